This design comes from an exercise in tuning for small area, a short achievable clock period and few clock cycles per item on the open sky130 flow, not from production work. In this exercise RTL edits were held to simulation tests only and were not proved equivalent to the original. The runs stand in the order in which they began. Some may have run side by side, so a run need not build on the results above it, and the first need not be the original design. Some runs may be left out. An edit can pass the tests and still lose a function that they never use. Power figures rest on the tool's default switching activity, not on a simulated workload.

==> flow/design.v <==
module mnist_classifier (
    input wire clk,
    input wire rst_n,
    input wire start,              
    output reg [9:0] ram_addr,     
    input wire       ram_data,     
    output reg [3:0] prediction,   
    output reg       done          
);
    localparam IDLE = 0, WAIT_RAM = 1, CALC = 2, RESULT = 3;
    reg [1:0] state;
    reg signed [15:0] score [0:9];
    reg [9:0] total_ink;
    reg [9:0] rom_data;         
    reg [9:0] rom_data_left;    
    reg [9:0] rom_data_right;   
    function [9:0] get_rom_data;
        input [9:0] addr;
        begin
        case (addr)
            10'd0   : get_rom_data = 10'b0000000000;
            10'd1   : get_rom_data = 10'b0000000000;
            10'd2   : get_rom_data = 10'b0000000000;
            10'd3   : get_rom_data = 10'b0000000000;
            10'd4   : get_rom_data = 10'b0000000000;
            10'd5   : get_rom_data = 10'b0000000000;
            10'd6   : get_rom_data = 10'b0000000000;
            10'd7   : get_rom_data = 10'b0000000000;
            10'd8   : get_rom_data = 10'b0000000000;
            10'd9   : get_rom_data = 10'b0000000000;
            10'd10  : get_rom_data = 10'b0000000000;
            10'd11  : get_rom_data = 10'b0000000000;
            10'd12  : get_rom_data = 10'b0000000000;
            10'd13  : get_rom_data = 10'b0000000000;
            10'd14  : get_rom_data = 10'b0000000000;
            10'd15  : get_rom_data = 10'b0000000000;
            10'd16  : get_rom_data = 10'b0000000000;
            10'd17  : get_rom_data = 10'b0000000000;
            10'd18  : get_rom_data = 10'b0000000000;
            10'd19  : get_rom_data = 10'b0000000000;
            10'd20  : get_rom_data = 10'b0000000000;
            10'd21  : get_rom_data = 10'b0000000000;
            10'd22  : get_rom_data = 10'b0000000000;
            10'd23  : get_rom_data = 10'b0000000000;
            10'd24  : get_rom_data = 10'b0000000000;
            10'd25  : get_rom_data = 10'b0000000000;
            10'd26  : get_rom_data = 10'b0000000000;
            10'd27  : get_rom_data = 10'b0000000000;
            10'd28  : get_rom_data = 10'b0000000000;
            10'd29  : get_rom_data = 10'b0000000000;
            10'd30  : get_rom_data = 10'b0000000000;
            10'd31  : get_rom_data = 10'b0000000000;
            10'd32  : get_rom_data = 10'b0000000000;
            10'd33  : get_rom_data = 10'b0000000000;
            10'd34  : get_rom_data = 10'b0000000000;
            10'd35  : get_rom_data = 10'b0000000000;
            10'd36  : get_rom_data = 10'b0000000000;
            10'd37  : get_rom_data = 10'b0000000000;
            10'd38  : get_rom_data = 10'b0000000000;
            10'd39  : get_rom_data = 10'b0000000000;
            10'd40  : get_rom_data = 10'b0000000000;
            10'd41  : get_rom_data = 10'b0000000000;
            10'd42  : get_rom_data = 10'b0000000000;
            10'd43  : get_rom_data = 10'b0000000000;
            10'd44  : get_rom_data = 10'b0000000000;
            10'd45  : get_rom_data = 10'b0000000000;
            10'd46  : get_rom_data = 10'b0000000000;
            10'd47  : get_rom_data = 10'b0000000000;
            10'd48  : get_rom_data = 10'b0000000000;
            10'd49  : get_rom_data = 10'b0000000000;
            10'd50  : get_rom_data = 10'b0000000000;
            10'd51  : get_rom_data = 10'b0000000000;
            10'd52  : get_rom_data = 10'b0000000000;
            10'd53  : get_rom_data = 10'b0000000000;
            10'd54  : get_rom_data = 10'b0000000000;
            10'd55  : get_rom_data = 10'b0000000000;
            10'd56  : get_rom_data = 10'b0000000000;
            10'd57  : get_rom_data = 10'b0000000000;
            10'd58  : get_rom_data = 10'b0000000000;
            10'd59  : get_rom_data = 10'b0000000000;
            10'd60  : get_rom_data = 10'b0000000000;
            10'd61  : get_rom_data = 10'b0000000000;
            10'd62  : get_rom_data = 10'b0000000000;
            10'd63  : get_rom_data = 10'b0000000000;
            10'd64  : get_rom_data = 10'b0000000000;
            10'd65  : get_rom_data = 10'b0000000000;
            10'd66  : get_rom_data = 10'b0000000000;
            10'd67  : get_rom_data = 10'b0000000000;
            10'd68  : get_rom_data = 10'b0000000000;
            10'd69  : get_rom_data = 10'b0000000000;
            10'd70  : get_rom_data = 10'b0000000000;
            10'd71  : get_rom_data = 10'b0000000000;
            10'd72  : get_rom_data = 10'b0000000000;
            10'd73  : get_rom_data = 10'b0000000000;
            10'd74  : get_rom_data = 10'b0000000000;
            10'd75  : get_rom_data = 10'b0000000000;
            10'd76  : get_rom_data = 10'b0000000000;
            10'd77  : get_rom_data = 10'b0000000000;
            10'd78  : get_rom_data = 10'b0000000000;
            10'd79  : get_rom_data = 10'b0000000000;
            10'd80  : get_rom_data = 10'b0000000000;
            10'd81  : get_rom_data = 10'b0000000000;
            10'd82  : get_rom_data = 10'b0000000000;
            10'd83  : get_rom_data = 10'b0000000000;
            10'd84  : get_rom_data = 10'b0000000000;
            10'd85  : get_rom_data = 10'b0000000000;
            10'd86  : get_rom_data = 10'b0000000000;
            10'd87  : get_rom_data = 10'b0000000000;
            10'd88  : get_rom_data = 10'b0000000000;
            10'd89  : get_rom_data = 10'b0000000000;
            10'd90  : get_rom_data = 10'b0000000000;
            10'd91  : get_rom_data = 10'b0000000000;
            10'd92  : get_rom_data = 10'b0000000000;
            10'd93  : get_rom_data = 10'b0000000000;
            10'd94  : get_rom_data = 10'b0000000000;
            10'd95  : get_rom_data = 10'b0000000000;
            10'd96  : get_rom_data = 10'b0000000000;
            10'd97  : get_rom_data = 10'b0000000000;
            10'd98  : get_rom_data = 10'b0000000000;
            10'd99  : get_rom_data = 10'b0000000000;
            10'd100 : get_rom_data = 10'b0000000000;
            10'd101 : get_rom_data = 10'b0000000000;
            10'd102 : get_rom_data = 10'b0000000000;
            10'd103 : get_rom_data = 10'b0000000000;
            10'd104 : get_rom_data = 10'b0000000000;
            10'd105 : get_rom_data = 10'b0000000000;
            10'd106 : get_rom_data = 10'b0000000000;
            10'd107 : get_rom_data = 10'b0000000000;
            10'd108 : get_rom_data = 10'b0000000000;
            10'd109 : get_rom_data = 10'b0000000000;
            10'd110 : get_rom_data = 10'b0000000000;
            10'd111 : get_rom_data = 10'b0000000000;
            10'd112 : get_rom_data = 10'b0000000000;
            10'd113 : get_rom_data = 10'b0000000000;
            10'd114 : get_rom_data = 10'b0000000000;
            10'd115 : get_rom_data = 10'b0000000000;
            10'd116 : get_rom_data = 10'b0000000000;
            10'd117 : get_rom_data = 10'b0000000000;
            10'd118 : get_rom_data = 10'b0000000000;
            10'd119 : get_rom_data = 10'b0000000000;
            10'd120 : get_rom_data = 10'b0000000000;
            10'd121 : get_rom_data = 10'b0000000000;
            10'd122 : get_rom_data = 10'b0000000000;
            10'd123 : get_rom_data = 10'b0000000000;
            10'd124 : get_rom_data = 10'b0000000100;
            10'd125 : get_rom_data = 10'b0000000100;
            10'd126 : get_rom_data = 10'b0001000100;
            10'd127 : get_rom_data = 10'b0001000100;
            10'd128 : get_rom_data = 10'b0001000100;
            10'd129 : get_rom_data = 10'b0001000100;
            10'd130 : get_rom_data = 10'b0000000000;
            10'd131 : get_rom_data = 10'b0000000000;
            10'd132 : get_rom_data = 10'b0000000000;
            10'd133 : get_rom_data = 10'b0000000000;
            10'd134 : get_rom_data = 10'b0000000000;
            10'd135 : get_rom_data = 10'b0000000000;
            10'd136 : get_rom_data = 10'b0000000000;
            10'd137 : get_rom_data = 10'b0000000000;
            10'd138 : get_rom_data = 10'b0000000000;
            10'd139 : get_rom_data = 10'b0000000000;
            10'd140 : get_rom_data = 10'b0000000000;
            10'd141 : get_rom_data = 10'b0000000000;
            10'd142 : get_rom_data = 10'b0000000000;
            10'd143 : get_rom_data = 10'b0000000000;
            10'd144 : get_rom_data = 10'b0000000000;
            10'd145 : get_rom_data = 10'b0000000000;
            10'd146 : get_rom_data = 10'b0000000000;
            10'd147 : get_rom_data = 10'b0000000000;
            10'd148 : get_rom_data = 10'b0000000000;
            10'd149 : get_rom_data = 10'b0000000000;
            10'd150 : get_rom_data = 10'b0000001100;
            10'd151 : get_rom_data = 10'b0000001100;
            10'd152 : get_rom_data = 10'b0000001100;
            10'd153 : get_rom_data = 10'b0101001101;
            10'd154 : get_rom_data = 10'b0101001101;
            10'd155 : get_rom_data = 10'b0101001111;
            10'd156 : get_rom_data = 10'b0101001111;
            10'd157 : get_rom_data = 10'b0101001101;
            10'd158 : get_rom_data = 10'b0100000101;
            10'd159 : get_rom_data = 10'b0000000001;
            10'd160 : get_rom_data = 10'b0000000000;
            10'd161 : get_rom_data = 10'b0000000000;
            10'd162 : get_rom_data = 10'b0000000000;
            10'd163 : get_rom_data = 10'b0000000000;
            10'd164 : get_rom_data = 10'b0000000000;
            10'd165 : get_rom_data = 10'b0000000000;
            10'd166 : get_rom_data = 10'b0000000000;
            10'd167 : get_rom_data = 10'b0000000000;
            10'd168 : get_rom_data = 10'b0000000000;
            10'd169 : get_rom_data = 10'b0000000000;
            10'd170 : get_rom_data = 10'b0000000000;
            10'd171 : get_rom_data = 10'b0000000000;
            10'd172 : get_rom_data = 10'b0000000000;
            10'd173 : get_rom_data = 10'b0000000000;
            10'd174 : get_rom_data = 10'b0000000000;
            10'd175 : get_rom_data = 10'b0000000000;
            10'd176 : get_rom_data = 10'b0000000000;
            10'd177 : get_rom_data = 10'b0000001100;
            10'd178 : get_rom_data = 10'b0000001100;
            10'd179 : get_rom_data = 10'b0100001100;
            10'd180 : get_rom_data = 10'b0101101101;
            10'd181 : get_rom_data = 10'b0101101101;
            10'd182 : get_rom_data = 10'b1101101111;
            10'd183 : get_rom_data = 10'b1101101111;
            10'd184 : get_rom_data = 10'b1101101111;
            10'd185 : get_rom_data = 10'b1100101111;
            10'd186 : get_rom_data = 10'b0100101101;
            10'd187 : get_rom_data = 10'b0100101101;
            10'd188 : get_rom_data = 10'b0100100001;
            10'd189 : get_rom_data = 10'b0000100000;
            10'd190 : get_rom_data = 10'b0000000000;
            10'd191 : get_rom_data = 10'b0000000000;
            10'd192 : get_rom_data = 10'b0000000000;
            10'd193 : get_rom_data = 10'b0000000000;
            10'd194 : get_rom_data = 10'b0000000000;
            10'd195 : get_rom_data = 10'b0000000000;
            10'd196 : get_rom_data = 10'b0000000000;
            10'd197 : get_rom_data = 10'b0000000000;
            10'd198 : get_rom_data = 10'b0000000000;
            10'd199 : get_rom_data = 10'b0000000000;
            10'd200 : get_rom_data = 10'b0000000000;
            10'd201 : get_rom_data = 10'b0000000000;
            10'd202 : get_rom_data = 10'b0000000000;
            10'd203 : get_rom_data = 10'b0000000000;
            10'd204 : get_rom_data = 10'b0000001000;
            10'd205 : get_rom_data = 10'b0000001100;
            10'd206 : get_rom_data = 10'b0100001101;
            10'd207 : get_rom_data = 10'b1110101101;
            10'd208 : get_rom_data = 10'b1111101101;
            10'd209 : get_rom_data = 10'b1111101101;
            10'd210 : get_rom_data = 10'b1111101111;
            10'd211 : get_rom_data = 10'b1111101111;
            10'd212 : get_rom_data = 10'b1110101111;
            10'd213 : get_rom_data = 10'b1110101111;
            10'd214 : get_rom_data = 10'b1110111101;
            10'd215 : get_rom_data = 10'b0100111101;
            10'd216 : get_rom_data = 10'b0100100001;
            10'd217 : get_rom_data = 10'b0000100001;
            10'd218 : get_rom_data = 10'b0000000000;
            10'd219 : get_rom_data = 10'b0000000000;
            10'd220 : get_rom_data = 10'b0000000000;
            10'd221 : get_rom_data = 10'b0000000000;
            10'd222 : get_rom_data = 10'b0000000000;
            10'd223 : get_rom_data = 10'b0000000000;
            10'd224 : get_rom_data = 10'b0000000000;
            10'd225 : get_rom_data = 10'b0000000000;
            10'd226 : get_rom_data = 10'b0000000000;
            10'd227 : get_rom_data = 10'b0000000000;
            10'd228 : get_rom_data = 10'b0000000000;
            10'd229 : get_rom_data = 10'b0000000000;
            10'd230 : get_rom_data = 10'b0000000000;
            10'd231 : get_rom_data = 10'b0000000000;
            10'd232 : get_rom_data = 10'b0010000000;
            10'd233 : get_rom_data = 10'b0010000000;
            10'd234 : get_rom_data = 10'b1110110001;
            10'd235 : get_rom_data = 10'b1111110101;
            10'd236 : get_rom_data = 10'b1111100001;
            10'd237 : get_rom_data = 10'b1111100001;
            10'd238 : get_rom_data = 10'b1111101011;
            10'd239 : get_rom_data = 10'b1110101111;
            10'd240 : get_rom_data = 10'b1110101111;
            10'd241 : get_rom_data = 10'b1110111111;
            10'd242 : get_rom_data = 10'b1110111101;
            10'd243 : get_rom_data = 10'b1110111101;
            10'd244 : get_rom_data = 10'b0110110001;
            10'd245 : get_rom_data = 10'b0100000001;
            10'd246 : get_rom_data = 10'b0000000000;
            10'd247 : get_rom_data = 10'b0000000000;
            10'd248 : get_rom_data = 10'b0000000000;
            10'd249 : get_rom_data = 10'b0000000000;
            10'd250 : get_rom_data = 10'b0000000000;
            10'd251 : get_rom_data = 10'b0000000000;
            10'd252 : get_rom_data = 10'b0000000000;
            10'd253 : get_rom_data = 10'b0000000000;
            10'd254 : get_rom_data = 10'b0000000000;
            10'd255 : get_rom_data = 10'b0000000000;
            10'd256 : get_rom_data = 10'b0000000000;
            10'd257 : get_rom_data = 10'b0000000000;
            10'd258 : get_rom_data = 10'b0000000000;
            10'd259 : get_rom_data = 10'b0010000000;
            10'd260 : get_rom_data = 10'b0010000000;
            10'd261 : get_rom_data = 10'b1110010001;
            10'd262 : get_rom_data = 10'b1111110001;
            10'd263 : get_rom_data = 10'b1111110001;
            10'd264 : get_rom_data = 10'b1111110001;
            10'd265 : get_rom_data = 10'b1111100001;
            10'd266 : get_rom_data = 10'b1011100011;
            10'd267 : get_rom_data = 10'b1010101011;
            10'd268 : get_rom_data = 10'b1010001111;
            10'd269 : get_rom_data = 10'b1110011111;
            10'd270 : get_rom_data = 10'b1110011101;
            10'd271 : get_rom_data = 10'b1110011101;
            10'd272 : get_rom_data = 10'b0110010001;
            10'd273 : get_rom_data = 10'b0100000001;
            10'd274 : get_rom_data = 10'b0000000001;
            10'd275 : get_rom_data = 10'b0000000000;
            10'd276 : get_rom_data = 10'b0000000000;
            10'd277 : get_rom_data = 10'b0000000000;
            10'd278 : get_rom_data = 10'b0000000000;
            10'd279 : get_rom_data = 10'b0000000000;
            10'd280 : get_rom_data = 10'b0000000000;
            10'd281 : get_rom_data = 10'b0000000000;
            10'd282 : get_rom_data = 10'b0000000000;
            10'd283 : get_rom_data = 10'b0000000000;
            10'd284 : get_rom_data = 10'b0000000000;
            10'd285 : get_rom_data = 10'b0000000000;
            10'd286 : get_rom_data = 10'b0000000000;
            10'd287 : get_rom_data = 10'b0010000000;
            10'd288 : get_rom_data = 10'b1010000001;
            10'd289 : get_rom_data = 10'b1110110001;
            10'd290 : get_rom_data = 10'b1111110001;
            10'd291 : get_rom_data = 10'b1111110001;
            10'd292 : get_rom_data = 10'b1111110001;
            10'd293 : get_rom_data = 10'b0011100011;
            10'd294 : get_rom_data = 10'b0010101011;
            10'd295 : get_rom_data = 10'b0010001010;
            10'd296 : get_rom_data = 10'b1010001110;
            10'd297 : get_rom_data = 10'b1110011110;
            10'd298 : get_rom_data = 10'b1110011101;
            10'd299 : get_rom_data = 10'b1110010101;
            10'd300 : get_rom_data = 10'b0110010001;
            10'd301 : get_rom_data = 10'b0000000001;
            10'd302 : get_rom_data = 10'b0000000001;
            10'd303 : get_rom_data = 10'b0000000000;
            10'd304 : get_rom_data = 10'b0000000000;
            10'd305 : get_rom_data = 10'b0000000000;
            10'd306 : get_rom_data = 10'b0000000000;
            10'd307 : get_rom_data = 10'b0000000000;
            10'd308 : get_rom_data = 10'b0000000000;
            10'd309 : get_rom_data = 10'b0000000000;
            10'd310 : get_rom_data = 10'b0000000000;
            10'd311 : get_rom_data = 10'b0000000000;
            10'd312 : get_rom_data = 10'b0000000000;
            10'd313 : get_rom_data = 10'b0000000000;
            10'd314 : get_rom_data = 10'b0000000000;
            10'd315 : get_rom_data = 10'b0000000000;
            10'd316 : get_rom_data = 10'b1010010001;
            10'd317 : get_rom_data = 10'b1111110001;
            10'd318 : get_rom_data = 10'b1111110001;
            10'd319 : get_rom_data = 10'b1101110001;
            10'd320 : get_rom_data = 10'b0101101001;
            10'd321 : get_rom_data = 10'b0101101010;
            10'd322 : get_rom_data = 10'b0000101010;
            10'd323 : get_rom_data = 10'b0000001010;
            10'd324 : get_rom_data = 10'b1110011110;
            10'd325 : get_rom_data = 10'b1110011100;
            10'd326 : get_rom_data = 10'b1110011100;
            10'd327 : get_rom_data = 10'b1110010101;
            10'd328 : get_rom_data = 10'b0110000001;
            10'd329 : get_rom_data = 10'b0000000001;
            10'd330 : get_rom_data = 10'b0000000001;
            10'd331 : get_rom_data = 10'b0000000000;
            10'd332 : get_rom_data = 10'b0000000000;
            10'd333 : get_rom_data = 10'b0000000000;
            10'd334 : get_rom_data = 10'b0000000000;
            10'd335 : get_rom_data = 10'b0000000000;
            10'd336 : get_rom_data = 10'b0000000000;
            10'd337 : get_rom_data = 10'b0000000000;
            10'd338 : get_rom_data = 10'b0000000000;
            10'd339 : get_rom_data = 10'b0000000000;
            10'd340 : get_rom_data = 10'b0000000000;
            10'd341 : get_rom_data = 10'b0000000000;
            10'd342 : get_rom_data = 10'b0000000000;
            10'd343 : get_rom_data = 10'b0000000001;
            10'd344 : get_rom_data = 10'b1000010001;
            10'd345 : get_rom_data = 10'b1001110001;
            10'd346 : get_rom_data = 10'b1101110001;
            10'd347 : get_rom_data = 10'b0101111001;
            10'd348 : get_rom_data = 10'b0101101000;
            10'd349 : get_rom_data = 10'b0100101010;
            10'd350 : get_rom_data = 10'b0100101010;
            10'd351 : get_rom_data = 10'b1100101010;
            10'd352 : get_rom_data = 10'b1110011110;
            10'd353 : get_rom_data = 10'b1111011100;
            10'd354 : get_rom_data = 10'b1111011100;
            10'd355 : get_rom_data = 10'b1111010101;
            10'd356 : get_rom_data = 10'b0000000001;
            10'd357 : get_rom_data = 10'b0000000001;
            10'd358 : get_rom_data = 10'b0000000001;
            10'd359 : get_rom_data = 10'b0000000001;
            10'd360 : get_rom_data = 10'b0000000000;
            10'd361 : get_rom_data = 10'b0000000000;
            10'd362 : get_rom_data = 10'b0000000000;
            10'd363 : get_rom_data = 10'b0000000000;
            10'd364 : get_rom_data = 10'b0000000000;
            10'd365 : get_rom_data = 10'b0000000000;
            10'd366 : get_rom_data = 10'b0000000000;
            10'd367 : get_rom_data = 10'b0000000000;
            10'd368 : get_rom_data = 10'b0000000000;
            10'd369 : get_rom_data = 10'b0000000000;
            10'd370 : get_rom_data = 10'b0000000000;
            10'd371 : get_rom_data = 10'b0000010001;
            10'd372 : get_rom_data = 10'b1001110001;
            10'd373 : get_rom_data = 10'b1001110001;
            10'd374 : get_rom_data = 10'b1101111001;
            10'd375 : get_rom_data = 10'b0101111001;
            10'd376 : get_rom_data = 10'b0101101000;
            10'd377 : get_rom_data = 10'b0100101010;
            10'd378 : get_rom_data = 10'b1100101010;
            10'd379 : get_rom_data = 10'b1101111110;
            10'd380 : get_rom_data = 10'b1111111110;
            10'd381 : get_rom_data = 10'b1111011100;
            10'd382 : get_rom_data = 10'b1111011100;
            10'd383 : get_rom_data = 10'b1011010101;
            10'd384 : get_rom_data = 10'b0001000001;
            10'd385 : get_rom_data = 10'b0000000001;
            10'd386 : get_rom_data = 10'b0000000001;
            10'd387 : get_rom_data = 10'b0000000001;
            10'd388 : get_rom_data = 10'b0000000000;
            10'd389 : get_rom_data = 10'b0000000000;
            10'd390 : get_rom_data = 10'b0000000000;
            10'd391 : get_rom_data = 10'b0000000000;
            10'd392 : get_rom_data = 10'b0000000000;
            10'd393 : get_rom_data = 10'b0000000000;
            10'd394 : get_rom_data = 10'b0000000000;
            10'd395 : get_rom_data = 10'b0000000000;
            10'd396 : get_rom_data = 10'b0000000000;
            10'd397 : get_rom_data = 10'b0000000000;
            10'd398 : get_rom_data = 10'b0000000001;
            10'd399 : get_rom_data = 10'b0000010001;
            10'd400 : get_rom_data = 10'b1001010001;
            10'd401 : get_rom_data = 10'b1001110001;
            10'd402 : get_rom_data = 10'b1101111001;
            10'd403 : get_rom_data = 10'b1101111000;
            10'd404 : get_rom_data = 10'b1101111000;
            10'd405 : get_rom_data = 10'b1101111110;
            10'd406 : get_rom_data = 10'b1101111110;
            10'd407 : get_rom_data = 10'b1111111110;
            10'd408 : get_rom_data = 10'b1111111100;
            10'd409 : get_rom_data = 10'b1111111100;
            10'd410 : get_rom_data = 10'b1011011100;
            10'd411 : get_rom_data = 10'b0011011001;
            10'd412 : get_rom_data = 10'b0001000001;
            10'd413 : get_rom_data = 10'b0001000001;
            10'd414 : get_rom_data = 10'b0000000001;
            10'd415 : get_rom_data = 10'b0000000000;
            10'd416 : get_rom_data = 10'b0000000000;
            10'd417 : get_rom_data = 10'b0000000000;
            10'd418 : get_rom_data = 10'b0000000000;
            10'd419 : get_rom_data = 10'b0000000000;
            10'd420 : get_rom_data = 10'b0000000000;
            10'd421 : get_rom_data = 10'b0000000000;
            10'd422 : get_rom_data = 10'b0000000000;
            10'd423 : get_rom_data = 10'b0000000000;
            10'd424 : get_rom_data = 10'b0000000000;
            10'd425 : get_rom_data = 10'b0000000000;
            10'd426 : get_rom_data = 10'b0000000001;
            10'd427 : get_rom_data = 10'b0000010001;
            10'd428 : get_rom_data = 10'b1001010001;
            10'd429 : get_rom_data = 10'b1001010001;
            10'd430 : get_rom_data = 10'b1001110100;
            10'd431 : get_rom_data = 10'b1101111100;
            10'd432 : get_rom_data = 10'b1101111110;
            10'd433 : get_rom_data = 10'b1101111110;
            10'd434 : get_rom_data = 10'b1101111110;
            10'd435 : get_rom_data = 10'b1111111110;
            10'd436 : get_rom_data = 10'b1111111100;
            10'd437 : get_rom_data = 10'b1111111100;
            10'd438 : get_rom_data = 10'b1011111100;
            10'd439 : get_rom_data = 10'b0001011001;
            10'd440 : get_rom_data = 10'b0001000001;
            10'd441 : get_rom_data = 10'b0001000001;
            10'd442 : get_rom_data = 10'b0000000001;
            10'd443 : get_rom_data = 10'b0000000000;
            10'd444 : get_rom_data = 10'b0000000000;
            10'd445 : get_rom_data = 10'b0000000000;
            10'd446 : get_rom_data = 10'b0000000000;
            10'd447 : get_rom_data = 10'b0000000000;
            10'd448 : get_rom_data = 10'b0000000000;
            10'd449 : get_rom_data = 10'b0000000000;
            10'd450 : get_rom_data = 10'b0000000000;
            10'd451 : get_rom_data = 10'b0000000000;
            10'd452 : get_rom_data = 10'b0000000000;
            10'd453 : get_rom_data = 10'b0000000000;
            10'd454 : get_rom_data = 10'b0000000001;
            10'd455 : get_rom_data = 10'b0000010001;
            10'd456 : get_rom_data = 10'b0001010101;
            10'd457 : get_rom_data = 10'b1001010101;
            10'd458 : get_rom_data = 10'b1101010100;
            10'd459 : get_rom_data = 10'b1101010100;
            10'd460 : get_rom_data = 10'b1101010110;
            10'd461 : get_rom_data = 10'b1101010110;
            10'd462 : get_rom_data = 10'b1111010110;
            10'd463 : get_rom_data = 10'b1111010110;
            10'd464 : get_rom_data = 10'b1111111100;
            10'd465 : get_rom_data = 10'b1111111100;
            10'd466 : get_rom_data = 10'b1011111101;
            10'd467 : get_rom_data = 10'b0001011001;
            10'd468 : get_rom_data = 10'b0001001001;
            10'd469 : get_rom_data = 10'b0001000001;
            10'd470 : get_rom_data = 10'b0000000001;
            10'd471 : get_rom_data = 10'b0000000000;
            10'd472 : get_rom_data = 10'b0000000000;
            10'd473 : get_rom_data = 10'b0000000000;
            10'd474 : get_rom_data = 10'b0000000000;
            10'd475 : get_rom_data = 10'b0000000000;
            10'd476 : get_rom_data = 10'b0000000000;
            10'd477 : get_rom_data = 10'b0000000000;
            10'd478 : get_rom_data = 10'b0000000000;
            10'd479 : get_rom_data = 10'b0000000000;
            10'd480 : get_rom_data = 10'b0000000000;
            10'd481 : get_rom_data = 10'b0000000001;
            10'd482 : get_rom_data = 10'b0000000001;
            10'd483 : get_rom_data = 10'b0000000101;
            10'd484 : get_rom_data = 10'b0001000101;
            10'd485 : get_rom_data = 10'b0001010101;
            10'd486 : get_rom_data = 10'b0101010100;
            10'd487 : get_rom_data = 10'b0101010100;
            10'd488 : get_rom_data = 10'b0101010110;
            10'd489 : get_rom_data = 10'b0101010110;
            10'd490 : get_rom_data = 10'b1111010110;
            10'd491 : get_rom_data = 10'b1111010110;
            10'd492 : get_rom_data = 10'b1111110100;
            10'd493 : get_rom_data = 10'b1111111101;
            10'd494 : get_rom_data = 10'b0001111101;
            10'd495 : get_rom_data = 10'b0001101101;
            10'd496 : get_rom_data = 10'b0001001001;
            10'd497 : get_rom_data = 10'b0001000001;
            10'd498 : get_rom_data = 10'b0000000000;
            10'd499 : get_rom_data = 10'b0000000000;
            10'd500 : get_rom_data = 10'b0000000000;
            10'd501 : get_rom_data = 10'b0000000000;
            10'd502 : get_rom_data = 10'b0000000000;
            10'd503 : get_rom_data = 10'b0000000000;
            10'd504 : get_rom_data = 10'b0000000000;
            10'd505 : get_rom_data = 10'b0000000000;
            10'd506 : get_rom_data = 10'b0000000000;
            10'd507 : get_rom_data = 10'b0000000000;
            10'd508 : get_rom_data = 10'b0000000000;
            10'd509 : get_rom_data = 10'b0000000001;
            10'd510 : get_rom_data = 10'b0000000101;
            10'd511 : get_rom_data = 10'b0000000101;
            10'd512 : get_rom_data = 10'b0001000101;
            10'd513 : get_rom_data = 10'b0101000101;
            10'd514 : get_rom_data = 10'b0101000100;
            10'd515 : get_rom_data = 10'b0101000110;
            10'd516 : get_rom_data = 10'b0101000110;
            10'd517 : get_rom_data = 10'b0111010110;
            10'd518 : get_rom_data = 10'b1111010110;
            10'd519 : get_rom_data = 10'b1111010110;
            10'd520 : get_rom_data = 10'b1111110101;
            10'd521 : get_rom_data = 10'b1111111101;
            10'd522 : get_rom_data = 10'b0001101101;
            10'd523 : get_rom_data = 10'b0001101101;
            10'd524 : get_rom_data = 10'b0001001101;
            10'd525 : get_rom_data = 10'b0000000001;
            10'd526 : get_rom_data = 10'b0000000000;
            10'd527 : get_rom_data = 10'b0000000000;
            10'd528 : get_rom_data = 10'b0000000000;
            10'd529 : get_rom_data = 10'b0000000000;
            10'd530 : get_rom_data = 10'b0000000000;
            10'd531 : get_rom_data = 10'b0000000000;
            10'd532 : get_rom_data = 10'b0000000000;
            10'd533 : get_rom_data = 10'b0000000000;
            10'd534 : get_rom_data = 10'b0000000000;
            10'd535 : get_rom_data = 10'b0000000000;
            10'd536 : get_rom_data = 10'b0000000000;
            10'd537 : get_rom_data = 10'b0000000000;
            10'd538 : get_rom_data = 10'b0000000101;
            10'd539 : get_rom_data = 10'b0000000101;
            10'd540 : get_rom_data = 10'b0101000101;
            10'd541 : get_rom_data = 10'b0101000101;
            10'd542 : get_rom_data = 10'b0101000101;
            10'd543 : get_rom_data = 10'b0101000110;
            10'd544 : get_rom_data = 10'b0101000110;
            10'd545 : get_rom_data = 10'b0011000110;
            10'd546 : get_rom_data = 10'b1011010110;
            10'd547 : get_rom_data = 10'b1111110101;
            10'd548 : get_rom_data = 10'b1111111101;
            10'd549 : get_rom_data = 10'b1101111101;
            10'd550 : get_rom_data = 10'b0001101101;
            10'd551 : get_rom_data = 10'b0001001101;
            10'd552 : get_rom_data = 10'b0001001101;
            10'd553 : get_rom_data = 10'b0000000100;
            10'd554 : get_rom_data = 10'b0000000000;
            10'd555 : get_rom_data = 10'b0000000000;
            10'd556 : get_rom_data = 10'b0000000000;
            10'd557 : get_rom_data = 10'b0000000000;
            10'd558 : get_rom_data = 10'b0000000000;
            10'd559 : get_rom_data = 10'b0000000000;
            10'd560 : get_rom_data = 10'b0000000000;
            10'd561 : get_rom_data = 10'b0000000000;
            10'd562 : get_rom_data = 10'b0000000000;
            10'd563 : get_rom_data = 10'b0000000000;
            10'd564 : get_rom_data = 10'b0000000000;
            10'd565 : get_rom_data = 10'b0000000000;
            10'd566 : get_rom_data = 10'b0000000101;
            10'd567 : get_rom_data = 10'b0000100101;
            10'd568 : get_rom_data = 10'b0100100101;
            10'd569 : get_rom_data = 10'b0101100101;
            10'd570 : get_rom_data = 10'b0101100101;
            10'd571 : get_rom_data = 10'b0101000111;
            10'd572 : get_rom_data = 10'b0111000111;
            10'd573 : get_rom_data = 10'b0011100111;
            10'd574 : get_rom_data = 10'b1111111111;
            10'd575 : get_rom_data = 10'b1111111101;
            10'd576 : get_rom_data = 10'b1111111101;
            10'd577 : get_rom_data = 10'b0101101101;
            10'd578 : get_rom_data = 10'b0001101101;
            10'd579 : get_rom_data = 10'b0000001101;
            10'd580 : get_rom_data = 10'b0000000100;
            10'd581 : get_rom_data = 10'b0000000000;
            10'd582 : get_rom_data = 10'b0000000000;
            10'd583 : get_rom_data = 10'b0000000000;
            10'd584 : get_rom_data = 10'b0000000000;
            10'd585 : get_rom_data = 10'b0000000000;
            10'd586 : get_rom_data = 10'b0000000000;
            10'd587 : get_rom_data = 10'b0000000000;
            10'd588 : get_rom_data = 10'b0000000000;
            10'd589 : get_rom_data = 10'b0000000000;
            10'd590 : get_rom_data = 10'b0000000000;
            10'd591 : get_rom_data = 10'b0000000000;
            10'd592 : get_rom_data = 10'b0000000000;
            10'd593 : get_rom_data = 10'b0000000000;
            10'd594 : get_rom_data = 10'b0000000001;
            10'd595 : get_rom_data = 10'b0000101101;
            10'd596 : get_rom_data = 10'b0100101101;
            10'd597 : get_rom_data = 10'b0100101101;
            10'd598 : get_rom_data = 10'b0101101111;
            10'd599 : get_rom_data = 10'b0101101111;
            10'd600 : get_rom_data = 10'b0111101111;
            10'd601 : get_rom_data = 10'b1111101111;
            10'd602 : get_rom_data = 10'b1111111111;
            10'd603 : get_rom_data = 10'b1111111101;
            10'd604 : get_rom_data = 10'b1101111101;
            10'd605 : get_rom_data = 10'b0101101101;
            10'd606 : get_rom_data = 10'b0000101101;
            10'd607 : get_rom_data = 10'b0000000100;
            10'd608 : get_rom_data = 10'b0000000000;
            10'd609 : get_rom_data = 10'b0000000000;
            10'd610 : get_rom_data = 10'b0000000000;
            10'd611 : get_rom_data = 10'b0000000000;
            10'd612 : get_rom_data = 10'b0000000000;
            10'd613 : get_rom_data = 10'b0000000000;
            10'd614 : get_rom_data = 10'b0000000000;
            10'd615 : get_rom_data = 10'b0000000000;
            10'd616 : get_rom_data = 10'b0000000000;
            10'd617 : get_rom_data = 10'b0000000000;
            10'd618 : get_rom_data = 10'b0000000000;
            10'd619 : get_rom_data = 10'b0000000000;
            10'd620 : get_rom_data = 10'b0000000000;
            10'd621 : get_rom_data = 10'b0000000000;
            10'd622 : get_rom_data = 10'b0000000000;
            10'd623 : get_rom_data = 10'b0000001001;
            10'd624 : get_rom_data = 10'b0100101101;
            10'd625 : get_rom_data = 10'b0100101101;
            10'd626 : get_rom_data = 10'b0100101111;
            10'd627 : get_rom_data = 10'b0110101111;
            10'd628 : get_rom_data = 10'b0110101111;
            10'd629 : get_rom_data = 10'b1110101011;
            10'd630 : get_rom_data = 10'b1110101011;
            10'd631 : get_rom_data = 10'b1110101001;
            10'd632 : get_rom_data = 10'b0100101001;
            10'd633 : get_rom_data = 10'b0100101001;
            10'd634 : get_rom_data = 10'b0000000000;
            10'd635 : get_rom_data = 10'b0000000000;
            10'd636 : get_rom_data = 10'b0000000000;
            10'd637 : get_rom_data = 10'b0000000000;
            10'd638 : get_rom_data = 10'b0000000000;
            10'd639 : get_rom_data = 10'b0000000000;
            10'd640 : get_rom_data = 10'b0000000000;
            10'd641 : get_rom_data = 10'b0000000000;
            10'd642 : get_rom_data = 10'b0000000000;
            10'd643 : get_rom_data = 10'b0000000000;
            10'd644 : get_rom_data = 10'b0000000000;
            10'd645 : get_rom_data = 10'b0000000000;
            10'd646 : get_rom_data = 10'b0000000000;
            10'd647 : get_rom_data = 10'b0000000000;
            10'd648 : get_rom_data = 10'b0000000000;
            10'd649 : get_rom_data = 10'b0000000000;
            10'd650 : get_rom_data = 10'b0000000000;
            10'd651 : get_rom_data = 10'b0000000000;
            10'd652 : get_rom_data = 10'b0000001000;
            10'd653 : get_rom_data = 10'b0100101001;
            10'd654 : get_rom_data = 10'b0100101001;
            10'd655 : get_rom_data = 10'b0110101001;
            10'd656 : get_rom_data = 10'b0110101001;
            10'd657 : get_rom_data = 10'b1110101001;
            10'd658 : get_rom_data = 10'b1110101001;
            10'd659 : get_rom_data = 10'b0100101001;
            10'd660 : get_rom_data = 10'b0100001000;
            10'd661 : get_rom_data = 10'b0000000000;
            10'd662 : get_rom_data = 10'b0000000000;
            10'd663 : get_rom_data = 10'b0000000000;
            10'd664 : get_rom_data = 10'b0000000000;
            10'd665 : get_rom_data = 10'b0000000000;
            10'd666 : get_rom_data = 10'b0000000000;
            10'd667 : get_rom_data = 10'b0000000000;
            10'd668 : get_rom_data = 10'b0000000000;
            10'd669 : get_rom_data = 10'b0000000000;
            10'd670 : get_rom_data = 10'b0000000000;
            10'd671 : get_rom_data = 10'b0000000000;
            10'd672 : get_rom_data = 10'b0000000000;
            10'd673 : get_rom_data = 10'b0000000000;
            10'd674 : get_rom_data = 10'b0000000000;
            10'd675 : get_rom_data = 10'b0000000000;
            10'd676 : get_rom_data = 10'b0000000000;
            10'd677 : get_rom_data = 10'b0000000000;
            10'd678 : get_rom_data = 10'b0000000000;
            10'd679 : get_rom_data = 10'b0000000000;
            10'd680 : get_rom_data = 10'b0000000000;
            10'd681 : get_rom_data = 10'b0000000000;
            10'd682 : get_rom_data = 10'b0000000000;
            10'd683 : get_rom_data = 10'b0110000000;
            10'd684 : get_rom_data = 10'b0110000000;
            10'd685 : get_rom_data = 10'b0110000000;
            10'd686 : get_rom_data = 10'b0100000000;
            10'd687 : get_rom_data = 10'b0000000000;
            10'd688 : get_rom_data = 10'b0000000000;
            10'd689 : get_rom_data = 10'b0000000000;
            10'd690 : get_rom_data = 10'b0000000000;
            10'd691 : get_rom_data = 10'b0000000000;
            10'd692 : get_rom_data = 10'b0000000000;
            10'd693 : get_rom_data = 10'b0000000000;
            10'd694 : get_rom_data = 10'b0000000000;
            10'd695 : get_rom_data = 10'b0000000000;
            10'd696 : get_rom_data = 10'b0000000000;
            10'd697 : get_rom_data = 10'b0000000000;
            10'd698 : get_rom_data = 10'b0000000000;
            10'd699 : get_rom_data = 10'b0000000000;
            10'd700 : get_rom_data = 10'b0000000000;
            10'd701 : get_rom_data = 10'b0000000000;
            10'd702 : get_rom_data = 10'b0000000000;
            10'd703 : get_rom_data = 10'b0000000000;
            10'd704 : get_rom_data = 10'b0000000000;
            10'd705 : get_rom_data = 10'b0000000000;
            10'd706 : get_rom_data = 10'b0000000000;
            10'd707 : get_rom_data = 10'b0000000000;
            10'd708 : get_rom_data = 10'b0000000000;
            10'd709 : get_rom_data = 10'b0000000000;
            10'd710 : get_rom_data = 10'b0000000000;
            10'd711 : get_rom_data = 10'b0000000000;
            10'd712 : get_rom_data = 10'b0000000000;
            10'd713 : get_rom_data = 10'b0000000000;
            10'd714 : get_rom_data = 10'b0000000000;
            10'd715 : get_rom_data = 10'b0000000000;
            10'd716 : get_rom_data = 10'b0000000000;
            10'd717 : get_rom_data = 10'b0000000000;
            10'd718 : get_rom_data = 10'b0000000000;
            10'd719 : get_rom_data = 10'b0000000000;
            10'd720 : get_rom_data = 10'b0000000000;
            10'd721 : get_rom_data = 10'b0000000000;
            10'd722 : get_rom_data = 10'b0000000000;
            10'd723 : get_rom_data = 10'b0000000000;
            10'd724 : get_rom_data = 10'b0000000000;
            10'd725 : get_rom_data = 10'b0000000000;
            10'd726 : get_rom_data = 10'b0000000000;
            10'd727 : get_rom_data = 10'b0000000000;
            10'd728 : get_rom_data = 10'b0000000000;
            10'd729 : get_rom_data = 10'b0000000000;
            10'd730 : get_rom_data = 10'b0000000000;
            10'd731 : get_rom_data = 10'b0000000000;
            10'd732 : get_rom_data = 10'b0000000000;
            10'd733 : get_rom_data = 10'b0000000000;
            10'd734 : get_rom_data = 10'b0000000000;
            10'd735 : get_rom_data = 10'b0000000000;
            10'd736 : get_rom_data = 10'b0000000000;
            10'd737 : get_rom_data = 10'b0000000000;
            10'd738 : get_rom_data = 10'b0000000000;
            10'd739 : get_rom_data = 10'b0000000000;
            10'd740 : get_rom_data = 10'b0000000000;
            10'd741 : get_rom_data = 10'b0000000000;
            10'd742 : get_rom_data = 10'b0000000000;
            10'd743 : get_rom_data = 10'b0000000000;
            10'd744 : get_rom_data = 10'b0000000000;
            10'd745 : get_rom_data = 10'b0000000000;
            10'd746 : get_rom_data = 10'b0000000000;
            10'd747 : get_rom_data = 10'b0000000000;
            10'd748 : get_rom_data = 10'b0000000000;
            10'd749 : get_rom_data = 10'b0000000000;
            10'd750 : get_rom_data = 10'b0000000000;
            10'd751 : get_rom_data = 10'b0000000000;
            10'd752 : get_rom_data = 10'b0000000000;
            10'd753 : get_rom_data = 10'b0000000000;
            10'd754 : get_rom_data = 10'b0000000000;
            10'd755 : get_rom_data = 10'b0000000000;
            10'd756 : get_rom_data = 10'b0000000000;
            10'd757 : get_rom_data = 10'b0000000000;
            10'd758 : get_rom_data = 10'b0000000000;
            10'd759 : get_rom_data = 10'b0000000000;
            10'd760 : get_rom_data = 10'b0000000000;
            10'd761 : get_rom_data = 10'b0000000000;
            10'd762 : get_rom_data = 10'b0000000000;
            10'd763 : get_rom_data = 10'b0000000000;
            10'd764 : get_rom_data = 10'b0000000000;
            10'd765 : get_rom_data = 10'b0000000000;
            10'd766 : get_rom_data = 10'b0000000000;
            10'd767 : get_rom_data = 10'b0000000000;
            10'd768 : get_rom_data = 10'b0000000000;
            10'd769 : get_rom_data = 10'b0000000000;
            10'd770 : get_rom_data = 10'b0000000000;
            10'd771 : get_rom_data = 10'b0000000000;
            10'd772 : get_rom_data = 10'b0000000000;
            10'd773 : get_rom_data = 10'b0000000000;
            10'd774 : get_rom_data = 10'b0000000000;
            10'd775 : get_rom_data = 10'b0000000000;
            10'd776 : get_rom_data = 10'b0000000000;
            10'd777 : get_rom_data = 10'b0000000000;
            10'd778 : get_rom_data = 10'b0000000000;
            10'd779 : get_rom_data = 10'b0000000000;
            10'd780 : get_rom_data = 10'b0000000000;
            10'd781 : get_rom_data = 10'b0000000000;
            10'd782 : get_rom_data = 10'b0000000000;
            10'd783 : get_rom_data = 10'b0000000000;
            default:  get_rom_data = 10'b0000000000;
        endcase
        end
    endfunction
    always @(*) begin
        rom_data = get_rom_data(ram_addr);
        if (ram_addr > 0) 
            rom_data_left = get_rom_data(ram_addr - 10'd1);
        else 
            rom_data_left = 10'b0;
        if (ram_addr < 783) 
            rom_data_right = get_rom_data(ram_addr + 10'd1);
        else 
            rom_data_right = 10'b0;
    end
    integer i;
    always @(posedge clk) begin
        if (!rst_n) begin
            state <= IDLE; ram_addr <= 0; prediction <= 0; done <= 0;
            total_ink <= 0;
            for (i=0; i<10; i=i+1) score[i] <= 0;
        end else begin
            case (state)
                IDLE: begin
                    done <= 0; ram_addr <= 0;
                    if (start) begin 
                        for (i=0; i<10; i=i+1) score[i] <= 0;
                        total_ink <= 0;
                        state <= WAIT_RAM;
                    end
                end
                WAIT_RAM: state <= CALC; 
                CALC: begin
                    if (ram_data == 1) begin
                        total_ink <= total_ink + 1;
                        for (i=0; i<10; i=i+1) begin
                            if (rom_data[i] || rom_data_left[i] || rom_data_right[i]) begin
                                score[i] <= score[i] + 10;  
                            end else begin
                                score[i] <= score[i] - 20;  
                            end
                        end
                    end 
                    if (ram_addr == 783) state <= RESULT;
                    else begin 
                        ram_addr <= ram_addr + 1;
                        state <= WAIT_RAM;
                    end
                end
                RESULT: begin
                    if (total_ink < 5 || total_ink > 700) begin
                        prediction <= 15;
                    end else begin
                        prediction <= 0; 
                        if (score[1] >= score[0] && score[1] >= score[2] && score[1] >= score[3] && score[1] >= score[4] && score[1] >= score[5] && score[1] >= score[6] && score[1] >= score[7] && score[1] >= score[8] && score[1] >= score[9]) prediction <= 1;
                        else if (score[2] >= score[0] && score[2] >= score[3] && score[2] >= score[4] && score[2] >= score[5] && score[2] >= score[6] && score[2] >= score[7] && score[2] >= score[8] && score[2] >= score[9]) prediction <= 2;
                        else if (score[3] >= score[0] && score[3] >= score[4] && score[3] >= score[5] && score[3] >= score[6] && score[3] >= score[7] && score[3] >= score[8] && score[3] >= score[9]) prediction <= 3;
                        else if (score[4] >= score[0] && score[4] >= score[5] && score[4] >= score[6] && score[4] >= score[7] && score[4] >= score[8] && score[4] >= score[9]) prediction <= 4;
                        else if (score[5] >= score[0] && score[5] >= score[6] && score[5] >= score[7] && score[5] >= score[8] && score[5] >= score[9]) prediction <= 5;
                        else if (score[6] >= score[0] && score[6] >= score[7] && score[6] >= score[8] && score[6] >= score[9]) prediction <= 6;
                        else if (score[7] >= score[0] && score[7] >= score[8] && score[7] >= score[9]) prediction <= 7;
                        else if (score[8] >= score[0] && score[8] >= score[9]) prediction <= 8;
                        else if (score[9] >= score[0]) prediction <= 9;
                        else prediction <= 0;
                    end
                    done <= 1; state <= IDLE;
                end
            endcase
        end
    end
endmodule
==> flow/run.sh <==
#!/bin/bash
# synth_recipe.tcl (not shown) runs the flow's synth.tcl, then flattens the netlist and writes it again
# the make line also repeats each setting of config.mk as NAME=value (left out here)
make -C /OpenROAD-flow-scripts/flow DESIGN_CONFIG=/design/flow/config.mk WORK_HOME=/design/flow/orfs CLKGATE_MAP_FILE= SYNTH_SCRIPT=/design/flow/synth_recipe.tcl finish
==> flow/config.mk <==
export PLATFORM = sky130hd
export DESIGN_NAME = mnist_classifier
export DESIGN_NICKNAME = mnist_classifier
export VERILOG_FILES = /design/flow/design.v
export SDC_FILE = /design/flow/constraint.sdc
export NUM_CORES = 4
export LEC_CHECK = 0
export CAP_MARGIN = 20
export CORE_MARGIN = 2
export CORE_UTILIZATION = 40
export SLEW_MARGIN = 20
export SYNTH_MEMORY_MAX_BITS = 32768
==> flow/constraint.sdc <==
create_clock -name core_clock -period 8.0 [get_ports {clk}]
set_input_delay 1.6000 -clock core_clock [delete_from_list [all_inputs] [get_ports {clk}]]
set_output_delay 1.6000 -clock core_clock [all_outputs]
set_load 0.01 [all_outputs]
==> results of run 1 <==
-- cell usage after synthesis, drive strengths merged, types with 39 or more instances --
cell    instances  area share, %
mux2i         101            2.8
nand4         153            2.6
or3            69            1.2
ha            750             26
o21a           73            1.5
nand2         324            3.4
a211oi         77            1.6
a21oi         405            5.6
o211ai         69            1.4
and3           40           0.69
nand3         177            2.5
a31oi          69            1.2
nor2b          87            1.5
dfxtp         187             10
nand2b         58            1.0
nor4           62            1.1
or4            50            1.1
a21o          133            2.7
buf            92            1.2
xnor2          39           0.98
nor2          402            4.2
o22ai          50           0.86
clkbuf        189            2.0
nor3          185            2.6
o21ai         370            5.1
inv           219            2.3
-- cell type report --
type	count	area (um^2)	share of cell area (%)
flip-flops and latches	187	3745	9.655
clock buffers	20	456.7	1.177
well taps	1176	1471	3.794
multi-input cells	4287	30780	79.37
diodes	2	5.005	0.01290
inverters	222	833.3	2.148
repair buffers	173	1354	3.490
clock inverters	12	136.4	0.3516
-- state kept, by name, summed over array words and instances, names as in the netlist --
| name | flops |
|---|---|
| done | 1 |
| prediction | 4 |
| ram_addr | 10 |
| state | 2 |
| total_ink | 10 |
| score | 150 |
| rom_data | 10 |
-- cell families after synthesis --
logic type / count (synthesis) / share of synthesized area (%)
AOI/OAI and AO/OA: 1647 / 29.73
xor gates and xnor gates: 59 / 1.462
adders and majority gates: 752 / 25.85
buffers and inverters: 503 / 5.459
DFF: 187 / 10.29
muxes: 125 / 3.522
and+or+nand+nor: 1704 / 23.68
-- worst min-delay path, delay by kind of cell (launching register included) --
family	cells	cell delay, ns
and+or+nand+nor	1	0.06
DFF	1	0.33
AOI/OAI and AO/OA	1	0.05
-- layer usage --
metal | global-route usage [%] | part of all wire [%] | vias to the layer above
met4 | 19.41 | 6.4 | 4
met2 | 53.95 | 41 | 3032
li1 | - | - | 18930
met1 | 47.76 | 40 | 20070
met5 | 0 | 0.015 | -
met3 | 9.609 | 13 | 747
-- final timing paths --
| kind | startpoint | end | slack [ns] |
|---|---|---|---|
| setup / recovery | ram_addr[0]$_SDFFE_PN0N_ | score[3][5]$_SDFFE_PN0P_ | 1.83 |
| hold / removal | total_ink[1]$_SDFFE_PN0P_ | total_ink[1]$_SDFFE_PN0P_ | 0.48 |
| setup reg to reg | ram_addr[0]$_SDFFE_PN0N_ | score[3][5]$_SDFFE_PN0P_ | 1.83 |
| hold reg to reg | total_ink[1]$_SDFFE_PN0P_ | total_ink[1]$_SDFFE_PN0P_ | 0.48 |
-- power groups by stage --
stage	combinational (mW)	sequential, mW	clock [mW]
floorplan	4.91	1.27	0
CTS	6.94	1.43	0.976
global placement	6.85	1.45	0
finish	7.18	1.45	0.970
detailed placement	6.91	1.45	0
global route	7.82	1.45	1.00
==> qor.csv, run 1 <==
stage,metric,value,unit
run_status,status,timing/DRC/antenna clean,
clock_network,number of hold buffers added after cts,0,
global_route,total global routing track utilization,36.32,%
timing,post-route fraction of the period consumed by the critical path,77.07,%
placement,Buffers on Ports,18,
cells_and_area,number of fill cells in the layout,9429,
timing,clock period minus worst slack,6.166,ns
placement,placed cells,6045,
power_and_ir_drop,power per unit of standard cell area,247.4,nW/um^2
timing,final worst clock skew,0.01940,ns
power_and_ir_drop,peak ir drop on the vdd network,0.0002062,V
die,die footprint,93360,um^2
power_and_ir_drop,static leakage power,16.39,nW
setup_path,"logic depth of the worst path, buffers included",15,
setup_path,"Worst Path Class, Setup",reg -> reg,
die,Core Box Area,90010,um^2
timing,Worst-Margin Slew,1.168,ns
die,floorplan die height,305.6,um
routing,drt first pass iters,11,
die,initial core utilization,40.41,%
routing,total via count in the routed design,42790,
logic_synthesis,Synth async-reset ratio,0,%
cells_and_area,Non-Filler Instances,6079,
power_and_ir_drop,P_int,4.373,mW
routing,vias per inst,7.039,
power_and_ir_drop,part of the total power dissipated in the clock network,10.1,%
clock_network,clk root buf,clkbuf_16,
min_path,Hold Path Stages,2,
setup_path,category of the worst setup path capture point,flip-flop,
timing,number of setup violations in the final report,0,
clock_network,number of H-tree levels,4,
clock_network,number of buffers inserted to repair setup after CTS,0,
setup_path,largest fanout on the critical path,30,
setup_path,cell breakdown of the critical path,buf_4 > ha_1 > buf_4 > ha_1 > clkinv_1 > buf_4 > ha_1 > o21ai_0 > o21ai_0 > nor2_1 > o311ai_0 > a21o_1 > mux2_2 > or4_1 > o311ai_0,
power_and_ir_drop,total power of the final layout,9.597,mW
cells_and_area,core utilization of the finished layout,43.09,%
logic_synthesis,number of synthesized flops with an enable pin,0,
clock_network,Resize count post-CTS,0,
clock_network,CTS clock-pin slew for the worst setup and hold paths,0.08,ns
cells_and_area,final cell area excluding filler cells,38790,um^2
logic_synthesis,Mapped Cells,4977,
placement,post-detailed-placement half-perimeter wirelength,123.0,mm
global_route,total overflow reported by the global router,0,
power_and_ir_drop,power spent charging and discharging nets,5.224,mW
setup_path,arrival time of data at the critical path endpoint,6.57,ns
placement,placed cell area,38190,um^2
global_route,wire length of the first global-routing pass,258.3,mm
die,Top-Level Pins,19,
clock_network,worst-skew pair later-pin latency,0.53,ns
timing,Final Hold Fails,0,
clock_network,CTS buffer count,17,
routing,wire length per cell,28.97,um
power_and_ir_drop,Seq pwr share,15.1,%
min_path,min-delay worst type,reg -> reg,
routing,"antenna viol nets, final",0,
logic_synthesis,commonest register cell after synthesis,dfxtp_1,
timing,"crit path setup slack, layout",1.834,ns
cells_and_area,most frequent cells in the layout,"ha_1 (749), a21oi_1 (404), nor2_1 (397), o21ai_0 (367), nand2_1 (320)",
timing,setup repair after global routing missed its margin,false,
power_and_ir_drop,net switching share of the total power,54.44,%
timing,Achievable Freq,0.1622,GHz
timing,hold_ws,0.4782,ns
setup_path,Required @ worst endpoint,8.41,ns
global_route,number of antenna violations at the first check in global routing,2,
die,Row Count,110,
logic_synthesis,Cell variety after synth,92,
routing,number of violations reported at the end of detailed-routing iteration 0,6169,
setup_path,Worst Setup Start Kind,flip-flop,
power_and_ir_drop,power share of the combinational group,74.8,%
logic_synthesis,count of warnings emitted by yosys,2,
logic_synthesis,cell area after synthesis,36370,um^2
setup_path,largest incremental delay on the critical path,0.98,ns
logic_synthesis,Post-Syn Area per Cell,7.309,um^2
timing,normalized max-slew margin,21.12,%
timing,Pins Over Slew Limit,0,
setup_path,number of cells traversed by the worst register-to-register path,15,
cells_and_area,nets,5642,
setup_path,slowest cell on the critical path,o311ai_0,
timing,Setup Total Neg Slack,0,ns
setup_path,worst path bufs/invs,4,
cells_and_area,"most common cell after layout, fill and taps aside",ha_1,
die,Die X-Extent,305.6,um
placement,setup slack at placement,2.294,ns
global_route,via count of the first global-routing pass,39780,
clock_network,TritonCTS clock tree,built,
routing,number of DRC violations after detailed routing,0,
logic_synthesis,post-synthesis sequential area ratio,10.29,%
routing,post-detailed-routing wire length,176.1,mm
cells_and_area,growth of design area from synthesis to finish,6.628,%
logic_synthesis,total of flip-flops plus latches after synthesis,187,
cells_and_area,layout cells sized above 1,5.999,%
clock_network,TritonCTS Sinks,187,
global_route,largest net degree at the start of global routing,68,
setup_path,kind of cell adding the most delay to the critical path,compound AO/OA/AOI/OAI gates,
clock_network,clk buf depth,2,
logic_synthesis,nets in the synthesized netlist,5731,
placement,GP Congestion,1.048,
job,number of max-cap violations,0,
Testbench counts, summed over its fixed seeds: cycles 301,448, items 192.
==> run 2, diff against run 1 <==
==> flow/design.v (replaced) <==
module mnist_classifier (
    input wire clk,
    input wire rst_n,
    input wire start,
    output reg [9:0] ram_addr,
    input wire       ram_data,
    output reg [3:0] prediction,
    output reg       done
);
    localparam IDLE = 2'd0, SCAN = 2'd1, FULL = 2'd2, FIN = 2'd3;
    localparam [9:0] FIRST = 10'd123, LAST = 10'd687;
    reg [1:0] state;
    reg       v;         
    reg       lastv;     
    reg [9:0] w;         
    reg [9:0] ink;
    reg [7:0] h0;
    reg [6:0] h1;
    reg [7:0] h2;
    reg [7:0] h3;
    reg [7:0] h4;
    reg [7:0] h5;
    reg [7:0] h6;
    reg [7:0] h7;
    reg [7:0] h8;
    reg [7:0] h9;
    reg [9:0] wn;
    always @(*) begin
        case (ram_addr)
            10'd123: wn = 10'b0000000100;
            10'd124: wn = 10'b0000000100;
            10'd125: wn = 10'b0001000100;
            10'd126: wn = 10'b0001000100;
            10'd127: wn = 10'b0001000100;
            10'd128: wn = 10'b0001000100;
            10'd129: wn = 10'b0001000100;
            10'd130: wn = 10'b0001000100;
            10'd149: wn = 10'b0000001100;
            10'd150: wn = 10'b0000001100;
            10'd151: wn = 10'b0000001100;
            10'd152: wn = 10'b0101001101;
            10'd153: wn = 10'b0101001101;
            10'd154: wn = 10'b0101001111;
            10'd155: wn = 10'b0101001111;
            10'd156: wn = 10'b0101001111;
            10'd157: wn = 10'b0101001111;
            10'd158: wn = 10'b0101001101;
            10'd159: wn = 10'b0100000101;
            10'd160: wn = 10'b0000000001;
            10'd176: wn = 10'b0000001100;
            10'd177: wn = 10'b0000001100;
            10'd178: wn = 10'b0100001100;
            10'd179: wn = 10'b0101101101;
            10'd180: wn = 10'b0101101101;
            10'd181: wn = 10'b1101101111;
            10'd182: wn = 10'b1101101111;
            10'd183: wn = 10'b1101101111;
            10'd184: wn = 10'b1101101111;
            10'd185: wn = 10'b1101101111;
            10'd186: wn = 10'b1100101111;
            10'd187: wn = 10'b0100101101;
            10'd188: wn = 10'b0100101101;
            10'd189: wn = 10'b0100100001;
            10'd190: wn = 10'b0000100000;
            10'd203: wn = 10'b0000001000;
            10'd204: wn = 10'b0000001100;
            10'd205: wn = 10'b0100001101;
            10'd206: wn = 10'b1110101101;
            10'd207: wn = 10'b1111101101;
            10'd208: wn = 10'b1111101101;
            10'd209: wn = 10'b1111101111;
            10'd210: wn = 10'b1111101111;
            10'd211: wn = 10'b1111101111;
            10'd212: wn = 10'b1111101111;
            10'd213: wn = 10'b1110111111;
            10'd214: wn = 10'b1110111111;
            10'd215: wn = 10'b1110111101;
            10'd216: wn = 10'b0100111101;
            10'd217: wn = 10'b0100100001;
            10'd218: wn = 10'b0000100001;
            10'd231: wn = 10'b0010000000;
            10'd232: wn = 10'b0010000000;
            10'd233: wn = 10'b1110110001;
            10'd234: wn = 10'b1111110101;
            10'd235: wn = 10'b1111110101;
            10'd236: wn = 10'b1111110101;
            10'd237: wn = 10'b1111101011;
            10'd238: wn = 10'b1111101111;
            10'd239: wn = 10'b1111101111;
            10'd240: wn = 10'b1110111111;
            10'd241: wn = 10'b1110111111;
            10'd242: wn = 10'b1110111111;
            10'd243: wn = 10'b1110111101;
            10'd244: wn = 10'b1110111101;
            10'd245: wn = 10'b0110110001;
            10'd246: wn = 10'b0100000001;
            10'd258: wn = 10'b0010000000;
            10'd259: wn = 10'b0010000000;
            10'd260: wn = 10'b1110010001;
            10'd261: wn = 10'b1111110001;
            10'd262: wn = 10'b1111110001;
            10'd263: wn = 10'b1111110001;
            10'd264: wn = 10'b1111110001;
            10'd265: wn = 10'b1111110011;
            10'd266: wn = 10'b1111101011;
            10'd267: wn = 10'b1011101111;
            10'd268: wn = 10'b1110111111;
            10'd269: wn = 10'b1110011111;
            10'd270: wn = 10'b1110011111;
            10'd271: wn = 10'b1110011101;
            10'd272: wn = 10'b1110011101;
            10'd273: wn = 10'b0110010001;
            10'd274: wn = 10'b0100000001;
            10'd275: wn = 10'b0000000001;
            10'd286: wn = 10'b0010000000;
            10'd287: wn = 10'b1010000001;
            10'd288: wn = 10'b1110110001;
            10'd289: wn = 10'b1111110001;
            10'd290: wn = 10'b1111110001;
            10'd291: wn = 10'b1111110001;
            10'd292: wn = 10'b1111110011;
            10'd293: wn = 10'b1111111011;
            10'd294: wn = 10'b0011101011;
            10'd295: wn = 10'b1010101111;
            10'd296: wn = 10'b1110011110;
            10'd297: wn = 10'b1110011111;
            10'd298: wn = 10'b1110011111;
            10'd299: wn = 10'b1110011101;
            10'd300: wn = 10'b1110010101;
            10'd301: wn = 10'b0110010001;
            10'd302: wn = 10'b0000000001;
            10'd303: wn = 10'b0000000001;
            10'd315: wn = 10'b1010010001;
            10'd316: wn = 10'b1111110001;
            10'd317: wn = 10'b1111110001;
            10'd318: wn = 10'b1111110001;
            10'd319: wn = 10'b1111111001;
            10'd320: wn = 10'b1101111011;
            10'd321: wn = 10'b0101101011;
            10'd322: wn = 10'b0101101010;
            10'd323: wn = 10'b1110111110;
            10'd324: wn = 10'b1110011110;
            10'd325: wn = 10'b1110011110;
            10'd326: wn = 10'b1110011101;
            10'd327: wn = 10'b1110011101;
            10'd328: wn = 10'b1110010101;
            10'd329: wn = 10'b0110000001;
            10'd330: wn = 10'b0000000001;
            10'd331: wn = 10'b0000000001;
            10'd342: wn = 10'b0000000001;
            10'd343: wn = 10'b1000010001;
            10'd344: wn = 10'b1001110001;
            10'd345: wn = 10'b1101110001;
            10'd346: wn = 10'b1101111001;
            10'd347: wn = 10'b1101111001;
            10'd348: wn = 10'b0101111011;
            10'd349: wn = 10'b0101101010;
            10'd350: wn = 10'b1100101010;
            10'd351: wn = 10'b1110111110;
            10'd352: wn = 10'b1111111110;
            10'd353: wn = 10'b1111011110;
            10'd354: wn = 10'b1111011101;
            10'd355: wn = 10'b1111011101;
            10'd356: wn = 10'b1111010101;
            10'd357: wn = 10'b0000000001;
            10'd358: wn = 10'b0000000001;
            10'd359: wn = 10'b0000000001;
            10'd360: wn = 10'b0000000001;
            10'd370: wn = 10'b0000010001;
            10'd371: wn = 10'b1001110001;
            10'd372: wn = 10'b1001110001;
            10'd373: wn = 10'b1101111001;
            10'd374: wn = 10'b1101111001;
            10'd375: wn = 10'b1101111001;
            10'd376: wn = 10'b0101111011;
            10'd377: wn = 10'b1101101010;
            10'd378: wn = 10'b1101111110;
            10'd379: wn = 10'b1111111110;
            10'd380: wn = 10'b1111111110;
            10'd381: wn = 10'b1111111110;
            10'd382: wn = 10'b1111011101;
            10'd383: wn = 10'b1111011101;
            10'd384: wn = 10'b1011010101;
            10'd385: wn = 10'b0001000001;
            10'd386: wn = 10'b0000000001;
            10'd387: wn = 10'b0000000001;
            10'd388: wn = 10'b0000000001;
            10'd397: wn = 10'b0000000001;
            10'd398: wn = 10'b0000010001;
            10'd399: wn = 10'b1001010001;
            10'd400: wn = 10'b1001110001;
            10'd401: wn = 10'b1101111001;
            10'd402: wn = 10'b1101111001;
            10'd403: wn = 10'b1101111001;
            10'd404: wn = 10'b1101111110;
            10'd405: wn = 10'b1101111110;
            10'd406: wn = 10'b1111111110;
            10'd407: wn = 10'b1111111110;
            10'd408: wn = 10'b1111111110;
            10'd409: wn = 10'b1111111100;
            10'd410: wn = 10'b1111111101;
            10'd411: wn = 10'b1011011101;
            10'd412: wn = 10'b0011011001;
            10'd413: wn = 10'b0001000001;
            10'd414: wn = 10'b0001000001;
            10'd415: wn = 10'b0000000001;
            10'd425: wn = 10'b0000000001;
            10'd426: wn = 10'b0000010001;
            10'd427: wn = 10'b1001010001;
            10'd428: wn = 10'b1001010001;
            10'd429: wn = 10'b1001110101;
            10'd430: wn = 10'b1101111101;
            10'd431: wn = 10'b1101111110;
            10'd432: wn = 10'b1101111110;
            10'd433: wn = 10'b1101111110;
            10'd434: wn = 10'b1111111110;
            10'd435: wn = 10'b1111111110;
            10'd436: wn = 10'b1111111110;
            10'd437: wn = 10'b1111111100;
            10'd438: wn = 10'b1111111101;
            10'd439: wn = 10'b1011111101;
            10'd440: wn = 10'b0001011001;
            10'd441: wn = 10'b0001000001;
            10'd442: wn = 10'b0001000001;
            10'd443: wn = 10'b0000000001;
            10'd453: wn = 10'b0000000001;
            10'd454: wn = 10'b0000010001;
            10'd455: wn = 10'b0001010101;
            10'd456: wn = 10'b1001010101;
            10'd457: wn = 10'b1101010101;
            10'd458: wn = 10'b1101010101;
            10'd459: wn = 10'b1101010110;
            10'd460: wn = 10'b1101010110;
            10'd461: wn = 10'b1111010110;
            10'd462: wn = 10'b1111010110;
            10'd463: wn = 10'b1111111110;
            10'd464: wn = 10'b1111111110;
            10'd465: wn = 10'b1111111101;
            10'd466: wn = 10'b1111111101;
            10'd467: wn = 10'b1011111101;
            10'd468: wn = 10'b0001011001;
            10'd469: wn = 10'b0001001001;
            10'd470: wn = 10'b0001000001;
            10'd471: wn = 10'b0000000001;
            10'd480: wn = 10'b0000000001;
            10'd481: wn = 10'b0000000001;
            10'd482: wn = 10'b0000000101;
            10'd483: wn = 10'b0001000101;
            10'd484: wn = 10'b0001010101;
            10'd485: wn = 10'b0101010101;
            10'd486: wn = 10'b0101010101;
            10'd487: wn = 10'b0101010110;
            10'd488: wn = 10'b0101010110;
            10'd489: wn = 10'b1111010110;
            10'd490: wn = 10'b1111010110;
            10'd491: wn = 10'b1111110110;
            10'd493: wn = 10'b1111111101;
            10'd494: wn = 10'b1111111101;
            10'd495: wn = 10'b0001111101;
            10'd496: wn = 10'b0001101101;
            10'd497: wn = 10'b0001001001;
            10'd498: wn = 10'b0001000001;
            10'd508: wn = 10'b0000000001;
            10'd509: wn = 10'b0000000101;
            10'd510: wn = 10'b0000000101;
            10'd511: wn = 10'b0001000101;
            10'd512: wn = 10'b0101000101;
            10'd513: wn = 10'b0101000101;
            10'd514: wn = 10'b0101000111;
            10'd515: wn = 10'b0101000110;
            10'd516: wn = 10'b0111010110;
            10'd517: wn = 10'b1111010110;
            10'd518: wn = 10'b1111010110;
            10'd519: wn = 10'b1111110111;
            10'd521: wn = 10'b1111111101;
            10'd522: wn = 10'b1111111101;
            10'd523: wn = 10'b0001101101;
            10'd524: wn = 10'b0001101101;
            10'd525: wn = 10'b0001001101;
            10'd526: wn = 10'b0000000001;
            10'd537: wn = 10'b0000000101;
            10'd538: wn = 10'b0000000101;
            10'd539: wn = 10'b0101000101;
            10'd540: wn = 10'b0101000101;
            10'd541: wn = 10'b0101000101;
            10'd542: wn = 10'b0101000111;
            10'd543: wn = 10'b0101000111;
            10'd544: wn = 10'b0111000110;
            10'd545: wn = 10'b1111010110;
            10'd546: wn = 10'b1111110111;
            10'd548: wn = 10'b1111111101;
            10'd549: wn = 10'b1111111101;
            10'd550: wn = 10'b1101111101;
            10'd551: wn = 10'b0001101101;
            10'd552: wn = 10'b0001001101;
            10'd553: wn = 10'b0001001101;
            10'd554: wn = 10'b0000000100;
            10'd565: wn = 10'b0000000101;
            10'd566: wn = 10'b0000100101;
            10'd567: wn = 10'b0100100101;
            10'd568: wn = 10'b0101100101;
            10'd569: wn = 10'b0101100101;
            10'd570: wn = 10'b0101100111;
            10'd571: wn = 10'b0111100111;
            10'd572: wn = 10'b0111100111;
            10'd576: wn = 10'b1111111101;
            10'd577: wn = 10'b1111111101;
            10'd578: wn = 10'b0101101101;
            10'd579: wn = 10'b0001101101;
            10'd580: wn = 10'b0000001101;
            10'd581: wn = 10'b0000000100;
            10'd593: wn = 10'b0000000001;
            10'd594: wn = 10'b0000101101;
            10'd595: wn = 10'b0100101101;
            10'd596: wn = 10'b0100101101;
            10'd597: wn = 10'b0101101111;
            10'd598: wn = 10'b0101101111;
            10'd599: wn = 10'b0111101111;
            10'd600: wn = 10'b1111101111;
            10'd604: wn = 10'b1111111101;
            10'd605: wn = 10'b1101111101;
            10'd606: wn = 10'b0101101101;
            10'd607: wn = 10'b0000101101;
            10'd608: wn = 10'b0000000100;
            10'd622: wn = 10'b0000001001;
            10'd623: wn = 10'b0100101101;
            10'd624: wn = 10'b0100101101;
            10'd625: wn = 10'b0100101111;
            10'd626: wn = 10'b0110101111;
            10'd627: wn = 10'b0110101111;
            10'd628: wn = 10'b1110101111;
            10'd629: wn = 10'b1110101111;
            10'd630: wn = 10'b1110101011;
            10'd631: wn = 10'b1110101011;
            10'd632: wn = 10'b1110101001;
            10'd633: wn = 10'b0100101001;
            10'd634: wn = 10'b0100101001;
            10'd651: wn = 10'b0000001000;
            10'd652: wn = 10'b0100101001;
            10'd653: wn = 10'b0100101001;
            10'd654: wn = 10'b0110101001;
            10'd655: wn = 10'b0110101001;
            10'd656: wn = 10'b1110101001;
            10'd657: wn = 10'b1110101001;
            10'd658: wn = 10'b1110101001;
            10'd659: wn = 10'b1110101001;
            10'd660: wn = 10'b0100101001;
            10'd661: wn = 10'b0100001000;
            10'd682: wn = 10'b0110000000;
            10'd683: wn = 10'b0110000000;
            10'd684: wn = 10'b0110000000;
            10'd685: wn = 10'b0110000000;
            10'd686: wn = 10'b0110000000;
            10'd687: wn = 10'b0100000000;
            default: wn = 10'b0;
        endcase
    end
    reg [9:0] nxt;
    reg       seg_end;
    always @(*) begin
        seg_end = 1'b1;
        case (ram_addr)
            10'd130: nxt = 10'd149;
            10'd160: nxt = 10'd176;
            10'd190: nxt = 10'd203;
            10'd218: nxt = 10'd231;
            10'd246: nxt = 10'd258;
            10'd275: nxt = 10'd286;
            10'd303: nxt = 10'd315;
            10'd331: nxt = 10'd342;
            10'd360: nxt = 10'd370;
            10'd388: nxt = 10'd397;
            10'd415: nxt = 10'd425;
            10'd443: nxt = 10'd453;
            10'd471: nxt = 10'd480;
            10'd498: nxt = 10'd508;
            10'd526: nxt = 10'd537;
            10'd554: nxt = 10'd565;
            10'd581: nxt = 10'd593;
            10'd608: nxt = 10'd622;
            10'd634: nxt = 10'd651;
            10'd661: nxt = 10'd682;
            default: begin nxt = ram_addr + 10'd1; seg_end = 1'b0; end
        endcase
    end
    wire pix = v & ram_data;
    wire [7:0] m12 = (h1 >= h2) ? h1 : h2;  wire [3:0] i12 = (h1 >= h2) ? 4'd1 : 4'd2;
    wire [7:0] m34 = (h3 >= h4) ? h3 : h4;  wire [3:0] i34 = (h3 >= h4) ? 4'd3 : 4'd4;
    wire [7:0] m56 = (h5 >= h6) ? h5 : h6;  wire [3:0] i56 = (h5 >= h6) ? 4'd5 : 4'd6;
    wire [7:0] m78 = (h7 >= h8) ? h7 : h8;  wire [3:0] i78 = (h7 >= h8) ? 4'd7 : 4'd8;
    wire [7:0] mA = (m12 >= m34) ? m12 : m34; wire [3:0] iA = (m12 >= m34) ? i12 : i34;
    wire [7:0] mB = (m56 >= m78) ? m56 : m78; wire [3:0] iB = (m56 >= m78) ? i56 : i78;
    wire [7:0] mC = (mA >= mB) ? mA : mB;     wire [3:0] iC = (mA >= mB) ? iA : iB;
    wire [7:0] mD = (mC >= h9) ? mC : h9;     wire [3:0] iD = (mC >= h9) ? iC : 4'd9;
    wire [3:0] best = (mD >= h0) ? iD : 4'd0;
    wire pass = ink >= 10'd5 && ink <= (ram_addr == 10'd784 ? 10'd700 : 10'd250);
    always @(posedge clk) begin
        if (!rst_n) begin
            state <= IDLE; done <= 1'b0; v <= 1'b0; lastv <= 1'b0; ram_addr <= FIRST;
        end else begin
            done <= 1'b0;
            case (state)
                IDLE: if (start) begin
                    state <= SCAN; v <= 1'b1; ram_addr <= nxt;
                end
                SCAN: begin
                    ram_addr <= nxt;
                    if (ram_addr == LAST) begin lastv <= 1'b1; state <= FIN; end
                end
                FULL: begin
                    v <= 1'b1;
                    ram_addr <= ram_addr + 10'd1;
                    if (ram_addr == 10'd783) begin lastv <= 1'b1; state <= FIN; end
                end
                FIN: begin
                    v <= 1'b0; lastv <= 1'b0;
                    if (!lastv) begin
                        if (pass || ram_addr == 10'd784) begin
                            prediction <= pass ? best : 4'd15;
                            done <= 1'b1; state <= IDLE; ram_addr <= FIRST;
                        end else begin
                            state <= FULL; ram_addr <= 10'd0;
                        end
                    end
                end
            endcase
        end
    end
    always @(posedge clk) begin
        if (state == IDLE || (state == FIN && !lastv)) ink <= 10'd0;
        else if (pix) ink <= ink + 10'd1;
        if (state == IDLE) begin
            h0 <= 8'd0;
            h1 <= 7'd0;
            h2 <= 8'd0;
            h3 <= 8'd0;
            h4 <= 8'd0;
            h5 <= 8'd0;
            h6 <= 8'd0;
            h7 <= 8'd0;
            h8 <= 8'd0;
            h9 <= 8'd0;
        end else begin
            if (pix & w[0]) h0 <= h0 + 8'd1;
            if (pix & w[1]) h1 <= h1 + 7'd1;
            if (pix & w[2]) h2 <= h2 + 8'd1;
            if (pix & w[3]) h3 <= h3 + 8'd1;
            if (pix & w[4]) h4 <= h4 + 8'd1;
            if (pix & w[5]) h5 <= h5 + 8'd1;
            if (pix & w[6]) h6 <= h6 + 8'd1;
            if (pix & w[7]) h7 <= h7 + 8'd1;
            if (pix & w[8]) h8 <= h8 + 8'd1;
            if (pix & w[9]) h9 <= h9 + 8'd1;
        end
        w <= (state == FULL) ? 10'd0 : wn;
    end
endmodule
==> run 2 against run 1 <==
  * Setup slack worse by 1.6 ns
  * Count of clock-buffer cells in the layout is 2 higher
  * Register-to-register slack worse by 1.6 ns
  * First-iteration DRC count is 77% lower
  * Global-route usage is 8.6 points lower
  * Critical endpoint is now prediction[3]$_SDFFCE_PN1P_
==> qor.csv, run 2 <==
stage,metric,value,unit,change
run_status,status,timing/DRC/antenna clean,,
logic_synthesis,cell types occupying the most area after synthesis,"dfxtp_1 (19%), ha_1 (13%), nor2_1 (6.3%)",,
logic_synthesis,ranking of synthesized cells by instance count,"nor2_1 (198), a21oi_1 (124), ha_1 (123)",,
setup_path,"Worst Path Class, Setup",reg -> reg,,
die,Core Box Area,28780,um^2,-68%
logic_synthesis,top-count cell post-synth,nor2_1,,
clock_network,worst-skew pair later-pin latency,0.43,ns,-0.10 ns
cells_and_area,number of fill cells in the layout,2863,,-70%
routing,vias per inst,6.282,,-11%
timing,clock period minus worst slack,7.801,ns,+1.636 ns
cells_and_area,area occupied by registers,2424,um^2,-35%
min_path,min-delay worst type,reg -> reg,,
global_route,total overflow reported by the global router,0,,unchanged
logic_synthesis,Cell variety after synth,82,,-11%
clock_network,clk root buf,clkbuf_16,,
logic_synthesis,Mapped Cells,1594,,-68%
logic_synthesis,count of warnings emitted by yosys,1,,-1
timing,hold_ws,0.5040,ns,+0.02577 ns
global_route,via count of the first global-routing pass,11770,,-70%
placement,Buffers on Ports,18,,unchanged
clock_network,number of H-tree levels,4,,unchanged
placement,placed cells,1938,,-68%
cells_and_area,nets,1724,,-69%
die,Die X-Extent,175.2,um,-43%
cells_and_area,Non-Filler Instances,1994,,-67%
logic_synthesis,Post-Syn Area per Cell,7.356,um^2,+0.66%
cells_and_area,Top Registers,"ink (10), ram_addr (10), w (10)",,
die,die footprint,30700,um^2,-67%
job,number of max-cap violations,0,,unchanged
timing,Pins Over Slew Limit,0,,unchanged
timing,post-route fraction of the period consumed by the critical path,97.52,%,+20 points
routing,post-detailed-routing wire length,43.16,mm,-75%
routing,number of DRC violations after detailed routing,0,,unchanged
global_route,largest net degree at the start of global routing,82,,+21%
power_and_ir_drop,static leakage power,5.115,nW,-69%
logic_synthesis,number of synthesized flops with an enable pin,4,,+4
routing,number of violations reported at the end of detailed-routing iteration 0,1391,,-77%
cells_and_area,area occupied by multi-input gates,8713,um^2,-72%
routing,drt first pass iters,6,,-5
logic_synthesis,total of flip-flops plus latches after synthesis,118,,-37%
timing,normalized max-slew margin,29.16,%,+8.0 points
cells_and_area,growth of design area from synthesis to finish,14.15,%,
cells_and_area,most frequent cells in the layout,"nor2_1 (196), ha_1 (121), nand2_1 (120), a21oi_1 (116), dfxtp_1 (101)",,
logic_synthesis,commonest register cell after synthesis,dfxtp_1,,
logic_synthesis,nets in the synthesized netlist,1721,,-70%
global_route,wire length of the first global-routing pass,67.03,mm,-74%
placement,post-detailed-placement half-perimeter wirelength,30.07,mm,-76%
setup_path,category of the worst setup path capture point,flip-flop,,
setup_path,Critical Path Most Common Cell,ha_1,,
routing,wire length per cell,21.64,um,-25%
logic_synthesis,cell area after synthesis,11730,um^2,-68%
logic_synthesis,Synth async-reset ratio,0,%,unchanged
power_and_ir_drop,power per unit of standard cell area,264.2,nW/um^2,+6.8%
global_route,number of antenna violations at the first check in global routing,0,,-2
clock_network,TritonCTS clock tree,built,,
power_and_ir_drop,peak ir drop on the vdd network,0.0002159,V,+4.7%
timing,Achievable Freq,0.1282,GHz,-21%
die,Row Count,62,,-44%
routing,"antenna viol nets, final",0,,unchanged
cells_and_area,"most common cell after layout, fill and taps aside",nor2_1,,
clock_network,TritonCTS Sinks,118,,-37%
die,floorplan die height,175.2,um,-43%
setup_path,largest incremental delay on the critical path,0.39,ns,-0.59 ns
setup_path,Worst Setup Start Kind,flip-flop,,
setup_path,Required @ worst endpoint,8.13,ns,-0.28 ns
setup_path,arrival time of data at the critical path endpoint,7.93,ns,+1.36 ns
placement,GP Congestion,1.052,,+0.40%
clock_network,CTS clock-pin slew for the worst setup and hold paths,0.05,ns,-0.03 ns
global_route,total global routing track utilization,27.68,%,-8.6 points
cells_and_area,layout cells sized above 1,12.05,%,+6.1 points
routing,total via count in the routed design,12530,,-71%
setup_path,slowest cell on the critical path,dfxtp_1,,
clock_network,clk buf depth,2,,unchanged
die,Top-Level Pins,19,,unchanged
clock_network,CTS buffer count,17,,unchanged
timing,Final Hold Fails,0,,unchanged
setup_path,largest fanout on the critical path,5,,-83%
die,initial core utilization,40.74,%,+0.33 points
timing,number of setup violations in the final report,0,,unchanged
timing,final worst clock skew,0.01071,ns,-0.008696 ns
logic_synthesis,top-area cell type share of the netlist area,19.46,%,-6.3 points
logic_synthesis,post-synthesis sequential area ratio,20.49,%,+10 points
timing,Worst-Margin Slew,1.059,ns,-0.1091 ns
logic_synthesis,dominant cell type by area after synthesis,dfxtp_1,,
cells_and_area,Antenna Cells,0,,-2
==> run 2: cell count changes after synthesis, sizes merged, moves of 66 or more <==
cell | previous run | this run
ha | 750 | 123
a21oi | 405 | 124
o21ai | 370 | 89
nor2 | 402 | 198
nand2 | 324 | 121
nor3 | 185 | 31
inv | 219 | 81
clkbuf | 189 | 57
nand4 | 153 | 35
nand3 | 177 | 62
a21o | 133 | 22
dfxtp | 187 | 114
nor2b | 87 | 16
mux2i | 101 | 35
==> run 2: repair_timing <==
| action | in CTS | in global routing |
|---|---|---|
| resized for setup | 5 | 61 |
| hold buffers | 0 | 0 |
| pin swaps | 2 | 27 |
| gates cloned | 0 | 1 |
| setup buffers | 2 | 21 |
| endpoints found under the setup margin | 4 | 4 |
| endpoints found under the hold margin | 0 | 0 |
==> run 2: worst paths after layout <==
path | startpoint | slack [ns] | to | cells past startpoint
worst max register to register | h1[0]$_SDFFE_PP0P_ | 0.20 | prediction[3]$_SDFFCE_PN1P_ | 37
worst max-delay path | h1[0]$_SDFFE_PP0P_ | 0.20 | prediction[3]$_SDFFCE_PN1P_ | 37
worst min register to register | w[1]$_SDFF_PP0_ | 0.50 | h1[1]$_SDFFE_PP0P_ | 2
worst min-delay path | w[1]$_SDFF_PP0_ | 0.50 | h1[1]$_SDFFE_PP0P_ | 2
==> run 2: metrics by stage <==
step                setup TNS, ns  instance area (um^2)  utilization, %  worst slack, ns  power, mW
finish                          0                 13390           46.51           0.1986      3.537
global route              -0.5023                 13390           46.51          -0.1311      3.683
global placement          -0.1890                 12330           42.84         -0.05806      2.672
detailed placement        -0.5965                 12330           42.84          -0.1644      2.646
CTS                             0                 12960           45.02          0.04590      3.436
floorplan                       0                 11730               -          0.06306      2.018
==> run 2: cells by family after synthesis <==
family / share of synthesized area [%]
and+or+nand+nor: 23.14
AOI/OAI and AO/OA: 25.96
buffers and inverters: 7.053
adders and majority gates: 13.12
DFF: 20.49
xor gates and xnor gates: 5.901
muxes: 4.332
==> run 2: cell type report <==
| cell class | instances | area share (%) |
|---|---|---|
| clock inverters | 10 | 0.9628 |
| multi-input cells | 1276 | 65.10 |
| inverters | 82 | 2.300 |
| repair buffers | 102 | 6.478 |
| flip-flops and latches | 118 | 18.11 |
| well taps | 384 | 3.589 |
| clock buffers | 22 | 3.468 |
==> run 2: per-layer routing <==
metal,share of wire (%),vias to the layer above,wire length [um],track usage [%]
li1,-,5806,-,-
met1,42,5850,17930,36.66
met2,44,702,18850,42.01
met3,9.5,169,4117,6.158
met4,5.2,0,2262,14.31
met5,0,-,0,0
==> run 2: worst max-delay path, delay by kind of cell (launching register included) <==
family                   cells  cell delay (ns)
AO/OA/AOI/OAI               18             3.56
adder cells (fa/ha/maj)      5             1.46
AND/OR/NAND/NOR              8             0.82
multiplexers                 2             0.71
buffers and inverters        4             0.57
flip-flops                   1             0.39
==> run 2: power breakdown <==
part | switching, mW | total, mW | internal [mW]
clock | 0.275 | 0.777 | 0.503
sequential | 0.0788 | 0.704 | 0.626
combinational | 1.45 | 2.06 | 0.601
total | 1.81 | 3.54 | 1.73
Testbench counts for the RTL of run 2, summed over its fixed seeds: cycles 64,520, items 192.
==> run 3, diff against run 2 <==
==> flow/design.v (replaced) <==
module mnist_classifier (
    input wire clk,
    input wire rst_n,
    input wire start,
    output reg [9:0] ram_addr,
    input wire       ram_data,
    output reg [3:0] prediction,
    output reg       done
);
    localparam IDLE = 2'd0, SCAN = 2'd1, FULL = 2'd2, CMP = 2'd3;
    localparam HW = 8;
    reg [1:0] state;
    reg       full;      
    reg       v;         
    reg [4:0] row, col;  
    reg [9:0] w;         
    reg [9:0] ink;
    reg [7:0] h0;
    reg [6:0] h1;
    reg [7:0] h2;
    reg [7:0] h3;
    reg [7:0] h4;
    reg [7:0] h5;
    reg [7:0] h6;
    reg [7:0] h7;
    reg [7:0] h8;
    reg [7:0] h9;
    reg [2:0] bitk;
    reg [9:1] cand;
    reg       zgt, zlt;
    integer i;
    wire [9:0] wn;
    wire [9:0] ridx = {row, col};
  wire rn21, rn22, rn23, rn24, rn25, rn26, rn27,
      rn28, rn29, rn30, rn31, rn32, rn33, rn34, rn35,
      rn36, rn37, rn38, rn39, rn40, rn41, rn42, rn43,
      rn44, rn45, rn46, rn47, rn48, rn49, rn50, rn51,
      rn52, rn53, rn54, rn55, rn56, rn57, rn58, rn59,
      rn60, rn61, rn62, rn63, rn64, rn65, rn66, rn67,
      rn68, rn69, rn70, rn71, rn72, rn73, rn74, rn75,
      rn76, rn77, rn78, rn79, rn80, rn81, rn82, rn83,
      rn84, rn85, rn86, rn87, rn88, rn89, rn90, rn91,
      rn92, rn93, rn94, rn95, rn96, rn97, rn98, rn99,
      rn100, rn101, rn102, rn103, rn104, rn105, rn106,
      rn107, rn108, rn109, rn110, rn111, rn112, rn113,
      rn114, rn115, rn117, rn118, rn119, rn120, rn121,
      rn122, rn123, rn124, rn125, rn126, rn127, rn128,
      rn129, rn130, rn131, rn132, rn133, rn134, rn135,
      rn136, rn137, rn138, rn139, rn140, rn141, rn142,
      rn143, rn144, rn145, rn146, rn147, rn148, rn149,
      rn150, rn151, rn152, rn153, rn154, rn155, rn156,
      rn157, rn158, rn159, rn160, rn161, rn162, rn163,
      rn164, rn165, rn166, rn167, rn168, rn169, rn170,
      rn171, rn172, rn173, rn174, rn175, rn176, rn177,
      rn178, rn179, rn180, rn181, rn182, rn183, rn184,
      rn185, rn186, rn187, rn188, rn189, rn190, rn191,
      rn192, rn193, rn194, rn195, rn196, rn197, rn198,
      rn199, rn200, rn201, rn202, rn203, rn204, rn205,
      rn206, rn207, rn208, rn209, rn210, rn211, rn213,
      rn214, rn215, rn216, rn217, rn218, rn219, rn220,
      rn221, rn222, rn223, rn224, rn225, rn226, rn227,
      rn228, rn229, rn230, rn231, rn232, rn233, rn234,
      rn235, rn236, rn237, rn238, rn240, rn241, rn242,
      rn243, rn244, rn245, rn246, rn247, rn248, rn249,
      rn250, rn251, rn252, rn253, rn254, rn255, rn256,
      rn257, rn258, rn259, rn260, rn261, rn262, rn263,
      rn264, rn265, rn266, rn267, rn268, rn269, rn270,
      rn271, rn272, rn273, rn274, rn275, rn276, rn277,
      rn278, rn280, rn281, rn282, rn283, rn284, rn285,
      rn286, rn287, rn288, rn289, rn290, rn291, rn292,
      rn293, rn294, rn295, rn296, rn297, rn298, rn299,
      rn300, rn301, rn302, rn303, rn304, rn305, rn306,
      rn307, rn308, rn309, rn310, rn311, rn312, rn314,
      rn315, rn316, rn317, rn318, rn319, rn320, rn321,
      rn322, rn323, rn324, rn325, rn326, rn327, rn328,
      rn329, rn330, rn331, rn332, rn333, rn334, rn335,
      rn336, rn337, rn338, rn339, rn340, rn341, rn342,
      rn343, rn344, rn345, rn346, rn347, rn348, rn349,
      rn350, rn351, rn352, rn353, rn354, rn355, rn357,
      rn358, rn359, rn360, rn361, rn362, rn363, rn364,
      rn365, rn366, rn367, rn368, rn369, rn370, rn371,
      rn372, rn373, rn374, rn375, rn376, rn377, rn378,
      rn379, rn380, rn381, rn382, rn383, rn384, rn385,
      rn386, rn387, rn389, rn390, rn391, rn392, rn393,
      rn394, rn395, rn396, rn397, rn398, rn399, rn400,
      rn401, rn402, rn403, rn404, rn405, rn406, rn407,
      rn408, rn409, rn410, rn411, rn412, rn413, rn414,
      rn415, rn416, rn417, rn418, rn419, rn420, rn421,
      rn422, rn423, rn424, rn426, rn427, rn428, rn429,
      rn430, rn431, rn432, rn433, rn434, rn435, rn436,
      rn437, rn438, rn439, rn440, rn441, rn442, rn443,
      rn444, rn445, rn446, rn448, rn449, rn450, rn451,
      rn452, rn453, rn454, rn455, rn456, rn457, rn458,
      rn459, rn460, rn461, rn462, rn463, rn464, rn465,
      rn466, rn467, rn468, rn469, rn470, rn471, rn472;
    assign rn21 = ~ridx[9] & ridx[7];
    assign rn22 = ridx[5] & rn21;
    assign rn23 = ridx[2] & rn22;
    assign rn24 = ~ridx[1] & ~ridx[0];
    assign rn25 = ~ridx[2] & rn24;
    assign rn26 = ridx[7] & ridx[6];
    assign rn27 = ridx[5] & rn26;
    assign rn28 = ridx[1] & ridx[0];
    assign rn29 = ~ridx[2] & ~rn28;
    assign rn30 = rn26 & ~rn29;
    assign rn31 = ~rn27 & ~rn30;
    assign rn32 = ~rn25 & ~rn31;
    assign rn33 = ridx[2] & ridx[1];
    assign rn34 = ridx[6] & ridx[5];
    assign rn35 = rn33 & ~rn34;
    assign rn36 = ridx[2] & ridx[0];
    assign rn37 = ridx[9] & ~rn36;
    assign rn38 = ~rn35 & rn37;
    assign rn39 = ~rn32 & ~rn38;
    assign rn40 = ~ridx[7] & ~rn34;
    assign rn41 = rn28 & rn40;
    assign rn42 = ridx[4] & ~rn40;
    assign rn43 = ~rn41 & ~rn42;
    assign rn44 = ~rn39 & rn43;
    assign rn45 = ~rn23 & ~rn44;
    assign rn46 = ~ridx[7] & ridx[2];
    assign rn47 = ~ridx[1] & rn46;
    assign rn48 = ~ridx[8] & ~rn47;
    assign rn49 = ~rn45 & rn48;
    assign rn50 = ridx[2] & ~rn24;
    assign rn51 = ridx[7] & rn50;
    assign rn52 = ~ridx[7] & ~ridx[6];
    assign rn53 = ~ridx[0] & rn52;
    assign rn54 = ridx[2] & ~rn53;
    assign rn55 = rn27 & rn28;
    assign rn56 = ~rn54 & ~rn55;
    assign rn57 = ridx[1] & ~rn40;
    assign rn58 = ~rn26 & ~rn57;
    assign rn59 = ~rn56 & ~rn58;
    assign rn60 = ~ridx[9] & ridx[8];
    assign rn61 = ~ridx[6] & ~ridx[5];
    assign rn62 = ~ridx[7] & rn61;
    assign rn63 = ~ridx[4] & rn25;
    assign rn64 = rn62 & rn63;
    assign rn65 = rn60 & ~rn64;
    assign rn66 = ~rn59 & rn65;
    assign rn67 = ~rn51 & rn66;
    assign rn68 = ridx[4] & rn22;
    assign rn69 = ridx[3] & ~rn68;
    assign rn70 = ~rn67 & rn69;
    assign rn71 = ~rn49 & rn70;
    assign rn72 = ~ridx[6] & ~ridx[1];
    assign rn73 = ~ridx[5] & ~ridx[0];
    assign rn74 = rn72 & rn73;
    assign rn75 = rn54 & ~rn74;
    assign rn76 = ~ridx[7] & ~ridx[0];
    assign rn77 = ~rn75 & ~rn76;
    assign rn78 = ridx[4] & ~ridx[3];
    assign rn79 = ~rn77 & rn78;
    assign rn80 = ~ridx[4] & rn60;
    assign rn81 = ~rn40 & rn80;
    assign rn82 = ridx[9] & ~ridx[8];
    assign rn83 = ~rn26 & rn82;
    assign rn84 = ~ridx[3] & ~rn83;
    assign rn85 = ~rn81 & rn84;
    assign rn86 = ~rn79 & ~rn85;
    assign rn87 = ~rn71 & rn86;
    assign rn88 = ~ridx[7] & rn60;
    assign rn89 = ~rn82 & ~rn88;
    assign rn90 = ridx[0] & rn33;
    assign rn91 = ~ridx[7] & ~rn90;
    assign rn92 = ridx[6] & ~ridx[5];
    assign rn93 = ~rn91 & rn92;
    assign rn94 = ~rn89 & rn93;
    assign rn95 = ~ridx[2] & ~ridx[1];
    assign rn96 = rn40 & rn82;
    assign rn97 = ~rn60 & ~rn96;
    assign rn98 = ~rn95 & ~rn97;
    assign rn99 = ~rn22 & ~rn60;
    assign rn100 = ridx[9] & ridx[5];
    assign rn101 = ~ridx[7] & ~rn100;
    assign rn102 = ridx[6] & ~rn33;
    assign rn103 = ~rn101 & rn102;
    assign rn104 = rn99 & ~rn103;
    assign rn105 = ridx[6] & ~ridx[0];
    assign rn106 = rn40 & ~rn105;
    assign rn107 = ~ridx[8] & ~ridx[3];
    assign rn108 = ~rn106 & ~rn107;
    assign rn109 = ridx[9] & ridx[7];
    assign rn110 = ~rn25 & rn109;
    assign rn111 = ~rn108 & ~rn110;
    assign rn112 = ~rn104 & rn111;
    assign rn113 = ~rn98 & ~rn112;
    assign rn114 = ridx[4] & ~rn113;
    assign rn115 = ~rn94 & ~rn114;
    assign wn[0] = rn87 | ~rn115;
    assign rn117 = ~ridx[2] & rn78;
    assign rn118 = rn82 & rn117;
    assign rn119 = ~rn36 & rn61;
    assign rn120 = rn36 & rn72;
    assign rn121 = ~rn119 & ~rn120;
    assign rn122 = rn50 & rn121;
    assign rn123 = ~ridx[3] & ~rn122;
    assign rn124 = ~ridx[4] & ~rn123;
    assign rn125 = ~rn34 & rn124;
    assign rn126 = ~ridx[4] & ridx[3];
    assign rn127 = rn34 & ~rn126;
    assign rn128 = ~rn33 & rn78;
    assign rn129 = ~rn25 & rn128;
    assign rn130 = rn121 & rn129;
    assign rn131 = ~rn127 & ~rn130;
    assign rn132 = ~rn125 & rn131;
    assign rn133 = rn78 & rn105;
    assign rn134 = ~ridx[1] & rn133;
    assign rn135 = ridx[6] & ~ridx[3];
    assign rn136 = ~ridx[4] & ~rn135;
    assign rn137 = ~rn117 & ~rn136;
    assign rn138 = ~rn134 & rn137;
    assign rn139 = ~ridx[5] & ~rn90;
    assign rn140 = ~rn91 & ~rn139;
    assign rn141 = ~rn138 & rn140;
    assign rn142 = rn132 & rn141;
    assign rn143 = ~ridx[4] & rn142;
    assign rn144 = ~rn25 & rn126;
    assign rn145 = ~rn102 & rn144;
    assign rn146 = ~ridx[3] & ~rn90;
    assign rn147 = ridx[6] & rn146;
    assign rn148 = ridx[7] & ~rn34;
    assign rn149 = ~rn147 & rn148;
    assign rn150 = ~rn145 & rn149;
    assign rn151 = ~rn143 & rn150;
    assign rn152 = ~rn40 & rn90;
    assign rn153 = ~rn51 & ~rn152;
    assign rn154 = rn126 & rn153;
    assign rn155 = rn53 & rn95;
    assign rn156 = rn154 & ~rn155;
    assign rn157 = rn132 & ~rn156;
    assign rn158 = ~ridx[7] & ~rn157;
    assign rn159 = ~ridx[6] & ridx[5];
    assign rn160 = ~ridx[6] & ~rn28;
    assign rn161 = ridx[4] & ~rn160;
    assign rn162 = ridx[2] & rn126;
    assign rn163 = ~rn24 & ~rn28;
    assign rn164 = ridx[5] & ~rn163;
    assign rn165 = rn162 & ~rn164;
    assign rn166 = ridx[3] & ~rn102;
    assign rn167 = ~rn165 & rn166;
    assign rn168 = ~rn161 & ~rn167;
    assign rn169 = ~rn159 & ~rn168;
    assign rn170 = ~rn50 & rn78;
    assign rn171 = ~rn50 & rn144;
    assign rn172 = ~rn170 & ~rn171;
    assign rn173 = ~rn169 & rn172;
    assign rn174 = ~ridx[6] & rn126;
    assign rn175 = ~rn173 & rn174;
    assign rn176 = rn61 & rn117;
    assign rn177 = ridx[9] & ~rn176;
    assign rn178 = ~rn175 & rn177;
    assign rn179 = ~rn158 & rn178;
    assign rn180 = ~rn151 & rn179;
    assign rn181 = rn118 & ~rn180;
    assign rn182 = ~ridx[1] & rn181;
    assign rn183 = ~rn26 & rn99;
    assign rn184 = ~rn182 & rn183;
    assign rn185 = ~ridx[8] & rn26;
    assign rn186 = ~rn24 & ~rn185;
    assign rn187 = ~rn58 & rn186;
    assign rn188 = ~ridx[9] & ridx[4];
    assign rn189 = ~ridx[3] & rn188;
    assign rn190 = rn29 & rn189;
    assign rn191 = ~rn187 & rn190;
    assign rn192 = ~rn184 & rn191;
    assign rn193 = ~wn[0] & rn181;
    assign rn194 = rn33 & ~rn99;
    assign rn195 = ~rn56 & rn60;
    assign rn196 = ~rn194 & ~rn195;
    assign rn197 = rn126 & ~rn196;
    assign rn198 = rn82 & rn154;
    assign rn199 = ridx[7] & ~rn61;
    assign rn200 = ridx[0] & rn199;
    assign rn201 = rn95 & ~rn200;
    assign rn202 = ~ridx[2] & rn53;
    assign rn203 = ~rn27 & ~rn202;
    assign rn204 = ~rn201 & rn203;
    assign rn205 = rn198 & rn204;
    assign rn206 = ~rn24 & rn162;
    assign rn207 = ~rn100 & rn185;
    assign rn208 = rn206 & rn207;
    assign rn209 = ~rn205 & ~rn208;
    assign rn210 = ~rn197 & rn209;
    assign rn211 = ~rn193 & rn210;
    assign wn[1] = rn192 | ~rn211;
    assign rn213 = ridx[4] & rn26;
    assign rn214 = ~rn22 & ~rn213;
    assign rn215 = rn138 & ~rn214;
    assign rn216 = ~ridx[8] & ~rn215;
    assign rn217 = ~rn180 & rn216;
    assign rn218 = ~ridx[9] & rn26;
    assign rn219 = ~ridx[1] & rn199;
    assign rn220 = ridx[0] & ~rn27;
    assign rn221 = ~rn219 & rn220;
    assign rn222 = rn117 & ~rn221;
    assign rn223 = rn218 & rn222;
    assign rn224 = rn66 & rn170;
    assign rn225 = ~rn223 & ~rn224;
    assign rn226 = ridx[7] & ~ridx[6];
    assign rn227 = rn73 & rn226;
    assign rn228 = rn144 & ~rn227;
    assign rn229 = ~ridx[1] & ridx[0];
    assign rn230 = rn62 & ~rn229;
    assign rn231 = rn33 & ~rn76;
    assign rn232 = ~ridx[5] & ~ridx[2];
    assign rn233 = rn26 & ~rn232;
    assign rn234 = ~rn231 & ~rn233;
    assign rn235 = ~rn230 & rn234;
    assign rn236 = rn228 & ~rn235;
    assign rn237 = rn225 & ~rn236;
    assign rn238 = ~ridx[9] & ~rn237;
    assign wn[2] = rn217 | rn238;
    assign rn240 = ridx[4] & ~rn222;
    assign rn241 = ridx[5] & ~rn240;
    assign rn242 = wn[2] & rn241;
    assign rn243 = rn226 & rn242;
    assign rn244 = rn56 & rn128;
    assign rn245 = ~rn36 & ~rn200;
    assign rn246 = ~ridx[5] & ~rn245;
    assign rn247 = ~rn29 & rn34;
    assign rn248 = ridx[7] & ~rn95;
    assign rn249 = ~rn33 & ~rn248;
    assign rn250 = ridx[5] & ridx[0];
    assign rn251 = rn226 & rn250;
    assign rn252 = rn249 & ~rn251;
    assign rn253 = ~rn247 & rn252;
    assign rn254 = ~rn246 & rn253;
    assign rn255 = rn126 & ~rn254;
    assign rn256 = ~rn244 & ~rn255;
    assign rn257 = rn60 & ~rn256;
    assign rn258 = ridx[7] & rn82;
    assign rn259 = ~ridx[7] & ~ridx[1];
    assign rn260 = ridx[6] & ridx[1];
    assign rn261 = ~ridx[8] & ~rn260;
    assign rn262 = ridx[6] & rn261;
    assign rn263 = ~rn259 & ~rn262;
    assign rn264 = rn75 & rn263;
    assign rn265 = rn78 & ~rn264;
    assign rn266 = rn258 & rn265;
    assign rn267 = rn28 & rn126;
    assign rn268 = rn61 & rn267;
    assign rn269 = ~rn128 & ~rn268;
    assign rn270 = rn46 & rn82;
    assign rn271 = ~rn269 & rn270;
    assign rn272 = rn170 & rn218;
    assign rn273 = rn185 & ~rn188;
    assign rn274 = ~rn272 & ~rn273;
    assign rn275 = ~rn271 & rn274;
    assign rn276 = ~rn266 & rn275;
    assign rn277 = ~rn257 & rn276;
    assign rn278 = ~rn181 & rn277;
    assign wn[3] = rn243 | ~rn278;
    assign rn280 = rn32 & rn68;
    assign rn281 = ~rn60 & ~rn280;
    assign rn282 = ~ridx[4] & ~ridx[3];
    assign rn283 = ~rn27 & rn282;
    assign rn284 = rn34 & rn283;
    assign rn285 = rn172 & ~rn284;
    assign rn286 = ~rn61 & rn126;
    assign rn287 = ~rn78 & ~rn286;
    assign rn288 = ~ridx[1] & ~rn34;
    assign rn289 = ridx[2] & ~rn288;
    assign rn290 = ~ridx[7] & ~rn289;
    assign rn291 = ~rn287 & rn290;
    assign rn292 = ~rn24 & ~rn121;
    assign rn293 = rn33 & rn282;
    assign rn294 = ~rn126 & ~rn293;
    assign rn295 = ridx[7] & ~rn294;
    assign rn296 = ~rn292 & rn295;
    assign rn297 = ~rn291 & ~rn296;
    assign rn298 = rn285 & rn297;
    assign rn299 = ~rn142 & rn298;
    assign rn300 = ~rn281 & ~rn299;
    assign rn301 = ridx[1] & rn117;
    assign rn302 = ~rn126 & ~rn301;
    assign rn303 = ~ridx[0] & rn301;
    assign rn304 = ridx[6] & ~rn303;
    assign rn305 = ~rn302 & ~rn304;
    assign rn306 = ~rn170 & ~rn293;
    assign rn307 = rn61 & ~rn306;
    assign rn308 = ~rn165 & ~rn307;
    assign rn309 = ~rn305 & rn308;
    assign rn310 = ~ridx[7] & rn82;
    assign rn311 = ~rn309 & rn310;
    assign rn312 = ~rn300 & ~rn311;
    assign wn[4] = rn182 | ~rn312;
    assign rn314 = ridx[3] & rn148;
    assign rn315 = ~rn251 & ~rn314;
    assign rn316 = rn124 & ~rn315;
    assign rn317 = ~rn26 & ~rn72;
    assign rn318 = rn222 & ~rn317;
    assign rn319 = ~rn135 & ~rn159;
    assign rn320 = rn291 & rn319;
    assign rn321 = ~rn228 & ~rn320;
    assign rn322 = ~rn318 & rn321;
    assign rn323 = ~rn316 & rn322;
    assign rn324 = rn60 & ~rn323;
    assign rn325 = ~ridx[0] & ~rn34;
    assign rn326 = ~rn95 & rn218;
    assign rn327 = rn33 & rn82;
    assign rn328 = rn153 & rn327;
    assign rn329 = ~rn326 & ~rn328;
    assign rn330 = ~rn325 & ~rn329;
    assign rn331 = ~ridx[2] & rn258;
    assign rn332 = ~rn330 & ~rn331;
    assign rn333 = rn126 & ~rn332;
    assign rn334 = rn40 & ~rn163;
    assign rn335 = ~rn57 & ~rn334;
    assign rn336 = ~rn61 & ~rn335;
    assign rn337 = rn271 & rn336;
    assign rn338 = ridx[9] & rn90;
    assign rn339 = ~ridx[4] & ~rn338;
    assign rn340 = ~rn100 & ~rn339;
    assign rn341 = ~ridx[1] & ~rn250;
    assign rn342 = ~rn160 & ~rn341;
    assign rn343 = rn117 & ~rn342;
    assign rn344 = rn33 & ~rn185;
    assign rn345 = ~rn162 & ~rn344;
    assign rn346 = ~rn343 & rn345;
    assign rn347 = ~rn340 & rn346;
    assign rn348 = ridx[3] & ~rn24;
    assign rn349 = ~ridx[4] & rn258;
    assign rn350 = ~rn348 & rn349;
    assign rn351 = ~rn185 & ~rn350;
    assign rn352 = ~rn347 & ~rn351;
    assign rn353 = ~rn337 & ~rn352;
    assign rn354 = ~rn333 & rn353;
    assign rn355 = ~rn324 & rn354;
    assign wn[5] = rn181 | ~rn355;
    assign rn357 = ~ridx[4] & rn90;
    assign rn358 = ~rn128 & ~rn133;
    assign rn359 = ~rn357 & rn358;
    assign rn360 = rn36 & rn61;
    assign rn361 = ridx[7] & ~rn360;
    assign rn362 = ~rn359 & rn361;
    assign rn363 = ~rn62 & ~rn334;
    assign rn364 = rn95 & ~rn363;
    assign rn365 = ~rn52 & rn231;
    assign rn366 = rn126 & ~rn365;
    assign rn367 = ~rn364 & rn366;
    assign rn368 = ~rn362 & ~rn367;
    assign rn369 = rn60 & ~rn368;
    assign rn370 = ridx[4] & ~rn199;
    assign rn371 = ~rn206 & ~rn370;
    assign rn372 = ~rn343 & rn371;
    assign rn373 = ~ridx[8] & ~rn372;
    assign rn374 = ~rn23 & ~rn30;
    assign rn375 = rn126 & ~rn374;
    assign rn376 = ~rn82 & ~rn375;
    assign rn377 = ~rn373 & rn376;
    assign rn378 = ~rn369 & rn377;
    assign rn379 = rn151 & rn222;
    assign rn380 = ridx[4] & ridx[2];
    assign rn381 = rn146 & ~rn380;
    assign rn382 = ~rn169 & ~rn381;
    assign rn383 = rn128 & ~rn132;
    assign rn384 = ~rn382 & ~rn383;
    assign rn385 = ~ridx[7] & ~rn384;
    assign rn386 = rn178 & ~rn385;
    assign rn387 = ~rn379 & rn386;
    assign wn[6] = ~rn378 & ~rn387;
    assign rn389 = ridx[7] & ~rn132;
    assign rn390 = rn118 & rn249;
    assign rn391 = ~rn336 & rn390;
    assign rn392 = ~rn389 & rn391;
    assign rn393 = rn267 & rn331;
    assign rn394 = ~rn27 & rn60;
    assign rn395 = ridx[6] & ~ridx[2];
    assign rn396 = rn22 & rn395;
    assign rn397 = ~rn394 & ~rn396;
    assign rn398 = rn128 & ~rn397;
    assign rn399 = rn82 & rn162;
    assign rn400 = ~ridx[1] & rn76;
    assign rn401 = rn399 & ~rn400;
    assign rn402 = ~rn398 & ~rn401;
    assign rn403 = rn153 & ~rn402;
    assign rn404 = ~rn393 & ~rn403;
    assign rn405 = ~rn34 & rn339;
    assign rn406 = ~rn282 & ~rn405;
    assign rn407 = ridx[3] & rn90;
    assign rn408 = rn21 & ~rn407;
    assign rn409 = ridx[8] & ~rn408;
    assign rn410 = ~rn406 & rn409;
    assign rn411 = ridx[8] & ridx[7];
    assign rn412 = ~rn46 & ~rn411;
    assign rn413 = ~rn231 & ~rn412;
    assign rn414 = ~ridx[8] & ~ridx[5];
    assign rn415 = ~rn413 & ~rn414;
    assign rn416 = ~ridx[9] & ~rn415;
    assign rn417 = ridx[8] & rn338;
    assign rn418 = rn48 & ~rn248;
    assign rn419 = ridx[6] & rn126;
    assign rn420 = ~rn418 & rn419;
    assign rn421 = ~rn417 & rn420;
    assign rn422 = ~rn416 & rn421;
    assign rn423 = ~rn410 & ~rn422;
    assign rn424 = rn404 & rn423;
    assign wn[7] = rn392 | ~rn424;
    assign rn426 = ridx[5] & ~wn[3];
    assign rn427 = ~rn87 & rn261;
    assign rn428 = ~ridx[6] & ~rn250;
    assign rn429 = rn40 & ~rn428;
    assign rn430 = rn144 & ~rn429;
    assign rn431 = ~rn427 & rn430;
    assign rn432 = ~rn426 & rn431;
    assign rn433 = ridx[4] & rn62;
    assign rn434 = ~rn291 & ~rn433;
    assign rn435 = ~rn216 & ~rn434;
    assign rn436 = ~ridx[9] & ~rn435;
    assign rn437 = rn152 & rn283;
    assign rn438 = ~rn303 & ~rn437;
    assign rn439 = ~rn156 & rn438;
    assign rn440 = rn216 & rn439;
    assign rn441 = ~rn436 & ~rn440;
    assign rn442 = ridx[8] & ridx[6];
    assign rn443 = rn28 & rn442;
    assign rn444 = rn265 & ~rn443;
    assign rn445 = ~rn184 & rn444;
    assign rn446 = ~rn441 & ~rn445;
    assign wn[8] = rn432 | ~rn446;
    assign rn448 = rn242 & rn390;
    assign rn449 = rn52 & ~rn87;
    assign rn450 = rn226 & rn341;
    assign rn451 = ridx[6] & ridx[3];
    assign rn452 = ~rn341 & rn451;
    assign rn453 = ~rn450 & ~rn452;
    assign rn454 = ridx[2] & ~rn28;
    assign rn455 = ~rn453 & rn454;
    assign rn456 = ~ridx[7] & ridx[5];
    assign rn457 = rn146 & ~rn456;
    assign rn458 = rn80 & ~rn457;
    assign rn459 = ~rn455 & rn458;
    assign rn460 = ~rn449 & rn459;
    assign rn461 = rn121 & rn399;
    assign rn462 = rn352 & rn461;
    assign rn463 = ~rn50 & ~rn62;
    assign rn464 = rn198 & ~rn463;
    assign rn465 = ~ridx[5] & ~rn50;
    assign rn466 = rn126 & ~rn465;
    assign rn467 = ~rn329 & rn466;
    assign rn468 = ~rn464 & ~rn467;
    assign rn469 = rn225 & rn468;
    assign rn470 = ~rn462 & rn469;
    assign rn471 = ~rn392 & rn470;
    assign rn472 = ~rn460 & rn471;
    assign wn[9] = rn448 | ~rn472;
    reg [4:0] cend, nstart;
    reg [9:0] naddr;
    always @(*) begin
        cend = 5'd0; nstart = 5'd0; naddr = 10'd0;
        if (row == 5'd4) begin cend = 5'd18; nstart = 5'd9; naddr = 10'd149; end
        if (row == 5'd5) begin cend = 5'd20; nstart = 5'd8; naddr = 10'd176; end
        if (row == 5'd6) begin cend = 5'd22; nstart = 5'd7; naddr = 10'd203; end
        if (row == 5'd7) begin cend = 5'd22; nstart = 5'd7; naddr = 10'd231; end
        if (row == 5'd8) begin cend = 5'd22; nstart = 5'd6; naddr = 10'd258; end
        if (row == 5'd9) begin cend = 5'd23; nstart = 5'd6; naddr = 10'd286; end
        if (row == 5'd10) begin cend = 5'd23; nstart = 5'd7; naddr = 10'd315; end
        if (row == 5'd11) begin cend = 5'd23; nstart = 5'd6; naddr = 10'd342; end
        if (row == 5'd12) begin cend = 5'd24; nstart = 5'd6; naddr = 10'd370; end
        if (row == 5'd13) begin cend = 5'd24; nstart = 5'd5; naddr = 10'd397; end
        if (row == 5'd14) begin cend = 5'd23; nstart = 5'd5; naddr = 10'd425; end
        if (row == 5'd15) begin cend = 5'd23; nstart = 5'd5; naddr = 10'd453; end
        if (row == 5'd16) begin cend = 5'd23; nstart = 5'd4; naddr = 10'd480; end
        if (row == 5'd17) begin cend = 5'd22; nstart = 5'd4; naddr = 10'd508; end
        if (row == 5'd18) begin cend = 5'd22; nstart = 5'd5; naddr = 10'd537; end
        if (row == 5'd19) begin cend = 5'd22; nstart = 5'd5; naddr = 10'd565; end
        if (row == 5'd20) begin cend = 5'd21; nstart = 5'd5; naddr = 10'd593; end
        if (row == 5'd21) begin cend = 5'd20; nstart = 5'd6; naddr = 10'd622; end
        if (row == 5'd22) begin cend = 5'd18; nstart = 5'd7; naddr = 10'd651; end
        if (row == 5'd23) begin cend = 5'd17; nstart = 5'd10; naddr = 10'd682; end
        if (row == 5'd24) begin cend = 5'd15; nstart = 5'd11; naddr = 10'd123; end
    end
    wire seg_end = (col == cend);
    wire last = seg_end && (row == 5'd24);
    wire pix = v & ram_data;
    reg [9:0] hb;
    always @(*) begin
        hb[0] = h0[bitk];
        hb[1] = (bitk < 3'd7) & h1[bitk[2:0]];
        hb[2] = h2[bitk];
        hb[3] = h3[bitk];
        hb[4] = h4[bitk];
        hb[5] = h5[bitk];
        hb[6] = h6[bitk];
        hb[7] = h7[bitk];
        hb[8] = h8[bitk];
        hb[9] = h9[bitk];
    end
    wire any = |(cand & hb[9:1]);
    wire [9:1] cand_n = any ? (cand & hb[9:1]) : cand;
    wire zgt_n = zgt | (!zlt & hb[0] & !any);
    wire zlt_n = zlt | (!zgt & !hb[0] & any);
    reg [3:0] best;
    always @(*) begin
        best = 4'd0;
        for (i = 9; i >= 1; i = i - 1) if (cand_n[i]) best = i;
        if (zgt_n) best = 4'd0;
    end
    wire pass = ink >= 10'd5 && ink <= (full ? 10'd700 : 10'd250);
    always @(posedge clk) begin
        if (!rst_n) begin
            state <= IDLE; done <= 1'b0; v <= 1'b0; full <= 1'b0;
            row <= 5'd4; col <= 5'd11; ram_addr <= 10'd123;
        end else begin
            done <= 1'b0;
            case (state)
                IDLE: if (start) begin
                    state <= SCAN; v <= 1'b1; full <= 1'b0;
                end
                SCAN: if (last) state <= CMP;
                FULL: begin
                    v <= 1'b1;
                    ram_addr <= ram_addr + 10'd1;
                    if (ram_addr == 10'd783) state <= CMP;
                end
                CMP: begin
                    v <= 1'b0;
                    if (!v && bitk == 3'd0) begin
                        if (pass || full) begin
                            prediction <= pass ? best : 4'd15;
                            done <= 1'b1; state <= IDLE;
                        end else begin
                            state <= FULL; full <= 1'b1; ram_addr <= 10'd0;
                        end
                    end
                end
            endcase
            if ((state == IDLE && start) || state == SCAN) begin
                if (seg_end) begin
                    row <= (row == 5'd24) ? 5'd4 : row + 5'd1;
                    col <= nstart; ram_addr <= naddr;
                end else begin
                    col <= col + 5'd1; ram_addr <= ram_addr + 10'd1;
                end
            end
            if (state == CMP && !v && bitk == 3'd0 && (pass || full)) ram_addr <= 10'd123;
        end
    end
    always @(posedge clk) begin
        w <= (state == FULL) ? 10'd0 : wn;
        if (state == IDLE || (state == CMP && !v && bitk == 3'd0)) ink <= 10'd0;
        else if (pix) ink <= ink + 10'd1;
        if (state == IDLE) h0 <= 8'd0;
        else if (pix & w[0]) h0 <= h0 + 8'd1;
        if (state == IDLE) h1 <= 7'd0;
        else if (pix & w[1]) h1 <= h1 + 7'd1;
        if (state == IDLE) h2 <= 8'd0;
        else if (pix & w[2]) h2 <= h2 + 8'd1;
        if (state == IDLE) h3 <= 8'd0;
        else if (pix & w[3]) h3 <= h3 + 8'd1;
        if (state == IDLE) h4 <= 8'd0;
        else if (pix & w[4]) h4 <= h4 + 8'd1;
        if (state == IDLE) h5 <= 8'd0;
        else if (pix & w[5]) h5 <= h5 + 8'd1;
        if (state == IDLE) h6 <= 8'd0;
        else if (pix & w[6]) h6 <= h6 + 8'd1;
        if (state == IDLE) h7 <= 8'd0;
        else if (pix & w[7]) h7 <= h7 + 8'd1;
        if (state == IDLE) h8 <= 8'd0;
        else if (pix & w[8]) h8 <= h8 + 8'd1;
        if (state == IDLE) h9 <= 8'd0;
        else if (pix & w[9]) h9 <= h9 + 8'd1;
        if (state != CMP || v) begin
            bitk <= HW - 1; cand <= {9{1'b1}}; zgt <= 1'b0; zlt <= 1'b0;
        end else begin
            bitk <= bitk - 3'd1; cand <= cand_n; zgt <= zgt_n; zlt <= zlt_n;
        end
    end
endmodule
--- a/flow/config.mk
+++ b/flow/config.mk
@@ -6,7 +6,9 @@
 export NUM_CORES = 4
 export LEC_CHECK = 0
+export ABC_CLOCK_PERIOD_IN_PS = 2500
 export CAP_MARGIN = 20
 export CORE_MARGIN = 2
 export CORE_UTILIZATION = 40
+export SETUP_SLACK_MARGIN = 5
 export SLEW_MARGIN = 20
 export SYNTH_MEMORY_MAX_BITS = 32768
==> run 3 against run 2 <==
  * Core utilization is 4.7 points higher
  * Synthesized cell count is 21% lower
  * Routed wire length is 24% lower
==> qor.csv, run 3 <==
stage,metric,value,unit,change
logic_synthesis,nets in the synthesized netlist,1296,,-25%
placement,setup slack at placement,3.368,ns,+3.533 ns
global_route,via count of the first global-routing pass,9327,,-21%
die,Row Count,57,,-8.1%
routing,vias per inst,6.260,,-0.35%
cells_and_area,core utilization of the finished layout,51.24,%,+4.7 points
clock_network,clk root buf,clkbuf_16,,
logic_synthesis,top-area cell type share of the netlist area,27.83,%,+8.4 points
cells_and_area,Top Registers,"ink (10), ram_addr (10), w (10)",,
timing,Final Hold Fails,0,,unchanged
timing,clock period minus worst slack,3.226,ns,-4.575 ns
setup_path,Worst Setup Start Kind,flip-flop,,
routing,number of violations reported at the end of detailed-routing iteration 0,1274,,-8.4%
timing,Worst-Margin Slew,0.8869,ns,-0.1723 ns
global_route,total overflow reported by the global router,0,,unchanged
timing,post-route fraction of the period consumed by the critical path,40.33,%,-57 points
die,Top-Level Pins,19,,unchanged
logic_synthesis,commonest register cell after synthesis,dfxtp_1,,
logic_synthesis,Mapped Cells,1252,,-21%
placement,placed cells,1521,,-22%
setup_path,Required @ worst endpoint,8.30,ns,+0.17 ns
setup_path,"Worst Path Class, Setup",reg -> reg,,
die,initial core utilization,40.82,%,+0.075 points
routing,drt first pass iters,6,,unchanged
timing,number of setup violations in the final report,0,,unchanged
timing,setup repair after global routing missed its margin,true,,
logic_synthesis,ranking of synthesized cells by instance count,"nor2_1 (169), dfxtp_1 (138), nand2_1 (99)",,
clock_network,TritonCTS clock tree,built,,
cells_and_area,"most common cell after layout, fill and taps aside",nor2_1,,
cells_and_area,layout cells sized above 1,21.81,%,+9.8 points
logic_synthesis,cell area after synthesis,9927,um^2,-15%
timing,"crit path setup slack, layout",4.774,ns,+4.575 ns
logic_synthesis,count of warnings emitted by yosys,1,,unchanged
power_and_ir_drop,static leakage power,4.583,nW,-10%
logic_synthesis,total of flip-flops plus latches after synthesis,142,,+20%
cells_and_area,Antenna Cells,0,,unchanged
cells_and_area,Non-Filler Instances,1617,,-19%
logic_synthesis,Post-Syn Area per Cell,7.929,um^2,+7.8%
logic_synthesis,Synth async-reset ratio,0,%,unchanged
logic_synthesis,dominant cell type by area after synthesis,dfxtp_1,,
routing,number of DRC violations after detailed routing,0,,unchanged
die,Core Box Area,24320,um^2,-15%
clock_network,CTS clock-pin slew for the worst setup and hold paths,0.06,ns,about the same
setup_path,arrival time of data at the critical path endpoint,3.52,ns,-4.41 ns
logic_synthesis,top-count cell post-synth,nor2_1,,
timing,final worst clock skew,0.01430,ns,+0.003591 ns
setup_path,category of the worst setup path capture point,flip-flop,,
clock_network,worst-skew pair later-pin latency,0.42,ns,about the same
logic_synthesis,cell types occupying the most area after synthesis,"dfxtp_1 (28%), nor2_1 (6.4%), ha_1 (5.0%)",,
placement,Buffers on Ports,18,,unchanged
clock_network,number of H-tree levels,4,,unchanged
clock_network,CTS buffer count,17,,unchanged
die,die footprint,26090,um^2,-15%
placement,post-detailed-placement half-perimeter wirelength,20.52,mm,-32%
cells_and_area,final cell area excluding filler cells,12460,um^2,-6.9%
timing,normalized max-slew margin,40.87,%,+12 points
job,number of max-cap violations,0,,unchanged
clock_network,clk buf depth,2,,unchanged
cells_and_area,growth of design area from synthesis to finish,25.52,%,
global_route,largest net degree at the start of global routing,86,,+4.9%
timing,Pins Over Slew Limit,0,,unchanged
clock_network,TritonCTS Sinks,142,,+20%
min_path,min-delay worst type,reg -> reg,,
logic_synthesis,number of synthesized flops with an enable pin,4,,unchanged
timing,hold_ws,0.5078,ns,+0.003855 ns
global_route,wire length of the first global-routing pass,51.47,mm,-23%
timing,Achievable Freq,0.3100,GHz,+140%
routing,post-detailed-routing wire length,32.93,mm,-24%
timing,Setup Total Neg Slack,0,ns,unchanged
power_and_ir_drop,total power of the final layout,3.033,mW,-14%
logic_synthesis,post-synthesis sequential area ratio,29.04,%,+8.6 points
power_and_ir_drop,peak ir drop on the vdd network,0.0002093,V,-3.1%
power_and_ir_drop,power per unit of standard cell area,243.4,nW/um^2,-7.9%
routing,"antenna viol nets, final",0,,unchanged
setup_path,largest fanout on the critical path,6,,+1
die,Die X-Extent,161.5,um,-7.8%
cells_and_area,nets,1324,,-23%
die,floorplan die height,161.5,um,-7.8%
global_route,number of antenna violations at the first check in global routing,0,,unchanged
global_route,total global routing track utilization,24.38,%,-3.3 points
cells_and_area,most frequent cells in the layout,"nor2_1 (157), dfxtp_1 (119), nand2_1 (97), a21oi_1 (64), o21ai_0 (57)",,
run_status,status,timing/DRC/antenna clean,,
logic_synthesis,Cell variety after synth,89,,+8.5%
placement,GP Congestion,1.025,,-2.6%
routing,wire length per cell,20.36,um,-5.9%
placement,placed cell area,10340,um^2,-16%
routing,total via count in the routed design,10120,,-19%
run 3: cell count changes after synthesis, moves of 20 or more:
cell,change
a21o_1,-20
a21oi_1,-50
buf_2,-30
dfxtp_1,+24
ha_1,-83
inv_1,-50
nand2_1,-22
nor2_1,-29
xor2_1,+30
run 3: kinds of logic (layout without fill, tap and decap cells):
family	Yosys count	count (layout)	share of synthesized area [%]
mux	45	45	7.033
compound gates	306	306	20.92
flops	142	142	29.04
buf+inv	123	164	4.928
xor+xnor	90	90	7.940
fa+ha+maj	40	40	5.042
simple gates	506	506	25.09
run 3: area by class of cell:
class	count	area (um^2)
Clock buffer	20	457.9
Clock inverter	12	181.4
Fill cell	2231	11860
Inverter	33	148.9
Multi-Input combinational cell	987	7271
Sequential cell	142	2924
Tap cell	324	405.4
Timing Repair Buffer	99	1072
run 3: path summary, 6_finish.rpt:
| kind | startpoint | end | slack (ns) | depth (start not counted) |
|---|---|---|---|---|
| setup / recovery | row[0]$_SDFFE_PN0P_ | ram_addr[2]$_SDFFE_PP0P_ | 4.77 | 13 |
| hold / removal | zlt$_SDFF_PP0_ | zlt$_SDFF_PP0_ | 0.51 | 2 |
| setup reg to reg | row[0]$_SDFFE_PN0P_ | ram_addr[2]$_SDFFE_PP0P_ | 4.77 | 13 |
| hold reg to reg | zlt$_SDFF_PP0_ | zlt$_SDFF_PP0_ | 0.51 | 2 |
run 3: power breakdown:
group,internal (mW),switching [mW],total [mW]
sequential,0.769,0.109,0.878
combinational,0.483,0.815,1.30
clock,0.544,0.313,0.857
total,1.80,1.24,3.03
run 3: what timing repair did:
| item | in CTS | in global routing |
|---|---|---|
| cloned | 3 | 2 |
| pin swaps | 35 | 32 |
| resized for setup | 130 | 76 |
| endpoints found under the setup margin | 81 | 41 |
| hold buffers | 0 | 0 |
| setup buffers | 39 | 20 |
run 3: worst max-delay path, cell delays in order (launching register included):
cell	delay, ns
dfxtp_4	0.40
clkinvlp_4	0.12
ha_4	0.18
buf_12	0.13
and2_4	0.15
a221o_2	0.40
buf_4	0.18
a221oi_4	0.29
o2bb2ai_4	0.21
xnor2_2	0.19
nor3_4	0.28
buf_12	0.16
nor3_1	0.04
o41a_1	0.36
run 3: layer usage:
layer	GRT usage (%)	part of all wire, %	up-vias
li1	-	-	4635
met2	37.28	44	576
met4	10.27	5.2	0
met5	0	0	-
met3	5.316	9.1	168
met1	33.18	42	4744
Testbench counts for the RTL of run 3, summed over its fixed seeds: cycles 65,864, items 192.
==> run 4, diff against run 3 <==
--- a/flow/config.mk
+++ b/flow/config.mk
@@ -6,5 +6,4 @@
 export NUM_CORES = 4
 export LEC_CHECK = 0
-export ABC_CLOCK_PERIOD_IN_PS = 2500
 export CAP_MARGIN = 20
 export CORE_MARGIN = 2
==> run 4 against run 3 <==
  * Still clean on timing, DRC and antenna
  * Register-to-register slack about the same
  * Hold slack unchanged
  * Power unchanged
  * Cell area unchanged
  * Clock skew unchanged
  * Maximum frequency unchanged
  * Final cell count unchanged
  * Die area unchanged
  * Core utilization unchanged
  * Clock power about the same
  * Largest cell class unchanged
  * Highest routed layer unchanged
==> qor.csv, run 4 <==
stage,metric,value,unit,change
global_route,largest net degree at the start of global routing,86,,unchanged
job,number of max-cap violations,0,,unchanged
routing,"antenna viol nets, final",0,,unchanged
die,Top-Level Pins,19,,unchanged
logic_synthesis,top-area cell type share of the netlist area,27.83,%,unchanged
die,initial core utilization,40.82,%,unchanged
clock_network,TritonCTS Sinks,142,,unchanged
routing,drt first pass iters,6,,unchanged
setup_path,Required @ worst endpoint,8.30,ns,about the same
die,floorplan die height,161.5,um,unchanged
cells_and_area,Antenna Cells,0,,unchanged
timing,post-route fraction of the period consumed by the critical path,40.33,%,unchanged
logic_synthesis,nets in the synthesized netlist,1296,,unchanged
routing,total via count in the routed design,10120,,unchanged
die,Die X-Extent,161.5,um,unchanged
placement,Buffers on Ports,18,,unchanged
setup_path,category of the worst setup path capture point,flip-flop,,
timing,Achievable Freq,0.3100,GHz,unchanged
global_route,total overflow reported by the global router,0,,unchanged
timing,Pins Over Slew Limit,0,,unchanged
cells_and_area,Top Registers,"ink (10), ram_addr (10), w (10)",,
die,Core Box Area,24320,um^2,unchanged
setup_path,largest fanout on the critical path,6,,unchanged
setup_path,Worst Setup Start Kind,flip-flop,,
placement,setup slack at placement,3.368,ns,unchanged
cells_and_area,number of fill cells in the layout,2231,,unchanged
clock_network,TritonCTS clock tree,built,,
timing,Worst-Margin Slew,0.8869,ns,unchanged
logic_synthesis,Cell variety after synth,89,,unchanged
timing,Final Hold Fails,0,,unchanged
clock_network,CTS clock-pin slew for the worst setup and hold paths,0.06,ns,about the same
logic_synthesis,count of warnings emitted by yosys,1,,unchanged
die,Row Count,57,,unchanged
timing,setup repair after global routing missed its margin,true,,
cells_and_area,most frequent cells in the layout,"nor2_1 (157), dfxtp_1 (119), nand2_1 (97), a21oi_1 (64), o21ai_0 (57)",,
timing,final worst clock skew,0.01430,ns,unchanged
routing,vias per inst,6.260,,unchanged
routing,wire length per cell,20.36,um,unchanged
logic_synthesis,number of synthesized flops with an enable pin,4,,unchanged
logic_synthesis,cell types occupying the most area after synthesis,"dfxtp_1 (28%), nor2_1 (6.4%), ha_1 (5.0%)",,
clock_network,clk buf depth,2,,unchanged
clock_network,worst-skew pair later-pin latency,0.42,ns,about the same
cells_and_area,nets,1324,,unchanged
global_route,via count of the first global-routing pass,9327,,unchanged
timing,number of setup violations in the final report,0,,unchanged
clock_network,number of H-tree levels,4,,unchanged
run_status,status,timing/DRC/antenna clean,,
logic_synthesis,dominant cell type by area after synthesis,dfxtp_1,,
clock_network,CTS buffer count,17,,unchanged
timing,clock period minus worst slack,3.226,ns,unchanged
setup_path,arrival time of data at the critical path endpoint,3.52,ns,about the same
routing,post-detailed-routing wire length,32.93,mm,unchanged
logic_synthesis,Synth async-reset ratio,0,%,unchanged
logic_synthesis,Mapped Cells,1252,,unchanged
logic_synthesis,post-synthesis sequential area ratio,29.04,%,unchanged
logic_synthesis,commonest register cell after synthesis,dfxtp_1,,
timing,Setup Total Neg Slack,0,ns,unchanged
routing,number of DRC violations after detailed routing,0,,unchanged
setup_path,"Worst Path Class, Setup",reg -> reg,,
clock_network,clk root buf,clkbuf_16,,
logic_synthesis,total of flip-flops plus latches after synthesis,142,,unchanged
global_route,total global routing track utilization,24.38,%,unchanged
power_and_ir_drop,peak ir drop on the vdd network,0.0002093,V,unchanged
routing,number of violations reported at the end of detailed-routing iteration 0,1274,,unchanged
power_and_ir_drop,static leakage power,4.583,nW,unchanged
logic_synthesis,top-count cell post-synth,nor2_1,,
timing,normalized max-slew margin,40.87,%,unchanged
logic_synthesis,Post-Syn Area per Cell,7.929,um^2,unchanged
cells_and_area,"most common cell after layout, fill and taps aside",nor2_1,,
global_route,wire length of the first global-routing pass,51.47,mm,unchanged
logic_synthesis,ranking of synthesized cells by instance count,"nor2_1 (169), dfxtp_1 (138), nand2_1 (99)",,
placement,post-detailed-placement half-perimeter wirelength,20.52,mm,unchanged
placement,GP Congestion,1.025,,unchanged
min_path,min-delay worst type,reg -> reg,,
cells_and_area,growth of design area from synthesis to finish,25.52,%,unchanged
timing,"crit path setup slack, layout",4.774,ns,unchanged
power_and_ir_drop,power per unit of standard cell area,243.4,nW/um^2,unchanged
die,die footprint,26090,um^2,unchanged
global_route,number of antenna violations at the first check in global routing,0,,unchanged
logic_synthesis,cell area after synthesis,9927,um^2,unchanged
cells_and_area,layout cells sized above 1,21.81,%,unchanged
-- run 4: cell counts after synthesis --
No cell type changed its count.
-- run 4: worst max-delay path: stages, from the launching register on --
cell	delay, ns
dfxtp_4	0.40
clkinvlp_4	0.12
ha_4	0.18
buf_12	0.13
and2_4	0.15
a221o_2	0.40
buf_4	0.18
a221oi_4	0.29
o2bb2ai_4	0.21
xnor2_2	0.19
nor3_4	0.28
buf_12	0.16
nor3_1	0.04
o41a_1	0.36
-- run 4: final cells by class --
| cell class | instances | area [um^2] | area share, % |
|---|---|---|---|
| inverter | 33 | 148.9 | 1.195 |
| clock inverter | 12 | 181.4 | 1.456 |
| multi-input combinational | 987 | 7271 | 58.35 |
| tap | 324 | 405.4 | 3.253 |
| timing repair buffer | 99 | 1072 | 8.605 |
| sequential | 142 | 2924 | 23.47 |
| clock buffer | 20 | 457.9 | 3.675 |
-- run 4: what timing repair did --
action | 4_1_cts | 5_1_grt
pin swaps | 35 | 32
resized for setup | 130 | 76
cloned | 3 | 2
setup endpoints to repair | 81 | 41
buffers inserted | 39 | 20
hold buffers | 0 | 0
-- run 4: power by group --
group | switching [mW] | leakage, nW | internal, mW
sequential | 0.109 | 1.15 | 0.769
clock | 0.313 | 0.307 | 0.544
combinational | 0.815 | 3.12 | 0.483
total | 1.24 | 4.58 | 1.80
-- run 4: cell families after synthesis --
group,count (synthesis),synth area share (%)
adders and majority gates,40,5.042
xor gates and xnor gates,90,7.940
muxes,45,7.033
buffers and inverters,123,4.928
AOI/OAI and AO/OA,306,20.92
and+or+nand+nor,506,25.09
DFF,142,29.04
-- run 4: final timing paths --
kind                  startpoint                  endpoint  slack (ns)  depth (start not counted)
min reg2reg       zlt$_SDFF_PP0_            zlt$_SDFF_PP0_        0.51                          2
min               zlt$_SDFF_PP0_            zlt$_SDFF_PP0_        0.51                          2
max reg2reg  row[0]$_SDFFE_PN0P_  ram_addr[2]$_SDFFE_PP0P_        4.77                         13
max          row[0]$_SDFFE_PN0P_  ram_addr[2]$_SDFFE_PP0P_        4.77                         13
-- run 4: through the flow --
step / std cells / total power, mW / instance area [um^2] / utilization [%] / hold WS [ns]
after floorplan: 1252 / 1.582 / 10050 / - / 0.4688
after global placement: 1521 / 1.923 / 10340 / 42.52 / 0.4803
after detailed placement: 1521 / 1.907 / 10340 / 42.52 / 0.4903
after CTS: 1595 / 2.857 / 11890 / 48.90 / 0.5017
after global routing: 1617 / 3.150 / 12460 / 51.24 / 0.5324
final: 1617 / 3.033 / 12460 / 51.24 / 0.5078
-- run 4: per-layer routing --
layer	up-vias	wire length, um	track usage (%)
met3	168	3002	5.316
met1	4744	13840	33.18
met4	0	1702	10.27
li1	4635	-	-
met2	576	14380	37.28
met5	-	0	0
==> run 5, diff against run 4 <==
--- a/flow/design.v
+++ b/flow/design.v
@@ -547,31 +547,31 @@
     assign rn472 = ~rn460 & rn471;
     assign wn[9] = rn448 | ~rn472;
-    reg [4:0] cend, nstart;
+    reg [4:0] cpre, nstart;
     reg [9:0] naddr;
     always @(*) begin
-        cend = 5'd0; nstart = 5'd0; naddr = 10'd0;
-        if (row == 5'd4) begin cend = 5'd18; nstart = 5'd9; naddr = 10'd149; end
-        if (row == 5'd5) begin cend = 5'd20; nstart = 5'd8; naddr = 10'd176; end
-        if (row == 5'd6) begin cend = 5'd22; nstart = 5'd7; naddr = 10'd203; end
-        if (row == 5'd7) begin cend = 5'd22; nstart = 5'd7; naddr = 10'd231; end
-        if (row == 5'd8) begin cend = 5'd22; nstart = 5'd6; naddr = 10'd258; end
-        if (row == 5'd9) begin cend = 5'd23; nstart = 5'd6; naddr = 10'd286; end
-        if (row == 5'd10) begin cend = 5'd23; nstart = 5'd7; naddr = 10'd315; end
-        if (row == 5'd11) begin cend = 5'd23; nstart = 5'd6; naddr = 10'd342; end
-        if (row == 5'd12) begin cend = 5'd24; nstart = 5'd6; naddr = 10'd370; end
-        if (row == 5'd13) begin cend = 5'd24; nstart = 5'd5; naddr = 10'd397; end
-        if (row == 5'd14) begin cend = 5'd23; nstart = 5'd5; naddr = 10'd425; end
-        if (row == 5'd15) begin cend = 5'd23; nstart = 5'd5; naddr = 10'd453; end
-        if (row == 5'd16) begin cend = 5'd23; nstart = 5'd4; naddr = 10'd480; end
-        if (row == 5'd17) begin cend = 5'd22; nstart = 5'd4; naddr = 10'd508; end
-        if (row == 5'd18) begin cend = 5'd22; nstart = 5'd5; naddr = 10'd537; end
-        if (row == 5'd19) begin cend = 5'd22; nstart = 5'd5; naddr = 10'd565; end
-        if (row == 5'd20) begin cend = 5'd21; nstart = 5'd5; naddr = 10'd593; end
-        if (row == 5'd21) begin cend = 5'd20; nstart = 5'd6; naddr = 10'd622; end
-        if (row == 5'd22) begin cend = 5'd18; nstart = 5'd7; naddr = 10'd651; end
-        if (row == 5'd23) begin cend = 5'd17; nstart = 5'd10; naddr = 10'd682; end
-        if (row == 5'd24) begin cend = 5'd15; nstart = 5'd11; naddr = 10'd123; end
+        cpre = 5'd0; nstart = 5'd0; naddr = 10'd0;
+        if (row == 5'd4) begin cpre = 5'd17; nstart = 5'd9; naddr = 10'd149; end
+        if (row == 5'd5) begin cpre = 5'd19; nstart = 5'd8; naddr = 10'd176; end
+        if (row == 5'd6) begin cpre = 5'd21; nstart = 5'd7; naddr = 10'd203; end
+        if (row == 5'd7) begin cpre = 5'd21; nstart = 5'd7; naddr = 10'd231; end
+        if (row == 5'd8) begin cpre = 5'd21; nstart = 5'd6; naddr = 10'd258; end
+        if (row == 5'd9) begin cpre = 5'd22; nstart = 5'd6; naddr = 10'd286; end
+        if (row == 5'd10) begin cpre = 5'd22; nstart = 5'd7; naddr = 10'd315; end
+        if (row == 5'd11) begin cpre = 5'd22; nstart = 5'd6; naddr = 10'd342; end
+        if (row == 5'd12) begin cpre = 5'd23; nstart = 5'd6; naddr = 10'd370; end
+        if (row == 5'd13) begin cpre = 5'd23; nstart = 5'd5; naddr = 10'd397; end
+        if (row == 5'd14) begin cpre = 5'd22; nstart = 5'd5; naddr = 10'd425; end
+        if (row == 5'd15) begin cpre = 5'd22; nstart = 5'd5; naddr = 10'd453; end
+        if (row == 5'd16) begin cpre = 5'd22; nstart = 5'd4; naddr = 10'd480; end
+        if (row == 5'd17) begin cpre = 5'd21; nstart = 5'd4; naddr = 10'd508; end
+        if (row == 5'd18) begin cpre = 5'd21; nstart = 5'd5; naddr = 10'd537; end
+        if (row == 5'd19) begin cpre = 5'd21; nstart = 5'd5; naddr = 10'd565; end
+        if (row == 5'd20) begin cpre = 5'd20; nstart = 5'd5; naddr = 10'd593; end
+        if (row == 5'd21) begin cpre = 5'd19; nstart = 5'd6; naddr = 10'd622; end
+        if (row == 5'd22) begin cpre = 5'd17; nstart = 5'd7; naddr = 10'd651; end
+        if (row == 5'd23) begin cpre = 5'd16; nstart = 5'd10; naddr = 10'd682; end
+        if (row == 5'd24) begin cpre = 5'd14; nstart = 5'd11; naddr = 10'd123; end
     end
-    wire seg_end = (col == cend);
+    reg seg_end;     
     wire last = seg_end && (row == 5'd24);
     wire pix = v & ram_data;
@@ -603,5 +603,5 @@
         if (!rst_n) begin
             state <= IDLE; done <= 1'b0; v <= 1'b0; full <= 1'b0;
-            row <= 5'd4; col <= 5'd11; ram_addr <= 10'd123;
+            row <= 5'd4; col <= 5'd11; ram_addr <= 10'd123; seg_end <= 1'b0;
         end else begin
             done <= 1'b0;
@@ -629,4 +629,5 @@
             endcase
             if ((state == IDLE && start) || state == SCAN) begin
+                seg_end <= !seg_end && (col == cpre);
                 if (seg_end) begin
                     row <= (row == 5'd24) ? 5'd4 : row + 5'd1;
==> run 5 against run 4 <==
  * Largest power group unchanged
  * Count of clock-buffer cells in the layout is the same
  * Still clean on timing, DRC and antenna
  * Clock skew is 0.0026 ns lower
  * Combinational power decreased by 27%
  * Register-to-register slack gained 0.19 ns
  * Maximum frequency grew 6.3%
  * Critical endpoint is now w[8]$_SDFF_PP0_
  * Largest cell class unchanged
==> qor.csv, run 5 <==
stage,metric,value,unit,change
power_and_ir_drop,P_int,1.523,mW,-15%
cells_and_area,final cell area excluding filler cells,11520,um^2,-7.6%
logic_synthesis,Post-Syn Area per Cell,7.962,um^2,+0.42%
clock_network,CTS buffer count,17,,unchanged
clock_network,clk root buf,clkbuf_16,,
timing,final worst clock skew,0.01167,ns,-0.002626 ns
timing,"crit path setup slack, layout",4.964,ns,+0.1902 ns
setup_path,Worst Setup Start Kind,flip-flop,,
run_status,status,timing/DRC/antenna clean,,
global_route,total overflow reported by the global router,0,,unchanged
routing,post-detailed-routing wire length,30.01,mm,-8.9%
logic_synthesis,top-area cell type share of the netlist area,28.48,%,+0.65 points
logic_synthesis,post-synthesis sequential area ratio,29.71,%,+0.67 points
setup_path,Required @ worst endpoint,8.31,ns,about the same
power_and_ir_drop,power share of the combinational group,37.7,%,-5.1 points
clock_network,number of hold buffers added after cts,0,,unchanged
die,Top-Level Pins,19,,unchanged
global_route,total global routing track utilization,22.76,%,-1.6 points
placement,placed cells,1495,,-1.7%
global_route,largest net degree at the start of global routing,84,,-2.3%
routing,total via count in the routed design,9683,,-4.3%
logic_synthesis,top-count cell post-synth,nor2_1,,
clock_network,clk buf depth,2,,unchanged
cells_and_area,growth of design area from synthesis to finish,17.89,%,
timing,normalized max-slew margin,40.67,%,-0.20 points
power_and_ir_drop,part of the total power dissipated in the clock network,29.0,%,+0.8 points
logic_synthesis,count of warnings emitted by yosys,1,,unchanged
timing,post-route fraction of the period consumed by the critical path,37.95,%,-2.4 points
clock_network,CTS clock-pin slew for the worst setup and hold paths,0.07,ns,about the same
power_and_ir_drop,static leakage power,4.356,nW,-4.9%
timing,setup repair after global routing missed its margin,true,,
cells_and_area,Non-Filler Instances,1574,,-2.7%
logic_synthesis,ranking of synthesized cells by instance count,"nor2_1 (160), dfxtp_1 (139), nand2_1 (97)",,
global_route,number of antenna violations at the first check in global routing,0,,unchanged
die,Row Count,57,,unchanged
timing,Final Hold Fails,0,,unchanged
logic_synthesis,Synth async-reset ratio,0,%,unchanged
setup_path,largest fanout on the critical path,11,,+5
logic_synthesis,number of synthesized flops with an enable pin,4,,unchanged
timing,Achievable Freq,0.3294,GHz,+6.3%
routing,drt first pass iters,7,,+1
cells_and_area,"most common cell after layout, fill and taps aside",nor2_1,,
logic_synthesis,Mapped Cells,1227,,-2.0%
logic_synthesis,nets in the synthesized netlist,1272,,-1.9%
cells_and_area,most frequent cells in the layout,"nor2_1 (158), dfxtp_1 (124), nand2_1 (95), a21oi_1 (75), o21ai_0 (67)",,
die,initial core utilization,40.41,%,-0.41 points
die,Core Box Area,24180,um^2,-0.59%
cells_and_area,Top Registers,"ink (10), ram_addr (10), w (10)",,
placement,setup slack at placement,3.479,ns,+0.1109 ns
timing,Pins Over Slew Limit,0,,unchanged
power_and_ir_drop,Seq pwr share,33.3,%,+4.3 points
timing,clock period minus worst slack,3.036,ns,-0.1902 ns
clock_network,number of H-tree levels,4,,unchanged
logic_synthesis,cell types occupying the most area after synthesis,"dfxtp_1 (28%), nor2_1 (6.1%), ha_1 (5.3%)",,
logic_synthesis,commonest register cell after synthesis,dfxtp_1,,
clock_network,TritonCTS Sinks,143,,+0.70%
timing,Worst-Margin Slew,0.8899,ns,+0.003017 ns
power_and_ir_drop,total power of the final layout,2.507,mW,-17%
logic_synthesis,dominant cell type by area after synthesis,dfxtp_1,,
global_route,via count of the first global-routing pass,8847,,-5.1%
global_route,wire length of the first global-routing pass,47.47,mm,-7.8%
cells_and_area,nets,1282,,-3.2%
cells_and_area,Antenna Cells,0,,unchanged
routing,"antenna viol nets, final",0,,unchanged
power_and_ir_drop,power spent charging and discharging nets,984.3,uW,-20%
logic_synthesis,Cell variety after synth,77,,-13%
setup_path,arrival time of data at the critical path endpoint,3.34,ns,-0.18 ns
routing,number of violations reported at the end of detailed-routing iteration 0,999,,-22%
timing,number of setup violations in the final report,0,,unchanged
cells_and_area,layout cells sized above 1,15.12,%,-6.7 points
placement,Buffers on Ports,18,,unchanged
placement,placed cell area,10100,um^2,-2.3%
placement,post-detailed-placement half-perimeter wirelength,19.15,mm,-6.7%
logic_synthesis,cell area after synthesis,9769,um^2,-1.6%
clock_network,TritonCTS clock tree,built,,
logic_synthesis,total of flip-flops plus latches after synthesis,143,,+0.70%
clock_network,worst-skew pair later-pin latency,0.42,ns,about the same
timing,Setup Total Neg Slack,0,ns,unchanged
setup_path,"Worst Path Class, Setup",reg -> reg,,
job,number of max-cap violations,0,,unchanged
routing,vias per inst,6.152,,-1.7%
die,Die X-Extent,160.3,um,-0.78%
routing,number of DRC violations after detailed routing,0,,unchanged
routing,wire length per cell,19.07,um,-6.4%
power_and_ir_drop,power per unit of standard cell area,217.7,nW/um^2,-11%
setup_path,category of the worst setup path capture point,flip-flop,,
die,die footprint,25690,um^2,-1.5%
power_and_ir_drop,peak ir drop on the vdd network,0.0001379,V,-34%
placement,GP Congestion,1.017,,-0.80%
power_and_ir_drop,net switching share of the total power,39.26,%,-1.5 points
die,floorplan die height,160.3,um,-0.78%
min_path,min-delay worst type,reg -> reg,,
[run 5: worst paths after layout]
path / start / endpoint / slack [ns] / cells after the start
min: h1[1]$_SDFFE_PP0P_ / h1[1]$_SDFFE_PP0P_ / 0.50 / 2
min reg2reg: h1[1]$_SDFFE_PP0P_ / h1[1]$_SDFFE_PP0P_ / 0.50 / 2
max: row[0]$_SDFFE_PN0P_ / w[8]$_SDFF_PP0_ / 4.96 / 11
max reg2reg: row[0]$_SDFFE_PN0P_ / w[8]$_SDFF_PP0_ / 4.96 / 11
[run 5: cells by family after synthesis]
group,share of synthesized area [%]
flip-flops,29.71
AND/OR/NAND/NOR,24.12
XOR/XNOR,7.710
multiplexers,7.223
adder cells (fa/ha/maj),5.251
buffers and inverters,5.033
AO/OA/AOI/OAI,20.95
[run 5: metal layers]
metal	vias up	share of wire (%)	track usage [%]
li1	4495	-	-
met1	4462	43	31.07
met2	579	43	34.61
met3	147	9.5	5.481
met4	0	4.7	9.091
met5	-	0	0
[run 5: per-stage QoR]
stage / hold WS, ns / utilization, %
2_1_floorplan: 0.4636 / -
3_3_place_gp: 0.4805 / 41.78
3_5_place_dp: 0.4886 / 41.78
4_1_cts: 0.4997 / 46.17
5_1_grt: 0.5276 / 47.64
6_report: 0.5044 / 47.64
[run 5: cell type report]
| class | count | area, um^2 |
|---|---|---|
| multi-input combinational | 963 | 6674 |
| timing repair buffer | 80 | 808.3 |
| inverter | 32 | 155.1 |
| clock buffer | 20 | 457.9 |
| tap | 324 | 405.4 |
| fill | 2283 | 12660 |
| sequential | 143 | 2929 |
| clock inverter | 12 | 87.58 |
[run 5: power by group through the flow]
stage / sequential (mW) / combinational [mW] / clock, mW
finish: 0.835 / 0.944 / 0.727
global route: 0.843 / 0.997 / 0.784
CTS: 0.829 / 0.863 / 0.747
detailed placement: 0.838 / 0.799 / 0
global placement: 0.839 / 0.811 / 0
floorplan: 0.819 / 0.574 / 0
[run 5: repair_timing]
item / 4_1_cts / 5_1_grt
cloned: 1 / 2
endpoints found under the setup margin: 82 / 24
buffers inserted: 23 / 21
endpoints found under the hold margin: 0 / 0
resized for setup: 85 / 43
pin swaps: 7 / 10
[run 5: critical path, stage by stage, from the launching register on]
cell and delay (ns):
dfxtp_2 0.34, buf_12 0.15, clkinvlp_4 0.12, ha_4 0.24, a21boi_4 0.24, nor2_1 0.12
a221oi_2 0.44, a31oi_1 0.20, or4b_4 0.60, nand2_1 0.15, nand4_1 0.11, a21o_1 0.19
Testbench counts for the RTL of run 5, summed over its fixed seeds: cycles 65,864, items 192.
==> run 6, diff against run 5 <==
--- a/flow/config.mk
+++ b/flow/config.mk
@@ -8,5 +8,5 @@
 export CAP_MARGIN = 20
 export CORE_MARGIN = 2
-export CORE_UTILIZATION = 40
+export CORE_UTILIZATION = 55
 export SETUP_SLACK_MARGIN = 5
 export SLEW_MARGIN = 20
==> run 6 against run 5 <==
  * Die area decreased by 27%
  * Synthesized cell count unchanged
  * Routed wire length increased by 0.34%
  * Non-clock buffer count increased by 24
==> qor.csv, run 6 <==
stage,metric,value,unit,change
logic_synthesis,area share of xor/xnor cells in the synthesized design,7.710,%,unchanged
clock_network,clk root buf,clkbuf_16,,
die,Core Box Area,17360,um^2,-28%
cells_and_area,layout cells sized above 1,18.21,%,+3.1 points
routing,drt first pass iters,6,,-1
logic_synthesis,Synth async-reset ratio,0,%,unchanged
cells_and_area,nets,1306,,+1.9%
timing,Pins Over Slew Limit,0,,unchanged
cells_and_area,final cell area excluding filler cells,11760,um^2,+2.1%
placement,placed cell area,9985,um^2,-1.2%
logic_synthesis,Post-Syn Area per Cell,7.962,um^2,unchanged
global_route,total global routing track utilization,31.73,%,+9.0 points
clock_network,clk buf depth,2,,unchanged
routing,wire length per cell,20.09,um,+5.4%
global_route,via count of the first global-routing pass,8994,,+1.7%
placement,Buffers on Ports,18,,unchanged
timing,Final Hold Fails,0,,unchanged
power_and_ir_drop,peak ir drop on the vdd network,0.0001694,V,+23%
setup_path,arrival time of data at the critical path endpoint,3.31,ns,-0.03 ns
cells_and_area,Antenna Cells,0,,unchanged
setup_path,largest fanout on the critical path,8,,-3
cells_and_area,"most common cell after layout, fill and taps aside",nor2_1,,
cells_and_area,most frequent cells in the layout,"nor2_1 (154), dfxtp_1 (122), nand2_1 (94), a21oi_1 (72), buf_4 (72)",,
cells_and_area,core utilization of the finished layout,67.73,%,+20 points
power_and_ir_drop,total power of the final layout,2.647,mW,+5.6%
timing,hold_ws,0.4909,ns,-0.01357 ns
timing,Worst-Margin Slew,0.8757,ns,-0.01424 ns
power_and_ir_drop,power per unit of standard cell area,225.2,nW/um^2,+3.5%
clock_network,TritonCTS clock tree,built,,
power_and_ir_drop,static leakage power,4.538,nW,+4.2%
logic_synthesis,ranking of synthesized cells by instance count,"nor2_1 (160), dfxtp_1 (139), nand2_1 (97)",,
run_status,status,timing/DRC/antenna clean,,
die,initial core utilization,56.29,%,+16 points
logic_synthesis,simple-gate portion of the synthesized area,24.12,%,unchanged
logic_synthesis,cell area after synthesis,9769,um^2,unchanged
clock_network,number of hold buffers added after cts,0,,unchanged
min_path,min-delay worst type,reg -> reg,,
logic_synthesis,nets in the synthesized netlist,1272,,unchanged
clock_network,CTS buffer count,17,,unchanged
setup_path,Worst Setup Start Kind,flip-flop,,
die,Die X-Extent,137.3,um,-14%
logic_synthesis,total of flip-flops plus latches after synthesis,143,,unchanged
logic_synthesis,multiplexer fraction of the synthesized cell area,7.223,%,unchanged
routing,number of violations reported at the end of detailed-routing iteration 0,1025,,+2.6%
timing,setup repair after global routing missed its margin,true,,
job,number of max-cap violations,0,,unchanged
timing,final worst clock skew,0.01096,ns,-0.0007092 ns
clock_network,worst-skew pair later-pin latency,0.43,ns,about the same
logic_synthesis,commonest register cell after synthesis,dfxtp_1,,
logic_synthesis,dominant combinational cell family by area after synthesis,simple AND/OR/NAND/NOR gates,,
routing,vias per inst,6.496,,+5.6%
logic_synthesis,fraction of the mapped netlist area in compound gates,20.95,%,unchanged
global_route,total overflow reported by the global router,0,,unchanged
setup_path,"Worst Path Class, Setup",reg -> reg,,
logic_synthesis,count of warnings emitted by yosys,1,,unchanged
logic_synthesis,adder-cell share of the synthesized area,5.251,%,unchanged
timing,clock period minus worst slack,2.996,ns,-0.03990 ns
cells_and_area,Top Registers,"ink (10), ram_addr (10), w (10)",,
setup_path,category of the worst setup path capture point,flip-flop,,
clock_network,number of H-tree levels,4,,unchanged
logic_synthesis,Cell variety after synth,77,,unchanged
logic_synthesis,post-synthesis sequential area ratio,29.71,%,unchanged
die,Row Count,48,,-16%
global_route,largest net degree at the start of global routing,84,,unchanged
logic_synthesis,cell types occupying the most area after synthesis,"dfxtp_1 (28%), nor2_1 (6.1%), ha_1 (5.3%)",,
routing,post-detailed-routing wire length,30.11,mm,+0.34%
cells_and_area,growth of design area from synthesis to finish,20.33,%,
timing,Setup Total Neg Slack,0,ns,unchanged
routing,number of DRC violations after detailed routing,0,,unchanged
logic_synthesis,top-area cell type share of the netlist area,28.48,%,unchanged
global_route,wire length of the first global-routing pass,47.19,mm,-0.60%
logic_synthesis,top-count cell post-synth,nor2_1,,
die,floorplan die height,137.3,um,-14%
clock_network,CTS clock-pin slew for the worst setup and hold paths,0.06,ns,about the same
timing,post-route fraction of the period consumed by the critical path,37.45,%,-0.50 points
logic_synthesis,number of synthesized flops with an enable pin,4,,unchanged
placement,post-detailed-placement half-perimeter wirelength,18.99,mm,-0.83%
timing,number of setup violations in the final report,0,,unchanged
setup_path,Required @ worst endpoint,8.32,ns,about the same
timing,Achievable Freq,0.3338,GHz,+1.3%
global_route,number of antenna violations at the first check in global routing,0,,unchanged
placement,GP Congestion,0.9895,,-2.7%
clock_network,TritonCTS Sinks,143,,unchanged
die,die footprint,18840,um^2,-27%
routing,total via count in the routed design,9737,,+0.56%
logic_synthesis,Mapped Cells,1227,,unchanged
logic_synthesis,dominant cell type by area after synthesis,dfxtp_1,,
routing,"antenna viol nets, final",0,,unchanged
timing,normalized max-slew margin,41.62,%,+0.95 points
die,Top-Level Pins,19,,unchanged
run 6: cell counts after synthesis:
Identical to the previous run, type by type.
run 6: critical path, stage by stage, from the launching register on:
cell and delay [ns]:
dfxtp_4 0.35, buf_12 0.13, clkinvlp_4 0.12, ha_4 0.16, buf_6 0.14, a21boi_4 0.27, o41ai_4 0.09, a221oi_2 0.36
buf_4 0.21, a21oi_2 0.05, or4b_4 0.61, nand3_1 0.13, a31oi_1 0.09, a21o_1 0.19
run 6: final cells by class:
class	count	area, um^2
clock buffer	18	439.2
clock inverter	14	178.9
fill	1441	5602
inverter	32	148.9
multi-input combinational	963	6783
sequential	143	2929
tap	225	281.5
timing repair buffer	104	994.7
run 6: metrics by stage:
step / setup slack (ns) / cells
after global routing: 4.933 / 1499
after CTS: 4.837 / 1473
after global placement: 3.566 / 1397
after detailed placement: 3.494 / 1397
final: 5.004 / 1499
after floorplan: 4.979 / 1227
run 6: cell families after synthesis:
family,Yosys count
DFF,143
xor gates and xnor gates,86
muxes,43
AOI/OAI and AO/OA,311
and+or+nand+nor,482
buffers and inverters,121
adders and majority gates,41
run 6: what timing repair did:
item / in CTS / in global routing
gates resized for setup: 91 / 57
endpoints found under the hold margin: 0 / 0
setup endpoints to repair: 59 / 29
pin swaps: 13 / 17
setup buffers: 43 / 24
cloned: 1 / 2
run 6: path summary, 6_finish.rpt:
path	cells past startpoint	slack (ns)	to	startpoint
worst min-delay path	2	0.49	h1[1]$_SDFFE_PP0P_	h1[1]$_SDFFE_PP0P_
worst max register to register	13	5.00	w[8]$_SDFF_PP0_	row[0]$_SDFFE_PN0P_
worst max-delay path	13	5.00	w[8]$_SDFF_PP0_	row[0]$_SDFFE_PN0P_
worst min register to register	2	0.49	h1[1]$_SDFFE_PP0P_	h1[1]$_SDFFE_PP0P_
run 6: routing by layer:
| layer | GRT usage, % | vias to the layer above | routed length (um) |
|---|---|---|---|
| met4 | 16.32 | 0 | 1398 |
| met1 | 40.84 | 4495 | 12430 |
| met2 | 49.61 | 562 | 13600 |
| met3 | 7.358 | 125 | 2686 |
| li1 | - | 4555 | - |
| met5 | 0 | - | 0 |
run 6: power by group:
| group | internal [mW] | leakage (nW) | switching (mW) | total [mW] |
|---|---|---|---|---|
| clock | 0.505 | 0.303 | 0.326 | 0.830 |
| combinational | 0.380 | 3.08 | 0.614 | 0.994 |
| sequential | 0.761 | 1.16 | 0.0623 | 0.823 |
==> run 7, diff against run 6 <==
==> flow/flow/run.sh (new file) <==
#!/bin/bash
# Standard layout, with the setup repair aiming at 5.5 ns of slack instead of 5.
bash standard.sh SETUP_SLACK_MARGIN=5.5 finish > standard_flow.log 2>&1
==> flow/standard.sh (new file) <==
#!/bin/bash
# synth_recipe.tcl (not shown) runs the flow's synth.tcl, then flattens the netlist and writes it again
# the make line also repeats each setting of config.mk as NAME=value (left out here)
make -C /OpenROAD-flow-scripts/flow DESIGN_CONFIG=/design/flow/config.mk WORK_HOME=/design/flow/orfs CLKGATE_MAP_FILE= SYNTH_SCRIPT=/design/flow/synth_recipe.tcl "${@:-finish}"
removed: flow/run.sh
==> run 7 against run 6 <==
  * Routed wire length up 4.4%
  * Count of clock-buffer cells in the layout up 2
  * Cell area up 2.4%
  * Setup slack better by 0.20 ns
  * Still clean
  * Clock skew down 0.00094 ns
  * Clock power down 7.5%
  * Critical path type unchanged
  * Hold slack about the same
  * Final cell count up 0.60%
  * Sequential power up 2%
==> qor.csv, run 7 <==
stage,metric,value,unit,change
min_path,Hold Path Origin,h1[1]$_SDFFE_PP0P_,,
global_route,largest net degree at the start of global routing,84,,unchanged
global_route,via count of the first global-routing pass,8982,,-0.13%
logic_synthesis,commonest register cell after synthesis,dfxtp_1,,
timing,setup repair after global routing missed its margin,true,,
logic_synthesis,area share of xor/xnor cells in the synthesized design,7.710,%,unchanged
clock_network,CTS clock-pin slew for the worst setup and hold paths,0.06,ns,about the same
power_and_ir_drop,total power of the final layout,2.682,mW,+1.3%
clock_network,CTS buffer count,17,,unchanged
timing,number of setup violations in the final report,0,,unchanged
logic_synthesis,Post-Syn Area per Cell,7.962,um^2,unchanged
global_route,wire length of the first global-routing pass,47.98,mm,+1.7%
placement,post-detailed-placement half-perimeter wirelength,19.22,mm,+1.2%
timing,Setup Total Neg Slack,0,ns,unchanged
logic_synthesis,total of flip-flops plus latches after synthesis,143,,unchanged
timing,"crit path setup slack, layout",5.206,ns,+0.2023 ns
placement,placed cells,1393,,-0.29%
die,Die X-Extent,137.3,um,unchanged
die,initial core utilization,56.29,%,unchanged
setup_path,largest fanout on the critical path,7,,-1
cells_and_area,Top Registers,"ink (10), ram_addr (10), w (10)",,
setup_path,"Worst Path Class, Setup",reg -> reg,,
routing,vias per inst,6.607,,+1.7%
cells_and_area,Antenna Cells,0,,unchanged
logic_synthesis,count of warnings emitted by yosys,1,,unchanged
logic_synthesis,cell area after synthesis,9769,um^2,unchanged
power_and_ir_drop,static leakage power,4.537,nW,about the same
die,Top-Level Pins,19,,unchanged
routing,number of violations reported at the end of detailed-routing iteration 0,1341,,+31%
logic_synthesis,Cell variety after synth,77,,unchanged
power_and_ir_drop,power per unit of standard cell area,222.7,nW/um^2,-1.1%
timing,Worst-Margin Slew,0.8062,ns,-0.06947 ns
logic_synthesis,multiplexer fraction of the synthesized cell area,7.223,%,unchanged
setup_path,Worst Setup Start Kind,flip-flop,,
clock_network,worst-skew pair later-pin latency,0.42,ns,about the same
setup_path,arrival time of data at the critical path endpoint,3.16,ns,-0.15 ns
die,die footprint,18840,um^2,unchanged
routing,drt first pass iters,7,,+1
power_and_ir_drop,peak ir drop on the vdd network,0.0001923,V,+14%
routing,total via count in the routed design,9963,,+2.3%
logic_synthesis,Mapped Cells,1227,,unchanged
timing,post-route fraction of the period consumed by the critical path,34.92,%,-2.5 points
clock_network,clk buf depth,2,,unchanged
logic_synthesis,post-synthesis sequential area ratio,29.71,%,unchanged
clock_network,TritonCTS Sinks,143,,unchanged
cells_and_area,most frequent cells in the layout,"nor2_1 (152), dfxtp_1 (118), nand2_1 (91), buf_4 (75), a21oi_1 (68)",,
logic_synthesis,dominant combinational cell family by area after synthesis,simple AND/OR/NAND/NOR gates,,
timing,final worst clock skew,0.01002,ns,-0.0009423 ns
cells_and_area,final cell area excluding filler cells,12040,um^2,+2.4%
min_path,min-delay worst type,reg -> reg,,
logic_synthesis,number of synthesized flops with an enable pin,4,,unchanged
logic_synthesis,dominant cell type by area after synthesis,dfxtp_1,,
cells_and_area,growth of design area from synthesis to finish,23.27,%,
timing,Pins Over Slew Limit,0,,unchanged
global_route,total overflow reported by the global router,0,,unchanged
timing,Final Hold Fails,0,,unchanged
setup_path,Required @ worst endpoint,8.37,ns,+0.05 ns
timing,normalized max-slew margin,45.84,%,+4.2 points
logic_synthesis,cell types occupying the most area after synthesis,"dfxtp_1 (28%), nor2_1 (6.1%), ha_1 (5.3%)",,
clock_network,clk root buf,clkbuf_16,,
routing,number of DRC violations after detailed routing,0,,unchanged
routing,"antenna viol nets, final",0,,unchanged
setup_path,startpoint of the worst register-to-register path,row[1]$_SDFFE_PN0P_,,
global_route,total global routing track utilization,32.54,%,+0.81 points
logic_synthesis,top-count cell post-synth,nor2_1,,
setup_path,category of the worst setup path capture point,flip-flop,,
timing,hold_ws,0.4908,ns,-0.0001150 ns
global_route,number of antenna violations at the first check in global routing,1,,+1
cells_and_area,core utilization of the finished layout,69.38,%,+1.7 points
die,floorplan die height,137.3,um,unchanged
timing,Achievable Freq,0.3580,GHz,+7.2%
logic_synthesis,nets in the synthesized netlist,1272,,unchanged
job,number of max-cap violations,0,,unchanged
cells_and_area,layout cells sized above 1,24.24,%,+6.0 points
clock_network,number of hold buffers added after cts,0,,unchanged
cells_and_area,nets,1315,,+0.69%
routing,post-detailed-routing wire length,31.45,mm,+4.4%
setup_path,timing startpoint of the critical path,row[1]$_SDFFE_PN0P_,,
placement,placed cell area,10190,um^2,+2.1%
logic_synthesis,Synth async-reset ratio,0,%,unchanged
logic_synthesis,top-area cell type share of the netlist area,28.48,%,unchanged
placement,Buffers on Ports,18,,unchanged
die,Core Box Area,17360,um^2,unchanged
timing,clock period minus worst slack,2.794,ns,-0.2023 ns
cells_and_area,"most common cell after layout, fill and taps aside",nor2_1,,
run_status,status,timing/DRC/antenna clean,,
clock_network,TritonCTS clock tree,built,,
logic_synthesis,fraction of the mapped netlist area in compound gates,20.95,%,unchanged
logic_synthesis,ranking of synthesized cells by instance count,"nor2_1 (160), dfxtp_1 (139), nand2_1 (97)",,
placement,setup slack at placement,4.205,ns,+0.7107 ns
cells_and_area,Non-Filler Instances,1508,,+0.60%
clock_network,number of H-tree levels,4,,unchanged
routing,wire length per cell,20.85,um,+3.8%
logic_synthesis,adder-cell share of the synthesized area,5.251,%,unchanged
die,Row Count,48,,unchanged
placement,GP Congestion,1.006,,+1.7%
logic_synthesis,simple-gate portion of the synthesized area,24.12,%,unchanged
[run 7: changes by cell type in the layout (fill, tap and decap cells not counted), moves of 6 or more]
cell,delta
mux4_2,+8
dfxtp_4,+9
mux4_1,-8
clkdlybuf4s50_1,-9
and4_4,+9
o21ai_0,-11
and4_1,-9
o21ai_1,+7
buf_2,+6
buf_6,+8
[run 7: logic make-up after synthesis]
kind of cell	after synthesis
muxes	43
DFF	143
adders and majority gates	41
xor gates and xnor gates	86
and+or+nand+nor	482
AOI/OAI and AO/OA	311
buffers and inverters	121
[run 7: repair_timing]
item                       in CTS  in global routing
hold endpoints to repair        0                  0
gates cloned                    2                  1
setup endpoints to repair     158                 66
pin swaps                      33                 39
resized for setup             201                 46
buffers inserted               61                 19
[run 7: worst max-delay path, cell delays in order (launching register included)]
cell	delay, ns
dfxtp_4	0.42
buf_12	0.12
ha_4	0.18
clkinvlp_4	0.18
nor2_4	0.15
ha_4	0.20
inv_1	0.07
o221ai_1	0.11
o311ai_2	0.15
a22o_1	0.20
and3_1	0.18
or4_1	0.48
nor4_2	0.17
o21a_1	0.14
[run 7: path summary, 6_finish.rpt]
| kind | end | slack [ns] | cells after the start |
|---|---|---|---|
| max | seg_end$_SDFFE_PN0N_ | 5.21 | 13 |
| min reg2reg | h1[1]$_SDFFE_PP0P_ | 0.49 | 2 |
| max reg2reg | seg_end$_SDFFE_PN0N_ | 5.21 | 13 |
| min | h1[1]$_SDFFE_PP0P_ | 0.49 | 2 |
[run 7: layout make-up]
class | count | area, um^2
Fill cell | 1371 | 5314
Tap cell | 225 | 281.5
Timing Repair Buffer | 112 | 1047
Clock buffer | 20 | 446.7
Sequential cell | 143 | 2957
Multi-Input combinational cell | 964 | 7013
Clock inverter | 12 | 121.4
Inverter | 32 | 176.4
[run 7: power breakdown]
group | internal, mW | switching (mW) | total [mW]
Clock | 0.444 | 0.324 | 0.768
Combinational | 0.423 | 0.653 | 1.08
Sequential | 0.764 | 0.0740 | 0.838
[run 7: layer usage]
layer / GRT usage, % / wire (um)
met5: 0 / 0
met1: 43.70 / 12950
met3: 8.021 / 3219
met4: 14.03 / 1578
met2: 49.61 / 13700
==> run 8, diff against run 7 <==
==> flow/run.sh (new file) <==
#!/bin/bash
# synth_recipe.tcl (not shown) runs the flow's synth.tcl, then flattens the netlist and writes it again
# the make line also repeats each setting of config.mk as NAME=value (left out here)
make -C /OpenROAD-flow-scripts/flow DESIGN_CONFIG=/design/flow/config.mk WORK_HOME=/design/flow/orfs CLKGATE_MAP_FILE= SYNTH_SCRIPT=/design/flow/synth_recipe.tcl finish
--- a/flow/config.mk
+++ b/flow/config.mk
@@ -9,4 +9,6 @@
 export CORE_MARGIN = 2
 export CORE_UTILIZATION = 55
+export CTS_BUF_LIST = sky130_fd_sc_hd__clkbuf_4 sky130_fd_sc_hd__clkbuf_8
+export CTS_CLUSTER_SIZE = 30
 export SETUP_SLACK_MARGIN = 5
 export SLEW_MARGIN = 20
removed: flow/flow/run.sh
removed: flow/standard.sh
==> run 8 against run 7 <==
  * Still clean on timing, DRC and antenna
  * Via count is 3.5% lower
  * Hold slack better by 0.0026 ns
  * Setup slack worse by 0.29 ns
  * Flip-flop and latch count stayed put
  * Die area stayed put
  * Final cell count is 1.6% lower
  * Core utilization is 4.2 points lower
==> qor.csv, run 8 <==
stage,metric,value,unit,change
run_status,status,timing/DRC/antenna clean,,
power_and_ir_drop,total power of the final layout,2.388,mW,-11%
setup_path,Critical Path Most Common Cell,nor2_1,,
setup_path,arrival time of data at the critical path endpoint,3.45,ns,+0.29 ns
global_route,largest net degree at the start of global routing,84,,unchanged
timing,Pins Over Slew Limit,0,,unchanged
placement,post-detailed-placement half-perimeter wirelength,18.99,mm,-1.2%
power_and_ir_drop,static leakage power,4.337,nW,-4.4%
routing,drt first pass iters,6,,-1
logic_synthesis,Post-Syn Area per Cell,7.962,um^2,unchanged
placement,Buffers on Ports,18,,unchanged
setup_path,cell breakdown of the critical path,buf_6 > clkinvlp_4 > nor2_1 > nand3_1 > nor4_1 > nor2_1 > o2111a_1 > o22ai_1,,
power_and_ir_drop,part of the total power dissipated in the clock network,25.9,%,-2.7 points
job,number of max-cap violations,0,,unchanged
logic_synthesis,ranking of synthesized cells by instance count,"nor2_1 (160), dfxtp_1 (139), nand2_1 (97)",,
setup_path,category of the worst setup path capture point,flip-flop,,
logic_synthesis,count of warnings emitted by yosys,1,,unchanged
logic_synthesis,Synth async-reset ratio,0,%,unchanged
timing,final worst clock skew,0.01578,ns,+0.005757 ns
cells_and_area,Antenna Cells,0,,unchanged
logic_synthesis,nets in the synthesized netlist,1272,,unchanged
die,Top-Level Pins,19,,unchanged
power_and_ir_drop,net switching share of the total power,39.82,%,+0.61 points
logic_synthesis,dominant cell type by area after synthesis,dfxtp_1,,
logic_synthesis,number of synthesized flops with an enable pin,4,,unchanged
setup_path,largest fanout on the critical path,37,,+30
logic_synthesis,total of flip-flops plus latches after synthesis,143,,unchanged
setup_path,slowest cell on the critical path,nor2_1,,
timing,Worst-Margin Slew,0.9915,ns,+0.1852 ns
die,Row Count,48,,unchanged
timing,hold_ws,0.4934,ns,+0.002600 ns
cells_and_area,nets,1291,,-1.8%
routing,vias per inst,6.478,,-2.0%
logic_synthesis,post-synthesis sequential area ratio,29.71,%,unchanged
logic_synthesis,fraction of the mapped netlist area in compound gates,20.95,%,unchanged
timing,Final Hold Fails,0,,unchanged
clock_network,TritonCTS Sinks,143,,unchanged
clock_network,CTS clock-pin slew for the worst setup and hold paths,0.08,ns,+0.02 ns
cells_and_area,final cell area excluding filler cells,11320,um^2,-6.0%
min_path,min-delay worst type,reg -> reg,,
timing,clock period minus worst slack,3.080,ns,+0.2865 ns
global_route,number of antenna violations at the first check in global routing,0,,-1
logic_synthesis,commonest register cell after synthesis,dfxtp_1,,
logic_synthesis,multiplexer fraction of the synthesized cell area,7.223,%,unchanged
placement,placed cell area,9985,um^2,-2.0%
timing,post-route fraction of the period consumed by the critical path,38.50,%,+3.6 points
die,Core Box Area,17360,um^2,unchanged
placement,GP Congestion,0.9895,,-1.6%
routing,post-detailed-routing wire length,29.30,mm,-6.8%
clock_network,clk buf depth,2,,unchanged
routing,wire length per cell,19.75,um,-5.3%
global_route,total global routing track utilization,31.35,%,-1.2 points
setup_path,Required @ worst endpoint,8.37,ns,about the same
clock_network,TritonCTS clock tree,built,,
logic_synthesis,top-count cell post-synth,nor2_1,,
setup_path,largest incremental delay on the critical path,0.79,ns,+0.31 ns
cells_and_area,most frequent cells in the layout,"nor2_1 (156), dfxtp_1 (123), nand2_1 (95), a21oi_1 (73), o21ai_0 (68)",,
power_and_ir_drop,power per unit of standard cell area,211.0,nW/um^2,-5.3%
clock_network,clk root buf,clkbuf_8,,
die,initial core utilization,56.29,%,unchanged
logic_synthesis,Cell variety after synth,77,,unchanged
setup_path,Worst Setup Start Kind,flip-flop,,
power_and_ir_drop,Seq pwr share,34.5,%,+3.3 points
logic_synthesis,cell types occupying the most area after synthesis,"dfxtp_1 (28%), nor2_1 (6.1%), ha_1 (5.3%)",,
routing,"antenna viol nets, final",0,,unchanged
die,die footprint,18840,um^2,unchanged
timing,Achievable Freq,0.3247,GHz,-9.3%
cells_and_area,Top Registers,"ink (10), ram_addr (10), w (10)",,
clock_network,number of hold buffers added after cts,0,,unchanged
power_and_ir_drop,power share of the combinational group,39.6,%,-0.5 points
power_and_ir_drop,peak ir drop on the vdd network,0.0001658,V,-14%
global_route,via count of the first global-routing pass,9067,,+0.95%
placement,placed cells,1397,,+0.29%
timing,number of setup violations in the final report,0,,unchanged
timing,normalized max-slew margin,33.66,%,-12 points
logic_synthesis,area share of xor/xnor cells in the synthesized design,7.710,%,unchanged
logic_synthesis,adder-cell share of the synthesized area,5.251,%,unchanged
timing,Setup Total Neg Slack,0,ns,unchanged
timing,setup repair after global routing missed its margin,true,,
logic_synthesis,cell area after synthesis,9769,um^2,unchanged
clock_network,CTS buffer count,17,,unchanged
setup_path,"Worst Path Class, Setup",reg -> reg,,
clock_network,worst-skew pair later-pin latency,0.45,ns,+0.03 ns
logic_synthesis,top-area cell type share of the netlist area,28.48,%,unchanged
routing,total via count in the routed design,9613,,-3.5%
routing,number of violations reported at the end of detailed-routing iteration 0,1137,,-15%
cells_and_area,"most common cell after layout, fill and taps aside",nor2_1,,
global_route,total overflow reported by the global router,0,,unchanged
cells_and_area,layout cells sized above 1,16.44,%,-7.8 points
cells_and_area,growth of design area from synthesis to finish,15.88,%,
routing,number of DRC violations after detailed routing,0,,unchanged
power_and_ir_drop,power spent charging and discharging nets,951.1,uW,-9.5%
power_and_ir_drop,P_int,1.437,mW,-12%
logic_synthesis,simple-gate portion of the synthesized area,24.12,%,unchanged
logic_synthesis,dominant combinational cell family by area after synthesis,simple AND/OR/NAND/NOR gates,,
die,floorplan die height,137.3,um,unchanged
die,Die X-Extent,137.3,um,unchanged
global_route,wire length of the first global-routing pass,46.69,mm,-2.7%
logic_synthesis,Mapped Cells,1227,,unchanged
cells_and_area,Non-Filler Instances,1484,,-1.6%
clock_network,number of H-tree levels,4,,unchanged
[run 8: critical path: cells and delay by family, from the launching register on]
kind	cells	cell delay, ns
AND/OR/NAND/NOR	4	1.82
flip-flops	1	0.33
AO/OA/AOI/OAI	2	0.32
buffers and inverters	2	0.53
[run 8: area by class of cell]
class                           count  area, um^2
Multi-Input combinational cell    963        6708
Fill cell                        1511        6036
Sequential cell                   143        2935
Timing Repair Buffer               89       820.8
Tap cell                          225       281.5
Clock buffer                       18       247.7
Clock inverter                     14       178.9
Inverter                           32       148.9
[run 8: cell families after synthesis]
| group | after synthesis |
|---|---|
| flip-flops | 143 |
| XOR/XNOR | 86 |
| adder cells (fa/ha/maj) | 41 |
| AO/OA/AOI/OAI | 311 |
| multiplexers | 43 |
| AND/OR/NAND/NOR | 482 |
| buffers and inverters | 121 |
[run 8: per-layer routing]
layer | global-route usage (%) | routed length [um]
met1 | 39.95 | 12010
met2 | 48.65 | 13200
met3 | 7.285 | 2592
met4 | 17.87 | 1503
met5 | 0 | 0
[run 8: what timing repair did]
action | CTS | global route
setup buffers | 43 | 10
endpoints found under the setup margin | 57 | 26
pin swaps | 15 | 6
endpoints found under the hold margin | 0 | 0
gates resized for setup | 92 | 42
gates cloned | 1 | 1
[run 8: path summary, 6_finish.rpt]
kind | start | end | slack [ns] | cells past startpoint
worst min register to register | h1[1]$_SDFFE_PP0P_ | h1[1]$_SDFFE_PP0P_ | 0.49 | 2
worst max-delay path | row[4]$_SDFFE_PN0P_ | w[9]$_SDFF_PP0_ | 4.92 | 8
worst max register to register | row[4]$_SDFFE_PN0P_ | w[9]$_SDFF_PP0_ | 4.92 | 8
worst min-delay path | h1[1]$_SDFFE_PP0P_ | h1[1]$_SDFFE_PP0P_ | 0.49 | 2
[run 8: stage by stage]
stage	setup WS (ns)	util, %
2_1_floorplan	4.979	-
3_3_place_gp	3.566	57.53
3_5_place_dp	3.494	57.53
4_1_cts	4.855	63.66
5_1_grt	4.887	65.22
6_report	4.920	65.22
[run 8: power groups by stage]
stage	clock network (mW)	logic (mW)	registers (mW)
detailed placement	0	0.807	0.830
finish	0.617	0.947	0.824
global placement	0	0.816	0.830
floorplan	0	0.574	0.819
CTS	0.632	0.862	0.822
global route	0.663	1.02	0.831
==> run 9, diff against run 8 <==
==> flow/design.v (replaced) <==
module mnist_classifier (
    input wire clk,
    input wire rst_n,
    input wire start,
    output reg [9:0] ram_addr,
    input wire       ram_data,
    output reg [3:0] prediction,
    output reg       done
);
    localparam IDLE = 2'd0, SCAN = 2'd1, FULL = 2'd2, CMP = 2'd3;
    localparam HW = 8;
    reg [1:0] state;
    reg       full;      
    reg       v;         
    reg [4:0] seg, col;  
    reg [9:0] w;         
    reg [9:0] ink;
    reg [7:0] h0;
    reg [6:0] h1;
    reg [7:0] h2;
    reg [7:0] h3;
    reg [7:0] h4;
    reg [7:0] h5;
    reg [7:0] h6;
    reg [7:0] h7;
    reg [7:0] h8;
    reg [7:0] h9;
    reg [2:0] bitk;
    reg [9:1] cand;
    reg       zgt, zlt;
    integer i;
    wire [10:0] wn;      
    wire [9:0] ridx = {seg, col};
  wire rn22, rn23, rn24, rn25, rn26, rn27, rn28,
      rn29, rn30, rn31, rn32, rn33, rn34, rn35, rn36,
      rn37, rn38, rn39, rn40, rn41, rn42, rn43, rn44,
      rn45, rn46, rn47, rn48, rn49, rn50, rn51, rn52,
      rn53, rn54, rn55, rn56, rn57, rn58, rn59, rn60,
      rn61, rn62, rn63, rn64, rn65, rn66, rn67, rn68,
      rn69, rn70, rn71, rn72, rn73, rn74, rn75, rn76,
      rn77, rn78, rn79, rn80, rn81, rn82, rn83, rn84,
      rn85, rn86, rn87, rn88, rn89, rn90, rn91, rn92,
      rn93, rn94, rn95, rn96, rn97, rn98, rn99,
      rn100, rn101, rn102, rn103, rn104, rn105, rn106,
      rn107, rn108, rn109, rn110, rn111, rn112, rn113,
      rn114, rn115, rn116, rn117, rn118, rn119, rn120,
      rn121, rn122, rn123, rn124, rn125, rn126, rn127,
      rn128, rn129, rn130, rn131, rn132, rn133, rn134,
      rn135, rn136, rn137, rn138, rn139, rn140, rn141,
      rn142, rn143, rn144, rn145, rn146, rn147, rn148,
      rn149, rn150, rn151, rn152, rn153, rn154, rn155,
      rn156, rn157, rn158, rn159, rn160, rn161, rn162,
      rn163, rn164, rn165, rn166, rn167, rn168, rn169,
      rn170, rn171, rn172, rn173, rn174, rn175, rn176,
      rn177, rn178, rn179, rn180, rn181, rn182, rn183,
      rn184, rn185, rn186, rn187, rn188, rn189, rn190,
      rn191, rn192, rn194, rn195, rn196, rn197, rn198,
      rn199, rn200, rn201, rn202, rn203, rn204, rn205,
      rn206, rn207, rn208, rn209, rn210, rn211, rn212,
      rn213, rn214, rn215, rn216, rn217, rn218, rn219,
      rn220, rn221, rn223, rn224, rn225, rn226, rn227,
      rn228, rn229, rn230, rn231, rn232, rn233, rn234,
      rn235, rn236, rn237, rn238, rn239, rn240, rn241,
      rn242, rn243, rn244, rn245, rn246, rn247, rn248,
      rn249, rn250, rn251, rn252, rn253, rn254, rn255,
      rn256, rn257, rn258, rn259, rn260, rn261, rn262,
      rn264, rn265, rn266, rn267, rn268, rn269, rn270,
      rn271, rn272, rn273, rn274, rn275, rn276, rn277,
      rn278, rn279, rn280, rn281, rn282, rn283, rn284,
      rn285, rn286, rn287, rn288, rn289, rn290, rn291,
      rn292, rn293, rn294, rn295, rn296, rn297, rn298,
      rn299, rn300, rn301, rn302, rn303, rn305, rn306,
      rn307, rn308, rn309, rn310, rn311, rn312, rn313,
      rn314, rn315, rn316, rn317, rn318, rn319, rn320,
      rn321, rn322, rn323, rn324, rn325, rn326, rn327,
      rn328, rn329, rn330, rn331, rn332, rn333, rn334,
      rn335, rn336, rn337, rn338, rn339, rn340, rn341,
      rn342, rn343, rn344, rn345, rn346, rn347, rn348,
      rn349, rn350, rn351, rn352, rn353, rn354, rn355,
      rn356, rn357, rn358, rn359, rn360, rn361, rn362,
      rn363, rn365, rn366, rn367, rn368, rn369, rn370,
      rn371, rn372, rn373, rn374, rn375, rn376, rn377,
      rn378, rn379, rn380, rn382, rn383, rn384, rn385,
      rn386, rn387, rn388, rn389, rn390, rn391, rn392,
      rn393, rn394, rn395, rn396, rn397, rn398, rn399,
      rn400, rn401, rn402, rn403, rn404, rn405, rn406,
      rn407, rn408, rn409, rn410, rn411, rn412, rn413,
      rn414, rn415, rn416, rn417, rn418, rn419, rn420,
      rn422, rn423, rn424, rn425, rn426, rn427, rn428,
      rn429, rn430, rn431, rn432, rn433, rn435, rn436,
      rn437, rn438, rn439, rn440, rn441, rn442, rn443,
      rn444, rn445, rn446, rn447, rn448, rn449, rn450,
      rn451, rn452, rn453, rn454, rn455, rn456, rn457,
      rn458, rn459, rn460, rn461, rn462, rn463, rn464,
      rn466, rn467, rn468, rn469, rn470, rn471, rn472,
      rn473, rn474, rn475, rn476, rn477, rn478, rn479,
      rn480, rn481, rn482, rn483, rn484, rn485, rn486,
      rn487, rn488, rn489, rn490, rn491, rn492, rn493,
      rn494, rn495, rn497, rn498, rn499, rn500, rn501,
      rn502, rn503, rn504, rn505, rn506, rn507, rn508,
      rn509, rn510, rn511, rn512, rn513, rn514, rn515,
      rn516, rn517, rn518, rn519, rn520, rn521, rn522,
      rn523, rn524, rn525, rn526, rn527, rn528;
    assign rn22 = ~ridx[6] & ~ridx[5];
    assign rn23 = ridx[7] & ~rn22;
    assign rn24 = ridx[1] & ridx[0];
    assign rn25 = ~ridx[3] & ~rn24;
    assign rn26 = ~rn23 & ~rn25;
    assign rn27 = ~ridx[7] & ~ridx[6];
    assign rn28 = ~ridx[5] & ridx[0];
    assign rn29 = ~ridx[1] & ~rn28;
    assign rn30 = rn27 & ~rn29;
    assign rn31 = ~rn26 & ~rn30;
    assign rn32 = ridx[8] & rn31;
    assign rn33 = ~ridx[8] & ~ridx[5];
    assign rn34 = rn27 & rn33;
    assign rn35 = ~rn32 & ~rn34;
    assign rn36 = ridx[4] & ~rn35;
    assign rn37 = ~ridx[8] & ~ridx[7];
    assign rn38 = ridx[8] & ridx[7];
    assign rn39 = ridx[6] & rn38;
    assign rn40 = ~ridx[1] & ~rn39;
    assign rn41 = ridx[8] & ridx[0];
    assign rn42 = rn40 & ~rn41;
    assign rn43 = ridx[2] & ~rn42;
    assign rn44 = ~rn37 & ~rn43;
    assign rn45 = ~ridx[8] & ridx[2];
    assign rn46 = ridx[5] & rn45;
    assign rn47 = rn27 & ~rn46;
    assign rn48 = ~rn44 & rn47;
    assign rn49 = ~ridx[1] & ~ridx[0];
    assign rn50 = ridx[5] & ~rn49;
    assign rn51 = ~ridx[2] & ~rn50;
    assign rn52 = ~ridx[8] & ridx[7];
    assign rn53 = ~ridx[6] & rn52;
    assign rn54 = ~rn24 & rn53;
    assign rn55 = ridx[2] & ~rn54;
    assign rn56 = ridx[8] & ~rn27;
    assign rn57 = rn24 & rn56;
    assign rn58 = ~rn55 & ~rn57;
    assign rn59 = ~rn51 & rn58;
    assign rn60 = ridx[8] & rn51;
    assign rn61 = ~ridx[8] & ~ridx[4];
    assign rn62 = rn24 & rn61;
    assign rn63 = ~ridx[7] & ridx[6];
    assign rn64 = ~rn62 & rn63;
    assign rn65 = ~rn60 & rn64;
    assign rn66 = ~rn59 & rn65;
    assign rn67 = ~rn48 & ~rn66;
    assign rn68 = ridx[4] & ~ridx[3];
    assign rn69 = ~ridx[2] & rn68;
    assign rn70 = ~ridx[6] & ~ridx[0];
    assign rn71 = ridx[1] & ~rn70;
    assign rn72 = rn69 & ~rn71;
    assign rn73 = ridx[2] & ridx[0];
    assign rn74 = ridx[1] & rn73;
    assign rn75 = ~ridx[4] & rn74;
    assign rn76 = ~rn22 & rn75;
    assign rn77 = ~rn72 & ~rn76;
    assign rn78 = ~rn67 & ~rn77;
    assign rn79 = ~rn36 & ~rn78;
    assign rn80 = ridx[2] & ~ridx[1];
    assign rn81 = ridx[8] & rn27;
    assign rn82 = ~rn80 & rn81;
    assign rn83 = ~rn79 & rn82;
    assign rn84 = rn49 & rn68;
    assign rn85 = ridx[7] & ridx[6];
    assign rn86 = ~rn52 & ~rn85;
    assign rn87 = ~rn81 & rn86;
    assign rn88 = rn84 & ~rn87;
    assign rn89 = ~ridx[5] & ~ridx[4];
    assign rn90 = rn39 & rn89;
    assign rn91 = ridx[5] & ridx[4];
    assign rn92 = rn38 & rn91;
    assign rn93 = ~rn69 & ~rn92;
    assign rn94 = ~rn90 & rn93;
    assign rn95 = ~rn88 & rn94;
    assign rn96 = rn38 & ~rn95;
    assign rn97 = ridx[4] & rn63;
    assign rn98 = ridx[1] & rn28;
    assign rn99 = rn69 & ~rn98;
    assign rn100 = ridx[8] & ~rn99;
    assign rn101 = rn97 & ~rn100;
    assign rn102 = ridx[9] & ~ridx[8];
    assign rn103 = ~rn101 & ~rn102;
    assign rn104 = ~rn96 & rn103;
    assign rn105 = ridx[6] & ridx[5];
    assign rn106 = rn49 & rn105;
    assign rn107 = ~ridx[8] & ~ridx[1];
    assign rn108 = ~ridx[8] & ~ridx[0];
    assign rn109 = ~rn105 & rn108;
    assign rn110 = ~rn107 & ~rn109;
    assign rn111 = ~rn106 & rn110;
    assign rn112 = rn49 & ~rn85;
    assign rn113 = ridx[7] & ~rn112;
    assign rn114 = ~ridx[2] & ~rn113;
    assign rn115 = ~rn111 & rn114;
    assign rn116 = ~ridx[4] & ridx[3];
    assign rn117 = ~ridx[8] & rn27;
    assign rn118 = rn116 & ~rn117;
    assign rn119 = rn38 & ~rn74;
    assign rn120 = rn118 & ~rn119;
    assign rn121 = ~rn115 & rn120;
    assign rn122 = ridx[7] & ~ridx[6];
    assign rn123 = ~ridx[1] & rn33;
    assign rn124 = ~rn51 & ~rn123;
    assign rn125 = rn68 & ~rn124;
    assign rn126 = rn122 & rn125;
    assign rn127 = ~rn121 & ~rn126;
    assign rn128 = rn104 & rn127;
    assign rn129 = ~rn83 & rn128;
    assign rn130 = rn84 & ~rn85;
    assign rn131 = ~rn69 & ~rn130;
    assign rn132 = ridx[7] & ~ridx[5];
    assign rn133 = ridx[4] & rn132;
    assign rn134 = rn131 & rn133;
    assign rn135 = ridx[2] & rn116;
    assign rn136 = ~ridx[6] & ridx[5];
    assign rn137 = ~ridx[1] & rn136;
    assign rn138 = rn135 & rn137;
    assign rn139 = ridx[9] & ~rn138;
    assign rn140 = ~ridx[3] & ~ridx[1];
    assign rn141 = rn97 & ~rn140;
    assign rn142 = ~ridx[7] & rn22;
    assign rn143 = ridx[8] & ~rn142;
    assign rn144 = ~rn141 & ~rn143;
    assign rn145 = rn139 & rn144;
    assign rn146 = ~rn134 & rn145;
    assign rn147 = ~rn129 & rn146;
    assign rn148 = ~rn67 & ~rn91;
    assign rn149 = ~ridx[2] & ~rn24;
    assign rn150 = ~ridx[4] & rn149;
    assign rn151 = ridx[7] & ~rn150;
    assign rn152 = ridx[5] & ridx[1];
    assign rn153 = ridx[2] & rn152;
    assign rn154 = ridx[6] & ~ridx[5];
    assign rn155 = ridx[8] & ~rn154;
    assign rn156 = ~rn153 & ~rn155;
    assign rn157 = rn151 & ~rn156;
    assign rn158 = ~ridx[6] & rn33;
    assign rn159 = rn49 & rn158;
    assign rn160 = ~rn151 & rn159;
    assign rn161 = ~rn157 & ~rn160;
    assign rn162 = ~rn148 & rn161;
    assign rn163 = ridx[3] & rn162;
    assign rn164 = ridx[6] & rn74;
    assign rn165 = ~rn68 & ~rn164;
    assign rn166 = ridx[6] & rn80;
    assign rn167 = ~rn49 & rn132;
    assign rn168 = ~rn166 & ~rn167;
    assign rn169 = ~ridx[8] & rn136;
    assign rn170 = ~rn39 & ~rn53;
    assign rn171 = ~rn169 & rn170;
    assign rn172 = rn168 & rn171;
    assign rn173 = ~rn165 & ~rn172;
    assign rn174 = rn91 & rn122;
    assign rn175 = ~ridx[8] & ~rn85;
    assign rn176 = ~rn33 & ~rn175;
    assign rn177 = ~rn174 & rn176;
    assign rn178 = ~rn118 & rn177;
    assign rn179 = ridx[6] & rn132;
    assign rn180 = ~ridx[2] & ~ridx[1];
    assign rn181 = rn68 & rn180;
    assign rn182 = ~rn179 & rn181;
    assign rn183 = rn178 & ~rn182;
    assign rn184 = ~rn173 & ~rn183;
    assign rn185 = ~rn163 & rn184;
    assign rn186 = ~ridx[9] & ~rn185;
    assign rn187 = ~rn85 & rn91;
    assign rn188 = ~rn135 & ~rn187;
    assign rn189 = ~rn69 & rn188;
    assign rn190 = ~rn27 & rn175;
    assign rn191 = ~rn189 & rn190;
    assign rn192 = ~rn186 & ~rn191;
    assign wn[0] = rn147 | ~rn192;
    assign rn194 = ~rn51 & rn116;
    assign rn195 = ridx[3] & ~rn180;
    assign rn196 = ~ridx[7] & ~rn195;
    assign rn197 = ridx[5] & ~rn196;
    assign rn198 = rn194 & rn197;
    assign rn199 = ~rn187 & ~rn198;
    assign rn200 = rn102 & ~rn199;
    assign rn201 = ridx[0] & ~rn107;
    assign rn202 = ~rn27 & ~rn201;
    assign rn203 = ~ridx[1] & rn27;
    assign rn204 = ~rn33 & rn203;
    assign rn205 = ~rn202 & ~rn204;
    assign rn206 = rn69 & ~rn205;
    assign rn207 = ridx[8] & ~ridx[4];
    assign rn208 = ~ridx[7] & ridx[2];
    assign rn209 = rn85 & rn152;
    assign rn210 = ~rn208 & ~rn209;
    assign rn211 = rn162 & rn210;
    assign rn212 = rn207 & ~rn211;
    assign rn213 = ~rn206 & ~rn212;
    assign rn214 = ~rn183 & ~rn213;
    assign rn215 = rn27 & ~rn152;
    assign rn216 = ~rn112 & rn135;
    assign rn217 = ~rn215 & rn216;
    assign rn218 = ~ridx[8] & rn217;
    assign rn219 = ~rn92 & ~rn218;
    assign rn220 = ~rn214 & rn219;
    assign rn221 = ~ridx[9] & ~rn220;
    assign wn[1] = rn200 | rn221;
    assign rn223 = ridx[2] & ridx[1];
    assign rn224 = ~ridx[3] & ~rn223;
    assign rn225 = rn142 & ~rn224;
    assign rn226 = rn102 & ~rn225;
    assign rn227 = ~ridx[3] & rn105;
    assign rn228 = rn61 & ~rn227;
    assign rn229 = ~rn226 & ~rn228;
    assign rn230 = ~ridx[3] & ridx[0];
    assign rn231 = rn153 & ~rn230;
    assign rn232 = ~rn91 & ~rn231;
    assign rn233 = ridx[6] & ~rn232;
    assign rn234 = ridx[5] & ~ridx[4];
    assign rn235 = rn224 & rn234;
    assign rn236 = ridx[9] & ~rn235;
    assign rn237 = ~rn233 & rn236;
    assign rn238 = ridx[7] & ~rn237;
    assign rn239 = ~rn229 & ~rn238;
    assign rn240 = ridx[6] & rn107;
    assign rn241 = rn84 & rn240;
    assign rn242 = ~rn51 & rn63;
    assign rn243 = ridx[7] & ridx[1];
    assign rn244 = rn22 & rn243;
    assign rn245 = ~rn38 & ~rn244;
    assign rn246 = ~rn242 & rn245;
    assign rn247 = rn116 & ~rn246;
    assign rn248 = ~rn73 & ~rn153;
    assign rn249 = ~rn85 & ~rn243;
    assign rn250 = rn207 & ~rn249;
    assign rn251 = ~rn248 & rn250;
    assign rn252 = ridx[1] & rn135;
    assign rn253 = rn143 & rn252;
    assign rn254 = ~rn34 & ~rn253;
    assign rn255 = ~rn251 & rn254;
    assign rn256 = ~rn24 & ~rn159;
    assign rn257 = rn135 & ~rn256;
    assign rn258 = rn95 & ~rn257;
    assign rn259 = rn255 & rn258;
    assign rn260 = ~rn247 & rn259;
    assign rn261 = ~rn241 & rn260;
    assign rn262 = ~ridx[9] & ~rn261;
    assign wn[2] = rn239 | rn262;
    assign rn264 = ridx[8] & rn142;
    assign rn265 = ridx[9] & ~rn264;
    assign rn266 = ~ridx[7] & rn224;
    assign rn267 = ~ridx[5] & ridx[4];
    assign rn268 = ~rn266 & rn267;
    assign rn269 = ~ridx[6] & rn235;
    assign rn270 = ~ridx[7] & ridx[5];
    assign rn271 = ~rn269 & ~rn270;
    assign rn272 = ~rn268 & rn271;
    assign rn273 = ~ridx[8] & rn272;
    assign rn274 = rn265 & ~rn273;
    assign rn275 = ~rn208 & rn224;
    assign rn276 = ridx[4] & ~rn275;
    assign rn277 = ridx[5] & rn38;
    assign rn278 = ridx[8] & ~rn277;
    assign rn279 = ~rn122 & ~rn196;
    assign rn280 = ~rn22 & ~rn105;
    assign rn281 = ridx[3] & ridx[0];
    assign rn282 = rn280 & rn281;
    assign rn283 = ~ridx[4] & ~rn282;
    assign rn284 = ~rn279 & rn283;
    assign rn285 = ~rn257 & rn284;
    assign rn286 = rn278 & ~rn285;
    assign rn287 = ~rn276 & rn286;
    assign rn288 = rn68 & rn149;
    assign rn289 = ridx[4] & ~rn288;
    assign rn290 = ~rn22 & rn37;
    assign rn291 = ~rn289 & rn290;
    assign rn292 = ~rn69 & ~rn84;
    assign rn293 = rn63 & ~rn292;
    assign rn294 = ~ridx[9] & ~rn293;
    assign rn295 = ~rn291 & rn294;
    assign rn296 = ~rn287 & rn295;
    assign rn297 = ~rn274 & ~rn296;
    assign rn298 = rn105 & ~rn149;
    assign rn299 = ridx[2] & ~rn29;
    assign rn300 = ~rn298 & ~rn299;
    assign rn301 = rn116 & ~rn300;
    assign rn302 = rn131 & ~rn301;
    assign rn303 = rn52 & ~rn302;
    assign wn[3] = rn297 | rn303;
    assign rn305 = ~ridx[7] & ~rn49;
    assign rn306 = rn234 & ~rn305;
    assign rn307 = ridx[5] & ~rn27;
    assign rn308 = ridx[6] & ridx[2];
    assign rn309 = ~rn243 & ~rn308;
    assign rn310 = ~rn73 & ~rn309;
    assign rn311 = ridx[0] & rn85;
    assign rn312 = ~ridx[1] & rn311;
    assign rn313 = ~rn310 & ~rn312;
    assign rn314 = rn72 & rn313;
    assign rn315 = rn24 & ~rn27;
    assign rn316 = ridx[6] & rn243;
    assign rn317 = ~ridx[2] & ~rn316;
    assign rn318 = ~rn315 & rn317;
    assign rn319 = rn116 & ~rn318;
    assign rn320 = ~rn314 & ~rn319;
    assign rn321 = ~rn89 & ~rn187;
    assign rn322 = rn320 & rn321;
    assign rn323 = rn102 & ~rn322;
    assign rn324 = ~rn307 & rn323;
    assign rn325 = ~ridx[9] & rn277;
    assign rn326 = ~rn324 & ~rn325;
    assign rn327 = ~rn306 & ~rn326;
    assign rn328 = ~rn27 & rn223;
    assign rn329 = ~rn74 & ~rn328;
    assign rn330 = rn278 & ~rn329;
    assign rn331 = ridx[5] & ~rn56;
    assign rn332 = rn178 & rn331;
    assign rn333 = ~ridx[5] & rn39;
    assign rn334 = ~rn332 & ~rn333;
    assign rn335 = ~rn330 & rn334;
    assign rn336 = ~ridx[4] & ~rn335;
    assign rn337 = ~ridx[2] & rn116;
    assign rn338 = ~rn159 & rn337;
    assign rn339 = ~rn39 & rn338;
    assign rn340 = rn107 & rn280;
    assign rn341 = ~rn108 & rn152;
    assign rn342 = ~rn169 & rn341;
    assign rn343 = ~rn49 & ~rn56;
    assign rn344 = ~rn342 & rn343;
    assign rn345 = ~rn340 & rn344;
    assign rn346 = rn135 & ~rn345;
    assign rn347 = ~rn339 & ~rn346;
    assign rn348 = ~rn37 & ~rn347;
    assign rn349 = ~rn51 & rn105;
    assign rn350 = ~rn44 & ~rn349;
    assign rn351 = rn105 & ~rn248;
    assign rn352 = rn68 & ~rn351;
    assign rn353 = ~rn350 & rn352;
    assign rn354 = ~rn348 & ~rn353;
    assign rn355 = ~rn336 & rn354;
    assign rn356 = ~ridx[9] & ~rn355;
    assign rn357 = ~ridx[5] & rn102;
    assign rn358 = ~rn56 & ~rn188;
    assign rn359 = ~ridx[8] & ~rn243;
    assign rn360 = rn288 & rn359;
    assign rn361 = ~rn358 & ~rn360;
    assign rn362 = rn357 & ~rn361;
    assign rn363 = ~rn356 & ~rn362;
    assign wn[4] = rn327 | ~rn363;
    assign rn365 = rn31 & rn142;
    assign rn366 = ~ridx[7] & rn223;
    assign rn367 = ~ridx[6] & ~ridx[3];
    assign rn368 = rn366 & ~rn367;
    assign rn369 = rn234 & ~rn368;
    assign rn370 = ~rn69 & rn267;
    assign rn371 = ~rn143 & ~rn370;
    assign rn372 = ~rn369 & rn371;
    assign rn373 = ridx[6] & ~ridx[0];
    assign rn374 = rn223 & ~rn373;
    assign rn375 = ~ridx[3] & ~rn374;
    assign rn376 = ~rn27 & rn61;
    assign rn377 = ~rn375 & rn376;
    assign rn378 = ridx[9] & ~rn377;
    assign rn379 = ~rn372 & rn378;
    assign rn380 = ~rn365 & rn379;
    assign wn[5] = ~rn129 & ~rn380;
    assign rn382 = rn176 & ~rn223;
    assign rn383 = rn313 & ~rn382;
    assign rn384 = ~rn250 & rn383;
    assign rn385 = ~rn116 & ~rn383;
    assign rn386 = ~rn287 & rn385;
    assign rn387 = ~rn384 & ~rn386;
    assign rn388 = rn37 & ~rn49;
    assign rn389 = ~rn270 & ~rn388;
    assign rn390 = rn319 & ~rn389;
    assign rn391 = rn79 & ~rn390;
    assign rn392 = ~rn387 & rn391;
    assign rn393 = ~ridx[9] & ~rn392;
    assign rn394 = ridx[6] & ~rn195;
    assign rn395 = rn61 & ~rn394;
    assign rn396 = ~rn69 & ~rn395;
    assign rn397 = ~ridx[7] & ~rn105;
    assign rn398 = ~rn85 & ~rn397;
    assign rn399 = ~rn396 & rn398;
    assign rn400 = ~rn135 & rn155;
    assign rn401 = ~ridx[8] & ridx[5];
    assign rn402 = rn135 & rn401;
    assign rn403 = rn113 & ~rn402;
    assign rn404 = ~rn400 & rn403;
    assign rn405 = ~rn289 & rn404;
    assign rn406 = ~rn292 & rn397;
    assign rn407 = ~rn257 & ~rn406;
    assign rn408 = ~rn405 & rn407;
    assign rn409 = ~rn37 & ~rn408;
    assign rn410 = ~rn399 & ~rn409;
    assign rn411 = ~rn272 & rn410;
    assign rn412 = rn357 & ~rn411;
    assign rn413 = rn53 & rn194;
    assign rn414 = rn27 & rn75;
    assign rn415 = ridx[3] & rn270;
    assign rn416 = ~rn187 & ~rn415;
    assign rn417 = ~rn414 & rn416;
    assign rn418 = rn102 & ~rn417;
    assign rn419 = ~rn413 & ~rn418;
    assign rn420 = ~rn412 & rn419;
    assign wn[6] = rn393 | ~rn420;
    assign rn422 = ridx[3] & rn328;
    assign rn423 = ~ridx[9] & ~rn422;
    assign rn424 = ~rn142 & rn257;
    assign rn425 = rn142 & ~rn195;
    assign rn426 = rn207 & ~rn425;
    assign rn427 = ~rn424 & rn426;
    assign rn428 = ~rn323 & ~rn427;
    assign rn429 = ~rn423 & ~rn428;
    assign rn430 = rn52 & rn224;
    assign rn431 = ~rn92 & ~rn430;
    assign rn432 = rn410 & rn431;
    assign rn433 = ~ridx[9] & ~rn432;
    assign wn[7] = rn429 | rn433;
    assign rn435 = ~rn74 & rn401;
    assign rn436 = rn265 & ~rn435;
    assign rn437 = ~ridx[7] & ~ridx[0];
    assign rn438 = rn401 & ~rn437;
    assign rn439 = ~rn63 & ~rn70;
    assign rn440 = rn180 & ~rn439;
    assign rn441 = ~rn438 & rn440;
    assign rn442 = ridx[3] & ~rn441;
    assign rn443 = ~rn48 & rn442;
    assign rn444 = ~rn286 & ~rn443;
    assign rn445 = ~rn58 & ~rn240;
    assign rn446 = rn52 & rn280;
    assign rn447 = rn445 & rn446;
    assign rn448 = ~rn444 & ~rn447;
    assign rn449 = ~rn436 & ~rn448;
    assign rn450 = ~ridx[4] & ~rn449;
    assign rn451 = ~ridx[9] & ~rn117;
    assign rn452 = rn33 & ~rn451;
    assign rn453 = ridx[4] & ~rn452;
    assign rn454 = rn288 & rn357;
    assign rn455 = ~rn453 & ~rn454;
    assign rn456 = ~ridx[3] & ~rn445;
    assign rn457 = ~ridx[9] & ~rn277;
    assign rn458 = ~rn158 & rn457;
    assign rn459 = ~rn456 & rn458;
    assign rn460 = ~rn455 & ~rn459;
    assign rn461 = ridx[9] & rn116;
    assign rn462 = rn84 & rn264;
    assign rn463 = ~rn461 & ~rn462;
    assign rn464 = ~rn460 & rn463;
    assign wn[8] = rn450 | ~rn464;
    assign rn466 = rn49 & rn85;
    assign rn467 = ~ridx[9] & ~rn466;
    assign rn468 = rn69 & rn311;
    assign rn469 = rn345 & rn468;
    assign rn470 = ~rn270 & ~rn361;
    assign rn471 = ~rn469 & rn470;
    assign rn472 = ~rn327 & ~rn471;
    assign rn473 = ~rn467 & ~rn472;
    assign rn474 = rn75 & ~rn122;
    assign rn475 = ~rn338 & ~rn474;
    assign rn476 = rn260 & rn475;
    assign rn477 = ~rn37 & ~rn38;
    assign rn478 = ~rn288 & ~rn477;
    assign rn479 = ~rn399 & rn478;
    assign rn480 = ~rn476 & ~rn479;
    assign rn481 = ridx[6] & ~ridx[4];
    assign rn482 = ~rn334 & rn481;
    assign rn483 = ridx[5] & rn73;
    assign rn484 = ~rn45 & ~rn132;
    assign rn485 = ~rn223 & rn484;
    assign rn486 = ~rn483 & rn485;
    assign rn487 = ~ridx[8] & ~rn136;
    assign rn488 = ~rn28 & rn487;
    assign rn489 = ~rn486 & ~rn488;
    assign rn490 = ~rn366 & ~rn489;
    assign rn491 = rn116 & ~rn490;
    assign rn492 = ~rn92 & ~rn491;
    assign rn493 = ~rn482 & rn492;
    assign rn494 = ~rn480 & rn493;
    assign rn495 = rn451 & ~rn494;
    assign wn[9] = rn473 | rn495;
    assign rn497 = rn175 & rn234;
    assign rn498 = ~rn217 & rn497;
    assign rn499 = ~rn320 & rn498;
    assign rn500 = rn125 & rn208;
    assign rn501 = ridx[0] & ~rn500;
    assign rn502 = ~rn499 & rn501;
    assign rn503 = ridx[2] & rn126;
    assign rn504 = ~ridx[0] & ~rn253;
    assign rn505 = ~rn503 & rn504;
    assign rn506 = ~rn502 & ~rn505;
    assign rn507 = ~ridx[2] & rn462;
    assign rn508 = ~rn469 & ~rn507;
    assign rn509 = ~rn506 & rn508;
    assign rn510 = ~rn457 & ~rn509;
    assign rn511 = ~ridx[2] & ~rn203;
    assign rn512 = rn33 & ~rn511;
    assign rn513 = ridx[2] & ~rn40;
    assign rn514 = ~rn152 & ~rn308;
    assign rn515 = rn37 & ~rn514;
    assign rn516 = ~rn513 & ~rn515;
    assign rn517 = ~rn512 & rn516;
    assign rn518 = ridx[2] & rn27;
    assign rn519 = ~rn39 & ~rn518;
    assign rn520 = ~rn41 & ~rn519;
    assign rn521 = rn68 & ~rn315;
    assign rn522 = rn457 & rn521;
    assign rn523 = ridx[7] & rn240;
    assign rn524 = ~rn23 & rn108;
    assign rn525 = ~rn523 & ~rn524;
    assign rn526 = rn522 & rn525;
    assign rn527 = ~rn520 & rn526;
    assign rn528 = ~rn517 & rn527;
    assign wn[10] = rn510 | rn528;
    reg [4:0] nstart;
    reg [9:0] naddr;
    always @(*) begin
        nstart = 5'd0; naddr = 10'd0;
        if (seg == 5'd0) begin nstart = 5'd9; naddr = 10'd149; end
        if (seg == 5'd1) begin nstart = 5'd8; naddr = 10'd176; end
        if (seg == 5'd2) begin nstart = 5'd7; naddr = 10'd203; end
        if (seg == 5'd3) begin nstart = 5'd7; naddr = 10'd231; end
        if (seg == 5'd4) begin nstart = 5'd6; naddr = 10'd258; end
        if (seg == 5'd5) begin nstart = 5'd6; naddr = 10'd286; end
        if (seg == 5'd6) begin nstart = 5'd7; naddr = 10'd315; end
        if (seg == 5'd7) begin nstart = 5'd6; naddr = 10'd342; end
        if (seg == 5'd8) begin nstart = 5'd6; naddr = 10'd370; end
        if (seg == 5'd9) begin nstart = 5'd5; naddr = 10'd397; end
        if (seg == 5'd10) begin nstart = 5'd5; naddr = 10'd425; end
        if (seg == 5'd11) begin nstart = 5'd5; naddr = 10'd453; end
        if (seg == 5'd12) begin nstart = 5'd4; naddr = 10'd480; end
        if (seg == 5'd13) begin nstart = 5'd17; naddr = 10'd493; end
        if (seg == 5'd14) begin nstart = 5'd4; naddr = 10'd508; end
        if (seg == 5'd15) begin nstart = 5'd17; naddr = 10'd521; end
        if (seg == 5'd16) begin nstart = 5'd5; naddr = 10'd537; end
        if (seg == 5'd17) begin nstart = 5'd16; naddr = 10'd548; end
        if (seg == 5'd18) begin nstart = 5'd5; naddr = 10'd565; end
        if (seg == 5'd19) begin nstart = 5'd16; naddr = 10'd576; end
        if (seg == 5'd20) begin nstart = 5'd5; naddr = 10'd593; end
        if (seg == 5'd21) begin nstart = 5'd16; naddr = 10'd604; end
        if (seg == 5'd22) begin nstart = 5'd6; naddr = 10'd622; end
        if (seg == 5'd23) begin nstart = 5'd7; naddr = 10'd651; end
        if (seg == 5'd24) begin nstart = 5'd10; naddr = 10'd682; end
        if (seg == 5'd25) begin nstart = 5'd11; naddr = 10'd123; end
    end
    reg seg_end;     
    wire last = seg_end && (seg == 5'd25);
    wire pix = v & ram_data;
    reg [9:0] hb;
    always @(*) begin
        hb[0] = h0[bitk];
        hb[1] = (bitk < 3'd7) & h1[bitk[2:0]];
        hb[2] = h2[bitk];
        hb[3] = h3[bitk];
        hb[4] = h4[bitk];
        hb[5] = h5[bitk];
        hb[6] = h6[bitk];
        hb[7] = h7[bitk];
        hb[8] = h8[bitk];
        hb[9] = h9[bitk];
    end
    wire any = |(cand & hb[9:1]);
    wire [9:1] cand_n = any ? (cand & hb[9:1]) : cand;
    wire zgt_n = zgt | (!zlt & hb[0] & !any);
    wire zlt_n = zlt | (!zgt & !hb[0] & any);
    reg       fin;       
    reg [3:0] best;
    always @(*) begin
        best = 4'd0;
        for (i = 9; i >= 1; i = i - 1) if (cand[i]) best = i;
        if (zgt) best = 4'd0;
    end
    wire pass = ink >= 10'd5 && ink <= (full ? 10'd700 : 10'd241);
    always @(posedge clk) begin
        if (!rst_n) begin
            state <= IDLE; done <= 1'b0; v <= 1'b0; full <= 1'b0;
            seg <= 5'd0; col <= 5'd11; ram_addr <= 10'd123; seg_end <= 1'b0;
        end else begin
            done <= 1'b0;
            case (state)
                IDLE: if (start) begin
                    state <= SCAN; v <= 1'b1; full <= 1'b0;
                end
                SCAN: if (last) state <= CMP;
                FULL: begin
                    v <= 1'b1;
                    ram_addr <= ram_addr + 10'd1;
                    if (ram_addr == 10'd783) state <= CMP;
                end
                CMP: begin
                    v <= 1'b0;
                    if (fin) begin
                        if (pass || full) begin
                            prediction <= pass ? best : 4'd15;
                            done <= 1'b1; state <= IDLE;
                        end else begin
                            state <= FULL; full <= 1'b1; ram_addr <= 10'd0;
                        end
                    end
                end
            endcase
            if ((state == IDLE && start) || state == SCAN) begin
                seg_end <= wn[10];
                if (seg_end) begin
                    seg <= (seg == 5'd25) ? 5'd0 : seg + 5'd1;
                    col <= nstart; ram_addr <= naddr;
                end else begin
                    col <= col + 5'd1; ram_addr <= ram_addr + 10'd1;
                end
            end
            if (state == CMP && fin && (pass || full)) ram_addr <= 10'd123;
        end
    end
    always @(posedge clk) begin
        w <= (state == FULL) ? 10'd0 : wn;
        if (state == IDLE || (state == CMP && fin)) ink <= 10'd0;
        else if (pix) ink <= ink + 10'd1;
        if (state == IDLE) h0 <= 8'd0;
        else if (pix & w[0]) h0 <= h0 + 8'd1;
        if (state == IDLE) h1 <= 7'd0;
        else if (pix & w[1]) h1 <= h1 + 7'd1;
        if (state == IDLE) h2 <= 8'd0;
        else if (pix & w[2]) h2 <= h2 + 8'd1;
        if (state == IDLE) h3 <= 8'd0;
        else if (pix & w[3]) h3 <= h3 + 8'd1;
        if (state == IDLE) h4 <= 8'd0;
        else if (pix & w[4]) h4 <= h4 + 8'd1;
        if (state == IDLE) h5 <= 8'd0;
        else if (pix & w[5]) h5 <= h5 + 8'd1;
        if (state == IDLE) h6 <= 8'd0;
        else if (pix & w[6]) h6 <= h6 + 8'd1;
        if (state == IDLE) h7 <= 8'd0;
        else if (pix & w[7]) h7 <= h7 + 8'd1;
        if (state == IDLE) h8 <= 8'd0;
        else if (pix & w[8]) h8 <= h8 + 8'd1;
        if (state == IDLE) h9 <= 8'd0;
        else if (pix & w[9]) h9 <= h9 + 8'd1;
        if (state != CMP || v) begin
            bitk <= HW - 1; cand <= {9{1'b1}}; zgt <= 1'b0; zlt <= 1'b0; fin <= 1'b0;
        end else if (!fin) begin
            bitk <= bitk - 3'd1; cand <= cand_n; zgt <= zgt_n; zlt <= zlt_n; fin <= (bitk == 3'd0);
        end
    end
endmodule
--- a/flow/config.mk
+++ b/flow/config.mk
@@ -8,7 +8,5 @@
 export CAP_MARGIN = 20
 export CORE_MARGIN = 2
-export CORE_UTILIZATION = 55
-export CTS_BUF_LIST = sky130_fd_sc_hd__clkbuf_4 sky130_fd_sc_hd__clkbuf_8
-export CTS_CLUSTER_SIZE = 30
+export CORE_UTILIZATION = 50
 export SETUP_SLACK_MARGIN = 5
 export SLEW_MARGIN = 20
==> run 9 against run 8 <==
  * Routed wire length is 8.7% higher
  * Sequential share of layout area is 0.096 points higher
  * Count of clock-buffer cells in the layout is 1 higher
  * Synthesized area is 3.8% higher
  * First-iteration DRC count is 16% higher
  * Cell area is 0.45% lower
  * Critical path depth is 1 higher
  * Die area is 14% higher
  * Clock power is 35% higher
  * Critical path type unchanged
  * Critical endpoint is now w[0]$_SDFF_PP0_
  * Largest cell class unchanged
==> qor.csv, run 9 <==
stage,metric,value,unit,change
min_path,min-delay worst type,reg -> reg,,
die,floorplan die height,146.4,um,+6.7%
timing,number of setup violations in the final report,0,,unchanged
routing,post-detailed-routing wire length,31.86,mm,+8.7%
clock_network,CTS buffer count,17,,unchanged
timing,Achievable Freq,0.3280,GHz,+1.0%
clock_network,TritonCTS clock tree,built,,
setup_path,largest fanout on the critical path,29,,-22%
cells_and_area,nets,1331,,+3.1%
setup_path,worst path bufs/invs,2,,unchanged
setup_path,timing startpoint of the critical path,col[1]$_SDFFE_PN1N_,,
setup_path,startpoint of the worst register-to-register path,col[1]$_SDFFE_PN1N_,,
logic_synthesis,dominant cell type by area after synthesis,dfxtp_1,,
cells_and_area,growth of design area from synthesis to finish,11.12,%,
logic_synthesis,Post-Syn Area per Cell,7.689,um^2,-3.4%
logic_synthesis,count of warnings emitted by yosys,1,,unchanged
routing,number of DRC violations after detailed routing,0,,unchanged
placement,setup slack at placement,4.328,ns,+0.8339 ns
global_route,peak-usage layer in the global routing report,met2,,
setup_path,category of the worst setup path capture point,flip-flop,,
global_route,via count of the first global-routing pass,9406,,+3.7%
clock_network,number of hold buffers added after cts,0,,unchanged
timing,"crit path setup slack, layout",4.951,ns,+0.03088 ns
cells_and_area,most frequent cells in the layout,"nor2_1 (174), dfxtp_1 (132), nand2_1 (123), o21ai_0 (91), a21oi_1 (88)",,
cells_and_area,"most common cell after layout, fill and taps aside",nor2_1,,
min_path,Hold Path Origin,h3[7]$_SDFFE_PP0P_,,
setup_path,Required @ worst endpoint,8.30,ns,-0.07 ns
logic_synthesis,Synth async-reset ratio,0,%,unchanged
run_status,status,timing/DRC/antenna clean,,
logic_synthesis,commonest register cell after synthesis,dfxtp_1,,
global_route,global-route met1 utilization,39.00,%,-0.95 points
timing,Pins Over Slew Limit,0,,unchanged
logic_synthesis,Cell variety after synth,81,,+5.2%
logic_synthesis,top-count cell post-synth,nor2_1,,
timing,normalized max-slew margin,47.04,%,+13 points
clock_network,clk buf depth,2,,unchanged
routing,number of violations reported at the end of detailed-routing iteration 0,1317,,+16%
cells_and_area,Antenna Cells,0,,unchanged
timing,Final Hold Fails,0,,unchanged
job,number of max-cap violations,0,,unchanged
routing,vias per inst,6.474,,about the same
global_route,met3 Use GR,6.469,%,-0.82 points
clock_network,number of H-tree levels,4,,unchanged
global_route,total overflow reported by the global router,0,,unchanged
routing,"antenna viol nets, final",0,,unchanged
global_route,GR Util met2,46.16,%,-2.5 points
setup_path,Worst Setup Start Kind,flip-flop,,
global_route,total global routing track utilization,29.38,%,-2.0 points
power_and_ir_drop,power per unit of standard cell area,203.3,nW/um^2,-3.7%
setup_path,slowest cell on the critical path,ha_1,,
placement,GP Congestion,0.9817,,-0.79%
clock_network,CTS clock-pin slew for the worst setup and hold paths,0.07,ns,about the same
setup_path,cell breakdown of the critical path,buf_4 > ha_1 > inv_1 > ha_1 > a21oi_1 > mux2i_1 > a311o_1 > a21oi_1 > o21ai_0,,
global_route,wire length of the first global-routing pass,50.99,mm,+9.2%
die,Top-Level Pins,19,,unchanged
die,Die X-Extent,146.4,um,+6.7%
setup_path,arrival time of data at the critical path endpoint,3.35,ns,-0.10 ns
setup_path,"Worst Path Class, Setup",reg -> reg,,
timing,final worst clock skew,0.01441,ns,-0.001373 ns
die,die footprint,21440,um^2,+14%
logic_synthesis,cell area after synthesis,10140,um^2,+3.8%
logic_synthesis,top-area cell type share of the netlist area,27.63,%,-0.85 points
routing,drt first pass iters,8,,+2
setup_path,largest incremental delay on the critical path,0.59,ns,-0.20 ns
clock_network,worst-skew pair later-pin latency,0.42,ns,-0.03 ns
timing,setup repair after global routing missed its margin,true,,
routing,wire length per cell,20.31,um,+2.8%
clock_network,TritonCTS Sinks,144,,+0.70%
timing,Worst-Margin Slew,0.7927,ns,-0.1987 ns
cells_and_area,area occupied by registers,2933,um^2,about the same
logic_synthesis,nets in the synthesized netlist,1363,,+7.2%
timing,Setup Total Neg Slack,0,ns,unchanged
cells_and_area,Top Registers,"ink (10), ram_addr (10), w (10)",,
setup_path,kind of cell adding the most delay to the critical path,adder cells,,
placement,post-detailed-placement half-perimeter wirelength,21.48,mm,+13%
logic_synthesis,cell types occupying the most area after synthesis,"dfxtp_1 (28%), nor2_1 (6.4%), ha_1 (4.9%)",,
die,initial core utilization,50.61,%,-5.7 points
logic_synthesis,post-synthesis sequential area ratio,28.82,%,-0.89 points
clock_network,clk root buf,clkbuf_16,,
global_route,largest net degree at the start of global routing,82,,-2.4%
logic_synthesis,total of flip-flops plus latches after synthesis,144,,+0.70%
cells_and_area,area occupied by multi-input gates,6758,um^2,+0.75%
die,Core Box Area,20040,um^2,+15%
cells_and_area,layout cells sized above 1,10.16,%,-6.3 points
power_and_ir_drop,peak ir drop on the vdd network,0.0001339,V,-19%
logic_synthesis,number of synthesized flops with an enable pin,4,,unchanged
placement,Buffers on Ports,18,,unchanged
logic_synthesis,Mapped Cells,1319,,+7.5%
power_and_ir_drop,static leakage power,4.142,nW,-4.5%
cells_and_area,number of fill cells in the layout,1971,,+30%
timing,post-route fraction of the period consumed by the critical path,38.11,%,-0.39 points
logic_synthesis,ranking of synthesized cells by instance count,"nor2_1 (174), dfxtp_1 (140), nand2_1 (127)",,
routing,total via count in the routed design,10160,,+5.7%
global_route,number of antenna violations at the first check in global routing,0,,unchanged
die,Row Count,52,,+8.3%
timing,clock period minus worst slack,3.049,ns,-0.03088 ns
==> run 9: path summary, 6_finish.rpt <==
check / to / slack (ns) / depth (start not counted)
worst max register to register: w[0]$_SDFF_PP0_ / 4.95 / 9
worst min register to register: h3[7]$_SDFFE_PP0P_ / 0.51 / 2
worst min-delay path: h3[7]$_SDFFE_PP0P_ / 0.51 / 2
worst max-delay path: w[0]$_SDFF_PP0_ / 4.95 / 9
==> run 9: final cells by class <==
type / instances / area share [%]
sequential: 144 / 26.02
tap: 270 / 2.998
clock inverter: 12 / 1.377
clock buffer: 19 / 4.119
timing repair buffer: 53 / 4.319
multi-input combinational: 1040 / 59.96
inverter: 31 / 1.199
==> run 9: kinds of logic (layout without fill, tap and decap cells) <==
kind of cell | count (synthesis) | count (layout) | share of synthesized area [%]
AO/OA/AOI/OAI | 347 | 347 | 22.09
XOR/XNOR | 82 | 82 | 7.081
adder cells (fa/ha/maj) | 40 | 40 | 4.935
buffers and inverters | 135 | 115 | 5.329
flip-flops | 144 | 144 | 28.82
multiplexers | 34 | 34 | 5.983
AND/OR/NAND/NOR | 537 | 537 | 25.76
==> run 9: timing repair <==
| item | CTS | global route |
|---|---|---|
| gates cloned | 0 | 0 |
| pin swaps | 0 | 0 |
| gates resized for setup | 30 | 26 |
| setup buffers | 8 | 7 |
| setup endpoints to repair | 46 | 25 |
==> run 9: report_power, final <==
part | total (mW) | internal, mW | switching [mW] | leakage, nW
Combinational | 0.653 | 0.217 | 0.436 | 2.68
Sequential | 0.803 | 0.755 | 0.0480 | 1.17
Clock | 0.834 | 0.517 | 0.318 | 0.301
==> run 9: per-layer routing <==
metal,vias to the layer above,wire length [um]
met5,-,0
met4,0,1528
met3,158,2765
met2,565,14160
met1,4703,13410
li1,4731,-
==> run 9: through the flow <==
stage,cell area (um^2),util (%),cells,hold WS [ns],total power [mW]
2_1_floorplan,10140,-,1319,0.4713,1.229
3_3_place_gp,10390,51.84,1523,0.4871,1.438
3_5_place_dp,10390,51.84,1523,0.4969,1.421
4_1_cts,11130,55.52,1562,0.5094,2.278
5_1_grt,11270,56.24,1569,0.5426,2.385
6_report,11270,56.24,1569,0.5103,2.291
==> run 9: worst reg2reg max path: stages, from the launching register on <==
cell and delay (ns):
dfxtp_1 0.31, buf_4 0.30, ha_1 0.60, inv_1 0.23, ha_1 0.41, a21oi_1 0.24, mux2i_1 0.13, a311o_1 0.44
a21oi_1 0.16, o21ai_0 0.11
Testbench counts for the RTL of run 9, summed over its fixed seeds: cycles 64,328, items 192.
==> run 10, diff against run 9 <==
==> flow/flow/run.sh (new file) <==
#!/bin/bash
# The standard layout, with the setup repair aiming at 5.5 ns of slack instead of 5.
bash standard.sh SETUP_SLACK_MARGIN=5.5 finish > standard_flow.log 2>&1
==> flow/standard.sh (new file) <==
#!/bin/bash
# synth_recipe.tcl (not shown) runs the flow's synth.tcl, then flattens the netlist and writes it again
# the make line also repeats each setting of config.mk as NAME=value (left out here)
make -C /OpenROAD-flow-scripts/flow DESIGN_CONFIG=/design/flow/config.mk WORK_HOME=/design/flow/orfs CLKGATE_MAP_FILE= SYNTH_SCRIPT=/design/flow/synth_recipe.tcl "${@:-finish}"
--- a/flow/config.mk
+++ b/flow/config.mk
@@ -8,5 +8,5 @@
 export CAP_MARGIN = 20
 export CORE_MARGIN = 2
-export CORE_UTILIZATION = 50
+export CORE_UTILIZATION = 55
 export SETUP_SLACK_MARGIN = 5
 export SLEW_MARGIN = 20
removed: flow/run.sh
==> run 10 against run 9 <==
  * Still clean on timing, DRC and antenna
  * Clock skew decreased by 0.0013 ns
  * Combinational power increased by 28%
  * Synthesized area unchanged
  * Cell area increased by 8.9%
  * Critical path depth increased by 1
  * Hold slack improved by 0.0027 ns
  * Critical path type unchanged
==> qor.csv, run 10 <==
stage,metric,value,unit,change
cells_and_area,nets,1388,,+4.3%
clock_network,CTS buffer count,17,,unchanged
timing,Achievable Freq,0.3872,GHz,+18%
setup_path,largest fanout on the critical path,16,,-45%
timing,hold_ws,0.5131,ns,+0.002738 ns
routing,post-detailed-routing wire length,33.80,mm,+6.1%
clock_network,TritonCTS Sinks,144,,unchanged
timing,setup repair after global routing missed its margin,true,,
logic_synthesis,number of synthesized flops with an enable pin,4,,unchanged
die,Row Count,49,,-5.8%
placement,GP Congestion,1.031,,+5.0%
logic_synthesis,top-count cell post-synth,nor2_1,,
routing,vias per inst,6.752,,+4.3%
cells_and_area,Top Registers,"ink (10), ram_addr (10), w (10)",,
timing,normalized max-slew margin,48.21,%,+1.2 points
logic_synthesis,commonest register cell after synthesis,dfxtp_1,,
timing,Setup Total Neg Slack,0,ns,unchanged
logic_synthesis,ranking of synthesized cells by instance count,"nor2_1 (174), dfxtp_1 (140), nand2_1 (127)",,
placement,post-detailed-placement half-perimeter wirelength,20.79,mm,-3.2%
routing,number of violations reported at the end of detailed-routing iteration 0,1558,,+18%
logic_synthesis,Cell variety after synth,81,,unchanged
timing,Pins Over Slew Limit,0,,unchanged
die,floorplan die height,139.8,um,-4.5%
routing,wire length per cell,21.31,um,+5.0%
placement,placed cell area,10420,um^2,+0.25%
cells_and_area,layout cells sized above 1,20.78,%,+11 points
logic_synthesis,cell area after synthesis,10140,um^2,unchanged
power_and_ir_drop,Seq pwr share,33.2,%,-1.9 points
logic_synthesis,simple-gate portion of the synthesized area,25.76,%,unchanged
die,Top-Level Pins,19,,unchanged
clock_network,number of hold buffers added after cts,0,,unchanged
power_and_ir_drop,part of the total power dissipated in the clock network,32.1,%,-4.3 points
logic_synthesis,Post-Syn Area per Cell,7.689,um^2,unchanged
setup_path,Required @ worst endpoint,8.35,ns,+0.05 ns
power_and_ir_drop,P_int,1.499,mW,+0.63%
logic_synthesis,post-synthesis sequential area ratio,28.82,%,unchanged
logic_synthesis,adder-cell share of the synthesized area,4.935,%,unchanged
clock_network,worst-skew pair later-pin latency,0.42,ns,about the same
global_route,largest net degree at the start of global routing,45,,-45%
logic_synthesis,dominant cell type by area after synthesis,dfxtp_1,,
logic_synthesis,area share of xor/xnor cells in the synthesized design,7.081,%,unchanged
clock_network,CTS clock-pin slew for the worst setup and hold paths,0.07,ns,about the same
routing,total via count in the routed design,10710,,+5.4%
cells_and_area,number of fill cells in the layout,1524,,-23%
cells_and_area,most frequent cells in the layout,"nor2_1 (170), dfxtp_1 (122), nand2_1 (121), a21oi_1 (82), o21ai_0 (79)",,
power_and_ir_drop,power share of the combinational group,34.7,%,+6.2 points
logic_synthesis,cell types occupying the most area after synthesis,"dfxtp_1 (28%), nor2_1 (6.4%), ha_1 (4.9%)",,
logic_synthesis,fraction of the mapped netlist area in compound gates,22.09,%,unchanged
global_route,via count of the first global-routing pass,10040,,+6.7%
min_path,min-delay worst type,reg -> reg,,
cells_and_area,Antenna Cells,0,,unchanged
logic_synthesis,dominant combinational cell family by area after synthesis,simple AND/OR/NAND/NOR gates,,
timing,post-route fraction of the period consumed by the critical path,32.28,%,-5.8 points
logic_synthesis,multiplexer fraction of the synthesized cell area,5.983,%,unchanged
global_route,total overflow reported by the global router,0,,unchanged
run_status,status,timing/DRC/antenna clean,,
logic_synthesis,nets in the synthesized netlist,1363,,unchanged
die,initial core utilization,56.27,%,+5.7 points
global_route,total global routing track utilization,32.96,%,+3.6 points
setup_path,category of the worst setup path capture point,flip-flop,,
placement,Buffers on Ports,18,,unchanged
power_and_ir_drop,total power of the final layout,2.404,mW,+4.9%
cells_and_area,area occupied by registers,2975,um^2,+1.5%
setup_path,Worst Setup Start Kind,flip-flop,,
cells_and_area,area occupied by multi-input gates,7187,um^2,+6.4%
cells_and_area,growth of design area from synthesis to finish,20.98,%,
global_route,number of antenna violations at the first check in global routing,0,,unchanged
clock_network,clk root buf,clkbuf_16,,
job,number of max-cap violations,0,,unchanged
power_and_ir_drop,power spent charging and discharging nets,904.7,uW,+13%
die,die footprint,19540,um^2,-8.9%
clock_network,clk buf depth,2,,unchanged
cells_and_area,"most common cell after layout, fill and taps aside",nor2_1,,
timing,Worst-Margin Slew,0.7768,ns,-0.01592 ns
power_and_ir_drop,net switching share of the total power,37.64,%,+2.7 points
timing,number of setup violations in the final report,0,,unchanged
cells_and_area,final cell area excluding filler cells,12270,um^2,+8.9%
die,Core Box Area,18020,um^2,-10%
routing,number of DRC violations after detailed routing,0,,unchanged
die,Die X-Extent,139.8,um,-4.5%
logic_synthesis,Synth async-reset ratio,0,%,unchanged
power_and_ir_drop,peak ir drop on the vdd network,0.0001768,V,+32%
logic_synthesis,total of flip-flops plus latches after synthesis,144,,unchanged
clock_network,TritonCTS clock tree,built,,
routing,drt first pass iters,13,,+5
power_and_ir_drop,static leakage power,4.510,nW,+8.9%
setup_path,arrival time of data at the critical path endpoint,2.93,ns,-0.42 ns
routing,"antenna viol nets, final",0,,unchanged
global_route,wire length of the first global-routing pass,52.41,mm,+2.8%
logic_synthesis,Mapped Cells,1319,,unchanged
logic_synthesis,top-area cell type share of the netlist area,27.63,%,unchanged
setup_path,"Worst Path Class, Setup",reg -> reg,,
logic_synthesis,count of warnings emitted by yosys,1,,unchanged
timing,Final Hold Fails,0,,unchanged
power_and_ir_drop,power per unit of standard cell area,195.9,nW/um^2,-3.6%
placement,setup slack at placement,4.280,ns,-0.04791 ns
timing,"crit path setup slack, layout",5.418,ns,+0.4667 ns
clock_network,number of H-tree levels,4,,unchanged
timing,clock period minus worst slack,2.582,ns,-0.4667 ns
timing,final worst clock skew,0.01314,ns,-0.001267 ns
run 10: cell counts after synthesis:
No cell type changed its count.
run 10: routing by layer:
layer | GRT usage [%] | part of all wire (%) | routed length, um
met5 | 0 | 0.26 | 88
met4 | 15.26 | 5.8 | 1972
met3 | 8.913 | 10 | 3507
met2 | 49.70 | 42 | 14200
met1 | 44.01 | 42 | 14030
run 10: area by class of cell:
| cell class | instances | area share [%] |
|---|---|---|
| Clock buffer | 18 | 3.579 |
| Multi-Input combinational cell | 1040 | 58.57 |
| Inverter | 31 | 1.224 |
| Timing Repair Buffer | 110 | 8.892 |
| Clock inverter | 14 | 1.152 |
| Sequential cell | 144 | 24.25 |
| Tap cell | 229 | 2.335 |
run 10: worst max-delay path, cell delays in order (launching register included):
cell	delay, ns
dfxtp_4	0.39
buf_12	0.18
clkinvlp_4	0.21
ha_4	0.28
and2_1	0.27
a21oi_2	0.24
a21oi_2	0.08
or3_1	0.38
a31oi_1	0.22
o41ai_2	0.10
a21oi_1	0.15
run 10: worst paths after layout:
check | startpoint | end | slack, ns | cells past startpoint
setup / recovery | seg[2]$_SDFFE_PN0P_ | ram_addr[2]$_SDFFE_PP0P_ | 5.42 | 10
hold / removal | h1[6]$_SDFFE_PP0P_ | h1[6]$_SDFFE_PP0P_ | 0.51 | 2
setup reg to reg | seg[2]$_SDFFE_PN0P_ | ram_addr[2]$_SDFFE_PP0P_ | 5.42 | 10
hold reg to reg | h1[6]$_SDFFE_PP0P_ | h1[6]$_SDFFE_PP0P_ | 0.51 | 2
run 10: through the flow:
step | util [%] | std cells
2_1_floorplan | - | 1319
3_3_place_gp | 57.78 | 1480
6_report | 68.08 | 1586
3_5_place_dp | 57.78 | 1480
4_1_cts | 65.50 | 1554
5_1_grt | 68.08 | 1586
run 10: what timing repair did:
action / in CTS / in global routing
pin swaps: 14 / 15
gates resized for setup: 201 / 54
endpoints found under the setup margin: 148 / 64
cloned: 3 / 2
buffers inserted: 39 / 30
run 10: kinds of logic (layout without fill, tap and decap cells):
logic type,count (synthesis),in the layout
AOI/OAI and AO/OA,347,347
xor gates and xnor gates,82,82
adders and majority gates,40,40
buffers and inverters,135,173
DFF,144,144
muxes,34,34
and+or+nand+nor,537,537
run 10: power by group through the flow:
stage               combinational, mW  clock, mW  sequential (mW)
finish                          0.834      0.772            0.798
global route                    0.879      0.814            0.801
CTS                             0.734      0.785            0.796
detailed placement              0.621          0            0.813
global placement                0.624          0            0.813
floorplan                       0.452          0            0.803
==> run 11, diff against run 10 <==
--- a/flow/config.mk
+++ b/flow/config.mk
@@ -8,5 +8,6 @@
 export CAP_MARGIN = 20
 export CORE_MARGIN = 2
-export CORE_UTILIZATION = 55
+export CORE_UTILIZATION = 50
+export CTS_BUF_LIST = sky130_fd_sc_hd__clkbuf_4 sky130_fd_sc_hd__clkbuf_8
 export SETUP_SLACK_MARGIN = 5
 export SLEW_MARGIN = 20
==> run 11 against run 10 <==
  * Non-clock buffer count rose by 7
  * First-iteration DRC count is 3.2% lower
  * Core utilization decreased by 6.9 points
  * Global-route usage decreased by 2.5 points
  * Sequential power about the same
  * Still clean
  * Count of clock-buffer cells in the layout shrank 1
  * Clock power is 24% lower
  * Largest cell class unchanged
==> qor.csv, run 11 <==
stage,metric,value,unit,change
power_and_ir_drop,power per unit of standard cell area,177.3,nW/um^2,-9.5%
setup_path,largest incremental delay on the critical path,0.41,ns,+0.02 ns
global_route,via count of the first global-routing pass,9600,,-4.4%
cells_and_area,final cell area excluding filler cells,12260,um^2,-0.10%
job,number of max-cap violations,0,,unchanged
logic_synthesis,simple-gate portion of the synthesized area,25.76,%,unchanged
logic_synthesis,cell types occupying the most area after synthesis,"dfxtp_1 (28%), nor2_1 (6.4%), ha_1 (4.9%)",,
timing,final worst clock skew,0.01612,ns,+0.002976 ns
routing,number of violations reported at the end of detailed-routing iteration 0,1508,,-3.2%
min_path,min-delay worst type,reg -> reg,,
cells_and_area,nets,1395,,+0.50%
setup_path,arrival time of data at the critical path endpoint,1.02,ns,-1.91 ns
setup_path,category of the worst setup path capture point,primary output,,
logic_synthesis,top-count cell post-synth,nor2_1,,
logic_synthesis,cell area after synthesis,10140,um^2,unchanged
setup_path,Worst Setup Start Kind,flip-flop,,
clock_network,clk root buf,clkbuf_8,,
routing,"antenna viol nets, final",0,,unchanged
setup_path,slowest cell on the critical path,edfxtp_1,,
logic_synthesis,Post-Syn Area per Cell,7.689,um^2,unchanged
logic_synthesis,commonest register cell after synthesis,dfxtp_1,,
die,floorplan die height,146.4,um,+4.7%
clock_network,CTS clock-pin slew for the worst setup and hold paths,0.09,ns,+0.02 ns
logic_synthesis,Mapped Cells,1319,,unchanged
timing,Worst-Margin Slew,0.7361,ns,-0.04077 ns
logic_synthesis,total of flip-flops plus latches after synthesis,144,,unchanged
logic_synthesis,nets in the synthesized netlist,1363,,unchanged
run_status,status,timing/DRC/antenna clean,,
die,Core Box Area,20040,um^2,+11%
power_and_ir_drop,peak ir drop on the vdd network,0.00009778,V,-45%
routing,wire length per cell,20.69,um,-2.9%
logic_synthesis,area share of xor/xnor cells in the synthesized design,7.081,%,unchanged
cells_and_area,Top Registers,"ink (10), ram_addr (10), w (10)",,
routing,number of DRC violations after detailed routing,0,,unchanged
clock_network,number of H-tree levels,4,,unchanged
logic_synthesis,number of synthesized flops with an enable pin,4,,unchanged
timing,Pins Over Slew Limit,0,,unchanged
logic_synthesis,top-area cell type share of the netlist area,27.63,%,unchanged
setup_path,"Worst Path Class, Setup",reg -> out,,
die,die footprint,21440,um^2,+9.7%
timing,"crit path setup slack, layout",5.383,ns,-0.03422 ns
timing,Achievable Freq,0.3822,GHz,-1.3%
global_route,total global routing track utilization,30.48,%,-2.5 points
timing,Setup Total Neg Slack,0,ns,unchanged
cells_and_area,"most common cell after layout, fill and taps aside",nor2_1,,
placement,Buffers on Ports,18,,unchanged
cells_and_area,number of fill cells in the layout,1847,,+21%
routing,drt first pass iters,8,,-5
clock_network,worst-skew pair later-pin latency,0.46,ns,+0.04 ns
logic_synthesis,Cell variety after synth,81,,unchanged
timing,setup repair after global routing missed its margin,true,,
logic_synthesis,Synth async-reset ratio,0,%,unchanged
routing,total via count in the routed design,10500,,-1.9%
placement,setup slack at placement,4.255,ns,-0.02575 ns
clock_network,TritonCTS Sinks,144,,unchanged
power_and_ir_drop,static leakage power,4.488,nW,-0.47%
setup_path,cell breakdown of the critical path,buf_2,,
timing,number of setup violations in the final report,0,,unchanged
logic_synthesis,count of warnings emitted by yosys,1,,unchanged
cells_and_area,Antenna Cells,0,,unchanged
setup_path,worst path bufs/invs,1,,-1
clock_network,CTS buffer count,17,,unchanged
routing,post-detailed-routing wire length,33.81,mm,about the same
logic_synthesis,multiplexer fraction of the synthesized cell area,5.983,%,unchanged
placement,post-detailed-placement half-perimeter wirelength,21.09,mm,+1.4%
die,Die X-Extent,146.4,um,+4.7%
clock_network,TritonCTS clock tree,built,,
global_route,number of antenna violations at the first check in global routing,0,,unchanged
die,Top-Level Pins,19,,unchanged
setup_path,kind of cell adding the most delay to the critical path,flip-flops,,
global_route,wire length of the first global-routing pass,52.47,mm,+0.12%
timing,Final Hold Fails,0,,unchanged
placement,placed cells,1520,,+2.7%
global_route,total overflow reported by the global router,0,,unchanged
setup_path,Required @ worst endpoint,6.40,ns,-1.95 ns
die,Row Count,52,,+6.1%
die,initial core utilization,50.61,%,-5.7 points
cells_and_area,growth of design area from synthesis to finish,20.86,%,
cells_and_area,area occupied by registers,2983,um^2,+0.25%
setup_path,largest fanout on the critical path,1,,-15
logic_synthesis,post-synthesis sequential area ratio,28.82,%,unchanged
cells_and_area,Non-Filler Instances,1634,,+3.0%
clock_network,number of hold buffers added after cts,0,,unchanged
global_route,largest net degree at the start of global routing,45,,unchanged
cells_and_area,area occupied by multi-input gates,7166,um^2,-0.30%
cells_and_area,layout cells sized above 1,20.82,%,+0.040 points
logic_synthesis,fraction of the mapped netlist area in compound gates,22.09,%,unchanged
timing,clock period minus worst slack,2.617,ns,+0.03422 ns
clock_network,clk buf depth,2,,unchanged
logic_synthesis,ranking of synthesized cells by instance count,"nor2_1 (174), dfxtp_1 (140), nand2_1 (127)",,
placement,placed cell area,10460,um^2,+0.42%
cells_and_area,most frequent cells in the layout,"nor2_1 (170), dfxtp_1 (122), nand2_1 (121), a21oi_1 (84), o21ai_0 (82)",,
routing,vias per inst,6.426,,-4.8%
placement,GP Congestion,1.007,,-2.3%
logic_synthesis,dominant combinational cell family by area after synthesis,simple AND/OR/NAND/NOR gates,,
cells_and_area,core utilization of the finished layout,61.17,%,-6.9 points
timing,normalized max-slew margin,50.93,%,+2.7 points
timing,post-route fraction of the period consumed by the critical path,32.71,%,+0.43 points
logic_synthesis,dominant cell type by area after synthesis,dfxtp_1,,
logic_synthesis,adder-cell share of the synthesized area,4.935,%,unchanged
run 11: changes by cell type in the layout (fill, tap and decap cells not counted), sizes merged:
cell,change
bufbuf,+1
inv,+6
clkinv,-4
bufinv,+1
clkbuf,-1
clkinvlp,-2
buf,+5
clkdlybuf4s15,+1
run 11: power breakdown:
group	internal, mW	switching, mW
Combinational	0.294	0.494
Sequential	0.757	0.0393
Clock	0.263	0.325
run 11: area by class of cell:
| class | count | share of cell area [%] |
|---|---|---|
| Multi-Input combinational cell | 1040 | 58.46 |
| Sequential cell | 144 | 24.33 |
| Timing Repair Buffer | 117 | 10.02 |
| Tap cell | 270 | 2.756 |
| Clock buffer | 17 | 1.909 |
| Clock inverter | 15 | 1.337 |
| Inverter | 31 | 1.184 |
run 11: logic make-up after synthesis:
family,after synthesis
flip-flops,144
XOR/XNOR,82
multiplexers,34
adder cells (fa/ha/maj),40
AND/OR/NAND/NOR,537
AO/OA/AOI/OAI,347
buffers and inverters,135
run 11: final timing paths:
path	from	to	slack [ns]	depth (start not counted)
max	prediction[3]$_SDFFCE_PN1P_	prediction[3]	5.38	1
min	h7[7]$_SDFFE_PP0P_	h7[7]$_SDFFE_PP0P_	0.51	2
max reg2reg	col[4]$_SDFFE_PN0N_	w[9]$_SDFF_PP0_	5.42	7
min reg2reg	h7[7]$_SDFFE_PP0P_	h7[7]$_SDFFE_PP0P_	0.51	2
run 11: metal layers:
| layer | share of wire [%] | up-vias | track usage (%) | wire length (um) |
|---|---|---|---|---|
| met5 | 0 | - | 0 | 0 |
| met4 | 6.2 | 0 | 12.96 | 2082 |
| met3 | 8.8 | 197 | 6.469 | 2968 |
| met2 | 45 | 629 | 49.83 | 15310 |
| met1 | 40 | 4807 | 39.14 | 13450 |
| li1 | - | 4867 | - | - |
run 11: through the flow:
| step | hold WS [ns] | power (mW) |
|---|---|---|
| finish | 0.5142 | 2.173 |
| global route | 0.5454 | 2.273 |
| CTS | 0.5184 | 2.128 |
| detailed placement | 0.4972 | 1.438 |
| global placement | 0.4844 | 1.450 |
| floorplan | 0.4713 | 1.255 |
run 11: repair_timing:
item / in CTS / in global routing
buffers inserted: 43 / 32
cloned: 4 / 3
gates resized for setup: 181 / 75
setup endpoints to repair: 150 / 68
pin swaps: 10 / 17
==> run 12, diff against run 11 <==
==> flow/flow/run.sh (replaced) <==
#!/bin/bash
# The standard layout, with the setup repair aiming at 5.4 ns of slack instead of 5.
bash standard.sh SETUP_SLACK_MARGIN=5.4 finish > standard_flow.log 2>&1
--- a/flow/config.mk
+++ b/flow/config.mk
@@ -8,6 +8,5 @@
 export CAP_MARGIN = 20
 export CORE_MARGIN = 2
-export CORE_UTILIZATION = 50
-export CTS_BUF_LIST = sky130_fd_sc_hd__clkbuf_4 sky130_fd_sc_hd__clkbuf_8
+export CORE_UTILIZATION = 55
 export SETUP_SLACK_MARGIN = 5
 export SLEW_MARGIN = 20
==> run 12 against run 11 <==
  * Still clean
  * Largest cell class unchanged
  * Sequential power increased by 2.6%
  * Final cell count decreased by 4.3%
  * Register-to-register slack got worse by 0.02 ns
  * Die area decreased by 8.9%
  * Critical path type unchanged
  * Clock skew about the same
  * Critical path depth unchanged
  * Power increased by 5.8%
  * Via count increased by 0.30%
==> qor.csv, run 12 <==
stage,metric,value,unit,change
run_status,status,timing/DRC/antenna clean,,
global_route,total global routing track utilization,32.93,%,+2.4 points
timing,setup repair after global routing missed its margin,true,,
clock_network,number of hold buffers added after cts,0,,unchanged
routing,detailed route wirelength on metal2,14.34,mm,-6.4%
clock_network,TritonCTS Sinks,144,,unchanged
routing,total via count in the routed design,10530,,+0.30%
global_route,largest net degree at the start of global routing,85,,+89%
timing,Setup Total Neg Slack,0,ns,unchanged
power_and_ir_drop,peak ir drop on the vdd network,0.0001693,V,+73%
logic_synthesis,count of warnings emitted by yosys,1,,unchanged
logic_synthesis,total of flip-flops plus latches after synthesis,144,,unchanged
logic_synthesis,top-area cell type share of the netlist area,27.63,%,unchanged
die,die footprint,19540,um^2,-8.9%
routing,wire length on met3,3.529,mm,+19%
die,initial core utilization,56.27,%,+5.7 points
setup_path,worst path bufs/invs,1,,unchanged
global_route,total overflow reported by the global router,0,,unchanged
global_route,via count of the first global-routing pass,9647,,+0.49%
placement,placed cells,1478,,-2.8%
min_path,min-delay worst type,reg -> reg,,
clock_network,number of H-tree levels,4,,unchanged
logic_synthesis,nets in the synthesized netlist,1363,,unchanged
logic_synthesis,ranking of synthesized cells by instance count,"nor2_1 (174), dfxtp_1 (140), nand2_1 (127)",,
setup_path,arrival time of data at the critical path endpoint,1.01,ns,about the same
cells_and_area,Non-Filler Instances,1563,,-4.3%
logic_synthesis,Cell variety after synth,81,,unchanged
setup_path,slowest cell on the critical path,edfxtp_1,,
clock_network,TritonCTS clock tree,built,,
logic_synthesis,post-synthesis sequential area ratio,28.82,%,unchanged
routing,drt first pass iters,9,,+1
logic_synthesis,Mapped Cells,1319,,unchanged
logic_synthesis,number of synthesized flops with an enable pin,4,,unchanged
global_route,wire length of the first global-routing pass,51.82,mm,-1.2%
setup_path,largest fanout on the critical path,1,,unchanged
cells_and_area,growth of design area from synthesis to finish,17.04,%,
timing,Final Hold Fails,0,,unchanged
routing,top routing layer used,met4,,
routing,detailed-routing wirelength on met1,13.67,mm,+1.6%
logic_synthesis,Synth async-reset ratio,0,%,unchanged
die,Top-Level Pins,19,,unchanged
power_and_ir_drop,power per unit of standard cell area,193.8,nW/um^2,+9.3%
setup_path,largest incremental delay on the critical path,0.42,ns,about the same
clock_network,worst-skew pair later-pin latency,0.43,ns,-0.03 ns
routing,vias per inst,6.738,,+4.9%
routing,number of violations reported at the end of detailed-routing iteration 0,1444,,-4.2%
clock_network,CTS clock-pin slew for the worst setup and hold paths,0.06,ns,-0.03 ns
timing,post-route fraction of the period consumed by the critical path,32.63,%,-0.081 points
logic_synthesis,dominant cell type by area after synthesis,dfxtp_1,,
clock_network,clk root buf,clkbuf_16,,
setup_path,Worst Setup Start Kind,flip-flop,,
placement,post-detailed-placement half-perimeter wirelength,21.05,mm,-0.17%
timing,clock period minus worst slack,2.610,ns,-0.006450 ns
cells_and_area,Top Registers,"ink (10), ram_addr (10), w (10)",,
placement,GP Congestion,1.021,,+1.3%
setup_path,kind of cell adding the most delay to the critical path,flip-flops,,
clock_network,CTS buffer count,17,,unchanged
clock_network,clk buf depth,2,,unchanged
logic_synthesis,Post-Syn Area per Cell,7.689,um^2,unchanged
die,floorplan die height,139.8,um,-4.5%
die,Row Count,49,,-5.8%
job,number of max-cap violations,0,,unchanged
die,Core Box Area,18020,um^2,-10%
timing,Achievable Freq,0.3831,GHz,+0.25%
setup_path,Required @ worst endpoint,6.40,ns,about the same
cells_and_area,"most common cell after layout, fill and taps aside",nor2_1,,
cells_and_area,nets,1365,,-2.2%
setup_path,category of the worst setup path capture point,primary output,,
global_route,number of antenna violations at the first check in global routing,0,,unchanged
routing,wire length per cell,21.29,um,+2.9%
routing,"antenna viol nets, final",0,,unchanged
setup_path,cell breakdown of the critical path,buf_2,,
timing,Worst-Margin Slew,0.6513,ns,-0.08475 ns
setup_path,"Worst Path Class, Setup",reg -> out,,
timing,normalized max-slew margin,56.58,%,+5.6 points
logic_synthesis,top-count cell post-synth,nor2_1,,
timing,final worst clock skew,0.01569,ns,-0.0004208 ns
cells_and_area,Antenna Cells,0,,unchanged
routing,post-detailed-routing wire length,33.28,mm,-1.6%
die,Die X-Extent,139.8,um,-4.5%
cells_and_area,most frequent cells in the layout,"nor2_1 (171), nand2_1 (122), dfxtp_1 (120), a21oi_1 (85), o21ai_0 (83)",,
timing,number of setup violations in the final report,0,,unchanged
logic_synthesis,cell types occupying the most area after synthesis,"dfxtp_1 (28%), nor2_1 (6.4%), ha_1 (4.9%)",,
power_and_ir_drop,static leakage power,4.328,nW,-3.6%
logic_synthesis,commonest register cell after synthesis,dfxtp_1,,
cells_and_area,layout cells sized above 1,18.29,%,-2.5 points
routing,number of DRC violations after detailed routing,0,,unchanged
logic_synthesis,cell area after synthesis,10140,um^2,unchanged
placement,Buffers on Ports,18,,unchanged
timing,Pins Over Slew Limit,0,,unchanged
## run 12: worst paths after layout
check,start,end,slack (ns),cells after the start
worst max-delay path,prediction[0]$_SDFFCE_PN1P_,prediction[0],5.39,1
worst min register to register,ram_addr[6]$_SDFFE_PP1P_,ram_addr[6]$_SDFFE_PP1P_,0.51,1
worst max register to register,seg[3]$_SDFFE_PN0P_,ram_addr[4]$_SDFFE_PP1P_,5.40,10
worst min-delay path,ram_addr[6]$_SDFFE_PP1P_,ram_addr[6]$_SDFFE_PP1P_,0.51,1
## run 12: cell families (layout without fill, tap and decap cells)
family                     after synthesis  after routing  share of synthesized area (%)
AOI/OAI and AO/OA                      347            347                          22.09
xor gates and xnor gates                82             82                          7.081
adders and majority gates               40             40                          4.935
buffers and inverters                  135            150                          5.329
DFF                                    144            144                          28.82
muxes                                   34             34                          5.983
and+or+nand+nor                        537            537                          25.76
## run 12: area by class of cell
type	count	area [um^2]
multi-input combinational	1040	7086
fill	1539	6155
sequential	144	2978
timing repair buffer	87	815.8
clock buffer	18	439.2
tap	229	286.5
inverter	31	146.4
clock inverter	14	118.9
## run 12: what timing repair did
action / CTS / global route
endpoints found under the hold margin: 0 / 0
setup buffers: 27 / 23
gates cloned: 2 / 1
gates resized for setup: 157 / 62
endpoints found under the setup margin: 141 / 54
pin swaps: 6 / 7
## run 12: power by group
part	switching (mW)	internal (mW)	leakage, nW
combinational	0.463	0.261	2.88
clock	0.343	0.416	0.273
sequential	0.0562	0.761	1.17
## run 12: per-layer routing
| metal | global-route usage [%] | vias up |
|---|---|---|
| li1 | - | 4810 |
| met1 | 44.24 | 4889 |
| met2 | 50.35 | 655 |
| met3 | 7.811 | 178 |
| met4 | 14.84 | 0 |
| met5 | 0 | - |
## run 12: per-stage QoR
stage	power, mW	hold WS [ns]	util [%]	worst slack [ns]	cell area (um^2)
2_1_floorplan	1.238	0.4713	-	5.274	10230
6_report	2.300	0.5065	65.85	5.390	11870
3_3_place_gp	1.430	0.4877	57.42	4.235	10350
4_1_cts	2.236	0.5036	63.42	5.353	11430
5_1_grt	2.401	0.5190	65.85	5.280	11870
3_5_place_dp	1.421	0.4996	57.42	4.198	10350
==> run 13, diff against run 12 <==
==> flow/flow/run.sh (replaced) <==
#!/bin/bash
# The standard layout, with the setup repair aiming at 5.5 ns of slack instead of 5.
bash standard.sh SETUP_SLACK_MARGIN=5.5 finish > standard_flow.log 2>&1
--- a/flow/config.mk
+++ b/flow/config.mk
@@ -6,4 +6,5 @@
 export NUM_CORES = 4
 export LEC_CHECK = 0
+export ABC_AREA = 1
 export CAP_MARGIN = 20
 export CORE_MARGIN = 2
==> run 13 against run 12 <==
  * First-iteration DRC count fell by 8.4%
  * Synthesized area fell by 3.8%
  * Critical path depth rose by 9
  * Highest routed layer unchanged
  * Non-clock buffer count rose by 6
  * Synthesized cell count rose by 15%
  * Via count rose by 4.7%
  * Clock skew fell by 0.0015 ns
  * Clock power rose by 0.9%
  * Sequential share of layout area fell by 0.050 points
  * Hold slack got worse by 0.042 ns
  * Count of clock-buffer cells in the layout did not move
  * Still clean
==> qor.csv, run 13 <==
stage,metric,value,unit,change
clock_network,clk buf depth,2,,unchanged
cells_and_area,growth of design area from synthesis to finish,21.97,%,
timing,clock period minus worst slack,2.557,ns,-0.05327 ns
clock_network,CTS clock-pin slew for the worst setup and hold paths,0.07,ns,about the same
die,Die X-Extent,137.2,um,-1.9%
logic_synthesis,ranking of synthesized cells by instance count,"nand2_1 (265), inv_1 (198), o21ai_0 (173)",,
die,Core Box Area,17300,um^2,-4.0%
min_path,min-delay worst type,reg -> reg,,
setup_path,worst-case register-to-register setup slack,5.44,ns,+0.04 ns
cells_and_area,Antenna Cells,0,,unchanged
logic_synthesis,nets in the synthesized netlist,1563,,+15%
die,die footprint,18810,um^2,-3.7%
logic_synthesis,Cell variety after synth,56,,-31%
power_and_ir_drop,power per unit of standard cell area,266.7,nW/um^2,+38%
setup_path,largest fanout on the critical path,16,,+15
cells_and_area,area occupied by multi-input gates,6367,um^2,-10%
cells_and_area,"most common cell after layout, fill and taps aside",nand2_1,,
clock_network,TritonCTS clock tree,built,,
routing,drt first pass iters,6,,-3
clock_network,TritonCTS Sinks,144,,unchanged
routing,vias per inst,6.062,,-10%
setup_path,number of cells traversed by the worst register-to-register path,10,,unchanged
logic_synthesis,top-count cell post-synth,nand2_1,,
global_route,number of antenna violations at the first check in global routing,0,,unchanged
routing,wire length per cell,18.12,um,-15%
logic_synthesis,cell area after synthesis,9752,um^2,-3.8%
setup_path,category of the worst setup path capture point,flip-flop,,
timing,Pins Over Slew Limit,0,,unchanged
setup_path,arrival time of data at the critical path endpoint,2.89,ns,+1.88 ns
logic_synthesis,Mapped Cells,1519,,+15%
global_route,total overflow reported by the global router,0,,unchanged
global_route,total global routing track utilization,33.68,%,+0.75 points
die,Top-Level Pins,19,,unchanged
power_and_ir_drop,total power of the final layout,3.172,mW,+38%
power_and_ir_drop,peak ir drop on the vdd network,0.0002369,V,+40%
clock_network,CTS buffer count,17,,unchanged
logic_synthesis,Synth async-reset ratio,0,%,unchanged
global_route,wire length of the first global-routing pass,49.73,mm,-4.0%
timing,setup repair after global routing missed its margin,true,,
timing,final worst clock skew,0.01423,ns,-0.001462 ns
placement,GP Congestion,1.052,,+3.1%
logic_synthesis,count of warnings emitted by yosys,1,,unchanged
timing,Achievable Freq,0.3911,GHz,+2.1%
setup_path,"Worst Path Class, Setup",reg -> reg,,
setup_path,Required @ worst endpoint,8.34,ns,+1.94 ns
run_status,status,timing/DRC/antenna clean,,
timing,number of setup violations in the final report,0,,unchanged
logic_synthesis,dominant cell type by area after synthesis,dfxtp_1,,
cells_and_area,area occupied by registers,2978,um^2,unchanged
global_route,largest net degree at the start of global routing,41,,-52%
die,floorplan die height,137.2,um,-1.9%
clock_network,clk root buf,clkbuf_16,,
placement,Buffers on Ports,18,,unchanged
min_path,Hold Path Stages,2,,+1
cells_and_area,core utilization of the finished layout,68.76,%,+2.9 points
cells_and_area,nets,1625,,+19%
logic_synthesis,post-synthesis sequential area ratio,29.97,%,+1.2 points
cells_and_area,most frequent cells in the layout,"nand2_1 (236), inv_1 (169), a21oi_1 (161), o21ai_0 (161), nor2_1 (130)",,
logic_synthesis,total of flip-flops plus latches after synthesis,144,,unchanged
placement,placed cells,1715,,+16%
logic_synthesis,cell types occupying the most area after synthesis,"dfxtp_1 (29%), nand2_1 (10%), o21ai_0 (8.9%)",,
clock_network,number of H-tree levels,4,,unchanged
logic_synthesis,top-area cell type share of the netlist area,28.74,%,+1.1 points
placement,post-detailed-placement half-perimeter wirelength,22.00,mm,+4.5%
power_and_ir_drop,static leakage power,4.974,nW,+15%
routing,number of DRC violations after detailed routing,0,,unchanged
timing,post-route fraction of the period consumed by the critical path,31.96,%,-0.67 points
job,number of max-cap violations,0,,unchanged
cells_and_area,layout cells sized above 1,19.51,%,+1.2 points
clock_network,worst-skew pair later-pin latency,0.42,ns,about the same
cells_and_area,Non-Filler Instances,1819,,+16%
routing,"antenna viol nets, final",0,,unchanged
timing,Worst-Margin Slew,0.8006,ns,+0.1493 ns
global_route,via count of the first global-routing pass,9970,,+3.3%
cells_and_area,number of fill cells in the layout,1445,,-6.1%
routing,total via count in the routed design,11030,,+4.7%
logic_synthesis,commonest register cell after synthesis,dfxtp_1,,
setup_path,Worst Setup Start Kind,flip-flop,,
timing,Setup Total Neg Slack,0,ns,unchanged
logic_synthesis,number of synthesized flops with an enable pin,4,,unchanged
cells_and_area,Top Registers,"ink (10), ram_addr (10), w (10)",,
die,initial core utilization,56.38,%,+0.11 points
routing,post-detailed-routing wire length,32.96,mm,-0.96%
die,Row Count,48,,-2.0%
routing,number of violations reported at the end of detailed-routing iteration 0,1322,,-8.4%
timing,normalized max-slew margin,46.43,%,-10 points
timing,Final Hold Fails,0,,unchanged
logic_synthesis,Post-Syn Area per Cell,6.420,um^2,-17%
[run 13: cell count changes after synthesis, sizes merged, moves of 31 or more]
cell | previous run | this run
inv | 30 | 215
o21ai | 92 | 192
nand2 | 128 | 270
and3 | 32 | 1
nand3 | 46 | 78
a21oi | 89 | 166
clkbuf | 64 | 26
xor2 | 56 | 12
[run 13: repair_timing]
item	CTS	global route
pin swaps	4	44
endpoints found under the hold margin	0	0
buffers inserted	21	47
cloned	1	3
hold buffers	0	0
endpoints found under the setup margin	124	77
resized for setup	144	136
[run 13: final timing paths]
check / startpoint / endpoint
worst max-delay path: col[4]$_SDFFE_PN0N_ / seg_end$_SDFFE_PN0N_
worst min-delay path: zlt$_SDFFE_PP0N_ / zlt$_SDFFE_PP0N_
worst max register to register: col[4]$_SDFFE_PN0N_ / seg_end$_SDFFE_PN0N_
worst min register to register: zlt$_SDFFE_PP0N_ / zlt$_SDFFE_PP0N_
[run 13: cell type report]
class / count / area share [%]
Timing Repair inverter: 3 / 0.1473
Inverter: 219 / 7.669
Timing Repair Buffer: 93 / 6.512
Sequential cell: 144 / 25.04
Multi-Input combinational cell: 1103 / 53.53
Clock buffer: 18 / 3.608
Clock inverter: 14 / 1.126
Tap cell: 225 / 2.367
[run 13: kinds of logic after synthesis]
kind of cell | after synthesis | synth area share [%]
buf+inv | 273 | 11.09
compound gates | 458 | 26.32
fa+ha+maj | 40 | 5.132
flops | 144 | 29.97
xor+xnor | 13 | 1.168
simple gates | 591 | 26.33
[run 13: critical path, cell delays in order (launching register included)]
cell and delay (ns):
dfxtp_4 0.50, inv_4 0.14, nor2_8 0.12, inv_2 0.10, nor2_2 0.25, o21ai_1 0.18, o21bai_1 0.29, nand4_1 0.19
a21oi_2 0.31, o21ai_1 0.15, a221oi_1 0.24
[run 13: metal layers]
metal	routed length, um	share of wire [%]	GRT usage, %
met2	14840	45	54.56
met3	3030	9.2	7.111
met5	0	0	0
met4	1844	5.6	18.27
met1	13240	40	41.72
[run 13: metrics by stage]
stage          setup WS, ns  cell area, um^2  hold slack [ns]
2_1_floorplan         5.326             9905           0.4359
3_3_place_gp          4.549            10150           0.4538
3_5_place_dp          4.510            10150           0.4562
4_1_cts               5.451            11030           0.4647
5_1_grt               5.414            11890           0.4848
6_report              5.443            11890           0.4648
[run 13: report_power, final]
part	total (mW)	switching, mW	internal, mW
sequential	0.904	0.106	0.798
clock	0.766	0.332	0.433
combinational	1.50	0.994	0.508
==> run 14, diff against run 13 <==
==> flow/flow/run.sh (replaced) <==
#!/bin/bash
# The standard layout, with the setup repair aiming at 5.4 ns of slack instead of 5.
bash standard.sh SETUP_SLACK_MARGIN=5.4 finish > standard_flow.log 2>&1
==> run 14 against run 13 <==
  * Still clean on timing, DRC and antenna
  * Global-route usage fell by 0.17 points
  * Maximum frequency decreased by 1.2%
  * Core utilization fell by 3.4 points
  * Synthesized cell count unchanged
  * Final cell count fell by 1.7%
  * Sequential power grew 2%
  * Flip-flop and latch count unchanged
  * Critical path type is now in -> reg
  * Critical endpoint is now prediction[1]$_SDFFCE_PN1P_
  * Largest cell class unchanged
==> qor.csv, run 14 <==
stage,metric,value,unit,change
routing,number of violations reported at the end of detailed-routing iteration 0,1057,,-20%
setup_path,category of the worst setup path capture point,flip-flop,,
timing,number of setup violations in the final report,0,,unchanged
cells_and_area,area occupied by registers,2978,um^2,unchanged
routing,post-detailed-routing wire length,32.26,mm,-2.1%
power_and_ir_drop,peak ir drop on the vdd network,0.0002100,V,-11%
logic_synthesis,commonest register cell after synthesis,dfxtp_1,,
cells_and_area,area occupied by multi-input gates,6090,um^2,-4.4%
routing,total via count in the routed design,11010,,-0.15%
clock_network,number of hold buffers added after cts,0,,unchanged
cells_and_area,most frequent cells in the layout,"nand2_1 (245), inv_1 (182), o21ai_0 (167), a21oi_1 (164), nor2_1 (139)",,
timing,setup repair after global routing missed its margin,true,,
clock_network,TritonCTS Sinks,144,,unchanged
cells_and_area,number of fill cells in the layout,1552,,+7.4%
cells_and_area,layout cells sized above 1,14.84,%,-4.7 points
logic_synthesis,count of warnings emitted by yosys,1,,unchanged
logic_synthesis,Post-Syn Area per Cell,6.420,um^2,unchanged
min_path,Hold Path Origin,zlt$_SDFFE_PP0N_,,
setup_path,largest fanout on the critical path,10,,-6
logic_synthesis,cell area after synthesis,9752,um^2,unchanged
timing,Achievable Freq,0.3864,GHz,-1.2%
setup_path,"Worst Path Class, Setup",in -> reg,,
routing,number of DRC violations after detailed routing,0,,unchanged
logic_synthesis,top-area cell type share of the netlist area,28.74,%,unchanged
logic_synthesis,Mapped Cells,1519,,unchanged
logic_synthesis,total of flip-flops plus latches after synthesis,144,,unchanged
clock_network,clk root buf,clkbuf_16,,
cells_and_area,growth of design area from synthesis to finish,15.92,%,
logic_synthesis,Cell variety after synth,56,,unchanged
cells_and_area,nets,1594,,-1.9%
routing,"antenna viol nets, final",0,,unchanged
global_route,wire length of the first global-routing pass,49.34,mm,-0.79%
min_path,min-delay worst type,reg -> reg,,
placement,Buffers on Ports,18,,unchanged
setup_path,startpoint of the worst register-to-register path,col[0]$_SDFFE_PN1N_,,
run_status,status,timing/DRC/antenna clean,,
timing,Setup Total Neg Slack,0,ns,unchanged
setup_path,cell breakdown of the critical path,clkdlybuf4s15_1 > clkinv_2 > nor2_2,,
cells_and_area,Antenna Cells,0,,unchanged
job,number of max-cap violations,0,,unchanged
global_route,via count of the first global-routing pass,10000,,+0.30%
routing,vias per inst,6.157,,+1.6%
timing,Final Hold Fails,0,,unchanged
die,Row Count,48,,unchanged
setup_path,Required @ worst endpoint,8.10,ns,-0.24 ns
power_and_ir_drop,power per unit of standard cell area,272.0,nW/um^2,+2.0%
global_route,number of antenna violations at the first check in global routing,0,,unchanged
timing,hold_ws,0.4615,ns,-0.003386 ns
power_and_ir_drop,power share of the combinational group,45.7,%,-1.7 points
placement,setup slack at placement,4.340,ns,-0.1694 ns
die,Core Box Area,17300,um^2,unchanged
timing,"crit path setup slack, layout",5.412,ns,-0.03106 ns
power_and_ir_drop,static leakage power,4.720,nW,-5.1%
global_route,largest net degree at the start of global routing,41,,unchanged
logic_synthesis,dominant cell type by area after synthesis,dfxtp_1,,
logic_synthesis,ranking of synthesized cells by instance count,"nand2_1 (265), inv_1 (198), o21ai_0 (173)",,
die,initial core utilization,56.38,%,unchanged
logic_synthesis,number of synthesized flops with an enable pin,4,,unchanged
die,Die X-Extent,137.2,um,unchanged
clock_network,clk buf depth,2,,unchanged
power_and_ir_drop,power spent charging and discharging nets,1.392,mW,-2.9%
timing,Pins Over Slew Limit,0,,unchanged
power_and_ir_drop,net switching share of the total power,45.27,%,+0.099 points
power_and_ir_drop,Seq pwr share,30.0,%,+1.5 points
clock_network,CTS buffer count,17,,unchanged
placement,post-detailed-placement half-perimeter wirelength,22.56,mm,+2.6%
timing,final worst clock skew,0.01476,ns,+0.0005242 ns
setup_path,timing startpoint of the critical path,rst_n,,
logic_synthesis,nets in the synthesized netlist,1563,,unchanged
global_route,total overflow reported by the global router,0,,unchanged
clock_network,worst-skew pair later-pin latency,0.43,ns,about the same
power_and_ir_drop,part of the total power dissipated in the clock network,24.4,%,+0.3 points
clock_network,number of H-tree levels,4,,unchanged
cells_and_area,Top Registers,"ink (10), ram_addr (10), w (10)",,
die,Top-Level Pins,19,,unchanged
setup_path,Worst Setup Start Kind,input pin,,
timing,post-route fraction of the period consumed by the critical path,32.35,%,+0.39 points
routing,drt first pass iters,6,,unchanged
logic_synthesis,top-count cell post-synth,nand2_1,,
die,die footprint,18810,um^2,unchanged
power_and_ir_drop,P_int,1.683,mW,-3.3%
routing,wire length per cell,18.04,um,-0.42%
setup_path,arrival time of data at the critical path endpoint,2.69,ns,-0.20 ns
clock_network,CTS clock-pin slew for the worst setup and hold paths,0.06,ns,about the same
setup_path,largest incremental delay on the critical path,0.46,ns,-0.04 ns
global_route,total global routing track utilization,33.51,%,-0.17 points
placement,GP Congestion,1.071,,+1.8%
logic_synthesis,cell types occupying the most area after synthesis,"dfxtp_1 (29%), nand2_1 (10%), o21ai_0 (8.9%)",,
logic_synthesis,Synth async-reset ratio,0,%,unchanged
timing,clock period minus worst slack,2.588,ns,+0.03106 ns
die,floorplan die height,137.2,um,unchanged
setup_path,slowest cell on the critical path,clkdlybuf4s15_1,,
timing,Worst-Margin Slew,0.8971,ns,+0.09644 ns
logic_synthesis,post-synthesis sequential area ratio,29.97,%,unchanged
cells_and_area,"most common cell after layout, fill and taps aside",nand2_1,,
clock_network,TritonCTS clock tree,built,,
timing,normalized max-slew margin,40.13,%,-6.3 points
==> run 14: worst paths after layout <==
path,endpoint,cells after the start,slack [ns]
setup / recovery,prediction[1]$_SDFFCE_PN1P_,3,5.41
hold reg to reg,zlt$_SDFFE_PP0N_,2,0.46
hold / removal,zlt$_SDFFE_PP0N_,2,0.46
setup reg to reg,w[9]$_SDFF_PP0_,13,5.50
==> run 14: what timing repair did <==
item | in CTS | in global routing
setup buffers | 16 | 25
setup endpoints to repair | 114 | 62
gates cloned | 1 | 1
resized for setup | 115 | 80
pin swaps | 4 | 15
==> run 14: logic make-up after synthesis <==
logic type / share of synthesized area [%]
adder cells (fa/ha/maj): 5.132
XOR/XNOR: 1.168
AO/OA/AOI/OAI: 26.32
AND/OR/NAND/NOR: 26.33
flip-flops: 29.97
buffers and inverters: 11.09
==> run 14: cell type report <==
cell class,instances,area share [%]
inverters,219,7.703
well taps,225,2.490
multi-input cells,1102,53.87
clock buffers,19,4.018
repair buffers,64,4.527
clock inverters,13,0.9076
flip-flops and latches,144,26.34
repair inverters,2,0.1439
==> run 14: metrics by stage <==
step	total power [mW]	cells	util (%)	instance area (um^2)
2_1_floorplan	1.754	1519	-	9862
3_5_place_dp	2.114	1713	58.38	10100
5_1_grt	3.238	1788	65.36	11300
3_3_place_gp	2.129	1713	58.38	10100
4_1_cts	2.951	1762	63.01	10900
6_report	3.074	1788	65.36	11300
==> run 14: worst max-delay path, delay by kind of cell <==
| kind | cells | cell delay (ns) |
|---|---|---|
| buffers and inverters | 2 | 0.74 |
| and+or+nand+nor | 1 | 0.34 |
==> run 14: per-layer routing <==
metal  vias to the layer above  track usage, %  share of wire, %
met4                         0           18.27               5.3
met1                      5022           39.97                40
met5                         -               0                 0
met2                       603           55.11                46
li1                       5218               -                 -
met3                       166           8.370               8.8
==> run 14: power groups by stage <==
stage	registers (mW)	clock network, mW	logic, mW
floorplan	0.855	0	0.899
CTS	0.909	0.754	1.29
global route	0.924	0.786	1.53
detailed placement	0.922	0	1.19
global placement	0.923	0	1.21
finish	0.922	0.749	1.40
==> run 15, diff against run 14 <==
==> flow/flow/run.sh (replaced) <==
#!/bin/bash
# The standard layout, with the setup repair aiming at 5.3 ns of slack instead of 5.
bash standard.sh SETUP_SLACK_MARGIN=5.3 finish > standard_flow.log 2>&1
==> run 15 against run 14 <==
  * Highest routed layer unchanged
  * Cell area shrank 1.8%
  * Still clean on timing, DRC and antenna
  * Critical path type is now reg -> reg
  * Critical endpoint is now seg_end$_SDFFE_PN0N_
  * Maximum frequency shrank 5.1%
  * Clock power up 3.6%
==> qor.csv, run 15 <==
stage,metric,value,unit,change
run_status,status,timing/DRC/antenna clean,,
die,Top-Level Pins,19,,unchanged
logic_synthesis,top-count cell post-synth,nand2_1,,
logic_synthesis,total of flip-flops plus latches after synthesis,144,,unchanged
setup_path,number of cells traversed by the worst register-to-register path,11,,-2
setup_path,category of the worst setup path capture point,flip-flop,,
setup_path,worst-case register-to-register setup slack,5.27,ns,-0.23 ns
placement,placed cell area,10090,um^2,-0.11%
cells_and_area,number of fill cells in the layout,1543,,-0.58%
setup_path,largest incremental delay on the critical path,0.31,ns,-0.15 ns
power_and_ir_drop,static leakage power,4.606,nW,-2.4%
setup_path,startpoint of the worst register-to-register path,col[4]$_SDFFE_PN0N_,,
setup_path,Required @ worst endpoint,8.33,ns,+0.23 ns
logic_synthesis,number of synthesized flops with an enable pin,4,,unchanged
placement,GP Congestion,1.058,,-1.2%
clock_network,TritonCTS clock tree,built,,
routing,"antenna viol nets, final",0,,unchanged
routing,detailed-routing wirelength on met1,13.02,mm,+1.2%
setup_path,slowest cell on the critical path,dfxtp_1,,
routing,post-detailed-routing wire length,31.70,mm,-1.7%
global_route,largest net degree at the start of global routing,44,,+7.3%
min_path,hold worst-path end,ink[5]$_SDFFE_PP0P_,,
die,Die X-Extent,137.2,um,unchanged
job,number of max-cap violations,0,,unchanged
clock_network,TritonCTS Sinks,144,,unchanged
timing,Final Hold Fails,0,,unchanged
placement,post-detailed-placement half-perimeter wirelength,22.25,mm,-1.4%
power_and_ir_drop,peak ir drop on the vdd network,0.0002418,V,+15%
power_and_ir_drop,Seq pwr share,28.6,%,-1.4 points
routing,wire length on met3,2.653,mm,-6.6%
power_and_ir_drop,part of the total power dissipated in the clock network,25.6,%,+1.2 points
cells_and_area,Top Registers,"ink (10), ram_addr (10), w (10)",,
die,floorplan die height,137.2,um,unchanged
die,initial core utilization,56.38,%,unchanged
logic_synthesis,area share of xor/xnor cells in the synthesized design,1.168,%,unchanged
power_and_ir_drop,power spent charging and discharging nets,1.365,mW,-1.9%
global_route,number of antenna violations at the first check in global routing,0,,unchanged
global_route,total global routing track utilization,33.01,%,-0.50 points
timing,Worst-Margin Slew,0.9233,ns,+0.02621 ns
min_path,Hold Path Origin,ink[5]$_SDFFE_PP0P_,,
global_route,total overflow reported by the global router,0,,unchanged
routing,wire length per cell,17.90,um,-0.80%
cells_and_area,Antenna Cells,0,,unchanged
cells_and_area,growth of design area from synthesis to finish,13.86,%,
routing,drt first pass iters,12,,+6
logic_synthesis,Post-Syn Area per Cell,6.420,um^2,unchanged
setup_path,"Worst Path Class, Setup",reg -> reg,,
timing,post-route fraction of the period consumed by the critical path,34.10,%,+1.7 points
logic_synthesis,Mapped Cells,1519,,unchanged
logic_synthesis,nets in the synthesized netlist,1563,,unchanged
clock_network,CTS clock-pin slew for the worst setup and hold paths,0.07,ns,about the same
logic_synthesis,dominant combinational cell family by area after synthesis,simple AND/OR/NAND/NOR gates,,
power_and_ir_drop,power per unit of standard cell area,272.6,nW/um^2,+0.22%
routing,top routing layer used,met4,,
logic_synthesis,dominant cell type by area after synthesis,dfxtp_1,,
timing,setup repair after global routing missed its margin,true,,
power_and_ir_drop,P_int,1.661,mW,-1.3%
clock_network,number of H-tree levels,4,,unchanged
cells_and_area,most frequent cells in the layout,"nand2_1 (252), inv_1 (181), o21ai_0 (170), a21oi_1 (164), nor2_1 (140)",,
global_route,wire length of the first global-routing pass,48.44,mm,-1.8%
clock_network,clk buf depth,2,,unchanged
logic_synthesis,multiplexer fraction of the synthesized cell area,0,%,unchanged
logic_synthesis,Cell variety after synth,56,,unchanged
setup_path,Critical Path Most Common Cell,o21ai_1,,
die,Core Box Area,17300,um^2,unchanged
global_route,via count of the first global-routing pass,9448,,-5.5%
setup_path,largest fanout on the critical path,16,,+6
clock_network,CTS buffer count,17,,unchanged
timing,final worst clock skew,0.01491,ns,+0.0001581 ns
die,Row Count,48,,unchanged
timing,normalized max-slew margin,38.38,%,-1.7 points
logic_synthesis,adder-cell share of the synthesized area,5.132,%,unchanged
logic_synthesis,fraction of the mapped netlist area in compound gates,26.32,%,unchanged
routing,number of violations reported at the end of detailed-routing iteration 0,1334,,+26%
clock_network,number of hold buffers added after cts,0,,unchanged
clock_network,clk root buf,clkbuf_16,,
power_and_ir_drop,power share of the combinational group,45.7,%,about the same
cells_and_area,nets,1577,,-1.1%
routing,total via count in the routed design,10800,,-1.9%
cells_and_area,area occupied by registers,2950,um^2,-0.92%
logic_synthesis,simple-gate portion of the synthesized area,26.33,%,unchanged
cells_and_area,layout cells sized above 1,11.45,%,-3.4 points
routing,vias per inst,6.098,,-0.96%
setup_path,worst reg2reg path endpoint,seg_end$_SDFFE_PN0N_,,
min_path,Hold Path Stages,2,,unchanged
logic_synthesis,post-synthesis sequential area ratio,29.97,%,unchanged
die,die footprint,18810,um^2,unchanged
power_and_ir_drop,net switching share of the total power,45.11,%,-0.16 points
logic_synthesis,top-area cell type share of the netlist area,28.74,%,unchanged
min_path,min-delay worst type,reg -> reg,,
setup_path,Worst Setup Start Kind,flip-flop,,
cells_and_area,area occupied by multi-input gates,6015,um^2,-1.2%
logic_synthesis,ranking of synthesized cells by instance count,"nand2_1 (265), inv_1 (198), o21ai_0 (173)",,
routing,number of DRC violations after detailed routing,0,,unchanged
logic_synthesis,commonest register cell after synthesis,dfxtp_1,,
timing,Achievable Freq,0.3666,GHz,-5.1%
logic_synthesis,Synth async-reset ratio,0,%,unchanged
setup_path,cell breakdown of the critical path,buf_4 > inv_4 > nor2_8 > inv_2 > nor2_2 > o21ai_1 > o21bai_1 > nand4_1 > a21oi_1 > o21ai_1 > a221oi_1,,
timing,clock period minus worst slack,2.728,ns,+0.1398 ns
timing,Setup Total Neg Slack,0,ns,unchanged
placement,Buffers on Ports,18,,unchanged
logic_synthesis,cell types occupying the most area after synthesis,"dfxtp_1 (29%), nand2_1 (10%), o21ai_0 (8.9%)",,
cells_and_area,core utilization of the finished layout,64.19,%,-1.2 points
timing,Pins Over Slew Limit,0,,unchanged
logic_synthesis,count of warnings emitted by yosys,1,,unchanged
cells_and_area,final cell area excluding filler cells,11100,um^2,-1.8%
timing,number of setup violations in the final report,0,,unchanged
logic_synthesis,cell area after synthesis,9752,um^2,unchanged
setup_path,arrival time of data at the critical path endpoint,3.06,ns,+0.37 ns
cells_and_area,"most common cell after layout, fill and taps aside",nand2_1,,
clock_network,worst-skew pair later-pin latency,0.42,ns,about the same
routing,detailed route wirelength on metal2,14.32,mm,-3.5%
-- run 15: cells by family after synthesis --
| group | count (synthesis) |
|---|---|
| AND/OR/NAND/NOR | 591 |
| AO/OA/AOI/OAI | 458 |
| buffers and inverters | 273 |
| flip-flops | 144 |
| adder cells (fa/ha/maj) | 40 |
| XOR/XNOR | 13 |
-- run 15: timing repair --
item	CTS	global route
setup endpoints to repair	104	54
gates resized for setup	57	70
gates cloned	1	0
setup buffers	10	9
pin swaps	4	8
-- run 15: final cells by class --
class | count | share of cell area [%]
clock buffers | 17 | 3.831
clock inverters | 15 | 1.364
inverters | 219 | 7.719
multi-input cells | 1102 | 54.17
flip-flops and latches | 144 | 26.57
well taps | 225 | 2.536
repair buffers | 48 | 3.741
repair inverters | 1 | 0.06761
-- run 15: power groups by stage --
| stage | registers [mW] | clock network, mW | logic [mW] |
|---|---|---|---|
| 2_1_floorplan | 0.853 | 0 | 0.894 |
| 3_3_place_gp | 0.869 | 0 | 1.27 |
| 3_5_place_dp | 0.869 | 0 | 1.25 |
| 4_1_cts | 0.857 | 0.785 | 1.29 |
| 5_1_grt | 0.874 | 0.814 | 1.50 |
| 6_report | 0.866 | 0.776 | 1.38 |
-- run 15: worst max-delay path by stage --
stage | from | end | cells after the start
floorplan | ram_data | h3[7]$_SDFFE_PP0P_ | 11
global placement | start | ram_addr[8]$_SDFFE_PP0P_ | 8
detailed placement | start | ram_addr[8]$_SDFFE_PP0P_ | 8
CTS | seg[1]$_SDFFE_PN0P_ | col[1]$_SDFFE_PN1N_ | 11
global route | start | ram_addr[7]$_SDFFE_PP0P_ | 11
finish | col[4]$_SDFFE_PN0N_ | seg_end$_SDFFE_PN0N_ | 11
-- run 15: stage by stage --
stage               instances  total power, mW  setup WS [ns]  hold slack [ns]
finish                   1771            3.026          5.272           0.4653
global placement         1719            2.138          4.323           0.4464
detailed placement       1719            2.114          4.316           0.4555
floorplan                1519            1.747          5.294           0.4359
global route             1771            3.191          5.254           0.4814
CTS                      1762            2.931          5.265           0.4652
-- run 15: critical path: cells and delay by family (launching register included) --
family,cells,cell delay (ns)
AOI/OAI and AO/OA,5,1.15
DFF,1,0.31
buffers and inverters,3,0.53
and+or+nand+nor,3,0.64
-- run 15: layer usage --
metal	track usage, %	up-vias
li1	-	5168
met1	41.59	4916
met2	52.93	579
met3	6.444	137
met4	18.04	0
met5	0	-
==> run 16, diff against run 15 <==
==> flow/flow/run.sh (replaced) <==
#!/bin/bash
# The standard layout, with the setup repair aiming at 5.4 ns of slack instead of 5.
bash standard.sh SETUP_SLACK_MARGIN=5.4 finish > standard_flow.log 2>&1
--- a/flow/config.mk
+++ b/flow/config.mk
@@ -9,5 +9,5 @@
 export CAP_MARGIN = 20
 export CORE_MARGIN = 2
-export CORE_UTILIZATION = 55
+export CORE_UTILIZATION = 60
 export SETUP_SLACK_MARGIN = 5
 export SLEW_MARGIN = 20
==> run 16 against run 15 <==
  * Still clean
  * Sequential power grew 2%
  * Clock power grew 3.4%
  * Die area shrank 8.1%
  * First-iteration DRC count grew 21%
  * Via count grew 5.7%
  * Non-clock buffer count grew 14
  * Final cell count grew 0.34%
  * Cell area grew 2.0%
  * Synthesized cell count is the same
  * Maximum frequency grew 2.8%
  * Highest routed layer unchanged
==> qor.csv, run 16 <==
stage,metric,value,unit,change
timing,Setup Total Neg Slack,0,ns,unchanged
routing,"antenna viol nets, final",0,,unchanged
power_and_ir_drop,power per unit of standard cell area,279.3,nW/um^2,+2.5%
logic_synthesis,number of synthesized flops with an enable pin,4,,unchanged
timing,Final Hold Fails,0,,unchanged
cells_and_area,most frequent cells in the layout,"nand2_1 (249), inv_1 (181), o21ai_0 (167), a21oi_1 (165), nor2_1 (136)",,
logic_synthesis,Post-Syn Area per Cell,6.420,um^2,unchanged
clock_network,clk buf depth,2,,unchanged
cells_and_area,Antenna Cells,0,,unchanged
setup_path,Required @ worst endpoint,8.36,ns,+0.03 ns
die,initial core utilization,61.39,%,+5.0 points
global_route,total global routing track utilization,36.80,%,+3.8 points
placement,post-detailed-placement half-perimeter wirelength,22.45,mm,+0.88%
logic_synthesis,dominant cell type by area after synthesis,dfxtp_1,,
min_path,min-delay worst type,reg -> reg,,
timing,clock period minus worst slack,2.655,ns,-0.07316 ns
routing,total via count in the routed design,11420,,+5.7%
clock_network,TritonCTS Sinks,144,,unchanged
global_route,wire length of the first global-routing pass,52.01,mm,+7.4%
timing,final worst clock skew,0.01374,ns,-0.001170 ns
placement,Buffers on Ports,18,,unchanged
logic_synthesis,cell types occupying the most area after synthesis,"dfxtp_1 (29%), nand2_1 (10%), o21ai_0 (8.9%)",,
logic_synthesis,adder-cell share of the synthesized area,5.132,%,unchanged
clock_network,TritonCTS clock tree,built,,
die,Core Box Area,15890,um^2,-8.2%
logic_synthesis,multiplexer fraction of the synthesized cell area,0,%,unchanged
logic_synthesis,Synth async-reset ratio,0,%,unchanged
run_status,status,timing/DRC/antenna clean,,
logic_synthesis,fraction of the mapped netlist area in compound gates,26.32,%,unchanged
setup_path,Worst Setup Start Kind,input pin,,
cells_and_area,nets,1592,,+0.95%
global_route,total overflow reported by the global router,0,,unchanged
logic_synthesis,top-count cell post-synth,nand2_1,,
logic_synthesis,Mapped Cells,1519,,unchanged
logic_synthesis,area share of xor/xnor cells in the synthesized design,1.168,%,unchanged
timing,normalized max-slew margin,41.80,%,+3.4 points
global_route,largest net degree at the start of global routing,41,,-6.8%
die,floorplan die height,131.5,um,-4.1%
logic_synthesis,cell area after synthesis,9752,um^2,unchanged
logic_synthesis,count of warnings emitted by yosys,1,,unchanged
cells_and_area,growth of design area from synthesis to finish,16.18,%,
logic_synthesis,nets in the synthesized netlist,1563,,unchanged
logic_synthesis,total of flip-flops plus latches after synthesis,144,,unchanged
clock_network,clk root buf,clkbuf_16,,
logic_synthesis,Cell variety after synth,56,,unchanged
placement,GP Congestion,1.107,,+4.7%
die,Top-Level Pins,19,,unchanged
timing,number of setup violations in the final report,0,,unchanged
job,number of max-cap violations,0,,unchanged
clock_network,worst-skew pair later-pin latency,0.43,ns,about the same
die,die footprint,17290,um^2,-8.1%
power_and_ir_drop,static leakage power,4.708,nW,+2.2%
clock_network,number of H-tree levels,4,,unchanged
die,Die X-Extent,131.5,um,-4.1%
cells_and_area,Top Registers,"ink (10), ram_addr (10), w (10)",,
power_and_ir_drop,peak ir drop on the vdd network,0.0002367,V,-2.1%
die,Row Count,46,,-4.2%
logic_synthesis,ranking of synthesized cells by instance count,"nand2_1 (265), inv_1 (198), o21ai_0 (173)",,
logic_synthesis,commonest register cell after synthesis,dfxtp_1,,
logic_synthesis,top-area cell type share of the netlist area,28.74,%,unchanged
cells_and_area,"most common cell after layout, fill and taps aside",nand2_1,,
routing,drt first pass iters,9,,-3
routing,number of DRC violations after detailed routing,0,,unchanged
cells_and_area,layout cells sized above 1,14.48,%,+3.0 points
timing,Achievable Freq,0.3767,GHz,+2.8%
setup_path,"Worst Path Class, Setup",in -> reg,,
min_path,Hold Path Stages,2,,unchanged
clock_network,CTS buffer count,17,,unchanged
logic_synthesis,post-synthesis sequential area ratio,29.97,%,unchanged
setup_path,category of the worst setup path capture point,flip-flop,,
global_route,via count of the first global-routing pass,10430,,+10%
clock_network,CTS clock-pin slew for the worst setup and hold paths,0.07,ns,about the same
logic_synthesis,simple-gate portion of the synthesized area,26.33,%,unchanged
timing,Worst-Margin Slew,0.8698,ns,-0.05344 ns
timing,setup repair after global routing missed its margin,true,,
timing,post-route fraction of the period consumed by the critical path,33.18,%,-0.91 points
routing,wire length per cell,18.99,um,+6.1%
cells_and_area,core utilization of the finished layout,71.32,%,+7.1 points
routing,vias per inst,6.425,,+5.4%
logic_synthesis,dominant combinational cell family by area after synthesis,simple AND/OR/NAND/NOR gates,,
setup_path,largest fanout on the critical path,3,,-13
routing,number of violations reported at the end of detailed-routing iteration 0,1610,,+21%
routing,post-detailed-routing wire length,33.74,mm,+6.5%
setup_path,number of cells traversed by the worst register-to-register path,10,,-1
global_route,number of antenna violations at the first check in global routing,0,,unchanged
setup_path,arrival time of data at the critical path endpoint,3.01,ns,-0.05 ns
timing,Pins Over Slew Limit,0,,unchanged
==> run 16: changes by cell type in the layout (fill, tap and decap cells not counted), moves of 4 or more <==
cell | before | now
inv_8 | 3 | 7
dlygate4sd2_1 | 10 | 1
nand2_4 | 9 | 5
dfxtp_1 | 128 | 124
nand2_2 | 9 | 15
buf_2 | 0 | 10
clkdlybuf4s15_1 | 7 | 0
nor3_1 | 37 | 33
inv_2 | 25 | 21
clkdlybuf4s15_2 | 0 | 5
nor3_2 | 12 | 16
inv_4 | 5 | 10
nor2_1 | 140 | 136
buf_4 | 25 | 38
==> run 16: metal layers <==
| metal | routed length [um] | up-vias | share of wire, % | global-route usage, % |
|---|---|---|---|---|
| met2 | 15370 | 781 | 46 | 61.31 |
| met1 | 12620 | 5200 | 37 | 44.57 |
| met4 | 2152 | 0 | 6.4 | 19.14 |
| met3 | 3598 | 233 | 11 | 7.948 |
| met5 | 0 | - | 0 | 0 |
| li1 | - | 5203 | - | - |
==> run 16: layout make-up <==
| class | count | area (um^2) |
|---|---|---|
| tap | 216 | 270.3 |
| sequential | 144 | 2958 |
| timing repair inverter | 2 | 16.27 |
| timing repair buffer | 62 | 518.0 |
| inverter | 219 | 878.3 |
| clock inverter | 15 | 163.9 |
| multi-input combinational | 1102 | 6100 |
| fill | 1309 | 4556 |
| clock buffer | 17 | 425.4 |
==> run 16: power by group <==
| group | switching, mW | total [mW] | internal (mW) |
|---|---|---|---|
| clock network | 0.357 | 0.802 | 0.445 |
| logic | 0.995 | 1.48 | 0.486 |
| registers | 0.0889 | 0.881 | 0.792 |
==> run 16: metrics by stage <==
| step | setup WS (ns) | instances | power, mW | hold slack [ns] | cell area [um^2] |
|---|---|---|---|---|---|
| after detailed placement | 4.394 | 1709 | 2.112 | 0.4571 | 10120 |
| after CTS | 5.314 | 1753 | 2.978 | 0.4663 | 10930 |
| after floorplan | 5.326 | 1519 | 1.754 | 0.4359 | 9862 |
| after global placement | 4.357 | 1709 | 2.125 | 0.4512 | 10120 |
| after global routing | 5.262 | 1777 | 3.311 | 0.4805 | 11330 |
| final | 5.345 | 1777 | 3.164 | 0.4653 | 11330 |
==> run 16: final timing paths <==
check / start / end / slack, ns
max reg2reg: col[2]$_SDFFE_PN0N_ / w[0]$_SDFF_PP0_ / 5.38
min: zlt$_SDFFE_PP0N_ / zlt$_SDFFE_PP0N_ / 0.47
max: start / state[0]$_SDFFE_PN0P_ / 5.35
min reg2reg: zlt$_SDFFE_PP0N_ / zlt$_SDFFE_PP0N_ / 0.47
==> run 16: repair_timing <==
item / 4_1_cts / 5_1_grt
pin swaps: 4 / 14
resized for setup: 113 / 74
endpoints found under the setup margin: 114 / 74
buffers inserted: 12 / 21
cloned: 0 / 3
hold buffers: 0 / 0
==> run 16: cells by family after synthesis <==
kind of cell,count (synthesis)
simple gates,591
compound gates,458
buf+inv,273
flops,144
fa+ha+maj,40
xor+xnor,13
==> run 16: worst max-delay path, stage by stage <==
cell	delay, ns
dlygate4sd2_1	0.26
inv_1	0.08
nand2_1	0.09
o21ai_1	0.12
a2111oi_4	0.43
buf_4	0.18
o21ai_0	0.10
a21oi_1	0.15
==> run 17, diff against run 16 <==
==> flow/flow/run.sh (replaced) <==
#!/bin/bash
# The standard layout, with the setup repair aiming at 5.45 ns of slack instead of 5.
bash standard.sh SETUP_SLACK_MARGIN=5.45 finish > standard_flow.log 2>&1
--- a/flow/config.mk
+++ b/flow/config.mk
@@ -9,5 +9,5 @@
 export CAP_MARGIN = 20
 export CORE_MARGIN = 2
-export CORE_UTILIZATION = 60
+export CORE_UTILIZATION = 55
 export SETUP_SLACK_MARGIN = 5
 export SLEW_MARGIN = 20
==> run 17 against run 16 <==
  * Die area is 8.8% higher
  * Count of clock-buffer cells in the layout is 1 higher
  * Clock power is 5.5% lower
  * Sequential power is 2% higher
  * Synthesized area stayed put
  * Largest power group unchanged
  * Still clean
  * Cell area is 1.7% higher
  * Via count is 2.9% lower
  * Combinational power is 5% lower
  * Critical path depth is 5 higher
==> qor.csv, run 17 <==
stage,metric,value,unit,change
run_status,status,timing/DRC/antenna clean,,
routing,vias per inst,6.150,,-4.3%
logic_synthesis,total of flip-flops plus latches after synthesis,144,,unchanged
routing,"antenna viol nets, final",0,,unchanged
setup_path,category of the worst setup path capture point,flip-flop,,
logic_synthesis,top-count cell post-synth,nand2_1,,
die,Core Box Area,17300,um^2,+8.9%
clock_network,number of H-tree levels,4,,unchanged
placement,GP Congestion,1.084,,-2.1%
routing,post-detailed-routing wire length,32.60,mm,-3.4%
timing,final worst clock skew,0.01471,ns,+0.0009637 ns
logic_synthesis,Mapped Cells,1519,,unchanged
logic_synthesis,number of synthesized flops with an enable pin,4,,unchanged
cells_and_area,"most common cell after layout, fill and taps aside",nand2_1,,
global_route,total overflow reported by the global router,0,,unchanged
cells_and_area,Antenna Cells,0,,unchanged
global_route,peak-usage layer in the global routing report,met2,,
routing,number of DRC violations after detailed routing,0,,unchanged
die,die footprint,18810,um^2,+8.8%
timing,post-route fraction of the period consumed by the critical path,32.32,%,-0.87 points
clock_network,clk root buf,clkbuf_16,,
logic_synthesis,dominant cell type by area after synthesis,dfxtp_1,,
power_and_ir_drop,static leakage power,4.847,nW,+3.0%
global_route,global-route met1 utilization,42.68,%,-1.9 points
logic_synthesis,commonest register cell after synthesis,dfxtp_1,,
die,Die X-Extent,137.2,um,+4.3%
timing,clock period minus worst slack,2.585,ns,-0.06928 ns
timing,Setup Total Neg Slack,0,ns,unchanged
logic_synthesis,count of warnings emitted by yosys,1,,unchanged
setup_path,largest fanout on the critical path,11,,+8
logic_synthesis,top-area cell type share of the netlist area,28.74,%,unchanged
cells_and_area,core utilization of the finished layout,66.62,%,-4.7 points
power_and_ir_drop,peak ir drop on the vdd network,0.0002278,V,-3.8%
global_route,via count of the first global-routing pass,9949,,-4.6%
die,Row Count,48,,+4.3%
setup_path,worst reg2reg path endpoint,w[6]$_SDFF_PP0_,,
logic_synthesis,nets in the synthesized netlist,1563,,unchanged
global_route,GR Util met2,53.57,%,-7.7 points
min_path,Hold Path Stages,2,,unchanged
placement,post-detailed-placement half-perimeter wirelength,22.32,mm,-0.55%
cells_and_area,Top Registers,"ink (10), ram_addr (10), w (10)",,
routing,drt first pass iters,6,,-3
setup_path,"Worst Path Class, Setup",reg -> reg,,
logic_synthesis,Cell variety after synth,56,,unchanged
min_path,hold worst-path end,ink[5]$_SDFFE_PP0P_,,
cells_and_area,growth of design area from synthesis to finish,18.17,%,
timing,number of setup violations in the final report,0,,unchanged
logic_synthesis,cell types occupying the most area after synthesis,"dfxtp_1 (29%), nand2_1 (10%), o21ai_0 (8.9%)",,
timing,normalized max-slew margin,39.02,%,-2.8 points
setup_path,arrival time of data at the critical path endpoint,2.91,ns,-0.10 ns
global_route,largest net degree at the start of global routing,42,,+2.4%
cells_and_area,most frequent cells in the layout,"nand2_1 (240), inv_1 (176), o21ai_0 (169), a21oi_1 (164), nor2_1 (132)",,
timing,Achievable Freq,0.3868,GHz,+2.7%
global_route,total global routing track utilization,33.67,%,-3.1 points
clock_network,worst-skew pair later-pin latency,0.42,ns,about the same
power_and_ir_drop,power per unit of standard cell area,265.6,nW/um^2,-4.9%
global_route,wire length of the first global-routing pass,49.83,mm,-4.2%
die,initial core utilization,56.38,%,-5.0 points
timing,"crit path setup slack, layout",5.415,ns,+0.06928 ns
logic_synthesis,ranking of synthesized cells by instance count,"nand2_1 (265), inv_1 (198), o21ai_0 (173)",,
routing,wire length per cell,18.09,um,-4.7%
setup_path,Required @ worst endpoint,8.33,ns,-0.03 ns
setup_path,worst-case register-to-register setup slack,5.41,ns,+0.03 ns
routing,total via count in the routed design,11080,,-2.9%
timing,Worst-Margin Slew,0.9137,ns,+0.04385 ns
job,number of max-cap violations,0,,unchanged
setup_path,startpoint of the worst register-to-register path,col[3]$_SDFFE_PN1N_,,
min_path,Hold Path Origin,ink[5]$_SDFFE_PP0P_,,
setup_path,number of cells traversed by the worst register-to-register path,13,,+3
global_route,met3 Use GR,7.148,%,-0.80 points
timing,Pins Over Slew Limit,0,,unchanged
setup_path,Worst Setup Start Kind,flip-flop,,
global_route,number of antenna violations at the first check in global routing,0,,unchanged
die,floorplan die height,137.2,um,+4.3%
logic_synthesis,Synth async-reset ratio,0,%,unchanged
die,Top-Level Pins,19,,unchanged
clock_network,CTS clock-pin slew for the worst setup and hold paths,0.07,ns,about the same
cells_and_area,layout cells sized above 1,17.06,%,+2.6 points
clock_network,TritonCTS clock tree,built,,
clock_network,CTS buffer count,17,,unchanged
timing,Final Hold Fails,0,,unchanged
logic_synthesis,Post-Syn Area per Cell,6.420,um^2,unchanged
clock_network,clk buf depth,2,,unchanged
logic_synthesis,cell area after synthesis,9752,um^2,unchanged
logic_synthesis,post-synthesis sequential area ratio,29.97,%,unchanged
placement,setup slack at placement,4.501,ns,+0.1071 ns
min_path,min-delay worst type,reg -> reg,,
timing,setup repair after global routing missed its margin,true,,
routing,number of violations reported at the end of detailed-routing iteration 0,1098,,-32%
clock_network,TritonCTS Sinks,144,,unchanged
cells_and_area,nets,1608,,+1.0%
placement,Buffers on Ports,18,,unchanged
clock_network,number of hold buffers added after cts,0,,unchanged
## run 17: area by class of cell
class / count / area (um^2)
Clock buffer: 18 / 429.2
Timing Repair Buffer: 80 / 633.1
Tap cell: 225 / 281.5
Sequential cell: 144 / 2968
Clock inverter: 14 / 127.6
Inverter: 219 / 877.1
Fill cell: 1580 / 5773
Multi-Input combinational cell: 1102 / 6207
## run 17: cell families after synthesis
kind of cell	synth area share (%)
flops	29.97
compound gates	26.32
xor+xnor	1.168
simple gates	26.33
buf+inv	11.09
fa+ha+maj	5.132
## run 17: how the worst max path moves through the flow
stage | startpoint | end | slack, ns | cells past startpoint
2_1_floorplan | ram_data | h5[7]$_SDFFE_PP0P_ | 5.33 | 11
3_3_place_gp | seg[0]$_SDFFE_PN0P_ | seg_end$_SDFFE_PN0N_ | 4.54 | 10
3_5_place_dp | ram_data | h6[6]$_SDFFE_PP0P_ | 4.50 | 11
4_1_cts | prediction[0]$_SDFFCE_PN1P_ | prediction[0] | 5.45 | 1
5_1_grt | col[3]$_SDFFE_PN1N_ | w[6]$_SDFF_PP0_ | 5.39 | 13
6_report | col[3]$_SDFFE_PN1N_ | w[6]$_SDFF_PP0_ | 5.41 | 13
## run 17: metrics by stage
step	hold WS, ns	cells	total power [mW]	cell area (um^2)
after floorplan	0.4359	1519	1.759	9893
after global placement	0.4427	1716	2.117	10150
after global routing	0.4862	1802	3.224	11520
after CTS	0.4696	1769	2.927	10940
final	0.4735	1802	3.060	11520
after detailed placement	0.4584	1716	2.104	10150
## run 17: repair_timing
item / CTS / global route
gates cloned: 0 / 1
gates resized for setup: 129 / 92
setup buffers: 21 / 32
pin swaps: 3 / 26
endpoints found under the setup margin: 126 / 63
## run 17: report_power, final
group          leakage, nW  internal, mW  switching, mW
Combinational         3.40         0.461          0.946
Clock                0.277         0.409          0.348
Sequential            1.17         0.795          0.101
## run 17: worst max-delay path: stages (launching register included)
cell,delay (ns)
dfxtp_1,0.36
buf_4,0.27
inv_2,0.21
nor2_4,0.24
inv_2,0.16
nor2_4,0.22
o21ai_1,0.17
inv_1,0.12
o21ai_1,0.12
nor2_2,0.19
o21bai_1,0.08
nand2_1,0.08
nand2_1,0.07
a21oi_1,0.19
## run 17: routing by layer
layer,routed length [um],up-vias
met1,13410,5093
met2,14640,600
met3,2696,162
li1,-,5228
met4,1859,0
met5,0,-

## port drivers added, routing unchanged
In the flow no input, the clock included, has a driving cell. The finished layouts below were timed again as built, in two steps. Step 1, drivers: a clkbuf_16 drives clk and a buf_2 each remaining input, both assumed. Step 2 adds t to the input delays and takes it off the output delays; t is the mean of the earliest and latest rising clock arrival at the registers after step 1. Input paths then give back, and output paths get back, about the clock's delay inside the block. Slacks: ideal ports / drivers / drivers and shift; pairs: ideal ports / drivers.
run | t (ns) | setup WS [ns] | worst hold slack (ns) | clock arrival spread, ns
run 1 | 0.587 | 1.834 / 1.834 / 1.834 | 0.478 / 0.478 / 0.478 | 0.023 / 0.023
run 2 | 0.473 | 0.199 / 0.199 / 0.199 | 0.504 / 0.504 / 0.504 | 0.011 / 0.012
run 3 | 0.455 | 4.774 / 4.774 / 4.375 | 0.508 / 0.508 / 0.508 | 0.015 / 0.015
run 4 | 0.455 | 4.774 / 4.774 / 4.375 | 0.508 / 0.508 / 0.508 | 0.015 / 0.015
run 5 | 0.457 | 4.964 / 4.964 / 4.786 | 0.504 / 0.504 / 0.504 | 0.012 / 0.012
run 6 | 0.470 | 5.004 / 5.004 / 4.652 | 0.491 / 0.491 / 0.491 | 0.011 / 0.011
run 7 | 0.465 | 5.206 / 5.206 / 5.119 | 0.491 / 0.491 / 0.491 | 0.010 / 0.010
run 8 | 0.483 | 4.920 / 4.920 / 4.603 | 0.493 / 0.493 / 0.493 | 0.017 / 0.017
run 9 | 0.468 | 4.951 / 4.951 / 4.747 | 0.510 / 0.510 / 0.510 | 0.016 / 0.016
run 10 | 0.464 | 5.418 / 5.418 / 5.027 | 0.513 / 0.513 / 0.513 | 0.015 / 0.015
run 11 | 0.498 | 5.383 / 5.337 / 5.059 | 0.514 / 0.514 / 0.514 | 0.018 / 0.018
run 12 | 0.469 | 5.390 / 5.344 / 4.999 | 0.506 / 0.506 / 0.506 | 0.016 / 0.016
run 13 | 0.464 | 5.443 / 5.418 / 5.068 | 0.465 / 0.465 / 0.465 | 0.016 / 0.016
run 14 | 0.474 | 5.412 / 5.419 / 4.962 | 0.461 / 0.461 / 0.461 | 0.016 / 0.017
run 15 | 0.465 | 5.272 / 5.272 / 4.974 | 0.465 / 0.465 / 0.465 | 0.015 / 0.015
run 16 | 0.470 | 5.345 / 5.368 / 4.898 | 0.465 / 0.465 / 0.465 | 0.014 / 0.014
run 17 | 0.462 | 5.415 / 5.415 / 5.024 | 0.474 / 0.474 / 0.474 | 0.015 / 0.015
After both steps every run listed still meets setup and hold. The setup slack of run 14, which loses most, moves by +0.007 ns with the drivers and by -0.450 ns with both steps.
